This is an optimization exercise on Yosys and OpenROAD, whose aim is small area, not a production implementation. Only simulation tests tie the RTL to the original design; equivalence was not proved. The runs stand in the order in which they began. Some may have run side by side, so a run need not build on the results above it, and the first need not be the original design. Some runs may be left out. An edit can pass the tests and still lose a function that they never use. Power and IR drop assume default switching activity.

### flow/design.v
package fpnew_pkg;
  typedef enum logic [2:0] {
    FP32    = 3'd0,
    FP64    = 3'd1,
    FP16    = 3'd2,
    FP8     = 3'd3,
    FP16ALT = 3'd4,
    FP8ALT  = 3'd5
  } fp_format_e;
  typedef enum logic [1:0] {
    INT8  = 2'd0,
    INT16 = 2'd1,
    INT32 = 2'd2,
    INT64 = 2'd3
  } int_format_e;
  typedef enum logic [2:0] {
    RNE = 3'b000,
    RTZ = 3'b001,
    RDN = 3'b010,
    RUP = 3'b011,
    RMM = 3'b100,
    ROD = 3'b101,
    DYN = 3'b111
  } roundmode_e;
  typedef enum logic [4:0] {
    FMADD    = 5'd0,
    FNMSUB   = 5'd1,
    ADD      = 5'd2,
    MUL      = 5'd3,
    DIV      = 5'd4,
    SQRT     = 5'd5,
    SGNJ     = 5'd6,
    MINMAX   = 5'd7,
    CMP      = 5'd8,
    CLASSIFY = 5'd9,
    F2F      = 5'd10,
    F2I      = 5'd11,
    I2F      = 5'd12,
    CPKAB    = 5'd13,
    CPKCD    = 5'd14,
    SDOTP    = 5'd15,
    EXVSUM   = 5'd16,
    VSUM     = 5'd17
  } operation_e;
  typedef struct packed {
    logic src;
    logic src2;
    logic dst;
  } fmt_mode_t;
  typedef struct packed {
    logic NV;
    logic DZ;
    logic OF;
    logic UF;
    logic NX;
  } status_t;
endpackage
package fpu_ss_pkg;
  parameter int          X_NUM_RS    = 3;
  parameter int          X_ID_WIDTH  = 4;
  parameter int          X_MEM_WIDTH = 32;
  parameter int          X_RFR_WIDTH = 32;
  parameter int          X_RFW_WIDTH = 32;
  parameter logic [31:0] X_MISA      = '0;
  parameter logic [ 1:0] X_ECS_XS    = '0;
  typedef struct packed {
    logic [          15:0] instr;
    logic [           1:0] mode;
    logic [X_ID_WIDTH-1:0] id;
  } x_compressed_req_t;
  typedef struct packed {
    logic [31:0] instr;
    logic        accept;
  } x_compressed_resp_t;
  typedef struct packed {
    logic                 [           31:0] instr;
    logic                 [            1:0] mode;
    logic                 [ X_ID_WIDTH-1:0] id;
    logic [  X_NUM_RS-1:0][X_RFR_WIDTH-1:0] rs;
    logic                 [   X_NUM_RS-1:0] rs_valid;
    logic                 [            5:0] ecs;
    logic                                   ecs_valid;
  } x_issue_req_t;
  typedef struct packed {
    logic accept;
    logic writeback;
    logic float;
    logic dualwrite;
    logic dualread;
    logic loadstore;
    logic exc;
  } x_issue_resp_t;
  typedef struct packed {
    logic [X_ID_WIDTH-1:0] id;
    logic                  commit_kill;
  } x_commit_t;
  typedef struct packed {
    logic [ X_ID_WIDTH-1:0] id;
    logic [           31:0] addr;
    logic [            1:0] mode;
    logic [            1:0] size;
    logic                   we;
    logic [X_MEM_WIDTH-1:0] wdata;
    logic                   last;
    logic                   spec;
  } x_mem_req_t;
  typedef struct packed {
    logic       exc;
    logic [5:0] exccode;
    logic       dbg;
  } x_mem_resp_t;
    typedef struct packed {
    logic [ X_ID_WIDTH-1:0] id;
    logic [X_MEM_WIDTH-1:0] rdata;
    logic                   err;
    logic                   dbg;
  } x_mem_result_t;
  typedef struct packed {
    logic [    X_ID_WIDTH-1:0] id;
    logic [   X_RFW_WIDTH-1:0] data;
    logic [               4:0] rd;
    logic                      we;
    logic [               2:0] ecswe;
    logic [               5:0] ecsdata;
    logic                      exc;
    logic [               5:0] exccode;
  } x_result_t;
  typedef struct packed {
    logic [16:0] comp_instr;
  } comp_prd_req_t;
  typedef struct packed {
    logic        accept;
    logic [32:0] decomp_instr;
  } comp_prd_rsp_t;
  typedef struct packed {
    logic [31:0] q_instr_data;
  } acc_prd_req_t;
  typedef struct packed {
    logic       p_accept;
    logic       p_is_mem_op;
    logic       p_writeback;
    logic [2:0] p_use_rs;
  } acc_prd_rsp_t;
  typedef struct packed {
    logic [31:0]  instr_data;
    logic [31:0]  instr_mask;
    acc_prd_rsp_t prd_rsp;
  } offload_instr_t;
  typedef enum logic [2:0] {
    None,
    AccBus,
    RegA,
    RegB,
    RegC,
    RegBRep,   
    RegDest
  } op_select_e;
  typedef enum logic [1:0] {
    Byte       = 2'b00,
    HalfWord   = 2'b01,
    Word       = 2'b10,
    DoubleWord = 2'b11
  } ls_size_e;
  typedef struct packed {
    logic [2:0][31:0] rs;
    logic [31:0]      instr_data;
    logic [3:0]       id;
    logic [1:0]       mode;
  } offloaded_data_t;
  typedef struct packed {
    logic [ 3:0] id;
    logic [ 4:0] rd;
    logic        we;
  } mem_metadata_t;
  typedef struct packed {
    logic [ 4:0] addr;
    logic        rd_is_fp;
    logic [ 3:0] id;
  } fpu_tag_t;
  parameter bit C_RVF = 1'b1;   
  parameter bit C_RVD = 1'b0;   
  parameter bit C_XF16 = 1'b1;   
  parameter bit C_XF16ALT = 1'b1;  
  parameter bit C_XF8 = 1'b1;   
  parameter bit C_XF8ALT = 1'b1;  
  parameter bit C_XFVEC = 1'b1;   
  parameter int unsigned C_LAT_FP64 = 'd2;  
  parameter int unsigned C_LAT_FP32 = 'd1;  
  parameter int unsigned C_LAT_FP16 = 'd1;  
  parameter int unsigned C_LAT_FP16ALT = 'd1;  
  parameter int unsigned C_LAT_FP8 = 'd1;  
  parameter int unsigned C_LAT_FP8ALT = 'd1;
  parameter int unsigned C_LAT_DIVSQRT = 'd1;   
  parameter int unsigned C_LAT_NONCOMP = 'd1;  
  parameter int unsigned C_LAT_CONV = 'd1;  
  parameter int unsigned C_LAT_DOTP = 'd2;
  parameter C_FLEN = C_RVD ? 64 :   
  C_RVF ? 32 :   
  C_XF16 ? 16 :   
  C_XF16ALT ? 16 :   
  C_XF8 ? 8 :   
  0;   
endpackage  
  package fpu_ss_instr_pkg;
  localparam logic [15:0] C_FLWSP            = 16'b011???????????10;
  localparam logic [15:0] C_FSWSP            = 16'b111???????????10;
  localparam logic [15:0] C_FLW              = 16'b011???????????00;
  localparam logic [15:0] C_FSW              = 16'b111???????????00;
  localparam logic [31:0] CSRRW_FSCSR        = 32'b000000000011?????001?????1110011;
  localparam logic [31:0] CSRRS_FRCSR        = 32'b000000000011?????010?????1110011;
  localparam logic [31:0] CSRRW_FSRM         = 32'b000000000010?????001?????1110011;
  localparam logic [31:0] CSRRS_FRRM         = 32'b000000000010?????010?????1110011;
  localparam logic [31:0] CSRRWI_FSRMI       = 32'b000000000010?????101?????1110011;
  localparam logic [31:0] CSRRW_FSFLAGS      = 32'b000000000001?????001?????1110011;
  localparam logic [31:0] CSRRS_FRFLAGS      = 32'b000000000001?????010?????1110011;
  localparam logic [31:0] CSRRWI_FSFLAGSI    = 32'b000000000001?????101?????1110011;
  localparam logic [31:0] CSRRW_FSMODE       = 32'b100000000000?????001?????1110011;
  localparam logic [31:0] CSRRS_FRMODE       = 32'b100000000000?????010?????1110011;
  localparam logic [31:0] CSRRWI_FSMODEI     = 32'b100000000000?????101?????1110011;
  localparam logic [31:0] CSRRW_FSSRM        = 32'b100000000001?????001?????1110011;
  localparam logic [31:0] CSRRS_FRSRM        = 32'b100000000001?????010?????1110011;
  localparam logic [31:0] CSRRWI_FSSRMI      = 32'b100000000001?????101?????1110011;
  localparam logic [31:0] BEQ                = 32'b?????????????????000?????1100011;
  localparam logic [31:0] BNE                = 32'b?????????????????001?????1100011;
  localparam logic [31:0] BLT                = 32'b?????????????????100?????1100011;
  localparam logic [31:0] BGE                = 32'b?????????????????101?????1100011;
  localparam logic [31:0] BLTU               = 32'b?????????????????110?????1100011;
  localparam logic [31:0] BGEU               = 32'b?????????????????111?????1100011;
  localparam logic [31:0] JALR               = 32'b?????????????????000?????1100111;
  localparam logic [31:0] JAL                = 32'b?????????????????????????1101111;
  localparam logic [31:0] LUI                = 32'b?????????????????????????0110111;
  localparam logic [31:0] AUIPC              = 32'b?????????????????????????0010111;
  localparam logic [31:0] ADDI               = 32'b?????????????????000?????0010011;
  localparam logic [31:0] SLLI               = 32'b000000???????????001?????0010011;
  localparam logic [31:0] SLTI               = 32'b?????????????????010?????0010011;
  localparam logic [31:0] SLTIU              = 32'b?????????????????011?????0010011;
  localparam logic [31:0] XORI               = 32'b?????????????????100?????0010011;
  localparam logic [31:0] SRLI               = 32'b000000???????????101?????0010011;
  localparam logic [31:0] SRAI               = 32'b010000???????????101?????0010011;
  localparam logic [31:0] ORI                = 32'b?????????????????110?????0010011;
  localparam logic [31:0] ANDI               = 32'b?????????????????111?????0010011;
  localparam logic [31:0] ADD                = 32'b0000000??????????000?????0110011;
  localparam logic [31:0] SUB                = 32'b0100000??????????000?????0110011;
  localparam logic [31:0] SLL                = 32'b0000000??????????001?????0110011;
  localparam logic [31:0] SLT                = 32'b0000000??????????010?????0110011;
  localparam logic [31:0] SLTU               = 32'b0000000??????????011?????0110011;
  localparam logic [31:0] XOR                = 32'b0000000??????????100?????0110011;
  localparam logic [31:0] SRL                = 32'b0000000??????????101?????0110011;
  localparam logic [31:0] SRA                = 32'b0100000??????????101?????0110011;
  localparam logic [31:0] OR                 = 32'b0000000??????????110?????0110011;
  localparam logic [31:0] AND                = 32'b0000000??????????111?????0110011;
  localparam logic [31:0] ADDIW              = 32'b?????????????????000?????0011011;
  localparam logic [31:0] SLLIW              = 32'b0000000??????????001?????0011011;
  localparam logic [31:0] SRLIW              = 32'b0000000??????????101?????0011011;
  localparam logic [31:0] SRAIW              = 32'b0100000??????????101?????0011011;
  localparam logic [31:0] ADDW               = 32'b0000000??????????000?????0111011;
  localparam logic [31:0] SUBW               = 32'b0100000??????????000?????0111011;
  localparam logic [31:0] SLLW               = 32'b0000000??????????001?????0111011;
  localparam logic [31:0] SRLW               = 32'b0000000??????????101?????0111011;
  localparam logic [31:0] SRAW               = 32'b0100000??????????101?????0111011;
  localparam logic [31:0] LB                 = 32'b?????????????????000?????0000011;
  localparam logic [31:0] LH                 = 32'b?????????????????001?????0000011;
  localparam logic [31:0] LW                 = 32'b?????????????????010?????0000011;
  localparam logic [31:0] LD                 = 32'b?????????????????011?????0000011;
  localparam logic [31:0] LBU                = 32'b?????????????????100?????0000011;
  localparam logic [31:0] LHU                = 32'b?????????????????101?????0000011;
  localparam logic [31:0] LWU                = 32'b?????????????????110?????0000011;
  localparam logic [31:0] SB                 = 32'b?????????????????000?????0100011;
  localparam logic [31:0] SH                 = 32'b?????????????????001?????0100011;
  localparam logic [31:0] SW                 = 32'b?????????????????010?????0100011;
  localparam logic [31:0] SD                 = 32'b?????????????????011?????0100011;
  localparam logic [31:0] FENCE              = 32'b?????????????????000?????0001111;
  localparam logic [31:0] FENCE_I            = 32'b?????????????????001?????0001111;
  localparam logic [31:0] MUL                = 32'b0000001??????????000?????0110011;
  localparam logic [31:0] MULH               = 32'b0000001??????????001?????0110011;
  localparam logic [31:0] MULHSU             = 32'b0000001??????????010?????0110011;
  localparam logic [31:0] MULHU              = 32'b0000001??????????011?????0110011;
  localparam logic [31:0] DIV                = 32'b0000001??????????100?????0110011;
  localparam logic [31:0] DIVU               = 32'b0000001??????????101?????0110011;
  localparam logic [31:0] REM                = 32'b0000001??????????110?????0110011;
  localparam logic [31:0] REMU               = 32'b0000001??????????111?????0110011;
  localparam logic [31:0] MULW               = 32'b0000001??????????000?????0111011;
  localparam logic [31:0] DIVW               = 32'b0000001??????????100?????0111011;
  localparam logic [31:0] DIVUW              = 32'b0000001??????????101?????0111011;
  localparam logic [31:0] REMW               = 32'b0000001??????????110?????0111011;
  localparam logic [31:0] REMUW              = 32'b0000001??????????111?????0111011;
  localparam logic [31:0] ANDN               = 32'b0100000??????????111?????0110011;
  localparam logic [31:0] ORN                = 32'b0100000??????????110?????0110011;
  localparam logic [31:0] XNOR               = 32'b0100000??????????100?????0110011;
  localparam logic [31:0] SLO                = 32'b0010000??????????001?????0110011;
  localparam logic [31:0] SRO                = 32'b0010000??????????101?????0110011;
  localparam logic [31:0] ROL                = 32'b0110000??????????001?????0110011;
  localparam logic [31:0] ROR                = 32'b0110000??????????101?????0110011;
  localparam logic [31:0] SBCLR              = 32'b0100100??????????001?????0110011;
  localparam logic [31:0] SBSET              = 32'b0010100??????????001?????0110011;
  localparam logic [31:0] SBINV              = 32'b0110100??????????001?????0110011;
  localparam logic [31:0] SBEXT              = 32'b0100100??????????101?????0110011;
  localparam logic [31:0] GORC               = 32'b0010100??????????101?????0110011;
  localparam logic [31:0] GREV               = 32'b0110100??????????101?????0110011;
  localparam logic [31:0] SLOI               = 32'b001000???????????001?????0010011;
  localparam logic [31:0] SROI               = 32'b001000???????????101?????0010011;
  localparam logic [31:0] RORI               = 32'b011000???????????101?????0010011;
  localparam logic [31:0] SBCLRI             = 32'b010010???????????001?????0010011;
  localparam logic [31:0] SBSETI             = 32'b001010???????????001?????0010011;
  localparam logic [31:0] SBINVI             = 32'b011010???????????001?????0010011;
  localparam logic [31:0] SBEXTI             = 32'b010010???????????101?????0010011;
  localparam logic [31:0] GORCI              = 32'b001010???????????101?????0010011;
  localparam logic [31:0] GREVI              = 32'b011010???????????101?????0010011;
  localparam logic [31:0] CMIX               = 32'b?????11??????????001?????0110011;
  localparam logic [31:0] CMOV               = 32'b?????11??????????101?????0110011;
  localparam logic [31:0] FSL                = 32'b?????10??????????001?????0110011;
  localparam logic [31:0] FSR                = 32'b?????10??????????101?????0110011;
  localparam logic [31:0] FSRI               = 32'b?????1???????????101?????0010011;
  localparam logic [31:0] CLZ                = 32'b011000000000?????001?????0010011;
  localparam logic [31:0] CTZ                = 32'b011000000001?????001?????0010011;
  localparam logic [31:0] PCNT               = 32'b011000000010?????001?????0010011;
  localparam logic [31:0] SEXT_B             = 32'b011000000100?????001?????0010011;
  localparam logic [31:0] SEXT_H             = 32'b011000000101?????001?????0010011;
  localparam logic [31:0] CRC32_B            = 32'b011000010000?????001?????0010011;
  localparam logic [31:0] CRC32_H            = 32'b011000010001?????001?????0010011;
  localparam logic [31:0] CRC32_W            = 32'b011000010010?????001?????0010011;
  localparam logic [31:0] CRC32C_B           = 32'b011000011000?????001?????0010011;
  localparam logic [31:0] CRC32C_H           = 32'b011000011001?????001?????0010011;
  localparam logic [31:0] CRC32C_W           = 32'b011000011010?????001?????0010011;
  localparam logic [31:0] SH1ADD             = 32'b0010000??????????010?????0110011;
  localparam logic [31:0] SH2ADD             = 32'b0010000??????????100?????0110011;
  localparam logic [31:0] SH3ADD             = 32'b0010000??????????110?????0110011;
  localparam logic [31:0] CLMUL              = 32'b0000101??????????001?????0110011;
  localparam logic [31:0] CLMULR             = 32'b0000101??????????010?????0110011;
  localparam logic [31:0] CLMULH             = 32'b0000101??????????011?????0110011;
  localparam logic [31:0] MIN                = 32'b0000101??????????100?????0110011;
  localparam logic [31:0] MAX                = 32'b0000101??????????101?????0110011;
  localparam logic [31:0] MINU               = 32'b0000101??????????110?????0110011;
  localparam logic [31:0] MAXU               = 32'b0000101??????????111?????0110011;
  localparam logic [31:0] SHFL               = 32'b0000100??????????001?????0110011;
  localparam logic [31:0] UNSHFL             = 32'b0000100??????????101?????0110011;
  localparam logic [31:0] BEXT               = 32'b0000100??????????110?????0110011;
  localparam logic [31:0] BDEP               = 32'b0100100??????????110?????0110011;
  localparam logic [31:0] PACK               = 32'b0000100??????????100?????0110011;
  localparam logic [31:0] PACKU              = 32'b0100100??????????100?????0110011;
  localparam logic [31:0] PACKH              = 32'b0000100??????????111?????0110011;
  localparam logic [31:0] BFP                = 32'b0100100??????????111?????0110011;
  localparam logic [31:0] SHFLI              = 32'b0000100??????????001?????0010011;
  localparam logic [31:0] UNSHFLI            = 32'b0000100??????????101?????0010011;
  localparam logic [31:0] AMOADD_W           = 32'b00000????????????010?????0101111;
  localparam logic [31:0] AMOXOR_W           = 32'b00100????????????010?????0101111;
  localparam logic [31:0] AMOOR_W            = 32'b01000????????????010?????0101111;
  localparam logic [31:0] AMOAND_W           = 32'b01100????????????010?????0101111;
  localparam logic [31:0] AMOMIN_W           = 32'b10000????????????010?????0101111;
  localparam logic [31:0] AMOMAX_W           = 32'b10100????????????010?????0101111;
  localparam logic [31:0] AMOMINU_W          = 32'b11000????????????010?????0101111;
  localparam logic [31:0] AMOMAXU_W          = 32'b11100????????????010?????0101111;
  localparam logic [31:0] AMOSWAP_W          = 32'b00001????????????010?????0101111;
  localparam logic [31:0] LR_W               = 32'b00010??00000?????010?????0101111;
  localparam logic [31:0] SC_W               = 32'b00011????????????010?????0101111;
  localparam logic [31:0] AMOADD_D           = 32'b00000????????????011?????0101111;
  localparam logic [31:0] AMOXOR_D           = 32'b00100????????????011?????0101111;
  localparam logic [31:0] AMOOR_D            = 32'b01000????????????011?????0101111;
  localparam logic [31:0] AMOAND_D           = 32'b01100????????????011?????0101111;
  localparam logic [31:0] AMOMIN_D           = 32'b10000????????????011?????0101111;
  localparam logic [31:0] AMOMAX_D           = 32'b10100????????????011?????0101111;
  localparam logic [31:0] AMOMINU_D          = 32'b11000????????????011?????0101111;
  localparam logic [31:0] AMOMAXU_D          = 32'b11100????????????011?????0101111;
  localparam logic [31:0] AMOSWAP_D          = 32'b00001????????????011?????0101111;
  localparam logic [31:0] LR_D               = 32'b00010??00000?????011?????0101111;
  localparam logic [31:0] SC_D               = 32'b00011????????????011?????0101111;
  localparam logic [31:0] ECALL              = 32'b00000000000000000000000001110011;
  localparam logic [31:0] EBREAK             = 32'b00000000000100000000000001110011;
  localparam logic [31:0] URET               = 32'b00000000001000000000000001110011;
  localparam logic [31:0] SRET               = 32'b00010000001000000000000001110011;
  localparam logic [31:0] MRET               = 32'b00110000001000000000000001110011;
  localparam logic [31:0] DRET               = 32'b01111011001000000000000001110011;
  localparam logic [31:0] SFENCE_VMA         = 32'b0001001??????????000000001110011;
  localparam logic [31:0] WFI                = 32'b00010000010100000000000001110011;
  localparam logic [31:0] CSRRW              = 32'b?????????????????001?????1110011;
  localparam logic [31:0] CSRRS              = 32'b?????????????????010?????1110011;
  localparam logic [31:0] CSRRC              = 32'b?????????????????011?????1110011;
  localparam logic [31:0] CSRRWI             = 32'b?????????????????101?????1110011;
  localparam logic [31:0] CSRRSI             = 32'b?????????????????110?????1110011;
  localparam logic [31:0] CSRRCI             = 32'b?????????????????111?????1110011;
  localparam logic [31:0] HFENCE_BVMA        = 32'b0010001??????????000000001110011;
  localparam logic [31:0] HFENCE_GVMA        = 32'b1010001??????????000000001110011;
  localparam logic [31:0] FADD_S             = 32'b0000000??????????????????1010011;
  localparam logic [31:0] FSUB_S             = 32'b0000100??????????????????1010011;
  localparam logic [31:0] FMUL_S             = 32'b0001000??????????????????1010011;
  localparam logic [31:0] FDIV_S             = 32'b0001100??????????????????1010011;
  localparam logic [31:0] FSGNJ_S            = 32'b0010000??????????000?????1010011;
  localparam logic [31:0] FSGNJN_S           = 32'b0010000??????????001?????1010011;
  localparam logic [31:0] FSGNJX_S           = 32'b0010000??????????010?????1010011;
  localparam logic [31:0] FMIN_S             = 32'b0010100??????????000?????1010011;
  localparam logic [31:0] FMAX_S             = 32'b0010100??????????001?????1010011;
  localparam logic [31:0] FSQRT_S            = 32'b010110000000?????????????1010011;
  localparam logic [31:0] FADD_D             = 32'b0000001??????????????????1010011;
  localparam logic [31:0] FSUB_D             = 32'b0000101??????????????????1010011;
  localparam logic [31:0] FMUL_D             = 32'b0001001??????????????????1010011;
  localparam logic [31:0] FDIV_D             = 32'b0001101??????????????????1010011;
  localparam logic [31:0] FSGNJ_D            = 32'b0010001??????????000?????1010011;
  localparam logic [31:0] FSGNJN_D           = 32'b0010001??????????001?????1010011;
  localparam logic [31:0] FSGNJX_D           = 32'b0010001??????????010?????1010011;
  localparam logic [31:0] FMIN_D             = 32'b0010101??????????000?????1010011;
  localparam logic [31:0] FMAX_D             = 32'b0010101??????????001?????1010011;
  localparam logic [31:0] FCVT_S_D           = 32'b010000000001?????????????1010011;
  localparam logic [31:0] FCVT_D_S           = 32'b010000100000?????????????1010011;
  localparam logic [31:0] FSQRT_D            = 32'b010110100000?????????????1010011;
  localparam logic [31:0] FADD_Q             = 32'b0000011??????????????????1010011;
  localparam logic [31:0] FSUB_Q             = 32'b0000111??????????????????1010011;
  localparam logic [31:0] FMUL_Q             = 32'b0001011??????????????????1010011;
  localparam logic [31:0] FDIV_Q             = 32'b0001111??????????????????1010011;
  localparam logic [31:0] FSGNJ_Q            = 32'b0010011??????????000?????1010011;
  localparam logic [31:0] FSGNJN_Q           = 32'b0010011??????????001?????1010011;
  localparam logic [31:0] FSGNJX_Q           = 32'b0010011??????????010?????1010011;
  localparam logic [31:0] FMIN_Q             = 32'b0010111??????????000?????1010011;
  localparam logic [31:0] FMAX_Q             = 32'b0010111??????????001?????1010011;
  localparam logic [31:0] FCVT_S_Q           = 32'b010000000011?????????????1010011;
  localparam logic [31:0] FCVT_Q_S           = 32'b010001100000?????????????1010011;
  localparam logic [31:0] FCVT_D_Q           = 32'b010000100011?????????????1010011;
  localparam logic [31:0] FCVT_Q_D           = 32'b010001100001?????????????1010011;
  localparam logic [31:0] FSQRT_Q            = 32'b010111100000?????????????1010011;
  localparam logic [31:0] FLE_S              = 32'b1010000??????????000?????1010011;
  localparam logic [31:0] FLT_S              = 32'b1010000??????????001?????1010011;
  localparam logic [31:0] FEQ_S              = 32'b1010000??????????010?????1010011;
  localparam logic [31:0] FLE_D              = 32'b1010001??????????000?????1010011;
  localparam logic [31:0] FLT_D              = 32'b1010001??????????001?????1010011;
  localparam logic [31:0] FEQ_D              = 32'b1010001??????????010?????1010011;
  localparam logic [31:0] FLE_Q              = 32'b1010011??????????000?????1010011;
  localparam logic [31:0] FLT_Q              = 32'b1010011??????????001?????1010011;
  localparam logic [31:0] FEQ_Q              = 32'b1010011??????????010?????1010011;
  localparam logic [31:0] FCVT_W_S           = 32'b110000000000?????????????1010011;
  localparam logic [31:0] FCVT_WU_S          = 32'b110000000001?????????????1010011;
  localparam logic [31:0] FCVT_L_S           = 32'b110000000010?????????????1010011;
  localparam logic [31:0] FCVT_LU_S          = 32'b110000000011?????????????1010011;
  localparam logic [31:0] FMV_X_W            = 32'b111000000000?????000?????1010011;
  localparam logic [31:0] FCLASS_S           = 32'b111000000000?????001?????1010011;
  localparam logic [31:0] FCVT_W_D           = 32'b110000100000?????????????1010011;
  localparam logic [31:0] FCVT_WU_D          = 32'b110000100001?????????????1010011;
  localparam logic [31:0] FCVT_L_D           = 32'b110000100010?????????????1010011;
  localparam logic [31:0] FCVT_LU_D          = 32'b110000100011?????????????1010011;
  localparam logic [31:0] FMV_X_D            = 32'b111000100000?????000?????1010011;
  localparam logic [31:0] FCLASS_D           = 32'b111000100000?????001?????1010011;
  localparam logic [31:0] FCVT_W_Q           = 32'b110001100000?????????????1010011;
  localparam logic [31:0] FCVT_WU_Q          = 32'b110001100001?????????????1010011;
  localparam logic [31:0] FCVT_L_Q           = 32'b110001100010?????????????1010011;
  localparam logic [31:0] FCVT_LU_Q          = 32'b110001100011?????????????1010011;
  localparam logic [31:0] FMV_X_Q            = 32'b111001100000?????000?????1010011;
  localparam logic [31:0] FCLASS_Q           = 32'b111001100000?????001?????1010011;
  localparam logic [31:0] FCVT_S_W           = 32'b110100000000?????????????1010011;
  localparam logic [31:0] FCVT_S_WU          = 32'b110100000001?????????????1010011;
  localparam logic [31:0] FCVT_S_L           = 32'b110100000010?????????????1010011;
  localparam logic [31:0] FCVT_S_LU          = 32'b110100000011?????????????1010011;
  localparam logic [31:0] FMV_W_X            = 32'b111100000000?????000?????1010011;
  localparam logic [31:0] FCVT_D_W           = 32'b110100100000?????????????1010011;
  localparam logic [31:0] FCVT_D_WU          = 32'b110100100001?????????????1010011;
  localparam logic [31:0] FCVT_D_L           = 32'b110100100010?????????????1010011;
  localparam logic [31:0] FCVT_D_LU          = 32'b110100100011?????????????1010011;
  localparam logic [31:0] FMV_D_X            = 32'b111100100000?????000?????1010011;
  localparam logic [31:0] FCVT_Q_W           = 32'b110101100000?????????????1010011;
  localparam logic [31:0] FCVT_Q_WU          = 32'b110101100001?????????????1010011;
  localparam logic [31:0] FCVT_Q_L           = 32'b110101100010?????????????1010011;
  localparam logic [31:0] FCVT_Q_LU          = 32'b110101100011?????????????1010011;
  localparam logic [31:0] FMV_Q_X            = 32'b111101100000?????000?????1010011;
  localparam logic [31:0] FLW                = 32'b?????????????????010?????0000111;
  localparam logic [31:0] FLD                = 32'b?????????????????011?????0000111;
  localparam logic [31:0] FLQ                = 32'b?????????????????100?????0000111;
  localparam logic [31:0] FSW                = 32'b?????????????????010?????0100111;
  localparam logic [31:0] FSD                = 32'b?????????????????011?????0100111;
  localparam logic [31:0] FSQ                = 32'b?????????????????100?????0100111;
  localparam logic [31:0] FMADD_S            = 32'b?????00??????????????????1000011;
  localparam logic [31:0] FMSUB_S            = 32'b?????00??????????????????1000111;
  localparam logic [31:0] FNMSUB_S           = 32'b?????00??????????????????1001011;
  localparam logic [31:0] FNMADD_S           = 32'b?????00??????????????????1001111;
  localparam logic [31:0] FMADD_D            = 32'b?????01??????????????????1000011;
  localparam logic [31:0] FMSUB_D            = 32'b?????01??????????????????1000111;
  localparam logic [31:0] FNMSUB_D           = 32'b?????01??????????????????1001011;
  localparam logic [31:0] FNMADD_D           = 32'b?????01??????????????????1001111;
  localparam logic [31:0] FMADD_Q            = 32'b?????11??????????????????1000011;
  localparam logic [31:0] FMSUB_Q            = 32'b?????11??????????????????1000111;
  localparam logic [31:0] FNMSUB_Q           = 32'b?????11??????????????????1001011;
  localparam logic [31:0] FNMADD_Q           = 32'b?????11??????????????????1001111;
  localparam logic [31:0] DMSRC              = 32'b0000000??????????000000000101011;
  localparam logic [31:0] DMDST              = 32'b0000001??????????000000000101011;
  localparam logic [31:0] DMCPYI             = 32'b0000010??????????000?????0101011;
  localparam logic [31:0] DMCPY              = 32'b0000011??????????000?????0101011;
  localparam logic [31:0] DMSTATI            = 32'b0000100?????00000000?????0101011;
  localparam logic [31:0] DMSTAT             = 32'b0000101?????00000000?????0101011;
  localparam logic [31:0] DMSTR              = 32'b0000110??????????000000000101011;
  localparam logic [31:0] DMREP              = 32'b000011100000?????000000000101011;
  localparam logic [31:0] FREP_O             = 32'b????????????????????????10001011;
  localparam logic [31:0] FREP_I             = 32'b????????????????????????00001011;
  localparam logic [31:0] IREP               = 32'b?????????????????????????0111111;
  localparam logic [31:0] SCFGRI             = 32'b????????????00000001?????0101011;
  localparam logic [31:0] SCFGWI             = 32'b?????????????????010000000101011;
  localparam logic [31:0] SCFGR              = 32'b0000000?????00001001?????0101011;
  localparam logic [31:0] SCFGW              = 32'b0000000??????????010000010101011;
  localparam logic [31:0] FLH                = 32'b?????????????????001?????0000111;
  localparam logic [31:0] FSH                = 32'b?????????????????001?????0100111;
  localparam logic [31:0] FMADD_H            = 32'b?????10??????????????????1000011;
  localparam logic [31:0] FMSUB_H            = 32'b?????10??????????????????1000111;
  localparam logic [31:0] FNMSUB_H           = 32'b?????10??????????????????1001011;
  localparam logic [31:0] FNMADD_H           = 32'b?????10??????????????????1001111;
  localparam logic [31:0] FADD_H             = 32'b0000010??????????????????1010011;
  localparam logic [31:0] FSUB_H             = 32'b0000110??????????????????1010011;
  localparam logic [31:0] FMUL_H             = 32'b0001010??????????????????1010011;
  localparam logic [31:0] FDIV_H             = 32'b0001110??????????????????1010011;
  localparam logic [31:0] FSQRT_H            = 32'b010111000000?????????????1010011;
  localparam logic [31:0] FSGNJ_H            = 32'b0010010??????????000?????1010011;
  localparam logic [31:0] FSGNJN_H           = 32'b0010010??????????001?????1010011;
  localparam logic [31:0] FSGNJX_H           = 32'b0010010??????????010?????1010011;
  localparam logic [31:0] FMIN_H             = 32'b0010110??????????000?????1010011;
  localparam logic [31:0] FMAX_H             = 32'b0010110??????????001?????1010011;
  localparam logic [31:0] FEQ_H              = 32'b1010010??????????010?????1010011;
  localparam logic [31:0] FLT_H              = 32'b1010010??????????001?????1010011;
  localparam logic [31:0] FLE_H              = 32'b1010010??????????000?????1010011;
  localparam logic [31:0] FCVT_W_H           = 32'b110001000000?????????????1010011;
  localparam logic [31:0] FCVT_WU_H          = 32'b110001000001?????????????1010011;
  localparam logic [31:0] FCVT_H_W           = 32'b110101000000?????????????1010011;
  localparam logic [31:0] FCVT_H_WU          = 32'b110101000001?????????????1010011;
  localparam logic [31:0] FMV_X_H            = 32'b111001000000?????000?????1010011;
  localparam logic [31:0] FCLASS_H           = 32'b111001000000?????001?????1010011;
  localparam logic [31:0] FMV_H_X            = 32'b111101000000?????000?????1010011;
  localparam logic [31:0] FCVT_L_H           = 32'b110001000010?????????????1010011;
  localparam logic [31:0] FCVT_LU_H          = 32'b110001000011?????????????1010011;
  localparam logic [31:0] FCVT_H_L           = 32'b110101000010?????????????1010011;
  localparam logic [31:0] FCVT_H_LU          = 32'b110101000011?????????????1010011;
  localparam logic [31:0] FCVT_S_H           = 32'b010000000010?????000?????1010011;
  localparam logic [31:0] FCVT_H_S           = 32'b010001000000?????????????1010011;
  localparam logic [31:0] FCVT_D_H           = 32'b010000100010?????000?????1010011;
  localparam logic [31:0] FCVT_H_D           = 32'b010001000001?????????????1010011;
  localparam logic [31:0] FLAH               = 32'b?????????????????001?????0000111;
  localparam logic [31:0] FSAH               = 32'b?????????????????001?????0100111;
  localparam logic [31:0] FMADD_AH           = 32'b?????10??????????????????1000011;
  localparam logic [31:0] FMSUB_AH           = 32'b?????10??????????????????1000111;
  localparam logic [31:0] FNMSUB_AH          = 32'b?????10??????????????????1001011;
  localparam logic [31:0] FNMADD_AH          = 32'b?????10??????????????????1001111;
  localparam logic [31:0] FADD_AH            = 32'b0000010??????????????????1010011;
  localparam logic [31:0] FSUB_AH            = 32'b0000110??????????????????1010011;
  localparam logic [31:0] FMUL_AH            = 32'b0001010??????????????????1010011;
  localparam logic [31:0] FDIV_AH            = 32'b0001110??????????????????1010011;
  localparam logic [31:0] FSQRT_AH           = 32'b010111000000?????????????1010011;
  localparam logic [31:0] FSGNJ_AH           = 32'b0010010??????????000?????1010011;
  localparam logic [31:0] FSGNJN_AH          = 32'b0010010??????????001?????1010011;
  localparam logic [31:0] FSGNJX_AH          = 32'b0010010??????????010?????1010011;
  localparam logic [31:0] FMIN_AH            = 32'b0010110??????????000?????1010011;
  localparam logic [31:0] FMAX_AH            = 32'b0010110??????????001?????1010011;
  localparam logic [31:0] FEQ_AH             = 32'b1010010??????????010?????1010011;
  localparam logic [31:0] FLT_AH             = 32'b1010010??????????001?????1010011;
  localparam logic [31:0] FLE_AH             = 32'b1010010??????????000?????1010011;
  localparam logic [31:0] FCVT_W_AH          = 32'b110001000000?????????????1010011;
  localparam logic [31:0] FCVT_WU_AH         = 32'b110001000001?????????????1010011;
  localparam logic [31:0] FCVT_AH_W          = 32'b110101000000?????????????1010011;
  localparam logic [31:0] FCVT_AH_WU         = 32'b110101000001?????????????1010011;
  localparam logic [31:0] FMV_X_AH           = 32'b111001000000?????000?????1010011;
  localparam logic [31:0] FCLASS_AH          = 32'b111001000000?????001?????1010011;
  localparam logic [31:0] FMV_AH_X           = 32'b111101000000?????000?????1010011;
  localparam logic [31:0] FCVT_L_AH          = 32'b110001000010?????????????1010011;
  localparam logic [31:0] FCVT_LU_AH         = 32'b110001000011?????????????1010011;
  localparam logic [31:0] FCVT_AH_L          = 32'b110101000010?????????????1010011;
  localparam logic [31:0] FCVT_AH_LU         = 32'b110101000011?????????????1010011;
  localparam logic [31:0] FCVT_S_AH          = 32'b010000000010?????000?????1010011;
  localparam logic [31:0] FCVT_AH_S          = 32'b010001000000?????????????1010011;
  localparam logic [31:0] FCVT_D_AH          = 32'b010000100010?????000?????1010011;
  localparam logic [31:0] FCVT_AH_D          = 32'b010001000001?????????????1010011;
  localparam logic [31:0] FCVT_H_H           = 32'b010001000010?????????????1010011;
  localparam logic [31:0] FCVT_AH_H          = 32'b010001000010?????????????1010011;
  localparam logic [31:0] FCVT_H_AH          = 32'b010001000010?????????????1010011;
  localparam logic [31:0] FCVT_AH_AH         = 32'b010001000010?????????????1010011;
  localparam logic [31:0] FLB                = 32'b?????????????????000?????0000111;
  localparam logic [31:0] FSB                = 32'b?????????????????000?????0100111;
  localparam logic [31:0] FMADD_B            = 32'b?????11??????????????????1000011;
  localparam logic [31:0] FMSUB_B            = 32'b?????11??????????????????1000111;
  localparam logic [31:0] FNMSUB_B           = 32'b?????11??????????????????1001011;
  localparam logic [31:0] FNMADD_B           = 32'b?????11??????????????????1001111;
  localparam logic [31:0] FADD_B             = 32'b0000011??????????????????1010011;
  localparam logic [31:0] FSUB_B             = 32'b0000111??????????????????1010011;
  localparam logic [31:0] FMUL_B             = 32'b0001011??????????????????1010011;
  localparam logic [31:0] FDIV_B             = 32'b0001111??????????????????1010011;
  localparam logic [31:0] FSQRT_B            = 32'b010111100000?????????????1010011;
  localparam logic [31:0] FSGNJ_B            = 32'b0010011??????????000?????1010011;
  localparam logic [31:0] FSGNJN_B           = 32'b0010011??????????001?????1010011;
  localparam logic [31:0] FSGNJX_B           = 32'b0010011??????????010?????1010011;
  localparam logic [31:0] FMIN_B             = 32'b0010111??????????000?????1010011;
  localparam logic [31:0] FMAX_B             = 32'b0010111??????????001?????1010011;
  localparam logic [31:0] FEQ_B              = 32'b1010011??????????010?????1010011;
  localparam logic [31:0] FLT_B              = 32'b1010011??????????001?????1010011;
  localparam logic [31:0] FLE_B              = 32'b1010011??????????000?????1010011;
  localparam logic [31:0] FCVT_W_B           = 32'b110001100000?????????????1010011;
  localparam logic [31:0] FCVT_WU_B          = 32'b110001100001?????????????1010011;
  localparam logic [31:0] FCVT_B_W           = 32'b110101100000?????????????1010011;
  localparam logic [31:0] FCVT_B_WU          = 32'b110101100001?????????????1010011;
  localparam logic [31:0] FMV_X_B            = 32'b111001100000?????000?????1010011;
  localparam logic [31:0] FCLASS_B           = 32'b111001100000?????001?????1010011;
  localparam logic [31:0] FMV_B_X            = 32'b111101100000?????000?????1010011;
  localparam logic [31:0] FCVT_L_B           = 32'b110001100010?????????????1010011;
  localparam logic [31:0] FCVT_LU_B          = 32'b110001100011?????????????1010011;
  localparam logic [31:0] FCVT_B_L           = 32'b110101100010?????????????1010011;
  localparam logic [31:0] FCVT_B_LU          = 32'b110101100011?????????????1010011;
  localparam logic [31:0] FCVT_S_B           = 32'b010000000011?????000?????1010011;
  localparam logic [31:0] FCVT_B_S           = 32'b010001100000?????????????1010011;
  localparam logic [31:0] FCVT_D_B           = 32'b010000100011?????000?????1010011;
  localparam logic [31:0] FCVT_B_D           = 32'b010001100001?????????????1010011;
  localparam logic [31:0] FCVT_H_B           = 32'b010001000011?????000?????1010011;
  localparam logic [31:0] FCVT_B_H           = 32'b010001100010?????????????1010011;
  localparam logic [31:0] FCVT_AH_B          = 32'b010001000011?????000?????1010011;
  localparam logic [31:0] FCVT_B_AH          = 32'b010001100010?????????????1010011;
  localparam logic [31:0] FLAB               = 32'b?????????????????000?????0000111;
  localparam logic [31:0] FSAB               = 32'b?????????????????000?????0100111;
  localparam logic [31:0] FMADD_AB           = 32'b?????11??????????????????1000011;
  localparam logic [31:0] FMSUB_AB           = 32'b?????11??????????????????1000111;
  localparam logic [31:0] FNMSUB_AB          = 32'b?????11??????????????????1001011;
  localparam logic [31:0] FNMADD_AB          = 32'b?????11??????????????????1001111;
  localparam logic [31:0] FADD_AB            = 32'b0000011??????????????????1010011;
  localparam logic [31:0] FSUB_AB            = 32'b0000111??????????????????1010011;
  localparam logic [31:0] FMUL_AB            = 32'b0001011??????????????????1010011;
  localparam logic [31:0] FDIV_AB            = 32'b0001111??????????????????1010011;
  localparam logic [31:0] FSQRT_AB           = 32'b010111100000?????????????1010011;
  localparam logic [31:0] FSGNJ_AB           = 32'b0010011??????????000?????1010011;
  localparam logic [31:0] FSGNJN_AB          = 32'b0010011??????????001?????1010011;
  localparam logic [31:0] FSGNJX_AB          = 32'b0010011??????????010?????1010011;
  localparam logic [31:0] FMIN_AB            = 32'b0010111??????????000?????1010011;
  localparam logic [31:0] FMAX_AB            = 32'b0010111??????????001?????1010011;
  localparam logic [31:0] FEQ_AB             = 32'b1010011??????????010?????1010011;
  localparam logic [31:0] FLT_AB             = 32'b1010011??????????001?????1010011;
  localparam logic [31:0] FLE_AB             = 32'b1010011??????????000?????1010011;
  localparam logic [31:0] FCVT_W_AB          = 32'b110001100000?????????????1010011;
  localparam logic [31:0] FCVT_WU_AB         = 32'b110001100001?????????????1010011;
  localparam logic [31:0] FCVT_AB_W          = 32'b110101100000?????????????1010011;
  localparam logic [31:0] FCVT_AB_WU         = 32'b110101100001?????????????1010011;
  localparam logic [31:0] FMV_X_AB           = 32'b111001100000?????000?????1010011;
  localparam logic [31:0] FCLASS_AB          = 32'b111001100000?????001?????1010011;
  localparam logic [31:0] FMV_AB_X           = 32'b111101100000?????000?????1010011;
  localparam logic [31:0] FCVT_L_AB          = 32'b110001100010?????????????1010011;
  localparam logic [31:0] FCVT_LU_AB         = 32'b110001100011?????????????1010011;
  localparam logic [31:0] FCVT_AB_L          = 32'b110101100010?????????????1010011;
  localparam logic [31:0] FCVT_AB_LU         = 32'b110101100011?????????????1010011;
  localparam logic [31:0] FCVT_S_AB          = 32'b010000000011?????000?????1010011;
  localparam logic [31:0] FCVT_AB_S          = 32'b010001100000?????????????1010011;
  localparam logic [31:0] FCVT_D_AB          = 32'b010000100011?????000?????1010011;
  localparam logic [31:0] FCVT_AB_D          = 32'b010001100001?????????????1010011;
  localparam logic [31:0] FCVT_H_AB          = 32'b010001000011?????000?????1010011;
  localparam logic [31:0] FCVT_AB_H          = 32'b010001100010?????????????1010011;
  localparam logic [31:0] FCVT_AH_AB         = 32'b010001000011?????000?????1010011;
  localparam logic [31:0] FCVT_AB_AH         = 32'b010001100010?????????????1010011;
  localparam logic [31:0] FCVT_B_B           = 32'b010001100011?????000?????1010011;
  localparam logic [31:0] FCVT_AB_B          = 32'b010001100011?????000?????1010011;
  localparam logic [31:0] FCVT_B_AB          = 32'b010001100011?????000?????1010011;
  localparam logic [31:0] FCVT_AB_AB         = 32'b010001100011?????000?????1010011;
  localparam logic [31:0] VFADD_S            = 32'b1000001??????????000?????0110011;
  localparam logic [31:0] VFADD_R_S          = 32'b1000001??????????100?????0110011;
  localparam logic [31:0] VFSUB_S            = 32'b1000010??????????000?????0110011;
  localparam logic [31:0] VFSUB_R_S          = 32'b1000010??????????100?????0110011;
  localparam logic [31:0] VFMUL_S            = 32'b1000011??????????000?????0110011;
  localparam logic [31:0] VFMUL_R_S          = 32'b1000011??????????100?????0110011;
  localparam logic [31:0] VFDIV_S            = 32'b1000100??????????000?????0110011;
  localparam logic [31:0] VFDIV_R_S          = 32'b1000100??????????100?????0110011;
  localparam logic [31:0] VFMIN_S            = 32'b1000101??????????000?????0110011;
  localparam logic [31:0] VFMIN_R_S          = 32'b1000101??????????100?????0110011;
  localparam logic [31:0] VFMAX_S            = 32'b1000110??????????000?????0110011;
  localparam logic [31:0] VFMAX_R_S          = 32'b1000110??????????100?????0110011;
  localparam logic [31:0] VFSQRT_S           = 32'b100011100000?????000?????0110011;
  localparam logic [31:0] VFMAC_S            = 32'b1001000??????????000?????0110011;
  localparam logic [31:0] VFMAC_R_S          = 32'b1001000??????????100?????0110011;
  localparam logic [31:0] VFMRE_S            = 32'b1001001??????????000?????0110011;
  localparam logic [31:0] VFMRE_R_S          = 32'b1001001??????????100?????0110011;
  localparam logic [31:0] VFCLASS_S          = 32'b100110000001?????000?????0110011;
  localparam logic [31:0] VFSGNJ_S           = 32'b1001101??????????000?????0110011;
  localparam logic [31:0] VFSGNJ_R_S         = 32'b1001101??????????100?????0110011;
  localparam logic [31:0] VFSGNJN_S          = 32'b1001110??????????000?????0110011;
  localparam logic [31:0] VFSGNJN_R_S        = 32'b1001110??????????100?????0110011;
  localparam logic [31:0] VFSGNJX_S          = 32'b1001111??????????000?????0110011;
  localparam logic [31:0] VFSGNJX_R_S        = 32'b1001111??????????100?????0110011;
  localparam logic [31:0] VFEQ_S             = 32'b1010000??????????000?????0110011;
  localparam logic [31:0] VFEQ_R_S           = 32'b1010000??????????100?????0110011;
  localparam logic [31:0] VFNE_S             = 32'b1010001??????????000?????0110011;
  localparam logic [31:0] VFNE_R_S           = 32'b1010001??????????100?????0110011;
  localparam logic [31:0] VFLT_S             = 32'b1010010??????????000?????0110011;
  localparam logic [31:0] VFLT_R_S           = 32'b1010010??????????100?????0110011;
  localparam logic [31:0] VFGE_S             = 32'b1010011??????????000?????0110011;
  localparam logic [31:0] VFGE_R_S           = 32'b1010011??????????100?????0110011;
  localparam logic [31:0] VFLE_S             = 32'b1010100??????????000?????0110011;
  localparam logic [31:0] VFLE_R_S           = 32'b1010100??????????100?????0110011;
  localparam logic [31:0] VFGT_S             = 32'b1010101??????????000?????0110011;
  localparam logic [31:0] VFGT_R_S           = 32'b1010101??????????100?????0110011;
  localparam logic [31:0] VFMV_X_S           = 32'b100110000000?????000?????0110011;
  localparam logic [31:0] VFMV_S_X           = 32'b100110000000?????100?????0110011;
  localparam logic [31:0] VFCVT_X_S          = 32'b100110000010?????000?????0110011;
  localparam logic [31:0] VFCVT_XU_S         = 32'b100110000010?????100?????0110011;
  localparam logic [31:0] VFCVT_S_X          = 32'b100110000011?????000?????0110011;
  localparam logic [31:0] VFCVT_S_XU         = 32'b100110000011?????100?????0110011;
  localparam logic [31:0] VFCPKA_S_S         = 32'b1011000??????????000?????0110011;
  localparam logic [31:0] VFCPKB_S_S         = 32'b1011000??????????100?????0110011;
  localparam logic [31:0] VFCPKC_S_S         = 32'b1011001??????????000?????0110011;
  localparam logic [31:0] VFCPKD_S_S         = 32'b1011001??????????100?????0110011;
  localparam logic [31:0] VFCPKA_S_D         = 32'b1011010??????????000?????0110011;
  localparam logic [31:0] VFCPKB_S_D         = 32'b1011010??????????100?????0110011;
  localparam logic [31:0] VFCPKC_S_D         = 32'b1011011??????????000?????0110011;
  localparam logic [31:0] VFCPKD_S_D         = 32'b1011011??????????100?????0110011;
  localparam logic [31:0] VFCVT_H_H          = 32'b100110000101?????010?????0110011;
  localparam logic [31:0] VFCVT_H_AH         = 32'b100110000101?????010?????0110011;
  localparam logic [31:0] VFCVT_AH_H         = 32'b100110000101?????010?????0110011;
  localparam logic [31:0] VFCVTU_H_H         = 32'b100110000101?????110?????0110011;
  localparam logic [31:0] VFCVTU_H_AH        = 32'b100110000101?????110?????0110011;
  localparam logic [31:0] VFCVTU_AH_H        = 32'b100110000101?????110?????0110011;
  localparam logic [31:0] VFADD_H            = 32'b1000001??????????010?????0110011;
  localparam logic [31:0] VFADD_R_H          = 32'b1000001??????????110?????0110011;
  localparam logic [31:0] VFSUB_H            = 32'b1000010??????????010?????0110011;
  localparam logic [31:0] VFSUB_R_H          = 32'b1000010??????????110?????0110011;
  localparam logic [31:0] VFMUL_H            = 32'b1000011??????????010?????0110011;
  localparam logic [31:0] VFMUL_R_H          = 32'b1000011??????????110?????0110011;
  localparam logic [31:0] VFDIV_H            = 32'b1000100??????????010?????0110011;
  localparam logic [31:0] VFDIV_R_H          = 32'b1000100??????????110?????0110011;
  localparam logic [31:0] VFMIN_H            = 32'b1000101??????????010?????0110011;
  localparam logic [31:0] VFMIN_R_H          = 32'b1000101??????????110?????0110011;
  localparam logic [31:0] VFMAX_H            = 32'b1000110??????????010?????0110011;
  localparam logic [31:0] VFMAX_R_H          = 32'b1000110??????????110?????0110011;
  localparam logic [31:0] VFSQRT_H           = 32'b100011100000?????010?????0110011;
  localparam logic [31:0] VFMAC_H            = 32'b1001000??????????010?????0110011;
  localparam logic [31:0] VFMAC_R_H          = 32'b1001000??????????110?????0110011;
  localparam logic [31:0] VFMRE_H            = 32'b1001001??????????010?????0110011;
  localparam logic [31:0] VFMRE_R_H          = 32'b1001001??????????110?????0110011;
  localparam logic [31:0] VFCLASS_H          = 32'b100110000001?????010?????0110011;
  localparam logic [31:0] VFSGNJ_H           = 32'b1001101??????????010?????0110011;
  localparam logic [31:0] VFSGNJ_R_H         = 32'b1001101??????????110?????0110011;
  localparam logic [31:0] VFSGNJN_H          = 32'b1001110??????????010?????0110011;
  localparam logic [31:0] VFSGNJN_R_H        = 32'b1001110??????????110?????0110011;
  localparam logic [31:0] VFSGNJX_H          = 32'b1001111??????????010?????0110011;
  localparam logic [31:0] VFSGNJX_R_H        = 32'b1001111??????????110?????0110011;
  localparam logic [31:0] VFEQ_H             = 32'b1010000??????????010?????0110011;
  localparam logic [31:0] VFEQ_R_H           = 32'b1010000??????????110?????0110011;
  localparam logic [31:0] VFNE_H             = 32'b1010001??????????010?????0110011;
  localparam logic [31:0] VFNE_R_H           = 32'b1010001??????????110?????0110011;
  localparam logic [31:0] VFLT_H             = 32'b1010010??????????010?????0110011;
  localparam logic [31:0] VFLT_R_H           = 32'b1010010??????????110?????0110011;
  localparam logic [31:0] VFGE_H             = 32'b1010011??????????010?????0110011;
  localparam logic [31:0] VFGE_R_H           = 32'b1010011??????????110?????0110011;
  localparam logic [31:0] VFLE_H             = 32'b1010100??????????010?????0110011;
  localparam logic [31:0] VFLE_R_H           = 32'b1010100??????????110?????0110011;
  localparam logic [31:0] VFGT_H             = 32'b1010101??????????010?????0110011;
  localparam logic [31:0] VFGT_R_H           = 32'b1010101??????????110?????0110011;
  localparam logic [31:0] VFMV_X_H           = 32'b100110000000?????010?????0110011;
  localparam logic [31:0] VFMV_H_X           = 32'b100110000000?????110?????0110011;
  localparam logic [31:0] VFCVT_X_H          = 32'b100110000010?????010?????0110011;
  localparam logic [31:0] VFCVT_XU_H         = 32'b100110000010?????110?????0110011;
  localparam logic [31:0] VFCVT_H_X          = 32'b100110000011?????010?????0110011;
  localparam logic [31:0] VFCVT_H_XU         = 32'b100110000011?????110?????0110011;
  localparam logic [31:0] VFCPKA_H_S         = 32'b1011000??????????010?????0110011;
  localparam logic [31:0] VFCPKB_H_S         = 32'b1011000??????????110?????0110011;
  localparam logic [31:0] VFCPKC_H_S         = 32'b1011001??????????010?????0110011;
  localparam logic [31:0] VFCPKD_H_S         = 32'b1011001??????????110?????0110011;
  localparam logic [31:0] VFCPKA_H_D         = 32'b1011010??????????010?????0110011;
  localparam logic [31:0] VFCPKB_H_D         = 32'b1011010??????????110?????0110011;
  localparam logic [31:0] VFCPKC_H_D         = 32'b1011011??????????010?????0110011;
  localparam logic [31:0] VFCPKD_H_D         = 32'b1011011??????????110?????0110011;
  localparam logic [31:0] VFCVT_S_H          = 32'b100110000110?????000?????0110011;
  localparam logic [31:0] VFCVTU_S_H         = 32'b100110000110?????100?????0110011;
  localparam logic [31:0] VFCVT_H_S          = 32'b100110000100?????010?????0110011;
  localparam logic [31:0] VFCVTU_H_S         = 32'b100110000100?????110?????0110011;
  localparam logic [31:0] VFADD_AH           = 32'b1000001??????????010?????0110011;
  localparam logic [31:0] VFADD_R_AH         = 32'b1000001??????????110?????0110011;
  localparam logic [31:0] VFSUB_AH           = 32'b1000010??????????010?????0110011;
  localparam logic [31:0] VFSUB_R_AH         = 32'b1000010??????????110?????0110011;
  localparam logic [31:0] VFMUL_AH           = 32'b1000011??????????010?????0110011;
  localparam logic [31:0] VFMUL_R_AH         = 32'b1000011??????????110?????0110011;
  localparam logic [31:0] VFDIV_AH           = 32'b1000100??????????010?????0110011;
  localparam logic [31:0] VFDIV_R_AH         = 32'b1000100??????????110?????0110011;
  localparam logic [31:0] VFMIN_AH           = 32'b1000101??????????010?????0110011;
  localparam logic [31:0] VFMIN_R_AH         = 32'b1000101??????????110?????0110011;
  localparam logic [31:0] VFMAX_AH           = 32'b1000110??????????010?????0110011;
  localparam logic [31:0] VFMAX_R_AH         = 32'b1000110??????????110?????0110011;
  localparam logic [31:0] VFSQRT_AH          = 32'b100011100000?????010?????0110011;
  localparam logic [31:0] VFMAC_AH           = 32'b1001000??????????010?????0110011;
  localparam logic [31:0] VFMAC_R_AH         = 32'b1001000??????????110?????0110011;
  localparam logic [31:0] VFMRE_AH           = 32'b1001001??????????010?????0110011;
  localparam logic [31:0] VFMRE_R_AH         = 32'b1001001??????????110?????0110011;
  localparam logic [31:0] VFCLASS_AH         = 32'b100110000001?????010?????0110011;
  localparam logic [31:0] VFSGNJ_AH          = 32'b1001101??????????010?????0110011;
  localparam logic [31:0] VFSGNJ_R_AH        = 32'b1001101??????????110?????0110011;
  localparam logic [31:0] VFSGNJN_AH         = 32'b1001110??????????010?????0110011;
  localparam logic [31:0] VFSGNJN_R_AH       = 32'b1001110??????????110?????0110011;
  localparam logic [31:0] VFSGNJX_AH         = 32'b1001111??????????010?????0110011;
  localparam logic [31:0] VFSGNJX_R_AH       = 32'b1001111??????????110?????0110011;
  localparam logic [31:0] VFEQ_AH            = 32'b1010000??????????010?????0110011;
  localparam logic [31:0] VFEQ_R_AH          = 32'b1010000??????????110?????0110011;
  localparam logic [31:0] VFNE_AH            = 32'b1010001??????????010?????0110011;
  localparam logic [31:0] VFNE_R_AH          = 32'b1010001??????????110?????0110011;
  localparam logic [31:0] VFLT_AH            = 32'b1010010??????????010?????0110011;
  localparam logic [31:0] VFLT_R_AH          = 32'b1010010??????????110?????0110011;
  localparam logic [31:0] VFGE_AH            = 32'b1010011??????????010?????0110011;
  localparam logic [31:0] VFGE_R_AH          = 32'b1010011??????????110?????0110011;
  localparam logic [31:0] VFLE_AH            = 32'b1010100??????????010?????0110011;
  localparam logic [31:0] VFLE_R_AH          = 32'b1010100??????????110?????0110011;
  localparam logic [31:0] VFGT_AH            = 32'b1010101??????????010?????0110011;
  localparam logic [31:0] VFGT_R_AH          = 32'b1010101??????????110?????0110011;
  localparam logic [31:0] VFMV_X_AH          = 32'b100110000000?????010?????0110011;
  localparam logic [31:0] VFMV_AH_X          = 32'b100110000000?????110?????0110011;
  localparam logic [31:0] VFCVT_X_AH         = 32'b100110000010?????010?????0110011;
  localparam logic [31:0] VFCVT_XU_AH        = 32'b100110000010?????110?????0110011;
  localparam logic [31:0] VFCVT_AH_X         = 32'b100110000011?????010?????0110011;
  localparam logic [31:0] VFCVT_AH_XU        = 32'b100110000011?????110?????0110011;
  localparam logic [31:0] VFCPKA_AH_S        = 32'b1011000??????????010?????0110011;
  localparam logic [31:0] VFCPKB_AH_S        = 32'b1011000??????????110?????0110011;
  localparam logic [31:0] VFCPKC_AH_S        = 32'b1011001??????????010?????0110011;
  localparam logic [31:0] VFCPKD_AH_S        = 32'b1011001??????????110?????0110011;
  localparam logic [31:0] VFCPKA_AH_D        = 32'b1011010??????????010?????0110011;
  localparam logic [31:0] VFCPKB_AH_D        = 32'b1011010??????????110?????0110011;
  localparam logic [31:0] VFCPKC_AH_D        = 32'b1011011??????????010?????0110011;
  localparam logic [31:0] VFCPKD_AH_D        = 32'b1011011??????????110?????0110011;
  localparam logic [31:0] VFCVT_S_AH         = 32'b100110000110?????000?????0110011;
  localparam logic [31:0] VFCVTU_S_AH        = 32'b100110000110?????100?????0110011;
  localparam logic [31:0] VFCVT_AH_S         = 32'b100110000100?????010?????0110011;
  localparam logic [31:0] VFCVTU_AH_S        = 32'b100110000100?????110?????0110011;
  localparam logic [31:0] VFADD_B            = 32'b1000001??????????011?????0110011;
  localparam logic [31:0] VFADD_R_B          = 32'b1000001??????????111?????0110011;
  localparam logic [31:0] VFSUB_B            = 32'b1000010??????????011?????0110011;
  localparam logic [31:0] VFSUB_R_B          = 32'b1000010??????????111?????0110011;
  localparam logic [31:0] VFMUL_B            = 32'b1000011??????????011?????0110011;
  localparam logic [31:0] VFMUL_R_B          = 32'b1000011??????????111?????0110011;
  localparam logic [31:0] VFDIV_B            = 32'b1000100??????????011?????0110011;
  localparam logic [31:0] VFDIV_R_B          = 32'b1000100??????????111?????0110011;
  localparam logic [31:0] VFMIN_B            = 32'b1000101??????????011?????0110011;
  localparam logic [31:0] VFMIN_R_B          = 32'b1000101??????????111?????0110011;
  localparam logic [31:0] VFMAX_B            = 32'b1000110??????????011?????0110011;
  localparam logic [31:0] VFMAX_R_B          = 32'b1000110??????????111?????0110011;
  localparam logic [31:0] VFSQRT_B           = 32'b100011100000?????011?????0110011;
  localparam logic [31:0] VFMAC_B            = 32'b1001000??????????011?????0110011;
  localparam logic [31:0] VFMAC_R_B          = 32'b1001000??????????111?????0110011;
  localparam logic [31:0] VFMRE_B            = 32'b1001001??????????011?????0110011;
  localparam logic [31:0] VFMRE_R_B          = 32'b1001001??????????111?????0110011;
  localparam logic [31:0] VFSGNJ_B           = 32'b1001101??????????011?????0110011;
  localparam logic [31:0] VFSGNJ_R_B         = 32'b1001101??????????111?????0110011;
  localparam logic [31:0] VFSGNJN_B          = 32'b1001110??????????011?????0110011;
  localparam logic [31:0] VFSGNJN_R_B        = 32'b1001110??????????111?????0110011;
  localparam logic [31:0] VFSGNJX_B          = 32'b1001111??????????011?????0110011;
  localparam logic [31:0] VFSGNJX_R_B        = 32'b1001111??????????111?????0110011;
  localparam logic [31:0] VFEQ_B             = 32'b1010000??????????011?????0110011;
  localparam logic [31:0] VFEQ_R_B           = 32'b1010000??????????111?????0110011;
  localparam logic [31:0] VFNE_B             = 32'b1010001??????????011?????0110011;
  localparam logic [31:0] VFNE_R_B           = 32'b1010001??????????111?????0110011;
  localparam logic [31:0] VFLT_B             = 32'b1010010??????????011?????0110011;
  localparam logic [31:0] VFLT_R_B           = 32'b1010010??????????111?????0110011;
  localparam logic [31:0] VFGE_B             = 32'b1010011??????????011?????0110011;
  localparam logic [31:0] VFGE_R_B           = 32'b1010011??????????111?????0110011;
  localparam logic [31:0] VFLE_B             = 32'b1010100??????????011?????0110011;
  localparam logic [31:0] VFLE_R_B           = 32'b1010100??????????111?????0110011;
  localparam logic [31:0] VFGT_B             = 32'b1010101??????????011?????0110011;
  localparam logic [31:0] VFGT_R_B           = 32'b1010101??????????111?????0110011;
  localparam logic [31:0] VFMV_X_B           = 32'b100110000000?????011?????0110011;
  localparam logic [31:0] VFMV_B_X           = 32'b100110000000?????111?????0110011;
  localparam logic [31:0] VFCLASS_B          = 32'b100110000001?????011?????0110011;
  localparam logic [31:0] VFCVT_X_B          = 32'b100110000010?????011?????0110011;
  localparam logic [31:0] VFCVT_XU_B         = 32'b100110000010?????111?????0110011;
  localparam logic [31:0] VFCVT_B_X          = 32'b100110000011?????011?????0110011;
  localparam logic [31:0] VFCVT_B_XU         = 32'b100110000011?????111?????0110011;
  localparam logic [31:0] VFCPKA_B_S         = 32'b1011000??????????011?????0110011;
  localparam logic [31:0] VFCPKB_B_S         = 32'b1011000??????????111?????0110011;
  localparam logic [31:0] VFCPKC_B_S         = 32'b1011001??????????011?????0110011;
  localparam logic [31:0] VFCPKD_B_S         = 32'b1011001??????????111?????0110011;
  localparam logic [31:0] VFCPKA_B_D         = 32'b1011010??????????011?????0110011;
  localparam logic [31:0] VFCPKB_B_D         = 32'b1011010??????????111?????0110011;
  localparam logic [31:0] VFCPKC_B_D         = 32'b1011011??????????011?????0110011;
  localparam logic [31:0] VFCPKD_B_D         = 32'b1011011??????????111?????0110011;
  localparam logic [31:0] VFCVT_S_B          = 32'b100110000111?????000?????0110011;
  localparam logic [31:0] VFCVTU_S_B         = 32'b100110000111?????100?????0110011;
  localparam logic [31:0] VFCVT_B_S          = 32'b100110000100?????011?????0110011;
  localparam logic [31:0] VFCVTU_B_S         = 32'b100110000100?????111?????0110011;
  localparam logic [31:0] VFCVT_H_B          = 32'b100110000111?????010?????0110011;
  localparam logic [31:0] VFCVTU_H_B         = 32'b100110000111?????110?????0110011;
  localparam logic [31:0] VFCVT_B_H          = 32'b100110000110?????011?????0110011;
  localparam logic [31:0] VFCVTU_B_H         = 32'b100110000110?????111?????0110011;
  localparam logic [31:0] VFCVT_AH_B         = 32'b100110000111?????010?????0110011;
  localparam logic [31:0] VFCVTU_AH_B        = 32'b100110000111?????110?????0110011;
  localparam logic [31:0] VFCVT_B_AH         = 32'b100110000110?????011?????0110011;
  localparam logic [31:0] VFCVTU_B_AH        = 32'b100110000110?????111?????0110011;
  localparam logic [31:0] VFCVT_B_B          = 32'b100110000111?????011?????0110011;
  localparam logic [31:0] VFCVT_AB_B         = 32'b100110000111?????011?????0110011;
  localparam logic [31:0] VFCVT_B_AB         = 32'b100110000111?????011?????0110011;
  localparam logic [31:0] VFCVTU_B_B         = 32'b100110000111?????111?????0110011;
  localparam logic [31:0] VFCVTU_AB_B        = 32'b100110000111?????111?????0110011;
  localparam logic [31:0] VFCVTU_B_AB        = 32'b100110000111?????111?????0110011;
  localparam logic [31:0] VFADD_AB           = 32'b1000001??????????011?????0110011;
  localparam logic [31:0] VFADD_R_AB         = 32'b1000001??????????111?????0110011;
  localparam logic [31:0] VFSUB_AB           = 32'b1000010??????????011?????0110011;
  localparam logic [31:0] VFSUB_R_AB         = 32'b1000010??????????111?????0110011;
  localparam logic [31:0] VFMUL_AB           = 32'b1000011??????????011?????0110011;
  localparam logic [31:0] VFMUL_R_AB         = 32'b1000011??????????111?????0110011;
  localparam logic [31:0] VFDIV_AB           = 32'b1000100??????????011?????0110011;
  localparam logic [31:0] VFDIV_R_AB         = 32'b1000100??????????111?????0110011;
  localparam logic [31:0] VFMIN_AB           = 32'b1000101??????????011?????0110011;
  localparam logic [31:0] VFMIN_R_AB         = 32'b1000101??????????111?????0110011;
  localparam logic [31:0] VFMAX_AB           = 32'b1000110??????????011?????0110011;
  localparam logic [31:0] VFMAX_R_AB         = 32'b1000110??????????111?????0110011;
  localparam logic [31:0] VFSQRT_AB          = 32'b100011100000?????011?????0110011;
  localparam logic [31:0] VFMAC_AB           = 32'b1001000??????????011?????0110011;
  localparam logic [31:0] VFMAC_R_AB         = 32'b1001000??????????111?????0110011;
  localparam logic [31:0] VFMRE_AB           = 32'b1001001??????????011?????0110011;
  localparam logic [31:0] VFMRE_R_AB         = 32'b1001001??????????111?????0110011;
  localparam logic [31:0] VFSGNJ_AB          = 32'b1001101??????????011?????0110011;
  localparam logic [31:0] VFSGNJ_R_AB        = 32'b1001101??????????111?????0110011;
  localparam logic [31:0] VFSGNJN_AB         = 32'b1001110??????????011?????0110011;
  localparam logic [31:0] VFSGNJN_R_AB       = 32'b1001110??????????111?????0110011;
  localparam logic [31:0] VFSGNJX_AB         = 32'b1001111??????????011?????0110011;
  localparam logic [31:0] VFSGNJX_R_AB       = 32'b1001111??????????111?????0110011;
  localparam logic [31:0] VFEQ_AB            = 32'b1010000??????????011?????0110011;
  localparam logic [31:0] VFEQ_R_AB          = 32'b1010000??????????111?????0110011;
  localparam logic [31:0] VFNE_AB            = 32'b1010001??????????011?????0110011;
  localparam logic [31:0] VFNE_R_AB          = 32'b1010001??????????111?????0110011;
  localparam logic [31:0] VFLT_AB            = 32'b1010010??????????011?????0110011;
  localparam logic [31:0] VFLT_R_AB          = 32'b1010010??????????111?????0110011;
  localparam logic [31:0] VFGE_AB            = 32'b1010011??????????011?????0110011;
  localparam logic [31:0] VFGE_R_AB          = 32'b1010011??????????111?????0110011;
  localparam logic [31:0] VFLE_AB            = 32'b1010100??????????011?????0110011;
  localparam logic [31:0] VFLE_R_AB          = 32'b1010100??????????111?????0110011;
  localparam logic [31:0] VFGT_AB            = 32'b1010101??????????011?????0110011;
  localparam logic [31:0] VFGT_R_AB          = 32'b1010101??????????111?????0110011;
  localparam logic [31:0] VFMV_X_AB          = 32'b100110000000?????011?????0110011;
  localparam logic [31:0] VFMV_AB_X          = 32'b100110000000?????111?????0110011;
  localparam logic [31:0] VFCLASS_AB         = 32'b100110000001?????011?????0110011;
  localparam logic [31:0] VFCVT_X_AB         = 32'b100110000010?????011?????0110011;
  localparam logic [31:0] VFCVT_XU_AB        = 32'b100110000010?????111?????0110011;
  localparam logic [31:0] VFCVT_AB_X         = 32'b100110000011?????011?????0110011;
  localparam logic [31:0] VFCVT_AB_XU        = 32'b100110000011?????111?????0110011;
  localparam logic [31:0] VFCPKA_AB_S        = 32'b1011000??????????011?????0110011;
  localparam logic [31:0] VFCPKB_AB_S        = 32'b1011000??????????111?????0110011;
  localparam logic [31:0] VFCPKC_AB_S        = 32'b1011001??????????011?????0110011;
  localparam logic [31:0] VFCPKD_AB_S        = 32'b1011001??????????111?????0110011;
  localparam logic [31:0] VFCPKA_AB_D        = 32'b1011010??????????011?????0110011;
  localparam logic [31:0] VFCPKB_AB_D        = 32'b1011010??????????111?????0110011;
  localparam logic [31:0] VFCPKC_AB_D        = 32'b1011011??????????011?????0110011;
  localparam logic [31:0] VFCPKD_AB_D        = 32'b1011011??????????111?????0110011;
  localparam logic [31:0] VFCVT_S_AB         = 32'b100110000111?????000?????0110011;
  localparam logic [31:0] VFCVTU_S_AB        = 32'b100110000111?????100?????0110011;
  localparam logic [31:0] VFCVT_AB_S         = 32'b100110000100?????011?????0110011;
  localparam logic [31:0] VFCVTU_AB_S        = 32'b100110000100?????111?????0110011;
  localparam logic [31:0] VFCVT_H_AB         = 32'b100110000111?????010?????0110011;
  localparam logic [31:0] VFCVTU_H_AB        = 32'b100110000111?????110?????0110011;
  localparam logic [31:0] VFCVT_AB_H         = 32'b100110000110?????011?????0110011;
  localparam logic [31:0] VFCVTU_AB_H        = 32'b100110000110?????111?????0110011;
  localparam logic [31:0] VFCVT_AH_AB        = 32'b100110000111?????010?????0110011;
  localparam logic [31:0] VFCVTU_AH_AB       = 32'b100110000111?????110?????0110011;
  localparam logic [31:0] VFCVT_AB_AH        = 32'b100110000110?????011?????0110011;
  localparam logic [31:0] VFCVTU_AB_AH       = 32'b100110000110?????111?????0110011;
  localparam logic [31:0] FMULEX_S_H         = 32'b0100110??????????????????1010011;
  localparam logic [31:0] FMACEX_S_H         = 32'b0101010??????????????????1010011;
  localparam logic [31:0] FMULEX_S_AH        = 32'b0100110??????????????????1010011;
  localparam logic [31:0] FMACEX_S_AH        = 32'b0101010??????????????????1010011;
  localparam logic [31:0] FMULEX_S_B         = 32'b0100111??????????????????1010011;
  localparam logic [31:0] FMACEX_S_B         = 32'b0101011??????????????????1010011;
  localparam logic [31:0] FMULEX_S_AB        = 32'b0100111??????????????????1010011;
  localparam logic [31:0] FMACEX_S_AB        = 32'b0101011??????????????????1010011;
  localparam logic [31:0] VFSUM_S            = 32'b100011111100?????000?????0110011;
  localparam logic [31:0] VFNSUM_S           = 32'b101011111100?????000?????0110011;
  localparam logic [31:0] VFSUM_H            = 32'b100011111110?????010?????0110011;
  localparam logic [31:0] VFNSUM_H           = 32'b101011111110?????010?????0110011;
  localparam logic [31:0] VFSUM_AH           = 32'b100011111110?????010?????0110011;
  localparam logic [31:0] VFNSUM_AH          = 32'b101011111110?????010?????0110011;
  localparam logic [31:0] VFSUM_B            = 32'b100011100111?????011?????0110011;
  localparam logic [31:0] VFNSUM_B           = 32'b101011100111?????011?????0110011;
  localparam logic [31:0] VFSUM_AB           = 32'b100011100111?????011?????0110011;
  localparam logic [31:0] VFNSUM_AB          = 32'b101011100111?????011?????0110011;
  localparam logic [31:0] VFSUMEX_S_H        = 32'b100011110110?????000?????0110011;
  localparam logic [31:0] VFNSUMEX_S_H       = 32'b101011110110?????000?????0110011;
  localparam logic [31:0] VFDOTPEX_S_H       = 32'b1001011??????????000?????0110011;
  localparam logic [31:0] VFDOTPEX_S_R_H     = 32'b1001011??????????100?????0110011;
  localparam logic [31:0] VFNDOTPEX_S_H      = 32'b1011101??????????000?????0110011;
  localparam logic [31:0] VFNDOTPEX_S_R_H    = 32'b1011101??????????100?????0110011;
  localparam logic [31:0] VFSUMEX_S_AH       = 32'b100011110110?????000?????0110011;
  localparam logic [31:0] VFNSUMEX_S_AH      = 32'b101011110110?????000?????0110011;
  localparam logic [31:0] VFDOTPEX_S_AH      = 32'b1001011??????????000?????0110011;
  localparam logic [31:0] VFDOTPEX_S_R_AH    = 32'b1001011??????????100?????0110011;
  localparam logic [31:0] VFNDOTPEX_S_AH     = 32'b1011101??????????000?????0110011;
  localparam logic [31:0] VFNDOTPEX_S_R_AH   = 32'b1011101??????????100?????0110011;
  localparam logic [31:0] VFSUMEX_H_B        = 32'b100011110111?????010?????0110011;
  localparam logic [31:0] VFNSUMEX_H_B       = 32'b101011110111?????010?????0110011;
  localparam logic [31:0] VFDOTPEX_H_B       = 32'b1001011??????????010?????0110011;
  localparam logic [31:0] VFDOTPEX_H_R_B     = 32'b1001011??????????110?????0110011;
  localparam logic [31:0] VFNDOTPEX_H_B      = 32'b1011101??????????010?????0110011;
  localparam logic [31:0] VFNDOTPEX_H_R_B    = 32'b1011101??????????110?????0110011;
  localparam logic [31:0] VFSUMEX_AH_B       = 32'b100011110111?????010?????0110011;
  localparam logic [31:0] VFNSUMEX_AH_B      = 32'b101011110111?????010?????0110011;
  localparam logic [31:0] VFDOTPEX_AH_B      = 32'b1001011??????????010?????0110011;
  localparam logic [31:0] VFDOTPEX_AH_R_B    = 32'b1001011??????????110?????0110011;
  localparam logic [31:0] VFNDOTPEX_AH_B     = 32'b1011101??????????010?????0110011;
  localparam logic [31:0] VFNDOTPEX_AH_R_B   = 32'b1011101??????????110?????0110011;
  localparam logic [31:0] VFSUMEX_H_AB       = 32'b100011110111?????010?????0110011;
  localparam logic [31:0] VFNSUMEX_H_AB      = 32'b101011110111?????010?????0110011;
  localparam logic [31:0] VFDOTPEX_H_AB      = 32'b1001011??????????010?????0110011;
  localparam logic [31:0] VFDOTPEX_H_R_AB    = 32'b1001011??????????110?????0110011;
  localparam logic [31:0] VFNDOTPEX_H_AB     = 32'b1011101??????????010?????0110011;
  localparam logic [31:0] VFNDOTPEX_H_R_AB   = 32'b1011101??????????110?????0110011;
  localparam logic [31:0] VFSUMEX_AH_AB      = 32'b100011110111?????010?????0110011;
  localparam logic [31:0] VFNSUMEX_AH_AB     = 32'b101011110111?????010?????0110011;
  localparam logic [31:0] VFDOTPEX_AH_AB     = 32'b1001011??????????010?????0110011;
  localparam logic [31:0] VFDOTPEX_AH_R_AB   = 32'b1001011??????????110?????0110011;
  localparam logic [31:0] VFNDOTPEX_AH_AB    = 32'b1011101??????????010?????0110011;
  localparam logic [31:0] VFNDOTPEX_AH_R_AB  = 32'b1011101??????????110?????0110011;
  localparam logic [31:0] IMV_X_W            = 32'b111000000000?????000?????1011011;
  localparam logic [31:0] IMV_W_X            = 32'b111100000000?????000?????1011011;
  localparam logic [31:0] IADDI              = 32'b?????????????????000?????1111011;
  localparam logic [31:0] ISLLI              = 32'b000000???????????001?????1111011;
  localparam logic [31:0] ISLTI              = 32'b?????????????????010?????1111011;
  localparam logic [31:0] ISLTIU             = 32'b?????????????????011?????1111011;
  localparam logic [31:0] IXORI              = 32'b?????????????????100?????1111011;
  localparam logic [31:0] ISRLI              = 32'b000000???????????101?????1111011;
  localparam logic [31:0] ISRAI              = 32'b010000???????????101?????1111011;
  localparam logic [31:0] IORI               = 32'b?????????????????110?????1111011;
  localparam logic [31:0] IANDI              = 32'b?????????????????111?????1111011;
  localparam logic [31:0] IADD               = 32'b0000000??????????000?????1011011;
  localparam logic [31:0] ISUB               = 32'b0100000??????????000?????1011011;
  localparam logic [31:0] ISLL               = 32'b0000000??????????001?????1011011;
  localparam logic [31:0] ISLT               = 32'b0000000??????????010?????1011011;
  localparam logic [31:0] ISLTU              = 32'b0000000??????????011?????1011011;
  localparam logic [31:0] IXOR               = 32'b0000000??????????100?????1011011;
  localparam logic [31:0] ISRL               = 32'b0000000??????????101?????1011011;
  localparam logic [31:0] ISRA               = 32'b0100000??????????101?????1011011;
  localparam logic [31:0] IOR                = 32'b0000000??????????110?????1011011;
  localparam logic [31:0] IAND               = 32'b0000000??????????111?????1011011;
  localparam logic [31:0] IMADD              = 32'b?????01??????????000?????1011011;
  localparam logic [31:0] IMSUB              = 32'b?????01??????????001?????1011011;
  localparam logic [31:0] INMSUB             = 32'b?????01??????????010?????1011011;
  localparam logic [31:0] INMADD             = 32'b?????01??????????011?????1011011;
  localparam logic [31:0] IMUL               = 32'b0000010??????????000?????1011011;
  localparam logic [31:0] IMULH              = 32'b0000010??????????001?????1011011;
  localparam logic [31:0] IMULHSU            = 32'b0000010??????????010?????1011011;
  localparam logic [31:0] IMULHU             = 32'b0000010??????????011?????1011011;
  localparam logic [31:0] IANDN              = 32'b0100000??????????111?????1011011;
  localparam logic [31:0] IORN               = 32'b0100000??????????110?????1011011;
  localparam logic [31:0] IXNOR              = 32'b0100000??????????100?????1011011;
  localparam logic [31:0] ISLO               = 32'b0010000??????????001?????1011011;
  localparam logic [31:0] ISRO               = 32'b0010000??????????101?????1011011;
  localparam logic [31:0] IROL               = 32'b0110000??????????001?????1011011;
  localparam logic [31:0] IROR               = 32'b0110000??????????101?????1011011;
  localparam logic [31:0] ISBCLR             = 32'b0100100??????????001?????1011011;
  localparam logic [31:0] ISBSET             = 32'b0010100??????????001?????1011011;
  localparam logic [31:0] ISBINV             = 32'b0110100??????????001?????1011011;
  localparam logic [31:0] ISBEXT             = 32'b0100100??????????101?????1011011;
  localparam logic [31:0] IGORC              = 32'b0010100??????????101?????1011011;
  localparam logic [31:0] IGREV              = 32'b0110100??????????101?????1011011;
  localparam logic [31:0] ISLOI              = 32'b001000???????????001?????1111011;
  localparam logic [31:0] ISROI              = 32'b001000???????????101?????1111011;
  localparam logic [31:0] IRORI              = 32'b011000???????????101?????1111011;
  localparam logic [31:0] ISBCLRI            = 32'b010010???????????001?????1111011;
  localparam logic [31:0] ISBSETI            = 32'b001010???????????001?????1111011;
  localparam logic [31:0] ISBINVI            = 32'b011010???????????001?????1111011;
  localparam logic [31:0] ISBEXTI            = 32'b010010???????????101?????1111011;
  localparam logic [31:0] IGORCI             = 32'b001010???????????101?????1111011;
  localparam logic [31:0] IGREVI             = 32'b011010???????????101?????1111011;
  localparam logic [31:0] ICLZ               = 32'b011000000000?????010?????1011011;
  localparam logic [31:0] ICTZ               = 32'b011000000001?????010?????1011011;
  localparam logic [31:0] IPCNT              = 32'b011000000010?????010?????1011011;
  localparam logic [31:0] ISEXT_B            = 32'b011000000100?????010?????1011011;
  localparam logic [31:0] ISEXT_H            = 32'b011000000101?????010?????1011011;
  localparam logic [31:0] ICRC32_B           = 32'b011000010000?????001?????1011011;
  localparam logic [31:0] ICRC32_H           = 32'b011000010001?????001?????1011011;
  localparam logic [31:0] ICRC32_W           = 32'b011000010010?????001?????1011011;
  localparam logic [31:0] ICRC32C_B          = 32'b011000011000?????001?????1011011;
  localparam logic [31:0] ICRC32C_H          = 32'b011000011001?????001?????1011011;
  localparam logic [31:0] ICRC32C_W          = 32'b011000011010?????001?????1011011;
  localparam logic [31:0] ISH1ADD            = 32'b0010000??????????010?????1011011;
  localparam logic [31:0] ISH2ADD            = 32'b0010000??????????100?????1011011;
  localparam logic [31:0] ISH3ADD            = 32'b0010000??????????110?????1011011;
  localparam logic [31:0] ICLMUL             = 32'b0000101??????????001?????1011011;
  localparam logic [31:0] ICLMULR            = 32'b0000101??????????010?????1011011;
  localparam logic [31:0] ICLMULH            = 32'b0000101??????????011?????1011011;
  localparam logic [31:0] IMIN               = 32'b0000101??????????100?????1011011;
  localparam logic [31:0] IMAX               = 32'b0000101??????????101?????1011011;
  localparam logic [31:0] IMINU              = 32'b0000101??????????110?????1011011;
  localparam logic [31:0] IMAXU              = 32'b0000101??????????111?????1011011;
  localparam logic [31:0] ISHFL              = 32'b0000100??????????001?????1011011;
  localparam logic [31:0] IUNSHFL            = 32'b0000100??????????101?????1011011;
  localparam logic [31:0] IBEXT              = 32'b0000100??????????110?????1011011;
  localparam logic [31:0] IBDEP              = 32'b0100100??????????110?????1011011;
  localparam logic [31:0] IPACK              = 32'b0000100??????????100?????1011011;
  localparam logic [31:0] IPACKU             = 32'b0100100??????????100?????1011011;
  localparam logic [31:0] IPACKH             = 32'b0000100??????????111?????1011011;
  localparam logic [31:0] IBFP               = 32'b0100100??????????111?????1011011;
  localparam logic [31:0] ISHFLI             = 32'b0000100??????????001?????1111011;
  localparam logic [31:0] IUNSHFLI           = 32'b0000100??????????101?????1111011;
  localparam logic [11:0] CSR_FFLAGS = 12'h1;
  localparam logic [11:0] CSR_FRM = 12'h2;
  localparam logic [11:0] CSR_FCSR = 12'h3;
  localparam logic [11:0] CSR_FMODE = 12'h800;
  localparam logic [11:0] CSR_FSRM = 12'h801;
  localparam logic [11:0] CSR_CYCLE = 12'hc00;
  localparam logic [11:0] CSR_TIME = 12'hc01;
  localparam logic [11:0] CSR_INSTRET = 12'hc02;
  localparam logic [11:0] CSR_HPMCOUNTER3 = 12'hc03;
  localparam logic [11:0] CSR_HPMCOUNTER4 = 12'hc04;
  localparam logic [11:0] CSR_HPMCOUNTER5 = 12'hc05;
  localparam logic [11:0] CSR_HPMCOUNTER6 = 12'hc06;
  localparam logic [11:0] CSR_HPMCOUNTER7 = 12'hc07;
  localparam logic [11:0] CSR_HPMCOUNTER8 = 12'hc08;
  localparam logic [11:0] CSR_HPMCOUNTER9 = 12'hc09;
  localparam logic [11:0] CSR_HPMCOUNTER10 = 12'hc0a;
  localparam logic [11:0] CSR_HPMCOUNTER11 = 12'hc0b;
  localparam logic [11:0] CSR_HPMCOUNTER12 = 12'hc0c;
  localparam logic [11:0] CSR_HPMCOUNTER13 = 12'hc0d;
  localparam logic [11:0] CSR_HPMCOUNTER14 = 12'hc0e;
  localparam logic [11:0] CSR_HPMCOUNTER15 = 12'hc0f;
  localparam logic [11:0] CSR_HPMCOUNTER16 = 12'hc10;
  localparam logic [11:0] CSR_HPMCOUNTER17 = 12'hc11;
  localparam logic [11:0] CSR_HPMCOUNTER18 = 12'hc12;
  localparam logic [11:0] CSR_HPMCOUNTER19 = 12'hc13;
  localparam logic [11:0] CSR_HPMCOUNTER20 = 12'hc14;
  localparam logic [11:0] CSR_HPMCOUNTER21 = 12'hc15;
  localparam logic [11:0] CSR_HPMCOUNTER22 = 12'hc16;
  localparam logic [11:0] CSR_HPMCOUNTER23 = 12'hc17;
  localparam logic [11:0] CSR_HPMCOUNTER24 = 12'hc18;
  localparam logic [11:0] CSR_HPMCOUNTER25 = 12'hc19;
  localparam logic [11:0] CSR_HPMCOUNTER26 = 12'hc1a;
  localparam logic [11:0] CSR_HPMCOUNTER27 = 12'hc1b;
  localparam logic [11:0] CSR_HPMCOUNTER28 = 12'hc1c;
  localparam logic [11:0] CSR_HPMCOUNTER29 = 12'hc1d;
  localparam logic [11:0] CSR_HPMCOUNTER30 = 12'hc1e;
  localparam logic [11:0] CSR_HPMCOUNTER31 = 12'hc1f;
  localparam logic [11:0] CSR_SSTATUS = 12'h100;
  localparam logic [11:0] CSR_SIE = 12'h104;
  localparam logic [11:0] CSR_STVEC = 12'h105;
  localparam logic [11:0] CSR_SCOUNTEREN = 12'h106;
  localparam logic [11:0] CSR_SSCRATCH = 12'h140;
  localparam logic [11:0] CSR_SEPC = 12'h141;
  localparam logic [11:0] CSR_SCAUSE = 12'h142;
  localparam logic [11:0] CSR_STVAL = 12'h143;
  localparam logic [11:0] CSR_SIP = 12'h144;
  localparam logic [11:0] CSR_SATP = 12'h180;
  localparam logic [11:0] CSR_BSSTATUS = 12'h200;
  localparam logic [11:0] CSR_BSIE = 12'h204;
  localparam logic [11:0] CSR_BSTVEC = 12'h205;
  localparam logic [11:0] CSR_BSSCRATCH = 12'h240;
  localparam logic [11:0] CSR_BSEPC = 12'h241;
  localparam logic [11:0] CSR_BSCAUSE = 12'h242;
  localparam logic [11:0] CSR_BSTVAL = 12'h243;
  localparam logic [11:0] CSR_BSIP = 12'h244;
  localparam logic [11:0] CSR_BSATP = 12'h280;
  localparam logic [11:0] CSR_HSTATUS = 12'ha00;
  localparam logic [11:0] CSR_HEDELEG = 12'ha02;
  localparam logic [11:0] CSR_HIDELEG = 12'ha03;
  localparam logic [11:0] CSR_HGATP = 12'ha80;
  localparam logic [11:0] CSR_UTVT = 12'h7;
  localparam logic [11:0] CSR_UNXTI = 12'h45;
  localparam logic [11:0] CSR_UINTSTATUS = 12'h46;
  localparam logic [11:0] CSR_USCRATCHCSW = 12'h48;
  localparam logic [11:0] CSR_USCRATCHCSWL = 12'h49;
  localparam logic [11:0] CSR_STVT = 12'h107;
  localparam logic [11:0] CSR_SNXTI = 12'h145;
  localparam logic [11:0] CSR_SINTSTATUS = 12'h146;
  localparam logic [11:0] CSR_SSCRATCHCSW = 12'h148;
  localparam logic [11:0] CSR_SSCRATCHCSWL = 12'h149;
  localparam logic [11:0] CSR_MTVT = 12'h307;
  localparam logic [11:0] CSR_MNXTI = 12'h345;
  localparam logic [11:0] CSR_MINTSTATUS = 12'h346;
  localparam logic [11:0] CSR_MSCRATCHCSW = 12'h348;
  localparam logic [11:0] CSR_MSCRATCHCSWL = 12'h349;
  localparam logic [11:0] CSR_MSTATUS = 12'h300;
  localparam logic [11:0] CSR_MISA = 12'h301;
  localparam logic [11:0] CSR_MEDELEG = 12'h302;
  localparam logic [11:0] CSR_MIDELEG = 12'h303;
  localparam logic [11:0] CSR_MIE = 12'h304;
  localparam logic [11:0] CSR_MTVEC = 12'h305;
  localparam logic [11:0] CSR_MCOUNTEREN = 12'h306;
  localparam logic [11:0] CSR_MSCRATCH = 12'h340;
  localparam logic [11:0] CSR_MEPC = 12'h341;
  localparam logic [11:0] CSR_MCAUSE = 12'h342;
  localparam logic [11:0] CSR_MTVAL = 12'h343;
  localparam logic [11:0] CSR_MIP = 12'h344;
  localparam logic [11:0] CSR_PMPCFG0 = 12'h3a0;
  localparam logic [11:0] CSR_PMPCFG1 = 12'h3a1;
  localparam logic [11:0] CSR_PMPCFG2 = 12'h3a2;
  localparam logic [11:0] CSR_PMPCFG3 = 12'h3a3;
  localparam logic [11:0] CSR_PMPADDR0 = 12'h3b0;
  localparam logic [11:0] CSR_PMPADDR1 = 12'h3b1;
  localparam logic [11:0] CSR_PMPADDR2 = 12'h3b2;
  localparam logic [11:0] CSR_PMPADDR3 = 12'h3b3;
  localparam logic [11:0] CSR_PMPADDR4 = 12'h3b4;
  localparam logic [11:0] CSR_PMPADDR5 = 12'h3b5;
  localparam logic [11:0] CSR_PMPADDR6 = 12'h3b6;
  localparam logic [11:0] CSR_PMPADDR7 = 12'h3b7;
  localparam logic [11:0] CSR_PMPADDR8 = 12'h3b8;
  localparam logic [11:0] CSR_PMPADDR9 = 12'h3b9;
  localparam logic [11:0] CSR_PMPADDR10 = 12'h3ba;
  localparam logic [11:0] CSR_PMPADDR11 = 12'h3bb;
  localparam logic [11:0] CSR_PMPADDR12 = 12'h3bc;
  localparam logic [11:0] CSR_PMPADDR13 = 12'h3bd;
  localparam logic [11:0] CSR_PMPADDR14 = 12'h3be;
  localparam logic [11:0] CSR_PMPADDR15 = 12'h3bf;
  localparam logic [11:0] CSR_TSELECT = 12'h7a0;
  localparam logic [11:0] CSR_TDATA1 = 12'h7a1;
  localparam logic [11:0] CSR_TDATA2 = 12'h7a2;
  localparam logic [11:0] CSR_TDATA3 = 12'h7a3;
  localparam logic [11:0] CSR_DCSR = 12'h7b0;
  localparam logic [11:0] CSR_DPC = 12'h7b1;
  localparam logic [11:0] CSR_DSCRATCH = 12'h7b2;
  localparam logic [11:0] CSR_MCYCLE = 12'hb00;
  localparam logic [11:0] CSR_MINSTRET = 12'hb02;
  localparam logic [11:0] CSR_MHPMCOUNTER3 = 12'hb03;
  localparam logic [11:0] CSR_MHPMCOUNTER4 = 12'hb04;
  localparam logic [11:0] CSR_MHPMCOUNTER5 = 12'hb05;
  localparam logic [11:0] CSR_MHPMCOUNTER6 = 12'hb06;
  localparam logic [11:0] CSR_MHPMCOUNTER7 = 12'hb07;
  localparam logic [11:0] CSR_MHPMCOUNTER8 = 12'hb08;
  localparam logic [11:0] CSR_MHPMCOUNTER9 = 12'hb09;
  localparam logic [11:0] CSR_MHPMCOUNTER10 = 12'hb0a;
  localparam logic [11:0] CSR_MHPMCOUNTER11 = 12'hb0b;
  localparam logic [11:0] CSR_MHPMCOUNTER12 = 12'hb0c;
  localparam logic [11:0] CSR_MHPMCOUNTER13 = 12'hb0d;
  localparam logic [11:0] CSR_MHPMCOUNTER14 = 12'hb0e;
  localparam logic [11:0] CSR_MHPMCOUNTER15 = 12'hb0f;
  localparam logic [11:0] CSR_MHPMCOUNTER16 = 12'hb10;
  localparam logic [11:0] CSR_MHPMCOUNTER17 = 12'hb11;
  localparam logic [11:0] CSR_MHPMCOUNTER18 = 12'hb12;
  localparam logic [11:0] CSR_MHPMCOUNTER19 = 12'hb13;
  localparam logic [11:0] CSR_MHPMCOUNTER20 = 12'hb14;
  localparam logic [11:0] CSR_MHPMCOUNTER21 = 12'hb15;
  localparam logic [11:0] CSR_MHPMCOUNTER22 = 12'hb16;
  localparam logic [11:0] CSR_MHPMCOUNTER23 = 12'hb17;
  localparam logic [11:0] CSR_MHPMCOUNTER24 = 12'hb18;
  localparam logic [11:0] CSR_MHPMCOUNTER25 = 12'hb19;
  localparam logic [11:0] CSR_MHPMCOUNTER26 = 12'hb1a;
  localparam logic [11:0] CSR_MHPMCOUNTER27 = 12'hb1b;
  localparam logic [11:0] CSR_MHPMCOUNTER28 = 12'hb1c;
  localparam logic [11:0] CSR_MHPMCOUNTER29 = 12'hb1d;
  localparam logic [11:0] CSR_MHPMCOUNTER30 = 12'hb1e;
  localparam logic [11:0] CSR_MHPMCOUNTER31 = 12'hb1f;
  localparam logic [11:0] CSR_MHPMEVENT3 = 12'h323;
  localparam logic [11:0] CSR_MHPMEVENT4 = 12'h324;
  localparam logic [11:0] CSR_MHPMEVENT5 = 12'h325;
  localparam logic [11:0] CSR_MHPMEVENT6 = 12'h326;
  localparam logic [11:0] CSR_MHPMEVENT7 = 12'h327;
  localparam logic [11:0] CSR_MHPMEVENT8 = 12'h328;
  localparam logic [11:0] CSR_MHPMEVENT9 = 12'h329;
  localparam logic [11:0] CSR_MHPMEVENT10 = 12'h32a;
  localparam logic [11:0] CSR_MHPMEVENT11 = 12'h32b;
  localparam logic [11:0] CSR_MHPMEVENT12 = 12'h32c;
  localparam logic [11:0] CSR_MHPMEVENT13 = 12'h32d;
  localparam logic [11:0] CSR_MHPMEVENT14 = 12'h32e;
  localparam logic [11:0] CSR_MHPMEVENT15 = 12'h32f;
  localparam logic [11:0] CSR_MHPMEVENT16 = 12'h330;
  localparam logic [11:0] CSR_MHPMEVENT17 = 12'h331;
  localparam logic [11:0] CSR_MHPMEVENT18 = 12'h332;
  localparam logic [11:0] CSR_MHPMEVENT19 = 12'h333;
  localparam logic [11:0] CSR_MHPMEVENT20 = 12'h334;
  localparam logic [11:0] CSR_MHPMEVENT21 = 12'h335;
  localparam logic [11:0] CSR_MHPMEVENT22 = 12'h336;
  localparam logic [11:0] CSR_MHPMEVENT23 = 12'h337;
  localparam logic [11:0] CSR_MHPMEVENT24 = 12'h338;
  localparam logic [11:0] CSR_MHPMEVENT25 = 12'h339;
  localparam logic [11:0] CSR_MHPMEVENT26 = 12'h33a;
  localparam logic [11:0] CSR_MHPMEVENT27 = 12'h33b;
  localparam logic [11:0] CSR_MHPMEVENT28 = 12'h33c;
  localparam logic [11:0] CSR_MHPMEVENT29 = 12'h33d;
  localparam logic [11:0] CSR_MHPMEVENT30 = 12'h33e;
  localparam logic [11:0] CSR_MHPMEVENT31 = 12'h33f;
  localparam logic [11:0] CSR_MVENDORID = 12'hf11;
  localparam logic [11:0] CSR_MARCHID = 12'hf12;
  localparam logic [11:0] CSR_MIMPID = 12'hf13;
  localparam logic [11:0] CSR_MHARTID = 12'hf14;
  localparam logic [11:0] CSR_SSR = 12'h7c0;
  localparam logic [11:0] CSR_FPMODE = 12'h7c1;
  localparam logic [11:0] CSR_CYCLEH = 12'hc80;
  localparam logic [11:0] CSR_TIMEH = 12'hc81;
  localparam logic [11:0] CSR_INSTRETH = 12'hc82;
  localparam logic [11:0] CSR_HPMCOUNTER3H = 12'hc83;
  localparam logic [11:0] CSR_HPMCOUNTER4H = 12'hc84;
  localparam logic [11:0] CSR_HPMCOUNTER5H = 12'hc85;
  localparam logic [11:0] CSR_HPMCOUNTER6H = 12'hc86;
  localparam logic [11:0] CSR_HPMCOUNTER7H = 12'hc87;
  localparam logic [11:0] CSR_HPMCOUNTER8H = 12'hc88;
  localparam logic [11:0] CSR_HPMCOUNTER9H = 12'hc89;
  localparam logic [11:0] CSR_HPMCOUNTER10H = 12'hc8a;
  localparam logic [11:0] CSR_HPMCOUNTER11H = 12'hc8b;
  localparam logic [11:0] CSR_HPMCOUNTER12H = 12'hc8c;
  localparam logic [11:0] CSR_HPMCOUNTER13H = 12'hc8d;
  localparam logic [11:0] CSR_HPMCOUNTER14H = 12'hc8e;
  localparam logic [11:0] CSR_HPMCOUNTER15H = 12'hc8f;
  localparam logic [11:0] CSR_HPMCOUNTER16H = 12'hc90;
  localparam logic [11:0] CSR_HPMCOUNTER17H = 12'hc91;
  localparam logic [11:0] CSR_HPMCOUNTER18H = 12'hc92;
  localparam logic [11:0] CSR_HPMCOUNTER19H = 12'hc93;
  localparam logic [11:0] CSR_HPMCOUNTER20H = 12'hc94;
  localparam logic [11:0] CSR_HPMCOUNTER21H = 12'hc95;
  localparam logic [11:0] CSR_HPMCOUNTER22H = 12'hc96;
  localparam logic [11:0] CSR_HPMCOUNTER23H = 12'hc97;
  localparam logic [11:0] CSR_HPMCOUNTER24H = 12'hc98;
  localparam logic [11:0] CSR_HPMCOUNTER25H = 12'hc99;
  localparam logic [11:0] CSR_HPMCOUNTER26H = 12'hc9a;
  localparam logic [11:0] CSR_HPMCOUNTER27H = 12'hc9b;
  localparam logic [11:0] CSR_HPMCOUNTER28H = 12'hc9c;
  localparam logic [11:0] CSR_HPMCOUNTER29H = 12'hc9d;
  localparam logic [11:0] CSR_HPMCOUNTER30H = 12'hc9e;
  localparam logic [11:0] CSR_HPMCOUNTER31H = 12'hc9f;
  localparam logic [11:0] CSR_MCYCLEH = 12'hb80;
  localparam logic [11:0] CSR_MINSTRETH = 12'hb82;
  localparam logic [11:0] CSR_MHPMCOUNTER3H = 12'hb83;
  localparam logic [11:0] CSR_MHPMCOUNTER4H = 12'hb84;
  localparam logic [11:0] CSR_MHPMCOUNTER5H = 12'hb85;
  localparam logic [11:0] CSR_MHPMCOUNTER6H = 12'hb86;
  localparam logic [11:0] CSR_MHPMCOUNTER7H = 12'hb87;
  localparam logic [11:0] CSR_MHPMCOUNTER8H = 12'hb88;
  localparam logic [11:0] CSR_MHPMCOUNTER9H = 12'hb89;
  localparam logic [11:0] CSR_MHPMCOUNTER10H = 12'hb8a;
  localparam logic [11:0] CSR_MHPMCOUNTER11H = 12'hb8b;
  localparam logic [11:0] CSR_MHPMCOUNTER12H = 12'hb8c;
  localparam logic [11:0] CSR_MHPMCOUNTER13H = 12'hb8d;
  localparam logic [11:0] CSR_MHPMCOUNTER14H = 12'hb8e;
  localparam logic [11:0] CSR_MHPMCOUNTER15H = 12'hb8f;
  localparam logic [11:0] CSR_MHPMCOUNTER16H = 12'hb90;
  localparam logic [11:0] CSR_MHPMCOUNTER17H = 12'hb91;
  localparam logic [11:0] CSR_MHPMCOUNTER18H = 12'hb92;
  localparam logic [11:0] CSR_MHPMCOUNTER19H = 12'hb93;
  localparam logic [11:0] CSR_MHPMCOUNTER20H = 12'hb94;
  localparam logic [11:0] CSR_MHPMCOUNTER21H = 12'hb95;
  localparam logic [11:0] CSR_MHPMCOUNTER22H = 12'hb96;
  localparam logic [11:0] CSR_MHPMCOUNTER23H = 12'hb97;
  localparam logic [11:0] CSR_MHPMCOUNTER24H = 12'hb98;
  localparam logic [11:0] CSR_MHPMCOUNTER25H = 12'hb99;
  localparam logic [11:0] CSR_MHPMCOUNTER26H = 12'hb9a;
  localparam logic [11:0] CSR_MHPMCOUNTER27H = 12'hb9b;
  localparam logic [11:0] CSR_MHPMCOUNTER28H = 12'hb9c;
  localparam logic [11:0] CSR_MHPMCOUNTER29H = 12'hb9d;
  localparam logic [11:0] CSR_MHPMCOUNTER30H = 12'hb9e;
  localparam logic [11:0] CSR_MHPMCOUNTER31H = 12'hb9f;
endpackage
module stream_fifo #(
    parameter int unsigned DEPTH = 3,
    parameter int unsigned WIDTH = 1
) (
    input  logic clk_i,
    input  logic rst_ni,
    input  logic [WIDTH-1:0] data_i,
    input  logic valid_i,
    output logic ready_o,
    output logic [WIDTH-1:0] data_o,
    output logic valid_o,
    input  logic ready_i
);
  localparam int unsigned AddrW = (DEPTH > 1) ? $clog2(DEPTH) : 1;
  logic [DEPTH-1:0][WIDTH-1:0] mem_q;
  logic [AddrW-1:0] rd_ptr_q, wr_ptr_q;
  logic [AddrW:0]   cnt_q;
  logic push, pop;
  assign ready_o = (cnt_q != DEPTH[AddrW:0]);
  assign valid_o = (cnt_q != '0);
  assign data_o  = mem_q[rd_ptr_q];
  assign push    = valid_i & ready_o;
  assign pop     = ready_i & valid_o;
  always_ff @(posedge clk_i, negedge rst_ni) begin
    if (~rst_ni) begin
      mem_q    <= '0;
      rd_ptr_q <= '0;
      wr_ptr_q <= '0;
      cnt_q    <= '0;
    end else begin
      if (push) begin
        mem_q[wr_ptr_q] <= data_i;
        wr_ptr_q <= (wr_ptr_q == AddrW'(DEPTH - 1)) ? '0 : wr_ptr_q + 1'b1;
      end
      if (pop) begin
        rd_ptr_q <= (rd_ptr_q == AddrW'(DEPTH - 1)) ? '0 : rd_ptr_q + 1'b1;
      end
      cnt_q <= cnt_q + {{AddrW{1'b0}}, push} - {{AddrW{1'b0}}, pop};
    end
  end
endmodule
module fpu_ss_compressed_predecoder
  (
    input  fpu_ss_pkg::comp_prd_req_t prd_req_i,
    output fpu_ss_pkg::comp_prd_rsp_t prd_rsp_o
);
  always_comb begin
    prd_rsp_o.accept = 1'b0;
    prd_rsp_o.decomp_instr = '0;
    unique casez (prd_req_i.comp_instr)
      16'b011???????????00  : begin
        prd_rsp_o.accept = 1'b1;
        prd_rsp_o.decomp_instr = { 5'b0, prd_req_i.comp_instr[5], prd_req_i.comp_instr[12:10], prd_req_i.comp_instr[6], 2'b00, 2'b01, prd_req_i.comp_instr[9:7], 3'b010, 2'b01, prd_req_i.comp_instr[4:2], 7'b000_0111 };
      end
      16'b011???????????10  : begin
        prd_rsp_o.accept = 1'b1;
        prd_rsp_o.decomp_instr = { 4'b0, prd_req_i.comp_instr[3:2], prd_req_i.comp_instr[12], prd_req_i.comp_instr[6:4], 2'b00, 5'h02, 3'b010, prd_req_i.comp_instr[11:7], 7'b000_0111 };
      end
      16'b111???????????00  : begin
        prd_rsp_o.accept = 1'b1;
        prd_rsp_o.decomp_instr = { 5'b0, prd_req_i.comp_instr[5], prd_req_i.comp_instr[12], 2'b01, prd_req_i.comp_instr[4:2], 2'b01, prd_req_i.comp_instr[9:7], 3'b010, prd_req_i.comp_instr[11:10], prd_req_i.comp_instr[6], 2'b00, 7'b010_0111 };
      end
      16'b111???????????10  : begin
        prd_rsp_o.accept = 1'b1;
        prd_rsp_o.decomp_instr = { 4'b0, prd_req_i.comp_instr[8:7], prd_req_i.comp_instr[12], prd_req_i.comp_instr[6:2], 5'h02, 3'b010, prd_req_i.comp_instr[11:9], 2'b00, 7'b010_0111 };
      end
      default: begin
        prd_rsp_o.accept = 1'b0;
        prd_rsp_o.decomp_instr = '0;
      end
    endcase
  end
endmodule  
module fpu_ss_predecoder #(
    parameter XDivSqrt   = 0,
    parameter XFVEC      = 0
) (
    input  fpu_ss_pkg::acc_prd_req_t prd_req_i,
    output fpu_ss_pkg::acc_prd_rsp_t prd_rsp_o
);
  always_comb begin
    prd_rsp_o.p_accept    = 1'b0;
    prd_rsp_o.p_writeback = 1'b0;
    prd_rsp_o.p_is_mem_op = 1'b0;
    prd_rsp_o.p_use_rs    = 3'b000;
    unique casez (prd_req_i.q_instr_data)
      32'b0000000??????????????????1010011  ,
      32'b0000100??????????????????1010011  ,
      32'b0001000??????????????????1010011  ,
      32'b0010000??????????000?????1010011  ,
      32'b0010000??????????001?????1010011  ,
      32'b0010000??????????010?????1010011  ,
      32'b0010100??????????000?????1010011  ,
      32'b0010100??????????001?????1010011  ,
      32'b?????00??????????????????1000011  ,
      32'b?????00??????????????????1000111  ,
      32'b?????00??????????????????1001011  ,
      32'b?????00??????????????????1001111  ,
      32'b0000010??????????????????1010011  ,
      32'b0000110??????????????????1010011  ,
      32'b0001010??????????????????1010011  ,
      32'b0010010??????????000?????1010011  ,
      32'b0010010??????????001?????1010011  ,
      32'b0010010??????????010?????1010011  ,
      32'b0010110??????????000?????1010011  ,
      32'b0010110??????????001?????1010011  ,
      32'b?????10??????????????????1000011  ,
      32'b?????10??????????????????1000111  ,
      32'b?????10??????????????????1001011  ,
      32'b?????10??????????????????1001111  ,
      32'b0100110??????????????????1010011  ,
      32'b0101010??????????????????1010011  ,
      32'b010000000010?????000?????1010011  ,
      32'b010001000000?????????????1010011  ,
      32'b010001000010?????????????1010011  ,
      32'b0000011??????????????????1010011  ,
      32'b0000111??????????????????1010011  ,
      32'b0001011??????????????????1010011  ,
      32'b0010011??????????000?????1010011  ,
      32'b0010011??????????001?????1010011  ,
      32'b0010011??????????010?????1010011  ,
      32'b0010111??????????000?????1010011  ,
      32'b0010111??????????001?????1010011  ,
      32'b?????11??????????????????1000011  ,
      32'b?????11??????????????????1000111  ,
      32'b?????11??????????????????1001011  ,
      32'b?????11??????????????????1001111  ,
      32'b0100111??????????????????1010011  ,
      32'b0101011??????????????????1010011  ,
      32'b010000000011?????000?????1010011  ,
      32'b010001100000?????????????1010011  ,
      32'b010001000011?????000?????1010011  ,
      32'b010001100010?????????????1010011  : begin
        prd_rsp_o.p_accept    = 1'b1;
        prd_rsp_o.p_writeback = 1'b0;
        prd_rsp_o.p_is_mem_op = 1'b0;
        prd_rsp_o.p_use_rs    = 3'b000;
      end
      32'b1010000??????????000?????1010011  ,
      32'b1010000??????????001?????1010011  ,
      32'b1010000??????????010?????1010011  ,
      32'b111000000000?????001?????1010011  ,
      32'b110000000000?????????????1010011  ,
      32'b110000000001?????????????1010011  ,
      32'b111000000000?????000?????1010011  ,
      32'b1010010??????????000?????1010011  ,
      32'b1010010??????????001?????1010011  ,
      32'b1010010??????????010?????1010011  ,
      32'b111001000000?????001?????1010011  ,
      32'b110001000000?????????????1010011  ,
      32'b110001000001?????????????1010011  ,
      32'b111001000000?????000?????1010011  ,
      32'b1010011??????????000?????1010011  ,
      32'b1010011??????????001?????1010011  ,
      32'b1010011??????????010?????1010011  ,
      32'b111001100000?????001?????1010011  ,
      32'b110001100000?????????????1010011  ,
      32'b110001100001?????????????1010011  ,
      32'b111001100000?????000?????1010011  ,
      32'b000000000010?????101?????1110011  ,
      32'b000000000001?????101?????1110011  ,
      32'b100000000000?????101?????1110011  ,
      32'b100000000001?????101?????1110011  : begin
        prd_rsp_o.p_accept    = 1'b1;
        prd_rsp_o.p_writeback = 1'b1;
        prd_rsp_o.p_is_mem_op = 1'b0;
        prd_rsp_o.p_use_rs    = 3'b000;
      end
      32'b111100000000?????000?????1010011  ,
      32'b110100000000?????????????1010011  ,
      32'b110100000001?????????????1010011  ,
      32'b111101000000?????000?????1010011  ,
      32'b110101000000?????????????1010011  ,
      32'b110101000001?????????????1010011  ,
      32'b111101100000?????000?????1010011  ,
      32'b110101100000?????????????1010011  ,
      32'b110101100001?????????????1010011  : begin
        prd_rsp_o.p_accept    = 1'b1;
        prd_rsp_o.p_writeback = 1'b0;
        prd_rsp_o.p_is_mem_op = 1'b0;
        prd_rsp_o.p_use_rs    = 3'b001;
      end
      32'b?????????????????010?????0000111  ,
      32'b?????????????????010?????0100111  ,
      32'b?????????????????001?????0000111  ,
      32'b?????????????????001?????0100111  ,
      32'b?????????????????000?????0000111  ,
      32'b?????????????????000?????0100111  : begin
        prd_rsp_o.p_accept    = 1'b1;
        prd_rsp_o.p_writeback = 1'b0;
        prd_rsp_o.p_is_mem_op = 1'b1;
        prd_rsp_o.p_use_rs    = 3'b001;
      end
      32'b000000000011?????001?????1110011  ,
      32'b000000000011?????010?????1110011  ,
      32'b000000000010?????001?????1110011  ,
      32'b000000000010?????010?????1110011  ,
      32'b000000000001?????001?????1110011  ,
      32'b000000000001?????010?????1110011  ,
      32'b100000000000?????001?????1110011  ,
      32'b100000000000?????010?????1110011  ,
      32'b100000000001?????001?????1110011  ,
      32'b100000000001?????010?????1110011  : begin
        prd_rsp_o.p_accept    = 1'b1;
        prd_rsp_o.p_writeback = 1'b1;
        prd_rsp_o.p_is_mem_op = 1'b0;
        prd_rsp_o.p_use_rs    = 3'b001;
      end
      32'b0001100??????????????????1010011  ,
      32'b010110000000?????????????1010011  : begin
        if(XDivSqrt) begin
          prd_rsp_o.p_accept    = 1'b1;
          prd_rsp_o.p_writeback = 1'b0;
          prd_rsp_o.p_is_mem_op = 1'b0;
          prd_rsp_o.p_use_rs    = 3'b000;
        end
      end
      32'b100011111110?????010?????0110011  ,
      32'b101011111110?????010?????0110011  ,
      32'b1000001??????????010?????0110011  ,
      32'b1000001??????????110?????0110011  ,
      32'b1000010??????????010?????0110011  ,
      32'b1000010??????????110?????0110011  ,
      32'b1000011??????????010?????0110011  ,
      32'b1000011??????????110?????0110011  ,
      32'b1000101??????????010?????0110011  ,
      32'b1000101??????????110?????0110011  ,
      32'b1000110??????????010?????0110011  ,
      32'b1000110??????????110?????0110011  ,
      32'b1001000??????????010?????0110011  ,
      32'b1001000??????????110?????0110011  ,
      32'b1001001??????????010?????0110011  ,
      32'b1001001??????????110?????0110011  ,
      32'b1001101??????????010?????0110011  ,
      32'b1001101??????????110?????0110011  ,
      32'b1001110??????????010?????0110011  ,
      32'b1001110??????????110?????0110011  ,
      32'b1001111??????????010?????0110011  ,
      32'b1001111??????????110?????0110011  ,
      32'b1011000??????????010?????0110011  ,
      32'b100110000110?????000?????0110011  ,
      32'b100110000110?????100?????0110011  ,
      32'b100110000100?????010?????0110011  ,
      32'b100110000100?????110?????0110011  ,
      32'b1001011??????????000?????0110011  ,
      32'b1001011??????????100?????0110011  ,
      32'b1011101??????????000?????0110011  ,
      32'b1011101??????????100?????0110011  ,
      32'b100011110110?????000?????0110011  ,
      32'b101011110110?????000?????0110011  ,
      32'b100011100111?????011?????0110011  ,
      32'b101011100111?????011?????0110011  ,
      32'b1000001??????????011?????0110011  ,
      32'b1000001??????????111?????0110011  ,
      32'b1000010??????????011?????0110011  ,
      32'b1000010??????????111?????0110011  ,
      32'b1000011??????????011?????0110011  ,
      32'b1000011??????????111?????0110011  ,
      32'b1000101??????????011?????0110011  ,
      32'b1000101??????????111?????0110011  ,
      32'b1000110??????????011?????0110011  ,
      32'b1000110??????????111?????0110011  ,
      32'b1001000??????????011?????0110011  ,
      32'b1001000??????????111?????0110011  ,
      32'b1001001??????????011?????0110011  ,
      32'b1001001??????????111?????0110011  ,
      32'b1001101??????????011?????0110011  ,
      32'b1001101??????????111?????0110011  ,
      32'b1001110??????????011?????0110011  ,
      32'b1001110??????????111?????0110011  ,
      32'b1001111??????????011?????0110011  ,
      32'b1001111??????????111?????0110011  ,
      32'b1011000??????????011?????0110011  ,
      32'b1011000??????????111?????0110011  ,
      32'b100110000111?????000?????0110011  ,
      32'b100110000111?????100?????0110011  ,
      32'b100110000100?????011?????0110011  ,
      32'b100110000100?????111?????0110011  ,
      32'b100110000101?????010?????0110011  ,
      32'b100110000101?????110?????0110011  ,
      32'b100110000111?????010?????0110011  ,
      32'b100110000111?????110?????0110011  ,
      32'b100110000110?????011?????0110011  ,
      32'b100110000110?????111?????0110011  ,
      32'b100110000111?????011?????0110011  ,
      32'b100110000111?????111?????0110011  ,
      32'b1001011??????????010?????0110011  ,
      32'b1001011??????????110?????0110011  ,
      32'b1011101??????????010?????0110011  ,
      32'b1011101??????????110?????0110011  ,
      32'b100011110111?????010?????0110011  ,
      32'b101011110111?????010?????0110011  : begin
        if(XFVEC) begin
          prd_rsp_o.p_accept    = 1'b1;
          prd_rsp_o.p_writeback = 1'b0;
          prd_rsp_o.p_is_mem_op = 1'b0;
          prd_rsp_o.p_use_rs    = 3'b000;
        end
      end
      32'b1010000??????????010?????0110011  ,
      32'b1010000??????????110?????0110011  ,
      32'b1010001??????????010?????0110011  ,
      32'b1010001??????????110?????0110011  ,
      32'b1010010??????????010?????0110011  ,
      32'b1010010??????????110?????0110011  ,
      32'b1010011??????????010?????0110011  ,
      32'b1010011??????????110?????0110011  ,
      32'b1010100??????????010?????0110011  ,
      32'b1010100??????????110?????0110011  ,
      32'b1010101??????????010?????0110011  ,
      32'b1010101??????????110?????0110011  ,
      32'b100110000001?????010?????0110011  ,
      32'b100110000000?????010?????0110011  ,
      32'b100110000010?????010?????0110011  ,
      32'b100110000010?????110?????0110011  ,
      32'b1010000??????????011?????0110011  ,
      32'b1010000??????????111?????0110011  ,
      32'b1010001??????????011?????0110011  ,
      32'b1010001??????????111?????0110011  ,
      32'b1010010??????????011?????0110011  ,
      32'b1010010??????????111?????0110011  ,
      32'b1010011??????????011?????0110011  ,
      32'b1010011??????????111?????0110011  ,
      32'b1010100??????????011?????0110011  ,
      32'b1010100??????????111?????0110011  ,
      32'b1010101??????????011?????0110011  ,
      32'b1010101??????????111?????0110011  ,
      32'b100110000001?????011?????0110011  ,
      32'b100110000000?????011?????0110011  ,
      32'b100110000010?????011?????0110011  ,
      32'b100110000010?????111?????0110011  : begin
        if(XFVEC) begin
          prd_rsp_o.p_accept    = 1'b1;
          prd_rsp_o.p_writeback = 1'b1;
          prd_rsp_o.p_is_mem_op = 1'b0;
          prd_rsp_o.p_use_rs    = 3'b000;
        end
      end
      32'b100110000000?????110?????0110011  ,
      32'b100110000011?????010?????0110011  ,
      32'b100110000011?????110?????0110011  ,
      32'b100110000000?????111?????0110011  ,
      32'b100110000011?????011?????0110011  ,
      32'b100110000011?????111?????0110011  : begin
        if(XFVEC) begin
          prd_rsp_o.p_accept    = 1'b1;
          prd_rsp_o.p_writeback = 1'b0;
          prd_rsp_o.p_is_mem_op = 1'b0;
          prd_rsp_o.p_use_rs    = 3'b001;
        end
      end
      default: begin
        prd_rsp_o.p_accept    = 1'b0;
        prd_rsp_o.p_writeback = 1'b0;
        prd_rsp_o.p_is_mem_op = 1'b0;
        prd_rsp_o.p_use_rs    = 3'b000;
      end
    endcase
  end
endmodule  
module fpu_ss_decoder #(
    parameter PULP_ZFINX = 0,
    parameter XDivSqrt   = 0,
    parameter XFVEC      = 0
) (
    input  logic                   [31:0] instr_i,
    input  fpnew_pkg::roundmode_e         fpu_rnd_mode_i,
    input  logic                          stochastic_rm_i,
    input  fpnew_pkg::fmt_mode_t          fpu_fmt_mode,
    output fpnew_pkg::operation_e         fpu_op_o,
    output fpu_ss_pkg::op_select_e [ 2:0] op_select_o,
    output fpnew_pkg::roundmode_e         fpu_rnd_mode_o,
    output logic                          set_dyn_rm_o,
    output fpnew_pkg::fp_format_e         src_fmt_o,
    output fpnew_pkg::fp_format_e         src2_fmt_o,
    output fpnew_pkg::fp_format_e         dst_fmt_o,
    output fpnew_pkg::int_format_e        int_fmt_o,
    output logic                          rd_is_fp_o,
    output logic                          vectorial_op_o,
    output logic                          op_mode_o,
    output logic                          use_fpu_o,
    output logic                          is_store_o,
    output logic                          is_load_o,
    output fpu_ss_pkg::ls_size_e          ls_size_o
);
  localparam RSR = 3'b101;
  logic rd_is_fp_dec;
  assign rd_is_fp_o = PULP_ZFINX ? 1'b0 : rd_is_fp_dec;
  always_comb begin
    fpu_op_o = fpnew_pkg::ADD;
    use_fpu_o = 1'b1;
    fpu_rnd_mode_o = (fpnew_pkg::roundmode_e'(instr_i[14:12]) == fpnew_pkg::DYN)
                   ? fpu_rnd_mode_i
                   : fpnew_pkg::roundmode_e'(instr_i[14:12]);
    set_dyn_rm_o = 1'b0;
    src_fmt_o  = fpnew_pkg::FP32;
    src2_fmt_o = fpnew_pkg::FP32;
    dst_fmt_o  = fpnew_pkg::FP32;
    int_fmt_o  = fpnew_pkg::INT32;
    op_select_o[0] = fpu_ss_pkg::None;
    op_select_o[1] = fpu_ss_pkg::None;
    op_select_o[2] = fpu_ss_pkg::None;
    vectorial_op_o = 1'b0;
    op_mode_o = 1'b0;
    is_store_o = 1'b0;
    is_load_o = 1'b0;
    ls_size_o = fpu_ss_pkg::Word;
    rd_is_fp_dec = 1'b1;
    unique casez (instr_i)
      32'b0000000??????????????????1010011  : begin
        fpu_op_o = fpnew_pkg::ADD;
        op_select_o[1] = fpu_ss_pkg::RegA;
        op_select_o[2] = fpu_ss_pkg::RegB;
      end
      32'b0000100??????????????????1010011  : begin
        fpu_op_o = fpnew_pkg::ADD;
        op_select_o[1] = fpu_ss_pkg::RegA;
        op_select_o[2] = fpu_ss_pkg::RegB;
        op_mode_o = 1'b1;
      end
      32'b0001000??????????????????1010011  : begin
        fpu_op_o = fpnew_pkg::MUL;
        op_select_o[0] = fpu_ss_pkg::RegA;
        op_select_o[1] = fpu_ss_pkg::RegB;
      end
      32'b0010000??????????000?????1010011  ,
      32'b0010000??????????001?????1010011  ,
      32'b0010000??????????010?????1010011  : begin
        fpu_op_o = fpnew_pkg::SGNJ;
        op_select_o[0] = fpu_ss_pkg::RegA;
        op_select_o[1] = fpu_ss_pkg::RegB;
      end
      32'b0010100??????????000?????1010011  ,
      32'b0010100??????????001?????1010011  : begin
        fpu_op_o = fpnew_pkg::MINMAX;
        op_select_o[0] = fpu_ss_pkg::RegA;
        op_select_o[1] = fpu_ss_pkg::RegB;
      end
      32'b?????00??????????????????1000011  : begin
        fpu_op_o = fpnew_pkg::FMADD;
        op_select_o[0] = fpu_ss_pkg::RegA;
        op_select_o[1] = fpu_ss_pkg::RegB;
        op_select_o[2] = fpu_ss_pkg::RegC;
      end
      32'b?????00??????????????????1000111  : begin
        fpu_op_o = fpnew_pkg::FMADD;
        op_select_o[0] = fpu_ss_pkg::RegA;
        op_select_o[1] = fpu_ss_pkg::RegB;
        op_select_o[2] = fpu_ss_pkg::RegC;
        op_mode_o      = 1'b1;
      end
      32'b?????00??????????????????1001011  : begin
        fpu_op_o = fpnew_pkg::FNMSUB;
        op_select_o[0] = fpu_ss_pkg::RegA;
        op_select_o[1] = fpu_ss_pkg::RegB;
        op_select_o[2] = fpu_ss_pkg::RegC;
      end
      32'b?????00??????????????????1001111  : begin
        fpu_op_o = fpnew_pkg::FNMSUB;
        op_select_o[0] = fpu_ss_pkg::RegA;
        op_select_o[1] = fpu_ss_pkg::RegB;
        op_select_o[2] = fpu_ss_pkg::RegC;
        op_mode_o      = 1'b1;
      end
      32'b0000010??????????????????1010011  : begin
        fpu_op_o = fpnew_pkg::ADD;
        op_select_o[1] = fpu_ss_pkg::RegA;
        op_select_o[2] = fpu_ss_pkg::RegB;
        src_fmt_o      = fpu_fmt_mode.src ? fpnew_pkg::FP16ALT : fpnew_pkg::FP16;
        src2_fmt_o     = fpnew_pkg::FP16;
        dst_fmt_o      = fpu_fmt_mode.dst ? fpnew_pkg::FP16ALT : fpnew_pkg::FP16;
      end
      32'b0000110??????????????????1010011  : begin
        fpu_op_o = fpnew_pkg::ADD;
        op_select_o[1] = fpu_ss_pkg::RegA;
        op_select_o[2] = fpu_ss_pkg::RegB;
        op_mode_o      = 1'b1;
        src_fmt_o      = fpu_fmt_mode.src ? fpnew_pkg::FP16ALT : fpnew_pkg::FP16;
        src2_fmt_o     = fpnew_pkg::FP16;
        dst_fmt_o      = fpu_fmt_mode.dst ? fpnew_pkg::FP16ALT : fpnew_pkg::FP16;
      end
      32'b0001010??????????????????1010011  : begin
        fpu_op_o = fpnew_pkg::MUL;
        op_select_o[0] = fpu_ss_pkg::RegA;
        op_select_o[1] = fpu_ss_pkg::RegB;
        src_fmt_o      = fpu_fmt_mode.src  ? fpnew_pkg::FP16ALT : fpnew_pkg::FP16;
        src2_fmt_o     = fpu_fmt_mode.src2 ? fpnew_pkg::FP16ALT : fpnew_pkg::FP16;
        dst_fmt_o      = fpu_fmt_mode.dst  ? fpnew_pkg::FP16ALT : fpnew_pkg::FP16;
      end
      32'b0010010??????????000?????1010011  ,
      32'b0010010??????????001?????1010011  ,
      32'b0010010??????????010?????1010011  : begin
        fpu_op_o = fpnew_pkg::SGNJ;
        op_select_o[0] = fpu_ss_pkg::RegA;
        op_select_o[1] = fpu_ss_pkg::RegB;
        src_fmt_o      = fpu_fmt_mode.dst ? fpnew_pkg::FP16ALT : fpnew_pkg::FP16;
        dst_fmt_o      = fpu_fmt_mode.dst ? fpnew_pkg::FP16ALT : fpnew_pkg::FP16;
      end
      32'b0010110??????????000?????1010011  ,
      32'b0010110??????????001?????1010011  : begin
        fpu_op_o = fpnew_pkg::MINMAX;
        op_select_o[0] = fpu_ss_pkg::RegA;
        op_select_o[1] = fpu_ss_pkg::RegB;
        src_fmt_o      = fpnew_pkg::FP16;
        dst_fmt_o      = fpnew_pkg::FP16;
        src_fmt_o      = fpu_fmt_mode.dst ? fpnew_pkg::FP16ALT : fpnew_pkg::FP16;
        dst_fmt_o      = fpu_fmt_mode.dst ? fpnew_pkg::FP16ALT : fpnew_pkg::FP16;
      end
      32'b?????10??????????????????1000011  : begin
        fpu_op_o = fpnew_pkg::FMADD;
        op_select_o[0] = fpu_ss_pkg::RegA;
        op_select_o[1] = fpu_ss_pkg::RegB;
        op_select_o[2] = fpu_ss_pkg::RegC;
        src_fmt_o      = fpu_fmt_mode.src  ? fpnew_pkg::FP16ALT : fpnew_pkg::FP16;
        src2_fmt_o     = fpu_fmt_mode.src2 ? fpnew_pkg::FP16ALT : fpnew_pkg::FP16;
        dst_fmt_o      = fpu_fmt_mode.dst  ? fpnew_pkg::FP16ALT : fpnew_pkg::FP16;
      end
      32'b?????10??????????????????1000111  : begin
        fpu_op_o = fpnew_pkg::FMADD;
        op_select_o[0] = fpu_ss_pkg::RegA;
        op_select_o[1] = fpu_ss_pkg::RegB;
        op_select_o[2] = fpu_ss_pkg::RegC;
        op_mode_o      = 1'b1;
        src_fmt_o      = fpu_fmt_mode.src  ? fpnew_pkg::FP16ALT : fpnew_pkg::FP16;
        src2_fmt_o     = fpu_fmt_mode.src2 ? fpnew_pkg::FP16ALT : fpnew_pkg::FP16;
        dst_fmt_o      = fpu_fmt_mode.dst  ? fpnew_pkg::FP16ALT : fpnew_pkg::FP16;
      end
      32'b?????10??????????????????1001011  : begin
        fpu_op_o = fpnew_pkg::FNMSUB;
        op_select_o[0] = fpu_ss_pkg::RegA;
        op_select_o[1] = fpu_ss_pkg::RegB;
        op_select_o[2] = fpu_ss_pkg::RegC;
        src_fmt_o      = fpu_fmt_mode.src  ? fpnew_pkg::FP16ALT : fpnew_pkg::FP16;
        src2_fmt_o     = fpu_fmt_mode.src2 ? fpnew_pkg::FP16ALT : fpnew_pkg::FP16;
        dst_fmt_o      = fpu_fmt_mode.dst  ? fpnew_pkg::FP16ALT : fpnew_pkg::FP16;
      end
      32'b?????10??????????????????1001111  : begin
        fpu_op_o = fpnew_pkg::FNMSUB;
        op_select_o[0] = fpu_ss_pkg::RegA;
        op_select_o[1] = fpu_ss_pkg::RegB;
        op_select_o[2] = fpu_ss_pkg::RegC;
        op_mode_o      = 1'b1;
        src_fmt_o      = fpu_fmt_mode.src  ? fpnew_pkg::FP16ALT : fpnew_pkg::FP16;
        src2_fmt_o     = fpu_fmt_mode.src2 ? fpnew_pkg::FP16ALT : fpnew_pkg::FP16;
        dst_fmt_o      = fpu_fmt_mode.dst  ? fpnew_pkg::FP16ALT : fpnew_pkg::FP16;
      end
      32'b0100110??????????????????1010011  : begin
        fpu_op_o = fpnew_pkg::MUL;
        op_select_o[0] = fpu_ss_pkg::RegA;
        op_select_o[1] = fpu_ss_pkg::RegB;
        src_fmt_o      = fpu_fmt_mode.src  ? fpnew_pkg::FP16ALT : fpnew_pkg::FP16;
        src2_fmt_o     = fpu_fmt_mode.src2 ? fpnew_pkg::FP16ALT : fpnew_pkg::FP16;
        dst_fmt_o      = fpnew_pkg::FP32;
      end
      32'b0101010??????????????????1010011  : begin
        fpu_op_o = fpnew_pkg::FMADD;
        op_select_o[0] = fpu_ss_pkg::RegA;
        op_select_o[1] = fpu_ss_pkg::RegB;
        op_select_o[2] = fpu_ss_pkg::RegC;
        src_fmt_o      = fpu_fmt_mode.src  ? fpnew_pkg::FP16ALT : fpnew_pkg::FP16;
        dst_fmt_o      = fpnew_pkg::FP32;
      end
      32'b010000000010?????000?????1010011  : begin
        fpu_op_o = fpnew_pkg::F2F;
        op_select_o[0] = fpu_ss_pkg::RegA;
        op_select_o[1] = fpu_ss_pkg::RegB;
        src_fmt_o      = fpu_fmt_mode.src  ? fpnew_pkg::FP16ALT : fpnew_pkg::FP16;
        dst_fmt_o      = fpnew_pkg::FP32;
      end
      32'b010001000000?????????????1010011  : begin
        fpu_op_o = fpnew_pkg::F2F;
        op_select_o[0] = fpu_ss_pkg::RegA;
        op_select_o[1] = fpu_ss_pkg::RegB;
        src_fmt_o      = fpnew_pkg::FP32;
        dst_fmt_o      = fpu_fmt_mode.src  ? fpnew_pkg::FP16ALT : fpnew_pkg::FP16;
      end
      32'b010001000010?????????????1010011  : begin
        fpu_op_o = fpnew_pkg::F2F;
        op_select_o[0] = fpu_ss_pkg::RegA;
        op_select_o[1] = fpu_ss_pkg::RegB;
        src_fmt_o      = fpu_fmt_mode.src  ? fpnew_pkg::FP16ALT : fpnew_pkg::FP16;
        dst_fmt_o      = fpu_fmt_mode.dst  ? fpnew_pkg::FP16ALT : fpnew_pkg::FP16;
      end
      32'b0000011??????????????????1010011  : begin
        fpu_op_o = fpnew_pkg::ADD;
        op_select_o[1] = fpu_ss_pkg::RegA;
        op_select_o[2] = fpu_ss_pkg::RegB;
        src_fmt_o      = fpu_fmt_mode.src  ? fpnew_pkg::FP8ALT : fpnew_pkg::FP8;
        dst_fmt_o      = fpu_fmt_mode.dst  ? fpnew_pkg::FP8ALT : fpnew_pkg::FP8;
      end
      32'b0000111??????????????????1010011  : begin
        fpu_op_o = fpnew_pkg::ADD;
        op_select_o[1] = fpu_ss_pkg::RegA;
        op_select_o[2] = fpu_ss_pkg::RegB;
        op_mode_o = 1'b1;
        src_fmt_o      = fpu_fmt_mode.src  ? fpnew_pkg::FP8ALT : fpnew_pkg::FP8;
        src2_fmt_o     = fpnew_pkg::FP8;
        dst_fmt_o      = fpu_fmt_mode.dst  ? fpnew_pkg::FP8ALT : fpnew_pkg::FP8;
      end
      32'b0001011??????????????????1010011  : begin
        fpu_op_o = fpnew_pkg::MUL;
        op_select_o[0] = fpu_ss_pkg::RegA;
        op_select_o[1] = fpu_ss_pkg::RegB;
        src_fmt_o      = fpu_fmt_mode.src  ? fpnew_pkg::FP8ALT : fpnew_pkg::FP8;
        src2_fmt_o     = fpu_fmt_mode.src2 ? fpnew_pkg::FP8ALT : fpnew_pkg::FP8;
        dst_fmt_o      = fpu_fmt_mode.dst  ? fpnew_pkg::FP8ALT : fpnew_pkg::FP8;
      end
      32'b0010011??????????000?????1010011  ,
      32'b0010011??????????001?????1010011  ,
      32'b0010011??????????010?????1010011  : begin
        fpu_op_o = fpnew_pkg::SGNJ;
        op_select_o[0] = fpu_ss_pkg::RegA;
        op_select_o[1] = fpu_ss_pkg::RegB;
        src_fmt_o      = fpu_fmt_mode.dst  ? fpnew_pkg::FP8ALT : fpnew_pkg::FP8;
        dst_fmt_o      = fpu_fmt_mode.dst  ? fpnew_pkg::FP8ALT : fpnew_pkg::FP8;
      end
      32'b0010111??????????000?????1010011  ,
      32'b0010111??????????001?????1010011  : begin
        fpu_op_o = fpnew_pkg::MINMAX;
        op_select_o[0] = fpu_ss_pkg::RegA;
        op_select_o[1] = fpu_ss_pkg::RegB;
        src_fmt_o      = fpu_fmt_mode.dst  ? fpnew_pkg::FP8ALT : fpnew_pkg::FP8;
        dst_fmt_o      = fpu_fmt_mode.dst  ? fpnew_pkg::FP8ALT : fpnew_pkg::FP8;
      end
      32'b?????11??????????????????1000011  : begin
        fpu_op_o = fpnew_pkg::FMADD;
        op_select_o[0] = fpu_ss_pkg::RegA;
        op_select_o[1] = fpu_ss_pkg::RegB;
        op_select_o[2] = fpu_ss_pkg::RegC;
        src_fmt_o      = fpu_fmt_mode.src  ? fpnew_pkg::FP8ALT : fpnew_pkg::FP8;
        src2_fmt_o     = fpu_fmt_mode.src2 ? fpnew_pkg::FP8ALT : fpnew_pkg::FP8;
        dst_fmt_o      = fpu_fmt_mode.dst  ? fpnew_pkg::FP8ALT : fpnew_pkg::FP8;
      end
      32'b?????11??????????????????1000111  : begin
        fpu_op_o = fpnew_pkg::FMADD;
        op_select_o[0] = fpu_ss_pkg::RegA;
        op_select_o[1] = fpu_ss_pkg::RegB;
        op_select_o[2] = fpu_ss_pkg::RegC;
        op_mode_o      = 1'b1;
        src_fmt_o      = fpu_fmt_mode.src  ? fpnew_pkg::FP8ALT : fpnew_pkg::FP8;
        src2_fmt_o     = fpu_fmt_mode.src2 ? fpnew_pkg::FP8ALT : fpnew_pkg::FP8;
        dst_fmt_o      = fpu_fmt_mode.dst  ? fpnew_pkg::FP8ALT : fpnew_pkg::FP8;
      end
      32'b?????11??????????????????1001011  : begin
        fpu_op_o = fpnew_pkg::FNMSUB;
        op_select_o[0] = fpu_ss_pkg::RegA;
        op_select_o[1] = fpu_ss_pkg::RegB;
        op_select_o[2] = fpu_ss_pkg::RegC;
        src_fmt_o      = fpu_fmt_mode.src  ? fpnew_pkg::FP8ALT : fpnew_pkg::FP8;
        src2_fmt_o     = fpu_fmt_mode.src2 ? fpnew_pkg::FP8ALT : fpnew_pkg::FP8;
        dst_fmt_o      = fpu_fmt_mode.dst  ? fpnew_pkg::FP8ALT : fpnew_pkg::FP8;
      end
      32'b?????11??????????????????1001111  : begin
        fpu_op_o = fpnew_pkg::FNMSUB;
        op_select_o[0] = fpu_ss_pkg::RegA;
        op_select_o[1] = fpu_ss_pkg::RegB;
        op_select_o[2] = fpu_ss_pkg::RegC;
        op_mode_o      = 1'b1;
        src_fmt_o      = fpu_fmt_mode.src  ? fpnew_pkg::FP8ALT : fpnew_pkg::FP8;
        src2_fmt_o     = fpu_fmt_mode.src2 ? fpnew_pkg::FP8ALT : fpnew_pkg::FP8;
        dst_fmt_o      = fpu_fmt_mode.dst  ? fpnew_pkg::FP8ALT : fpnew_pkg::FP8;
      end
      32'b0100111??????????????????1010011  : begin
        fpu_op_o = fpnew_pkg::MUL;
        op_select_o[0] = fpu_ss_pkg::RegA;
        op_select_o[1] = fpu_ss_pkg::RegB;
        src_fmt_o      = fpu_fmt_mode.src  ? fpnew_pkg::FP8ALT : fpnew_pkg::FP8;
        src2_fmt_o     = fpu_fmt_mode.src2 ? fpnew_pkg::FP8ALT : fpnew_pkg::FP8;
        dst_fmt_o      = fpnew_pkg::FP32;
      end
      32'b0101011??????????????????1010011  : begin
        fpu_op_o = fpnew_pkg::FMADD;
        op_select_o[0] = fpu_ss_pkg::RegA;
        op_select_o[1] = fpu_ss_pkg::RegB;
        op_select_o[2] = fpu_ss_pkg::RegDest;
        src_fmt_o      = fpu_fmt_mode.src  ? fpnew_pkg::FP8ALT : fpnew_pkg::FP8;
        src2_fmt_o     = fpu_fmt_mode.src2 ? fpnew_pkg::FP8ALT : fpnew_pkg::FP8;
        dst_fmt_o      = fpnew_pkg::FP32;
      end
      32'b010000000011?????000?????1010011  : begin
        fpu_op_o = fpnew_pkg::F2F;
        op_select_o[0] = fpu_ss_pkg::RegA;
        op_select_o[1] = fpu_ss_pkg::RegB;
        src_fmt_o      = fpu_fmt_mode.src  ? fpnew_pkg::FP8ALT : fpnew_pkg::FP8;
        dst_fmt_o      = fpnew_pkg::FP32;
      end
      32'b010001100000?????????????1010011  : begin
        fpu_op_o = fpnew_pkg::F2F;
        op_select_o[0] = fpu_ss_pkg::RegA;
        op_select_o[1] = fpu_ss_pkg::RegB;
        src_fmt_o      = fpnew_pkg::FP32;
        dst_fmt_o      = fpu_fmt_mode.dst  ? fpnew_pkg::FP8ALT : fpnew_pkg::FP8;
      end
      32'b010001000011?????000?????1010011  : begin
        fpu_op_o = fpnew_pkg::F2F;
        op_select_o[0] = fpu_ss_pkg::RegA;
        op_select_o[1] = fpu_ss_pkg::RegB;
        src_fmt_o      = fpu_fmt_mode.src  ? fpnew_pkg::FP8ALT : fpnew_pkg::FP8;
        dst_fmt_o      = fpu_fmt_mode.dst  ? fpnew_pkg::FP16ALT : fpnew_pkg::FP16;
      end
      32'b010001100010?????????????1010011  : begin
        fpu_op_o = fpnew_pkg::F2F;
        op_select_o[0] = fpu_ss_pkg::RegA;
        op_select_o[1] = fpu_ss_pkg::RegB;
        src_fmt_o      = fpu_fmt_mode.src  ? fpnew_pkg::FP16ALT : fpnew_pkg::FP16;
        dst_fmt_o      = fpu_fmt_mode.dst  ? fpnew_pkg::FP8ALT : fpnew_pkg::FP8;
      end
      32'b1010000??????????000?????1010011  ,
      32'b1010000??????????001?????1010011  ,
      32'b1010000??????????010?????1010011  : begin
        fpu_op_o = fpnew_pkg::CMP;
        op_select_o[0]   = fpu_ss_pkg::RegA;
        op_select_o[1]   = fpu_ss_pkg::RegB;
        src_fmt_o        = fpnew_pkg::FP32;
        dst_fmt_o        = fpnew_pkg::FP32;
        rd_is_fp_dec       = 1'b0;
      end
      32'b111000000000?????001?????1010011  : begin
        fpu_op_o = fpnew_pkg::CLASSIFY;
        op_select_o[0]   = fpu_ss_pkg::RegA;
        fpu_rnd_mode_o   = fpnew_pkg::RNE;
        src_fmt_o        = fpnew_pkg::FP32;
        dst_fmt_o        = fpnew_pkg::FP32;
        rd_is_fp_dec       = 1'b0;
      end
      32'b110000000000?????????????1010011  ,
      32'b110000000001?????????????1010011  : begin
        fpu_op_o = fpnew_pkg::F2I;
        op_select_o[0]   = fpu_ss_pkg::RegA;
        src_fmt_o        = fpnew_pkg::FP32;
        dst_fmt_o        = fpnew_pkg::FP32;
        rd_is_fp_dec       = 1'b0;
        if ((instr_i & 32'hfff0007f) == 32'hc0100053) op_mode_o = 1'b1;  
      end
      32'b111000000000?????000?????1010011  : begin
        fpu_op_o = fpnew_pkg::SGNJ;
        fpu_rnd_mode_o   = fpnew_pkg::RUP;  
        src_fmt_o        = fpnew_pkg::FP32;
        dst_fmt_o        = fpnew_pkg::FP32;
        op_mode_o        = 1'b1;  
        op_select_o[0]   = fpu_ss_pkg::RegA;
        rd_is_fp_dec       = 1'b0;
      end
      32'b1010010??????????000?????1010011  ,
      32'b1010010??????????001?????1010011  ,
      32'b1010010??????????010?????1010011  : begin
        fpu_op_o = fpnew_pkg::CMP;
        op_select_o[0]   = fpu_ss_pkg::RegA;
        op_select_o[1]   = fpu_ss_pkg::RegB;
        src_fmt_o        = fpnew_pkg::FP16;
        dst_fmt_o        = fpnew_pkg::FP16;
        if (fpu_fmt_mode.src == 1'b1) begin
          src_fmt_o    = fpnew_pkg::FP16ALT;
          dst_fmt_o    = fpnew_pkg::FP16ALT;
        end
        rd_is_fp_dec       = 1'b0;
      end
      32'b111001000000?????001?????1010011  : begin
        fpu_op_o = fpnew_pkg::CLASSIFY;
        op_select_o[0]   = fpu_ss_pkg::RegA;
        fpu_rnd_mode_o   = fpnew_pkg::RNE;
        src_fmt_o        = fpnew_pkg::FP16;
        dst_fmt_o        = fpnew_pkg::FP16;
        if (fpu_fmt_mode.src == 1'b1) begin
          src_fmt_o      = fpnew_pkg::FP16ALT;
          dst_fmt_o      = fpnew_pkg::FP16ALT;
        end
        rd_is_fp_dec       = 1'b0;
      end
      32'b110001000000?????????????1010011  ,
      32'b110001000001?????????????1010011  : begin
        fpu_op_o = fpnew_pkg::F2I;
        op_select_o[0]   = fpu_ss_pkg::RegA;
        src_fmt_o        = fpnew_pkg::FP16;
        dst_fmt_o        = fpnew_pkg::FP16;
        rd_is_fp_dec       = 1'b0;
        if ((instr_i & 32'hfff0007f) == 32'hc4100053) op_mode_o = 1'b1;  
      end
      32'b111001000000?????000?????1010011  : begin
        fpu_op_o = fpnew_pkg::SGNJ;
        fpu_rnd_mode_o   = fpnew_pkg::RUP;  
        src_fmt_o        = fpnew_pkg::FP16;
        dst_fmt_o        = fpnew_pkg::FP16;
        if (fpu_fmt_mode.src == 1'b1) begin
          src_fmt_o      = fpnew_pkg::FP16ALT;
          dst_fmt_o      = fpnew_pkg::FP16ALT;
        end
        op_mode_o        = 1'b1;  
        op_select_o[0]   = fpu_ss_pkg::RegA;
        rd_is_fp_dec       = 1'b0;
      end
      32'b1010011??????????000?????1010011  ,
      32'b1010011??????????001?????1010011  ,
      32'b1010011??????????010?????1010011  : begin
        fpu_op_o = fpnew_pkg::CMP;
        op_select_o[0]   = fpu_ss_pkg::RegA;
        op_select_o[1]   = fpu_ss_pkg::RegB;
        src_fmt_o        = fpnew_pkg::FP8;
        dst_fmt_o        = fpnew_pkg::FP8;
        if (fpu_fmt_mode.src == 1'b1) begin
          src_fmt_o      = fpnew_pkg::FP8ALT;
          dst_fmt_o      = fpnew_pkg::FP8ALT;
        end
        rd_is_fp_dec       = 1'b0;
      end
      32'b111001100000?????001?????1010011  : begin
        fpu_op_o = fpnew_pkg::CLASSIFY;
        op_select_o[0]   = fpu_ss_pkg::RegA;
        fpu_rnd_mode_o   = fpnew_pkg::RNE;
        src_fmt_o        = fpnew_pkg::FP8;
        dst_fmt_o        = fpnew_pkg::FP8;
        if (fpu_fmt_mode.src == 1'b1) begin
          src_fmt_o      = fpnew_pkg::FP8ALT;
          dst_fmt_o      = fpnew_pkg::FP8ALT;
        end
        rd_is_fp_dec       = 1'b0;
      end
      32'b110001100000?????????????1010011  ,
      32'b110001100001?????????????1010011  : begin
        fpu_op_o = fpnew_pkg::F2I;
        op_select_o[0]   = fpu_ss_pkg::RegA;
        src_fmt_o        = fpnew_pkg::FP8;
        dst_fmt_o        = fpnew_pkg::FP8;
        if (fpu_fmt_mode.src == 1'b1) begin
          src_fmt_o      = fpnew_pkg::FP8ALT;
          dst_fmt_o      = fpnew_pkg::FP8ALT;
        end
        rd_is_fp_dec       = 1'b0;
        if ((instr_i & 32'hfff0007f) == 32'hc6100053) op_mode_o = 1'b1;  
      end
      32'b111001100000?????000?????1010011  : begin
        fpu_op_o = fpnew_pkg::SGNJ;
        fpu_rnd_mode_o   = fpnew_pkg::RUP;  
        src_fmt_o        = fpnew_pkg::FP8;
        dst_fmt_o        = fpnew_pkg::FP8;
        if (fpu_fmt_mode.src == 1'b1) begin
          src_fmt_o      = fpnew_pkg::FP8ALT;
          dst_fmt_o      = fpnew_pkg::FP8ALT;
        end
        op_mode_o        = 1'b1;  
        op_select_o[0]   = fpu_ss_pkg::RegA;
        rd_is_fp_dec       = 1'b0;
      end
      32'b111100000000?????000?????1010011  : begin
        fpu_op_o = fpnew_pkg::SGNJ;
        op_select_o[0] = fpu_ss_pkg::AccBus;
        fpu_rnd_mode_o = fpnew_pkg::RUP;  
        src_fmt_o      = fpnew_pkg::FP32;
        dst_fmt_o      = fpnew_pkg::FP32;
      end
      32'b110100000000?????????????1010011  ,
      32'b110100000001?????????????1010011  : begin
        fpu_op_o = fpnew_pkg::I2F;
        op_select_o[0] = fpu_ss_pkg::AccBus;
        dst_fmt_o      = fpnew_pkg::FP32;
        if ((instr_i & 32'hfff0007f) == 32'hd0100053) op_mode_o = 1'b1;  
      end
      32'b111101000000?????000?????1010011  : begin
        fpu_op_o = fpnew_pkg::SGNJ;
        op_select_o[0] = fpu_ss_pkg::AccBus;
        fpu_rnd_mode_o = fpnew_pkg::RUP;  
        src_fmt_o      = fpnew_pkg::FP16;
        dst_fmt_o      = fpnew_pkg::FP16;
        if (fpu_fmt_mode.dst == 1'b1) begin
          src_fmt_o    = fpnew_pkg::FP16ALT;
          dst_fmt_o    = fpnew_pkg::FP16ALT;
        end
      end
      32'b110101000000?????????????1010011  ,
      32'b110101000001?????????????1010011  : begin
        fpu_op_o = fpnew_pkg::I2F;
        op_select_o[0] = fpu_ss_pkg::AccBus;
        src_fmt_o      = fpnew_pkg::FP16;
        dst_fmt_o      = fpnew_pkg::FP16;
        if (fpu_fmt_mode.dst == 1'b1) begin
          src_fmt_o    = fpnew_pkg::FP16ALT;
          dst_fmt_o    = fpnew_pkg::FP16ALT;
        end
        if ((instr_i & 32'hfff0007f) == 32'hd4100053) op_mode_o = 1'b1;  
      end
      32'b?????????????????010?????0000111  : begin
        is_load_o = 1'b1;
        use_fpu_o = 1'b0;
      end
      32'b?????????????????010?????0100111  : begin
        is_store_o = 1'b1;
        op_select_o[1] = fpu_ss_pkg::RegB;
        use_fpu_o = 1'b0;
        rd_is_fp_dec = 1'b0;
      end
      32'b?????????????????001?????0000111  : begin
        is_load_o = 1'b1;
        ls_size_o = fpu_ss_pkg::HalfWord;
        use_fpu_o = 1'b0;
      end
      32'b?????????????????001?????0100111  : begin
        is_store_o = 1'b1;
        op_select_o[1] = fpu_ss_pkg::RegB;
        ls_size_o = fpu_ss_pkg::HalfWord;
        use_fpu_o = 1'b0;
        rd_is_fp_dec = 1'b0;
      end
      32'b?????????????????000?????0000111  : begin
        is_load_o = 1'b1;
        ls_size_o = fpu_ss_pkg::Byte;
        use_fpu_o = 1'b0;
      end
      32'b?????????????????000?????0100111  : begin
        is_store_o = 1'b1;
        op_select_o[1] = fpu_ss_pkg::RegB;
        ls_size_o = fpu_ss_pkg::Byte;
        use_fpu_o = 1'b0;
        rd_is_fp_dec = 1'b0;
      end
      32'b0001100??????????????????1010011  : begin
        if(XDivSqrt) begin
          fpu_op_o = fpnew_pkg::DIV;
          op_select_o[0] = fpu_ss_pkg::RegA;
          op_select_o[1] = fpu_ss_pkg::RegB;
        end
      end
      32'b010110000000?????????????1010011  : begin
        if(XDivSqrt) begin
          fpu_op_o = fpnew_pkg::SQRT;
          op_select_o[0] = fpu_ss_pkg::RegA;
          op_select_o[1] = fpu_ss_pkg::RegA;
        end
      end
      32'b100011111110?????010?????0110011  ,
      32'b101011111110?????010?????0110011  : begin
        if(XFVEC) begin
          fpu_op_o = fpnew_pkg::VSUM;
          op_select_o[0] = fpu_ss_pkg::RegA;
          op_select_o[1] = fpu_ss_pkg::RegB;
          op_select_o[2] = fpu_ss_pkg::RegDest;
          src_fmt_o      = fpu_fmt_mode.src  ? fpnew_pkg::FP16ALT : fpnew_pkg::FP16;
          src2_fmt_o     = fpnew_pkg::FP16;
          dst_fmt_o      = fpu_fmt_mode.dst  ? fpnew_pkg::FP16ALT : fpnew_pkg::FP16;
          vectorial_op_o = 1'b1;
          set_dyn_rm_o   = ~stochastic_rm_i;
          fpu_rnd_mode_o = fpnew_pkg::roundmode_e'(RSR);  
          if ((instr_i & 32'hfff0707f) == 32'hafe02033) op_mode_o = 1'b1;  
        end
      end
      32'b1000001??????????010?????0110011  ,
      32'b1000001??????????110?????0110011  : begin
        if(XFVEC) begin
          fpu_op_o = fpnew_pkg::ADD;
          op_select_o[1] = fpu_ss_pkg::RegA;
          op_select_o[2] = fpu_ss_pkg::RegB;
          src_fmt_o      = fpu_fmt_mode.src  ? fpnew_pkg::FP16ALT : fpnew_pkg::FP16;
          src2_fmt_o     = fpnew_pkg::FP16;
          dst_fmt_o      = fpu_fmt_mode.dst  ? fpnew_pkg::FP16ALT : fpnew_pkg::FP16;
          vectorial_op_o = 1'b1;
          set_dyn_rm_o   = 1'b1;
          if ((instr_i & 32'hfe00707f) == 32'h82006033) op_select_o[2] = fpu_ss_pkg::RegBRep;  
        end
      end
      32'b1000010??????????010?????0110011  ,
      32'b1000010??????????110?????0110011  : begin
        if(XFVEC) begin
          fpu_op_o  = fpnew_pkg::ADD;
          op_select_o[1] = fpu_ss_pkg::RegA;
          op_select_o[2] = fpu_ss_pkg::RegB;
          op_mode_o      = 1'b1;
          src_fmt_o      = fpu_fmt_mode.src  ? fpnew_pkg::FP16ALT : fpnew_pkg::FP16;
          src2_fmt_o     = fpnew_pkg::FP16;
          dst_fmt_o      = fpu_fmt_mode.dst  ? fpnew_pkg::FP16ALT : fpnew_pkg::FP16;
          vectorial_op_o = 1'b1;
          set_dyn_rm_o   = 1'b1;
          if ((instr_i & 32'hfe00707f) == 32'h84006033) op_select_o[2] = fpu_ss_pkg::RegBRep;  
        end
      end
      32'b1000011??????????010?????0110011  ,
      32'b1000011??????????110?????0110011  : begin
        if(XFVEC) begin
          fpu_op_o = fpnew_pkg::MUL;
          op_select_o[0] = fpu_ss_pkg::RegA;
          op_select_o[1] = fpu_ss_pkg::RegB;
          src_fmt_o      = fpnew_pkg::FP16;
          dst_fmt_o      = fpnew_pkg::FP16;
          src_fmt_o      = fpu_fmt_mode.src  ? fpnew_pkg::FP16ALT : fpnew_pkg::FP16;
          src2_fmt_o     = fpu_fmt_mode.src2 ? fpnew_pkg::FP16ALT : fpnew_pkg::FP16;
          dst_fmt_o      = fpu_fmt_mode.dst  ? fpnew_pkg::FP16ALT : fpnew_pkg::FP16;
          vectorial_op_o = 1'b1;
          set_dyn_rm_o   = 1'b1;
          if ((instr_i & 32'hfe00707f) == 32'h86006033) op_select_o[1] = fpu_ss_pkg::RegBRep;  
        end
      end
      32'b1000101??????????010?????0110011  ,
      32'b1000101??????????110?????0110011  : begin
        if(XFVEC) begin
          fpu_op_o = fpnew_pkg::MINMAX;
          op_select_o[0] = fpu_ss_pkg::RegA;
          op_select_o[1] = fpu_ss_pkg::RegB;
          fpu_rnd_mode_o = fpnew_pkg::RNE;
          src_fmt_o      = fpnew_pkg::FP16;
          dst_fmt_o      = fpnew_pkg::FP16;
          src_fmt_o      = fpu_fmt_mode.dst  ? fpnew_pkg::FP16ALT : fpnew_pkg::FP16;
          dst_fmt_o      = fpu_fmt_mode.dst  ? fpnew_pkg::FP16ALT : fpnew_pkg::FP16;
          vectorial_op_o = 1'b1;
          if ((instr_i & 32'hfe00707f) == 32'h8a006033) op_select_o[1] = fpu_ss_pkg::RegBRep;  
        end
      end
      32'b1000110??????????010?????0110011  ,
      32'b1000110??????????110?????0110011  : begin
        if(XFVEC) begin
          fpu_op_o = fpnew_pkg::MINMAX;
          op_select_o[0] = fpu_ss_pkg::RegA;
          op_select_o[1] = fpu_ss_pkg::RegB;
          src_fmt_o      = fpu_fmt_mode.dst  ? fpnew_pkg::FP16ALT : fpnew_pkg::FP16;
          dst_fmt_o      = fpu_fmt_mode.dst  ? fpnew_pkg::FP16ALT : fpnew_pkg::FP16;
          fpu_rnd_mode_o = fpnew_pkg::RTZ;
          vectorial_op_o = 1'b1;
          if ((instr_i & 32'hfe00707f) == 32'h8c006033) op_select_o[1] = fpu_ss_pkg::RegBRep;  
        end
      end
      32'b1001000??????????010?????0110011  ,
      32'b1001000??????????110?????0110011  : begin
        if(XFVEC) begin
          fpu_op_o = fpnew_pkg::FMADD;
          op_select_o[0] = fpu_ss_pkg::RegA;
          op_select_o[1] = fpu_ss_pkg::RegB;
          op_select_o[2] = fpu_ss_pkg::RegDest;
          src_fmt_o      = fpu_fmt_mode.src  ? fpnew_pkg::FP16ALT : fpnew_pkg::FP16;
          src2_fmt_o     = fpu_fmt_mode.src2 ? fpnew_pkg::FP16ALT : fpnew_pkg::FP16;
          dst_fmt_o      = fpu_fmt_mode.dst  ? fpnew_pkg::FP16ALT : fpnew_pkg::FP16;
          vectorial_op_o = 1'b1;
          set_dyn_rm_o   = 1'b1;
          if ((instr_i & 32'hfe00707f) == 32'h90006033) op_select_o[1] = fpu_ss_pkg::RegBRep;  
        end
      end
      32'b1001001??????????010?????0110011  ,
      32'b1001001??????????110?????0110011  : begin
        if(XFVEC) begin
          fpu_op_o = fpnew_pkg::FNMSUB;
          op_select_o[0] = fpu_ss_pkg::RegA;
          op_select_o[1] = fpu_ss_pkg::RegB;
          op_select_o[2] = fpu_ss_pkg::RegDest;
          src_fmt_o      = fpu_fmt_mode.src  ? fpnew_pkg::FP16ALT : fpnew_pkg::FP16;
          src2_fmt_o     = fpu_fmt_mode.src2 ? fpnew_pkg::FP16ALT : fpnew_pkg::FP16;
          dst_fmt_o      = fpu_fmt_mode.dst  ? fpnew_pkg::FP16ALT : fpnew_pkg::FP16;
          vectorial_op_o = 1'b1;
          set_dyn_rm_o   = 1'b1;
          if ((instr_i & 32'hfe00707f) == 32'h92006033) op_select_o[1] = fpu_ss_pkg::RegBRep;  
        end
      end
      32'b1001101??????????010?????0110011  ,
      32'b1001101??????????110?????0110011  : begin
        if(XFVEC) begin
          fpu_op_o = fpnew_pkg::SGNJ;
          op_select_o[0] = fpu_ss_pkg::RegA;
          op_select_o[1] = fpu_ss_pkg::RegB;
          fpu_rnd_mode_o = fpnew_pkg::RNE;
          src_fmt_o      = fpu_fmt_mode.dst  ? fpnew_pkg::FP16ALT : fpnew_pkg::FP16;
          dst_fmt_o      = fpu_fmt_mode.dst  ? fpnew_pkg::FP16ALT : fpnew_pkg::FP16;
          vectorial_op_o = 1'b1;
          if ((instr_i & 32'hfe00707f) == 32'h9a006033) op_select_o[1] = fpu_ss_pkg::RegBRep;  
        end
      end
      32'b1001110??????????010?????0110011  ,
      32'b1001110??????????110?????0110011  : begin
        if(XFVEC) begin
          fpu_op_o = fpnew_pkg::SGNJ;
          op_select_o[0] = fpu_ss_pkg::RegA;
          op_select_o[1] = fpu_ss_pkg::RegB;
          fpu_rnd_mode_o = fpnew_pkg::RTZ;
          src_fmt_o      = fpu_fmt_mode.dst  ? fpnew_pkg::FP16ALT : fpnew_pkg::FP16;
          dst_fmt_o      = fpu_fmt_mode.dst  ? fpnew_pkg::FP16ALT : fpnew_pkg::FP16;
          vectorial_op_o = 1'b1;
          if ((instr_i & 32'hfe00707f) == 32'h9c006033) op_select_o[1] = fpu_ss_pkg::RegBRep;  
        end
      end
      32'b1001111??????????010?????0110011  ,
      32'b1001111??????????110?????0110011  : begin
        if(XFVEC) begin
          fpu_op_o = fpnew_pkg::SGNJ;
          op_select_o[0] = fpu_ss_pkg::RegA;
          op_select_o[1] = fpu_ss_pkg::RegB;
          fpu_rnd_mode_o = fpnew_pkg::RDN;
          src_fmt_o      = fpu_fmt_mode.dst  ? fpnew_pkg::FP16ALT : fpnew_pkg::FP16;
          dst_fmt_o      = fpu_fmt_mode.dst  ? fpnew_pkg::FP16ALT : fpnew_pkg::FP16;
          vectorial_op_o = 1'b1;
          if ((instr_i & 32'hfe00707f) == 32'h9e006033) op_select_o[1] = fpu_ss_pkg::RegBRep;  
        end
      end
      32'b1011000??????????010?????0110011  : begin
        if(XFVEC) begin
          fpu_op_o = fpnew_pkg::CPKAB;
          op_select_o[0] = fpu_ss_pkg::RegA;
          op_select_o[1] = fpu_ss_pkg::RegB;
          op_select_o[2] = fpu_ss_pkg::RegDest;
          src_fmt_o      = fpnew_pkg::FP32;
          dst_fmt_o      = fpu_fmt_mode.dst  ? fpnew_pkg::FP16ALT : fpnew_pkg::FP16;
          vectorial_op_o = 1'b1;
          set_dyn_rm_o   = 1'b1;
        end
      end
      32'b100110000110?????000?????0110011  ,
      32'b100110000110?????100?????0110011  : begin
        if(XFVEC) begin
          fpu_op_o = fpnew_pkg::F2F;
          op_select_o[0] = fpu_ss_pkg::RegA;
          op_select_o[1] = fpu_ss_pkg::RegB;
          src_fmt_o      = fpu_fmt_mode.src  ? fpnew_pkg::FP16ALT : fpnew_pkg::FP16;
          dst_fmt_o      = fpnew_pkg::FP32;
          vectorial_op_o = 1'b1;
          set_dyn_rm_o   = 1'b1;
          if ((instr_i & 32'hfff0707f) == 32'h98604033) op_mode_o = 1'b1;  
        end
      end
      32'b100110000100?????010?????0110011  ,
      32'b100110000100?????110?????0110011  : begin
        if(XFVEC) begin
          fpu_op_o = fpnew_pkg::F2F;
          op_select_o[0] = fpu_ss_pkg::RegA;
          op_select_o[1] = fpu_ss_pkg::RegB;
          src_fmt_o      = fpnew_pkg::FP32;
          dst_fmt_o      = fpu_fmt_mode.dst  ? fpnew_pkg::FP16ALT : fpnew_pkg::FP16;
          vectorial_op_o = 1'b1;
          set_dyn_rm_o   = 1'b1;
          if ((instr_i & 32'hfff0707f) == 32'h98406033) op_mode_o = 1'b1;  
        end
      end
      32'b1001011??????????000?????0110011  ,
      32'b1001011??????????100?????0110011  : begin
        if(XFVEC) begin
          fpu_op_o = fpnew_pkg::SDOTP;
          op_select_o[0] = fpu_ss_pkg::RegA;
          op_select_o[1] = fpu_ss_pkg::RegB;
          op_select_o[2] = fpu_ss_pkg::RegDest;
          src_fmt_o      = fpu_fmt_mode.src  ? fpnew_pkg::FP16ALT : fpnew_pkg::FP16;
          src2_fmt_o     = fpu_fmt_mode.src2 ? fpnew_pkg::FP16ALT : fpnew_pkg::FP16;
          dst_fmt_o      = fpnew_pkg::FP32;
          vectorial_op_o = 1'b1;
          set_dyn_rm_o   = ~stochastic_rm_i;
          fpu_rnd_mode_o = fpnew_pkg::roundmode_e'(RSR);  
          if ((instr_i & 32'hfe00707f) == 32'h96004033) op_select_o[2] = fpu_ss_pkg::RegBRep;  
        end
      end
      32'b1011101??????????000?????0110011  ,
      32'b1011101??????????100?????0110011  : begin
        if(XFVEC) begin
          fpu_op_o = fpnew_pkg::SDOTP;
          op_select_o[0] = fpu_ss_pkg::RegA;
          op_select_o[1] = fpu_ss_pkg::RegB;
          op_select_o[2] = fpu_ss_pkg::RegDest;
          op_mode_o      = 1'b1;
          src_fmt_o      = fpu_fmt_mode.src  ? fpnew_pkg::FP16ALT : fpnew_pkg::FP16;
          src2_fmt_o     = fpu_fmt_mode.src2 ? fpnew_pkg::FP16ALT : fpnew_pkg::FP16;
          dst_fmt_o      = fpnew_pkg::FP32;
          vectorial_op_o = 1'b1;
          set_dyn_rm_o   = ~stochastic_rm_i;
          fpu_rnd_mode_o = fpnew_pkg::roundmode_e'(RSR);  
          if ((instr_i & 32'hfe00707f) == 32'hba004033) op_select_o[2] = fpu_ss_pkg::RegBRep;  
        end
      end
      32'b100011110110?????000?????0110011  ,
      32'b101011110110?????000?????0110011  : begin
        if(XFVEC) begin
          fpu_op_o = fpnew_pkg::EXVSUM;
          op_select_o[0] = fpu_ss_pkg::RegA;
          op_select_o[2] = fpu_ss_pkg::RegDest;
          src_fmt_o      = fpu_fmt_mode.src  ? fpnew_pkg::FP16ALT : fpnew_pkg::FP16;
          src2_fmt_o     = fpnew_pkg::FP16;
          dst_fmt_o      = fpnew_pkg::FP32;
          vectorial_op_o = 1'b1;
          set_dyn_rm_o   = ~stochastic_rm_i;
          fpu_rnd_mode_o = fpnew_pkg::roundmode_e'(RSR);  
          if ((instr_i & 32'hfff0707f) == 32'haf600033) op_mode_o = 1'b1;  
        end
      end
      32'b100011100111?????011?????0110011  ,
      32'b101011100111?????011?????0110011  : begin
        if(XFVEC) begin
          fpu_op_o = fpnew_pkg::VSUM;
          op_select_o[0] = fpu_ss_pkg::RegA;
          op_select_o[2] = fpu_ss_pkg::RegDest;
          src_fmt_o      = fpu_fmt_mode.src  ? fpnew_pkg::FP8ALT : fpnew_pkg::FP8;
          src2_fmt_o     = fpnew_pkg::FP8;
          dst_fmt_o      = fpu_fmt_mode.dst  ? fpnew_pkg::FP8ALT : fpnew_pkg::FP8;
          vectorial_op_o = 1'b1;
          set_dyn_rm_o   = ~stochastic_rm_i;
          fpu_rnd_mode_o = fpnew_pkg::roundmode_e'(RSR);  
          if ((instr_i & 32'hfff0707f) == 32'hae703033) op_mode_o = 1'b1;  
        end
      end
      32'b1000001??????????011?????0110011  ,
      32'b1000001??????????111?????0110011  : begin
        if(XFVEC) begin
          fpu_op_o = fpnew_pkg::ADD;
          op_select_o[1] = fpu_ss_pkg::RegA;
          op_select_o[2] = fpu_ss_pkg::RegB;
          src_fmt_o      = fpu_fmt_mode.src  ? fpnew_pkg::FP8ALT : fpnew_pkg::FP8;
          src2_fmt_o     = fpnew_pkg::FP8;
          dst_fmt_o      = fpu_fmt_mode.dst  ? fpnew_pkg::FP8ALT : fpnew_pkg::FP8;
          vectorial_op_o = 1'b1;
          set_dyn_rm_o   = 1'b1;
          if ((instr_i & 32'hfe00707f) == 32'h82007033) op_select_o[2] = fpu_ss_pkg::RegBRep;  
        end
      end
      32'b1000010??????????011?????0110011  ,
      32'b1000010??????????111?????0110011  : begin
        if(XFVEC) begin
          fpu_op_o  = fpnew_pkg::ADD;
          op_select_o[1] = fpu_ss_pkg::RegA;
          op_select_o[2] = fpu_ss_pkg::RegB;
          op_mode_o      = 1'b1;
          src_fmt_o      = fpu_fmt_mode.src  ? fpnew_pkg::FP8ALT : fpnew_pkg::FP8;
          src2_fmt_o     = fpnew_pkg::FP8;
          dst_fmt_o      = fpu_fmt_mode.dst  ? fpnew_pkg::FP8ALT : fpnew_pkg::FP8;
          vectorial_op_o = 1'b1;
          set_dyn_rm_o   = 1'b1;
          if ((instr_i & 32'hfe00707f) == 32'h84007033) op_select_o[2] = fpu_ss_pkg::RegBRep;  
        end
      end
      32'b1000011??????????011?????0110011  ,
      32'b1000011??????????111?????0110011  : begin
        if(XFVEC) begin
          fpu_op_o = fpnew_pkg::MUL;
          op_select_o[0] = fpu_ss_pkg::RegA;
          op_select_o[1] = fpu_ss_pkg::RegB;
          src_fmt_o      = fpu_fmt_mode.src  ? fpnew_pkg::FP8ALT : fpnew_pkg::FP8;
          src2_fmt_o     = fpu_fmt_mode.src2 ? fpnew_pkg::FP8ALT : fpnew_pkg::FP8;
          dst_fmt_o      = fpu_fmt_mode.dst  ? fpnew_pkg::FP8ALT : fpnew_pkg::FP8;
          vectorial_op_o = 1'b1;
          set_dyn_rm_o   = 1'b1;
          if ((instr_i & 32'hfe00707f) == 32'h86007033) op_select_o[1] = fpu_ss_pkg::RegBRep;  
        end
      end
      32'b1000101??????????011?????0110011  ,
      32'b1000101??????????111?????0110011  : begin
        if(XFVEC) begin
          fpu_op_o = fpnew_pkg::MINMAX;
          op_select_o[0] = fpu_ss_pkg::RegA;
          op_select_o[1] = fpu_ss_pkg::RegB;
          fpu_rnd_mode_o = fpnew_pkg::RNE;
          src_fmt_o      = fpu_fmt_mode.dst  ? fpnew_pkg::FP8ALT : fpnew_pkg::FP8;
          dst_fmt_o      = fpu_fmt_mode.dst  ? fpnew_pkg::FP8ALT : fpnew_pkg::FP8;
          vectorial_op_o = 1'b1;
          if ((instr_i & 32'hfe00707f) == 32'h8a007033) op_select_o[1] = fpu_ss_pkg::RegBRep;  
        end
      end
      32'b1000110??????????011?????0110011  ,
      32'b1000110??????????111?????0110011  : begin
        if(XFVEC) begin
          fpu_op_o = fpnew_pkg::MINMAX;
          op_select_o[0] = fpu_ss_pkg::RegA;
          op_select_o[1] = fpu_ss_pkg::RegB;
          src_fmt_o      = fpu_fmt_mode.dst  ? fpnew_pkg::FP8ALT : fpnew_pkg::FP8;
          dst_fmt_o      = fpu_fmt_mode.dst  ? fpnew_pkg::FP8ALT : fpnew_pkg::FP8;
          fpu_rnd_mode_o = fpnew_pkg::RTZ;
          vectorial_op_o = 1'b1;
          if ((instr_i & 32'hfe00707f) == 32'h8c007033) op_select_o[1] = fpu_ss_pkg::RegBRep;  
        end
      end
      32'b1001000??????????011?????0110011  ,
      32'b1001000??????????111?????0110011  : begin
        if(XFVEC) begin
          fpu_op_o = fpnew_pkg::FMADD;
          op_select_o[0] = fpu_ss_pkg::RegA;
          op_select_o[1] = fpu_ss_pkg::RegB;
          op_select_o[2] = fpu_ss_pkg::RegDest;
          src_fmt_o      = fpu_fmt_mode.src  ? fpnew_pkg::FP8ALT : fpnew_pkg::FP8;
          src2_fmt_o     = fpu_fmt_mode.src2 ? fpnew_pkg::FP8ALT : fpnew_pkg::FP8;
          dst_fmt_o      = fpu_fmt_mode.dst  ? fpnew_pkg::FP8ALT : fpnew_pkg::FP8;
          vectorial_op_o = 1'b1;
          set_dyn_rm_o   = 1'b1;
          if ((instr_i & 32'hfe00707f) == 32'h90007033) op_select_o[1] = fpu_ss_pkg::RegBRep;  
        end
      end
      32'b1001001??????????011?????0110011  ,
      32'b1001001??????????111?????0110011  : begin
        if(XFVEC) begin
          fpu_op_o = fpnew_pkg::FNMSUB;
          op_select_o[0] = fpu_ss_pkg::RegA;
          op_select_o[1] = fpu_ss_pkg::RegB;
          op_select_o[2] = fpu_ss_pkg::RegDest;
          src_fmt_o      = fpu_fmt_mode.src  ? fpnew_pkg::FP8ALT : fpnew_pkg::FP8;
          src2_fmt_o     = fpu_fmt_mode.src2 ? fpnew_pkg::FP8ALT : fpnew_pkg::FP8;
          dst_fmt_o      = fpu_fmt_mode.dst  ? fpnew_pkg::FP8ALT : fpnew_pkg::FP8;
          vectorial_op_o = 1'b1;
          set_dyn_rm_o   = 1'b1;
          if ((instr_i & 32'hfe00707f) == 32'h92007033) op_select_o[1] = fpu_ss_pkg::RegBRep;  
        end
      end
      32'b1001101??????????011?????0110011  ,
      32'b1001101??????????111?????0110011  : begin
        if(XFVEC) begin
          fpu_op_o = fpnew_pkg::SGNJ;
          op_select_o[0] = fpu_ss_pkg::RegA;
          op_select_o[1] = fpu_ss_pkg::RegB;
          fpu_rnd_mode_o = fpnew_pkg::RNE;
          src_fmt_o      = fpu_fmt_mode.dst  ? fpnew_pkg::FP8ALT : fpnew_pkg::FP8;
          dst_fmt_o      = fpu_fmt_mode.dst  ? fpnew_pkg::FP8ALT : fpnew_pkg::FP8;
          vectorial_op_o = 1'b1;
          if ((instr_i & 32'hfe00707f) == 32'h9a007033) op_select_o[1] = fpu_ss_pkg::RegBRep;  
        end
      end
      32'b1001110??????????011?????0110011  ,
      32'b1001110??????????111?????0110011  : begin
        if(XFVEC) begin
          fpu_op_o = fpnew_pkg::SGNJ;
          op_select_o[0] = fpu_ss_pkg::RegA;
          op_select_o[1] = fpu_ss_pkg::RegB;
          fpu_rnd_mode_o = fpnew_pkg::RTZ;
          src_fmt_o      = fpu_fmt_mode.dst  ? fpnew_pkg::FP8ALT : fpnew_pkg::FP8;
          dst_fmt_o      = fpu_fmt_mode.dst  ? fpnew_pkg::FP8ALT : fpnew_pkg::FP8;
          vectorial_op_o = 1'b1;
          if ((instr_i & 32'hfe00707f) == 32'h9c007033) op_select_o[1] = fpu_ss_pkg::RegBRep;  
        end
      end
      32'b1001111??????????011?????0110011  ,
      32'b1001111??????????111?????0110011  : begin
        if(XFVEC) begin
          fpu_op_o = fpnew_pkg::SGNJ;
          op_select_o[0] = fpu_ss_pkg::RegA;
          op_select_o[1] = fpu_ss_pkg::RegB;
          fpu_rnd_mode_o = fpnew_pkg::RDN;
          src_fmt_o      = fpu_fmt_mode.dst  ? fpnew_pkg::FP8ALT : fpnew_pkg::FP8;
          dst_fmt_o      = fpu_fmt_mode.dst  ? fpnew_pkg::FP8ALT : fpnew_pkg::FP8;
          vectorial_op_o = 1'b1;
          if ((instr_i & 32'hfe00707f) == 32'h9e007033) op_select_o[1] = fpu_ss_pkg::RegBRep;  
        end
      end
      32'b1011000??????????011?????0110011  ,
      32'b1011000??????????111?????0110011  : begin
        if(XFVEC) begin
          fpu_op_o = fpnew_pkg::CPKAB;
          op_select_o[0] = fpu_ss_pkg::RegA;
          op_select_o[1] = fpu_ss_pkg::RegB;
          op_select_o[2] = fpu_ss_pkg::RegDest;
          src_fmt_o      = fpnew_pkg::FP32;
          dst_fmt_o      = fpu_fmt_mode.dst  ? fpnew_pkg::FP8ALT : fpnew_pkg::FP8;
          vectorial_op_o = 1'b1;
          set_dyn_rm_o   = 1'b1;
          if ((instr_i & 32'hfe00707f) == 32'hb0007033) op_mode_o = 1;  
        end
      end
      32'b100110000111?????000?????0110011  ,
      32'b100110000111?????100?????0110011  : begin
        if(XFVEC) begin
          fpu_op_o = fpnew_pkg::F2F;
          op_select_o[0] = fpu_ss_pkg::RegA;
          op_select_o[1] = fpu_ss_pkg::RegB;
          src_fmt_o      = fpu_fmt_mode.src  ? fpnew_pkg::FP8ALT : fpnew_pkg::FP8;
          dst_fmt_o      = fpnew_pkg::FP32;
          vectorial_op_o = 1'b1;
          set_dyn_rm_o   = 1'b1;
          if ((instr_i & 32'hfff0707f) == 32'h98704033) op_mode_o = 1'b1;  
        end
      end
      32'b100110000100?????011?????0110011  ,
      32'b100110000100?????111?????0110011  : begin
        if(XFVEC) begin
          fpu_op_o = fpnew_pkg::F2F;
          op_select_o[0] = fpu_ss_pkg::RegA;
          op_select_o[1] = fpu_ss_pkg::RegB;
          src_fmt_o      = fpnew_pkg::FP32;
          dst_fmt_o      = fpu_fmt_mode.dst  ? fpnew_pkg::FP8ALT : fpnew_pkg::FP8;
          vectorial_op_o = 1'b1;
          set_dyn_rm_o   = 1'b1;
          if ((instr_i & 32'hfff0707f) == 32'h98407033) op_mode_o = 1'b1;  
        end
      end
      32'b100110000101?????010?????0110011  ,
      32'b100110000101?????110?????0110011  : begin
        if(XFVEC) begin
          fpu_op_o = fpnew_pkg::F2F;
          op_select_o[0] = fpu_ss_pkg::RegA;
          op_select_o[1] = fpu_ss_pkg::RegB;
          src_fmt_o      = fpu_fmt_mode.src  ? fpnew_pkg::FP16ALT : fpnew_pkg::FP16;
          dst_fmt_o      = fpu_fmt_mode.dst  ? fpnew_pkg::FP16ALT : fpnew_pkg::FP16;
          vectorial_op_o = 1'b1;
          set_dyn_rm_o   = 1'b1;
          if ((instr_i & 32'hfff0707f) == 32'h98506033) op_mode_o = 1'b1;  
        end
      end
      32'b100110000111?????010?????0110011  ,
      32'b100110000111?????110?????0110011  : begin
        if(XFVEC) begin
          fpu_op_o = fpnew_pkg::F2F;
          op_select_o[0] = fpu_ss_pkg::RegA;
          op_select_o[1] = fpu_ss_pkg::RegB;
          src_fmt_o      = fpu_fmt_mode.src  ? fpnew_pkg::FP8ALT : fpnew_pkg::FP8;
          dst_fmt_o      = fpu_fmt_mode.dst  ? fpnew_pkg::FP16ALT : fpnew_pkg::FP16;
          vectorial_op_o = 1'b1;
          set_dyn_rm_o   = 1'b1;
          if ((instr_i & 32'hfff0707f) == 32'h98706033) op_mode_o = 1'b1;  
        end
      end
      32'b100110000110?????011?????0110011  ,
      32'b100110000110?????111?????0110011  : begin
        if(XFVEC) begin
          fpu_op_o = fpnew_pkg::F2F;
          op_select_o[0] = fpu_ss_pkg::RegA;
          op_select_o[1] = fpu_ss_pkg::RegB;
          src_fmt_o      = fpu_fmt_mode.src  ? fpnew_pkg::FP16ALT : fpnew_pkg::FP16;
          dst_fmt_o      = fpu_fmt_mode.dst  ? fpnew_pkg::FP8ALT : fpnew_pkg::FP8;
          vectorial_op_o = 1'b1;
          set_dyn_rm_o   = 1'b1;
          if ((instr_i & 32'hfff0707f) == 32'h98607033) op_mode_o = 1'b1;  
        end
      end
      32'b100110000111?????011?????0110011  ,
      32'b100110000111?????111?????0110011  : begin
        if(XFVEC) begin
          fpu_op_o = fpnew_pkg::F2F;
          op_select_o[0] = fpu_ss_pkg::RegA;
          op_select_o[1] = fpu_ss_pkg::RegB;
          src_fmt_o      = fpu_fmt_mode.src  ? fpnew_pkg::FP8ALT : fpnew_pkg::FP8;
          dst_fmt_o      = fpu_fmt_mode.dst  ? fpnew_pkg::FP8ALT : fpnew_pkg::FP8;
          vectorial_op_o = 1'b1;
          set_dyn_rm_o   = 1'b1;
          if ((instr_i & 32'hfff0707f) == 32'h98707033) op_mode_o = 1'b1;  
        end
      end
      32'b1001011??????????010?????0110011  ,
      32'b1001011??????????110?????0110011  : begin
        if(XFVEC) begin
          fpu_op_o = fpnew_pkg::SDOTP;
          op_select_o[0] = fpu_ss_pkg::RegA;
          op_select_o[1] = fpu_ss_pkg::RegB;
          op_select_o[2] = fpu_ss_pkg::RegDest;
          src_fmt_o      = fpu_fmt_mode.src  ? fpnew_pkg::FP8ALT : fpnew_pkg::FP8;
          src2_fmt_o     = fpu_fmt_mode.src2 ? fpnew_pkg::FP8ALT : fpnew_pkg::FP8;
          dst_fmt_o      = fpu_fmt_mode.dst  ? fpnew_pkg::FP16ALT : fpnew_pkg::FP16;
          vectorial_op_o = 1'b1;
          set_dyn_rm_o   = ~stochastic_rm_i;
          fpu_rnd_mode_o = fpnew_pkg::roundmode_e'(RSR);  
          if ((instr_i & 32'hfe00707f) == 32'h96006033) op_select_o[2] = fpu_ss_pkg::RegBRep;  
        end
      end
      32'b1011101??????????010?????0110011  ,
      32'b1011101??????????110?????0110011  : begin
        if(XFVEC) begin
          fpu_op_o = fpnew_pkg::SDOTP;
          op_select_o[0] = fpu_ss_pkg::RegA;
          op_select_o[1] = fpu_ss_pkg::RegB;
          op_select_o[2] = fpu_ss_pkg::RegDest;
          op_mode_o      = 1'b1;
          src_fmt_o      = fpu_fmt_mode.src  ? fpnew_pkg::FP8ALT : fpnew_pkg::FP8;
          src2_fmt_o     = fpu_fmt_mode.src2 ? fpnew_pkg::FP8ALT : fpnew_pkg::FP8;
          dst_fmt_o      = fpu_fmt_mode.dst  ? fpnew_pkg::FP16ALT : fpnew_pkg::FP16;
          vectorial_op_o = 1'b1;
          set_dyn_rm_o   = ~stochastic_rm_i;
          fpu_rnd_mode_o = fpnew_pkg::roundmode_e'(RSR);  
          if ((instr_i & 32'hfe00707f) == 32'hba006033) op_select_o[2] = fpu_ss_pkg::RegBRep;  
        end
      end
      32'b100011110111?????010?????0110011  ,
      32'b101011110111?????010?????0110011  : begin
        if(XFVEC) begin
          fpu_op_o = fpnew_pkg::EXVSUM;
          op_select_o[0] = fpu_ss_pkg::RegA;
          op_select_o[2] = fpu_ss_pkg::RegDest;
          src_fmt_o      = fpu_fmt_mode.src  ? fpnew_pkg::FP8ALT : fpnew_pkg::FP8;
          src2_fmt_o     = fpnew_pkg::FP8;
          dst_fmt_o      = fpu_fmt_mode.dst  ? fpnew_pkg::FP16ALT : fpnew_pkg::FP16;
          vectorial_op_o = 1'b1;
          set_dyn_rm_o   = ~stochastic_rm_i;
          fpu_rnd_mode_o = fpnew_pkg::roundmode_e'(RSR);  
          if ((instr_i & 32'hfff0707f) == 32'haf702033) op_mode_o = 1'b1;  
        end
      end
      32'b1010000??????????010?????0110011  ,
      32'b1010000??????????110?????0110011  : begin
        if(XFVEC) begin
          fpu_op_o = fpnew_pkg::CMP;
          op_select_o[0]   = fpu_ss_pkg::RegA;
          op_select_o[1]   = fpu_ss_pkg::RegB;
          fpu_rnd_mode_o   = fpnew_pkg::RDN;
          src_fmt_o        = fpnew_pkg::FP16;
          dst_fmt_o        = fpnew_pkg::FP16;
          if (fpu_fmt_mode.src == 1'b1) begin
            src_fmt_o      = fpnew_pkg::FP16ALT;
            dst_fmt_o      = fpnew_pkg::FP16ALT;
          end
          vectorial_op_o   = 1'b1;
          rd_is_fp_dec       = 1'b0;
          if ((instr_i & 32'hfe00707f) == 32'ha0006033) op_select_o[1] = fpu_ss_pkg::RegBRep;  
        end
      end
      32'b1010001??????????010?????0110011  ,
      32'b1010001??????????110?????0110011  : begin
        if(XFVEC) begin
          fpu_op_o = fpnew_pkg::CMP;
          op_select_o[0]   = fpu_ss_pkg::RegA;
          op_select_o[1]   = fpu_ss_pkg::RegB;
          fpu_rnd_mode_o   = fpnew_pkg::RDN;
          src_fmt_o        = fpnew_pkg::FP16;
          dst_fmt_o        = fpnew_pkg::FP16;
          if (fpu_fmt_mode.src == 1'b1) begin
            src_fmt_o      = fpnew_pkg::FP16ALT;
            dst_fmt_o      = fpnew_pkg::FP16ALT;
          end
          op_mode_o        = 1'b1;
          vectorial_op_o   = 1'b1;
          rd_is_fp_dec       = 1'b0;
          if ((instr_i & 32'hfe00707f) == 32'ha2006033) op_select_o[1] = fpu_ss_pkg::RegBRep;  
        end
      end
      32'b1010010??????????010?????0110011  ,
      32'b1010010??????????110?????0110011  : begin
        if(XFVEC) begin
          fpu_op_o = fpnew_pkg::CMP;
          op_select_o[0]   = fpu_ss_pkg::RegA;
          op_select_o[1]   = fpu_ss_pkg::RegB;
          fpu_rnd_mode_o   = fpnew_pkg::RTZ;
          src_fmt_o        = fpnew_pkg::FP16;
          dst_fmt_o        = fpnew_pkg::FP16;
          if (fpu_fmt_mode.src == 1'b1) begin
            src_fmt_o      = fpnew_pkg::FP16ALT;
            dst_fmt_o      = fpnew_pkg::FP16ALT;
          end
          vectorial_op_o   = 1'b1;
          rd_is_fp_dec       = 1'b0;
          if ((instr_i & 32'hfe00707f) == 32'ha4006033) op_select_o[1] = fpu_ss_pkg::RegBRep;  
        end
      end
      32'b1010011??????????010?????0110011  ,
      32'b1010011??????????110?????0110011  : begin
        if(XFVEC) begin
          fpu_op_o = fpnew_pkg::CMP;
          op_select_o[0]   = fpu_ss_pkg::RegA;
          op_select_o[1]   = fpu_ss_pkg::RegB;
          fpu_rnd_mode_o   = fpnew_pkg::RTZ;
          src_fmt_o        = fpnew_pkg::FP16;
          dst_fmt_o        = fpnew_pkg::FP16;
          if (fpu_fmt_mode.src == 1'b1) begin
            src_fmt_o      = fpnew_pkg::FP16ALT;
            dst_fmt_o      = fpnew_pkg::FP16ALT;
          end
          op_mode_o        = 1'b1;
          vectorial_op_o   = 1'b1;
          rd_is_fp_dec       = 1'b0;
          if ((instr_i & 32'hfe00707f) == 32'ha6006033) op_select_o[1] = fpu_ss_pkg::RegBRep;  
        end
      end
      32'b1010100??????????010?????0110011  ,
      32'b1010100??????????110?????0110011  : begin
        if(XFVEC) begin
          fpu_op_o = fpnew_pkg::CMP;
          op_select_o[0]   = fpu_ss_pkg::RegA;
          op_select_o[1]   = fpu_ss_pkg::RegB;
          fpu_rnd_mode_o   = fpnew_pkg::RNE;
          src_fmt_o        = fpnew_pkg::FP16;
          dst_fmt_o        = fpnew_pkg::FP16;
          if (fpu_fmt_mode.src == 1'b1) begin
            src_fmt_o      = fpnew_pkg::FP16ALT;
            dst_fmt_o      = fpnew_pkg::FP16ALT;
          end
          vectorial_op_o   = 1'b1;
          rd_is_fp_dec       = 1'b0;
          if ((instr_i & 32'hfe00707f) == 32'ha8006033) op_select_o[1] = fpu_ss_pkg::RegBRep;  
        end
      end
      32'b1010101??????????010?????0110011  ,
      32'b1010101??????????110?????0110011  : begin
        if(XFVEC) begin
          fpu_op_o = fpnew_pkg::CMP;
          op_select_o[0]   = fpu_ss_pkg::RegA;
          op_select_o[1]   = fpu_ss_pkg::RegB;
          fpu_rnd_mode_o   = fpnew_pkg::RNE;
          src_fmt_o        = fpnew_pkg::FP16;
          dst_fmt_o        = fpnew_pkg::FP16;
          if (fpu_fmt_mode.src == 1'b1) begin
            src_fmt_o      = fpnew_pkg::FP16ALT;
            dst_fmt_o      = fpnew_pkg::FP16ALT;
          end
          op_mode_o        = 1'b1;
          vectorial_op_o   = 1'b1;
          rd_is_fp_dec       = 1'b0;
          if ((instr_i & 32'hfe00707f) == 32'haa006033) op_select_o[1] = fpu_ss_pkg::RegBRep;  
        end
      end
      32'b100110000001?????010?????0110011  : begin
        if(XFVEC) begin
          fpu_op_o = fpnew_pkg::CLASSIFY;
          op_select_o[0]   = fpu_ss_pkg::RegA;
          fpu_rnd_mode_o   = fpnew_pkg::RNE;
          src_fmt_o        = fpnew_pkg::FP16;
          dst_fmt_o        = fpnew_pkg::FP16;
          if (fpu_fmt_mode.src == 1'b1) begin
            src_fmt_o      = fpnew_pkg::FP16ALT;
            dst_fmt_o      = fpnew_pkg::FP16ALT;
          end
          vectorial_op_o   = 1'b1;
          rd_is_fp_dec       = 1'b0;
        end
      end
      32'b100110000000?????010?????0110011  : begin
        if(XFVEC) begin
          fpu_op_o = fpnew_pkg::SGNJ;
          fpu_rnd_mode_o   = fpnew_pkg::RUP;  
          src_fmt_o        = fpnew_pkg::FP16;
          dst_fmt_o        = fpnew_pkg::FP16;
          if (fpu_fmt_mode.src == 1'b1) begin
            src_fmt_o      = fpnew_pkg::FP16ALT;
            dst_fmt_o      = fpnew_pkg::FP16ALT;
          end
          op_mode_o        = 1'b1;  
          op_select_o[0]   = fpu_ss_pkg::RegA;
          vectorial_op_o   = 1'b1;
          rd_is_fp_dec       = 1'b0;
        end
      end
      32'b100110000010?????010?????0110011  ,
      32'b100110000010?????110?????0110011  : begin
        if(XFVEC) begin
          fpu_op_o = fpnew_pkg::F2I;
          op_select_o[0]   = fpu_ss_pkg::RegA;
          src_fmt_o        = fpnew_pkg::FP16;
          dst_fmt_o        = fpnew_pkg::FP16;
          if (fpu_fmt_mode.src == 1'b1) begin
            src_fmt_o      = fpnew_pkg::FP16ALT;
            dst_fmt_o      = fpnew_pkg::FP16ALT;
          end
          int_fmt_o        = fpnew_pkg::INT16;
          vectorial_op_o   = 1'b1;
          rd_is_fp_dec       = 1'b0;
          set_dyn_rm_o     = 1'b1;
          if ((instr_i & 32'hfff0707f) == 32'h98206033) op_mode_o = 1'b1;  
          end
        end
      32'b1010000??????????011?????0110011  ,
      32'b1010000??????????111?????0110011  : begin
        if(XFVEC) begin
          fpu_op_o = fpnew_pkg::CMP;
          op_select_o[0]   = fpu_ss_pkg::RegA;
          op_select_o[1]   = fpu_ss_pkg::RegB;
          fpu_rnd_mode_o   = fpnew_pkg::RDN;
          src_fmt_o        = fpnew_pkg::FP8;
          dst_fmt_o        = fpnew_pkg::FP8;
          if (fpu_fmt_mode.src == 1'b1) begin
            src_fmt_o      = fpnew_pkg::FP8ALT;
            dst_fmt_o      = fpnew_pkg::FP8ALT;
          end
          vectorial_op_o   = 1'b1;
          rd_is_fp_dec       = 1'b0;
          if ((instr_i & 32'hfe00707f) == 32'ha0007033) op_select_o[1] = fpu_ss_pkg::RegBRep;  
        end
      end
      32'b1010001??????????011?????0110011  ,
      32'b1010001??????????111?????0110011  : begin
        if(XFVEC) begin
          fpu_op_o = fpnew_pkg::CMP;
          op_select_o[0]   = fpu_ss_pkg::RegA;
          op_select_o[1]   = fpu_ss_pkg::RegB;
          fpu_rnd_mode_o   = fpnew_pkg::RDN;
          src_fmt_o        = fpnew_pkg::FP8;
          dst_fmt_o        = fpnew_pkg::FP8;
          if (fpu_fmt_mode.src == 1'b1) begin
            src_fmt_o      = fpnew_pkg::FP8ALT;
            dst_fmt_o      = fpnew_pkg::FP8ALT;
          end
          op_mode_o        = 1'b1;
          vectorial_op_o   = 1'b1;
          rd_is_fp_dec       = 1'b0;
          if ((instr_i & 32'hfe00707f) == 32'ha2007033) op_select_o[1] = fpu_ss_pkg::RegBRep;  
        end
      end
      32'b1010010??????????011?????0110011  ,
      32'b1010010??????????111?????0110011  : begin
        if(XFVEC) begin
          fpu_op_o = fpnew_pkg::CMP;
          op_select_o[0]   = fpu_ss_pkg::RegA;
          op_select_o[1]   = fpu_ss_pkg::RegB;
          fpu_rnd_mode_o   = fpnew_pkg::RTZ;
          src_fmt_o        = fpnew_pkg::FP8;
          dst_fmt_o        = fpnew_pkg::FP8;
          if (fpu_fmt_mode.src == 1'b1) begin
            src_fmt_o      = fpnew_pkg::FP8ALT;
            dst_fmt_o      = fpnew_pkg::FP8ALT;
          end
          vectorial_op_o   = 1'b1;
          rd_is_fp_dec       = 1'b0;
          if ((instr_i & 32'hfe00707f) == 32'ha4007033) op_select_o[1] = fpu_ss_pkg::RegBRep;  
        end
      end
      32'b1010011??????????011?????0110011  ,
      32'b1010011??????????111?????0110011  : begin
        if(XFVEC) begin
          fpu_op_o = fpnew_pkg::CMP;
          op_select_o[0]   = fpu_ss_pkg::RegA;
          op_select_o[1]   = fpu_ss_pkg::RegB;
          fpu_rnd_mode_o   = fpnew_pkg::RTZ;
          src_fmt_o        = fpnew_pkg::FP8;
          dst_fmt_o        = fpnew_pkg::FP8;
          if (fpu_fmt_mode.src == 1'b1) begin
            src_fmt_o      = fpnew_pkg::FP8ALT;
            dst_fmt_o      = fpnew_pkg::FP8ALT;
          end
          op_mode_o        = 1'b1;
          vectorial_op_o   = 1'b1;
          rd_is_fp_dec       = 1'b0;
          if ((instr_i & 32'hfe00707f) == 32'ha6007033) op_select_o[1] = fpu_ss_pkg::RegBRep;  
        end
      end
      32'b1010100??????????011?????0110011  ,
      32'b1010100??????????111?????0110011  : begin
        if(XFVEC) begin
          fpu_op_o = fpnew_pkg::CMP;
          op_select_o[0]   = fpu_ss_pkg::RegA;
          op_select_o[1]   = fpu_ss_pkg::RegB;
          fpu_rnd_mode_o   = fpnew_pkg::RNE;
          src_fmt_o        = fpnew_pkg::FP8;
          dst_fmt_o        = fpnew_pkg::FP8;
          if (fpu_fmt_mode.src == 1'b1) begin
            src_fmt_o      = fpnew_pkg::FP8ALT;
            dst_fmt_o      = fpnew_pkg::FP8ALT;
          end
          vectorial_op_o   = 1'b1;
          rd_is_fp_dec       = 1'b0;
          if ((instr_i & 32'hfe00707f) == 32'ha8007033) op_select_o[1] = fpu_ss_pkg::RegBRep;  
        end
      end
      32'b1010101??????????011?????0110011  ,
      32'b1010101??????????111?????0110011  : begin
        if(XFVEC) begin
          fpu_op_o = fpnew_pkg::CMP;
          op_select_o[0]   = fpu_ss_pkg::RegA;
          op_select_o[1]   = fpu_ss_pkg::RegB;
          fpu_rnd_mode_o   = fpnew_pkg::RNE;
          src_fmt_o        = fpnew_pkg::FP8;
          dst_fmt_o        = fpnew_pkg::FP8;
          if (fpu_fmt_mode.src == 1'b1) begin
            src_fmt_o      = fpnew_pkg::FP8ALT;
            dst_fmt_o      = fpnew_pkg::FP8ALT;
          end
          op_mode_o        = 1'b1;
          vectorial_op_o   = 1'b1;
          rd_is_fp_dec       = 1'b0;
          if ((instr_i & 32'hfe00707f) == 32'haa007033) op_select_o[1] = fpu_ss_pkg::RegBRep;  
        end
      end
      32'b100110000001?????011?????0110011  : begin
        if(XFVEC) begin
          fpu_op_o = fpnew_pkg::CLASSIFY;
          op_select_o[0]   = fpu_ss_pkg::RegA;
          fpu_rnd_mode_o   = fpnew_pkg::RNE;
          src_fmt_o        = fpnew_pkg::FP8;
          dst_fmt_o        = fpnew_pkg::FP8;
          if (fpu_fmt_mode.src == 1'b1) begin
            src_fmt_o      = fpnew_pkg::FP8ALT;
            dst_fmt_o      = fpnew_pkg::FP8ALT;
          end
          vectorial_op_o   = 1'b1;
          rd_is_fp_dec       = 1'b0;
        end
      end
      32'b100110000000?????011?????0110011  : begin
        if(XFVEC) begin
          fpu_op_o = fpnew_pkg::SGNJ;
          fpu_rnd_mode_o   = fpnew_pkg::RUP;  
          src_fmt_o        = fpnew_pkg::FP8;
          dst_fmt_o        = fpnew_pkg::FP8;
          if (fpu_fmt_mode.src == 1'b1) begin
            src_fmt_o      = fpnew_pkg::FP8ALT;
            dst_fmt_o      = fpnew_pkg::FP8ALT;
          end
          op_mode_o        = 1'b1;  
          op_select_o[0]   = fpu_ss_pkg::RegA;
          vectorial_op_o   = 1'b1;
          rd_is_fp_dec       = 1'b0;
        end
      end
      32'b100110000010?????011?????0110011  ,
      32'b100110000010?????111?????0110011  : begin
        if(XFVEC) begin
          fpu_op_o = fpnew_pkg::F2I;
          op_select_o[0]   = fpu_ss_pkg::RegA;
          src_fmt_o        = fpnew_pkg::FP8;
          dst_fmt_o        = fpnew_pkg::FP8;
          if (fpu_fmt_mode.src == 1'b1) begin
            src_fmt_o      = fpnew_pkg::FP8ALT;
            dst_fmt_o      = fpnew_pkg::FP8ALT;
          end
          int_fmt_o        = fpnew_pkg::INT8;
          vectorial_op_o   = 1'b1;
          rd_is_fp_dec       = 1'b0;
          set_dyn_rm_o     = 1'b1;
          if ((instr_i & 32'hfff0707f) == 32'h98207033) op_mode_o = 1'b1;  
        end
      end
      32'b100110000000?????110?????0110011  : begin
        if(XFVEC) begin
          fpu_op_o = fpnew_pkg::SGNJ;
          op_select_o[0] = fpu_ss_pkg::AccBus;
          fpu_rnd_mode_o = fpnew_pkg::RUP;  
          src_fmt_o      = fpnew_pkg::FP16;
          dst_fmt_o      = fpnew_pkg::FP16;
          if (fpu_fmt_mode.dst == 1'b1) begin
            src_fmt_o    = fpnew_pkg::FP16ALT;
            dst_fmt_o    = fpnew_pkg::FP16ALT;
          end
          vectorial_op_o = 1'b1;
        end
      end
      32'b100110000011?????010?????0110011  ,
      32'b100110000011?????110?????0110011  : begin
        if(XFVEC) begin
          fpu_op_o = fpnew_pkg::I2F;
          op_select_o[0] = fpu_ss_pkg::AccBus;
          src_fmt_o      = fpnew_pkg::FP16;
          dst_fmt_o      = fpnew_pkg::FP16;
          if (fpu_fmt_mode.dst == 1'b1) begin
            src_fmt_o    = fpnew_pkg::FP16ALT;
            dst_fmt_o    = fpnew_pkg::FP16ALT;
          end
          int_fmt_o      = fpnew_pkg::INT16;
          vectorial_op_o = 1'b1;
          set_dyn_rm_o   = 1'b1;
          if ((instr_i & 32'hfff0707f) == 32'h98306033) op_mode_o = 1'b1;  
        end
      end
      32'b111101100000?????000?????1010011  : begin
        if(XFVEC) begin
          fpu_op_o = fpnew_pkg::SGNJ;
          op_select_o[0] = fpu_ss_pkg::AccBus;
          fpu_rnd_mode_o = fpnew_pkg::RUP;  
          src_fmt_o      = fpnew_pkg::FP8;
          dst_fmt_o      = fpnew_pkg::FP8;
          if (fpu_fmt_mode.dst == 1'b1) begin
            src_fmt_o    = fpnew_pkg::FP8ALT;
            dst_fmt_o    = fpnew_pkg::FP8ALT;
          end
        end
      end
      32'b110101100000?????????????1010011  ,
      32'b110101100001?????????????1010011  : begin
        if(XFVEC) begin
          fpu_op_o = fpnew_pkg::I2F;
          op_select_o[0] = fpu_ss_pkg::AccBus;
          src_fmt_o      = fpnew_pkg::FP8;
          dst_fmt_o      = fpnew_pkg::FP8;
          if ((instr_i & 32'hfff0007f) == 32'hd6100053) op_mode_o = 1'b1;  
        end
      end
      32'b100110000000?????111?????0110011  : begin
        if(XFVEC) begin
          fpu_op_o = fpnew_pkg::SGNJ;
          op_select_o[0] = fpu_ss_pkg::AccBus;
          fpu_rnd_mode_o = fpnew_pkg::RUP;  
          src_fmt_o      = fpnew_pkg::FP8;
          dst_fmt_o      = fpnew_pkg::FP8;
          vectorial_op_o = 1'b1;
        end
      end
      32'b100110000011?????011?????0110011  ,
      32'b100110000011?????111?????0110011  : begin
        if(XFVEC) begin
          fpu_op_o = fpnew_pkg::I2F;
          op_select_o[0] = fpu_ss_pkg::AccBus;
          src_fmt_o      = fpnew_pkg::FP8;
          dst_fmt_o      = fpnew_pkg::FP8;
          int_fmt_o      = fpnew_pkg::INT8;
          vectorial_op_o = 1'b1;
          set_dyn_rm_o   = 1'b1;
          if ((instr_i & 32'hfff0707f) == 32'h98307033) op_mode_o = 1'b1;  
        end
      end
      default: begin
        use_fpu_o = 1'b0;
        rd_is_fp_dec = 1'b0;
      end
    endcase
    if (set_dyn_rm_o) fpu_rnd_mode_o = fpu_rnd_mode_i;
  end
endmodule  
module fpu_ss_controller
#(
    parameter PULP_ZFINX = 0,
    parameter INPUT_BUFFER_DEPTH = 0,
    parameter OUT_OF_ORDER = 1,
    parameter FORWARDING = 1
) (
    input logic clk_i,
    input logic rst_ni,
    input  logic       in_buf_push_ready_i,
    input  logic [2:0] prd_rsp_use_rs_i,
    input  logic [2:0] x_issue_req_rs_valid_i,
    output logic       x_issue_ready_o,
    input  logic       x_commit_valid_i,
    input  fpu_ss_pkg::x_commit_t  x_commit_i,
    input  logic in_buf_pop_valid_i,
    output logic in_buf_pop_ready_o,
    input  logic       rd_is_fp_i,
    input  logic [4:0] fpr_wb_addr_i,
    input  logic [4:0] rd_i,
    output logic       fpr_we_o,
    input  logic [3:0] fpu_out_id_i,
    input  logic                         rd_in_is_fp_i,
    input  logic                   [4:0] rs1_i,
    input  logic                   [4:0] rs2_i,
    input  logic                   [4:0] rs3_i,
    output logic                   [2:0] fpu_fwd_o,
    output logic                   [2:0] lsu_fwd_o,
    input  fpu_ss_pkg::op_select_e [2:0] op_select_i,
    output logic                         dep_rs_o,
    output logic                         dep_rd_o,
    input  logic                         x_issue_ready_i,
    input logic is_load_i,
    input logic is_store_i,
    output logic x_mem_valid_o,
    input  logic x_mem_ready_i,
    output logic x_mem_req_we_o,
    output logic x_mem_req_spec_o,
    output logic x_mem_req_last_o,
    output logic                      mem_push_valid_o,
    input  logic                      mem_push_ready_i,
    output logic                      mem_pop_ready_o,
    input  fpu_ss_pkg::mem_metadata_t mem_pop_data_i,
    input  logic x_mem_result_valid_i,
    input  logic       use_fpu_i,
    output logic       fpu_in_valid_o,
    input  logic       fpu_in_ready_i,
    input  logic [3:0] fpu_in_id_i,
    input  logic       fpu_out_valid_i,
    output logic       fpu_out_ready_o,
    input  logic x_result_ready_i,
    output logic x_result_valid_o,
    input  logic csr_instr_i
);
  logic [2:0] valid_operands;
  logic       dep_rs1;
  logic       dep_rs2;
  logic       dep_rs1_add;  
  logic       dep_rs2_add;  
  logic       dep_rs3;
  logic x_result_hs;
  logic x_mem_req_hs;
  logic        instr_inflight_d;
  logic        instr_inflight_q;
  logic        instr_offloaded_d;
  logic        instr_offloaded_q;
  logic [31:0] rd_scoreboard_d;
  logic [31:0] rd_scoreboard_q;
  logic [15:0] id_scoreboard_d;
  logic [15:0] id_scoreboard_q;
  always_comb begin
    x_issue_ready_o = 1'b0;
    if (((prd_rsp_use_rs_i[0] & x_issue_req_rs_valid_i[0]) | !prd_rsp_use_rs_i[0])
      & ((prd_rsp_use_rs_i[1] & x_issue_req_rs_valid_i[1]) | !prd_rsp_use_rs_i[1])
      & ((prd_rsp_use_rs_i[2] & x_issue_req_rs_valid_i[2]) | !prd_rsp_use_rs_i[2])
      & in_buf_push_ready_i) begin
      x_issue_ready_o = 1'b1;
    end
  end
  always_comb begin
    in_buf_pop_ready_o = 1'b0;
    if ((fpu_in_valid_o & fpu_in_ready_i) | (x_result_hs & csr_instr_i) | x_mem_req_hs) begin
      in_buf_pop_ready_o = 1'b1;
    end
  end
  always_comb begin
    fpr_we_o = 1'b0;
    if ((fpu_out_valid_i & fpu_out_ready_o & rd_is_fp_i) | (mem_pop_data_i.we & x_mem_result_valid_i) & ~PULP_ZFINX) begin
      fpr_we_o = 1'b1;
    end
  end
  assign dep_rs1     = rd_scoreboard_q[rs1_i] & in_buf_pop_valid_i & (op_select_i[0] == fpu_ss_pkg::RegA);
  assign dep_rs1_add = rd_scoreboard_q[rs2_i] & in_buf_pop_valid_i & (op_select_i[1] == fpu_ss_pkg::RegA);
  assign dep_rs2     = rd_scoreboard_q[rs2_i] & in_buf_pop_valid_i & (op_select_i[1] == fpu_ss_pkg::RegB);
  assign dep_rs2_add = rd_scoreboard_q[rs3_i] & in_buf_pop_valid_i & (op_select_i[2] == fpu_ss_pkg::RegB);
  assign dep_rs3     = rd_scoreboard_q[rs3_i] & in_buf_pop_valid_i & (op_select_i[2] == fpu_ss_pkg::RegC);
  assign dep_rs_o    = (dep_rs1     & ~(fpu_fwd_o[0] | lsu_fwd_o[0]))
                     | (dep_rs1_add & ~(fpu_fwd_o[1] | lsu_fwd_o[1]))
                     | (dep_rs2     & ~(fpu_fwd_o[1] | lsu_fwd_o[1]))
                     | (dep_rs2_add & ~(fpu_fwd_o[2] | lsu_fwd_o[2]))
                     | (dep_rs3     & ~(fpu_fwd_o[2] | lsu_fwd_o[2]));
  assign dep_rd_o    = rd_scoreboard_q[rd_i] & rd_in_is_fp_i & ~(((fpu_out_valid_i & fpu_out_ready_o) | x_mem_result_valid_i)
                     & fpr_we_o & (fpr_wb_addr_i == rd_i));
  always_comb begin
    fpu_fwd_o[0] = 1'b0;
    fpu_fwd_o[1] = 1'b0;
    fpu_fwd_o[2] = 1'b0;
    lsu_fwd_o[0] = 1'b0;
    lsu_fwd_o[1] = 1'b0;
    lsu_fwd_o[2] = 1'b0;
    if (FORWARDING) begin
      valid_operands[0] = op_select_i[0] == fpu_ss_pkg::RegA;
      valid_operands[1] = op_select_i[1] == fpu_ss_pkg::RegA | op_select_i[1] == fpu_ss_pkg::RegB;
      valid_operands[2] = op_select_i[2] == fpu_ss_pkg::RegB | op_select_i[2] == fpu_ss_pkg::RegC | op_select_i[2] == fpu_ss_pkg::RegDest;
      fpu_fwd_o[0] = valid_operands[0] & fpu_out_valid_i & fpu_out_ready_o & rd_is_fp_i & rs1_i == fpr_wb_addr_i;
      fpu_fwd_o[1] = valid_operands[1] & fpu_out_valid_i & fpu_out_ready_o & rd_is_fp_i & rs2_i == fpr_wb_addr_i;
      fpu_fwd_o[2] = valid_operands[2] & fpu_out_valid_i & fpu_out_ready_o & rd_is_fp_i & rs3_i == fpr_wb_addr_i;
      lsu_fwd_o[0] = valid_operands[0] & x_mem_result_valid_i & mem_pop_data_i.we & rs1_i == mem_pop_data_i.rd;
      lsu_fwd_o[1] = valid_operands[1] & x_mem_result_valid_i & mem_pop_data_i.we & rs2_i == mem_pop_data_i.rd;
      lsu_fwd_o[2] = valid_operands[2] & x_mem_result_valid_i & mem_pop_data_i.we & rs3_i == mem_pop_data_i.rd;
    end
  end
  assign x_mem_req_hs = x_mem_valid_o & x_mem_ready_i;
  assign x_mem_req_spec_o = 1'b0;   
  assign mem_push_valid_o = x_mem_req_hs;
  assign mem_pop_ready_o = x_mem_result_valid_i;
  always_comb begin
    x_mem_valid_o = 1'b0;
    if ((is_load_i | is_store_i) & ~dep_rs_o & ~dep_rd_o & in_buf_pop_valid_i & mem_push_ready_i
       & (x_issue_ready_i | INPUT_BUFFER_DEPTH)) begin
      x_mem_valid_o = 1'b1;
    end
  end
  always_comb begin
    x_mem_req_we_o = 1'b0;
    if (is_store_i) begin
      x_mem_req_we_o = 1'b1;
    end
  end
  always_comb begin
    x_mem_req_last_o = 1'b0;
    if (x_mem_valid_o) begin
      x_mem_req_last_o = 1'b1;
    end
  end
  assign fpu_out_ready_o = ~x_mem_result_valid_i;
  always_comb begin
    fpu_in_valid_o = 1'b0;
    if (use_fpu_i & in_buf_pop_valid_i & (id_scoreboard_q[fpu_in_id_i] | ((x_commit_i.id == fpu_in_id_i)
       & ~x_commit_i.commit_kill)) & ~dep_rs_o & ~dep_rd_o & (x_issue_ready_i | ~PULP_ZFINX) & OUT_OF_ORDER) begin
      fpu_in_valid_o = 1'b1;
    end else if (use_fpu_i  & in_buf_pop_valid_i & (id_scoreboard_q[fpu_in_id_i] | ((x_commit_i.id == fpu_in_id_i)
                & ~x_commit_i.commit_kill)) & ~dep_rs_o & ~dep_rd_o & (fpu_out_valid_i | ~instr_inflight_q) & ~OUT_OF_ORDER) begin
      fpu_in_valid_o = 1'b1;
    end
  end
  assign x_result_hs = x_result_ready_i & x_result_valid_o;
  always_comb begin
    x_result_valid_o = 1'b0;
    if (fpu_out_valid_i | csr_instr_i) begin
      x_result_valid_o = 1'b1;
    end
  end
  always_comb begin
    instr_inflight_d = instr_inflight_q;
    if ((fpu_out_valid_i & fpu_out_ready_o) & ~fpu_in_valid_o) begin
      instr_inflight_d = 1'b0;
    end else if (fpu_in_valid_o) begin
      instr_inflight_d = 1'b1;
    end
  end
  always_comb begin
    instr_offloaded_d = instr_offloaded_q;
    if (in_buf_pop_valid_i & x_mem_req_hs) begin
      instr_offloaded_d = 1'b1;
    end else if (x_mem_result_valid_i) begin
      instr_offloaded_d = 1'b0;
    end
  end
  always_comb begin
    rd_scoreboard_d = rd_scoreboard_q;
    if ((fpu_in_valid_o & fpu_in_ready_i & rd_in_is_fp_i) | (x_mem_req_hs & is_load_i & in_buf_pop_valid_i)) begin
      rd_scoreboard_d[rd_i] = 1'b1;
    end
    if ((fpu_out_ready_o & fpu_out_valid_i) & ~(fpu_in_valid_o & fpu_in_ready_i & fpr_wb_addr_i == rd_i)) begin
      rd_scoreboard_d[fpr_wb_addr_i] = 1'b0;
    end else if (x_mem_result_valid_i & mem_pop_data_i.we & ~(fpu_in_valid_o & fpu_in_ready_i & rd_in_is_fp_i
                & (mem_pop_data_i.rd == rd_i))) begin
      rd_scoreboard_d[mem_pop_data_i.rd] = 1'b0;
    end
  end
  always_comb begin
    id_scoreboard_d = id_scoreboard_q;
    if (x_commit_valid_i & ~x_commit_i.commit_kill) begin
      id_scoreboard_d[x_commit_i.id] = 1'b1;
    end
    if (fpu_out_ready_o & fpu_out_valid_i) begin
      id_scoreboard_d[fpu_out_id_i] = 1'b0;
    end
  end
  always_ff @(posedge clk_i, negedge rst_ni) begin
    if (~rst_ni) begin
      instr_inflight_q  <= 1'b0;
      instr_offloaded_q <= 1'b0;
      rd_scoreboard_q   <= '0;
      id_scoreboard_q   <= '0;
    end else begin
      instr_inflight_q  <= instr_inflight_d;
      instr_offloaded_q <= instr_offloaded_d;
      rd_scoreboard_q   <= rd_scoreboard_d;
      id_scoreboard_q   <= id_scoreboard_d;
    end
  end
endmodule  
module fpu_ss_csr (
    input logic clk_i,
    input logic rst_ni,
    input  logic               [31:0] instr_i,
    input  logic               [31:0] csr_data_i,
    input  fpnew_pkg::status_t        fpu_status_i,
    input  logic                      in_buf_pop_valid_i,
    input  logic                      fpu_out_valid_i,
    input  logic               [ 3:0] csr_id_i,
    output logic               [31:0] csr_rdata_o,
    output logic               [ 2:0] frm_o,
    output logic                      csr_wb_o,
    output logic               [ 4:0] csr_wb_addr_o,
    output logic               [ 3:0] csr_wb_id_o,
    output logic                      csr_instr_o
);
  logic [31:0] fcsr_d, fcsr_q, instr_q;
  assign frm_o = fcsr_q[7:5];
  assign csr_wb_addr_o = instr_q[11:7];
  always_ff @(posedge clk_i, negedge rst_ni) begin : proc_instr_q
    if(~rst_ni) begin
      instr_q <= '0;
      csr_wb_id_o <= '0;
    end else begin
      if (in_buf_pop_valid_i) begin
        csr_wb_id_o <= csr_id_i;
        instr_q <= instr_i;
      end else begin
        instr_q <= '0;
      end
    end
  end
  always_comb begin
    fcsr_d      = fcsr_q;
    csr_wb_o    = 1'b0;
    csr_rdata_o = '0;
    csr_instr_o = 1'b1;
    unique casez (instr_q)
      32'b000000000011?????001?????1110011  : begin   
        fcsr_d      = csr_data_i;
        csr_wb_o    = 1'b1;
        csr_rdata_o = fcsr_q;
      end
      32'b000000000011?????010?????1110011  : begin   
        csr_wb_o    = 1'b1;
        csr_rdata_o = fcsr_q;
      end
      32'b000000000010?????001?????1110011  : begin   
        fcsr_d[7:5] = csr_data_i[2:0];
        csr_wb_o    = 1'b1;
        csr_rdata_o = {29'b0, fcsr_q[7:5]};
      end
      32'b000000000010?????010?????1110011  : begin  
        csr_wb_o    = 1'b1;
        csr_rdata_o = {29'b0, fcsr_q[7:5]};
      end
      32'b000000000010?????101?????1110011  : begin  
        fcsr_d[7:5] = instr_i[17:15];
      end
      32'b000000000001?????001?????1110011  : begin   
        fcsr_d[4:0] = csr_data_i[4:0];
        csr_wb_o    = 1'b1;
        csr_rdata_o = {27'b0, fcsr_q[4:0]};
      end
      32'b000000000001?????010?????1110011  : begin  
        csr_wb_o    = 1'b1;
        csr_rdata_o = {27'b0, fcsr_q[4:0]};
      end
      32'b000000000001?????101?????1110011  : begin  
        fcsr_d[4:0] = instr_i[19:15];
      end
      32'b100000000000?????001?????1110011  : begin
        fcsr_d[10:8]= csr_data_i[2:0];
        csr_wb_o    = 1'b1;
        csr_rdata_o = {29'b0, fcsr_q[10:8]};
      end
      32'b100000000000?????010?????1110011  : begin
        csr_wb_o    = 1'b1;
        csr_rdata_o = {29'b0, fcsr_q[10:8]};
      end
      32'b100000000000?????101?????1110011  : begin
        fcsr_d[10:8] = instr_i[17:15];
      end
      32'b100000000001?????001?????1110011  : begin
        fcsr_d[11:11]= csr_data_i[0:0];
        csr_wb_o    = 1'b1;
        csr_rdata_o = {31'b0, fcsr_q[11:11]};
      end
      32'b100000000001?????010?????1110011  : begin
        csr_wb_o    = 1'b1;
        csr_rdata_o = {31'b0, fcsr_q[11:11]};
      end
      32'b100000000001?????101?????1110011  : begin
        fcsr_d[11:11] = instr_i[15:15];
      end
      default: begin
        if (fpu_out_valid_i) begin
          fcsr_d = {
            fcsr_q[31:5],
            fpu_status_i.NV,
            fpu_status_i.DZ,
            fpu_status_i.OF,
            fpu_status_i.UF,
            fpu_status_i.NX
          };
        end else begin
          fcsr_d = fcsr_q;
        end
        csr_wb_o = 1'b0;
        csr_rdata_o = '0;
        csr_instr_o = 1'b0;
      end
    endcase
  end
  always_ff @(posedge clk_i, negedge rst_ni) begin
    if (~rst_ni) begin
      fcsr_q <= '0;
    end else begin
      fcsr_q <= fcsr_d;
    end
  end
endmodule  
module fpu_ss_regfile (
    input  logic              clk_i,
    input  logic              rst_ni,
    input  logic [ 2:0][ 4:0] raddr_i,
    output logic [ 2:0][31:0] rdata_o,
    input  logic [ 4:0]       waddr_i,
    input  logic [31:0]       wdata_i,
    input  logic              we_i
);
  localparam int unsigned NumWords = 32;
  logic [NumWords-1:0][31:0] mem;
  for (genvar i = 0; i < NumWords; i++) begin : gen_words
    always_ff @(posedge clk_i) begin
      if (we_i && (waddr_i == i)) begin
        mem[i] <= ~wdata_i;
      end
    end
  end
  for (genvar p = 0; p < 3; p++) begin : gen_read_port
    always_comb begin
      rdata_o[p] = '0;
      for (int unsigned i = 0; i < NumWords; i++) begin
        rdata_o[p] = rdata_o[p] | ({32{raddr_i[p] == i}} & ~mem[i]);
      end
    end
  end
endmodule  
module fpu_ss
#(
    parameter                                 PULP_ZFINX         = 0,
    parameter                                 INPUT_BUFFER_DEPTH = 0,
    parameter                                 OUT_OF_ORDER       = 1,
    parameter                                 FORWARDING         = 1,
    parameter                                 XDIVSQRT           = 1,
    parameter                                 XFVEC              = 1
) (
    input logic clk_i,
    input logic rst_ni,
    input  logic x_compressed_valid_i,
    output logic x_compressed_ready_o,
    input  fpu_ss_pkg::x_compressed_req_t x_compressed_req_i,
    output fpu_ss_pkg::x_compressed_resp_t x_compressed_resp_o,
    input  logic x_issue_valid_i,
    output logic x_issue_ready_o,
    input  fpu_ss_pkg::x_issue_req_t x_issue_req_i,
    output fpu_ss_pkg::x_issue_resp_t x_issue_resp_o,
    input  logic x_commit_valid_i,
    input  fpu_ss_pkg::x_commit_t x_commit_i,
    output logic x_mem_valid_o,
    input  logic x_mem_ready_i,
    output fpu_ss_pkg::x_mem_req_t x_mem_req_o,
    input  fpu_ss_pkg::x_mem_resp_t x_mem_resp_i,
    input  logic x_mem_result_valid_i,
    input  fpu_ss_pkg::x_mem_result_t x_mem_result_i,
    output logic x_result_valid_o,
    input  logic x_result_ready_i,
    output fpu_ss_pkg::x_result_t x_result_o,
    output logic [ 2:0][31:0]      fpu_operands_o,
    output fpnew_pkg::roundmode_e  fpu_rnd_mode_o,
    output fpnew_pkg::operation_e  fpu_op_o,
    output logic                   fpu_op_mod_o,
    output fpnew_pkg::fp_format_e  fpu_src_fmt_o,
    output fpnew_pkg::fp_format_e  fpu_src2_fmt_o,
    output fpnew_pkg::fp_format_e  fpu_dst_fmt_o,
    output fpnew_pkg::int_format_e fpu_int_fmt_o,
    output logic                   fpu_vectorial_op_o,
    output fpu_ss_pkg::fpu_tag_t               fpu_tag_o,
    output logic                   fpu_in_valid_o,
    input  logic                   fpu_in_ready_i,
    input  logic [31:0]            fpu_result_i,
    input  fpnew_pkg::status_t     fpu_status_i,
    input  fpu_ss_pkg::fpu_tag_t               fpu_tag_i,
    input  logic                   fpu_out_valid_i,
    output logic                   fpu_out_ready_o
);
  fpu_ss_pkg::comp_prd_req_t                                  comp_prd_req;
  fpu_ss_pkg::comp_prd_rsp_t                                  comp_prd_rsp;
  fpu_ss_pkg::acc_prd_req_t                                   prd_req;
  fpu_ss_pkg::acc_prd_rsp_t                                   prd_rsp;
  logic                                           in_buf_push_ready;
  logic                                           x_issue_ready;
  fpu_ss_pkg::offloaded_data_t                                in_buf_push_data;
  fpu_ss_pkg::offloaded_data_t                                in_buf_pop_data;
  logic                                           in_buf_push_valid;
  logic                                           in_buf_pop_valid;
  logic                                           in_buf_pop_ready;
  fpnew_pkg::operation_e                          fpu_op;
  fpu_ss_pkg::op_select_e                  [       2:0      ] op_select_dec;
  fpu_ss_pkg::op_select_e                  [       2:0      ] op_select;
  fpnew_pkg::roundmode_e                          fpu_rnd_mode;
  logic                                           set_dyn_rm;
  fpnew_pkg::fp_format_e                          src_fmt;
  fpnew_pkg::fp_format_e                          src2_fmt;
  fpnew_pkg::fp_format_e                          dst_fmt;
  fpnew_pkg::int_format_e                         int_fmt;
  logic                                           rd_is_fp;
  logic                                           csr_instr;
  logic                                           vectorial_op;
  logic                                           op_mode;
  logic                                           use_fpu;
  logic                                           is_store;
  logic                                           is_load;
  fpu_ss_pkg::ls_size_e                                       ls_size;
  logic                                           error;
  logic                          [ 2:0]           fpu_fwd;
  logic                          [ 2:0]           lsu_fwd;
  logic                                           dep_rs;
  logic                                           dep_rd;
  logic                          [31:0]           instr;
  logic                          [ 2:0]   [31:0]  fpu_operands_dec;
  logic                          [ 2:0]   [31:0]  fpu_operands;
  logic                          [ 2:0]   [31:0]  int_operands;
  logic                          [ 2:0]   [31:0]  fpr_operands;
  logic                          [ 4:0]           rs1;
  logic                          [ 4:0]           rs2;
  logic                          [ 4:0]           rs3;
  logic                          [ 4:0]           rd;
  logic                          [31:0]           offset;
  logic                          [ 2:0]   [ 4:0]  fpr_raddr;
  logic                          [ 4:0]           fpr_wb_addr;
  logic                          [31:0]           fpr_wb_data;
  logic                                           fpr_we;
  logic                                           mem_push_valid;
  logic                                           mem_push_ready;
  logic                                           mem_pop_valid;
  logic                                           mem_pop_ready;
  fpu_ss_pkg::mem_metadata_t                                  mem_push_data;
  fpu_ss_pkg::mem_metadata_t                                  mem_pop_data;
  logic                                           csr_wb;
  logic                          [31:0]           csr_rdata;
  logic                          [ 4:0]           csr_wb_addr;
  logic                          [ 3:0]           csr_wb_id;
  logic                          [ 2:0]           frm;
  fpu_ss_pkg::fpu_tag_t                                       fpu_tag_in;
  fpu_ss_pkg::fpu_tag_t                                       fpu_tag_out;
  logic                                           fpu_in_valid;
  logic                                           fpu_in_ready;
  logic                                           fpu_out_valid;
  logic                                           fpu_out_ready;
  logic                          [31:0]           fpu_result;
  fpnew_pkg::status_t                             fpu_status;
  assign x_compressed_ready_o = x_compressed_valid_i;
  assign comp_prd_req.comp_instr = x_compressed_req_i.instr;
  assign x_compressed_resp_o.instr = comp_prd_rsp.decomp_instr;
  assign x_compressed_resp_o.accept = comp_prd_rsp.accept;
  assign prd_req.q_instr_data = x_issue_req_i.instr;
  assign x_issue_resp_o.accept = prd_rsp.p_accept;
  assign x_issue_resp_o.writeback = prd_rsp.p_writeback;
  assign x_issue_resp_o.loadstore = prd_rsp.p_is_mem_op;
  assign x_issue_resp_o.float = '0;
  assign x_issue_resp_o.dualwrite = '0;
  assign x_issue_resp_o.dualread  = '0;
  assign x_issue_resp_o.exc = '0;
  assign in_buf_push_valid = x_issue_valid_i & x_issue_ready_o;
  assign in_buf_push_data.rs = x_issue_req_i.rs;
  assign in_buf_push_data.instr_data = x_issue_req_i.instr;
  assign in_buf_push_data.id = x_issue_req_i.id;
  assign in_buf_push_data.mode = x_issue_req_i.mode;
  assign instr = in_buf_pop_data.instr_data;
  assign int_operands[0] = in_buf_pop_data.rs[0];
  assign int_operands[1] = in_buf_pop_data.rs[1];
  assign int_operands[2] = in_buf_pop_data.rs[2];
  assign rs1 = instr[19:15];
  assign rs2 = instr[24:20];
  assign rs3 = instr[31:27];
  assign rd  = instr[11:7];
  assign fpu_tag_in.addr = rd;
  assign fpu_tag_in.rd_is_fp = rd_is_fp;
  assign fpu_tag_in.id = in_buf_pop_data.id;
  assign mem_push_data.id   = in_buf_pop_data.id;
  assign mem_push_data.rd   = rd;
  assign mem_push_data.we   = is_load;
  assign x_mem_req_o.mode   = in_buf_pop_data.mode;
  assign x_mem_req_o.size   = instr[13:12];
  assign x_mem_req_o.id     = in_buf_pop_data.id;
  always_comb begin
    x_mem_req_o.wdata = fpr_operands[1];
    if (fpu_fwd[1]) begin
      x_mem_req_o.wdata = fpu_result;
    end else if (lsu_fwd[1]) begin
      x_mem_req_o.wdata = x_mem_result_i.rdata;
    end
  end
  always_comb begin
    if (~x_mem_req_o.we) begin
      offset = instr[31:20];
      if (instr[31]) begin
        offset = {20'b1111_1111_1111_1111_1111, instr[31:20]};
      end
    end else begin
      offset = {instr[31:25], instr[11:7]};
      if (instr[31]) begin
        offset = {20'b1111_1111_1111_1111_1111, instr[31:25], instr[11:7]};
      end
    end
    x_mem_req_o.addr = int_operands[0] + offset;
  end
  fpu_ss_compressed_predecoder fpu_ss_compressed_predecoder_i
    (
      .prd_req_i(comp_prd_req),
      .prd_rsp_o(comp_prd_rsp)
  );
  fpu_ss_predecoder #(
      .XDivSqrt(XDIVSQRT),
      .XFVEC(XFVEC)
  ) fpu_ss_predecoder_i (
      .prd_req_i(prd_req),
      .prd_rsp_o(prd_rsp)
  );
  assign in_buf_pop_data = in_buf_push_data;
  assign x_issue_ready_o = x_issue_ready & ~dep_rs & ~dep_rd;  
  assign in_buf_push_ready = 1'b1;
  assign in_buf_pop_valid = x_issue_valid_i;
  fpu_ss_decoder #(
      .PULP_ZFINX(PULP_ZFINX),
      .XDivSqrt(XDIVSQRT),
      .XFVEC(XFVEC)
  ) fpu_ss_decoder_i (
      .instr_i        (instr),
      .fpu_rnd_mode_i (fpnew_pkg::roundmode_e'(frm)),
      .stochastic_rm_i(csr_rdata[11]),
      .fpu_fmt_mode   (fpnew_pkg::fmt_mode_t'(csr_rdata[10:8])),
      .fpu_op_o       (fpu_op),
      .op_select_o    (op_select_dec),
      .fpu_rnd_mode_o (fpu_rnd_mode),
      .set_dyn_rm_o   (set_dyn_rm),
      .src_fmt_o      (src_fmt),
      .src2_fmt_o     (src2_fmt),
      .dst_fmt_o      (dst_fmt),
      .int_fmt_o      (int_fmt),
      .rd_is_fp_o     (rd_is_fp),
      .vectorial_op_o (vectorial_op),
      .op_mode_o      (op_mode),
      .use_fpu_o      (use_fpu),
      .is_store_o     (is_store),
      .is_load_o      (is_load),
      .ls_size_o      (ls_size)
  );
  stream_fifo #(
      .DEPTH       (3),
      .WIDTH       (10)  
  ) mem_stream_fifo_i (
      .clk_i     (clk_i),
      .rst_ni    (rst_ni),
      .data_i (mem_push_data),
      .valid_i(mem_push_valid),
      .ready_o(mem_push_ready),
      .data_o (mem_pop_data),
      .valid_o(mem_pop_valid),
      .ready_i(mem_pop_ready)
  );
  fpu_ss_csr fpu_ss_csr_i (
      .clk_i (clk_i),
      .rst_ni(rst_ni),
      .instr_i            (instr),
      .csr_data_i         (int_operands[0]),
      .fpu_status_i       (fpu_status),
      .in_buf_pop_valid_i (in_buf_pop_valid),
      .fpu_out_valid_i    (fpu_out_valid),
      .csr_id_i           (in_buf_pop_data.id),
      .csr_rdata_o        (csr_rdata),
      .frm_o              (frm),
      .csr_wb_o           (csr_wb),
      .csr_wb_addr_o      (csr_wb_addr),
      .csr_wb_id_o        (csr_wb_id),
      .csr_instr_o        (csr_instr)
  );
  fpu_ss_controller #(
      .PULP_ZFINX(PULP_ZFINX),
      .INPUT_BUFFER_DEPTH(INPUT_BUFFER_DEPTH),
      .OUT_OF_ORDER(OUT_OF_ORDER),
      .FORWARDING(FORWARDING)
  ) fpu_ss_controller_i (
      .clk_i (clk_i),
      .rst_ni(rst_ni),
      .in_buf_push_ready_i (in_buf_push_ready),
      .prd_rsp_use_rs_i (prd_rsp.p_use_rs),
      .x_issue_req_rs_valid_i (x_issue_req_i.rs_valid),
      .x_issue_ready_o  (x_issue_ready),
      .x_commit_valid_i (x_commit_valid_i),
      .x_commit_i       (x_commit_i),
      .in_buf_pop_valid_i (in_buf_pop_valid),
      .in_buf_pop_ready_o (in_buf_pop_ready),
      .rd_is_fp_i(fpu_tag_out.rd_is_fp),
      .fpr_wb_addr_i(fpr_wb_addr),
      .rd_i(rd),
      .fpr_we_o(fpr_we),
      .fpu_out_id_i (fpu_tag_out.id),
      .rd_in_is_fp_i(rd_is_fp),
      .rs1_i(fpr_raddr[0]),
      .rs2_i(fpr_raddr[1]),
      .rs3_i(fpr_raddr[2]),
      .fpu_fwd_o(fpu_fwd),
      .lsu_fwd_o(lsu_fwd),
      .op_select_i(op_select),
      .dep_rs_o(dep_rs),
      .dep_rd_o(dep_rd),
      .x_issue_ready_i(x_issue_ready_o),
      .is_load_i (is_load),
      .is_store_i(is_store),
      .x_mem_valid_o    (x_mem_valid_o),
      .x_mem_ready_i    (x_mem_ready_i),
      .x_mem_req_we_o   (x_mem_req_o.we),
      .x_mem_req_spec_o (x_mem_req_o.spec),
      .x_mem_req_last_o (x_mem_req_o.last),
      .mem_push_valid_o (mem_push_valid),
      .mem_push_ready_i (mem_push_ready),
      .mem_pop_ready_o  (mem_pop_ready),
      .mem_pop_data_i   (mem_pop_data),
      .x_mem_result_valid_i(x_mem_result_valid_i),
      .fpu_in_valid_o  (fpu_in_valid),
      .fpu_in_ready_i  (fpu_in_ready),
      .use_fpu_i       (use_fpu),
      .fpu_in_id_i     (in_buf_pop_data.id),
      .fpu_out_valid_i (fpu_out_valid),
      .fpu_out_ready_o (fpu_out_ready),
      .x_result_ready_i(x_result_ready_i),
      .x_result_valid_o(x_result_valid_o),
      .csr_instr_i(csr_instr)
  );
  generate
    if (!PULP_ZFINX) begin : gen_fp_register_file
      always_comb begin
        fpr_raddr[0] = rs1;
        fpr_raddr[1] = rs2;
        fpr_raddr[2] = rs3;
        case (op_select_dec[1])
          fpu_ss_pkg::RegA: begin
            fpr_raddr[1] = rs1;
          end
          default: ;
        endcase
        case (op_select_dec[2])
          fpu_ss_pkg::RegB, fpu_ss_pkg::RegBRep: begin
            fpr_raddr[2] = rs2;
          end
          fpu_ss_pkg::RegDest: begin
            fpr_raddr[2] = rd;
          end
          default: ;
        endcase
      end
      always_comb begin
        fpr_wb_data = fpu_result;
        if (x_mem_result_valid_i) begin
          fpr_wb_data = x_mem_result_i.rdata;
        end
      end
      always_comb begin
        fpr_wb_addr = fpu_tag_out.addr;
        if (x_mem_result_valid_i) begin
          fpr_wb_addr = mem_pop_data.rd;
        end else if (~use_fpu & ~fpu_out_valid) begin
          fpr_wb_addr = rd;
        end
      end
      fpu_ss_regfile fpu_ss_regfile_i (
          .clk_i(clk_i),
          .rst_ni(rst_ni),
          .raddr_i(fpr_raddr),
          .rdata_o(fpr_operands),
          .waddr_i(fpr_wb_addr),
          .wdata_i(fpr_wb_data),
          .we_i   (fpr_we)
      );
    end else begin : gen_no_fp_register_file
      assign fpr_operands = int_operands;
    end
  endgenerate
  for (genvar i = 0; i < 3; i++) begin
    always_comb begin
      op_select[i] = op_select_dec[i];
      if (PULP_ZFINX) begin
        case (op_select_dec[i])
          fpu_ss_pkg::None, fpu_ss_pkg::AccBus: begin
            op_select[i] = op_select_dec[i];
          end
          fpu_ss_pkg::RegA, fpu_ss_pkg::RegB, fpu_ss_pkg::RegBRep, fpu_ss_pkg::RegC, fpu_ss_pkg::RegDest: begin
            op_select[i] = fpu_ss_pkg::AccBus;
          end
        endcase
      end
    end
  end
  for (genvar i = 0; i < 3; i++) begin : gen_operand_select
    always_comb begin
      case (op_select[i])
        fpu_ss_pkg::None: begin
          fpu_operands_dec[i] = '1;
        end
        fpu_ss_pkg::AccBus: begin
          fpu_operands_dec[i] = int_operands[i];
          if (fpu_fwd[i]) begin
            fpu_operands_dec[i] = fpu_result;
          end
        end
        fpu_ss_pkg::RegA, fpu_ss_pkg::RegB, fpu_ss_pkg::RegBRep, fpu_ss_pkg::RegC, fpu_ss_pkg::RegDest: begin
          fpu_operands_dec[i] = fpr_operands[i];
          if (fpu_fwd[i] & (fpu_op != fpnew_pkg::ADD)) begin
            fpu_operands_dec[i] = fpu_result;
          end else if (lsu_fwd[i] & (fpu_op != fpnew_pkg::ADD)) begin
            fpu_operands_dec[i] = x_mem_result_i.rdata;
          end
          if (op_select[i] == fpu_ss_pkg::RegBRep) begin
            case (src_fmt)
              fpnew_pkg::FP32: fpu_operands_dec[i] = {(32 / 32) {fpu_operands_dec[i][31:0]}};
              fpnew_pkg::FP16, fpnew_pkg::FP16ALT:
              fpu_operands_dec[i] = {(32 / 16) {fpu_operands_dec[i][15:0]}};
              fpnew_pkg::FP8: fpu_operands_dec[i] = {(32 / 8) {fpu_operands_dec[i][7:0]}};
              default: fpu_operands_dec[i] = fpu_operands_dec[i][32-1:0];
            endcase
          end
        end
        default: begin
          fpu_operands_dec[i] = '0;
        end
      endcase
    end
  end
  always_comb begin
    fpu_operands = fpu_operands_dec;
    if (PULP_ZFINX) begin
      if (op_select_dec[1] == fpu_ss_pkg::RegA) begin
        fpu_operands[1] = int_operands[0];
      end
      if (op_select_dec[2] == fpu_ss_pkg::RegB) begin
        fpu_operands[2] = int_operands[1];
      end
    end else begin
      if (lsu_fwd[1] & (fpu_op == fpnew_pkg::ADD) & use_fpu) begin
        fpu_operands[1] = x_mem_result_i.rdata;
      end
      if (lsu_fwd[2] & (fpu_op == fpnew_pkg::ADD) & use_fpu) begin
        fpu_operands[2] = x_mem_result_i.rdata;
      end
      if (fpu_fwd[1] & (fpu_op == fpnew_pkg::ADD) & use_fpu) begin
        fpu_operands[1] = fpu_result;
      end
      if (fpu_fwd[2] & (fpu_op == fpnew_pkg::ADD) & use_fpu) begin
        fpu_operands[2] = fpu_result;
      end
    end
  end
  assign fpu_operands_o     = fpu_operands;
  assign fpu_rnd_mode_o     = fpnew_pkg::roundmode_e'(fpu_rnd_mode);
  assign fpu_op_o           = fpnew_pkg::operation_e'(fpu_op);
  assign fpu_op_mod_o       = op_mode;
  assign fpu_src_fmt_o      = fpnew_pkg::fp_format_e'(src_fmt);
  assign fpu_src2_fmt_o     = fpnew_pkg::fp_format_e'(src2_fmt);
  assign fpu_dst_fmt_o      = fpnew_pkg::fp_format_e'(dst_fmt);
  assign fpu_int_fmt_o      = fpnew_pkg::int_format_e'(int_fmt);
  assign fpu_vectorial_op_o = vectorial_op;
  assign fpu_tag_o          = fpu_tag_in;
  assign fpu_in_valid_o     = fpu_in_valid;
  assign fpu_in_ready       = fpu_in_ready_i;
  assign fpu_result         = fpu_result_i;
  assign fpu_status         = fpu_status_i;
  assign fpu_tag_out        = fpu_tag_i;
  assign fpu_out_valid      = fpu_out_valid_i;
  assign fpu_out_ready_o    = fpu_out_ready;
  assign x_result_o.exc     = 1'b0;   
  assign x_result_o.exccode = '0;  
  always_comb begin
    x_result_o.data = fpu_result;
    if (csr_wb & ~fpu_out_valid & csr_wb & ~fpu_out_valid) begin
      x_result_o.data = csr_wb_addr;
    end
  end
  always_comb begin
    x_result_o.rd = '0;
    x_result_o.id = '0;
    if (fpu_out_valid & x_result_valid_o & x_result_ready_i) begin
      x_result_o.rd = fpu_tag_out.addr;
      x_result_o.id = fpu_tag_out.id;
    end else if (x_result_valid_o & x_result_ready_i & ~fpu_out_valid) begin
      x_result_o.rd = csr_wb_addr;
      x_result_o.id = csr_wb_id;
    end
  end
  always_comb begin
    x_result_o.we = 1'b0;
    if ((fpu_out_valid & ~fpu_tag_out.rd_is_fp) | (csr_wb)) begin
      x_result_o.we = 1'b1;
    end
  end
  always_comb begin
    x_result_o.ecswe   = '0;
    x_result_o.ecsdata = '0;
    if (fpu_out_valid & x_result_valid_o & x_result_ready_i & fpu_tag_out.rd_is_fp) begin
      x_result_o.ecswe   = 3'b010;
      x_result_o.ecsdata = 6'b001100;
    end
  end
endmodule   
module fpu_ss_top (
    input  logic        clk_i,
    input  logic        rst_ni,
    input  logic        x_compressed_valid_i,
    output logic        x_compressed_ready_o,
    input  logic [15:0] x_compressed_instr_i,
    output logic [31:0] x_compressed_resp_instr_o,
    output logic        x_compressed_resp_accept_o,
    input  logic        x_issue_valid_i,
    output logic        x_issue_ready_o,
    input  logic [31:0] x_issue_instr_i,
    input  logic [ 1:0] x_issue_mode_i,
    input  logic [ 3:0] x_issue_id_i,
    input  logic [31:0] x_issue_rs0_i,
    input  logic [31:0] x_issue_rs1_i,
    input  logic [31:0] x_issue_rs2_i,
    input  logic [ 2:0] x_issue_rs_valid_i,
    output logic        x_issue_resp_accept_o,
    output logic        x_issue_resp_writeback_o,
    output logic        x_issue_resp_loadstore_o,
    input  logic        x_commit_valid_i,
    input  logic [ 3:0] x_commit_id_i,
    input  logic        x_commit_kill_i,
    output logic        x_mem_valid_o,
    input  logic        x_mem_ready_i,
    output logic [ 3:0] x_mem_id_o,
    output logic [31:0] x_mem_addr_o,
    output logic [ 1:0] x_mem_mode_o,
    output logic [ 1:0] x_mem_size_o,
    output logic        x_mem_we_o,
    output logic [31:0] x_mem_wdata_o,
    input  logic        x_mem_result_valid_i,
    input  logic [31:0] x_mem_result_rdata_i,
    output logic        x_result_valid_o,
    input  logic        x_result_ready_i,
    output logic [ 3:0] x_result_id_o,
    output logic [31:0] x_result_data_o,
    output logic [ 4:0] x_result_rd_o,
    output logic        x_result_we_o,
    output logic [ 2:0] x_result_ecswe_o,
    output logic [ 5:0] x_result_ecsdata_o,
    output logic        fpu_in_valid_o,
    input  logic        fpu_in_ready_i,
    output logic [95:0] fpu_operands_o,
    output logic [ 2:0] fpu_rnd_mode_o,
    output logic [ 4:0] fpu_op_o,
    output logic        fpu_op_mod_o,
    output logic [ 2:0] fpu_src_fmt_o,
    output logic [ 2:0] fpu_src2_fmt_o,
    output logic [ 2:0] fpu_dst_fmt_o,
    output logic [ 1:0] fpu_int_fmt_o,
    output logic        fpu_vectorial_op_o,
    output logic [ 9:0] fpu_tag_o,
    input  logic        fpu_out_valid_i,
    output logic        fpu_out_ready_o,
    input  logic [31:0] fpu_result_i,
    input  logic [ 4:0] fpu_status_i,
    input  logic [ 9:0] fpu_tag_i
);
  fpu_ss_pkg::x_compressed_req_t  x_compressed_req;
  fpu_ss_pkg::x_compressed_resp_t x_compressed_resp;
  fpu_ss_pkg::x_issue_req_t       x_issue_req;
  fpu_ss_pkg::x_issue_resp_t      x_issue_resp;
  fpu_ss_pkg::x_commit_t          x_commit;
  fpu_ss_pkg::x_mem_req_t         x_mem_req;
  fpu_ss_pkg::x_mem_resp_t        x_mem_resp;
  fpu_ss_pkg::x_mem_result_t      x_mem_result;
  fpu_ss_pkg::x_result_t          x_result;
  fpnew_pkg::roundmode_e  fpu_rnd_mode;
  fpnew_pkg::operation_e  fpu_op;
  fpnew_pkg::fp_format_e  fpu_src_fmt, fpu_src2_fmt, fpu_dst_fmt;
  fpnew_pkg::int_format_e fpu_int_fmt;
  fpu_ss_pkg::fpu_tag_t               fpu_tag_in, fpu_tag_out;
  assign x_compressed_req.instr = x_compressed_instr_i;
  assign x_compressed_req.mode  = '0;
  assign x_compressed_req.id    = '0;
  assign x_compressed_resp_instr_o  = x_compressed_resp.instr;
  assign x_compressed_resp_accept_o = x_compressed_resp.accept;
  assign x_issue_req.instr     = x_issue_instr_i;
  assign x_issue_req.mode      = x_issue_mode_i;
  assign x_issue_req.id        = x_issue_id_i;
  assign x_issue_req.rs        = {x_issue_rs2_i, x_issue_rs1_i, x_issue_rs0_i};
  assign x_issue_req.rs_valid  = x_issue_rs_valid_i;
  assign x_issue_req.ecs       = '0;
  assign x_issue_req.ecs_valid = 1'b0;
  assign x_issue_resp_accept_o    = x_issue_resp.accept;
  assign x_issue_resp_writeback_o = x_issue_resp.writeback;
  assign x_issue_resp_loadstore_o = x_issue_resp.loadstore;
  assign x_commit.id          = x_commit_id_i;
  assign x_commit.commit_kill = x_commit_kill_i;
  assign x_mem_id_o    = x_mem_req.id;
  assign x_mem_addr_o  = x_mem_req.addr;
  assign x_mem_mode_o  = x_mem_req.mode;
  assign x_mem_size_o  = x_mem_req.size;
  assign x_mem_we_o    = x_mem_req.we;
  assign x_mem_wdata_o = x_mem_req.wdata;
  assign x_mem_resp    = '0;
  assign x_mem_result.id    = '0;
  assign x_mem_result.rdata = x_mem_result_rdata_i;
  assign x_mem_result.err   = 1'b0;
  assign x_mem_result.dbg   = 1'b0;
  assign x_result_id_o      = x_result.id;
  assign x_result_data_o    = x_result.data;
  assign x_result_rd_o      = x_result.rd;
  assign x_result_we_o      = x_result.we;
  assign x_result_ecswe_o   = x_result.ecswe;
  assign x_result_ecsdata_o = x_result.ecsdata;
  assign fpu_rnd_mode_o = fpu_rnd_mode;
  assign fpu_op_o       = fpu_op;
  assign fpu_src_fmt_o  = fpu_src_fmt;
  assign fpu_src2_fmt_o = fpu_src2_fmt;
  assign fpu_dst_fmt_o  = fpu_dst_fmt;
  assign fpu_int_fmt_o  = fpu_int_fmt;
  assign fpu_tag_o      = fpu_tag_in;
  assign fpu_tag_out    = fpu_tag_i;
  fpu_ss #(
      .PULP_ZFINX        (0),
      .INPUT_BUFFER_DEPTH(0),
      .OUT_OF_ORDER      (1),
      .FORWARDING        (1)
  ) fpu_ss_i (
      .clk_i               (clk_i),
      .rst_ni              (rst_ni),
      .x_compressed_valid_i(x_compressed_valid_i),
      .x_compressed_ready_o(x_compressed_ready_o),
      .x_compressed_req_i  (x_compressed_req),
      .x_compressed_resp_o (x_compressed_resp),
      .x_issue_valid_i     (x_issue_valid_i),
      .x_issue_ready_o     (x_issue_ready_o),
      .x_issue_req_i       (x_issue_req),
      .x_issue_resp_o      (x_issue_resp),
      .x_commit_valid_i    (x_commit_valid_i),
      .x_commit_i          (x_commit),
      .x_mem_valid_o       (x_mem_valid_o),
      .x_mem_ready_i       (x_mem_ready_i),
      .x_mem_req_o         (x_mem_req),
      .x_mem_resp_i        (x_mem_resp),
      .x_mem_result_valid_i(x_mem_result_valid_i),
      .x_mem_result_i      (x_mem_result),
      .x_result_valid_o    (x_result_valid_o),
      .x_result_ready_i    (x_result_ready_i),
      .x_result_o          (x_result),
      .fpu_operands_o      (fpu_operands_o),
      .fpu_rnd_mode_o      (fpu_rnd_mode),
      .fpu_op_o            (fpu_op),
      .fpu_op_mod_o        (fpu_op_mod_o),
      .fpu_src_fmt_o       (fpu_src_fmt),
      .fpu_src2_fmt_o      (fpu_src2_fmt),
      .fpu_dst_fmt_o       (fpu_dst_fmt),
      .fpu_int_fmt_o       (fpu_int_fmt),
      .fpu_vectorial_op_o  (fpu_vectorial_op_o),
      .fpu_tag_o           (fpu_tag_in),
      .fpu_in_valid_o      (fpu_in_valid_o),
      .fpu_in_ready_i      (fpu_in_ready_i),
      .fpu_result_i        (fpu_result_i),
      .fpu_status_i        (fpu_status_i),
      .fpu_tag_i           (fpu_tag_out),
      .fpu_out_valid_i     (fpu_out_valid_i),
      .fpu_out_ready_o     (fpu_out_ready_o)
  );
endmodule
### flow/run.sh
#!/bin/bash
# synth_recipe.tcl (not shown) runs the flow's synth.tcl, then flattens the netlist and writes it again
# the make line also repeats each setting of config.mk as NAME=value (left out here)
make -C /OpenROAD-flow-scripts/flow DESIGN_CONFIG=/design/flow/config.mk WORK_HOME=/design/flow/orfs CLKGATE_MAP_FILE= SYNTH_SCRIPT=/design/flow/synth_recipe.tcl finish
### flow/config.mk
export PLATFORM = sky130hd
export DESIGN_NAME = fpu_ss_top
export DESIGN_NICKNAME = fpu_ss_top
export VERILOG_FILES = /design/flow/design.v
export SDC_FILE = /design/flow/constraint.sdc
export NUM_CORES = 4
export LEC_CHECK = 0
export ABC_AREA = 1
export ABC_CLOCK_PERIOD_IN_PS = 15000
export CAP_MARGIN = 20
export CORE_MARGIN = 2
export CORE_UTILIZATION = 60
export PLACE_DENSITY = 0.72
export SLEW_MARGIN = 20
### flow/constraint.sdc
create_clock -name core_clock -period 15.0 [get_ports {clk_i}]
set_input_delay 3.0000 -clock core_clock [delete_from_list [all_inputs] [get_ports {clk_i}]]
set_output_delay 3.0000 -clock core_clock [all_outputs]
set_load 0.01 [all_outputs]
==> impl_metrics.ini, run 1 <==
[outcome]
status = aborted with a tool error
haltStage = 5_1_grt
stop_error = [ERROR GRT-0116] Global routing finished with congestion. Check the congestion regions in the DRC Viewer.

[logic_synthesis]
synth_area_per_cell_um2 = 7.49
yosys_warnings = 872
synth_edf_count = 1024
ys_async_sr_fraction_pct = 9.78
synth.cell_area_um2 = 77900
synth_largest_area_cell = edfxtp_1
synth.area.top_cells = edfxtp_1 (39%), nand2_1 (11%), o22ai_1 (7.7%)
synth-main-ff-cell = edfxtp_1
synthTopCellsByCount = nand2_1 (2,311), nor2_1 (1,581), inv_1 (1,039)
synth_most_common_cell = nand2_1
seq_area_frac_synth_pct = 43.0
synth_cells = 10400
synth_top_area_share_pct = 39.5
ys_ff_latch = 1135
synth.distinct_cells = 72

[cts]
htree_levels = 3
postCtsResizedCells = 0
cts_buffers = 113
cts.sink_count = 1135
post_cts_buffers = 0
cts-root-buf = clkbuf_16
hold_buffers = 0
cts_buffer_depth = 3

[global_routing]
grt_max_degree = 72

[floorplanning]
num_rows = 132
io-pin-count = 540
die_w_um = 364
start_util_pct = 60.3
die_h_um = 364

[placement]
dp_slack_ps = 1120
routabilityCongestion = 1.23
dp_hpwl_um = 336000
place.port_buffers = 446
dp.cells = 12500
==> logic make-up after synthesis <==
| kind of cell | after synthesis | share of synthesized area, % |
|---|---|---|
| xor gates and xnor gates | 48 | 0.539 |
| and+or+nand+nor | 5278 | 29.1 |
| adders and majority gates | 62 | 1.01 |
| buffers and inverters | 1641 | 8.66 |
| AOI/OAI and AO/OA | 2236 | 17.6 |
| DFF | 1135 | 43.0 |
| other | 1 | 0.00481 |
| muxes | 5 | 0.0690 |
==> power groups by stage <==
stage	Clock, mW	Combinational, mW	Sequential [mW]
global placement	0	1.45	3.65
floorplan	0	0.777	3.64
detailed placement	0	1.48	3.65
CTS	2.93	1.49	3.58
==> worst max path at each step <==
stage | startpoint | end | slack (ps) | cells after the start
CTS | x_issue_instr_i[3] | fpu_operands_o[62] | 1090 | 29
detailed placement | x_issue_instr_i[3] | fpu_operands_o[62] | 1120 | 29
global placement | x_issue_instr_i[3] | fpu_operands_o[62] | 1220 | 29
floorplan | x_issue_instr_i[1] | x_mem_addr_o[31] | 4870 | 36
==> per-stage QoR <==
stage / power [mW] / hold WS, ps / instance area (um^2)
CTS: 8.00 / 487 / 89500
detailed placement: 5.13 / 469 / 85700
global placement: 5.09 / 467 / 85600
floorplan: 4.42 / 443 / 78000
==> run 2: too many edits to list; what changed since run 1 <==
flow/design.v: 4180 -> 3402 lines; modules unchanged: 1
  stream_fifo: edited, 41 -> 46 lines
  fpu_ss_compressed_predecoder_core: new, 88 lines
  fpu_ss_compressed_predecoder: edited, 32 -> 12 lines
  fpu_ss_predecoder_core: new, 311 lines
  fpu_ss_predecoder: edited, 287 -> 14 lines
  fpu_ss_decoder_core: new, 851 lines, shown in part
  fpu_ss_decoder: edited, 1510 -> 79 lines
  fpu_ss_controller: edited, 214 -> 97 lines
  fpu_ss_csr: edited, 122 -> 71 lines
  fpu_ss_regfile: edited, 27 -> 25 lines
  fpu_ss: edited, 467 -> 328 lines, not shown
==> module stream_fifo, changes in run 2 <==
@@ -22,7 +22,13 @@
   assign push    = valid_i & ready_o;
   assign pop     = ready_i & valid_o;
+  for (genvar i = 0; i < DEPTH; i++) begin : gen_entries
+    always_ff @(posedge clk_i) begin
+      if (push && (wr_ptr_q == i)) begin
+        mem_q[i] <= data_i;
+      end
+    end
+  end
   always_ff @(posedge clk_i, negedge rst_ni) begin
     if (~rst_ni) begin
-      mem_q    <= '0;
       rd_ptr_q <= '0;
       wr_ptr_q <= '0;
@@ -30,5 +36,4 @@
     end else begin
       if (push) begin
-        mem_q[wr_ptr_q] <= data_i;
         wr_ptr_q <= (wr_ptr_q == AddrW'(DEPTH - 1)) ? '0 : wr_ptr_q + 1'b1;
       end
==> module fpu_ss_compressed_predecoder_core as of run 2 <==
module fpu_ss_compressed_predecoder_core(prd_req_i, prd_rsp_o);
  input [16:0] prd_req_i;
  wire [16:0] prd_req_i;
  output [33:0] prd_rsp_o;
  wire [33:0] prd_rsp_o;
  wire _00_;
  wire _01_;
  wire _02_;
  wire _03_;
  wire _04_;
  wire _05_;
  wire _06_;
  wire _07_;
  wire _08_;
  wire _09_;
  wire _10_;
  wire _11_;
  wire _12_;
  wire _13_;
  wire _14_;
  wire _15_;
  wire _16_;
  wire _17_;
  wire _18_;
  wire _19_;
  wire _20_;
  wire _21_;
  wire _22_;
  wire _23_;
  wire _24_;
  wire _25_;
  wire _26_;
  wire _27_;
  wire _28_;
  wire _29_;
  wire _30_;
  assign _00_ = prd_req_i[0] | prd_req_i[16];
  assign _01_ = ~(prd_req_i[14] & prd_req_i[13]);
  assign _02_ = _00_ | _01_;
  assign prd_rsp_o[0] = ~_02_;
  assign prd_rsp_o[5] = prd_req_i[15] & ~(_02_);
  assign _03_ = _02_ | prd_req_i[1];
  assign _04_ = _03_ | prd_req_i[15];
  assign _05_ = prd_req_i[3] & ~(_04_);
  assign _06_ = ~prd_req_i[1];
  assign _07_ = _02_ | _06_;
  assign _08_ = _07_ | prd_req_i[15];
  assign _09_ = prd_req_i[8] & ~(_08_);
  assign prd_rsp_o[8] = _05_ | _09_;
  assign _10_ = prd_req_i[2] & ~(_04_);
  assign _11_ = prd_req_i[7] & ~(_08_);
  assign prd_rsp_o[7] = _10_ | _11_;
  assign _12_ = _07_ & ~(prd_rsp_o[5]);
  assign prd_rsp_o[11] = prd_req_i[11] & ~(_12_);
  assign _13_ = prd_req_i[15] ? prd_req_i[6] : prd_req_i[4];
  assign _14_ = _13_ & ~(_03_);
  assign _15_ = prd_req_i[9] & ~(_07_);
  assign prd_rsp_o[9] = _14_ | _15_;
  assign prd_rsp_o[25] = prd_req_i[12] & ~(_02_);
  assign _16_ = prd_req_i[5] & ~(_03_);
  assign _17_ = prd_req_i[2] & ~(_08_);
  assign _18_ = _16_ | _17_;
  assign _19_ = _07_ | ~(prd_req_i[15]);
  assign _20_ = prd_req_i[7] & ~(_19_);
  assign prd_rsp_o[26] = _18_ | _20_;
  assign _21_ = prd_req_i[6] & ~(_04_);
  assign _22_ = prd_req_i[4] & ~(_12_);
  assign prd_rsp_o[22] = _21_ | _22_;
  assign _23_ = prd_req_i[11] & ~(_04_);
  assign _24_ = prd_req_i[6] & ~(_07_);
  assign prd_rsp_o[24] = _23_ | _24_;
  assign _25_ = prd_req_i[5] | ~(prd_req_i[1]);
  assign _26_ = prd_req_i[10] & ~(_02_);
  assign _27_ = _12_ & ~(_26_);
  assign prd_rsp_o[23] = _25_ & ~(_27_);
  assign prd_rsp_o[21] = prd_rsp_o[5] & prd_req_i[3];
  assign prd_rsp_o[20] = prd_rsp_o[5] & prd_req_i[2];
  assign prd_rsp_o[18] = ~_03_;
  assign prd_rsp_o[17] = prd_req_i[9] & ~(_03_);
  assign _28_ = ~(prd_req_i[8] | prd_req_i[1]);
  assign prd_rsp_o[16] = ~(_28_ | _02_);
  assign _29_ = prd_req_i[3] & ~(_08_);
  assign _30_ = prd_req_i[8] & ~(_19_);
  assign prd_rsp_o[27] = _29_ | _30_;
  assign prd_rsp_o[10] = _26_ | ~(_04_);
  assign prd_rsp_o[15] = prd_req_i[7] & ~(_03_);
  assign { prd_rsp_o[33:28], prd_rsp_o[19], prd_rsp_o[14:12], prd_rsp_o[6], prd_rsp_o[4:1] } = { prd_rsp_o[0], 7'h00, prd_rsp_o[0], 4'h0, prd_rsp_o[0], prd_rsp_o[0] };
endmodule
==> module fpu_ss_compressed_predecoder as of run 2 <==
module fpu_ss_compressed_predecoder
  (
    input  fpu_ss_pkg::comp_prd_req_t prd_req_i,
    output fpu_ss_pkg::comp_prd_rsp_t prd_rsp_o
);
  logic [33:0] prd_rsp_o_w;
  assign prd_rsp_o = prd_rsp_o_w;
  fpu_ss_compressed_predecoder_core u_core (
      .prd_req_i(prd_req_i),
      .prd_rsp_o(prd_rsp_o_w)
  );
endmodule
==> module fpu_ss_predecoder_core as of run 2 <==
module fpu_ss_predecoder_core(prd_req_i, prd_rsp_o);
  input [31:0] prd_req_i;
  wire [31:0] prd_req_i;
  output [5:0] prd_rsp_o;
  wire [5:0] prd_rsp_o;
  wire _000_;
  wire _001_;
  wire _002_;
  wire _003_;
  wire _004_;
  wire _005_;
  wire _006_;
  wire _007_;
  wire _008_;
  wire _009_;
  wire _010_;
  wire _011_;
  wire _012_;
  wire _013_;
  wire _014_;
  wire _015_;
  wire _016_;
  wire _017_;
  wire _018_;
  wire _019_;
  wire _020_;
  wire _021_;
  wire _022_;
  wire _023_;
  wire _024_;
  wire _025_;
  wire _026_;
  wire _027_;
  wire _028_;
  wire _029_;
  wire _030_;
  wire _031_;
  wire _032_;
  wire _033_;
  wire _034_;
  wire _035_;
  wire _036_;
  wire _037_;
  wire _038_;
  wire _039_;
  wire _040_;
  wire _041_;
  wire _042_;
  wire _043_;
  wire _044_;
  wire _045_;
  wire _046_;
  wire _047_;
  wire _048_;
  wire _049_;
  wire _050_;
  wire _051_;
  wire _052_;
  wire _053_;
  wire _054_;
  wire _055_;
  wire _056_;
  wire _057_;
  wire _058_;
  wire _059_;
  wire _060_;
  wire _061_;
  wire _062_;
  wire _063_;
  wire _064_;
  wire _065_;
  wire _066_;
  wire _067_;
  wire _068_;
  wire _069_;
  wire _070_;
  wire _071_;
  wire _072_;
  wire _073_;
  wire _074_;
  wire _075_;
  wire _076_;
  wire _077_;
  wire _078_;
  wire _079_;
  wire _080_;
  wire _081_;
  wire _082_;
  wire _083_;
  wire _084_;
  wire _085_;
  wire _086_;
  wire _087_;
  wire _088_;
  wire _089_;
  wire _090_;
  wire _091_;
  wire _092_;
  wire _093_;
  wire _094_;
  wire _095_;
  wire _096_;
  wire _097_;
  wire _098_;
  wire _099_;
  wire _100_;
  wire _101_;
  wire _102_;
  wire _103_;
  wire _104_;
  wire _105_;
  wire _106_;
  wire _107_;
  wire _108_;
  wire _109_;
  wire _110_;
  wire _111_;
  wire _112_;
  wire _113_;
  wire _114_;
  wire _115_;
  wire _116_;
  wire _117_;
  wire _118_;
  wire _119_;
  wire _120_;
  wire _121_;
  wire _122_;
  wire _123_;
  wire _124_;
  wire _125_;
  wire _126_;
  wire _127_;
  wire _128_;
  wire _129_;
  wire _130_;
  wire _131_;
  wire _132_;
  wire _133_;
  wire _134_;
  wire _135_;
  wire _136_;
  wire _137_;
  wire _138_;
  wire _139_;
  wire _140_;
  wire _141_;
  wire _142_;
  wire _143_;
  wire _144_;
  wire _145_;
  wire _146_;
  wire _147_;
  wire _148_;
  wire _149_;
  assign _078_ = prd_req_i[14] | prd_req_i[6];
  assign _079_ = prd_req_i[4] | ~(prd_req_i[2]);
  assign _080_ = _078_ | _079_;
  assign _081_ = prd_req_i[13] & prd_req_i[12];
  assign _082_ = ~(_080_ | _081_);
  assign _083_ = ~(prd_req_i[0] & prd_req_i[1]);
  assign _084_ = _083_ | prd_req_i[3];
  assign prd_rsp_o[4] = _082_ & ~(_084_);
  assign _085_ = ~prd_req_i[30];
  assign _086_ = _085_ & ~(_081_);
  assign _087_ = prd_req_i[28] | prd_req_i[14];
  assign _088_ = prd_req_i[27] & prd_req_i[13];
  assign _089_ = _087_ | _088_;
  assign _090_ = _086_ & ~(_089_);
  assign _091_ = ~prd_req_i[29];
  assign _092_ = _090_ & ~(_091_);
  assign _093_ = prd_req_i[21] | ~(prd_req_i[30]);
  assign _094_ = prd_req_i[24] | prd_req_i[23];
  assign _095_ = _094_ | prd_req_i[22];
  assign _096_ = _093_ | _095_;
  assign _097_ = ~(prd_req_i[13] | prd_req_i[14]);
  assign _098_ = _097_ & ~(prd_req_i[20]);
  assign _099_ = _098_ | _091_;
  assign _100_ = _096_ | ~(_099_);
  assign _101_ = _092_ | ~(_100_);
  assign _102_ = prd_req_i[2] | ~(prd_req_i[4]);
  assign _103_ = _102_ | _084_;
  assign _104_ = prd_req_i[31] & ~(_103_);
  assign _105_ = prd_req_i[5] | ~(prd_req_i[6]);
  assign _106_ = prd_req_i[25] & ~(prd_req_i[26]);
  assign _107_ = _105_ | _106_;
  assign _108_ = _104_ & ~(_107_);
  assign _109_ = ~(prd_req_i[28] | prd_req_i[27]);
  assign _110_ = ~(_108_ & _109_);
  assign _111_ = _101_ & ~(_110_);
  assign _112_ = ~prd_req_i[13];
  assign _113_ = prd_req_i[20] & prd_req_i[21];
  assign _114_ = _112_ & ~(_113_);
  assign _115_ = ~prd_req_i[14];
  assign _116_ = _114_ | _115_;
  assign _117_ = prd_req_i[26] | prd_req_i[25];
  assign _118_ = _117_ | _095_;
  assign _119_ = _118_ | _103_;
  assign _120_ = prd_req_i[30] | ~(prd_req_i[5]);
  assign _121_ = _109_ & ~(_120_);
  assign _122_ = ~(prd_req_i[31] & prd_req_i[21]);
  assign _123_ = prd_req_i[13] | prd_req_i[12];
  assign _124_ = ~(_122_ & _123_);
  assign _125_ = _121_ & ~(_124_);
  assign _126_ = prd_req_i[29] | ~(prd_req_i[6]);
  assign _127_ = _126_ | _081_;
  assign _128_ = prd_req_i[20] | prd_req_i[21];
  assign _129_ = ~(_128_ | prd_req_i[31]);
  assign _130_ = _127_ | _129_;
  assign _131_ = _125_ & ~(_130_);
  assign _132_ = _119_ | ~(_131_);
  assign _133_ = _116_ & ~(_132_);
  assign _134_ = _111_ | _133_;
  assign _135_ = _120_ | prd_req_i[6];
  assign _136_ = _104_ & ~(_135_);
  assign _137_ = _136_ & ~(_112_);
  assign _138_ = prd_req_i[21] ? prd_req_i[20] : prd_req_i[14];
  assign _139_ = prd_req_i[29] & ~(_106_);
  assign _140_ = ~prd_req_i[26];
  assign _141_ = prd_req_i[28] & prd_req_i[27];
  assign _142_ = _140_ & ~(_141_);
  assign _143_ = _139_ | _142_;
  assign _144_ = _143_ | _118_;
  assign _145_ = _138_ | _144_;
  assign _146_ = _109_ | _140_;
  assign _147_ = prd_req_i[28] | ~(prd_req_i[29]);
  assign _148_ = _146_ & ~(_147_);
  assign _149_ = _145_ & ~(_148_);
  assign _000_ = _137_ & ~(_149_);
  assign prd_rsp_o[3] = _134_ | _000_;
  assign _001_ = ~prd_req_i[22];
  assign _002_ = _094_ | _001_;
  assign _003_ = _002_ | _117_;
  assign _004_ = prd_req_i[21] & ~(prd_req_i[12]);
  assign _005_ = _112_ & ~(_004_);
  assign _006_ = _003_ | _005_;
  assign _007_ = prd_req_i[13] & ~(prd_req_i[20]);
  assign _008_ = _007_ | prd_req_i[12];
  assign _009_ = prd_req_i[21] | ~(prd_req_i[20]);
  assign _010_ = _009_ & ~(_004_);
  assign _011_ = _008_ & ~(_010_);
  assign _012_ = _006_ | _011_;
  assign _013_ = prd_req_i[28] & ~(prd_req_i[27]);
  assign _014_ = _013_ | prd_req_i[29];
  assign _015_ = prd_req_i[12] | ~(prd_req_i[25]);
  assign _016_ = _014_ & ~(_015_);
  assign _017_ = _012_ & ~(_016_);
  assign _018_ = _017_ | _143_;
  assign _019_ = ~(prd_req_i[20] ^ prd_req_i[13]);
  assign _020_ = _019_ | prd_req_i[23];
  assign _021_ = prd_req_i[23] & ~(_007_);
  assign _022_ = _021_ | prd_req_i[12];
  assign _023_ = _020_ & ~(_022_);
  assign _024_ = prd_req_i[20] & ~(_094_);
  assign _025_ = _023_ | _024_;
  assign _026_ = _087_ | ~(prd_req_i[21]);
  assign _027_ = _026_ | _001_;
  assign _028_ = ~(_081_ | prd_req_i[24]);
  assign _029_ = _027_ | _028_;
  assign _030_ = prd_req_i[25] & ~(prd_req_i[28]);
  assign _031_ = prd_req_i[27] & ~(_030_);
  assign _032_ = _031_ | _146_;
  assign _033_ = _029_ | _032_;
  assign _034_ = _025_ & ~(_033_);
  assign _035_ = prd_req_i[12] | ~(prd_req_i[14]);
  assign _036_ = prd_req_i[27] | prd_req_i[25];
  assign _037_ = _035_ & ~(_036_);
  assign _038_ = _037_ | _091_;
  assign _039_ = ~(_013_ | _117_);
  assign _040_ = prd_req_i[13] & ~(_039_);
  assign _041_ = ~(_040_ & _032_);
  assign _042_ = _038_ & ~(_041_);
  assign _043_ = _034_ | _042_;
  assign _044_ = _018_ & ~(_043_);
  assign _045_ = _136_ & ~(_044_);
  assign _046_ = _045_ | prd_rsp_o[3];
  assign _047_ = ~(_146_ & prd_req_i[30]);
  assign _048_ = _140_ ? prd_req_i[25] : _141_;
  assign _049_ = _047_ & ~(_048_);
  assign _050_ = ~(_128_ | _144_);
  assign _051_ = _049_ | _050_;
  assign _052_ = ~(_123_ | prd_req_i[25]);
  assign _053_ = _052_ & ~(_026_);
  assign _054_ = prd_req_i[26] & ~(prd_req_i[20]);
  assign _055_ = _053_ | _054_;
  assign _056_ = _095_ | prd_req_i[27];
  assign _057_ = _055_ & ~(_056_);
  assign _058_ = _051_ | _057_;
  assign _059_ = _105_ | prd_req_i[31];
  assign _060_ = _059_ | _103_;
  assign _061_ = prd_req_i[29] & ~(_090_);
  assign _062_ = _060_ | _061_;
  assign _063_ = _058_ & ~(_062_);
  assign _064_ = ~(_083_ | prd_req_i[4]);
  assign _065_ = _064_ & ~(_107_);
  assign _066_ = _063_ | _065_;
  assign _067_ = ~(prd_req_i[29] & prd_req_i[12]);
  assign _068_ = ~(_067_ & _013_);
  assign _069_ = _068_ | _100_;
  assign _070_ = _108_ & ~(_069_);
  assign _071_ = _070_ | prd_rsp_o[4];
  assign _072_ = ~(_009_ & _138_);
  assign _073_ = _072_ | _144_;
  assign _074_ = _137_ & ~(_073_);
  assign _075_ = _071_ | _074_;
  assign _076_ = _066_ | _075_;
  assign prd_rsp_o[5] = _046_ | _076_;
  assign _077_ = _115_ & ~(_132_);
  assign prd_rsp_o[0] = _077_ | _075_;
  assign prd_rsp_o[2:1] = 2'h0;
endmodule
==> module fpu_ss_predecoder as of run 2 <==
module fpu_ss_predecoder #(
    parameter XDivSqrt   = 0,
    parameter XFVEC      = 0
) (
    input  fpu_ss_pkg::acc_prd_req_t prd_req_i,
    output fpu_ss_pkg::acc_prd_rsp_t prd_rsp_o
);
  logic [5:0] prd_rsp_o_w;
  assign prd_rsp_o = prd_rsp_o_w;
  fpu_ss_predecoder_core u_core (
      .prd_req_i(prd_req_i),
      .prd_rsp_o(prd_rsp_o_w)
  );
endmodule
==> module fpu_ss_decoder_core as of run 2, first 83 of 851 lines <==
module fpu_ss_decoder_core(instr_i, stochastic_rm_i, set_dyn_rm_o, rd_is_fp_o, vectorial_op_o, op_mode_o, use_fpu_o, is_store_o, is_load_o, fpu_rnd_mode_i, fpu_fmt_mode, fpu_op_o, op_select_o, fpu_rnd_mode_o, src_fmt_o, src2_fmt_o, dst_fmt_o, int_fmt_o, ls_size_o);
  input [31:0] instr_i;
  wire [31:0] instr_i;
  input stochastic_rm_i;
  wire stochastic_rm_i;
  output set_dyn_rm_o;
  wire set_dyn_rm_o;
  output rd_is_fp_o;
  wire rd_is_fp_o;
  output vectorial_op_o;
  wire vectorial_op_o;
  output op_mode_o;
  wire op_mode_o;
  output use_fpu_o;
  wire use_fpu_o;
  output is_store_o;
  wire is_store_o;
  output is_load_o;
  wire is_load_o;
  input [2:0] fpu_rnd_mode_i;
  wire [2:0] fpu_rnd_mode_i;
  input [2:0] fpu_fmt_mode;
  wire [2:0] fpu_fmt_mode;
  output [4:0] fpu_op_o;
  wire [4:0] fpu_op_o;
  output [8:0] op_select_o;
  wire [8:0] op_select_o;
  output [2:0] fpu_rnd_mode_o;
  wire [2:0] fpu_rnd_mode_o;
  output [2:0] src_fmt_o;
  wire [2:0] src_fmt_o;
  output [2:0] src2_fmt_o;
  wire [2:0] src2_fmt_o;
  output [2:0] dst_fmt_o;
  wire [2:0] dst_fmt_o;
  output [1:0] int_fmt_o;
  wire [1:0] int_fmt_o;
  output [1:0] ls_size_o;
  wire [1:0] ls_size_o;
  wire _000_;
  wire _001_;
  wire _002_;
  wire _003_;
  wire _004_;
  wire _005_;
  wire _006_;
  wire _007_;
  wire _008_;
  wire _009_;
  wire _010_;
  wire _011_;
  wire _012_;
  wire _013_;
  wire _014_;
  wire _015_;
  wire _016_;
  wire _017_;
  wire _018_;
  wire _019_;
  wire _020_;
  wire _021_;
  wire _022_;
  wire _023_;
  wire _024_;
  wire _025_;
  wire _026_;
  wire _027_;
  wire _028_;
  wire _029_;
  wire _030_;
  wire _031_;
  wire _032_;
  wire _033_;
  wire _034_;
  wire _035_;
  wire _036_;
  wire _037_;
  wire _038_;
  wire _039_;
  wire _040_;
  wire _041_;
  wire _042_;
  wire _043_;
==> module fpu_ss_decoder as of run 2 <==
module fpu_ss_decoder #(
    parameter PULP_ZFINX = 0,
    parameter XDivSqrt   = 0,
    parameter XFVEC      = 0
) (
    input  logic                   [31:0] instr_i,
    input  fpnew_pkg::roundmode_e         fpu_rnd_mode_i,
    input  logic                          stochastic_rm_i,
    input  fpnew_pkg::fmt_mode_t          fpu_fmt_mode,
    output fpnew_pkg::operation_e         fpu_op_o,
    output fpu_ss_pkg::op_select_e [ 2:0] op_select_o,
    output fpnew_pkg::roundmode_e         fpu_rnd_mode_o,
    output logic                          set_dyn_rm_o,
    output fpnew_pkg::fp_format_e         src_fmt_o,
    output fpnew_pkg::fp_format_e         src2_fmt_o,
    output fpnew_pkg::fp_format_e         dst_fmt_o,
    output fpnew_pkg::int_format_e        int_fmt_o,
    output logic                          rd_is_fp_o,
    output logic                          vectorial_op_o,
    output logic                          op_mode_o,
    output logic                          use_fpu_o,
    output logic                          is_store_o,
    output logic                          is_load_o,
    output fpu_ss_pkg::ls_size_e          ls_size_o
);
  logic [0:0] set_dyn_rm_o_w;
  assign set_dyn_rm_o = set_dyn_rm_o_w;
  logic [0:0] rd_is_fp_o_w;
  assign rd_is_fp_o = rd_is_fp_o_w;
  logic [0:0] vectorial_op_o_w;
  assign vectorial_op_o = vectorial_op_o_w;
  logic [0:0] op_mode_o_w;
  assign op_mode_o = op_mode_o_w;
  logic [0:0] use_fpu_o_w;
  assign use_fpu_o = use_fpu_o_w;
  logic [0:0] is_store_o_w;
  assign is_store_o = is_store_o_w;
  logic [0:0] is_load_o_w;
  assign is_load_o = is_load_o_w;
  logic [4:0] fpu_op_o_w;
  assign fpu_op_o = fpnew_pkg::operation_e'(fpu_op_o_w);
  logic [8:0] op_select_o_w;
  assign op_select_o[0] = fpu_ss_pkg::op_select_e'(op_select_o_w[2:0]);
  assign op_select_o[1] = fpu_ss_pkg::op_select_e'(op_select_o_w[5:3]);
  assign op_select_o[2] = fpu_ss_pkg::op_select_e'(op_select_o_w[8:6]);
  logic [2:0] fpu_rnd_mode_o_w;
  assign fpu_rnd_mode_o = fpnew_pkg::roundmode_e'(fpu_rnd_mode_o_w);
  logic [2:0] src_fmt_o_w;
  assign src_fmt_o = fpnew_pkg::fp_format_e'(src_fmt_o_w);
  logic [2:0] src2_fmt_o_w;
  assign src2_fmt_o = fpnew_pkg::fp_format_e'(src2_fmt_o_w);
  logic [2:0] dst_fmt_o_w;
  assign dst_fmt_o = fpnew_pkg::fp_format_e'(dst_fmt_o_w);
  logic [1:0] int_fmt_o_w;
  assign int_fmt_o = fpnew_pkg::int_format_e'(int_fmt_o_w);
  logic [1:0] ls_size_o_w;
  assign ls_size_o = fpu_ss_pkg::ls_size_e'(ls_size_o_w);
  fpu_ss_decoder_core u_core (
      .instr_i(instr_i),
      .stochastic_rm_i(stochastic_rm_i),
      .set_dyn_rm_o(set_dyn_rm_o_w),
      .rd_is_fp_o(rd_is_fp_o_w),
      .vectorial_op_o(vectorial_op_o_w),
      .op_mode_o(op_mode_o_w),
      .use_fpu_o(use_fpu_o_w),
      .is_store_o(is_store_o_w),
      .is_load_o(is_load_o_w),
      .fpu_rnd_mode_i(fpu_rnd_mode_i),
      .fpu_fmt_mode(fpu_fmt_mode),
      .fpu_op_o(fpu_op_o_w),
      .op_select_o(op_select_o_w),
      .fpu_rnd_mode_o(fpu_rnd_mode_o_w),
      .src_fmt_o(src_fmt_o_w),
      .src2_fmt_o(src2_fmt_o_w),
      .dst_fmt_o(dst_fmt_o_w),
      .int_fmt_o(int_fmt_o_w),
      .ls_size_o(ls_size_o_w)
  );
endmodule
==> module fpu_ss_controller as of run 2 <==
module fpu_ss_controller (
    input logic clk_i,
    input logic rst_ni,
    input  logic [2:0] prd_rsp_use_rs_i,
    input  logic [2:0] x_issue_req_rs_valid_i,
    output logic       x_issue_ready_o,
    input  logic                  x_commit_valid_i,
    input  fpu_ss_pkg::x_commit_t x_commit_i,
    input  logic in_buf_pop_valid_i,
    input  logic [4:0] fpr_wb_addr_i,
    input  logic       fpr_we_i,
    input  logic [4:0] rd_i,
    input  logic [3:0] fpu_out_id_i,
    input  logic            rd_in_is_fp_i,
    input  logic [2:0][31:0] rsel_i,    
    input  logic [2:0]      dep_chk_i,
    output logic            dep_rs_o,
    output logic            dep_rd_o,
    input  logic            x_issue_ready_i,
    input logic is_load_i,
    input logic is_store_i,
    output logic x_mem_valid_o,
    input  logic x_mem_ready_i,
    output logic x_mem_req_we_o,
    output logic       mem_push_valid_o,
    input  logic       mem_push_ready_i,
    output logic       mem_pop_ready_o,
    input  logic       mem_pop_we_i,
    input  logic [4:0] mem_pop_rd_i,
    input  logic x_mem_result_valid_i,
    input  logic       use_fpu_i,
    output logic       fpu_in_valid_o,
    input  logic       fpu_in_ready_i,
    input  logic [3:0] fpu_in_id_i,
    input  logic       fpu_out_valid_i,
    output logic       fpu_out_ready_o,
    output logic x_result_valid_o,
    input  logic csr_instr_i
);
  logic        x_mem_req_hs;
  logic        fpu_in_hs;
  logic        fpu_out_hs;
  logic [31:0] rd_scoreboard_d;
  logic [31:0] rd_scoreboard_q;
  logic [15:0] id_scoreboard_d;
  logic [15:0] id_scoreboard_q;
  assign x_issue_ready_o = &(~prd_rsp_use_rs_i | x_issue_req_rs_valid_i);
  always_comb begin
    dep_rs_o = 1'b0;
    for (int p = 0; p < 3; p++) begin
      if (dep_chk_i[p] & |(rsel_i[p] & rd_scoreboard_q)) dep_rs_o = in_buf_pop_valid_i;
    end
  end
  assign dep_rd_o = rd_scoreboard_q[rd_i] & rd_in_is_fp_i & ~(fpr_we_i & (fpr_wb_addr_i == rd_i));
  assign x_mem_req_hs     = x_mem_valid_o & x_mem_ready_i;
  assign mem_push_valid_o = x_mem_req_hs;
  assign mem_pop_ready_o  = x_mem_result_valid_i;
  assign x_mem_valid_o    = (is_load_i | is_store_i) & ~dep_rs_o & ~dep_rd_o & in_buf_pop_valid_i
                          & mem_push_ready_i & x_issue_ready_i;
  assign x_mem_req_we_o   = is_store_i;
  assign fpu_out_ready_o = ~x_mem_result_valid_i;
  assign fpu_out_hs      = fpu_out_valid_i & ~x_mem_result_valid_i;
  assign fpu_in_valid_o  = use_fpu_i & in_buf_pop_valid_i
                         & (id_scoreboard_q[fpu_in_id_i] | ((x_commit_i.id == fpu_in_id_i) & ~x_commit_i.commit_kill))
                         & ~dep_rs_o & ~dep_rd_o;
  assign fpu_in_hs       = fpu_in_valid_o & fpu_in_ready_i;
  assign x_result_valid_o = fpu_out_valid_i | csr_instr_i;
  always_comb begin
    rd_scoreboard_d = rd_scoreboard_q;
    if ((fpu_in_hs & rd_in_is_fp_i) | (x_mem_req_hs & is_load_i)) begin
      rd_scoreboard_d[rd_i] = 1'b1;
    end
    if (fpu_out_hs & ~(fpu_in_hs & fpr_wb_addr_i == rd_i)) begin
      rd_scoreboard_d[fpr_wb_addr_i] = 1'b0;
    end else if (x_mem_result_valid_i & mem_pop_we_i & ~(fpu_in_hs & rd_in_is_fp_i & (mem_pop_rd_i == rd_i))) begin
      rd_scoreboard_d[mem_pop_rd_i] = 1'b0;
    end
  end
  always_comb begin
    id_scoreboard_d = id_scoreboard_q;
    if (x_commit_valid_i & ~x_commit_i.commit_kill) begin
      id_scoreboard_d[x_commit_i.id] = 1'b1;
    end
    if (fpu_out_hs) begin
      id_scoreboard_d[fpu_out_id_i] = 1'b0;
    end
  end
  always_ff @(posedge clk_i, negedge rst_ni) begin
    if (~rst_ni) begin
      rd_scoreboard_q <= '0;
      id_scoreboard_q <= '0;
    end else begin
      rd_scoreboard_q <= rd_scoreboard_d;
      id_scoreboard_q <= id_scoreboard_d;
    end
  end
endmodule  
==> module fpu_ss_csr as of run 2 <==
module fpu_ss_csr (
    input logic clk_i,
    input logic rst_ni,
    input  logic               [31:0] instr_i,
    input  logic               [31:0] csr_data_i,
    input  fpnew_pkg::status_t        fpu_status_i,
    input  logic                      in_buf_pop_valid_i,
    input  logic                      fpu_out_valid_i,
    input  logic               [ 3:0] csr_id_i,
    output logic               [ 3:0] csr_fmode_o,    
    output logic               [ 2:0] frm_o,
    output logic                      csr_wb_o,
    output logic               [ 4:0] csr_wb_addr_o,
    output logic               [ 3:0] csr_wb_id_o,
    output logic                      csr_instr_o
);
  logic [11:0] fcsr_d, fcsr_q;
  logic       sys_d;
  logic [4:0] fld_d, fld_q;    
  logic [2:0] acc_d, acc_q;    
  assign sys_d  = (instr_i[6:0] == 7'b1110011) & in_buf_pop_valid_i;
  assign fld_d[0] = sys_d & (instr_i[31:20] == 12'h003);
  assign fld_d[1] = sys_d & (instr_i[31:20] == 12'h002);
  assign fld_d[2] = sys_d & (instr_i[31:20] == 12'h001);
  assign fld_d[3] = sys_d & (instr_i[31:20] == 12'h800);
  assign fld_d[4] = sys_d & (instr_i[31:20] == 12'h801);
  assign acc_d[0] = (instr_i[14:12] == 3'b001);
  assign acc_d[1] = (instr_i[14:12] == 3'b010);
  assign acc_d[2] = (instr_i[14:12] == 3'b101) & ~(instr_i[31:20] == 12'h003);
  always_ff @(posedge clk_i, negedge rst_ni) begin
    if (~rst_ni) begin
      fld_q <= '0;
      acc_q <= '0;
    end else begin
      fld_q <= (|acc_d) ? fld_d : 5'b0;
      acc_q <= acc_d;
    end
  end
  always_ff @(posedge clk_i) begin
    csr_wb_id_o   <= csr_id_i;
    csr_wb_addr_o <= instr_i[11:7];
  end
  assign csr_instr_o = |fld_q;
  assign csr_wb_o    = csr_instr_o & (acc_q[0] | acc_q[1]);
  assign csr_fmode_o = (fld_q[0] & (acc_q[0] | acc_q[1])) ? fcsr_q[11:8] : 4'b0;
  assign frm_o       = fcsr_q[7:5];
  always_comb begin
    fcsr_d = fcsr_q;
    if (!csr_instr_o) begin
      if (fpu_out_valid_i) fcsr_d[4:0] = fpu_status_i;
    end else if (acc_q[0]) begin
      if (fld_q[0]) fcsr_d        = csr_data_i[11:0];
      if (fld_q[1]) fcsr_d[7:5]   = csr_data_i[2:0];
      if (fld_q[2]) fcsr_d[4:0]   = csr_data_i[4:0];
      if (fld_q[3]) fcsr_d[10:8]  = csr_data_i[2:0];
      if (fld_q[4]) fcsr_d[11]    = csr_data_i[0];
    end else if (acc_q[2]) begin
      if (fld_q[1]) fcsr_d[7:5]   = instr_i[17:15];
      if (fld_q[2]) fcsr_d[4:0]   = instr_i[19:15];
      if (fld_q[3]) fcsr_d[10:8]  = instr_i[17:15];
      if (fld_q[4]) fcsr_d[11]    = instr_i[15];
    end
  end
  always_ff @(posedge clk_i, negedge rst_ni) begin
    if (~rst_ni) begin
      fcsr_q <= '0;
    end else begin
      fcsr_q <= fcsr_d;
    end
  end
endmodule  
==> module fpu_ss_regfile as of run 2 <==
module fpu_ss_regfile (
    input  logic              clk_i,
    input  logic [ 2:0][31:0] rsel_i,
    output logic [ 2:0][31:0] rdata_o,
    input  logic [31:0]       wsel_i,
    input  logic [31:0]       wdata_i
);
  localparam int unsigned NumWords = 32;
  logic [NumWords-1:0][31:0] mem_n;
  for (genvar i = 0; i < NumWords; i++) begin : gen_words
    always_ff @(posedge clk_i) begin
      if (wsel_i[i]) begin
        mem_n[i] <= ~wdata_i;
      end
    end
  end
  for (genvar p = 0; p < 3; p++) begin : gen_read_port
    always_comb begin
      rdata_o[p] = '0;
      for (int unsigned i = 0; i < NumWords; i++) begin
        rdata_o[p] = rdata_o[p] | ({32{rsel_i[p][i]}} & ~mem_n[i]);
      end
    end
  end
endmodule  
removed: flow/run.sh
==> flow/flow/run.sh (new file) <==
#!/bin/bash
# Own layout flow: the standard layout (standard.sh) with two changes.
#  1. Synthesis is the standard flow's synthesis script (synth_recipe.tcl, sourcing ORFS's
#     synth.tcl) with only the ABC script replaced by flow/area.abc, an
#     area-oriented mapping (the clock period leaves plenty of slack). The
#     registers, their names and cell types are those of the standard synthesis.
#  2. Ports are buffered with sky130_fd_sc_hd__buf_1.
# Each tool's output goes to a log file in this folder.
set -euo pipefail
W=$(pwd)

# synthesis script with the ABC script replaced
sed "s#^source \$::env(SCRIPTS_DIR)/synth_preamble.tcl#&\nset abc_args [lreplace \$abc_args 1 1 $W/flow/area.abc]#" \
  "$FLOW_HOME/scripts/synth.tcl" > "$W/flow_synth.tcl"
grep -q "flow/area.abc" "$W/flow_synth.tcl"
sed "s#source \$::env(SCRIPTS_DIR)/synth.tcl#source $W/flow_synth.tcl#" synth_recipe.tcl > "$W/flow_synth_recipe.tcl"
grep -q "flow_synth.tcl" "$W/flow_synth_recipe.tcl"
sed "s#$W/synth_recipe.tcl#$W/flow_synth_recipe.tcl#" standard.sh > "$W/flow_standard.sh"
grep -q "flow_synth_recipe.tcl" "$W/flow_standard.sh"

bash "$W/flow_standard.sh" synth > "$W/synth.log" 2>&1
bash standard.sh "BUFFER_PORTS_ARGS=-buffer_cell sky130_fd_sc_hd__buf_1" finish > "$W/layout.log" 2>&1
==> flow/flow/area.abc (new file) <==
strash
balance
rewrite
refactor
balance
rewrite
rewrite -z
balance
refactor -z
rewrite -z
balance
dch
amap
topo
==> flow/standard.sh (new file) <==
#!/bin/bash
# synth_recipe.tcl (not shown) runs the flow's synth.tcl, then flattens the netlist and writes it again
# the make line also repeats each setting of config.mk as NAME=value (left out here)
make -C /OpenROAD-flow-scripts/flow DESIGN_CONFIG=/design/flow/config.mk WORK_HOME=/design/flow/orfs CLKGATE_MAP_FILE= SYNTH_SCRIPT=/design/flow/synth_recipe.tcl "${@:-finish}"
--- a/flow/config.mk
+++ b/flow/config.mk
@@ -6,9 +6,7 @@
 export NUM_CORES = 4
 export LEC_CHECK = 0
-export ABC_AREA = 1
 export ABC_CLOCK_PERIOD_IN_PS = 15000
 export CAP_MARGIN = 20
 export CORE_MARGIN = 2
-export CORE_UTILIZATION = 60
-export PLACE_DENSITY = 0.72
+export CORE_UTILIZATION = 40
 export SLEW_MARGIN = 20
==> run 2 against run 1 <==
The layout now fails its checks (negative setup slack). Synthesized cell count fell by 46%. Synthesized area fell by 24%.
==> impl_metrics.ini, run 2 <==
[layout]
fin_nets = 6904
instances_no_fill = 8691
areaGrowthSynthToFinish_pct = 22.3
largest_reg_flops = 1024
final_cell_mix = nor2_1 (1,211), edfxtp_1 (1,042), o22ai_1 (729), buf_1 (442), buf_4 (408)
drive_above_1_share_pct = 12.7
final_common_cell = nor2_1
reg_top3 = fpu_ss_i.fpu_ss_regfile_i.mem_n x1024, fpu_ss_i.fpu_ss_controller_i.rd_scoreboard_q x32, fpu_ss_i.mem_stream_fifo_i.mem_q x18
largest-register = fpu_ss_i.fpu_ss_regfile_i.mem_n

[timing]
timing.hold.ws_ps = 506
setup_ws_ps = -68.6
worstMarginPinSlew_ps = 1440
hold_viol_final = 0
maxSlewHeadroom_pct = 3.92
rsz0062_at_grt = no
fmax_mhz = 66.4
finClkSkew_ps = 20.3
setup_viol = 1
slew_viol_final = 0
finalCriticalPeriod_ps = 15070
post-route-period-util_pct = 100
tns_ps = -68.6

[outcome]
status = finished with violations
failed_checks = negative setup slack

[cts]
cts_buffers = 130
cts_buffer_depth = 3
htree_levels = 4
insertion_delay_ps = 830
post_cts_buffers = 0
cts-root-buf = clkbuf_16
cts.sink_count = 1121
hold_buffers = 0
path_clk_slew_ps = 60
cts_tree = done

[power]
power_mw = 8.49
leakage_nw = 24.0
ir_drop_mv = 0.0883
power_density_nw_per_um2 = 117

[floorplanning]
core-area_um2 = 147000
num_rows = 141
die_w_um = 389
die_h_um = 389
design.die.area_um2 = 151000
start_util_pct = 40.2
io-pin-count = 540

[placement]
dp_hpwl_um = 265000
dp.cells = 8397
place.port_buffers = 445
dp_slack_ps = 578
routabilityCongestion = 1.11

[worst_hold_path]
hp-class = flop to flop
worstHoldEndpoint = fpu_ss_i.fpu_ss_csr_i.fcsr_q[9]
hold_depth = 1
hp-start = fpu_ss_i.fpu_ss_csr_i.fcsr_q[9]

[detailed_routing]
first_pass_iters = 15
dr_total_vias = 70700
wl_per_cell_um = 48.9
drt_iter0_markers = 16900
post-route-drc-count = 0
wirelength_um = 425000
vias_per_cell = 8.14
ant_nets = 0

[logic_synthesis]
synth_area_per_cell_um2 = 10.6
synth.distinct_cells = 59
ys_async_sr_fraction_pct = 6.24
synth_cells = 5583
synth_largest_area_cell = edfxtp_1
yosys_warnings = 869
seq_area_frac_synth_pct = 56.2
synth_most_common_cell = nor2_1
synth_edf_count = 1042
synth_top_area_share_pct = 52.9
synthTopCellsByCount = nor2_1 (1,215), edfxtp_1 (1,042), o22ai_1 (761)
ys_ff_latch = 1121
synth-main-ff-cell = edfxtp_1
synth.cell_area_um2 = 59200
synth.area.top_cells = edfxtp_1 (53%), o22ai_1 (8.0%), nor2_1 (7.7%)

[worst_setup_path]
arrival_ps = 12070
cp_slowest_stage_delay_ps = 630
crit_slowest_cell = or4_1
r2r_setup_slack_ps = 5590
cp_max_fo = 12
r2r-end = fpu_ss_i.fpu_ss_controller_i.rd_scoreboard_q[13]
r2r_start = fpu_ss_i.mem_stream_fifo_i.rd_ptr_q[0]
critPathLaunchType = primary input
worst-setup-path-type = primary input to output port
cp_data_required_time_ps = 12000
r2r_cells = 27
cp-end-kind = output port

[global_routing]
grt_pass1_vias = 62700
grt_antenna_before_repair = 39
grt_overflow = 0
grt_max_degree = 71
track_usage_pct = 53.9
grt_pass1_wl_um = 550000

[flow_run]
drv_cap = 0
## run 2: worst max-delay path: cells and delay by family
family                 cells  cell delay [ps]
AO/OA/AOI/OAI              7             2590
AND/OR/NAND/NOR           14             4170
buffers and inverters     11             2270
## run 2: worst max path at each step
stage | slack, ps | endpoint | from | cells after the start
after floorplan | 1560 | fpu_operands_o[42] | x_issue_instr_i[1] | 27
after global placement | 420 | fpu_operands_o[74] | x_issue_instr_i[26] | 30
after detailed placement | 580 | fpu_operands_o[61] | x_issue_instr_i[5] | 30
after CTS | 480 | fpu_operands_o[61] | x_issue_instr_i[5] | 30
after global routing | 30 | fpu_operands_o[88] | x_issue_instr_i[26] | 30
final | -70 | fpu_operands_o[56] | x_issue_instr_i[31] | 32
## run 2: cells by family (layout without fill, tap and decap cells)
kind of cell / after synthesis / after routing / share of synthesized area [%]
buffers and inverters: 265 / 1369 / 1.94
AND/OR/NAND/NOR: 2366 / 2366 / 19.1
adder cells (fa/ha/maj): 58 / 58 / 1.25
flip-flops: 1121 / 1121 / 56.2
other: 1 / 75 / 0.00634
AO/OA/AOI/OAI: 1772 / 1772 / 21.5
## run 2: area by class of cell
class / count / area, um^2
tap: 1930 / 2410
antenna: 59 / 148
clock inverter: 84 / 1020
timing repair buffer: 910 / 5900
fill: 13600 / 74900
multi-input combinational: 4212 / 25400
sequential: 1121 / 33200
inverter: 224 / 842
clock buffer: 151 / 3400
## run 2: routing by layer
layer	track usage [%]	wire [um]
met1	62.4	138000
met2	69.2	156000
met3	33.3	81900
met4	43.7	47400
met5	8.17	1740
## run 2: through the flow
step / instance area [um^2] / utilization, %
after floorplan: 59200 / -
after global placement: 67800 / 46.0
after detailed placement: 67800 / 46.0
after CTS: 72200 / 49.0
after global routing: 72200 / 49.0
final: 72400 / 49.1
## run 2: timing repair
item	CTS	global route
gates resized for setup	0	1
setup endpoints to repair	0	2
endpoints found under the hold margin	0	0
## run 2: report_power, final
group          leakage (nW)  switching, mW  total (mW)  internal [mW]
Clock                  2.13           1.45        3.42           1.97
Combinational          11.5           1.10        1.45          0.347
Sequential             10.4         0.0697        3.63           3.56
--- run 3: outline of the changes from run 2 ---
flow/design.v: 3402 -> 7895 lines; modules unchanged: 11
  fpu_ss_core: new, 4692 lines, shown in part
  fpu_ss: edited, 328 -> 129 lines
==> module fpu_ss_core as of run 3, first 49 of 4692 lines <==
module fpu_ss_core(clk_i, rst_ni, x_compressed_valid_i, x_compressed_ready_o, x_issue_valid_i, x_issue_ready_o, x_commit_valid_i, x_mem_valid_o, x_mem_ready_i, x_mem_result_valid_i, x_result_valid_o, x_result_ready_i, fpu_operands_o, fpu_op_mod_o, fpu_vectorial_op_o, fpu_in_valid_o, fpu_in_ready_i, fpu_result_i, fpu_out_valid_i, fpu_out_ready_o, fpu_op_o
, fpu_rnd_mode_o, x_commit_i, fpu_status_i, x_compressed_req_i, x_compressed_resp_o, x_issue_req_i, x_issue_resp_o, x_mem_req_o, x_mem_resp_i, x_mem_result_i, x_result_o, fpu_src_fmt_o, fpu_src2_fmt_o, fpu_dst_fmt_o, fpu_int_fmt_o, fpu_tag_o, fpu_tag_i);
  input clk_i;
  wire clk_i;
  input rst_ni;
  wire rst_ni;
  input x_compressed_valid_i;
  wire x_compressed_valid_i;
  output x_compressed_ready_o;
  wire x_compressed_ready_o;
  input x_issue_valid_i;
  wire x_issue_valid_i;
  output x_issue_ready_o;
  wire x_issue_ready_o;
  input x_commit_valid_i;
  wire x_commit_valid_i;
  output x_mem_valid_o;
  wire x_mem_valid_o;
  input x_mem_ready_i;
  wire x_mem_ready_i;
  input x_mem_result_valid_i;
  wire x_mem_result_valid_i;
  output x_result_valid_o;
  wire x_result_valid_o;
  input x_result_ready_i;
  wire x_result_ready_i;
  output [95:0] fpu_operands_o;
  wire [95:0] fpu_operands_o;
  output fpu_op_mod_o;
  wire fpu_op_mod_o;
  output fpu_vectorial_op_o;
  wire fpu_vectorial_op_o;
  output fpu_in_valid_o;
  wire fpu_in_valid_o;
  input fpu_in_ready_i;
  wire fpu_in_ready_i;
  input [31:0] fpu_result_i;
  wire [31:0] fpu_result_i;
  input fpu_out_valid_i;
  wire fpu_out_valid_i;
  output fpu_out_ready_o;
  wire fpu_out_ready_o;
  output [4:0] fpu_op_o;
  wire [4:0] fpu_op_o;
  output [2:0] fpu_rnd_mode_o;
  wire [2:0] fpu_rnd_mode_o;
  input [4:0] x_commit_i;
  wire [4:0] x_commit_i;
  input [4:0] fpu_status_i;
==> module fpu_ss as of run 3 <==
module fpu_ss
#(
    parameter                                 PULP_ZFINX         = 0,
    parameter                                 INPUT_BUFFER_DEPTH = 0,
    parameter                                 OUT_OF_ORDER       = 1,
    parameter                                 FORWARDING         = 1,
    parameter                                 XDIVSQRT           = 1,
    parameter                                 XFVEC              = 1
) (
    input logic clk_i,
    input logic rst_ni,
    input  logic x_compressed_valid_i,
    output logic x_compressed_ready_o,
    input  fpu_ss_pkg::x_compressed_req_t x_compressed_req_i,
    output fpu_ss_pkg::x_compressed_resp_t x_compressed_resp_o,
    input  logic x_issue_valid_i,
    output logic x_issue_ready_o,
    input  fpu_ss_pkg::x_issue_req_t x_issue_req_i,
    output fpu_ss_pkg::x_issue_resp_t x_issue_resp_o,
    input  logic x_commit_valid_i,
    input  fpu_ss_pkg::x_commit_t x_commit_i,
    output logic x_mem_valid_o,
    input  logic x_mem_ready_i,
    output fpu_ss_pkg::x_mem_req_t x_mem_req_o,
    input  fpu_ss_pkg::x_mem_resp_t x_mem_resp_i,
    input  logic x_mem_result_valid_i,
    input  fpu_ss_pkg::x_mem_result_t x_mem_result_i,
    output logic x_result_valid_o,
    input  logic x_result_ready_i,
    output fpu_ss_pkg::x_result_t x_result_o,
    output logic [ 2:0][31:0]      fpu_operands_o,
    output fpnew_pkg::roundmode_e  fpu_rnd_mode_o,
    output fpnew_pkg::operation_e  fpu_op_o,
    output logic                   fpu_op_mod_o,
    output fpnew_pkg::fp_format_e  fpu_src_fmt_o,
    output fpnew_pkg::fp_format_e  fpu_src2_fmt_o,
    output fpnew_pkg::fp_format_e  fpu_dst_fmt_o,
    output fpnew_pkg::int_format_e fpu_int_fmt_o,
    output logic                   fpu_vectorial_op_o,
    output fpu_ss_pkg::fpu_tag_t               fpu_tag_o,
    output logic                   fpu_in_valid_o,
    input  logic                   fpu_in_ready_i,
    input  logic [31:0]            fpu_result_i,
    input  fpnew_pkg::status_t     fpu_status_i,
    input  fpu_ss_pkg::fpu_tag_t               fpu_tag_i,
    input  logic                   fpu_out_valid_i,
    output logic                   fpu_out_ready_o
);
  logic [0:0] x_compressed_ready_o_w;
  assign x_compressed_ready_o = x_compressed_ready_o_w;
  logic [0:0] x_issue_ready_o_w;
  assign x_issue_ready_o = x_issue_ready_o_w;
  logic [0:0] x_mem_valid_o_w;
  assign x_mem_valid_o = x_mem_valid_o_w;
  logic [0:0] x_result_valid_o_w;
  assign x_result_valid_o = x_result_valid_o_w;
  logic [95:0] fpu_operands_o_w;
  assign fpu_operands_o = fpu_operands_o_w;
  logic [0:0] fpu_op_mod_o_w;
  assign fpu_op_mod_o = fpu_op_mod_o_w;
  logic [0:0] fpu_vectorial_op_o_w;
  assign fpu_vectorial_op_o = fpu_vectorial_op_o_w;
  logic [0:0] fpu_in_valid_o_w;
  assign fpu_in_valid_o = fpu_in_valid_o_w;
  logic [0:0] fpu_out_ready_o_w;
  assign fpu_out_ready_o = fpu_out_ready_o_w;
  logic [4:0] fpu_op_o_w;
  assign fpu_op_o = fpnew_pkg::operation_e'(fpu_op_o_w);
  logic [2:0] fpu_rnd_mode_o_w;
  assign fpu_rnd_mode_o = fpnew_pkg::roundmode_e'(fpu_rnd_mode_o_w);
  logic [32:0] x_compressed_resp_o_w;
  assign x_compressed_resp_o = x_compressed_resp_o_w;
  logic [6:0] x_issue_resp_o_w;
  assign x_issue_resp_o = x_issue_resp_o_w;
  logic [74:0] x_mem_req_o_w;
  assign x_mem_req_o = x_mem_req_o_w;
  logic [57:0] x_result_o_w;
  assign x_result_o = x_result_o_w;
  logic [2:0] fpu_src_fmt_o_w;
  assign fpu_src_fmt_o = fpnew_pkg::fp_format_e'(fpu_src_fmt_o_w);
  logic [2:0] fpu_src2_fmt_o_w;
  assign fpu_src2_fmt_o = fpnew_pkg::fp_format_e'(fpu_src2_fmt_o_w);
  logic [2:0] fpu_dst_fmt_o_w;
  assign fpu_dst_fmt_o = fpnew_pkg::fp_format_e'(fpu_dst_fmt_o_w);
  logic [1:0] fpu_int_fmt_o_w;
  assign fpu_int_fmt_o = fpnew_pkg::int_format_e'(fpu_int_fmt_o_w);
  logic [9:0] fpu_tag_o_w;
  assign fpu_tag_o = fpu_tag_o_w;
  fpu_ss_core u_core (
      .clk_i(clk_i),
      .rst_ni(rst_ni),
      .x_compressed_valid_i(x_compressed_valid_i),
      .x_compressed_ready_o(x_compressed_ready_o_w),
      .x_issue_valid_i(x_issue_valid_i),
      .x_issue_ready_o(x_issue_ready_o_w),
      .x_commit_valid_i(x_commit_valid_i),
      .x_mem_valid_o(x_mem_valid_o_w),
      .x_mem_ready_i(x_mem_ready_i),
      .x_mem_result_valid_i(x_mem_result_valid_i),
      .x_result_valid_o(x_result_valid_o_w),
      .x_result_ready_i(x_result_ready_i),
      .fpu_operands_o(fpu_operands_o_w),
      .fpu_op_mod_o(fpu_op_mod_o_w),
      .fpu_vectorial_op_o(fpu_vectorial_op_o_w),
      .fpu_in_valid_o(fpu_in_valid_o_w),
      .fpu_in_ready_i(fpu_in_ready_i),
      .fpu_result_i(fpu_result_i),
      .fpu_out_valid_i(fpu_out_valid_i),
      .fpu_out_ready_o(fpu_out_ready_o_w),
      .fpu_op_o(fpu_op_o_w),
      .fpu_rnd_mode_o(fpu_rnd_mode_o_w),
      .x_commit_i(x_commit_i),
      .fpu_status_i(fpu_status_i),
      .x_compressed_req_i(x_compressed_req_i),
      .x_compressed_resp_o(x_compressed_resp_o_w),
      .x_issue_req_i(x_issue_req_i),
      .x_issue_resp_o(x_issue_resp_o_w),
      .x_mem_req_o(x_mem_req_o_w),
      .x_mem_resp_i(x_mem_resp_i),
      .x_mem_result_i(x_mem_result_i),
      .x_result_o(x_result_o_w),
      .fpu_src_fmt_o(fpu_src_fmt_o_w),
      .fpu_src2_fmt_o(fpu_src2_fmt_o_w),
      .fpu_dst_fmt_o(fpu_dst_fmt_o_w),
      .fpu_int_fmt_o(fpu_int_fmt_o_w),
      .fpu_tag_o(fpu_tag_o_w),
      .fpu_tag_i(fpu_tag_i)
  );
endmodule   
==> flow/flow/run.sh (replaced) <==
#!/bin/bash
# Own layout flow: the standard layout (standard.sh) with these changes.
#  1. Synthesis is the standard flow's synthesis script (synth_recipe.tcl, sourcing ORFS's
#     synth.tcl) with the ABC script replaced by flow/area.abc, an area-oriented
#     mapping (the clock period leaves plenty of slack), and with the register
#     file array module (fpu_ss_regfile) mapped by ABC on its own before the
#     design is flattened (SYNTH_KEEP_MODULES). The registers, their names and
#     cell types are those of the standard synthesis.
#  2. Ports are buffered with sky130_fd_sc_hd__buf_1.
# Each tool's output goes to a log file in this folder.
set -euo pipefail
W=$(pwd)

# synthesis script with the ABC script replaced
sed "s#^source \$::env(SCRIPTS_DIR)/synth_preamble.tcl#&\nset abc_args [lreplace \$abc_args 1 1 $W/flow/area.abc]#" \
  "$FLOW_HOME/scripts/synth.tcl" > "$W/flow_synth.tcl"
grep -q "flow/area.abc" "$W/flow_synth.tcl"
sed "s#source \$::env(SCRIPTS_DIR)/synth.tcl#source $W/flow_synth.tcl#" synth_recipe.tcl > "$W/flow_synth_recipe.tcl"
grep -q "flow_synth.tcl" "$W/flow_synth_recipe.tcl"
# The standard flow's config, and the register file module kept apart until ABC has run
cp config.mk "$W/flow_config.mk"
echo "export SYNTH_KEEP_MODULES = fpu_ss_regfile" >> "$W/flow_config.mk"
sed -e "s#$W/synth_recipe.tcl#$W/flow_synth_recipe.tcl#" -e "s#DESIGN_CONFIG=$W/config.mk#DESIGN_CONFIG=$W/flow_config.mk#" \
  standard.sh > "$W/flow_standard.sh"
grep -q "flow_synth_recipe.tcl" "$W/flow_standard.sh"
grep -q "flow_config.mk" "$W/flow_standard.sh"

bash "$W/flow_standard.sh" synth > "$W/synth.log" 2>&1
bash standard.sh "BUFFER_PORTS_ARGS=-buffer_cell sky130_fd_sc_hd__buf_1" finish > "$W/layout.log" 2>&1
--- a/flow/config.mk
+++ b/flow/config.mk
@@ -9,4 +9,7 @@
 export CAP_MARGIN = 20
 export CORE_MARGIN = 2
-export CORE_UTILIZATION = 40
+export CORE_UTILIZATION = 45
+export CTS_CLUSTER_DIAMETER = 70
+export CTS_CLUSTER_SIZE = 22
+export SETUP_SLACK_MARGIN = 0.7
 export SLEW_MARGIN = 20
==> run 3 against run 2 <==
Now clean on timing, DRC and antenna. Combinational power shrank 33%. Maximum frequency grew 5.5%. Synthesized cell count shrank 13%. Flip-flop and latch count is the same. Hold slack gained 8.8 ps. Clock skew grew 13 ps. Critical path depth shrank 6.
==> impl_metrics.ini, run 3 <==
[outcome]
status = complete, no violations

[logic_synthesis]
synth.area.top_cells = edfxtp_1 (57%), o22ai_1 (19%), nor4_1 (4.6%)
synthAdderAreaFrac_pct = 0.705
muxShareOfSynthArea_pct = 0
synth_top_family_by_area = compound AO/OA/AOI/OAI gates
synth_cells = 4860
synthSimpleGateAreaFrac_pct = 11.6
synth.cell_area_um2 = 55000
seq_area_frac_synth_pct = 60.4
synth_area_per_cell_um2 = 11.3
synth-compound-area-share_pct = 24.2
synth.distinct_cells = 52
synth_largest_area_cell = edfxtp_1
synth_edf_count = 1042
yosys_warnings = 866
ys_ff_latch = 1121
ys_async_sr_fraction_pct = 6.24
synth-main-ff-cell = edfxtp_1
synth_top_area_share_pct = 56.9
synth_most_common_cell = o22ai_1
yosys.area_share.xor_xnor_pct = 0
synthTopCellsByCount = o22ai_1 (1,634), edfxtp_1 (1,042), nor4_1 (409)

[cts]
cts_buffers = 83
cts_tree = done
cts-root-buf = clkbuf_16
insertion_delay_ps = 740
cts_buffer_depth = 3
path_clk_slew_ps = 70
cts.sink_count = 1121
htree_levels = 3

[worst_setup_path]
cpLargestDelayFamily = compound AO/OA/AOI/OAI gates
worst-setup-path-type = primary input to output port
crit_slowest_cell = o22ai_1
cp-end-kind = output port
cp_data_required_time_ps = 12000
path_buf_inv = 9
cp_max_fo = 14
cpMostUsedCell = clkinv_1
cp_slowest_stage_delay_ps = 660
critPathLaunchType = primary input
r2r_setup_slack_ps = 7260
arrival_ps = 11290

[layout]
multi_input_area_um2 = 20500
n_fill_cell = 10600
drive_above_1_share_pct = 10.1
largest_reg_flops = 1024
final_cell_mix = o22ai_1 (1,634), edfxtp_1 (1,042), buf_1 (443), nor4_1 (406), clkinv_1 (354)
fin_nets = 5996
reg_top3 = fpu_ss_i.u_core.fpu_ss_regfile_i.mem_n x1024, fpu_ss_i.u_core.g_fpu_ss_controller_i_rd_scoreboard_q x32, fpu_ss_i.u_core.g_mem_stream_fifo_i_mem_q x18
seq_area_um2 = 33200
final_area_um2 = 65100
areaGrowthSynthToFinish_pct = 18.4
largest-register = fpu_ss_i.u_core.fpu_ss_regfile_i.mem_n
final_common_cell = o22ai_1

[floorplanning]
num_rows = 128
die_w_um = 354
die_h_um = 354
start_util_pct = 45.3
core-area_um2 = 122000
io-pin-count = 540
design.die.area_um2 = 125000

[global_routing]
grt_pass1_vias = 53100
grt_pass1_wl_um = 419000
grt_max_degree = 62
grt_antenna_before_repair = 28
track_usage_pct = 48.2
grt_overflow = 0

[detailed_routing]
post-route-drc-count = 0
vias_per_cell = 7.94
wirelength_um = 313000
ant_nets = 0
dr_total_vias = 59000
first_pass_iters = 12
wl_per_cell_um = 42.1
drt_iter0_markers = 11600

[timing]
setup_viol = 0
tns_ps = 0
finClkSkew_ps = 32.8
slew_viol_final = 0
rsz0062_at_grt = yes
finalCriticalPeriod_ps = 14290
fmax_mhz = 70.0
post-route-period-util_pct = 95.3
hold_viol_final = 0
setup_ws_ps = 710
worstMarginPinSlew_ps = 1370
maxSlewHeadroom_pct = 8.36

[placement]
routabilityCongestion = 1.07
place_area_um2 = 61900
dp_hpwl_um = 208000
place.port_buffers = 445
dp_slack_ps = 406

[flow_run]
drv_cap = 0

[power]
power_density_nw_per_um2 = 110
ir_drop_mv = 0.113
leakage_nw = 20.2

[worst_hold_path]
hp-class = flop to flop
[run 3: repair_timing]
item,CTS,global route
buffers inserted,0,9
resized for setup,3,27
pin swaps,0,4
hold buffers,0,0
gates cloned,0,0
endpoints found under the setup margin,6,81
[run 3: stage by stage]
| stage | power, mW | utilization [%] | instances | hold WS [ps] |
|---|---|---|---|---|
| 2_1_floorplan | 4.12 | - | 4875 | 475 |
| 3_3_place_gp | 4.64 | 50.9 | 7253 | 492 |
| 3_5_place_dp | 4.64 | 50.9 | 7253 | 500 |
| 4_1_cts | 7.07 | 53.4 | 7401 | 519 |
| 5_1_grt | 7.28 | 53.6 | 7418 | 535 |
| 6_report | 7.17 | 53.6 | 7435 | 514 |
[run 3: layout make-up]
class                      count  share of cell area [%]
tap                         1625                    3.12
clock buffer                  89                    3.35
multi-input combinational   3342                    31.5
antenna                       23                  0.0883
clock inverter                59                    1.19
inverter                     371                    2.22
timing repair buffer         805                    7.49
sequential                  1121                    51.0
[run 3: per-module statistics from Yosys (local to each module, per instance)]
module,cells,cell area [um^2],times used
fpu_ss_regfile,3168,43800,1
fpu_ss_top,1692,11200,1
[run 3: path summary, 6_finish.rpt]
kind | start | end | cells after the start
worst max-delay path | x_issue_instr_i[30] | fpu_operands_o[77] | 26
worst min-delay path | flop | flop | 1
worst max register to register | fpu_ss_i.u_core.g_mem_stream_fifo_i_rd_ptr_q[1] | flop | 28
worst min register to register | flop | flop | 1
max in group asynchronous | rst_ni | asynchronous set/reset pin | 2
min in group asynchronous | rst_ni | asynchronous set/reset pin | 1
[run 3: per-layer routing]
metal  wire, um  global-route usage [%]  vias to the layer above  share of wire, %
li1           -                       -                    22600                 -
met1     103000                    57.6                    27900                33
met3      58500                    25.7                     1803                19
met4      29500                    33.9                       38               9.4
met5        738                    2.60                        -              0.24
met2     122000                    65.9                     6766                39
[run 3: report_power, final]
| group | leakage, nW | internal (mW) | switching, mW |
|---|---|---|---|
| clock | 1.43 | 1.20 | 1.32 |
| sequential | 10.4 | 3.56 | 0.125 |
| combinational | 8.41 | 0.252 | 0.718 |
[run 3: kinds of logic (layout without fill, tap and decap cells)]
group                      count (synthesis)  in the layout
and+or+nand+nor                         1237           1237
adders and majority gates                 25             25
other                                      1             39
AOI/OAI and AO/OA                       2064           2064
buffers and inverters                    412           1324
DFF                                     1121           1121
==> inputs of run 4 (changes only) <==
--- a/flow/config.mk
+++ b/flow/config.mk
@@ -9,7 +9,7 @@
 export CAP_MARGIN = 20
 export CORE_MARGIN = 2
-export CORE_UTILIZATION = 45
-export CTS_CLUSTER_DIAMETER = 70
-export CTS_CLUSTER_SIZE = 22
-export SETUP_SLACK_MARGIN = 0.7
+export CORE_UTILIZATION = 48
+export CTS_CLUSTER_DIAMETER = 75
+export CTS_CLUSTER_SIZE = 24
+export SETUP_SLACK_MARGIN = 1.0
 export SLEW_MARGIN = 20
==> run 4 against run 3 <==
Clock skew up 8.0 ps. Still clean. Die area decreased by 6.2%. Flip-flop and latch count unchanged. Synthesized area unchanged. Clock-buffer cell count down 12. Power fell by 4.5%. Final area about the same. Global-route usage up 4.7 points. Largest power group unchanged.
==> impl_metrics.ini, run 4 <==
[cts]
insertion_delay_ps = 730
htree_levels = 3
cts-root-buf = clkbuf_16
path_clk_slew_ps = 90
cts_tree = done
cts_buffer_depth = 3
cts_buffers = 70
cts.sink_count = 1121

[floorplanning]
core-area_um2 = 114000
die_h_um = 343
design.die.area_um2 = 117000
io-pin-count = 540
die_w_um = 343
num_rows = 124
start_util_pct = 48.3

[global_routing]
grt_antenna_before_repair = 27
grt_pass1_wl_um = 428000
grt_max_degree = 71
grt_pass1_vias = 54400
grt_overflow = 0
track_usage_pct = 52.9

[worst_setup_path]
r2r_cells = 24
cp_data_required_time_ps = 12000
r2r_setup_slack_ps = 7440
cp-end-kind = output port
crit_slowest_cell = nand2_1
critPathLaunchType = primary input
cpMostUsedCell = clkinv_1
r2r_start = fpu_ss_i.u_core.g_mem_stream_fifo_i_rd_ptr_q[1]
worst-setup-path-type = primary input to output port
cp_slowest_stage_delay_ps = 1410
arrival_ps = 11170
cp_max_fo = 15

[power]
power.internal_mw = 4.77
p_sw_share_pct = 30.4
switchingPower_mw = 2.08
clock_power_share_pct = 31.8
leakage_nw = 20.2
power_density_nw_per_um2 = 105
comb_power_share_pct = 14.3
ir_drop_mv = 0.111
p_seq_share_pct = 53.9

[timing]
slew_viol_final = 0
finClkSkew_ps = 40.8
finalCriticalPeriod_ps = 14170
setup_ws_ps = 827
fmax_mhz = 70.6
tns_ps = 0
maxSlewHeadroom_pct = 13.8
setup_viol = 0
rsz0062_at_grt = yes
post-route-period-util_pct = 94.5
worstMarginPinSlew_ps = 1280
hold_viol_final = 0

[layout]
areaGrowthSynthToFinish_pct = 18.3
largest_reg_flops = 1024
drive_above_1_share_pct = 12.2
post-route-util_pct = 57.1
final_common_cell = o22ai_1
fin_nets = 6042
n_fill_cell = 9745
final_cell_mix = o22ai_1 (1,629), edfxtp_1 (1,042), buf_1 (436), buf_4 (386), nor4_1 (382)
reg_top3 = fpu_ss_i.u_core.fpu_ss_regfile_i.mem_n x1024, fpu_ss_i.u_core.g_fpu_ss_controller_i_rd_scoreboard_q x32, fpu_ss_i.u_core.g_mem_stream_fifo_i_mem_q x18
largest-register = fpu_ss_i.u_core.fpu_ss_regfile_i.mem_n

[detailed_routing]
dr_total_vias = 60100
vias_per_cell = 8.16
wirelength_um = 322000
ant_nets = 0
wl_per_cell_um = 43.7
post-route-drc-count = 0
drt_iter0_markers = 12400
first_pass_iters = 14

[outcome]
status = complete, no violations

[logic_synthesis]
synthTopCellsByCount = o22ai_1 (1,634), edfxtp_1 (1,042), nor4_1 (409)
synth.distinct_cells = 52
seq_area_frac_synth_pct = 60.4
synth_cells = 4860
ys_async_sr_fraction_pct = 6.24
synth_most_common_cell = o22ai_1
ys_ff_latch = 1121
yosys_warnings = 866
synth.cell_area_um2 = 55000
synth_edf_count = 1042
synth_area_per_cell_um2 = 11.3
synth.area.top_cells = edfxtp_1 (57%), o22ai_1 (19%), nor4_1 (4.6%)
synth_largest_area_cell = edfxtp_1
synth-main-ff-cell = edfxtp_1
synth_top_area_share_pct = 56.9

[flow_run]
drv_cap = 0

[placement]
routabilityCongestion = 1.09
place.port_buffers = 445
dp_hpwl_um = 215000
dp_slack_ps = -176

[worst_hold_path]
hp-class = flop to flop
hold_depth = 1
[run 4: cell count changes in the layout (fill, tap and decap cells not counted), moves of 12 or more]
cell	previous run	this run
inv_2	5	17
buf_12	38	26
buf_4	320	386
nor4_2	3	26
nor4_1	406	382
clkinv_1	354	326
clkbuf_16	87	71
[run 4: metal layers]
layer / track usage [%] / part of all wire [%] / vias to the layer above
li1: - / - / 22600
met3: 30.8 / 20 / 2194
met1: 60.8 / 31 / 28100
met2: 70.9 / 38 / 7134
met4: 40.9 / 10 / 53
met5: 8.05 / 0.58 / -
[run 4: final cells by class]
type,count,area (um^2),area share (%)
Sequential cell,1121,33200,51.0
Multi-Input combinational cell,3342,20900,32.1
Timing Repair Buffer,864,5200,7.99
Tap cell,1512,1890,2.91
Clock buffer,77,1810,2.79
Inverter,371,1490,2.28
Clock inverter,45,503,0.773
Antenna cell,31,77.6,0.119
[run 4: power groups by stage]
stage	Combinational (mW)	Sequential (mW)	Clock, mW
4_1_cts	0.901	3.68	2.14
5_1_grt	0.989	3.69	2.26
2_1_floorplan	0.435	3.69	0
3_5_place_dp	0.894	3.75	0
6_report	0.980	3.69	2.18
3_3_place_gp	0.889	3.75	0
[run 4: worst max-delay path, delay by kind of cell]
kind	cells	cell delay, ps
buf+inv	10	3410
compound gates	7	2150
simple gates	8	2590
[run 4: stage by stage]
| step | cell area, um^2 | power (mW) | hold WS [ps] | cells |
|---|---|---|---|---|
| 2_1_floorplan | 55100 | 4.12 | 475 | 4875 |
| 3_3_place_gp | 61800 | 4.64 | 496 | 7173 |
| 3_5_place_dp | 61800 | 4.64 | 497 | 7173 |
| 4_1_cts | 64400 | 6.72 | 519 | 7319 |
| 5_1_grt | 65000 | 6.94 | 543 | 7343 |
| 6_report | 65100 | 6.85 | 516 | 7363 |
[run 4: what timing repair did]
item | in CTS | in global routing
gates resized for setup | 34 | 121
pin swaps | 9 | 15
setup endpoints to repair | 32 | 107
setup buffers | 24 | 13
hold buffers | 0 | 0
[run 4: cell families after synthesis]
family | Yosys count | share of synthesized area, %
AO/OA/AOI/OAI | 2064 | 24.2
buffers and inverters | 412 | 3.09
adder cells (fa/ha/maj) | 25 | 0.705
AND/OR/NAND/NOR | 1237 | 11.6
other | 1 | 0.00681
flip-flops | 1121 | 60.4
[run 4: worst max-delay path by stage]
stage,start,endpoint
after floorplan,x_issue_instr_i[12],x_mem_addr_o[31]
after global placement,x_issue_instr_i[12],x_mem_addr_o[29]
after detailed placement,x_issue_instr_i[12],x_mem_addr_o[29]
after CTS,x_issue_instr_i[1],fpu_operands_o[30]
after global routing,x_issue_instr_i[13],x_mem_addr_o[13]
final,x_issue_instr_i[29],fpu_operands_o[80]
[run 4: modules after synthesis (local to each module, per instance)]
module | times used | cells | flops+latches | cell area [um^2]
fpu_ss_top | 1 | 1692 | 97 | 11200
fpu_ss_regfile | 1 | 3168 | 1024 | 43800
==> inputs of run 5 (changes only) <==
--- a/flow/config.mk
+++ b/flow/config.mk
@@ -9,7 +9,7 @@
 export CAP_MARGIN = 20
 export CORE_MARGIN = 2
-export CORE_UTILIZATION = 48
-export CTS_CLUSTER_DIAMETER = 75
-export CTS_CLUSTER_SIZE = 24
-export SETUP_SLACK_MARGIN = 1.0
+export CORE_UTILIZATION = 45
+export CTS_CLUSTER_DIAMETER = 70
+export CTS_CLUSTER_SIZE = 22
+export SETUP_SLACK_MARGIN = 0.5
 export SLEW_MARGIN = 20
==> run 5 against run 4 <==
Final area hardly changed. Still clean on timing, DRC and antenna. Wire length is 2.8% lower. Largest power group unchanged. Combinational power is 1% lower. Clock power is 15% higher. Power is 4.7% higher. Flip-flop and latch count stayed put. Clock skew is 10 ps lower. Hold slack worse by 2.1 ps.
==> impl_metrics.ini, run 5 <==
[worst_setup_path]
cp-end-kind = output port
worstSetupEndpoint = fpu_operands_o[61]
critPathLaunchType = primary input
cpLargestDelayFamily = simple AND/OR/NAND/NOR gates
path_buf_inv = 8
cp.depth = 32
cp_data_required_time_ps = 12000
r2r_setup_slack_ps = 7250
cp_max_fo = 14
worst-setup-path-type = primary input to output port
cp_slowest_stage_delay_ps = 740
cp-startpoint = x_issue_instr_i[0]
crit_slowest_cell = nor4_1
r2r_start = fpu_ss_i.u_core.g_mem_stream_fifo_i_rd_ptr_q[1]
arrival_ps = 11300
r2r_cells = 28

[timing]
post-route-period-util_pct = 95.3
fmax_mhz = 69.9
maxSlewHeadroom_pct = 9.03
tns_ps = 0
slew_viol_final = 0
rsz0062_at_grt = yes
finClkSkew_ps = 30.5
worstMarginPinSlew_ps = 1360
setup_viol = 0
finalCriticalPeriod_ps = 14300
hold_viol_final = 0

[cts]
cts-root-buf = clkbuf_16
htree_levels = 3
insertion_delay_ps = 750
cts_buffers = 83
cts_tree = done
cts_buffer_depth = 3
cts.sink_count = 1121
path_clk_slew_ps = 70

[layout]
final_cell_mix = o22ai_1 (1,634), edfxtp_1 (1,042), buf_1 (443), nor4_1 (408), clkinv_1 (358)
n_fill_cell = 10600
reg_top3 = fpu_ss_i.u_core.fpu_ss_regfile_i.mem_n x1024, fpu_ss_i.u_core.g_fpu_ss_controller_i_rd_scoreboard_q x32, fpu_ss_i.u_core.g_mem_stream_fifo_i_mem_q x18
areaGrowthSynthToFinish_pct = 18.3
drive_above_1_share_pct = 9.89
final_area_um2 = 65100
instances_no_fill = 7434
final_common_cell = o22ai_1
largest-register = fpu_ss_i.u_core.fpu_ss_regfile_i.mem_n
largest_reg_flops = 1024
fin_nets = 5993

[power]
power_mw = 7.17
ir_drop_mv = 0.114
power_density_nw_per_um2 = 110
leakage_nw = 20.2

[detailed_routing]
first_pass_iters = 10
vias_per_cell = 7.92
post-route-drc-count = 0
wirelength_um = 313000
drt_iter0_markers = 11300
dr_total_vias = 58900
ant_nets = 0
wl_per_cell_um = 42.1

[floorplanning]
io-pin-count = 540
design.die.area_um2 = 125000
core-area_um2 = 122000
die_w_um = 354
die_h_um = 354
start_util_pct = 45.3
num_rows = 128

[logic_synthesis]
synth_top_area_share_pct = 56.9
synth_cells = 4860
ys_async_sr_fraction_pct = 6.24
synth_most_common_cell = o22ai_1
synth-main-ff-cell = edfxtp_1
synth_largest_area_cell = edfxtp_1
yosys_warnings = 866
synth.area.top_cells = edfxtp_1 (57%), o22ai_1 (19%), nor4_1 (4.6%)
synth.cell_area_um2 = 55000
synth.distinct_cells = 52
seq_area_frac_synth_pct = 60.4
synth_edf_count = 1042
ys_ff_latch = 1121
synthTopCellsByCount = o22ai_1 (1,634), edfxtp_1 (1,042), nor4_1 (409)
synth_area_per_cell_um2 = 11.3

[global_routing]
grt_pass1_wl_um = 419000
track_usage_pct = 48.2
grt_max_degree = 62
grt_pass1_vias = 53100
grt_antenna_before_repair = 27
grt_overflow = 0

[flow_run]
drv_cap = 0

[worst_hold_path]
hold_depth = 1
hp-class = flop to flop

[outcome]
status = complete, no violations

[placement]
routabilityCongestion = 1.07
dp.cells = 7253
dp_hpwl_um = 208000
place.port_buffers = 445
place_area_um2 = 61900
run 5: cell type report:
type,instances,area [um^2],area share [%]
repair buffers,802,4860,7.46
well taps,1625,2030,3.12
clock buffers,89,2180,3.36
inverters,371,1430,2.20
diodes,25,62.6,0.0961
flip-flops and latches,1121,33200,51.0
clock inverters,59,777,1.19
multi-input cells,3342,20500,31.5
run 5: Yosys stat by module (local to each module, per instance):
module          flip-flops and latches  area, um^2
fpu_ss_top                          97       11200
fpu_ss_regfile                    1024       43800
run 5: report_power, final:
group	switching (mW)	total (mW)	internal, mW
Sequential	0.126	3.68	3.56
Combinational	0.717	0.968	0.251
Clock	1.31	2.51	1.20
Total	2.16	7.17	5.01
run 5: timing repair:
action                                  CTS  global route
resized for setup                         1            22
hold buffers                              0             0
pin swaps                                 0             2
setup buffers                             0             6
endpoints found under the setup margin    1            36
run 5: per-stage QoR:
step,setup WS [ps],utilization (%),hold WS [ps]
6_report,699,53.6,514
5_1_grt,396,53.5,535
4_1_cts,542,53.4,519
3_5_place_dp,406,50.9,500
3_3_place_gp,451,50.9,492
2_1_floorplan,1480,-,475
run 5: logic make-up after synthesis:
logic type | synth area share (%)
buffers and inverters | 3.09
DFF | 60.4
other | 0.00681
and+or+nand+nor | 11.6
adders and majority gates | 0.705
AOI/OAI and AO/OA | 24.2
run 5: worst min-delay path by stage:
stage                                                     to  slack [ps]                                     startpoint
2_1_floorplan  fpu_ss_i.u_core.g_fpu_ss_csr_i_fcsr_q_reg_10_         470  fpu_ss_i.u_core.g_fpu_ss_csr_i_fcsr_q_reg_10_
3_3_place_gp                                            flop         490                                           flop
5_1_grt        fpu_ss_i.u_core.g_fpu_ss_csr_i_fcsr_q_reg_11_         540  fpu_ss_i.u_core.g_fpu_ss_csr_i_fcsr_q_reg_11_
3_5_place_dp                                            flop         500                                           flop
6_report                                                flop         510                                           flop
4_1_cts                                                 flop         520                                           flop
run 5: per-layer routing:
layer | wire length [um] | up-vias | share of wire (%) | track usage (%)
met1 | 103000 | 27900 | 33 | 57.7
met3 | 58100 | 1808 | 19 | 25.6
met2 | 122000 | 6560 | 39 | 65.9
li1 | - | 22600 | - | -
met4 | 29500 | 40 | 9.4 | 34.0
met5 | 830 | - | 0.27 | 2.60

## separate check: timing with driven ports
The results above use ideal ports. As a check the final layouts listed here were re-extracted and re-timed, cells and wires unchanged.
Step 1, drivers: a clkbuf_16 drives clk_i and a buf_2 each remaining input, both assumed.
Step 2 adds t to the input delays and takes it off the output delays; t is the mean of the earliest and latest rising clock arrival at the registers after step 1. Input paths then give back, and output paths get back, about the clock's delay inside the block.
Three values: no drivers, after step 1, after step 2; two values: the first two.
run	t (ns)	setup WS [ns]	worst hold slack (ns)	worst setup path after step 2	clock arrival spread, ns
run 2	0.921	-0.069 / -0.110 / -0.110	0.506 / 0.506 / 0.506	input to output	0.027 / 0.027
run 3	0.804	0.710 / 0.646 / 0.646	0.514 / 0.514 / 0.514	input to output	0.052 / 0.052
run 4	0.800	0.827 / 0.797 / 0.797	0.516 / 0.516 / 0.516	input to output	0.052 / 0.052
run 5	0.810	0.699 / 0.670 / 0.670	0.514 / 0.514 / 0.514	input to output	0.047 / 0.048
For run 3, which loses most, drivers alone change the setup slack by -0.064 ns; drivers and shift together by -0.064 ns.
